Source: an optimization exercise on an open RTL-to-GDS flow (aim: small area and a short achievable clock period). Production flows keep margins and buffers that such runs may drop.
RTL that was checked went through simulation tests only; none was proved equivalent to the original.
Order is by start time. A run may have started before the one above it ended, and the first run may already hold edits.
Some runs may be left out. An edit can pass the tests and still lose a function that they never use.
No functional check of the RTL was part of runs 3, 10 to 12 and 16 to 18.
Power figures rest on the tool's default switching activity, not on a simulated workload.

<file path="flow/design.v">
module flp32_mac_5stg(
	clk,
	nrst,
	i_a,
	i_b,
	i_c,
	i_valid,
	o_p,
	o_sign,
	o_zero,
	o_nan,
	o_inf,
	o_valid
);
localparam EWIDTH = 8;		 
localparam SWIDTH = 23;		 
localparam RSWIDTH = 23;	 
localparam FWIDTH = 1 + EWIDTH + SWIDTH;
localparam [EWIDTH-1:0] BIAS = (1 << (EWIDTH - 1)) - 1;
localparam L0 = 0;
localparam H0 = 7;
localparam L1 = 8;
localparam H1 = 15;
localparam L2 = 16;
localparam H2 = 23;
input wire			clk;
input wire			nrst;
input wire [FWIDTH-1:0]		i_a;		 
input wire [FWIDTH-1:0]		i_b;
input wire [FWIDTH-1:0]		i_c;
input wire			i_valid;	 
output wire [FWIDTH-1:0]	o_p;		 
output wire			o_sign;		 
output wire			o_zero;		 
output wire			o_nan;		 
output wire			o_inf;		 
output wire			o_valid;	 
reg [FWIDTH-1:0]	a_p0;
reg [FWIDTH-1:0]	b_p0;
reg [FWIDTH-1:0]	c_p0;
reg			valid_p0;
always @(posedge clk or negedge nrst)
begin
	if(!nrst)
	begin
		valid_p0 <= 1'b0;
	end
	else
	begin
		valid_p0 <= i_valid;
		if(i_valid)
		begin
			a_p0 <= i_a;
			b_p0 <= i_b;
			c_p0 <= i_c;
		end
	end
end
wire			u_sna_p0;
wire [EWIDTH-1:0]	u_exa_p0;
wire [SWIDTH:0]		u_sga_p0;
wire			u_zeroa_p0;
wire			u_nana_p0;
wire			u_infa_p0;
wire			u_snb_p0;
wire [EWIDTH-1:0]	u_exb_p0;
wire [SWIDTH:0]		u_sgb_p0;
wire			u_zerob_p0;
wire			u_nanb_p0;
wire			u_infb_p0;
wire			u_snc_p0;
wire [EWIDTH-1:0]	u_exc_p0;
wire [SWIDTH:0]		u_sgc_p0;
wire			u_zeroc_p0;
wire			u_nanc_p0;
wire			u_infc_p0;
flp_unpack #(
	.EWIDTH(EWIDTH),
	.SWIDTH(SWIDTH)
) unpack_a_p0 (
	.i_fpd(a_p0),
	.o_sn(u_sna_p0),
	.o_ex(u_exa_p0),
	.o_sg(u_sga_p0),
	.o_zero(u_zeroa_p0),
	.o_nan(u_nana_p0),
	.o_inf(u_infa_p0)
);
flp_unpack #(
	.EWIDTH(EWIDTH),
	.SWIDTH(SWIDTH)
) unpack_b_p0 (
	.i_fpd(b_p0),
	.o_sn(u_snb_p0),
	.o_ex(u_exb_p0),
	.o_sg(u_sgb_p0),
	.o_zero(u_zerob_p0),
	.o_nan(u_nanb_p0),
	.o_inf(u_infb_p0)
);
flp_unpack #(
	.EWIDTH(EWIDTH),
	.SWIDTH(SWIDTH)
) unpack_c_p0 (
	.i_fpd(c_p0),
	.o_sn(u_snc_p0),
	.o_ex(u_exc_p0),
	.o_sg(u_sgc_p0),
	.o_zero(u_zeroc_p0),
	.o_nan(u_nanc_p0),
	.o_inf(u_infc_p0)
);
wire [2*(SWIDTH+1)-1:0] m_sgp_p0;
flp_imult_stage #(
	.WIDTH(SWIDTH+1),
	.L(L0),
	.H(H0)
) imult_p0 (
	.i_mlpr(u_sgb_p0),
	.i_mlpd(u_sgc_p0),
	.i_prod({2*(SWIDTH+1){1'b0}}),
	.o_prod(m_sgp_p0)
);
reg			valid_p1;
reg			u_sna_p1;
reg [EWIDTH-1:0]	u_exa_p1;
reg [SWIDTH:0]		u_sga_p1;
reg			u_zeroa_p1;
reg			u_nana_p1;
reg			u_infa_p1;
reg			u_snb_p1;
reg [EWIDTH-1:0]	u_exb_p1;
reg [SWIDTH:0]		u_sgb_p1;
reg			u_zerob_p1;
reg			u_nanb_p1;
reg			u_infb_p1;
reg			u_snc_p1;
reg [EWIDTH-1:0]	u_exc_p1;
reg [SWIDTH:0]		u_sgc_p1;
reg			u_zeroc_p1;
reg			u_nanc_p1;
reg			u_infc_p1;
reg [2*(SWIDTH+1)-1:0]	m_psgp_p1;
always @(posedge clk or negedge nrst)
begin
	if(!nrst)
	begin
		valid_p1 <= 1'b0;
	end
	else
	begin
		valid_p1 <= valid_p0;
		if(valid_p0)
		begin
			u_sna_p1 <= u_sna_p0;
			u_exa_p1 <= u_exa_p0;
			u_sga_p1 <= u_sga_p0;
			u_zeroa_p1 <= u_zeroa_p0;
			u_nana_p1 <= u_nana_p0;
			u_infa_p1 <= u_infa_p0;
			u_snb_p1 <= u_snb_p0;
			u_exb_p1 <= u_exb_p0;
			u_sgb_p1 <= u_sgb_p0;
			u_zerob_p1 <= u_zerob_p0;
			u_nanb_p1 <= u_nanb_p0;
			u_infb_p1 <= u_infb_p0;
			u_snc_p1 <= u_snc_p0;
			u_exc_p1 <= u_exc_p0;
			u_sgc_p1 <= u_sgc_p0;
			u_zeroc_p1 <= u_zeroc_p0;
			u_nanc_p1 <= u_nanc_p0;
			u_infc_p1 <= u_infc_p0;
			m_psgp_p1 <= m_sgp_p0;
		end
	end
end
wire [2*(SWIDTH+1)-1:0] m_sgp_p1;
flp_imult_stage #(
	.WIDTH(SWIDTH+1),
	.L(L1),
	.H(H1)
) imult_p1 (
	.i_mlpr(u_sgb_p1),
	.i_mlpd(u_sgc_p1),
	.i_prod(m_psgp_p1),
	.o_prod(m_sgp_p1)
);
wire [EWIDTH+1:0] m_exp_t_p1 = { 2'b00, u_exb_p1 } + { 2'b00, u_exc_p1 }
				- { 2'b00, BIAS };
wire m_sn_p1 = u_snb_p1 ^ u_snc_p1;
wire m_uf_p1 = m_exp_t_p1[EWIDTH+1];
wire m_of_p1 = m_exp_t_p1[EWIDTH] & ~m_uf_p1;
wire m_zero_p1 = u_zerob_p1 | u_zeroc_p1 | m_uf_p1;
wire m_nan_p1 = u_nanb_p1 | u_nanc_p1 | (u_zerob_p1 & u_infc_p1) |
			(u_zeroc_p1 & u_infb_p1);
wire m_inf_p1 = u_infb_p1 | u_infc_p1 | m_of_p1;
wire [EWIDTH-1:0] m_exp_p1 = m_exp_t_p1[EWIDTH-1:0];
reg			valid_p2;
reg			u_sna_p2;
reg [EWIDTH-1:0]	u_exa_p2;
reg [SWIDTH:0]		u_sga_p2;
reg			u_zeroa_p2;
reg			u_nana_p2;
reg			u_infa_p2;
reg [SWIDTH:0]		u_sgb_p2;
reg [SWIDTH:0]		u_sgc_p2;
reg			m_sn_p2;
reg			m_zero_p2;
reg			m_nan_p2;
reg			m_inf_p2;
reg [2*(SWIDTH+1)-1:0]	m_psgp_p2;
reg [EWIDTH-1:0]	m_pexp_p2;
always @(posedge clk or negedge nrst)
begin
	if(!nrst)
	begin
		valid_p2 <= 1'b0;
	end
	else
	begin
		valid_p2 <= valid_p1;
		if(valid_p1)
		begin
			u_sna_p2 <= u_sna_p1;
			u_exa_p2 <= u_exa_p1;
			u_sga_p2 <= u_sga_p1;
			u_zeroa_p2 <= u_zeroa_p1;
			u_nana_p2 <= u_nana_p1;
			u_infa_p2 <= u_infa_p1;
			u_sgb_p2 <= u_sgb_p1;
			u_sgc_p2 <= u_sgc_p1;
			m_sn_p2 <= m_sn_p1;
			m_zero_p2 <= m_zero_p1;
			m_nan_p2 <= m_nan_p1;
			m_inf_p2 <= m_inf_p1;
			m_psgp_p2 <= m_sgp_p1;
			m_pexp_p2 <= m_exp_p1;
		end
	end
end
wire [2*(SWIDTH+1)-1:0] m_sgp_t_p2;
flp_imult_stage #(
	.WIDTH(SWIDTH+1),
	.L(L2),
	.H(H2)
) imult_p2 (
	.i_mlpr(u_sgb_p2),
	.i_mlpd(u_sgc_p2),
	.i_prod(m_psgp_p2),
	.o_prod(m_sgp_t_p2)
);
wire [SWIDTH+RSWIDTH+1:0] m_sgp_p2 = m_zero_p2 ? {SWIDTH+RSWIDTH+2{1'b0}} :
	m_sgp_t_p2;
wire [EWIDTH-1:0] m_exp_p2 = m_zero_p2 ? {EWIDTH{1'b0}} : m_pexp_p2;
reg				valid_p3;
reg				u_sna_p3;
reg [EWIDTH-1:0]		u_exa_p3;
reg [SWIDTH:0]			u_sga_p3;
reg				u_zeroa_p3;
reg				u_nana_p3;
reg				u_infa_p3;
reg				m_sn_p3;
reg				m_zero_p3;
reg				m_nan_p3;
reg				m_inf_p3;
reg [SWIDTH+RSWIDTH+1:0]	m_sgp_p3;
reg [EWIDTH-1:0]		m_exp_p3;
always @(posedge clk or negedge nrst)
begin
	if(!nrst)
	begin
		valid_p3 <= 1'b0;
	end
	else
	begin
		valid_p3 <= valid_p2;
		if(valid_p2)
		begin
			u_sna_p3 <= u_sna_p2;
			u_exa_p3 <= u_exa_p2;
			u_sga_p3 <= u_sga_p2;
			u_zeroa_p3 <= u_zeroa_p2;
			u_nana_p3 <= u_nana_p2;
			u_infa_p3 <= u_infa_p2;
			m_sn_p3 <= m_sn_p2;
			m_zero_p3 <= m_zero_p2;
			m_nan_p3 <= m_nan_p2;
			m_inf_p3 <= m_inf_p2;
			m_sgp_p3 <= m_sgp_p2;
			m_exp_p3 <= m_exp_p2;
		end
	end
end
wire [SWIDTH+RSWIDTH+1:0] ae_sga_p3;
wire [SWIDTH+RSWIDTH+1:0] ae_sgp_p3;
wire [EWIDTH-1:0] ae_exp_p3;
flp_alignr #(
	.EWIDTH(EWIDTH),
	.XWIDTH(SWIDTH+RSWIDTH+2)
) alignr_p3 (
	.i_sg1({ 1'b0, u_sga_p3, {RSWIDTH{1'b0}} }),
	.i_ex1(u_exa_p3),
	.i_sg2(m_sgp_p3),
	.i_ex2(m_exp_p3),
	.o_sg1(ae_sga_p3),
	.o_sg2(ae_sgp_p3),
	.o_ex(ae_exp_p3)
);
wire a_sn_p3;
wire [SWIDTH+RSWIDTH+2:0] a_sg_p3;
wire a_zero_p3;
flp_iadd #(
	.WIDTH(SWIDTH+RSWIDTH+2)
) iadd_p3 (
	.i_sn1(u_sna_p3),
	.i_sg1(ae_sga_p3),
	.i_sn2(m_sn_p3),
	.i_sg2(ae_sgp_p3),
	.o_sn(a_sn_p3),
	.o_sg(a_sg_p3),
	.o_zero(a_zero_p3)
);
reg				valid_p4;
reg				u_sna_p4;
reg				u_zeroa_p4;
reg				u_nana_p4;
reg				u_infa_p4;
reg				m_sn_p4;
reg				m_zero_p4;
reg				m_nan_p4;
reg				m_inf_p4;
reg [EWIDTH-1:0]		ae_exp_p4;
reg				a_sn_p4;
reg [SWIDTH+RSWIDTH+2:0]	a_sg_p4;
reg				a_zero_p4;
always @(posedge clk or negedge nrst)
begin
	if(!nrst)
	begin
		valid_p4 <= 1'b0;
	end
	else
	begin
		valid_p4 <= valid_p3;
		if(valid_p3)
		begin
			u_sna_p4 <= u_sna_p3;
			u_zeroa_p4 <= u_zeroa_p3;
			u_nana_p4 <= u_nana_p3;
			u_infa_p4 <= u_infa_p3;
			m_sn_p4 <= m_sn_p3;
			m_zero_p4 <= m_zero_p3;
			m_nan_p4 <= m_nan_p3;
			m_inf_p4 <= m_inf_p3;
			ae_exp_p4 <= ae_exp_p3;
			a_sn_p4 <= a_sn_p3;
			a_sg_p4 <= a_sg_p3;
			a_zero_p4 <= a_zero_p3;
		end
	end
end
wire [SWIDTH+RSWIDTH:0] n_sg_p4;
wire [EWIDTH+1:0] n_exd_p4;
wire [EWIDTH+1:0] n_exp_p4 = { 2'b0, ae_exp_p4 } + n_exd_p4;
wire n_uf_p4 = n_exp_p4[EWIDTH+1];
wire n_of_p4 = n_exp_p4[EWIDTH] & ~n_uf_p4;
flp_norm #(
	.INWIDTH(SWIDTH+RSWIDTH+3),
	.EWIDTH(EWIDTH),
	.SWIDTH(SWIDTH),
	.RSWIDTH(RSWIDTH)
) norm_p4 (
	.i_sg(a_sg_p4),
	.o_sg(n_sg_p4),
	.o_exd(n_exd_p4)
);
wire [SWIDTH:0] r_sg_p4;
wire [EWIDTH+1:0] r_exd_p4;
wire [EWIDTH+1:0] r_exp_p4 = { 2'b0, ae_exp_p4 } + n_exd_p4 + r_exd_p4;
wire r_uf_p4 = r_exp_p4[EWIDTH+1];
wire r_of_p4 = r_exp_p4[EWIDTH] & ~r_uf_p4;
flp_round #(
	.EWIDTH(EWIDTH),
	.SWIDTH(SWIDTH),
	.RSWIDTH(RSWIDTH)
) round_p4 (
	.i_sg(n_sg_p4),
	.o_sg(r_sg_p4),
	.o_exd(r_exd_p4)
);
wire p_sn_p4 = (u_infa_p4 | m_inf_p4 ? (u_infa_p4 & u_sna_p4) |
			(m_inf_p4 & m_sn_p4) : a_sn_p4);
wire p_zero_p4 = (u_zeroa_p4 & m_zero_p4) | a_zero_p4 | n_uf_p4 | r_uf_p4;
wire p_nan_p4 = u_nana_p4 | m_nan_p4 | (u_infa_p4 & m_inf_p4 &
			(u_sna_p4 ^ m_sn_p4));
wire p_inf_p4 = u_infa_p4 | m_inf_p4 | n_of_p4 | r_of_p4;
wire [EWIDTH-1:0] p_ex_p4 = r_exp_p4[EWIDTH-1:0];
flp_pack #(
	.EWIDTH(EWIDTH),
	.SWIDTH(SWIDTH)
) pack_p4 (
	.i_sn(p_sn_p4),
	.i_ex(p_ex_p4),
	.i_sg(r_sg_p4),
	.i_zero(p_zero_p4),
	.i_nan(p_nan_p4),
	.i_inf(p_inf_p4),
	.o_fpd(o_p)
);
assign o_sign = p_sn_p4;
assign o_zero = p_zero_p4;
assign o_nan = p_nan_p4;
assign o_inf = p_inf_p4;
assign o_valid = valid_p4;
endmodule  
module flp_iadd(
	i_sn1,
	i_sg1,
	i_sn2,
	i_sg2,
	o_sn,
	o_sg,
	o_zero
);
parameter WIDTH = 32;
input wire		i_sn1;
input wire [WIDTH-1:0]	i_sg1;
input wire		i_sn2;
input wire [WIDTH-1:0]	i_sg2;
output wire		o_sn;
output wire [WIDTH:0]	o_sg;
output wire		o_zero;
wire [WIDTH+1:0]	op1 = |i_sg1 ? { {2{i_sn1}}, (i_sn1 ? -i_sg1 : i_sg1) }
				: {WIDTH+2{1'b0}};
wire [WIDTH+1:0]	op2 = |i_sg2 ? { {2{i_sn2}}, (i_sn2 ? -i_sg2 : i_sg2) }
				: {WIDTH+2{1'b0}};
wire [WIDTH+1:0]	sum = op1 + op2;
assign o_sn = sum[WIDTH+1] | (i_sn1 & i_sn2);
assign o_zero = ~|sum;
assign o_sg = o_sn ? -sum[WIDTH:0] : sum[WIDTH:0];
endmodule  
module flp_imult_stage(
	i_mlpr,
	i_mlpd,
	i_prod,
	o_prod
);
parameter WIDTH = 32;	 
parameter L = 0;	 
parameter H = 31;	 
input wire [WIDTH-1:0]		i_mlpr;	 
input wire [WIDTH-1:0]		i_mlpd;	 
input wire [2*WIDTH-1:0]	i_prod;	 
output wire [2*WIDTH-1:0]	o_prod;	 
reg [2*WIDTH-1:0]	prod;		 
wire [2*WIDTH-1:0]	mlpd[L:H];	 
assign o_prod = prod;	 
genvar g;
generate
	for(g = L; g <= H; g = g + 1)
	begin: mlpd_table
		assign mlpd[g] = { {WIDTH-g{1'b0}}, i_mlpd, {g{1'b0}} };
	end
endgenerate
integer i;
always @(*)
begin
	prod = i_prod;
	for(i = L; i <= H; i = i + 1)
	begin
		if(i_mlpr[i] == 1'b1)
			prod = prod + mlpd[i];
	end
end
endmodule  
module flp_pack(
	i_sn,
	i_ex,
	i_sg,
	i_zero,
	i_nan,
	i_inf,
	o_fpd
);
parameter EWIDTH = 8;	 
parameter SWIDTH = 23;	 
input wire			i_sn;	 
input wire [EWIDTH-1:0]		i_ex;	 
input wire [SWIDTH:0]		i_sg;	 
input wire			i_zero;	 
input wire			i_nan;	 
input wire			i_inf;	 
output wire [EWIDTH+SWIDTH:0]	o_fpd;	 
reg [SWIDTH-1:0]	sg;	 
reg [EWIDTH-1:0]	ex;	 
always @(*)
begin
	sg = i_sg[SWIDTH-1:0];
	if(i_nan)
		sg = {SWIDTH{1'b1}};
	else if(i_inf || i_zero)
		sg = {SWIDTH{1'b0}};
end
always @(*)
begin
	ex = i_ex;
	if(i_nan || i_inf)
		ex = {EWIDTH{1'b1}};
	else if(i_zero)
		ex = {EWIDTH{1'b0}};
end
assign o_fpd = { i_sn, ex, sg };
endmodule  
module flp_unpack(
	i_fpd,
	o_sn,
	o_ex,
	o_sg,
	o_zero,
	o_nan,
	o_inf
);
parameter EWIDTH = 8;	 
parameter SWIDTH = 23;	 
input wire [EWIDTH+SWIDTH:0]	i_fpd;	 
output wire			o_sn;	 
output wire [EWIDTH-1:0]	o_ex;	 
output wire [SWIDTH:0]		o_sg;	 
output wire			o_zero;	 
output wire			o_nan;	 
output wire			o_inf;	 
wire			sn = i_fpd[EWIDTH+SWIDTH];
wire [EWIDTH-1:0]	ex = i_fpd[EWIDTH+SWIDTH-1:SWIDTH];
wire [SWIDTH:0]		sg = { 1'b1, i_fpd[SWIDTH-1:0] };
wire zero = ~(|ex);	 
wire aex = &ex;			 
wire osg = |sg[SWIDTH-1:0];	 
wire nan = aex & osg;	 
wire inf = aex & ~osg;	 
assign o_sn = sn;
assign o_ex = ex;
assign o_sg = zero ? {SWIDTH+1{1'b0}} : sg;
assign o_zero = zero;
assign o_nan = nan;
assign o_inf = inf;
endmodule  
module flp_round(
	i_sg,
	o_sg,
	o_exd
);
parameter EWIDTH = 8;	 
parameter SWIDTH = 23;	 
parameter RSWIDTH = 2;	 
localparam INWIDTH = 1 + SWIDTH + RSWIDTH;
input wire [INWIDTH-1:0]	i_sg;	 
output reg [SWIDTH:0]		o_sg;	 
output reg [EWIDTH+1:0]		o_exd;	 
wire s = |i_sg[RSWIDTH-2:0];	 
wire r = i_sg[RSWIDTH-1];	 
wire g = i_sg[RSWIDTH];		 
reg [SWIDTH+1:0]	sg;	 
always @(*)
begin
	sg = { 1'b0, i_sg[INWIDTH-1:RSWIDTH] };
	if((g && r) || (r && s))
		sg = { 1'b0, i_sg[INWIDTH-1:RSWIDTH] } + 1'b1;
end
always @(*)
begin
	o_sg = sg[SWIDTH:0];
	o_exd = {EWIDTH+2{1'b0}};
	if(sg[SWIDTH+1])
	begin
		o_sg = sg[SWIDTH+1:1];
		o_exd = { {EWIDTH+1{1'b0}}, 1'b1 };
	end
end
endmodule  
module flp_norm(
	i_sg,
	o_sg,
	o_exd
);
parameter INWIDTH = 32;		 
parameter EWIDTH = 8;		 
parameter SWIDTH = 23;		 
parameter RSWIDTH = 2;		 
localparam OUTWIDTH = 1 + SWIDTH + RSWIDTH;
input wire [INWIDTH-1:0]	i_sg;	 
output reg [OUTWIDTH-1:0]	o_sg;	 
output reg [EWIDTH+1:0]		o_exd;	 
localparam PW = 64;	 
reg [PW-1:0]	x;
reg [5:0]	lz;
always @(*)
begin
	x = { i_sg, {PW-INWIDTH{1'b0}} };
	lz = 6'd0;
	if(~|x[PW-1:PW-32]) begin x = x << 32; lz[5] = 1'b1; end
	if(~|x[PW-1:PW-16]) begin x = x << 16; lz[4] = 1'b1; end
	if(~|x[PW-1:PW-8]) begin x = x << 8; lz[3] = 1'b1; end
	if(~|x[PW-1:PW-4]) begin x = x << 4; lz[2] = 1'b1; end
	if(~|x[PW-1:PW-2]) begin x = x << 2; lz[1] = 1'b1; end
	if(~x[PW-1]) begin x = x << 1; lz[0] = 1'b1; end
end
always @(*)
begin
	o_sg = { x[PW-1:PW-OUTWIDTH+1], |x[PW-OUTWIDTH:0] };
	o_exd = |i_sg ? (INWIDTH - OUTWIDTH) - { {EWIDTH-4{1'b0}}, lz }
		: {EWIDTH+2{1'b0}};
end
endmodule  
module flp_alignr(
	i_sg1,
	i_ex1,
	i_sg2,
	i_ex2,
	o_sg1,
	o_sg2,
	o_ex
);
parameter EWIDTH = 8;		 
parameter XWIDTH = 24;		 
input wire [XWIDTH-1:0]		i_sg1;	 
input wire [EWIDTH-1:0]		i_ex1;	 
input wire [XWIDTH-1:0]		i_sg2;	 
input wire [EWIDTH-1:0]		i_ex2;	 
output reg [XWIDTH-1:0]		o_sg1;	 
output reg [XWIDTH-1:0]		o_sg2;	 
output wire [EWIDTH-1:0]	o_ex;	 
wire [EWIDTH:0]		exd;	 
wire			exneg;	 
wire [EWIDTH-1:0]	shamt;	 
wire [XWIDTH-1:0]	shsg;	 
wire [XWIDTH-1:0]	shr;	 
wire [XWIDTH-1:0]	mask;	 
wire [XWIDTH-1:0]	sg;	 
assign exd = { 1'b0, i_ex1 } - { 1'b0, i_ex2 };
assign exneg = exd[EWIDTH];
assign shamt = exneg ? -exd[EWIDTH-1:0] : exd[EWIDTH-1:0];
assign shsg = exneg ? i_sg1 : i_sg2;
assign shr = shsg >> shamt;
assign mask = ~({XWIDTH{1'b1}} << shamt);
assign sg = { shr[XWIDTH-1:1], |(shsg & { mask[XWIDTH-2:0], 1'b1 }) };
assign o_ex = exneg ? i_ex2 : i_ex1;
always @(*)
begin
	o_sg1 = exneg ? sg : i_sg1;
	o_sg2 = !exneg ? sg : i_sg2;
end
endmodule  
</file>
<file path="flow/config.mk">
export PLATFORM = sky130hd
export DESIGN_NAME = flp32_mac_5stg
export DESIGN_NICKNAME = flp32_mac_5stg
export VERILOG_FILES = /design/flow/design.v
export SDC_FILE = /design/flow/constraint.sdc
export NUM_CORES = 4
export LEC_CHECK = 0
export CAP_MARGIN = 20
export CORE_MARGIN = 2
export CORE_UTILIZATION = 40
export SLEW_MARGIN = 20
</file>
<file path="flow/constraint.sdc">
create_clock -name core_clock -period 14.0 [get_ports {clk}]
set_input_delay 2.8000 -clock core_clock [delete_from_list [all_inputs] [get_ports {clk}]]
set_output_delay 2.8000 -clock core_clock [all_outputs]
set_load 0.01 [all_outputs]
</file>
<file path="flow/run.sh">
#!/bin/bash
# synth_recipe.tcl (not shown) runs the flow's synth.tcl, then flattens the netlist and writes it again
# the make line also repeats each setting of config.mk as NAME=value (left out here)
make -C /OpenROAD-flow-scripts/flow DESIGN_CONFIG=/design/flow/config.mk WORK_HOME=/design/flow/orfs CLKGATE_MAP_FILE= SYNTH_SCRIPT=/design/flow/synth_recipe.tcl finish
</file>
==> flow_metrics.env, run 1 <==
export IMPL_cts_max_level=2
export IMPL_grt_setup_unrepaired="yes"
export IMPL_gp_congestion=1.04
export IMPL_maxCapViolations=0
export IMPL_hold_slack_ps=365
export IMPL_ys_ff_latch=516
export IMPL_layout_min_cycle_time_ps=13270
export IMPL_clkSinkCount=516
export IMPL_setup_violations=0
export IMPL_grt_max_degree=71
export IMPL_tightest_slew_ps=1180
export IMPL_ff2ff_setup_slack_ps=730
export IMPL_final_max_slew_viol_count=0
export IMPL_portBuffers=135
export IMPL_hold_violations=0
export IMPL_r2r_start="m_psgp_p2[17]"
export IMPL_areaGrowthSynthToFinish_pct=11.0
export IMPL_cts_hold_buffers=0
export IMPL_synthArstFlopShare_pct=0.969
export IMPL_cts_made_buffers=59
export IMPL_die_x_um=412
export IMPL_crit_top_cell="ha_1"
export IMPL_critPathArrivalTime_ps=13710
export IMPL_relSlewSlack_pct=21.3
export IMPL_yosysTopAreaCell="edfxtp_1"
export IMPL_status="complete, no violations"
export IMPL_synth_cells=8054
export IMPL_r2r_cells=61
export IMPL_fin_crit_sh_pct=94.8
export IMPL_fp_dieArea_um2=170000
export IMPL_grt_pass1_vias=60200
export IMPL_synth_area_top_cells="edfxtp_1 (23%), ha_1 (13%), xnor2_1 (5.4%), a21oi_1 (4.4%), o21ai_0 (4.0%)"
export IMPL_crit_type="reg -> reg"
export IMPL_syn_area_um2=66700
export IMPL_fp_dieH_um=412
export IMPL_synth_cell_types=106
export IMPL_seqCellArea_um2=15500
export IMPL_totalWireLength_um=229000
export IMPL_endpoint="m_sgp_p3[46]"
export IMPL_clockRootBuffer="clkbuf_16"
export IMPL_groute_usage_overall_pct=26.0
export IMPL_startpoint_type="flop"
export IMPL_drtAntennaViolNets=0
export IMPL_synth_fp_nets=8858
export IMPL_crit_start="m_psgp_p2[17]"
export IMPL_end_kind="flop"
export IMPL_start_util_pct=40.3
export IMPL_row_count=149
export IMPL_dp_hpwl_um=181000
export IMPL_cts_tree="yes"
export IMPL_nFillCells=16100
export IMPL_overflow=0
export IMPL_ios=136
export IMPL_cts_buffer_depth=3
export IMPL_r2r_end="m_sgp_p3[46]"
export IMPL_drt_iter0_drc=5692
export IMPL_antenna_found_initial=5
export IMPL_cp_buffers_inverters=2
export IMPL_min_path_type="reg -> reg"
export IMPL_cp_required_ps=14450
export IMPL_critPathMaxStageDelay_ps=420
export IMPL_grt_pass1_wl_um=352000
export IMPL_wl_per_cell_um=22.0
export IMPL_crit_cells=61
export IMPL_vias=63800
export IMPL_cp_slowest_cell="edfxtp_1"
export IMPL_crit_family="compound AO/OA/AOI/OAI gates"
export IMPL_drive_gt1_share_pct=10.1
export IMPL_viasPerCell=6.12
export IMPL_drc=0
export IMPL_multi_input_area_um2=49300
export IMPL_yosysTopAreaCellShare_pct=23.0
export IMPL_skew_ps=23.4
export IMPL_synth_edf_count=511
export IMPL_synth_top_flop_cell="edfxtp_1"
export IMPL_core_area_um2=165000
export IMPL_ys_seq_area_share_pct=23.2
export IMPL_ys_warn_count=8
export IMPL_fmax_mhz=75.4
export IMPL_synth_avg_cell_area_um2=8.28
export IMPL_critPathMaxFanout=5
export IMPL_path_clk_slew_ps=60
export IMPL_firstDrtPassIters=6
export IMPL_nets=8983
export IMPL_clk_latency_ps=710
[worst reg2reg max path: cells and delay by family, from the launching register on]
family	cells	cell delay (ps)
buffers and inverters	2	350
and+or+nand+nor	15	2310
DFF	1	420
adders and majority gates	8	2530
AOI/OAI and AO/OA	23	4960
muxes	5	1450
xor gates and xnor gates	8	1000
[synthesized netlist by cell type, types with 31 or more instances]
cell       instances
nor2_1           686
ha_1             678
nand2_1          662
a21oi_1          580
o21ai_0          529
edfxtp_1         511
xnor2_1          412
inv_1            330
nor3_1           277
mux2_2           223
clkbuf_1         216
xor2_1           214
nand3_1          211
mux2i_1          177
a21o_1           172
and2_1           153
nor2b_1          117
a31oi_1          109
or3_1            109
o21a_1           108
o31ai_1          101
a211oi_1          94
nand4_1           82
o211ai_1          82
and3_1            81
nand2b_1          73
o21bai_1          69
or2_2             68
nor4_1            64
buf_1             47
buf_2             41
o22ai_1           41
o41ai_1           39
a31o_2            38
a22oi_1           37
mux4_2            32
o2111ai_1         31
[stage by stage]
step	setup TNS [ps]	area [µm²]	instances	utilization, %	setup slack [ps]
2_1_floorplan	0	66700	8054	-	1010
3_3_place_gp	0	71400	10300	43.2	78.8
3_5_place_dp	-101	71400	10300	43.2	-66.7
4_1_cts	0	73600	10400	44.5	112
5_1_grt	-135	74100	10400	44.8	-38.5
6_report	0	74100	10400	44.8	734
[how the worst min path moves through the flow]
stage                   from       end  slack [ps]  cells after the start
global route        valid_p2  valid_p3         370                      0
finish              valid_p3  valid_p4         360                      0
detailed placement  valid_p3  valid_p4         360                      0
CTS                 valid_p3  valid_p4         370                      0
floorplan           valid_p3  valid_p4         350                      0
global placement    valid_p3  valid_p4         350                      0
[per-layer routing]
| metal | GRT usage, % | vias to the layer above | part of all wire [%] |
|---|---|---|---|
| met3 | 3.41 | 429 | 6.2 |
| met5 | 0 | - | 0.011 |
| li1 | - | 30600 | - |
| met1 | 35.0 | 30700 | 44 |
| met2 | 42.6 | 2021 | 46 |
| met4 | 8.80 | 4 | 3.5 |
[timing repair]
action                                  CTS  global route
resized for setup                         3            92
pin swaps                                 0             5
setup buffers                             0            12
endpoints found under the setup margin    4            26
[layout by cell type, fill, tap and decap left out, types with 97 or more instances in the layout]
cell | netlist | routed
nor2_1 | 686 | 682
ha_1 | 678 | 671
nand2_1 | 662 | 660
a21oi_1 | 580 | 575
o21ai_0 | 529 | 520
edfxtp_1 | 511 | 511
xnor2_1 | 412 | 408
inv_1 | 330 | 328
nor3_1 | 277 | 270
buf_4 | 5 | 238
mux2_2 | 223 | 223
xor2_1 | 214 | 214
nand3_1 | 211 | 211
mux2i_1 | 177 | 177
a21o_1 | 172 | 172
and2_1 | 153 | 146
clkdlybuf4s50_1 | 0 | 135
nor2b_1 | 117 | 116
or3_1 | 109 | 108
o21a_1 | 108 | 108
a31oi_1 | 109 | 105
o31ai_1 | 101 | 97
[registers in the layout, summed over array words and instances, names as in the netlist, 16 cells and up]
name / cells
a_sg_p4: 49
m_psgp_p1: 32
u_sgc_p2: 24
c_p0: 32
u_sgc_p1: 24
u_sgb_p1: 16
a_p0: 32
m_sgp_p3: 48
m_psgp_p2: 40
u_sga_p1: 24
b_p0: 32
u_sga_p3: 24
u_sga_p2: 24
[cell families (layout without fill, tap and decap cells)]
kind of cell             Yosys count  after routing  share of synthesized area, %
AO/OA/AOI/OAI                   2428           2428                          24.1
XOR/XNOR                         627            627                          8.25
adder cells (fa/ha/maj)          705            705                          13.5
buffers and inverters            646            820                          3.75
flip-flops                       516            516                          23.2
multiplexers                     432            432                          7.50
other                              0              4                             0
AND/OR/NAND/NOR                 2700           2700                          19.7
[layout make-up]
class	count	share of cell area (%)
flip-flops and latches	516	20.9
well taps	2189	3.70
multi-input cells	6892	66.5
inverters	335	1.71
clock inverters	45	0.855
diodes	4	0.0135
clock buffers	65	2.02
repair buffers	375	4.27
Power of run 1 is not shown: default switching activity piles up to over one toggle a cycle in this logic, so the estimate is an artifact.
==> inputs of run 2 (changes only) <==
==> flow/design.v (replaced) <==
module flp32_mac_5stg(
	clk,
	nrst,
	i_a,
	i_b,
	i_c,
	i_valid,
	o_p,
	o_sign,
	o_zero,
	o_nan,
	o_inf,
	o_valid
);
parameter CUT_I = 1;	 
parameter CUT_A = 0;	 
parameter CUT_B = 1;	 
parameter CUT_C = 1;	 
parameter CUT_D = 1;	 
parameter CUT_E = 1;	 
parameter CUT_F = 1;	 
input wire		clk;
input wire		nrst;
input wire [31:0]	i_a;
input wire [31:0]	i_b;
input wire [31:0]	i_c;
input wire		i_valid;
output wire [31:0]	o_p;
output wire		o_sign;
output wire		o_zero;
output wire		o_nan;
output wire		o_inf;
output wire		o_valid;
localparam NCUT = CUT_I + CUT_A + CUT_B + CUT_C + CUT_D + CUT_E + CUT_F;
reg [NCUT-1:0] vld;
integer k;
always @(posedge clk or negedge nrst)
begin
	if(!nrst)
		vld <= {NCUT{1'b0}};
	else
	begin
		vld[0] <= i_valid;
		for(k = 1; k < NCUT; k = k + 1)
			vld[k] <= vld[k-1];
	end
end
assign o_valid = vld[NCUT-1];
wire [31:0] a0, b0, c0;
flp_pipe #(.W(96), .EN(CUT_I)) pipe_i (.clk(clk), .d({i_a, i_b, i_c}),
	.q({a0, b0, c0}));
wire [7:0] exb = b0[30:23];
wire [7:0] exc = c0[30:23];
wire zb = ~|exb;
wire zc = ~|exc;
wire infb = (&exb) & ~|b0[22:0];
wire infc = (&exc) & ~|c0[22:0];
wire nanb = (&exb) & |b0[22:0];
wire nanc = (&exc) & |c0[22:0];
wire [23:0] sgb = { ~zb, b0[22:0] & {23{~zb}} };
wire [23:0] sgc = { ~zc, c0[22:0] & {23{~zc}} };
wire [9:0] m_exp_t = { 2'b00, exb } + { 2'b00, exc } - 10'd127;
wire m_uf = m_exp_t[9];
wire m_of = m_exp_t[8] & ~m_uf;
wire m_zero1 = zb | zc | m_uf;
wire m_nan1 = nanb | nanc | (zb & infc) | (zc & infb);
wire m_inf1 = infb | infc | m_of;
wire m_sn1 = b0[31] ^ c0[31];
wire [7:0] m_exp1 = m_zero1 ? 8'd0 : m_exp_t[7:0];
wire [47:0] ms1, mc1;
mul24_csa mul(.x(sgc), .y(sgb), .s(ms1), .c(mc1));
wire [31:0] a2;
wire [47:0] ms2, mc2;
wire m_zero2, m_nan2, m_inf2, m_sn2;
wire [7:0] m_exp2;
flp_pipe #(.W(32+96+12), .EN(CUT_A)) pipe_a (.clk(clk),
	.d({a0, ms1, mc1, m_zero1, m_nan1, m_inf1, m_sn1, m_exp1}),
	.q({a2, ms2, mc2, m_zero2, m_nan2, m_inf2, m_sn2, m_exp2}));
wire [47:0] p2 = ms2 + mc2;
wire [31:0] a3;
wire [47:0] p3;
wire m_zero3, m_nan3, m_inf3, m_sn3;
wire [7:0] m_exp3;
flp_pipe #(.W(32+48+12), .EN(CUT_B)) pipe_b (.clk(clk),
	.d({a2, p2, m_zero2, m_nan2, m_inf2, m_sn2, m_exp2}),
	.q({a3, p3, m_zero3, m_nan3, m_inf3, m_sn3, m_exp3}));
wire [7:0] exa3 = a3[30:23];
wire za3 = ~|exa3;
wire [47:0] sga3 = { 1'b0, ~za3, a3[22:0] & {23{~za3}}, 23'd0 };
wire [8:0] d_ap = { 1'b0, exa3 } - { 1'b0, m_exp3 };
wire [7:0] d_pa = m_exp3 - exa3;
wire exneg = d_ap[8];
wire [7:0] shamt = exneg ? d_pa : d_ap[7:0];
wire [7:0] ae_exp3 = exneg ? m_exp3 : exa3;
wire [47:0] shsg = exneg ? sga3 : (p3 & {48{~m_zero3}});
wire [47:0] shr = shsg >> shamt;
wire [47:0] lmask = ~({48{1'b1}} << shamt);
wire jam = |(shsg & { lmask[46:0], 1'b1 });
wire [47:0] shj = { shr[47:1], jam };
wire [47:0] x3 = exneg ? shj : sga3;
wire [47:0] y3 = exneg ? p3 : shj;
wire infa3 = (&exa3) & ~|a3[22:0];
wire nana3 = (&exa3) & |a3[22:0];
wire sna3 = a3[31];
wire f_inf3 = infa3 | m_inf3;
wire f_sn3 = (infa3 & sna3) | (m_inf3 & m_sn3);
wire f_zz3 = za3 & m_zero3;
wire f_nan3 = nana3 | m_nan3 | (infa3 & m_inf3 & (sna3 ^ m_sn3));
wire [47:0] x4, y4;
wire [7:0] ae_exp4;
wire sna4, m_sn4, f_inf4, f_sn4, f_zz4, f_nan4;
flp_pipe #(.W(96+8+6), .EN(CUT_C)) pipe_c (.clk(clk),
	.d({x3, y3, ae_exp3, sna3, m_sn3, f_inf3, f_sn3, f_zz3, f_nan3}),
	.q({x4, y4, ae_exp4, sna4, m_sn4, f_inf4, f_sn4, f_zz4, f_nan4}));
wire eff = sna4 ^ m_sn4;
wire [49:0] s1 = { 2'b00, x4 } + ({ 2'b00, y4 } ^ {50{eff}}) + { 49'd0, eff };
wire [48:0] s2 = { 1'b0, y4 } - { 1'b0, x4 };
wire s1neg = s1[49];
wire [48:0] a_sg4 = s1neg ? s2 : s1[48:0];
wire a_zero4 = ~|s1;
wire a_sn4 = eff ? (sna4 ? ~s1neg & ~a_zero4 : s1neg) : sna4;
wire [48:0] a_sg5;
wire [7:0] ae_exp5;
wire a_zero5, a_sn5, f_inf5, f_sn5, f_zz5, f_nan5;
flp_pipe #(.W(49+8+6), .EN(CUT_D)) pipe_d (.clk(clk),
	.d({a_sg4, ae_exp4, a_zero4, a_sn4, f_inf4, f_sn4, f_zz4, f_nan4}),
	.q({a_sg5, ae_exp5, a_zero5, a_sn5, f_inf5, f_sn5, f_zz5, f_nan5}));
reg [48:0] nx;
reg [5:0] lz;
always @(*)
begin
	nx = a_sg5;
	lz = 6'd0;
	if(~|nx[48:17]) begin nx = nx << 32; lz[5] = 1'b1; end
	if(~|nx[48:33]) begin nx = nx << 16; lz[4] = 1'b1; end
	if(~|nx[48:41]) begin nx = nx << 8; lz[3] = 1'b1; end
	if(~|nx[48:45]) begin nx = nx << 4; lz[2] = 1'b1; end
	if(~|nx[48:47]) begin nx = nx << 2; lz[1] = 1'b1; end
	if(~nx[48]) begin nx = nx << 1; lz[0] = 1'b1; end
end
wire [23:0] n_sig5 = nx[48:25];
wire n_r5 = nx[24];
wire n_s5 = |nx[23:0];
wire [9:0] n_exp5 = { 2'b00, ae_exp5 } + 10'd2 - { 4'd0, lz };
wire [23:0] n_sig6;
wire [9:0] n_exp6;
wire n_r6, n_s6, a_zero6, a_sn6, f_inf6, f_sn6, f_zz6, f_nan6;
flp_pipe #(.W(24+10+8), .EN(CUT_E)) pipe_e (.clk(clk),
	.d({n_sig5, n_exp5, n_r5, n_s5, a_zero5, a_sn5, f_inf5, f_sn5, f_zz5, f_nan5}),
	.q({n_sig6, n_exp6, n_r6, n_s6, a_zero6, a_sn6, f_inf6, f_sn6, f_zz6, f_nan6}));
wire inc = n_r6 & (n_sig6[0] | n_s6);
wire [24:0] r_sum = { 1'b0, n_sig6 } + { 24'd0, inc };
wire [9:0] r_exp = n_exp6 + { 9'd0, r_sum[24] };
wire n_uf = n_exp6[9];
wire n_of = n_exp6[8] & ~n_exp6[9];
wire r_uf = r_exp[9];
wire r_of = r_exp[8] & ~r_exp[9];
wire p_sn = f_inf6 ? f_sn6 : a_sn6;
wire p_zero = f_zz6 | a_zero6 | n_uf | r_uf;
wire p_nan = f_nan6;
wire p_inf = f_inf6 | n_of | r_of;
wire [7:0] p_ex = (p_nan | p_inf) ? 8'hff : p_zero ? 8'h00 : r_exp[7:0];
wire [22:0] p_fr = p_nan ? {23{1'b1}} : (p_inf | p_zero) ? 23'd0 : r_sum[22:0];
flp_pipe #(.W(36), .EN(CUT_F)) pipe_f (.clk(clk),
	.d({p_sn, p_ex, p_fr, p_sn, p_zero, p_nan, p_inf}),
	.q({o_p, o_sign, o_zero, o_nan, o_inf}));
endmodule  
module mul24_csa(x, y, s, c);
input wire [23:0] x;	 
input wire [23:0] y;	 
output wire [47:0] s;
output wire [47:0] c;
wire b1_1;
wire b2_2;
wire bn_3;
wire pp4;
wire pp5;
wire pp6;
wire pp7;
wire pp8;
wire pp9;
wire pp10;
wire pp11;
wire pp12;
wire pp13;
wire pp14;
wire pp15;
wire pp16;
wire pp17;
wire pp18;
wire pp19;
wire pp20;
wire pp21;
wire pp22;
wire pp23;
wire pp24;
wire pp25;
wire pp26;
wire pp27;
wire pp28;
wire ns29;
wire b1_30;
wire b2_31;
wire bn_32;
wire pp33;
wire pp34;
wire pp35;
wire pp36;
wire pp37;
wire pp38;
wire pp39;
wire pp40;
wire pp41;
wire pp42;
wire pp43;
wire pp44;
wire pp45;
wire pp46;
wire pp47;
wire pp48;
wire pp49;
wire pp50;
wire pp51;
wire pp52;
wire pp53;
wire pp54;
wire pp55;
wire pp56;
wire pp57;
wire ns58;
wire b1_59;
wire b2_60;
wire bn_61;
wire pp62;
wire pp63;
wire pp64;
wire pp65;
wire pp66;
wire pp67;
wire pp68;
wire pp69;
wire pp70;
wire pp71;
wire pp72;
wire pp73;
wire pp74;
wire pp75;
wire pp76;
wire pp77;
wire pp78;
wire pp79;
wire pp80;
wire pp81;
wire pp82;
wire pp83;
wire pp84;
wire pp85;
wire pp86;
wire ns87;
wire b1_88;
wire b2_89;
wire bn_90;
wire pp91;
wire pp92;
wire pp93;
wire pp94;
wire pp95;
wire pp96;
wire pp97;
wire pp98;
wire pp99;
wire pp100;
wire pp101;
wire pp102;
wire pp103;
wire pp104;
wire pp105;
wire pp106;
wire pp107;
wire pp108;
wire pp109;
wire pp110;
wire pp111;
wire pp112;
wire pp113;
wire pp114;
wire pp115;
wire ns116;
wire b1_117;
wire b2_118;
wire bn_119;
wire pp120;
wire pp121;
wire pp122;
wire pp123;
wire pp124;
wire pp125;
wire pp126;
wire pp127;
wire pp128;
wire pp129;
wire pp130;
wire pp131;
wire pp132;
wire pp133;
wire pp134;
wire pp135;
wire pp136;
wire pp137;
wire pp138;
wire pp139;
wire pp140;
wire pp141;
wire pp142;
wire pp143;
wire pp144;
wire ns145;
wire b1_146;
wire b2_147;
wire bn_148;
wire pp149;
wire pp150;
wire pp151;
wire pp152;
wire pp153;
wire pp154;
wire pp155;
wire pp156;
wire pp157;
wire pp158;
wire pp159;
wire pp160;
wire pp161;
wire pp162;
wire pp163;
wire pp164;
wire pp165;
wire pp166;
wire pp167;
wire pp168;
wire pp169;
wire pp170;
wire pp171;
wire pp172;
wire pp173;
wire ns174;
wire b1_175;
wire b2_176;
wire bn_177;
wire pp178;
wire pp179;
wire pp180;
wire pp181;
wire pp182;
wire pp183;
wire pp184;
wire pp185;
wire pp186;
wire pp187;
wire pp188;
wire pp189;
wire pp190;
wire pp191;
wire pp192;
wire pp193;
wire pp194;
wire pp195;
wire pp196;
wire pp197;
wire pp198;
wire pp199;
wire pp200;
wire pp201;
wire pp202;
wire ns203;
wire b1_204;
wire b2_205;
wire bn_206;
wire pp207;
wire pp208;
wire pp209;
wire pp210;
wire pp211;
wire pp212;
wire pp213;
wire pp214;
wire pp215;
wire pp216;
wire pp217;
wire pp218;
wire pp219;
wire pp220;
wire pp221;
wire pp222;
wire pp223;
wire pp224;
wire pp225;
wire pp226;
wire pp227;
wire pp228;
wire pp229;
wire pp230;
wire pp231;
wire ns232;
wire b1_233;
wire b2_234;
wire bn_235;
wire pp236;
wire pp237;
wire pp238;
wire pp239;
wire pp240;
wire pp241;
wire pp242;
wire pp243;
wire pp244;
wire pp245;
wire pp246;
wire pp247;
wire pp248;
wire pp249;
wire pp250;
wire pp251;
wire pp252;
wire pp253;
wire pp254;
wire pp255;
wire pp256;
wire pp257;
wire pp258;
wire pp259;
wire pp260;
wire ns261;
wire b1_262;
wire b2_263;
wire bn_264;
wire pp265;
wire pp266;
wire pp267;
wire pp268;
wire pp269;
wire pp270;
wire pp271;
wire pp272;
wire pp273;
wire pp274;
wire pp275;
wire pp276;
wire pp277;
wire pp278;
wire pp279;
wire pp280;
wire pp281;
wire pp282;
wire pp283;
wire pp284;
wire pp285;
wire pp286;
wire pp287;
wire pp288;
wire pp289;
wire ns290;
wire b1_291;
wire b2_292;
wire bn_293;
wire pp294;
wire pp295;
wire pp296;
wire pp297;
wire pp298;
wire pp299;
wire pp300;
wire pp301;
wire pp302;
wire pp303;
wire pp304;
wire pp305;
wire pp306;
wire pp307;
wire pp308;
wire pp309;
wire pp310;
wire pp311;
wire pp312;
wire pp313;
wire pp314;
wire pp315;
wire pp316;
wire pp317;
wire pp318;
wire ns319;
wire b1_320;
wire b2_321;
wire bn_322;
wire pp323;
wire pp324;
wire pp325;
wire pp326;
wire pp327;
wire pp328;
wire pp329;
wire pp330;
wire pp331;
wire pp332;
wire pp333;
wire pp334;
wire pp335;
wire pp336;
wire pp337;
wire pp338;
wire pp339;
wire pp340;
wire pp341;
wire pp342;
wire pp343;
wire pp344;
wire pp345;
wire pp346;
wire pp347;
wire ns348;
wire pp349;
wire pp350;
wire pp351;
wire pp352;
wire pp353;
wire pp354;
wire pp355;
wire pp356;
wire pp357;
wire pp358;
wire pp359;
wire pp360;
wire pp361;
wire pp362;
wire pp363;
wire pp364;
wire pp365;
wire pp366;
wire pp367;
wire pp368;
wire pp369;
wire pp370;
wire pp371;
wire pp372;
wire hs373;
wire hc374;
wire hs375;
wire hc376;
wire hs377;
wire hc378;
wire hs379;
wire hc380;
wire fs381;
wire fc382;
wire hs383;
wire hc384;
wire fs385;
wire fc386;
wire hs387;
wire hc388;
wire fs389;
wire fc390;
wire fs391;
wire fc392;
wire hs393;
wire hc394;
wire fs395;
wire fc396;
wire fs397;
wire fc398;
wire hs399;
wire hc400;
wire fs401;
wire fc402;
wire fs403;
wire fc404;
wire fs405;
wire fc406;
wire hs407;
wire hc408;
wire fs409;
wire fc410;
wire fs411;
wire fc412;
wire fs413;
wire fc414;
wire hs415;
wire hc416;
wire fs417;
wire fc418;
wire fs419;
wire fc420;
wire fs421;
wire fc422;
wire fs423;
wire fc424;
wire fs425;
wire fc426;
wire fs427;
wire fc428;
wire fs429;
wire fc430;
wire fs431;
wire fc432;
wire fs433;
wire fc434;
wire fs435;
wire fc436;
wire fs437;
wire fc438;
wire fs439;
wire fc440;
wire fs441;
wire fc442;
wire fs443;
wire fc444;
wire fs445;
wire fc446;
wire fs447;
wire fc448;
wire fs449;
wire fc450;
wire fs451;
wire fc452;
wire fs453;
wire fc454;
wire hs455;
wire hc456;
wire fs457;
wire fc458;
wire fs459;
wire fc460;
wire fs461;
wire fc462;
wire fs463;
wire fc464;
wire fs465;
wire fc466;
wire hs467;
wire hc468;
wire fs469;
wire fc470;
wire fs471;
wire fc472;
wire fs473;
wire fc474;
wire hs475;
wire hc476;
wire fs477;
wire fc478;
wire hs479;
wire hc480;
wire hs481;
wire hc482;
wire hs483;
wire hc484;
wire fs485;
wire fc486;
wire hs487;
wire hc488;
wire fs489;
wire fc490;
wire hs491;
wire hc492;
wire fs493;
wire fc494;
wire fs495;
wire fc496;
wire hs497;
wire hc498;
wire fs499;
wire fc500;
wire fs501;
wire fc502;
wire hs503;
wire hc504;
wire fs505;
wire fc506;
wire fs507;
wire fc508;
wire fs509;
wire fc510;
wire fs511;
wire fc512;
wire fs513;
wire fc514;
wire fs515;
wire fc516;
wire fs517;
wire fc518;
wire fs519;
wire fc520;
wire fs521;
wire fc522;
wire fs523;
wire fc524;
wire fs525;
wire fc526;
wire fs527;
wire fc528;
wire fs529;
wire fc530;
wire fs531;
wire fc532;
wire fs533;
wire fc534;
wire fs535;
wire fc536;
wire fs537;
wire fc538;
wire fs539;
wire fc540;
wire fs541;
wire fc542;
wire fs543;
wire fc544;
wire fs545;
wire fc546;
wire fs547;
wire fc548;
wire fs549;
wire fc550;
wire fs551;
wire fc552;
wire fs553;
wire fc554;
wire fs555;
wire fc556;
wire fs557;
wire fc558;
wire fs559;
wire fc560;
wire fs561;
wire fc562;
wire fs563;
wire fc564;
wire fs565;
wire fc566;
wire fs567;
wire fc568;
wire fs569;
wire fc570;
wire fs571;
wire fc572;
wire fs573;
wire fc574;
wire fs575;
wire fc576;
wire fs577;
wire fc578;
wire fs579;
wire fc580;
wire fs581;
wire fc582;
wire fs583;
wire fc584;
wire fs585;
wire fc586;
wire fs587;
wire fc588;
wire fs589;
wire fc590;
wire fs591;
wire fc592;
wire fs593;
wire fc594;
wire fs595;
wire fc596;
wire fs597;
wire fc598;
wire fs599;
wire fc600;
wire fs601;
wire fc602;
wire fs603;
wire fc604;
wire fs605;
wire fc606;
wire fs607;
wire fc608;
wire fs609;
wire fc610;
wire fs611;
wire fc612;
wire fs613;
wire fc614;
wire fs615;
wire fc616;
wire fs617;
wire fc618;
wire fs619;
wire fc620;
wire fs621;
wire fc622;
wire fs623;
wire fc624;
wire fs625;
wire fc626;
wire fs627;
wire fc628;
wire hs629;
wire hc630;
wire fs631;
wire fc632;
wire fs633;
wire fc634;
wire fs635;
wire fc636;
wire hs637;
wire hc638;
wire fs639;
wire fc640;
wire hs641;
wire hc642;
wire hs643;
wire hc644;
wire hs645;
wire hc646;
wire fs647;
wire fc648;
wire hs649;
wire hc650;
wire fs651;
wire fc652;
wire hs653;
wire hc654;
wire fs655;
wire fc656;
wire fs657;
wire fc658;
wire fs659;
wire fc660;
wire fs661;
wire fc662;
wire fs663;
wire fc664;
wire fs665;
wire fc666;
wire fs667;
wire fc668;
wire fs669;
wire fc670;
wire fs671;
wire fc672;
wire fs673;
wire fc674;
wire fs675;
wire fc676;
wire fs677;
wire fc678;
wire fs679;
wire fc680;
wire fs681;
wire fc682;
wire fs683;
wire fc684;
wire fs685;
wire fc686;
wire fs687;
wire fc688;
wire fs689;
wire fc690;
wire fs691;
wire fc692;
wire fs693;
wire fc694;
wire fs695;
wire fc696;
wire fs697;
wire fc698;
wire fs699;
wire fc700;
wire fs701;
wire fc702;
wire fs703;
wire fc704;
wire fs705;
wire fc706;
wire fs707;
wire fc708;
wire fs709;
wire fc710;
wire fs711;
wire fc712;
wire fs713;
wire fc714;
wire fs715;
wire fc716;
wire fs717;
wire fc718;
wire fs719;
wire fc720;
wire fs721;
wire fc722;
wire fs723;
wire fc724;
wire fs725;
wire fc726;
wire fs727;
wire fc728;
wire fs729;
wire fc730;
wire fs731;
wire fc732;
wire fs733;
wire fc734;
wire fs735;
wire fc736;
wire fs737;
wire fc738;
wire fs739;
wire fc740;
wire fs741;
wire fc742;
wire fs743;
wire fc744;
wire fs745;
wire fc746;
wire fs747;
wire fc748;
wire fs749;
wire fc750;
wire fs751;
wire fc752;
wire fs753;
wire fc754;
wire fs755;
wire fc756;
wire fs757;
wire fc758;
wire fs759;
wire fc760;
wire fs761;
wire fc762;
wire fs763;
wire fc764;
wire fs765;
wire fc766;
wire fs767;
wire fc768;
wire fs769;
wire fc770;
wire fs771;
wire fc772;
wire fs773;
wire fc774;
wire fs775;
wire fc776;
wire fs777;
wire fc778;
wire fs779;
wire fc780;
wire fs781;
wire fc782;
wire fs783;
wire fc784;
wire hs785;
wire hc786;
wire fs787;
wire fc788;
wire hs789;
wire hc790;
wire hs791;
wire hc792;
wire hs793;
wire hc794;
wire fs795;
wire fc796;
wire fs797;
wire fc798;
wire fs799;
wire fc800;
wire fs801;
wire fc802;
wire fs803;
wire fc804;
wire fs805;
wire fc806;
wire fs807;
wire fc808;
wire fs809;
wire fc810;
wire fs811;
wire fc812;
wire fs813;
wire fc814;
wire fs815;
wire fc816;
wire fs817;
wire fc818;
wire fs819;
wire fc820;
wire fs821;
wire fc822;
wire fs823;
wire fc824;
wire fs825;
wire fc826;
wire fs827;
wire fc828;
wire fs829;
wire fc830;
wire fs831;
wire fc832;
wire fs833;
wire fc834;
wire fs835;
wire fc836;
wire fs837;
wire fc838;
wire fs839;
wire fc840;
wire fs841;
wire fc842;
wire fs843;
wire fc844;
wire fs845;
wire fc846;
wire fs847;
wire fc848;
wire fs849;
wire fc850;
wire fs851;
wire fc852;
wire fs853;
wire fc854;
wire fs855;
wire fc856;
wire fs857;
wire fc858;
wire fs859;
wire fc860;
wire fs861;
wire fc862;
wire fs863;
wire fc864;
wire fs865;
wire fc866;
wire fs867;
wire fc868;
wire fs869;
wire fc870;
wire fs871;
wire fc872;
wire fs873;
wire fc874;
wire hs875;
wire hc876;
wire hs877;
wire hc878;
wire hs879;
wire hc880;
wire fs881;
wire fc882;
wire fs883;
wire fc884;
wire fs885;
wire fc886;
wire fs887;
wire fc888;
wire fs889;
wire fc890;
wire fs891;
wire fc892;
wire fs893;
wire fc894;
wire fs895;
wire fc896;
wire fs897;
wire fc898;
wire fs899;
wire fc900;
wire fs901;
wire fc902;
wire fs903;
wire fc904;
wire fs905;
wire fc906;
wire fs907;
wire fc908;
wire fs909;
wire fc910;
wire fs911;
wire fc912;
wire fs913;
wire fc914;
wire fs915;
wire fc916;
wire fs917;
wire fc918;
wire fs919;
wire fc920;
wire fs921;
wire fc922;
wire fs923;
wire fc924;
wire fs925;
wire fc926;
wire fs927;
wire fc928;
wire fs929;
wire fc930;
wire fs931;
wire fc932;
wire fs933;
wire fc934;
wire fs935;
wire fc936;
wire fs937;
wire fc938;
wire fs939;
wire fc940;
wire fs941;
wire fc942;
wire fs943;
wire fc944;
wire fs945;
wire fc946;
wire fs947;
wire fc948;
wire fs949;
wire fc950;
wire fs951;
wire fc952;
wire fs953;
wire fc954;
wire fs955;
wire fc956;
wire fs957;
wire fc958;
wire fs959;
wire fc960;
wire fs961;
wire fc962;
wire fs963;
wire fc964;
wire fs965;
wire fc966;
wire fs967;
wire fc968;
assign b1_1 = y[0] ^ 1'b0;
assign b2_2 = (y[1] & ~y[0] & ~1'b0) | (~y[1] & y[0] & 1'b0);
assign bn_3 = y[1];
assign pp4 = ((b1_1 & x[0]) | (b2_2 & 1'b0)) ^ bn_3;
assign pp5 = ((b1_1 & x[1]) | (b2_2 & x[0])) ^ bn_3;
assign pp6 = ((b1_1 & x[2]) | (b2_2 & x[1])) ^ bn_3;
assign pp7 = ((b1_1 & x[3]) | (b2_2 & x[2])) ^ bn_3;
assign pp8 = ((b1_1 & x[4]) | (b2_2 & x[3])) ^ bn_3;
assign pp9 = ((b1_1 & x[5]) | (b2_2 & x[4])) ^ bn_3;
assign pp10 = ((b1_1 & x[6]) | (b2_2 & x[5])) ^ bn_3;
assign pp11 = ((b1_1 & x[7]) | (b2_2 & x[6])) ^ bn_3;
assign pp12 = ((b1_1 & x[8]) | (b2_2 & x[7])) ^ bn_3;
assign pp13 = ((b1_1 & x[9]) | (b2_2 & x[8])) ^ bn_3;
assign pp14 = ((b1_1 & x[10]) | (b2_2 & x[9])) ^ bn_3;
assign pp15 = ((b1_1 & x[11]) | (b2_2 & x[10])) ^ bn_3;
assign pp16 = ((b1_1 & x[12]) | (b2_2 & x[11])) ^ bn_3;
assign pp17 = ((b1_1 & x[13]) | (b2_2 & x[12])) ^ bn_3;
assign pp18 = ((b1_1 & x[14]) | (b2_2 & x[13])) ^ bn_3;
assign pp19 = ((b1_1 & x[15]) | (b2_2 & x[14])) ^ bn_3;
assign pp20 = ((b1_1 & x[16]) | (b2_2 & x[15])) ^ bn_3;
assign pp21 = ((b1_1 & x[17]) | (b2_2 & x[16])) ^ bn_3;
assign pp22 = ((b1_1 & x[18]) | (b2_2 & x[17])) ^ bn_3;
assign pp23 = ((b1_1 & x[19]) | (b2_2 & x[18])) ^ bn_3;
assign pp24 = ((b1_1 & x[20]) | (b2_2 & x[19])) ^ bn_3;
assign pp25 = ((b1_1 & x[21]) | (b2_2 & x[20])) ^ bn_3;
assign pp26 = ((b1_1 & x[22]) | (b2_2 & x[21])) ^ bn_3;
assign pp27 = ((b1_1 & x[23]) | (b2_2 & x[22])) ^ bn_3;
assign pp28 = ((b1_1 & 1'b0) | (b2_2 & x[23])) ^ bn_3;
assign ns29 = ~bn_3;
assign b1_30 = y[2] ^ y[1];
assign b2_31 = (y[3] & ~y[2] & ~y[1]) | (~y[3] & y[2] & y[1]);
assign bn_32 = y[3];
assign pp33 = ((b1_30 & x[0]) | (b2_31 & 1'b0)) ^ bn_32;
assign pp34 = ((b1_30 & x[1]) | (b2_31 & x[0])) ^ bn_32;
assign pp35 = ((b1_30 & x[2]) | (b2_31 & x[1])) ^ bn_32;
assign pp36 = ((b1_30 & x[3]) | (b2_31 & x[2])) ^ bn_32;
assign pp37 = ((b1_30 & x[4]) | (b2_31 & x[3])) ^ bn_32;
assign pp38 = ((b1_30 & x[5]) | (b2_31 & x[4])) ^ bn_32;
assign pp39 = ((b1_30 & x[6]) | (b2_31 & x[5])) ^ bn_32;
assign pp40 = ((b1_30 & x[7]) | (b2_31 & x[6])) ^ bn_32;
assign pp41 = ((b1_30 & x[8]) | (b2_31 & x[7])) ^ bn_32;
assign pp42 = ((b1_30 & x[9]) | (b2_31 & x[8])) ^ bn_32;
assign pp43 = ((b1_30 & x[10]) | (b2_31 & x[9])) ^ bn_32;
assign pp44 = ((b1_30 & x[11]) | (b2_31 & x[10])) ^ bn_32;
assign pp45 = ((b1_30 & x[12]) | (b2_31 & x[11])) ^ bn_32;
assign pp46 = ((b1_30 & x[13]) | (b2_31 & x[12])) ^ bn_32;
assign pp47 = ((b1_30 & x[14]) | (b2_31 & x[13])) ^ bn_32;
assign pp48 = ((b1_30 & x[15]) | (b2_31 & x[14])) ^ bn_32;
assign pp49 = ((b1_30 & x[16]) | (b2_31 & x[15])) ^ bn_32;
assign pp50 = ((b1_30 & x[17]) | (b2_31 & x[16])) ^ bn_32;
assign pp51 = ((b1_30 & x[18]) | (b2_31 & x[17])) ^ bn_32;
assign pp52 = ((b1_30 & x[19]) | (b2_31 & x[18])) ^ bn_32;
assign pp53 = ((b1_30 & x[20]) | (b2_31 & x[19])) ^ bn_32;
assign pp54 = ((b1_30 & x[21]) | (b2_31 & x[20])) ^ bn_32;
assign pp55 = ((b1_30 & x[22]) | (b2_31 & x[21])) ^ bn_32;
assign pp56 = ((b1_30 & x[23]) | (b2_31 & x[22])) ^ bn_32;
assign pp57 = ((b1_30 & 1'b0) | (b2_31 & x[23])) ^ bn_32;
assign ns58 = ~bn_32;
assign b1_59 = y[4] ^ y[3];
assign b2_60 = (y[5] & ~y[4] & ~y[3]) | (~y[5] & y[4] & y[3]);
assign bn_61 = y[5];
assign pp62 = ((b1_59 & x[0]) | (b2_60 & 1'b0)) ^ bn_61;
assign pp63 = ((b1_59 & x[1]) | (b2_60 & x[0])) ^ bn_61;
assign pp64 = ((b1_59 & x[2]) | (b2_60 & x[1])) ^ bn_61;
assign pp65 = ((b1_59 & x[3]) | (b2_60 & x[2])) ^ bn_61;
assign pp66 = ((b1_59 & x[4]) | (b2_60 & x[3])) ^ bn_61;
assign pp67 = ((b1_59 & x[5]) | (b2_60 & x[4])) ^ bn_61;
assign pp68 = ((b1_59 & x[6]) | (b2_60 & x[5])) ^ bn_61;
assign pp69 = ((b1_59 & x[7]) | (b2_60 & x[6])) ^ bn_61;
assign pp70 = ((b1_59 & x[8]) | (b2_60 & x[7])) ^ bn_61;
assign pp71 = ((b1_59 & x[9]) | (b2_60 & x[8])) ^ bn_61;
assign pp72 = ((b1_59 & x[10]) | (b2_60 & x[9])) ^ bn_61;
assign pp73 = ((b1_59 & x[11]) | (b2_60 & x[10])) ^ bn_61;
assign pp74 = ((b1_59 & x[12]) | (b2_60 & x[11])) ^ bn_61;
assign pp75 = ((b1_59 & x[13]) | (b2_60 & x[12])) ^ bn_61;
assign pp76 = ((b1_59 & x[14]) | (b2_60 & x[13])) ^ bn_61;
assign pp77 = ((b1_59 & x[15]) | (b2_60 & x[14])) ^ bn_61;
assign pp78 = ((b1_59 & x[16]) | (b2_60 & x[15])) ^ bn_61;
assign pp79 = ((b1_59 & x[17]) | (b2_60 & x[16])) ^ bn_61;
assign pp80 = ((b1_59 & x[18]) | (b2_60 & x[17])) ^ bn_61;
assign pp81 = ((b1_59 & x[19]) | (b2_60 & x[18])) ^ bn_61;
assign pp82 = ((b1_59 & x[20]) | (b2_60 & x[19])) ^ bn_61;
assign pp83 = ((b1_59 & x[21]) | (b2_60 & x[20])) ^ bn_61;
assign pp84 = ((b1_59 & x[22]) | (b2_60 & x[21])) ^ bn_61;
assign pp85 = ((b1_59 & x[23]) | (b2_60 & x[22])) ^ bn_61;
assign pp86 = ((b1_59 & 1'b0) | (b2_60 & x[23])) ^ bn_61;
assign ns87 = ~bn_61;
assign b1_88 = y[6] ^ y[5];
assign b2_89 = (y[7] & ~y[6] & ~y[5]) | (~y[7] & y[6] & y[5]);
assign bn_90 = y[7];
assign pp91 = ((b1_88 & x[0]) | (b2_89 & 1'b0)) ^ bn_90;
assign pp92 = ((b1_88 & x[1]) | (b2_89 & x[0])) ^ bn_90;
assign pp93 = ((b1_88 & x[2]) | (b2_89 & x[1])) ^ bn_90;
assign pp94 = ((b1_88 & x[3]) | (b2_89 & x[2])) ^ bn_90;
assign pp95 = ((b1_88 & x[4]) | (b2_89 & x[3])) ^ bn_90;
assign pp96 = ((b1_88 & x[5]) | (b2_89 & x[4])) ^ bn_90;
assign pp97 = ((b1_88 & x[6]) | (b2_89 & x[5])) ^ bn_90;
assign pp98 = ((b1_88 & x[7]) | (b2_89 & x[6])) ^ bn_90;
assign pp99 = ((b1_88 & x[8]) | (b2_89 & x[7])) ^ bn_90;
assign pp100 = ((b1_88 & x[9]) | (b2_89 & x[8])) ^ bn_90;
assign pp101 = ((b1_88 & x[10]) | (b2_89 & x[9])) ^ bn_90;
assign pp102 = ((b1_88 & x[11]) | (b2_89 & x[10])) ^ bn_90;
assign pp103 = ((b1_88 & x[12]) | (b2_89 & x[11])) ^ bn_90;
assign pp104 = ((b1_88 & x[13]) | (b2_89 & x[12])) ^ bn_90;
assign pp105 = ((b1_88 & x[14]) | (b2_89 & x[13])) ^ bn_90;
assign pp106 = ((b1_88 & x[15]) | (b2_89 & x[14])) ^ bn_90;
assign pp107 = ((b1_88 & x[16]) | (b2_89 & x[15])) ^ bn_90;
assign pp108 = ((b1_88 & x[17]) | (b2_89 & x[16])) ^ bn_90;
assign pp109 = ((b1_88 & x[18]) | (b2_89 & x[17])) ^ bn_90;
assign pp110 = ((b1_88 & x[19]) | (b2_89 & x[18])) ^ bn_90;
assign pp111 = ((b1_88 & x[20]) | (b2_89 & x[19])) ^ bn_90;
assign pp112 = ((b1_88 & x[21]) | (b2_89 & x[20])) ^ bn_90;
assign pp113 = ((b1_88 & x[22]) | (b2_89 & x[21])) ^ bn_90;
assign pp114 = ((b1_88 & x[23]) | (b2_89 & x[22])) ^ bn_90;
assign pp115 = ((b1_88 & 1'b0) | (b2_89 & x[23])) ^ bn_90;
assign ns116 = ~bn_90;
assign b1_117 = y[8] ^ y[7];
assign b2_118 = (y[9] & ~y[8] & ~y[7]) | (~y[9] & y[8] & y[7]);
assign bn_119 = y[9];
assign pp120 = ((b1_117 & x[0]) | (b2_118 & 1'b0)) ^ bn_119;
assign pp121 = ((b1_117 & x[1]) | (b2_118 & x[0])) ^ bn_119;
assign pp122 = ((b1_117 & x[2]) | (b2_118 & x[1])) ^ bn_119;
assign pp123 = ((b1_117 & x[3]) | (b2_118 & x[2])) ^ bn_119;
assign pp124 = ((b1_117 & x[4]) | (b2_118 & x[3])) ^ bn_119;
assign pp125 = ((b1_117 & x[5]) | (b2_118 & x[4])) ^ bn_119;
assign pp126 = ((b1_117 & x[6]) | (b2_118 & x[5])) ^ bn_119;
assign pp127 = ((b1_117 & x[7]) | (b2_118 & x[6])) ^ bn_119;
assign pp128 = ((b1_117 & x[8]) | (b2_118 & x[7])) ^ bn_119;
assign pp129 = ((b1_117 & x[9]) | (b2_118 & x[8])) ^ bn_119;
assign pp130 = ((b1_117 & x[10]) | (b2_118 & x[9])) ^ bn_119;
assign pp131 = ((b1_117 & x[11]) | (b2_118 & x[10])) ^ bn_119;
assign pp132 = ((b1_117 & x[12]) | (b2_118 & x[11])) ^ bn_119;
assign pp133 = ((b1_117 & x[13]) | (b2_118 & x[12])) ^ bn_119;
assign pp134 = ((b1_117 & x[14]) | (b2_118 & x[13])) ^ bn_119;
assign pp135 = ((b1_117 & x[15]) | (b2_118 & x[14])) ^ bn_119;
assign pp136 = ((b1_117 & x[16]) | (b2_118 & x[15])) ^ bn_119;
assign pp137 = ((b1_117 & x[17]) | (b2_118 & x[16])) ^ bn_119;
assign pp138 = ((b1_117 & x[18]) | (b2_118 & x[17])) ^ bn_119;
assign pp139 = ((b1_117 & x[19]) | (b2_118 & x[18])) ^ bn_119;
assign pp140 = ((b1_117 & x[20]) | (b2_118 & x[19])) ^ bn_119;
assign pp141 = ((b1_117 & x[21]) | (b2_118 & x[20])) ^ bn_119;
assign pp142 = ((b1_117 & x[22]) | (b2_118 & x[21])) ^ bn_119;
assign pp143 = ((b1_117 & x[23]) | (b2_118 & x[22])) ^ bn_119;
assign pp144 = ((b1_117 & 1'b0) | (b2_118 & x[23])) ^ bn_119;
assign ns145 = ~bn_119;
assign b1_146 = y[10] ^ y[9];
assign b2_147 = (y[11] & ~y[10] & ~y[9]) | (~y[11] & y[10] & y[9]);
assign bn_148 = y[11];
assign pp149 = ((b1_146 & x[0]) | (b2_147 & 1'b0)) ^ bn_148;
assign pp150 = ((b1_146 & x[1]) | (b2_147 & x[0])) ^ bn_148;
assign pp151 = ((b1_146 & x[2]) | (b2_147 & x[1])) ^ bn_148;
assign pp152 = ((b1_146 & x[3]) | (b2_147 & x[2])) ^ bn_148;
assign pp153 = ((b1_146 & x[4]) | (b2_147 & x[3])) ^ bn_148;
assign pp154 = ((b1_146 & x[5]) | (b2_147 & x[4])) ^ bn_148;
assign pp155 = ((b1_146 & x[6]) | (b2_147 & x[5])) ^ bn_148;
assign pp156 = ((b1_146 & x[7]) | (b2_147 & x[6])) ^ bn_148;
assign pp157 = ((b1_146 & x[8]) | (b2_147 & x[7])) ^ bn_148;
assign pp158 = ((b1_146 & x[9]) | (b2_147 & x[8])) ^ bn_148;
assign pp159 = ((b1_146 & x[10]) | (b2_147 & x[9])) ^ bn_148;
assign pp160 = ((b1_146 & x[11]) | (b2_147 & x[10])) ^ bn_148;
assign pp161 = ((b1_146 & x[12]) | (b2_147 & x[11])) ^ bn_148;
assign pp162 = ((b1_146 & x[13]) | (b2_147 & x[12])) ^ bn_148;
assign pp163 = ((b1_146 & x[14]) | (b2_147 & x[13])) ^ bn_148;
assign pp164 = ((b1_146 & x[15]) | (b2_147 & x[14])) ^ bn_148;
assign pp165 = ((b1_146 & x[16]) | (b2_147 & x[15])) ^ bn_148;
assign pp166 = ((b1_146 & x[17]) | (b2_147 & x[16])) ^ bn_148;
assign pp167 = ((b1_146 & x[18]) | (b2_147 & x[17])) ^ bn_148;
assign pp168 = ((b1_146 & x[19]) | (b2_147 & x[18])) ^ bn_148;
assign pp169 = ((b1_146 & x[20]) | (b2_147 & x[19])) ^ bn_148;
assign pp170 = ((b1_146 & x[21]) | (b2_147 & x[20])) ^ bn_148;
assign pp171 = ((b1_146 & x[22]) | (b2_147 & x[21])) ^ bn_148;
assign pp172 = ((b1_146 & x[23]) | (b2_147 & x[22])) ^ bn_148;
assign pp173 = ((b1_146 & 1'b0) | (b2_147 & x[23])) ^ bn_148;
assign ns174 = ~bn_148;
assign b1_175 = y[12] ^ y[11];
assign b2_176 = (y[13] & ~y[12] & ~y[11]) | (~y[13] & y[12] & y[11]);
assign bn_177 = y[13];
assign pp178 = ((b1_175 & x[0]) | (b2_176 & 1'b0)) ^ bn_177;
assign pp179 = ((b1_175 & x[1]) | (b2_176 & x[0])) ^ bn_177;
assign pp180 = ((b1_175 & x[2]) | (b2_176 & x[1])) ^ bn_177;
assign pp181 = ((b1_175 & x[3]) | (b2_176 & x[2])) ^ bn_177;
assign pp182 = ((b1_175 & x[4]) | (b2_176 & x[3])) ^ bn_177;
assign pp183 = ((b1_175 & x[5]) | (b2_176 & x[4])) ^ bn_177;
assign pp184 = ((b1_175 & x[6]) | (b2_176 & x[5])) ^ bn_177;
assign pp185 = ((b1_175 & x[7]) | (b2_176 & x[6])) ^ bn_177;
assign pp186 = ((b1_175 & x[8]) | (b2_176 & x[7])) ^ bn_177;
assign pp187 = ((b1_175 & x[9]) | (b2_176 & x[8])) ^ bn_177;
assign pp188 = ((b1_175 & x[10]) | (b2_176 & x[9])) ^ bn_177;
assign pp189 = ((b1_175 & x[11]) | (b2_176 & x[10])) ^ bn_177;
assign pp190 = ((b1_175 & x[12]) | (b2_176 & x[11])) ^ bn_177;
assign pp191 = ((b1_175 & x[13]) | (b2_176 & x[12])) ^ bn_177;
assign pp192 = ((b1_175 & x[14]) | (b2_176 & x[13])) ^ bn_177;
assign pp193 = ((b1_175 & x[15]) | (b2_176 & x[14])) ^ bn_177;
assign pp194 = ((b1_175 & x[16]) | (b2_176 & x[15])) ^ bn_177;
assign pp195 = ((b1_175 & x[17]) | (b2_176 & x[16])) ^ bn_177;
assign pp196 = ((b1_175 & x[18]) | (b2_176 & x[17])) ^ bn_177;
assign pp197 = ((b1_175 & x[19]) | (b2_176 & x[18])) ^ bn_177;
assign pp198 = ((b1_175 & x[20]) | (b2_176 & x[19])) ^ bn_177;
assign pp199 = ((b1_175 & x[21]) | (b2_176 & x[20])) ^ bn_177;
assign pp200 = ((b1_175 & x[22]) | (b2_176 & x[21])) ^ bn_177;
assign pp201 = ((b1_175 & x[23]) | (b2_176 & x[22])) ^ bn_177;
assign pp202 = ((b1_175 & 1'b0) | (b2_176 & x[23])) ^ bn_177;
assign ns203 = ~bn_177;
assign b1_204 = y[14] ^ y[13];
assign b2_205 = (y[15] & ~y[14] & ~y[13]) | (~y[15] & y[14] & y[13]);
assign bn_206 = y[15];
assign pp207 = ((b1_204 & x[0]) | (b2_205 & 1'b0)) ^ bn_206;
assign pp208 = ((b1_204 & x[1]) | (b2_205 & x[0])) ^ bn_206;
assign pp209 = ((b1_204 & x[2]) | (b2_205 & x[1])) ^ bn_206;
assign pp210 = ((b1_204 & x[3]) | (b2_205 & x[2])) ^ bn_206;
assign pp211 = ((b1_204 & x[4]) | (b2_205 & x[3])) ^ bn_206;
assign pp212 = ((b1_204 & x[5]) | (b2_205 & x[4])) ^ bn_206;
assign pp213 = ((b1_204 & x[6]) | (b2_205 & x[5])) ^ bn_206;
assign pp214 = ((b1_204 & x[7]) | (b2_205 & x[6])) ^ bn_206;
assign pp215 = ((b1_204 & x[8]) | (b2_205 & x[7])) ^ bn_206;
assign pp216 = ((b1_204 & x[9]) | (b2_205 & x[8])) ^ bn_206;
assign pp217 = ((b1_204 & x[10]) | (b2_205 & x[9])) ^ bn_206;
assign pp218 = ((b1_204 & x[11]) | (b2_205 & x[10])) ^ bn_206;
assign pp219 = ((b1_204 & x[12]) | (b2_205 & x[11])) ^ bn_206;
assign pp220 = ((b1_204 & x[13]) | (b2_205 & x[12])) ^ bn_206;
assign pp221 = ((b1_204 & x[14]) | (b2_205 & x[13])) ^ bn_206;
assign pp222 = ((b1_204 & x[15]) | (b2_205 & x[14])) ^ bn_206;
assign pp223 = ((b1_204 & x[16]) | (b2_205 & x[15])) ^ bn_206;
assign pp224 = ((b1_204 & x[17]) | (b2_205 & x[16])) ^ bn_206;
assign pp225 = ((b1_204 & x[18]) | (b2_205 & x[17])) ^ bn_206;
assign pp226 = ((b1_204 & x[19]) | (b2_205 & x[18])) ^ bn_206;
assign pp227 = ((b1_204 & x[20]) | (b2_205 & x[19])) ^ bn_206;
assign pp228 = ((b1_204 & x[21]) | (b2_205 & x[20])) ^ bn_206;
assign pp229 = ((b1_204 & x[22]) | (b2_205 & x[21])) ^ bn_206;
assign pp230 = ((b1_204 & x[23]) | (b2_205 & x[22])) ^ bn_206;
assign pp231 = ((b1_204 & 1'b0) | (b2_205 & x[23])) ^ bn_206;
assign ns232 = ~bn_206;
assign b1_233 = y[16] ^ y[15];
assign b2_234 = (y[17] & ~y[16] & ~y[15]) | (~y[17] & y[16] & y[15]);
assign bn_235 = y[17];
assign pp236 = ((b1_233 & x[0]) | (b2_234 & 1'b0)) ^ bn_235;
assign pp237 = ((b1_233 & x[1]) | (b2_234 & x[0])) ^ bn_235;
assign pp238 = ((b1_233 & x[2]) | (b2_234 & x[1])) ^ bn_235;
assign pp239 = ((b1_233 & x[3]) | (b2_234 & x[2])) ^ bn_235;
assign pp240 = ((b1_233 & x[4]) | (b2_234 & x[3])) ^ bn_235;
assign pp241 = ((b1_233 & x[5]) | (b2_234 & x[4])) ^ bn_235;
assign pp242 = ((b1_233 & x[6]) | (b2_234 & x[5])) ^ bn_235;
assign pp243 = ((b1_233 & x[7]) | (b2_234 & x[6])) ^ bn_235;
assign pp244 = ((b1_233 & x[8]) | (b2_234 & x[7])) ^ bn_235;
assign pp245 = ((b1_233 & x[9]) | (b2_234 & x[8])) ^ bn_235;
assign pp246 = ((b1_233 & x[10]) | (b2_234 & x[9])) ^ bn_235;
assign pp247 = ((b1_233 & x[11]) | (b2_234 & x[10])) ^ bn_235;
assign pp248 = ((b1_233 & x[12]) | (b2_234 & x[11])) ^ bn_235;
assign pp249 = ((b1_233 & x[13]) | (b2_234 & x[12])) ^ bn_235;
assign pp250 = ((b1_233 & x[14]) | (b2_234 & x[13])) ^ bn_235;
assign pp251 = ((b1_233 & x[15]) | (b2_234 & x[14])) ^ bn_235;
assign pp252 = ((b1_233 & x[16]) | (b2_234 & x[15])) ^ bn_235;
assign pp253 = ((b1_233 & x[17]) | (b2_234 & x[16])) ^ bn_235;
assign pp254 = ((b1_233 & x[18]) | (b2_234 & x[17])) ^ bn_235;
assign pp255 = ((b1_233 & x[19]) | (b2_234 & x[18])) ^ bn_235;
assign pp256 = ((b1_233 & x[20]) | (b2_234 & x[19])) ^ bn_235;
assign pp257 = ((b1_233 & x[21]) | (b2_234 & x[20])) ^ bn_235;
assign pp258 = ((b1_233 & x[22]) | (b2_234 & x[21])) ^ bn_235;
assign pp259 = ((b1_233 & x[23]) | (b2_234 & x[22])) ^ bn_235;
assign pp260 = ((b1_233 & 1'b0) | (b2_234 & x[23])) ^ bn_235;
assign ns261 = ~bn_235;
assign b1_262 = y[18] ^ y[17];
assign b2_263 = (y[19] & ~y[18] & ~y[17]) | (~y[19] & y[18] & y[17]);
assign bn_264 = y[19];
assign pp265 = ((b1_262 & x[0]) | (b2_263 & 1'b0)) ^ bn_264;
assign pp266 = ((b1_262 & x[1]) | (b2_263 & x[0])) ^ bn_264;
assign pp267 = ((b1_262 & x[2]) | (b2_263 & x[1])) ^ bn_264;
assign pp268 = ((b1_262 & x[3]) | (b2_263 & x[2])) ^ bn_264;
assign pp269 = ((b1_262 & x[4]) | (b2_263 & x[3])) ^ bn_264;
assign pp270 = ((b1_262 & x[5]) | (b2_263 & x[4])) ^ bn_264;
assign pp271 = ((b1_262 & x[6]) | (b2_263 & x[5])) ^ bn_264;
assign pp272 = ((b1_262 & x[7]) | (b2_263 & x[6])) ^ bn_264;
assign pp273 = ((b1_262 & x[8]) | (b2_263 & x[7])) ^ bn_264;
assign pp274 = ((b1_262 & x[9]) | (b2_263 & x[8])) ^ bn_264;
assign pp275 = ((b1_262 & x[10]) | (b2_263 & x[9])) ^ bn_264;
assign pp276 = ((b1_262 & x[11]) | (b2_263 & x[10])) ^ bn_264;
assign pp277 = ((b1_262 & x[12]) | (b2_263 & x[11])) ^ bn_264;
assign pp278 = ((b1_262 & x[13]) | (b2_263 & x[12])) ^ bn_264;
assign pp279 = ((b1_262 & x[14]) | (b2_263 & x[13])) ^ bn_264;
assign pp280 = ((b1_262 & x[15]) | (b2_263 & x[14])) ^ bn_264;
assign pp281 = ((b1_262 & x[16]) | (b2_263 & x[15])) ^ bn_264;
assign pp282 = ((b1_262 & x[17]) | (b2_263 & x[16])) ^ bn_264;
assign pp283 = ((b1_262 & x[18]) | (b2_263 & x[17])) ^ bn_264;
assign pp284 = ((b1_262 & x[19]) | (b2_263 & x[18])) ^ bn_264;
assign pp285 = ((b1_262 & x[20]) | (b2_263 & x[19])) ^ bn_264;
assign pp286 = ((b1_262 & x[21]) | (b2_263 & x[20])) ^ bn_264;
assign pp287 = ((b1_262 & x[22]) | (b2_263 & x[21])) ^ bn_264;
assign pp288 = ((b1_262 & x[23]) | (b2_263 & x[22])) ^ bn_264;
assign pp289 = ((b1_262 & 1'b0) | (b2_263 & x[23])) ^ bn_264;
assign ns290 = ~bn_264;
assign b1_291 = y[20] ^ y[19];
assign b2_292 = (y[21] & ~y[20] & ~y[19]) | (~y[21] & y[20] & y[19]);
assign bn_293 = y[21];
assign pp294 = ((b1_291 & x[0]) | (b2_292 & 1'b0)) ^ bn_293;
assign pp295 = ((b1_291 & x[1]) | (b2_292 & x[0])) ^ bn_293;
assign pp296 = ((b1_291 & x[2]) | (b2_292 & x[1])) ^ bn_293;
assign pp297 = ((b1_291 & x[3]) | (b2_292 & x[2])) ^ bn_293;
assign pp298 = ((b1_291 & x[4]) | (b2_292 & x[3])) ^ bn_293;
assign pp299 = ((b1_291 & x[5]) | (b2_292 & x[4])) ^ bn_293;
assign pp300 = ((b1_291 & x[6]) | (b2_292 & x[5])) ^ bn_293;
assign pp301 = ((b1_291 & x[7]) | (b2_292 & x[6])) ^ bn_293;
assign pp302 = ((b1_291 & x[8]) | (b2_292 & x[7])) ^ bn_293;
assign pp303 = ((b1_291 & x[9]) | (b2_292 & x[8])) ^ bn_293;
assign pp304 = ((b1_291 & x[10]) | (b2_292 & x[9])) ^ bn_293;
assign pp305 = ((b1_291 & x[11]) | (b2_292 & x[10])) ^ bn_293;
assign pp306 = ((b1_291 & x[12]) | (b2_292 & x[11])) ^ bn_293;
assign pp307 = ((b1_291 & x[13]) | (b2_292 & x[12])) ^ bn_293;
assign pp308 = ((b1_291 & x[14]) | (b2_292 & x[13])) ^ bn_293;
assign pp309 = ((b1_291 & x[15]) | (b2_292 & x[14])) ^ bn_293;
assign pp310 = ((b1_291 & x[16]) | (b2_292 & x[15])) ^ bn_293;
assign pp311 = ((b1_291 & x[17]) | (b2_292 & x[16])) ^ bn_293;
assign pp312 = ((b1_291 & x[18]) | (b2_292 & x[17])) ^ bn_293;
assign pp313 = ((b1_291 & x[19]) | (b2_292 & x[18])) ^ bn_293;
assign pp314 = ((b1_291 & x[20]) | (b2_292 & x[19])) ^ bn_293;
assign pp315 = ((b1_291 & x[21]) | (b2_292 & x[20])) ^ bn_293;
assign pp316 = ((b1_291 & x[22]) | (b2_292 & x[21])) ^ bn_293;
assign pp317 = ((b1_291 & x[23]) | (b2_292 & x[22])) ^ bn_293;
assign pp318 = ((b1_291 & 1'b0) | (b2_292 & x[23])) ^ bn_293;
assign ns319 = ~bn_293;
assign b1_320 = y[22] ^ y[21];
assign b2_321 = (y[23] & ~y[22] & ~y[21]) | (~y[23] & y[22] & y[21]);
assign bn_322 = y[23];
assign pp323 = ((b1_320 & x[0]) | (b2_321 & 1'b0)) ^ bn_322;
assign pp324 = ((b1_320 & x[1]) | (b2_321 & x[0])) ^ bn_322;
assign pp325 = ((b1_320 & x[2]) | (b2_321 & x[1])) ^ bn_322;
assign pp326 = ((b1_320 & x[3]) | (b2_321 & x[2])) ^ bn_322;
assign pp327 = ((b1_320 & x[4]) | (b2_321 & x[3])) ^ bn_322;
assign pp328 = ((b1_320 & x[5]) | (b2_321 & x[4])) ^ bn_322;
assign pp329 = ((b1_320 & x[6]) | (b2_321 & x[5])) ^ bn_322;
assign pp330 = ((b1_320 & x[7]) | (b2_321 & x[6])) ^ bn_322;
assign pp331 = ((b1_320 & x[8]) | (b2_321 & x[7])) ^ bn_322;
assign pp332 = ((b1_320 & x[9]) | (b2_321 & x[8])) ^ bn_322;
assign pp333 = ((b1_320 & x[10]) | (b2_321 & x[9])) ^ bn_322;
assign pp334 = ((b1_320 & x[11]) | (b2_321 & x[10])) ^ bn_322;
assign pp335 = ((b1_320 & x[12]) | (b2_321 & x[11])) ^ bn_322;
assign pp336 = ((b1_320 & x[13]) | (b2_321 & x[12])) ^ bn_322;
assign pp337 = ((b1_320 & x[14]) | (b2_321 & x[13])) ^ bn_322;
assign pp338 = ((b1_320 & x[15]) | (b2_321 & x[14])) ^ bn_322;
assign pp339 = ((b1_320 & x[16]) | (b2_321 & x[15])) ^ bn_322;
assign pp340 = ((b1_320 & x[17]) | (b2_321 & x[16])) ^ bn_322;
assign pp341 = ((b1_320 & x[18]) | (b2_321 & x[17])) ^ bn_322;
assign pp342 = ((b1_320 & x[19]) | (b2_321 & x[18])) ^ bn_322;
assign pp343 = ((b1_320 & x[20]) | (b2_321 & x[19])) ^ bn_322;
assign pp344 = ((b1_320 & x[21]) | (b2_321 & x[20])) ^ bn_322;
assign pp345 = ((b1_320 & x[22]) | (b2_321 & x[21])) ^ bn_322;
assign pp346 = ((b1_320 & x[23]) | (b2_321 & x[22])) ^ bn_322;
assign pp347 = ((b1_320 & 1'b0) | (b2_321 & x[23])) ^ bn_322;
assign ns348 = ~bn_322;
assign pp349 = y[23] & x[0];
assign pp350 = y[23] & x[1];
assign pp351 = y[23] & x[2];
assign pp352 = y[23] & x[3];
assign pp353 = y[23] & x[4];
assign pp354 = y[23] & x[5];
assign pp355 = y[23] & x[6];
assign pp356 = y[23] & x[7];
assign pp357 = y[23] & x[8];
assign pp358 = y[23] & x[9];
assign pp359 = y[23] & x[10];
assign pp360 = y[23] & x[11];
assign pp361 = y[23] & x[12];
assign pp362 = y[23] & x[13];
assign pp363 = y[23] & x[14];
assign pp364 = y[23] & x[15];
assign pp365 = y[23] & x[16];
assign pp366 = y[23] & x[17];
assign pp367 = y[23] & x[18];
assign pp368 = y[23] & x[19];
assign pp369 = y[23] & x[20];
assign pp370 = y[23] & x[21];
assign pp371 = y[23] & x[22];
assign pp372 = y[23] & x[23];
assign hs373 = ns29 ^ pp56;
assign hc374 = ns29 & pp56;
assign hs375 = pp57 ^ pp84;
assign hc376 = pp57 & pp84;
assign hs377 = pp20 ^ pp47;
assign hc378 = pp20 & pp47;
assign hs379 = pp21 ^ pp48;
assign hc380 = pp21 & pp48;
assign fs381 = pp22 ^ pp49 ^ pp76;
assign fc382 = (pp22 & pp49) | (pp22 & pp76) | (pp49 & pp76);
assign hs383 = pp103 ^ pp130;
assign hc384 = pp103 & pp130;
assign fs385 = pp23 ^ pp50 ^ pp77;
assign fc386 = (pp23 & pp50) | (pp23 & pp77) | (pp50 & pp77);
assign hs387 = pp104 ^ pp131;
assign hc388 = pp104 & pp131;
assign fs389 = pp24 ^ pp51 ^ pp78;
assign fc390 = (pp24 & pp51) | (pp24 & pp78) | (pp51 & pp78);
assign fs391 = pp105 ^ pp132 ^ pp159;
assign fc392 = (pp105 & pp132) | (pp105 & pp159) | (pp132 & pp159);
assign hs393 = pp186 ^ pp213;
assign hc394 = pp186 & pp213;
assign fs395 = pp25 ^ pp52 ^ pp79;
assign fc396 = (pp25 & pp52) | (pp25 & pp79) | (pp52 & pp79);
assign fs397 = pp106 ^ pp133 ^ pp160;
assign fc398 = (pp106 & pp133) | (pp106 & pp160) | (pp133 & pp160);
assign hs399 = pp187 ^ pp214;
assign hc400 = pp187 & pp214;
assign fs401 = pp26 ^ pp53 ^ pp80;
assign fc402 = (pp26 & pp53) | (pp26 & pp80) | (pp53 & pp80);
assign fs403 = pp107 ^ pp134 ^ pp161;
assign fc404 = (pp107 & pp134) | (pp107 & pp161) | (pp134 & pp161);
assign fs405 = pp188 ^ pp215 ^ pp242;
assign fc406 = (pp188 & pp215) | (pp188 & pp242) | (pp215 & pp242);
assign hs407 = pp269 ^ pp296;
assign hc408 = pp269 & pp296;
assign fs409 = pp27 ^ pp54 ^ pp81;
assign fc410 = (pp27 & pp54) | (pp27 & pp81) | (pp54 & pp81);
assign fs411 = pp108 ^ pp135 ^ pp162;
assign fc412 = (pp108 & pp135) | (pp108 & pp162) | (pp135 & pp162);
assign fs413 = pp189 ^ pp216 ^ pp243;
assign fc414 = (pp189 & pp216) | (pp189 & pp243) | (pp216 & pp243);
assign hs415 = pp270 ^ pp297;
assign hc416 = pp270 & pp297;
assign fs417 = pp28 ^ pp55 ^ pp82;
assign fc418 = (pp28 & pp55) | (pp28 & pp82) | (pp55 & pp82);
assign fs419 = pp109 ^ pp136 ^ pp163;
assign fc420 = (pp109 & pp136) | (pp109 & pp163) | (pp136 & pp163);
assign fs421 = pp190 ^ pp217 ^ pp244;
assign fc422 = (pp190 & pp217) | (pp190 & pp244) | (pp217 & pp244);
assign fs423 = pp271 ^ pp298 ^ pp325;
assign fc424 = (pp271 & pp298) | (pp271 & pp325) | (pp298 & pp325);
assign fs425 = pp83 ^ pp110 ^ pp137;
assign fc426 = (pp83 & pp110) | (pp83 & pp137) | (pp110 & pp137);
assign fs427 = pp164 ^ pp191 ^ pp218;
assign fc428 = (pp164 & pp191) | (pp164 & pp218) | (pp191 & pp218);
assign fs429 = pp245 ^ pp272 ^ pp299;
assign fc430 = (pp245 & pp272) | (pp245 & pp299) | (pp272 & pp299);
assign fs431 = pp326 ^ pp350 ^ 1'b1;
assign fc432 = (pp326 & pp350) | (pp326 & 1'b1) | (pp350 & 1'b1);
assign fs433 = pp111 ^ pp138 ^ pp165;
assign fc434 = (pp111 & pp138) | (pp111 & pp165) | (pp138 & pp165);
assign fs435 = pp192 ^ pp219 ^ pp246;
assign fc436 = (pp192 & pp219) | (pp192 & pp246) | (pp219 & pp246);
assign fs437 = pp273 ^ pp300 ^ pp327;
assign fc438 = (pp273 & pp300) | (pp273 & pp327) | (pp300 & pp327);
assign fs439 = pp351 ^ 1'b1 ^ hs375;
assign fc440 = (pp351 & 1'b1) | (pp351 & hs375) | (1'b1 & hs375);
assign fs441 = ns58 ^ pp85 ^ pp112;
assign fc442 = (ns58 & pp85) | (ns58 & pp112) | (pp85 & pp112);
assign fs443 = pp139 ^ pp166 ^ pp193;
assign fc444 = (pp139 & pp166) | (pp139 & pp193) | (pp166 & pp193);
assign fs445 = pp220 ^ pp247 ^ pp274;
assign fc446 = (pp220 & pp247) | (pp220 & pp274) | (pp247 & pp274);
assign fs447 = pp301 ^ pp328 ^ pp352;
assign fc448 = (pp301 & pp328) | (pp301 & pp352) | (pp328 & pp352);
assign fs449 = pp86 ^ pp113 ^ pp140;
assign fc450 = (pp86 & pp113) | (pp86 & pp140) | (pp113 & pp140);
assign fs451 = pp167 ^ pp194 ^ pp221;
assign fc452 = (pp167 & pp194) | (pp167 & pp221) | (pp194 & pp221);
assign fs453 = pp248 ^ pp275 ^ pp302;
assign fc454 = (pp248 & pp275) | (pp248 & pp302) | (pp275 & pp302);
assign hs455 = pp329 ^ pp353;
assign hc456 = pp329 & pp353;
assign fs457 = ns87 ^ pp114 ^ pp141;
assign fc458 = (ns87 & pp114) | (ns87 & pp141) | (pp114 & pp141);
assign fs459 = pp168 ^ pp195 ^ pp222;
assign fc460 = (pp168 & pp195) | (pp168 & pp222) | (pp195 & pp222);
assign fs461 = pp249 ^ pp276 ^ pp303;
assign fc462 = (pp249 & pp276) | (pp249 & pp303) | (pp276 & pp303);
assign fs463 = pp115 ^ pp142 ^ pp169;
assign fc464 = (pp115 & pp142) | (pp115 & pp169) | (pp142 & pp169);
assign fs465 = pp196 ^ pp223 ^ pp250;
assign fc466 = (pp196 & pp223) | (pp196 & pp250) | (pp223 & pp250);
assign hs467 = pp277 ^ pp304;
assign hc468 = pp277 & pp304;
assign fs469 = ns116 ^ pp143 ^ pp170;
assign fc470 = (ns116 & pp143) | (ns116 & pp170) | (pp143 & pp170);
assign fs471 = pp197 ^ pp224 ^ pp251;
assign fc472 = (pp197 & pp224) | (pp197 & pp251) | (pp224 & pp251);
assign fs473 = pp144 ^ pp171 ^ pp198;
assign fc474 = (pp144 & pp171) | (pp144 & pp198) | (pp171 & pp198);
assign hs475 = pp225 ^ pp252;
assign hc476 = pp225 & pp252;
assign fs477 = ns145 ^ pp172 ^ pp199;
assign fc478 = (ns145 & pp172) | (ns145 & pp199) | (pp172 & pp199);
assign hs479 = pp173 ^ pp200;
assign hc480 = pp173 & pp200;
assign hs481 = pp14 ^ pp41;
assign hc482 = pp14 & pp41;
assign hs483 = pp15 ^ pp42;
assign hc484 = pp15 & pp42;
assign fs485 = pp16 ^ pp43 ^ pp70;
assign fc486 = (pp16 & pp43) | (pp16 & pp70) | (pp43 & pp70);
assign hs487 = pp97 ^ pp124;
assign hc488 = pp97 & pp124;
assign fs489 = pp17 ^ pp44 ^ pp71;
assign fc490 = (pp17 & pp44) | (pp17 & pp71) | (pp44 & pp71);
assign hs491 = pp98 ^ pp125;
assign hc492 = pp98 & pp125;
assign fs493 = pp18 ^ pp45 ^ pp72;
assign fc494 = (pp18 & pp45) | (pp18 & pp72) | (pp45 & pp72);
assign fs495 = pp99 ^ pp126 ^ pp153;
assign fc496 = (pp99 & pp126) | (pp99 & pp153) | (pp126 & pp153);
assign hs497 = pp180 ^ pp207;
assign hc498 = pp180 & pp207;
assign fs499 = pp19 ^ pp46 ^ pp73;
assign fc500 = (pp19 & pp46) | (pp19 & pp73) | (pp46 & pp73);
assign fs501 = pp100 ^ pp127 ^ pp154;
assign fc502 = (pp100 & pp127) | (pp100 & pp154) | (pp127 & pp154);
assign hs503 = pp181 ^ pp208;
assign hc504 = pp181 & pp208;
assign fs505 = pp74 ^ pp101 ^ pp128;
assign fc506 = (pp74 & pp101) | (pp74 & pp128) | (pp101 & pp128);
assign fs507 = pp155 ^ pp182 ^ pp209;
assign fc508 = (pp155 & pp182) | (pp155 & pp209) | (pp182 & pp209);
assign fs509 = pp236 ^ bn_235 ^ hs377;
assign fc510 = (pp236 & bn_235) | (pp236 & hs377) | (bn_235 & hs377);
assign fs511 = pp75 ^ pp102 ^ pp129;
assign fc512 = (pp75 & pp102) | (pp75 & pp129) | (pp102 & pp129);
assign fs513 = pp156 ^ pp183 ^ pp210;
assign fc514 = (pp156 & pp183) | (pp156 & pp210) | (pp183 & pp210);
assign fs515 = pp237 ^ hs379 ^ hc378;
assign fc516 = (pp237 & hs379) | (pp237 & hc378) | (hs379 & hc378);
assign fs517 = pp157 ^ pp184 ^ pp211;
assign fc518 = (pp157 & pp184) | (pp157 & pp211) | (pp184 & pp211);
assign fs519 = pp238 ^ pp265 ^ bn_264;
assign fc520 = (pp238 & pp265) | (pp238 & bn_264) | (pp265 & bn_264);
assign fs521 = fs381 ^ hs383 ^ hc380;
assign fc522 = (fs381 & hs383) | (fs381 & hc380) | (hs383 & hc380);
assign fs523 = pp158 ^ pp185 ^ pp212;
assign fc524 = (pp158 & pp185) | (pp158 & pp212) | (pp185 & pp212);
assign fs525 = pp239 ^ pp266 ^ fs385;
assign fc526 = (pp239 & pp266) | (pp239 & fs385) | (pp266 & fs385);
assign fs527 = hs387 ^ fc382 ^ hc384;
assign fc528 = (hs387 & fc382) | (hs387 & hc384) | (fc382 & hc384);
assign fs529 = pp240 ^ pp267 ^ pp294;
assign fc530 = (pp240 & pp267) | (pp240 & pp294) | (pp267 & pp294);
assign fs531 = bn_293 ^ fs389 ^ fs391;
assign fc532 = (bn_293 & fs389) | (bn_293 & fs391) | (fs389 & fs391);
assign fs533 = hs393 ^ fc386 ^ hc388;
assign fc534 = (hs393 & fc386) | (hs393 & hc388) | (fc386 & hc388);
assign fs535 = pp241 ^ pp268 ^ pp295;
assign fc536 = (pp241 & pp268) | (pp241 & pp295) | (pp268 & pp295);
assign fs537 = fs395 ^ fs397 ^ hs399;
assign fc538 = (fs395 & fs397) | (fs395 & hs399) | (fs397 & hs399);
assign fs539 = fc390 ^ fc392 ^ hc394;
assign fc540 = (fc390 & fc392) | (fc390 & hc394) | (fc392 & hc394);
assign fs541 = pp323 ^ bn_322 ^ fs401;
assign fc542 = (pp323 & bn_322) | (pp323 & fs401) | (bn_322 & fs401);
assign fs543 = fs403 ^ fs405 ^ hs407;
assign fc544 = (fs403 & fs405) | (fs403 & hs407) | (fs405 & hs407);
assign fs545 = fc396 ^ fc398 ^ hc400;
assign fc546 = (fc396 & fc398) | (fc396 & hc400) | (fc398 & hc400);
assign fs547 = pp324 ^ fs409 ^ fs411;
assign fc548 = (pp324 & fs409) | (pp324 & fs411) | (fs409 & fs411);
assign fs549 = fs413 ^ hs415 ^ fc402;
assign fc550 = (fs413 & hs415) | (fs413 & fc402) | (hs415 & fc402);
assign fs551 = fc404 ^ fc406 ^ hc408;
assign fc552 = (fc404 & fc406) | (fc404 & hc408) | (fc406 & hc408);
assign fs553 = pp349 ^ fs417 ^ fs419;
assign fc554 = (pp349 & fs417) | (pp349 & fs419) | (fs417 & fs419);
assign fs555 = fs421 ^ fs423 ^ fc410;
assign fc556 = (fs421 & fs423) | (fs421 & fc410) | (fs423 & fc410);
assign fs557 = fc412 ^ fc414 ^ hc416;
assign fc558 = (fc412 & fc414) | (fc412 & hc416) | (fc414 & hc416);
assign fs559 = hs373 ^ fs425 ^ fs427;
assign fc560 = (hs373 & fs425) | (hs373 & fs427) | (fs425 & fs427);
assign fs561 = fs429 ^ fs431 ^ fc418;
assign fc562 = (fs429 & fs431) | (fs429 & fc418) | (fs431 & fc418);
assign fs563 = fc420 ^ fc422 ^ fc424;
assign fc564 = (fc420 & fc422) | (fc420 & fc424) | (fc422 & fc424);
assign fs565 = hc374 ^ fs433 ^ fs435;
assign fc566 = (hc374 & fs433) | (hc374 & fs435) | (fs433 & fs435);
assign fs567 = fs437 ^ fs439 ^ fc426;
assign fc568 = (fs437 & fs439) | (fs437 & fc426) | (fs439 & fc426);
assign fs569 = fc428 ^ fc430 ^ fc432;
assign fc570 = (fc428 & fc430) | (fc428 & fc432) | (fc430 & fc432);
assign fs571 = hc376 ^ fs441 ^ fs443;
assign fc572 = (hc376 & fs441) | (hc376 & fs443) | (fs441 & fs443);
assign fs573 = fs445 ^ fs447 ^ fc434;
assign fc574 = (fs445 & fs447) | (fs445 & fc434) | (fs447 & fc434);
assign fs575 = fc436 ^ fc438 ^ fc440;
assign fc576 = (fc436 & fc438) | (fc436 & fc440) | (fc438 & fc440);
assign fs577 = 1'b1 ^ fs449 ^ fs451;
assign fc578 = (1'b1 & fs449) | (1'b1 & fs451) | (fs449 & fs451);
assign fs579 = fs453 ^ hs455 ^ fc442;
assign fc580 = (fs453 & hs455) | (fs453 & fc442) | (hs455 & fc442);
assign fs581 = fc444 ^ fc446 ^ fc448;
assign fc582 = (fc444 & fc446) | (fc444 & fc448) | (fc446 & fc448);
assign fs583 = pp330 ^ pp354 ^ fs457;
assign fc584 = (pp330 & pp354) | (pp330 & fs457) | (pp354 & fs457);
assign fs585 = fs459 ^ fs461 ^ fc450;
assign fc586 = (fs459 & fs461) | (fs459 & fc450) | (fs461 & fc450);
assign fs587 = fc452 ^ fc454 ^ hc456;
assign fc588 = (fc452 & fc454) | (fc452 & hc456) | (fc454 & hc456);
assign fs589 = pp331 ^ pp355 ^ 1'b1;
assign fc590 = (pp331 & pp355) | (pp331 & 1'b1) | (pp355 & 1'b1);
assign fs591 = fs463 ^ fs465 ^ hs467;
assign fc592 = (fs463 & fs465) | (fs463 & hs467) | (fs465 & hs467);
assign fs593 = fc458 ^ fc460 ^ fc462;
assign fc594 = (fc458 & fc460) | (fc458 & fc462) | (fc460 & fc462);
assign fs595 = pp278 ^ pp305 ^ pp332;
assign fc596 = (pp278 & pp305) | (pp278 & pp332) | (pp305 & pp332);
assign fs597 = pp356 ^ fs469 ^ fs471;
assign fc598 = (pp356 & fs469) | (pp356 & fs471) | (fs469 & fs471);
assign fs599 = fc464 ^ fc466 ^ hc468;
assign fc600 = (fc464 & fc466) | (fc464 & hc468) | (fc466 & hc468);
assign fs601 = pp279 ^ pp306 ^ pp333;
assign fc602 = (pp279 & pp306) | (pp279 & pp333) | (pp306 & pp333);
assign fs603 = pp357 ^ 1'b1 ^ fs473;
assign fc604 = (pp357 & 1'b1) | (pp357 & fs473) | (1'b1 & fs473);
assign fs605 = hs475 ^ fc470 ^ fc472;
assign fc606 = (hs475 & fc470) | (hs475 & fc472) | (fc470 & fc472);
assign fs607 = pp226 ^ pp253 ^ pp280;
assign fc608 = (pp226 & pp253) | (pp226 & pp280) | (pp253 & pp280);
assign fs609 = pp307 ^ pp334 ^ pp358;
assign fc610 = (pp307 & pp334) | (pp307 & pp358) | (pp334 & pp358);
assign fs611 = fs477 ^ fc474 ^ hc476;
assign fc612 = (fs477 & fc474) | (fs477 & hc476) | (fc474 & hc476);
assign fs613 = pp227 ^ pp254 ^ pp281;
assign fc614 = (pp227 & pp254) | (pp227 & pp281) | (pp254 & pp281);
assign fs615 = pp308 ^ pp335 ^ pp359;
assign fc616 = (pp308 & pp335) | (pp308 & pp359) | (pp335 & pp359);
assign fs617 = 1'b1 ^ hs479 ^ fc478;
assign fc618 = (1'b1 & hs479) | (1'b1 & fc478) | (hs479 & fc478);
assign fs619 = ns174 ^ pp201 ^ pp228;
assign fc620 = (ns174 & pp201) | (ns174 & pp228) | (pp201 & pp228);
assign fs621 = pp255 ^ pp282 ^ pp309;
assign fc622 = (pp255 & pp282) | (pp255 & pp309) | (pp282 & pp309);
assign fs623 = pp336 ^ pp360 ^ hc480;
assign fc624 = (pp336 & pp360) | (pp336 & hc480) | (pp360 & hc480);
assign fs625 = pp202 ^ pp229 ^ pp256;
assign fc626 = (pp202 & pp229) | (pp202 & pp256) | (pp229 & pp256);
assign fs627 = pp283 ^ pp310 ^ pp337;
assign fc628 = (pp283 & pp310) | (pp283 & pp337) | (pp310 & pp337);
assign hs629 = pp361 ^ 1'b1;
assign hc630 = pp361 & 1'b1;
assign fs631 = ns203 ^ pp230 ^ pp257;
assign fc632 = (ns203 & pp230) | (ns203 & pp257) | (pp230 & pp257);
assign fs633 = pp284 ^ pp311 ^ pp338;
assign fc634 = (pp284 & pp311) | (pp284 & pp338) | (pp311 & pp338);
assign fs635 = pp231 ^ pp258 ^ pp285;
assign fc636 = (pp231 & pp258) | (pp231 & pp285) | (pp258 & pp285);
assign hs637 = pp312 ^ pp339;
assign hc638 = pp312 & pp339;
assign fs639 = ns232 ^ pp259 ^ pp286;
assign fc640 = (ns232 & pp259) | (ns232 & pp286) | (pp259 & pp286);
assign hs641 = pp260 ^ pp287;
assign hc642 = pp260 & pp287;
assign hs643 = pp10 ^ pp37;
assign hc644 = pp10 & pp37;
assign hs645 = pp11 ^ pp38;
assign hc646 = pp11 & pp38;
assign fs647 = pp12 ^ pp39 ^ pp66;
assign fc648 = (pp12 & pp39) | (pp12 & pp66) | (pp39 & pp66);
assign hs649 = pp93 ^ pp120;
assign hc650 = pp93 & pp120;
assign fs651 = pp13 ^ pp40 ^ pp67;
assign fc652 = (pp13 & pp40) | (pp13 & pp67) | (pp40 & pp67);
assign hs653 = pp94 ^ pp121;
assign hc654 = pp94 & pp121;
assign fs655 = pp68 ^ pp95 ^ pp122;
assign fc656 = (pp68 & pp95) | (pp68 & pp122) | (pp95 & pp122);
assign fs657 = pp149 ^ bn_148 ^ hs481;
assign fc658 = (pp149 & bn_148) | (pp149 & hs481) | (bn_148 & hs481);
assign fs659 = pp69 ^ pp96 ^ pp123;
assign fc660 = (pp69 & pp96) | (pp69 & pp123) | (pp96 & pp123);
assign fs661 = pp150 ^ hs483 ^ hc482;
assign fc662 = (pp150 & hs483) | (pp150 & hc482) | (hs483 & hc482);
assign fs663 = pp151 ^ pp178 ^ bn_177;
assign fc664 = (pp151 & pp178) | (pp151 & bn_177) | (pp178 & bn_177);
assign fs665 = fs485 ^ hs487 ^ hc484;
assign fc666 = (fs485 & hs487) | (fs485 & hc484) | (hs487 & hc484);
assign fs667 = pp152 ^ pp179 ^ fs489;
assign fc668 = (pp152 & pp179) | (pp152 & fs489) | (pp179 & fs489);
assign fs669 = hs491 ^ fc486 ^ hc488;
assign fc670 = (hs491 & fc486) | (hs491 & hc488) | (fc486 & hc488);
assign fs671 = bn_206 ^ fs493 ^ fs495;
assign fc672 = (bn_206 & fs493) | (bn_206 & fs495) | (fs493 & fs495);
assign fs673 = hs497 ^ fc490 ^ hc492;
assign fc674 = (hs497 & fc490) | (hs497 & hc492) | (fc490 & hc492);
assign fs675 = fs499 ^ fs501 ^ hs503;
assign fc676 = (fs499 & fs501) | (fs499 & hs503) | (fs501 & hs503);
assign fs677 = fc494 ^ fc496 ^ hc498;
assign fc678 = (fc494 & fc496) | (fc494 & hc498) | (fc496 & hc498);
assign fs679 = fs505 ^ fs507 ^ fs509;
assign fc680 = (fs505 & fs507) | (fs505 & fs509) | (fs507 & fs509);
assign fs681 = fc500 ^ fc502 ^ hc504;
assign fc682 = (fc500 & fc502) | (fc500 & hc504) | (fc502 & hc504);
assign fs683 = fs511 ^ fs513 ^ fs515;
assign fc684 = (fs511 & fs513) | (fs511 & fs515) | (fs513 & fs515);
assign fs685 = fc506 ^ fc508 ^ fc510;
assign fc686 = (fc506 & fc508) | (fc506 & fc510) | (fc508 & fc510);
assign fs687 = fs517 ^ fs519 ^ fs521;
assign fc688 = (fs517 & fs519) | (fs517 & fs521) | (fs519 & fs521);
assign fs689 = fc512 ^ fc514 ^ fc516;
assign fc690 = (fc512 & fc514) | (fc512 & fc516) | (fc514 & fc516);
assign fs691 = fs523 ^ fs525 ^ fs527;
assign fc692 = (fs523 & fs525) | (fs523 & fs527) | (fs525 & fs527);
assign fs693 = fc518 ^ fc520 ^ fc522;
assign fc694 = (fc518 & fc520) | (fc518 & fc522) | (fc520 & fc522);
assign fs695 = fs529 ^ fs531 ^ fs533;
assign fc696 = (fs529 & fs531) | (fs529 & fs533) | (fs531 & fs533);
assign fs697 = fc524 ^ fc526 ^ fc528;
assign fc698 = (fc524 & fc526) | (fc524 & fc528) | (fc526 & fc528);
assign fs699 = fs535 ^ fs537 ^ fs539;
assign fc700 = (fs535 & fs537) | (fs535 & fs539) | (fs537 & fs539);
assign fs701 = fc530 ^ fc532 ^ fc534;
assign fc702 = (fc530 & fc532) | (fc530 & fc534) | (fc532 & fc534);
assign fs703 = fs541 ^ fs543 ^ fs545;
assign fc704 = (fs541 & fs543) | (fs541 & fs545) | (fs543 & fs545);
assign fs705 = fc536 ^ fc538 ^ fc540;
assign fc706 = (fc536 & fc538) | (fc536 & fc540) | (fc538 & fc540);
assign fs707 = fs547 ^ fs549 ^ fs551;
assign fc708 = (fs547 & fs549) | (fs547 & fs551) | (fs549 & fs551);
assign fs709 = fc542 ^ fc544 ^ fc546;
assign fc710 = (fc542 & fc544) | (fc542 & fc546) | (fc544 & fc546);
assign fs711 = fs553 ^ fs555 ^ fs557;
assign fc712 = (fs553 & fs555) | (fs553 & fs557) | (fs555 & fs557);
assign fs713 = fc548 ^ fc550 ^ fc552;
assign fc714 = (fc548 & fc550) | (fc548 & fc552) | (fc550 & fc552);
assign fs715 = fs559 ^ fs561 ^ fs563;
assign fc716 = (fs559 & fs561) | (fs559 & fs563) | (fs561 & fs563);
assign fs717 = fc554 ^ fc556 ^ fc558;
assign fc718 = (fc554 & fc556) | (fc554 & fc558) | (fc556 & fc558);
assign fs719 = fs565 ^ fs567 ^ fs569;
assign fc720 = (fs565 & fs567) | (fs565 & fs569) | (fs567 & fs569);
assign fs721 = fc560 ^ fc562 ^ fc564;
assign fc722 = (fc560 & fc562) | (fc560 & fc564) | (fc562 & fc564);
assign fs723 = fs571 ^ fs573 ^ fs575;
assign fc724 = (fs571 & fs573) | (fs571 & fs575) | (fs573 & fs575);
assign fs725 = fc566 ^ fc568 ^ fc570;
assign fc726 = (fc566 & fc568) | (fc566 & fc570) | (fc568 & fc570);
assign fs727 = fs577 ^ fs579 ^ fs581;
assign fc728 = (fs577 & fs579) | (fs577 & fs581) | (fs579 & fs581);
assign fs729 = fc572 ^ fc574 ^ fc576;
assign fc730 = (fc572 & fc574) | (fc572 & fc576) | (fc574 & fc576);
assign fs731 = fs583 ^ fs585 ^ fs587;
assign fc732 = (fs583 & fs585) | (fs583 & fs587) | (fs585 & fs587);
assign fs733 = fc578 ^ fc580 ^ fc582;
assign fc734 = (fc578 & fc580) | (fc578 & fc582) | (fc580 & fc582);
assign fs735 = fs589 ^ fs591 ^ fs593;
assign fc736 = (fs589 & fs591) | (fs589 & fs593) | (fs591 & fs593);
assign fs737 = fc584 ^ fc586 ^ fc588;
assign fc738 = (fc584 & fc586) | (fc584 & fc588) | (fc586 & fc588);
assign fs739 = fs595 ^ fs597 ^ fs599;
assign fc740 = (fs595 & fs597) | (fs595 & fs599) | (fs597 & fs599);
assign fs741 = fc590 ^ fc592 ^ fc594;
assign fc742 = (fc590 & fc592) | (fc590 & fc594) | (fc592 & fc594);
assign fs743 = fs601 ^ fs603 ^ fs605;
assign fc744 = (fs601 & fs603) | (fs601 & fs605) | (fs603 & fs605);
assign fs745 = fc596 ^ fc598 ^ fc600;
assign fc746 = (fc596 & fc598) | (fc596 & fc600) | (fc598 & fc600);
assign fs747 = fs607 ^ fs609 ^ fs611;
assign fc748 = (fs607 & fs609) | (fs607 & fs611) | (fs609 & fs611);
assign fs749 = fc602 ^ fc604 ^ fc606;
assign fc750 = (fc602 & fc604) | (fc602 & fc606) | (fc604 & fc606);
assign fs751 = fs613 ^ fs615 ^ fs617;
assign fc752 = (fs613 & fs615) | (fs613 & fs617) | (fs615 & fs617);
assign fs753 = fc608 ^ fc610 ^ fc612;
assign fc754 = (fc608 & fc610) | (fc608 & fc612) | (fc610 & fc612);
assign fs755 = fs619 ^ fs621 ^ fs623;
assign fc756 = (fs619 & fs621) | (fs619 & fs623) | (fs621 & fs623);
assign fs757 = fc614 ^ fc616 ^ fc618;
assign fc758 = (fc614 & fc616) | (fc614 & fc618) | (fc616 & fc618);
assign fs759 = fs625 ^ fs627 ^ hs629;
assign fc760 = (fs625 & fs627) | (fs625 & hs629) | (fs627 & hs629);
assign fs761 = fc620 ^ fc622 ^ fc624;
assign fc762 = (fc620 & fc622) | (fc620 & fc624) | (fc622 & fc624);
assign fs763 = pp362 ^ fs631 ^ fs633;
assign fc764 = (pp362 & fs631) | (pp362 & fs633) | (fs631 & fs633);
assign fs765 = fc626 ^ fc628 ^ hc630;
assign fc766 = (fc626 & fc628) | (fc626 & hc630) | (fc628 & hc630);
assign fs767 = pp363 ^ 1'b1 ^ fs635;
assign fc768 = (pp363 & 1'b1) | (pp363 & fs635) | (1'b1 & fs635);
assign fs769 = hs637 ^ fc632 ^ fc634;
assign fc770 = (hs637 & fc632) | (hs637 & fc634) | (fc632 & fc634);
assign fs771 = pp313 ^ pp340 ^ pp364;
assign fc772 = (pp313 & pp340) | (pp313 & pp364) | (pp340 & pp364);
assign fs773 = fs639 ^ fc636 ^ hc638;
assign fc774 = (fs639 & fc636) | (fs639 & hc638) | (fc636 & hc638);
assign fs775 = pp314 ^ pp341 ^ pp365;
assign fc776 = (pp314 & pp341) | (pp314 & pp365) | (pp341 & pp365);
assign fs777 = 1'b1 ^ hs641 ^ fc640;
assign fc778 = (1'b1 & hs641) | (1'b1 & fc640) | (hs641 & fc640);
assign fs779 = ns261 ^ pp288 ^ pp315;
assign fc780 = (ns261 & pp288) | (ns261 & pp315) | (pp288 & pp315);
assign fs781 = pp342 ^ pp366 ^ hc642;
assign fc782 = (pp342 & pp366) | (pp342 & hc642) | (pp366 & hc642);
assign fs783 = pp289 ^ pp316 ^ pp343;
assign fc784 = (pp289 & pp316) | (pp289 & pp343) | (pp316 & pp343);
assign hs785 = pp367 ^ 1'b1;
assign hc786 = pp367 & 1'b1;
assign fs787 = ns290 ^ pp317 ^ pp344;
assign fc788 = (ns290 & pp317) | (ns290 & pp344) | (pp317 & pp344);
assign hs789 = pp318 ^ pp345;
assign hc790 = pp318 & pp345;
assign hs791 = pp8 ^ pp35;
assign hc792 = pp8 & pp35;
assign hs793 = pp9 ^ pp36;
assign hc794 = pp9 & pp36;
assign fs795 = pp64 ^ pp91 ^ bn_90;
assign fc796 = (pp64 & pp91) | (pp64 & bn_90) | (pp91 & bn_90);
assign fs797 = pp65 ^ pp92 ^ hs645;
assign fc798 = (pp65 & pp92) | (pp65 & hs645) | (pp92 & hs645);
assign fs799 = bn_119 ^ fs647 ^ hs649;
assign fc800 = (bn_119 & fs647) | (bn_119 & hs649) | (fs647 & hs649);
assign fs801 = fs651 ^ hs653 ^ fc648;
assign fc802 = (fs651 & hs653) | (fs651 & fc648) | (hs653 & fc648);
assign fs803 = fs655 ^ fs657 ^ fc652;
assign fc804 = (fs655 & fs657) | (fs655 & fc652) | (fs657 & fc652);
assign fs805 = fs659 ^ fs661 ^ fc656;
assign fc806 = (fs659 & fs661) | (fs659 & fc656) | (fs661 & fc656);
assign fs807 = fs663 ^ fs665 ^ fc660;
assign fc808 = (fs663 & fs665) | (fs663 & fc660) | (fs665 & fc660);
assign fs809 = fs667 ^ fs669 ^ fc664;
assign fc810 = (fs667 & fs669) | (fs667 & fc664) | (fs669 & fc664);
assign fs811 = fs671 ^ fs673 ^ fc668;
assign fc812 = (fs671 & fs673) | (fs671 & fc668) | (fs673 & fc668);
assign fs813 = fs675 ^ fs677 ^ fc672;
assign fc814 = (fs675 & fs677) | (fs675 & fc672) | (fs677 & fc672);
assign fs815 = fs679 ^ fs681 ^ fc676;
assign fc816 = (fs679 & fs681) | (fs679 & fc676) | (fs681 & fc676);
assign fs817 = fs683 ^ fs685 ^ fc680;
assign fc818 = (fs683 & fs685) | (fs683 & fc680) | (fs685 & fc680);
assign fs819 = fs687 ^ fs689 ^ fc684;
assign fc820 = (fs687 & fs689) | (fs687 & fc684) | (fs689 & fc684);
assign fs821 = fs691 ^ fs693 ^ fc688;
assign fc822 = (fs691 & fs693) | (fs691 & fc688) | (fs693 & fc688);
assign fs823 = fs695 ^ fs697 ^ fc692;
assign fc824 = (fs695 & fs697) | (fs695 & fc692) | (fs697 & fc692);
assign fs825 = fs699 ^ fs701 ^ fc696;
assign fc826 = (fs699 & fs701) | (fs699 & fc696) | (fs701 & fc696);
assign fs827 = fs703 ^ fs705 ^ fc700;
assign fc828 = (fs703 & fs705) | (fs703 & fc700) | (fs705 & fc700);
assign fs829 = fs707 ^ fs709 ^ fc704;
assign fc830 = (fs707 & fs709) | (fs707 & fc704) | (fs709 & fc704);
assign fs831 = fs711 ^ fs713 ^ fc708;
assign fc832 = (fs711 & fs713) | (fs711 & fc708) | (fs713 & fc708);
assign fs833 = fs715 ^ fs717 ^ fc712;
assign fc834 = (fs715 & fs717) | (fs715 & fc712) | (fs717 & fc712);
assign fs835 = fs719 ^ fs721 ^ fc716;
assign fc836 = (fs719 & fs721) | (fs719 & fc716) | (fs721 & fc716);
assign fs837 = fs723 ^ fs725 ^ fc720;
assign fc838 = (fs723 & fs725) | (fs723 & fc720) | (fs725 & fc720);
assign fs839 = fs727 ^ fs729 ^ fc724;
assign fc840 = (fs727 & fs729) | (fs727 & fc724) | (fs729 & fc724);
assign fs841 = fs731 ^ fs733 ^ fc728;
assign fc842 = (fs731 & fs733) | (fs731 & fc728) | (fs733 & fc728);
assign fs843 = fs735 ^ fs737 ^ fc732;
assign fc844 = (fs735 & fs737) | (fs735 & fc732) | (fs737 & fc732);
assign fs845 = fs739 ^ fs741 ^ fc736;
assign fc846 = (fs739 & fs741) | (fs739 & fc736) | (fs741 & fc736);
assign fs847 = fs743 ^ fs745 ^ fc740;
assign fc848 = (fs743 & fs745) | (fs743 & fc740) | (fs745 & fc740);
assign fs849 = fs747 ^ fs749 ^ fc744;
assign fc850 = (fs747 & fs749) | (fs747 & fc744) | (fs749 & fc744);
assign fs851 = fs751 ^ fs753 ^ fc748;
assign fc852 = (fs751 & fs753) | (fs751 & fc748) | (fs753 & fc748);
assign fs853 = fs755 ^ fs757 ^ fc752;
assign fc854 = (fs755 & fs757) | (fs755 & fc752) | (fs757 & fc752);
assign fs855 = fs759 ^ fs761 ^ fc756;
assign fc856 = (fs759 & fs761) | (fs759 & fc756) | (fs761 & fc756);
assign fs857 = fs763 ^ fs765 ^ fc760;
assign fc858 = (fs763 & fs765) | (fs763 & fc760) | (fs765 & fc760);
assign fs859 = fs767 ^ fs769 ^ fc764;
assign fc860 = (fs767 & fs769) | (fs767 & fc764) | (fs769 & fc764);
assign fs861 = fs771 ^ fs773 ^ fc768;
assign fc862 = (fs771 & fs773) | (fs771 & fc768) | (fs773 & fc768);
assign fs863 = fs775 ^ fs777 ^ fc772;
assign fc864 = (fs775 & fs777) | (fs775 & fc772) | (fs777 & fc772);
assign fs865 = fs779 ^ fs781 ^ fc776;
assign fc866 = (fs779 & fs781) | (fs779 & fc776) | (fs781 & fc776);
assign fs867 = fs783 ^ hs785 ^ fc780;
assign fc868 = (fs783 & hs785) | (fs783 & fc780) | (hs785 & fc780);
assign fs869 = pp368 ^ fs787 ^ fc784;
assign fc870 = (pp368 & fs787) | (pp368 & fc784) | (fs787 & fc784);
assign fs871 = pp369 ^ 1'b1 ^ hs789;
assign fc872 = (pp369 & 1'b1) | (pp369 & hs789) | (1'b1 & hs789);
assign fs873 = ns319 ^ pp346 ^ pp370;
assign fc874 = (ns319 & pp346) | (ns319 & pp370) | (pp346 & pp370);
assign hs875 = pp347 ^ pp371;
assign hc876 = pp347 & pp371;
assign hs877 = pp6 ^ pp33;
assign hc878 = pp6 & pp33;
assign hs879 = pp7 ^ pp34;
assign hc880 = pp7 & pp34;
assign fs881 = pp62 ^ bn_61 ^ hs791;
assign fc882 = (pp62 & bn_61) | (pp62 & hs791) | (bn_61 & hs791);
assign fs883 = pp63 ^ hs793 ^ hc792;
assign fc884 = (pp63 & hs793) | (pp63 & hc792) | (hs793 & hc792);
assign fs885 = hs643 ^ fs795 ^ hc794;
assign fc886 = (hs643 & fs795) | (hs643 & hc794) | (fs795 & hc794);
assign fs887 = hc644 ^ fs797 ^ fc796;
assign fc888 = (hc644 & fs797) | (hc644 & fc796) | (fs797 & fc796);
assign fs889 = hc646 ^ fs799 ^ fc798;
assign fc890 = (hc646 & fs799) | (hc646 & fc798) | (fs799 & fc798);
assign fs891 = hc650 ^ fs801 ^ fc800;
assign fc892 = (hc650 & fs801) | (hc650 & fc800) | (fs801 & fc800);
assign fs893 = hc654 ^ fs803 ^ fc802;
assign fc894 = (hc654 & fs803) | (hc654 & fc802) | (fs803 & fc802);
assign fs895 = fc658 ^ fs805 ^ fc804;
assign fc896 = (fc658 & fs805) | (fc658 & fc804) | (fs805 & fc804);
assign fs897 = fc662 ^ fs807 ^ fc806;
assign fc898 = (fc662 & fs807) | (fc662 & fc806) | (fs807 & fc806);
assign fs899 = fc666 ^ fs809 ^ fc808;
assign fc900 = (fc666 & fs809) | (fc666 & fc808) | (fs809 & fc808);
assign fs901 = fc670 ^ fs811 ^ fc810;
assign fc902 = (fc670 & fs811) | (fc670 & fc810) | (fs811 & fc810);
assign fs903 = fc674 ^ fs813 ^ fc812;
assign fc904 = (fc674 & fs813) | (fc674 & fc812) | (fs813 & fc812);
assign fs905 = fc678 ^ fs815 ^ fc814;
assign fc906 = (fc678 & fs815) | (fc678 & fc814) | (fs815 & fc814);
assign fs907 = fc682 ^ fs817 ^ fc816;
assign fc908 = (fc682 & fs817) | (fc682 & fc816) | (fs817 & fc816);
assign fs909 = fc686 ^ fs819 ^ fc818;
assign fc910 = (fc686 & fs819) | (fc686 & fc818) | (fs819 & fc818);
assign fs911 = fc690 ^ fs821 ^ fc820;
assign fc912 = (fc690 & fs821) | (fc690 & fc820) | (fs821 & fc820);
assign fs913 = fc694 ^ fs823 ^ fc822;
assign fc914 = (fc694 & fs823) | (fc694 & fc822) | (fs823 & fc822);
assign fs915 = fc698 ^ fs825 ^ fc824;
assign fc916 = (fc698 & fs825) | (fc698 & fc824) | (fs825 & fc824);
assign fs917 = fc702 ^ fs827 ^ fc826;
assign fc918 = (fc702 & fs827) | (fc702 & fc826) | (fs827 & fc826);
assign fs919 = fc706 ^ fs829 ^ fc828;
assign fc920 = (fc706 & fs829) | (fc706 & fc828) | (fs829 & fc828);
assign fs921 = fc710 ^ fs831 ^ fc830;
assign fc922 = (fc710 & fs831) | (fc710 & fc830) | (fs831 & fc830);
assign fs923 = fc714 ^ fs833 ^ fc832;
assign fc924 = (fc714 & fs833) | (fc714 & fc832) | (fs833 & fc832);
assign fs925 = fc718 ^ fs835 ^ fc834;
assign fc926 = (fc718 & fs835) | (fc718 & fc834) | (fs835 & fc834);
assign fs927 = fc722 ^ fs837 ^ fc836;
assign fc928 = (fc722 & fs837) | (fc722 & fc836) | (fs837 & fc836);
assign fs929 = fc726 ^ fs839 ^ fc838;
assign fc930 = (fc726 & fs839) | (fc726 & fc838) | (fs839 & fc838);
assign fs931 = fc730 ^ fs841 ^ fc840;
assign fc932 = (fc730 & fs841) | (fc730 & fc840) | (fs841 & fc840);
assign fs933 = fc734 ^ fs843 ^ fc842;
assign fc934 = (fc734 & fs843) | (fc734 & fc842) | (fs843 & fc842);
assign fs935 = fc738 ^ fs845 ^ fc844;
assign fc936 = (fc738 & fs845) | (fc738 & fc844) | (fs845 & fc844);
assign fs937 = fc742 ^ fs847 ^ fc846;
assign fc938 = (fc742 & fs847) | (fc742 & fc846) | (fs847 & fc846);
assign fs939 = fc746 ^ fs849 ^ fc848;
assign fc940 = (fc746 & fs849) | (fc746 & fc848) | (fs849 & fc848);
assign fs941 = fc750 ^ fs851 ^ fc850;
assign fc942 = (fc750 & fs851) | (fc750 & fc850) | (fs851 & fc850);
assign fs943 = fc754 ^ fs853 ^ fc852;
assign fc944 = (fc754 & fs853) | (fc754 & fc852) | (fs853 & fc852);
assign fs945 = fc758 ^ fs855 ^ fc854;
assign fc946 = (fc758 & fs855) | (fc758 & fc854) | (fs855 & fc854);
assign fs947 = fc762 ^ fs857 ^ fc856;
assign fc948 = (fc762 & fs857) | (fc762 & fc856) | (fs857 & fc856);
assign fs949 = fc766 ^ fs859 ^ fc858;
assign fc950 = (fc766 & fs859) | (fc766 & fc858) | (fs859 & fc858);
assign fs951 = fc770 ^ fs861 ^ fc860;
assign fc952 = (fc770 & fs861) | (fc770 & fc860) | (fs861 & fc860);
assign fs953 = fc774 ^ fs863 ^ fc862;
assign fc954 = (fc774 & fs863) | (fc774 & fc862) | (fs863 & fc862);
assign fs955 = fc778 ^ fs865 ^ fc864;
assign fc956 = (fc778 & fs865) | (fc778 & fc864) | (fs865 & fc864);
assign fs957 = fc782 ^ fs867 ^ fc866;
assign fc958 = (fc782 & fs867) | (fc782 & fc866) | (fs867 & fc866);
assign fs959 = hc786 ^ fs869 ^ fc868;
assign fc960 = (hc786 & fs869) | (hc786 & fc868) | (fs869 & fc868);
assign fs961 = fc788 ^ fs871 ^ fc870;
assign fc962 = (fc788 & fs871) | (fc788 & fc870) | (fs871 & fc870);
assign fs963 = hc790 ^ fs873 ^ fc872;
assign fc964 = (hc790 & fs873) | (hc790 & fc872) | (fs873 & fc872);
assign fs965 = 1'b1 ^ hs875 ^ fc874;
assign fc966 = (1'b1 & hs875) | (1'b1 & fc874) | (hs875 & fc874);
assign fs967 = ns348 ^ pp372 ^ hc876;
assign fc968 = (ns348 & pp372) | (ns348 & hc876) | (pp372 & hc876);
assign s[0] = pp4;
assign c[0] = bn_3;
assign s[1] = pp5;
assign c[1] = 1'b0;
assign s[2] = bn_32;
assign c[2] = hs877;
assign s[3] = hs879;
assign c[3] = hc878;
assign s[4] = fs881;
assign c[4] = hc880;
assign s[5] = fs883;
assign c[5] = fc882;
assign s[6] = fs885;
assign c[6] = fc884;
assign s[7] = fs887;
assign c[7] = fc886;
assign s[8] = fs889;
assign c[8] = fc888;
assign s[9] = fs891;
assign c[9] = fc890;
assign s[10] = fs893;
assign c[10] = fc892;
assign s[11] = fs895;
assign c[11] = fc894;
assign s[12] = fs897;
assign c[12] = fc896;
assign s[13] = fs899;
assign c[13] = fc898;
assign s[14] = fs901;
assign c[14] = fc900;
assign s[15] = fs903;
assign c[15] = fc902;
assign s[16] = fs905;
assign c[16] = fc904;
assign s[17] = fs907;
assign c[17] = fc906;
assign s[18] = fs909;
assign c[18] = fc908;
assign s[19] = fs911;
assign c[19] = fc910;
assign s[20] = fs913;
assign c[20] = fc912;
assign s[21] = fs915;
assign c[21] = fc914;
assign s[22] = fs917;
assign c[22] = fc916;
assign s[23] = fs919;
assign c[23] = fc918;
assign s[24] = fs921;
assign c[24] = fc920;
assign s[25] = fs923;
assign c[25] = fc922;
assign s[26] = fs925;
assign c[26] = fc924;
assign s[27] = fs927;
assign c[27] = fc926;
assign s[28] = fs929;
assign c[28] = fc928;
assign s[29] = fs931;
assign c[29] = fc930;
assign s[30] = fs933;
assign c[30] = fc932;
assign s[31] = fs935;
assign c[31] = fc934;
assign s[32] = fs937;
assign c[32] = fc936;
assign s[33] = fs939;
assign c[33] = fc938;
assign s[34] = fs941;
assign c[34] = fc940;
assign s[35] = fs943;
assign c[35] = fc942;
assign s[36] = fs945;
assign c[36] = fc944;
assign s[37] = fs947;
assign c[37] = fc946;
assign s[38] = fs949;
assign c[38] = fc948;
assign s[39] = fs951;
assign c[39] = fc950;
assign s[40] = fs953;
assign c[40] = fc952;
assign s[41] = fs955;
assign c[41] = fc954;
assign s[42] = fs957;
assign c[42] = fc956;
assign s[43] = fs959;
assign c[43] = fc958;
assign s[44] = fs961;
assign c[44] = fc960;
assign s[45] = fs963;
assign c[45] = fc962;
assign s[46] = fs965;
assign c[46] = fc964;
assign s[47] = fs967;
assign c[47] = fc966;
endmodule
module flp_pipe(
	clk,
	d,
	q
);
parameter W = 1;	 
parameter EN = 1;	 
input wire		clk;
input wire [W-1:0]	d;
output wire [W-1:0]	q;
generate
	if(EN)
	begin: g_reg
		reg [W-1:0] r;
		always @(posedge clk)
			r <= d;
		assign q = r;
	end
	else
	begin: g_wire
		assign q = d;
	end
endgenerate
endmodule  
==> run 2 against run 1 <==
Still clean. Setup slack improved by 4600 ps. Maximum frequency grew 53%. Die area down 38%.
==> flow_metrics.env, run 2 <==
export IMPL_final_cell_area_um2=44900
export IMPL_final_cell_mix="dfxtp_1 (436), nand2_1 (382), inv_1 (372)"
export IMPL_cts_hold_buffers=0
export IMPL_yosysMostFrequentCell="dfxtp_1"
export IMPL_areaGrowthSynthToFinish_pct=9.86
export IMPL_end_kind="flop"
export IMPL_fmax_mhz=115
export IMPL_ff2ff_setup_slack_ps=5310
export IMPL_reg_top3="pipe_c.g_reg.r: 110 flops, pipe_i.g_reg.r: 96 flops, pipe_b.g_reg.r: 92 flops"
export IMPL_cts_max_level=2
export IMPL_grt_pass1_wl_um=224000
export IMPL_gp_congestion=0.976
export IMPL_die_x_um=324
export IMPL_hold_start="pipe_c.g_reg.r[3]"
export IMPL_yosysTopAreaCellShare_pct=21.5
export IMPL_critPathMaxFanout=67
export IMPL_hold_violations=0
export IMPL_relSlewSlack_pct=28.1
export IMPL_r2r_start="pipe_i.g_reg.r[27]"
export IMPL_antenna_found_initial=1
export IMPL_hold_path_cell_count=0
export IMPL_layout_min_cycle_time_ps=8690
export IMPL_setup_violations=0
export IMPL_mostFrequentLayoutCell="dfxtp_1"
export IMPL_drive_gt1_share_pct=6.22
export IMPL_synth_top_flop_cell="dfxtp_1"
export IMPL_dp_hpwl_um=112000
export IMPL_netlist_top_cells_count="dfxtp_1 (438), nand2_1 (385), inv_1 (372)"
export IMPL_synth_area_top_cells="dfxtp_1 (21%), fa_1 (12%), xnor2_1 (7.6%), ha_1 (7.2%), nand2_1 (3.5%)"
export IMPL_synth_cells=4848
export IMPL_clkSinkCount=444
export IMPL_final_max_slew_viol_count=0
export IMPL_min_to="pipe_d.g_reg.r[3]"
export IMPL_largest_reg_flops=110
export IMPL_drtAntennaViolNets=0
export IMPL_hold_slack_ps=315
export IMPL_clk_latency_ps=640
export IMPL_ys_warn_count=7
export IMPL_crit_type="reg -> reg"
export IMPL_syn_area_um2=40900
export IMPL_cts_setup_buffers=0
export IMPL_core_area_um2=102000
export IMPL_placed_area_um2=43300
export IMPL_viasPerCell=5.95
export IMPL_r2r_end="pipe_b.g_reg.r[58]"
export IMPL_wl_per_cell_um=23.9
export IMPL_firstDrtPassIters=6
export IMPL_fp_dieArea_um2=105000
export IMPL_top_register="pipe_c.g_reg.r"
export IMPL_portBuffers=135
export IMPL_skew_ps=25.8
export IMPL_min_path_type="reg -> reg"
export IMPL_yosysTopAreaCell="dfxtp_1"
export IMPL_drt_iter0_drc=3655
export IMPL_ios=136
export IMPL_synthArstFlopShare_pct=1.35
export IMPL_tns_ps=0
export IMPL_synth_edf_count=0
export IMPL_cts_tree="yes"
export IMPL_fp_dieH_um=324
export IMPL_totalWireLength_um=148000
export IMPL_start_util_pct=40.2
export IMPL_startpoint_type="flop"
export IMPL_row_count=117
export IMPL_grt_setup_unrepaired="no"
export IMPL_ctsResizeCount=0
export IMPL_vias=36800
export IMPL_grt_max_degree=83
export IMPL_cts_made_buffers=48
export IMPL_ys_ff_latch=444
export IMPL_clockRootBuffer="clkbuf_16"
export IMPL_cts_buffer_depth=3
export IMPL_overflow=0
export IMPL_nets=5360
export IMPL_ys_seq_area_share_pct=21.8
export IMPL_tightest_slew_ps=1080
export IMPL_status="complete, no violations"
export IMPL_synth_fp_nets=5420
export IMPL_groute_usage_overall_pct=27.9
export IMPL_cp_required_ps=14550
export IMPL_drc=0
export IMPL_synth_avg_cell_area_um2=8.43
export IMPL_nFillCells=10300
export IMPL_maxCapViolations=0
export IMPL_fin_crit_sh_pct=62.0
export IMPL_path_clk_slew_ps=60
export IMPL_synth_cell_types=116
export IMPL_r2r_cells=24
export IMPL_grt_pass1_vias=36600
export IMPL_critPathArrivalTime_ps=9240
export IMPL_final_util_pct=44.2
-- run 2: final cells by class --
| type | count | area (µm²) | area share [%] |
|---|---|---|---|
| Inverter | 376 | 1410 | 3.14 |
| Timing Repair Buffer | 221 | 2000 | 4.46 |
| Tap cell | 1368 | 1710 | 3.81 |
| Antenna cell | 1 | 2.50 | 0.00557 |
| Sequential cell | 444 | 8920 | 19.9 |
| Clock buffer | 65 | 1330 | 2.95 |
| Multi-Input combinational cell | 3697 | 29300 | 65.2 |
| Clock inverter | 22 | 243 | 0.541 |
-- run 2: worst max path at each step --
stage,start,endpoint,slack [ps],depth (start not counted)
after floorplan,pipe_i.g_reg.r[61],pipe_b.g_reg.r[59],6370,30
after global placement,pipe_i.g_reg.r[25],pipe_b.g_reg.r[58],5590,24
after detailed placement,pipe_i.g_reg.r[29],pipe_b.g_reg.r[58],5410,24
after CTS,pipe_i.g_reg.r[28],pipe_b.g_reg.r[58],5380,24
after global routing,pipe_i.g_reg.r[28],pipe_b.g_reg.r[58],4880,24
final,pipe_i.g_reg.r[27],pipe_b.g_reg.r[58],5310,24
-- run 2: cell families (layout without fill, tap and decap cells) --
kind of cell,Yosys count,in the layout,share of synthesized area (%)
flops,444,444,21.8
simple gates,1128,1128,13.3
xor+xnor,501,501,10.8
compound gates,1394,1394,23.3
other cells,1,2,0.00917
fa+ha+maj,479,479,19.0
buf+inv,707,684,6.74
mux,194,194,5.05
-- run 2: through the flow --
step           setup WS [ps]  cells
2_1_floorplan           6370   4848
4_1_cts                 5380   6192
3_3_place_gp            5590   6105
6_report                5310   6194
5_1_grt                 4880   6193
3_5_place_dp            5410   6105
-- run 2: worst max-delay path, cell delays in order (launching register included) --
cell and delay, ps:
dfxtp_1 440, nor4_4 70, nand2_4 500, buf_4 660, and3_1 970, a22oi_1 240
xnor2_1 180, ha_1 330, fa_1 530, fa_1 520, inv_1 60, fa_1 490
fa_1 520, inv_1 40, ha_1 330, and3_1 240, and3_1 210, nand3_1 80
o21a_1 240, a31oi_1 360, a31oi_1 260, o311ai_1 670, a31oi_1 220, o21ai_0 250
xor2_1 170
-- run 2: per-layer routing --
metal  vias up  share of wire [%]  GRT usage (%)
met2      1801                 46           45.5
met4         0                6.5           16.3
li1      17100                  -              -
met3       472                8.1           4.98
met5         -                  0              0
met1     17500                 40           34.5
Power of run 2 is left out for the same reason.
==> run 3: too many edits to list; what changed since run 2 <==
flow/design.v: 2229 -> 4542 lines; modules unchanged: 0
  flp32_mac_5stg: edited, 167 -> 4536 lines, shown in part
  fa1: new, 6 lines
  removed: mul24_csa, flp_pipe
==> module flp32_mac_5stg, changes in run 3, first 75 of 4637 lines <==
@@ -12,124 +12,4480 @@
 	o_inf,
 	o_valid
 );
-parameter CUT_I = 1;	 
-parameter CUT_A = 0;	 
-parameter CUT_B = 1;	 
-parameter CUT_C = 1;	 
-parameter CUT_D = 1;	 
-parameter CUT_E = 1;	 
-parameter CUT_F = 1;	 
 input wire		clk;
 input wire		nrst;
 input wire [31:0]	i_a;
 input wire [31:0]	i_b;
 input wire [31:0]	i_c;
 input wire		i_valid;
-output wire [31:0]	o_p;
-output wire		o_sign;
-output wire		o_zero;
-output wire		o_nan;
-output wire		o_inf;
+output reg [31:0]	o_p;
+output reg		o_sign;
+output reg		o_zero;
+output reg		o_nan;
+output reg		o_inf;
 output wire		o_valid;
-localparam NCUT = CUT_I + CUT_A + CUT_B + CUT_C + CUT_D + CUT_E + CUT_F;
-reg [NCUT-1:0] vld;
-integer k;
+reg [5:0] vld;
 always @(posedge clk or negedge nrst)
 begin
 	if(!nrst)
-		vld <= {NCUT{1'b0}};
+		vld <= 6'd0;
 	else
-	begin
-		vld[0] <= i_valid;
-		for(k = 1; k < NCUT; k = k + 1)
-			vld[k] <= vld[k-1];
-	end
-end
-assign o_valid = vld[NCUT-1];
-wire [31:0] a0, b0, c0;
-flp_pipe #(.W(96), .EN(CUT_I)) pipe_i (.clk(clk), .d({i_a, i_b, i_c}),
-	.q({a0, b0, c0}));
+		vld <= { vld[4:0], i_valid };
+end
+assign o_valid = vld[5];
+reg [31:0] a0, b0, c0;
+always @(posedge clk)
+begin
+	a0 <= i_a;
+	b0 <= i_b;
+	c0 <= i_c;
+end
+wire [7:0] exa = a0[30:23];
 wire [7:0] exb = b0[30:23];
 wire [7:0] exc = c0[30:23];
+wire za = ~|exa;
 wire zb = ~|exb;
 wire zc = ~|exc;
+wire infa = (&exa) & ~|a0[22:0];
 wire infb = (&exb) & ~|b0[22:0];
 wire infc = (&exc) & ~|c0[22:0];
+wire nana = (&exa) & |a0[22:0];
 wire nanb = (&exb) & |b0[22:0];
 wire nanc = (&exc) & |c0[22:0];
-wire [23:0] sgb = { ~zb, b0[22:0] & {23{~zb}} };
-wire [23:0] sgc = { ~zc, c0[22:0] & {23{~zc}} };
+wire sna = a0[31];
 wire [9:0] m_exp_t = { 2'b00, exb } + { 2'b00, exc } - 10'd127;
 wire m_uf = m_exp_t[9];
==> module fa1 as of run 3 <==
module fa1(a, b, c, s, co);
input wire a, b, c;
output wire s, co;
assign s = a ^ b ^ c;
assign co = (a & b) | (a & c) | (b & c);
endmodule  
--- a/flow/config.mk
+++ b/flow/config.mk
@@ -9,3 +9,5 @@
 export CORE_MARGIN = 2
 export CORE_UTILIZATION = 40
 export SLEW_MARGIN = 20
+export SYNTH_HIERARCHICAL = 1
+export SYNTH_MINIMUM_KEEP_SIZE = 0
==> run 3 against run 2 <==
Setup slack improved by 2000 ps. Sequential cell count rose by 53. Register-to-register slack improved by 2000 ps. Global-route usage fell by 4.3 points. Synthesized area fell by 1.5%. Die area fell by 1.5%. Sequential share of layout area rose by 2.4 points. Hold slack got worse by 2.8 ps. Clock skew rose by 23 ps. Non-clock buffer count fell by 5. Via count fell by 15%.
==> flow_metrics.env, run 3 <==
export IMPL_status="complete, no violations"
export IMPL_startpoint_type="flop"
export IMPL_path_clk_slew_ps=70
export IMPL_die_x_um=321
export IMPL_synth_avg_cell_area_um2=9.65
export IMPL_hold_violations=0
export IMPL_mostFrequentLayoutCell="nand2_1"
export IMPL_crit_top_cell="inv_1"
export IMPL_areaGrowthSynthToFinish_pct=11.4
export IMPL_synth_cell_types=88
export IMPL_critPathMaxFanout=28
export IMPL_fp_dieH_um=321
export IMPL_cts_hold_buffers=0
export IMPL_ios=136
export IMPL_largest_reg_flops=49
export IMPL_cp_buffers_inverters=7
export IMPL_min_path_type="reg -> reg"
export IMPL_reg_top3="a_sg3: 49 flops, oth2: 48 flops, v2r: 48 flops"
export IMPL_final_util_pct=44.9
export IMPL_critPathArrivalTime_ps=7190
export IMPL_layout_min_cycle_time_ps=6660
export IMPL_wl_per_cell_um=22.2
export IMPL_tightest_slew_ps=1080
export IMPL_synth_edf_count=0
export IMPL_crit_cells=23
export IMPL_setup_violations=0
export IMPL_cts_max_level=2
export IMPL_final_cell_mix="nand2_1 (710), fa_1 (534), dfxtp_1 (483)"
export IMPL_synth_top_flop_cell="dfxtp_1"
export IMPL_synthArstFlopShare_pct=1.21
export IMPL_grt_pass1_vias=32200
export IMPL_r2r_cells=23
export IMPL_r2r_end="n_exp4[9]"
export IMPL_diodes=0
export IMPL_grt_max_degree=60
export IMPL_cts_setup_buffers=0
export IMPL_cts_buffer_depth=3
export IMPL_row_count=116
export IMPL_drc=0
export IMPL_grt_setup_unrepaired="no"
export IMPL_cts_tree="yes"
export IMPL_syn_area_um2=40200
export IMPL_ys_ff_latch=497
export IMPL_yosysMostFrequentCell="nand2_1"
export IMPL_synth_area_top_cells="fa_1 (27%), dfxtp_1 (24%), nand2_1 (6.6%), ha_1 (5.1%), mux2i_1 (3.9%)"
export IMPL_drive_gt1_share_pct=8.18
export IMPL_overflow=0
export IMPL_vias=31200
export IMPL_relSlewSlack_pct=28.1
export IMPL_antenna_found_initial=1
export IMPL_fmax_mhz=150
export IMPL_skew_ps=48.9
export IMPL_r2r_start="a_sg3[29]"
export IMPL_cts_made_buffers=57
export IMPL_crit_start="a_sg3[29]"
export IMPL_yosysTopAreaCell="fa_1"
export IMPL_core_area_um2=99900
export IMPL_maxCapViolations=0
export IMPL_viasPerCell=5.65
export IMPL_ff2ff_setup_slack_ps=7340
export IMPL_critPathMaxStageDelay_ps=920
export IMPL_drt_iter0_drc=2548
export IMPL_clockRootBuffer="clkbuf_16"
export IMPL_synth_fp_nets=4967
export IMPL_firstDrtPassIters=6
export IMPL_clkSinkCount=497
export IMPL_top_register="a_sg3"
export IMPL_tns_ps=0
export IMPL_cp_slowest_cell="and4_1"
export IMPL_crit_type="reg -> reg"
export IMPL_drtAntennaViolNets=0
export IMPL_fp_dieArea_um2=103000
export IMPL_synth_cells=4169
export IMPL_cp_required_ps=14530
export IMPL_fin_crit_sh_pct=47.6
export IMPL_ys_seq_area_share_pct=24.8
export IMPL_nets=4968
export IMPL_crit_path_cell_trace="or4_1, nor2_1, a31oi_2, buf_4, clkinv_2, a21oi_1, a2111oi_4, and4_1, inv_4, o21a_1, o21a_1, buf_4, ha_1, inv_1, ha_1, inv_1, fa_1, inv_1, a21oi_1, o21bai_1, a21o_1, a21o_1, a21boi_0"
export IMPL_gp_congestion=0.947
export IMPL_start_util_pct=40.3
export IMPL_portBuffers=135
export IMPL_netlist_top_cells_count="nand2_1 (711), fa_1 (534), dfxtp_1 (491)"
export IMPL_grt_pass1_wl_um=189000
export IMPL_ctsResizeCount=0
export IMPL_final_max_slew_viol_count=0
export IMPL_totalWireLength_um=122000
export IMPL_yosysTopAreaCellShare_pct=26.6
export IMPL_crit_family="simple AND/OR/NAND/NOR gates"
export IMPL_clk_latency_ps=670
export IMPL_dp_hpwl_um=89400
export IMPL_end_kind="flop"
export IMPL_groute_usage_overall_pct=23.6
export IMPL_ys_warn_count=7
export IMPL_endpoint="n_exp4[9]"
-- run 3: cell count changes in the layout (fill, tap and decap cells not counted), sizes merged, moves of 114 or more --
cell,delta
inv,-134
o21ai,-144
xnor2,-243
fa,+296
xor2,-114
nand2,+327
a22oi,-125
a21oi,-136
-- run 3: stage by stage --
stage / hold slack (ps) / cells / setup WS, ps / cell area, µm²
after global placement: 310 / 5409 / 7430 / 42800
final: 312 / 5516 / 7340 / 44800
after global routing: 329 / 5516 / 6780 / 44800
after detailed placement: 312 / 5409 / 7390 / 42800
after floorplan: 310 / 4169 / 8290 / 40200
after CTS: 319 / 5516 / 7450 / 44800
-- run 3: worst reg2reg max path: cells and delay by family, from the launching register on --
kind                       cells  cell delay [ps]
AOI/OAI and AO/OA             10             2100
and+or+nand+nor                3             2090
buffers and inverters          7             1190
adders and majority gates      3              830
DFF                            1              340
-- run 3: kinds of logic after synthesis --
kind of cell / count (synthesis) / synth area share (%)
DFF: 497 / 24.8
adders and majority gates: 699 / 31.7
AOI/OAI and AO/OA: 602 / 10.3
and+or+nand+nor: 1429 / 16.6
muxes: 281 / 8.43
buffers and inverters: 517 / 5.01
xor gates and xnor gates: 144 / 3.13
-- run 3: worst min path at each step --
stage,start,endpoint,slack (ps),depth (start not counted)
2_1_floorplan,a_sn3,a_sn4,310,0
4_1_cts,ae_exp2[4],ae_exp3[4],320,0
5_1_grt,ae_exp2[2],ae_exp3[2],330,0
6_report,ae_exp2[4],ae_exp3[4],310,0
3_5_place_dp,ae_exp2[4],ae_exp3[4],310,0
3_3_place_gp,f_inf3,f_inf4,310,0
-- run 3: cell type report --
| class | count | area, µm² |
|---|---|---|
| clock buffers | 71 | 1520 |
| fillers | 9500 | 55000 |
| inverters | 243 | 916 |
| repair buffers | 216 | 1960 |
| flip-flops and latches | 497 | 9990 |
| clock inverters | 36 | 553 |
| well taps | 1298 | 1620 |
| multi-input cells | 3155 | 28300 |
-- run 3: modules after synthesis (local to each module, per instance) --
| module | area [µm²] | flip-flops and latches | cells inside | copies in the design |
|---|---|---|---|---|
| fa1 | 20.0 | 0 | 1 | 483 |
| flp32_mac_5stg | 30600 | 497 | 3686 | 1 |
-- run 3: metal layers --
layer  GRT usage, %  wire length [µm]
met1           29.1             49800
met2           40.6             59400
met3           3.99              7550
met4           10.5              5760
met5              0                 0
Power of run 3 is not shown: the default activity estimate is doubtful for this run.
--- run 4: outline of the changes from run 3 ---
flow/design.v: 4542 -> 5237 lines; modules unchanged: 1
  flp32_mac_5stg: edited, 4536 -> 5231 lines, shown in part
==> module flp32_mac_5stg, changes in run 4, first 88 of 2230 lines <==
@@ -60,12 +60,12 @@
 wire m_nan = nanb | nanc | (zb & infc) | (zc & infb);
 wire m_inf = infb | infc | m_of;
 wire m_sn = b0[31] ^ c0[31];
-wire [7:0] m_exp = m_zero ? 8'd0 : m_exp_t[7:0];
-wire [8:0] d_ap = { 1'b0, exa } - { 1'b0, m_exp };
-wire [7:0] d_pa = m_exp - exa;
-wire exneg = d_ap[8];
-wire [7:0] shamt = exneg ? d_pa : d_ap[7:0];
-wire [7:0] ae_exp = exneg ? m_exp : exa;
+wire [9:0] dd_t = { 2'b00, exa } - { 2'b00, exb } - { 2'b00, exc } + 10'd127;
+wire [9:0] dn_t = { 2'b00, exb } + { 2'b00, exc } - { 2'b00, exa } - 10'd127;
+wire dneg = dd_t[8] ^ m_of;		 
+wire exneg = ~m_zero & dneg;
+wire [7:0] shamt = m_zero ? exa : dneg ? dn_t[7:0] : dd_t[7:0];
+wire [7:0] ae_exp = exneg ? m_exp_t[7:0] : exa;
 wire f_inf = infa | m_inf;
 wire f_sn = (infa & sna) | (m_inf & m_sn);
 wire f_zz = za & m_zero;
@@ -3156,54 +3156,134 @@
 wire c_p270;
 wire c_g271;
 wire c_p272;
-wire c_s273;
-wire c_s274;
-wire c_s275;
-wire c_s276;
-wire c_s277;
-wire c_s278;
-wire c_s279;
-wire c_s280;
-wire c_s281;
-wire c_s282;
-wire c_s283;
-wire c_s284;
-wire c_s285;
-wire c_s286;
-wire c_s287;
-wire c_s288;
-wire c_s289;
-wire c_s290;
-wire c_s291;
-wire c_s292;
-wire c_s293;
-wire c_s294;
-wire c_s295;
-wire c_s296;
-wire c_s297;
-wire c_s298;
-wire c_s299;
-wire c_s300;
-wire c_s301;
-wire c_s302;
-wire c_s303;
-wire c_s304;
-wire c_s305;
-wire c_s306;
-wire c_s307;
-wire c_s308;
-wire c_s309;
-wire c_s310;
-wire c_s311;
-wire c_s312;
-wire c_s313;
-wire c_s314;
-wire c_s315;
-wire c_s316;
-wire c_s317;
-wire c_s318;
-wire c_s319;
-wire c_s320;
+wire c_g273;
+wire c_p274;
+wire c_g275;
+wire c_p276;
+wire c_g277;
+wire c_p278;
+wire c_g279;
+wire c_p280;
+wire c_g281;
+wire c_p282;
+wire c_g283;
+wire c_p284;
+wire c_g285;
+wire c_p286;
+wire c_g287;
+wire c_p288;
+wire c_g289;
==> run 4 against run 3 <==
Sequential cell count grew 3. Still clean. Cell count grew 4.4%. Count of clock-buffer cells in the layout shrank 1. Utilization is 0.25 points higher. Synthesized cell count grew 5.4%. Largest cell class unchanged. Highest routed layer unchanged.
==> flow_metrics.env, run 4 <==
export IMPL_syn_area_um2=40400
export IMPL_p_per_area_nw_per_um2=248
export IMPL_clkSinkCount=500
export IMPL_final_cell_mix="nand2_1 (788), fa_1 (506), dfxtp_1 (491)"
export IMPL_relSlewSlack_pct=27.5
export IMPL_antenna_found_initial=0
export IMPL_ys_seq_area_share_pct=24.8
export IMPL_reg_top3="a_sg3: 49 flops, oth2: 48 flops"
export IMPL_drtAntennaViolNets=0
export IMPL_grt_max_degree=53
export IMPL_largest_reg_flops=49
export IMPL_ys_warn_count=7
export IMPL_crit_path_cell_trace="buf_4, inv_1, or2_2, o21ai_0, ha_1, nand4_1, nor3_1, nand3_1, a21oi_1, o21bai_1, a311o_1, a21oi_1, or3_1, mux2_2, xor2_1"
export IMPL_path_clk_slew_ps=60
export IMPL_cts_max_level=2
export IMPL_setup_violations=0
export IMPL_crit_top_cell="a21oi_1"
export IMPL_startpoint_type="flop"
export IMPL_nets=5250
export IMPL_final_max_slew_viol_count=0
export IMPL_cp_slowest_cell="inv_1"
export IMPL_drive_gt1_share_pct=6.88
export IMPL_synth_area_top_cells="fa_1 (25%), dfxtp_1 (24%), nand2_1 (7.3%), ha_1 (7.2%), mux2i_1 (3.4%)"
export IMPL_crit_type="reg -> reg"
export IMPL_hold_path_cell_count=0
export IMPL_placed_cells=5648
export IMPL_cts_tree="yes"
export IMPL_critPathMaxStageDelay_ps=740
export IMPL_wl_per_cell_um=21.8
export IMPL_yosysTopAreaCellShare_pct=25.1
export IMPL_cp_required_ps=14570
export IMPL_cts_made_buffers=60
export IMPL_diodes=0
export IMPL_status="complete, no violations"
export IMPL_row_count=116
export IMPL_leakagePower_nw=19.2
export IMPL_irDropWorstVdd_mv=0.127
export IMPL_ys_ff_latch=500
export IMPL_synth_edf_count=0
export IMPL_maxCapViolations=0
export IMPL_synthArstFlopShare_pct=1.20
export IMPL_r2r_cells=15
export IMPL_fmax_mhz=178
export IMPL_cts_buffer_depth=3
export IMPL_gp_congestion=1.01
export IMPL_die_x_um=322
export IMPL_dp_hpwl_um=91100
export IMPL_start_util_pct=40.4
export IMPL_placed_area_um2=43000
export IMPL_synth_fp_nets=5233
export IMPL_top_register="a_sg3"
export IMPL_skew_ps=63.3
export IMPL_synth_top_flop_cell="dfxtp_1"
export IMPL_tns_ps=0
export IMPL_end_kind="flop"
export IMPL_areaGrowthSynthToFinish_pct=11.9
export IMPL_netlist_top_cells_count="nand2_1 (788), fa_1 (506), dfxtp_1 (494)"
export IMPL_core_area_um2=100000
export IMPL_grt_pass1_vias=33300
export IMPL_layout_cells_non_filler=5761
export IMPL_cts_setup_buffers=0
export IMPL_grt_pass1_wl_um=194000
export IMPL_min_path_type="reg -> reg"
export IMPL_drc=0
export IMPL_totalWireLength_um=125000
export IMPL_final_cell_area_um2=45200
export IMPL_drt_iter0_drc=2458
export IMPL_layout_min_cycle_time_ps=5600
export IMPL_mostFrequentLayoutCell="nand2_1"
export IMPL_ctsResizeCount=0
export IMPL_critPathMaxFanout=52
export IMPL_grt_setup_unrepaired="no"
export IMPL_viasPerCell=5.58
export IMPL_vias=32100
export IMPL_power_total_w=0.0112
export IMPL_nFillCells=9772
export IMPL_overflow=0
export IMPL_yosysMostFrequentCell="nand2_1"
export IMPL_clk_latency_ps=700
export IMPL_synth_avg_cell_area_um2=9.20
export IMPL_cts_hold_buffers=0
export IMPL_fp_dieH_um=322
export IMPL_synth_cells=4395
export IMPL_yosysTopAreaCell="fa_1"
export IMPL_ios=136
export IMPL_synth_cell_types=93
export IMPL_hold_violations=0
export IMPL_clockRootBuffer="clkbuf_16"
export IMPL_firstDrtPassIters=8
export IMPL_critPathArrivalTime_ps=6170
export IMPL_tightest_slew_ps=1080
export IMPL_fp_dieArea_um2=104000
export IMPL_groute_usage_overall_pct=24.1
export IMPL_final_util_pct=45.2
export IMPL_fin_crit_sh_pct=40.0
export IMPL_portBuffers=135
## run 4: cell count changes after synthesis, moves of 41 or more
| cell | delta |
|---|---|
| ha_1 | +68 |
| inv_1 | +99 |
| a21oi_1 | +57 |
| nand2_1 | +77 |
| nor3_1 | -41 |
| o21ai_0 | +71 |
## run 4: layout make-up
class | count | area [µm²] | share of cell area, %
clock inverter | 43 | 612 | 1.35
inverter | 342 | 1280 | 2.84
sequential | 500 | 10000 | 22.2
clock buffer | 70 | 1610 | 3.56
multi-input combinational | 3297 | 28100 | 62.2
timing repair buffer | 211 | 1920 | 4.25
tap | 1298 | 1620 | 3.59
## run 4: logic make-up (layout without fill, tap and decap cells)
logic type,after synthesis,count (layout),synth area share (%)
AO/OA/AOI/OAI,786,786,12.8
flip-flops,500,500,24.8
AND/OR/NAND/NOR,1406,1406,15.8
XOR/XNOR,185,185,4.01
buffers and inverters,598,666,5.62
adder cells (fa/ha/maj),740,740,32.3
multiplexers,180,180,4.59
## run 4: worst paths after layout
check | start | end | slack [ps]
max | sh2[1] | a_sg3[25] | 8400
max in group asynchronous | nrst | vld[4] | 11440
min | ae_exp3[0] | ae_exp4[0] | 330
min reg2reg | ae_exp3[0] | ae_exp4[0] | 330
max reg2reg | sh2[1] | a_sg3[25] | 8400
min in group asynchronous | nrst | vld[3] | 2360
## run 4: metal layers
| layer | vias up | part of all wire, % | track usage, % |
|---|---|---|---|
| met5 | - | 0 | 0 |
| met4 | 0 | 5.4 | 12.1 |
| met3 | 398 | 6.0 | 3.31 |
| met2 | 1345 | 49 | 41.9 |
| met1 | 15800 | 40 | 29.2 |
| li1 | 14600 | - | - |
## run 4: report_power, final
group          switching (W)  leakage [nW]  internal [W]
sequential          0.000397          4.21       0.00198
combinational        0.00423          14.0       0.00289
clock               0.000669          1.08       0.00103
total                0.00529          19.2       0.00591
## run 4: worst max-delay path, delay by kind of cell, from the launching register on
kind / cells / cell delay, ps
multiplexers: 1 / 300
buffers and inverters: 2 / 990
AND/OR/NAND/NOR: 5 / 1620
AO/OA/AOI/OAI: 5 / 1500
XOR/XNOR: 1 / 260
adder cells (fa/ha/maj): 1 / 460
flip-flops: 1 / 300
## run 4: per-stage QoR
| step | setup slack, ps | hold WS [ps] |
|---|---|---|
| 2_1_floorplan | 9080 | 310 |
| 4_1_cts | 8440 | 325 |
| 3_5_place_dp | 8460 | 312 |
| 5_1_grt | 7880 | 330 |
| 3_3_place_gp | 8540 | 311 |
| 6_report | 8400 | 325 |
## run 4: modules after synthesis (local to each module, per instance)
module          area, µm²  flops+latches
fa1                  20.0              0
flp32_mac_5stg      30700            500
## Run 5: large edit since run 4, in outline
flow/design.v: 5237 -> 5104 lines; modules unchanged: 1
  flp32_mac_5stg: edited, 5231 -> 5098 lines, shown in part
==> module flp32_mac_5stg as of run 5, first 74 of 5098 lines <==
module flp32_mac_5stg(
	clk,
	nrst,
	i_a,
	i_b,
	i_c,
	i_valid,
	o_p,
	o_sign,
	o_zero,
	o_nan,
	o_inf,
	o_valid
);
input wire		clk;
input wire		nrst;
input wire [31:0]	i_a;
input wire [31:0]	i_b;
input wire [31:0]	i_c;
input wire		i_valid;
output reg [31:0]	o_p;
output reg		o_sign;
output reg		o_zero;
output reg		o_nan;
output reg		o_inf;
output wire		o_valid;
reg [5:0] vld;
always @(posedge clk or negedge nrst)
begin
	if(!nrst)
		vld <= 6'd0;
	else
		vld <= { vld[4:0], i_valid };
end
assign o_valid = vld[5];
reg [31:0] a0, b0, c0;
always @(posedge clk)
begin
	a0 <= i_a;
	b0 <= i_b;
	c0 <= i_c;
end
wire [7:0] exa = a0[30:23];
wire [7:0] exb = b0[30:23];
wire [7:0] exc = c0[30:23];
wire za = ~|exa;
wire zb = ~|exb;
wire zc = ~|exc;
wire infa = (&exa) & ~|a0[22:0];
wire infb = (&exb) & ~|b0[22:0];
wire infc = (&exc) & ~|c0[22:0];
wire nana = (&exa) & |a0[22:0];
wire nanb = (&exb) & |b0[22:0];
wire nanc = (&exc) & |c0[22:0];
wire sna = a0[31];
wire [9:0] m_exp_t = { 2'b00, exb } + { 2'b00, exc } - 10'd127;
wire m_uf = m_exp_t[9];
wire m_of = m_exp_t[8] & ~m_uf;
wire m_zero = zb | zc | m_uf;
wire m_nan = nanb | nanc | (zb & infc) | (zc & infb);
wire m_inf = infb | infc | m_of;
wire m_sn = b0[31] ^ c0[31];
wire [9:0] dd_t = { 2'b00, exa } - { 2'b00, exb } - { 2'b00, exc } + 10'd127;
wire [9:0] dn_t = { 2'b00, exb } + { 2'b00, exc } - { 2'b00, exa } - 10'd127;
wire dneg = dd_t[8] ^ m_of;		 
wire exneg = ~m_zero & dneg;
wire [7:0] shamt = m_zero ? exa : dneg ? dn_t[7:0] : dd_t[7:0];
wire [7:0] ae_exp = exneg ? m_exp_t[7:0] : exa;
wire f_inf = infa | m_inf;
wire f_sn = (infa & sna) | (m_inf & m_sn);
wire f_zz = za & m_zero;
wire f_nan = nana | m_nan | (infa & m_inf & (sna ^ m_sn));
wire [23:0] mx = { 1'b1, c0[22:0] };
wire [23:0] my = { 1'b1, b0[22:0] };
==> run 5 against run 4 <==
Maximum frequency is 17% higher. Register-to-register slack improved by 810 ps. Critical path type unchanged. Cell area increased by 3.3%. Die area up 4.0%. Non-clock buffer count fell by 5. Critical path depth fell by 1. Via count increased by 2.8%. Highest routed layer unchanged. Largest cell class unchanged.
==> flow_metrics.env, run 5 <==
export IMPL_synth_top_flop_cell="dfxtp_1"
export IMPL_fp_dieArea_um2=108000
export IMPL_crit_path_cell_trace="buf_4, mux2_2, o21ai_0, inv_1, ha_1, a21o_1, a21o_1, a221oi_1, o221ai_1, a221o_1, a31oi_2, inv_1, a31o_2, xnor2_1"
export IMPL_wl_per_cell_um=22.3
export IMPL_firstDrtPassIters=6
export IMPL_yosysTopAreaCellShare_pct=23.8
export IMPL_startpoint_type="flop"
export IMPL_path_clk_slew_ps=60
export IMPL_start_util_pct=40.5
export IMPL_vias=33100
export IMPL_cts_hold_buffers=0
export IMPL_cp_required_ps=14580
export IMPL_synth_area_top_cells="fa_1 (24%), dfxtp_1 (24%), ha_1 (9.6%), nand2_1 (7.1%), xnor2_1 (3.9%)"
export IMPL_largest_reg_flops=49
export IMPL_mostFrequentLayoutCell="nand2_1"
export IMPL_groute_usage_overall_pct=24.8
export IMPL_critPathMaxStageDelay_ps=530
export IMPL_r2r_cells=14
export IMPL_grt_pass1_vias=34200
export IMPL_relSlewSlack_pct=27.7
export IMPL_critPathArrivalTime_ps=5380
export IMPL_portBuffers=135
export IMPL_yosysMostFrequentCell="nand2_1"
export IMPL_die_x_um=328
export IMPL_r2r_start="sh2[0]"
export IMPL_ys_ff_latch=504
export IMPL_critPathMaxFanout=34
export IMPL_top_register="a_sg3"
export IMPL_diodes=0
export IMPL_crit_type="reg -> reg"
export IMPL_post_place_ws_ps=9040
export IMPL_row_count=118
export IMPL_drt_iter0_drc=2639
export IMPL_cts_made_buffers=56
export IMPL_hold_violations=0
export IMPL_synth_avg_cell_area_um2=9.22
export IMPL_nFillCells=10200
export IMPL_ctsResizeCount=0
export IMPL_syn_area_um2=42100
export IMPL_skew_ps=45.9
export IMPL_viasPerCell=5.52
export IMPL_ys_seq_area_share_pct=24.1
export IMPL_hold_start="ae_exp1[2]"
export IMPL_final_max_slew_viol_count=0
export IMPL_fp_dieH_um=328
export IMPL_clk_latency_ps=690
export IMPL_fin_crit_sh_pct=34.3
export IMPL_grt_max_degree=53
export IMPL_min_path_type="reg -> reg"
export IMPL_synth_edf_count=0
export IMPL_cts_setup_buffers=0
export IMPL_setup_violations=0
export IMPL_hold_path_cell_count=0
export IMPL_end_kind="flop"
export IMPL_core_area_um2=104000
export IMPL_hold_slack_ps=327
export IMPL_cts_max_level=2
export IMPL_crit_start="sh2[0]"
export IMPL_layout_min_cycle_time_ps=4800
export IMPL_netlist_top_cells_count="nand2_1 (800), fa_1 (500), dfxtp_1 (498)"
export IMPL_synth_cell_types=109
export IMPL_grt_pass1_wl_um=205000
export IMPL_tightest_slew_ps=1080
export IMPL_totalWireLength_um=133000
export IMPL_status="complete, no violations"
export IMPL_fmax_mhz=208
export IMPL_cts_tree="yes"
export IMPL_clkSinkCount=504
export IMPL_drtAntennaViolNets=0
export IMPL_cp_slowest_cell="dfxtp_2"
export IMPL_synth_cells=4561
export IMPL_timing_final_ws_setup_ps=9200
export IMPL_grt_setup_unrepaired="no"
export IMPL_drive_gt1_share_pct=6.48
export IMPL_yosysTopAreaCell="fa_1"
export IMPL_dp_hpwl_um=102000
export IMPL_antenna_found_initial=0
export IMPL_gp_congestion=0.994
export IMPL_overflow=0
export IMPL_synthArstFlopShare_pct=1.19
export IMPL_ios=136
export IMPL_tns_ps=0
export IMPL_cts_buffer_depth=3
export IMPL_final_util_pct=44.9
export IMPL_areaGrowthSynthToFinish_pct=11.0
export IMPL_maxCapViolations=0
export IMPL_synth_fp_nets=5482
export IMPL_ys_warn_count=7
export IMPL_nets=5484
export IMPL_clockRootBuffer="clkbuf_16"
export IMPL_final_cell_mix="nand2_1 (800), fa_1 (500), dfxtp_1 (492)"
export IMPL_drc=0
==> run 5: cell type report <==
class	instances	area, µm²	area share (%)
timing repair buffer	206	1900	4.08
tap	1380	1730	3.70
inverter	412	1550	3.31
multi-input combinational	3383	29400	63.0
sequential	504	10100	21.7
clock buffer	64	1470	3.15
clock inverter	42	528	1.13
==> run 5: path summary, 6_finish.rpt <==
| path | end | slack (ps) |
|---|---|---|
| min in group asynchronous | vld[4] | 2350 |
| setup / recovery | a_sg3[34] | 9200 |
| max in group asynchronous | vld[5] | 11430 |
| setup reg to reg | a_sg3[34] | 9200 |
| hold / removal | ae_exp2[2] | 330 |
| hold reg to reg | ae_exp2[2] | 330 |
==> run 5: worst max-delay path, delay by kind of cell (launching register included) <==
family,cells,cell delay [ps]
xor+xnor,1,120
buf+inv,3,770
compound gates,8,2680
mux,1,400
flops,1,530
fa+ha+maj,1,200
==> run 5: cells by family after synthesis <==
family,after synthesis,share of synthesized area (%)
flip-flops,504,24.1
buffers and inverters,674,6.15
XOR/XNOR,272,5.74
AO/OA/AOI/OAI,785,12.5
adder cells (fa/ha/maj),822,33.4
AND/OR/NAND/NOR,1335,14.1
multiplexers,169,4.15
==> run 5: per-stage QoR <==
stage,instance area [µm²],std cells
finish,46700,5991
global route,46700,5991
CTS,46700,5990
detailed placement,44700,5884
global placement,44700,5884
floorplan,42100,4561
==> run 5: per-module statistics from Yosys, one instance, submodules excluded <==
module	times used	area, µm²	cells inside
fa1	483	20.0	1
flp32_mac_5stg	1	32400	4078
==> run 5: per-layer routing <==
| metal | global-route usage [%] | up-vias | wire, µm |
|---|---|---|---|
| li1 | - | 15100 | - |
| met1 | 31.6 | 16200 | 55300 |
| met2 | 40.4 | 1395 | 61800 |
| met3 | 4.04 | 354 | 9070 |
| met4 | 12.8 | 0 | 7160 |
| met5 | 0 | - | 0 |
Power of run 5 is not shown: the default activity estimate is doubtful for this run.
## Run 6: large edit since run 5, in outline
flow/design.v: 5104 -> 5083 lines; modules unchanged: 1
  flp32_mac_5stg: edited, 5098 -> 5077 lines, shown in part
==> module flp32_mac_5stg, changes in run 6, first 65 of 3322 lines <==
@@ -24,44 +24,52 @@
 output reg		o_nan;
 output reg		o_inf;
 output wire		o_valid;
-reg [5:0] vld;
+reg [6:0] vld;
 always @(posedge clk or negedge nrst)
 begin
 	if(!nrst)
-		vld <= 6'd0;
+		vld <= 7'd0;
 	else
-		vld <= { vld[4:0], i_valid };
+		vld <= { vld[5:0], i_valid };
 end
-assign o_valid = vld[5];
-reg [31:0] a0, b0, c0;
+assign o_valid = vld[6];
+wire [7:0] i_exb = i_b[30:23];
+wire [7:0] i_exc = i_c[30:23];
+wire i_zb = ~|i_exb;
+wire i_zc = ~|i_exc;
+wire i_infb = (&i_exb) & ~|i_b[22:0];
+wire i_infc = (&i_exc) & ~|i_c[22:0];
+wire i_nanb = (&i_exb) & |i_b[22:0];
+wire i_nanc = (&i_exc) & |i_c[22:0];
+reg [31:0] a0;
+reg [22:0] fb0, fc0;
+reg [8:0] sbc0;
+reg snm0, zbc0, mnan0, minf0;
 always @(posedge clk)
 begin
 	a0 <= i_a;
-	b0 <= i_b;
-	c0 <= i_c;
+	fb0 <= i_b[22:0];
+	fc0 <= i_c[22:0];
+	sbc0 <= { 1'b0, i_exb } + { 1'b0, i_exc };
+	snm0 <= i_b[31] ^ i_c[31];
+	zbc0 <= i_zb | i_zc;
+	mnan0 <= i_nanb | i_nanc | (i_zb & i_infc) | (i_zc & i_infb);
+	minf0 <= i_infb | i_infc;
 end
 wire [7:0] exa = a0[30:23];
-wire [7:0] exb = b0[30:23];
-wire [7:0] exc = c0[30:23];
 wire za = ~|exa;
-wire zb = ~|exb;
-wire zc = ~|exc;
 wire infa = (&exa) & ~|a0[22:0];
-wire infb = (&exb) & ~|b0[22:0];
-wire infc = (&exc) & ~|c0[22:0];
 wire nana = (&exa) & |a0[22:0];
-wire nanb = (&exb) & |b0[22:0];
-wire nanc = (&exc) & |c0[22:0];
 wire sna = a0[31];
-wire [9:0] m_exp_t = { 2'b00, exb } + { 2'b00, exc } - 10'd127;
+wire [9:0] m_exp_t = { 1'b0, sbc0 } - 10'd127;
 wire m_uf = m_exp_t[9];
 wire m_of = m_exp_t[8] & ~m_uf;
-wire m_zero = zb | zc | m_uf;
-wire m_nan = nanb | nanc | (zb & infc) | (zc & infb);
-wire m_inf = infb | infc | m_of;
-wire m_sn = b0[31] ^ c0[31];
-wire [9:0] dd_t = { 2'b00, exa } - { 2'b00, exb } - { 2'b00, exc } + 10'd127;
--- a/flow/config.mk
+++ b/flow/config.mk
@@ -8,6 +8,6 @@
 export CAP_MARGIN = 20
 export CORE_MARGIN = 2
 export CORE_UTILIZATION = 40
-export SLEW_MARGIN = 20
+export SLEW_MARGIN = 35
 export SYNTH_HIERARCHICAL = 1
 export SYNTH_MINIMUM_KEEP_SIZE = 0
==> run 6 against run 5 <==
Utilization is 0.37 points higher. Sequential cell count increased by 132. First-iteration DRC count shrank 12%. Synthesized cell count fell by 1.9%. Register-to-register slack gained 470 ps. Cell count grew 0.48%. Global-route usage fell by 3.0 points. Critical endpoint is now o_p[31]. Highest routed layer is now met5.
==> flow_metrics.env, run 6 <==
export IMPL_layout_min_cycle_time_ps=4320
export IMPL_cts_buffer_depth=3
export IMPL_maxCapViolations=0
export IMPL_groute_usage_overall_pct=21.8
export IMPL_clkSinkCount=636
export IMPL_p_per_area_nw_per_um2=247
export IMPL_wl_per_cell_um=20.3
export IMPL_final_util_pct=45.3
export IMPL_gp_congestion=0.954
export IMPL_critPathArrivalTime_ps=1520
export IMPL_hold_slack_ps=325
export IMPL_final_max_slew_viol_count=0
export IMPL_crit_path_cell_trace="clkdlybuf4s50_1"
export IMPL_clockRootBuffer="clkbuf_16"
export IMPL_grt_setup_unrepaired="no"
export IMPL_tightest_slew_ps=917
export IMPL_critPathMaxStageDelay_ps=540
export IMPL_diodes=0
export IMPL_die_x_um=334
export IMPL_crit_family="buffers and inverters"
export IMPL_synth_cell_types=86
export IMPL_synth_edf_count=0
export IMPL_irDropWorstVdd_mv=0.130
export IMPL_yosysTopAreaCellShare_pct=28.9
export IMPL_row_count=121
export IMPL_cp_buffers_inverters=1
export IMPL_crit_type="reg -> out"
export IMPL_viasPerCell=5.27
export IMPL_synth_top_flop_cell="dfxtp_1"
export IMPL_core_area_um2=109000
export IMPL_leakagePower_nw=20.8
export IMPL_cts_hold_buffers=0
export IMPL_critPathMaxFanout=2
export IMPL_ys_seq_area_share_pct=29.3
export IMPL_synth_fp_nets=5382
export IMPL_firstDrtPassIters=7
export IMPL_syn_area_um2=43600
export IMPL_fmax_mhz=231
export IMPL_synth_cells=4476
export IMPL_cts_max_level=3
export IMPL_vias=31700
export IMPL_hold_violations=0
export IMPL_grt_pass1_wl_um=189000
export IMPL_grt_pass1_vias=32700
export IMPL_cts_made_buffers=74
export IMPL_mostFrequentLayoutCell="nand2_1"
export IMPL_drive_gt1_share_pct=6.43
export IMPL_antenna_found_initial=2
export IMPL_startpoint_type="flop"
export IMPL_totalWireLength_um=122000
export IMPL_synthArstFlopShare_pct=1.10
export IMPL_relSlewSlack_pct=38.3
export IMPL_netlist_top_cells_count="nand2_1 (718), dfxtp_1 (629), fa_1 (493)"
export IMPL_largest_reg_flops=49
export IMPL_cts_tree="yes"
export IMPL_ctsResizeCount=0
export IMPL_nets=5452
export IMPL_start_util_pct=40.2
export IMPL_final_cell_mix="nand2_1 (718), dfxtp_1 (623), fa_1 (493)"
export IMPL_portBuffers=135
export IMPL_fin_crit_sh_pct=30.9
export IMPL_grt_max_degree=57
export IMPL_skew_ps=49.8
export IMPL_status="complete, no violations"
export IMPL_top_register="a_sg4"
export IMPL_cp_slowest_cell="clkdlybuf4s50_1"
export IMPL_min_path_type="reg -> reg"
export IMPL_yosysMostFrequentCell="nand2_1"
export IMPL_synth_area_top_cells="dfxtp_1 (29%), fa_1 (23%), ha_1 (9.0%), nand2_1 (6.2%), xnor2_1 (4.1%)"
export IMPL_drc=0
export IMPL_areaGrowthSynthToFinish_pct=12.8
export IMPL_cp_required_ps=11200
export IMPL_ys_ff_latch=636
export IMPL_tns_ps=0
export IMPL_path_clk_slew_ps=60
export IMPL_fp_dieArea_um2=112000
export IMPL_dp_hpwl_um=92000
export IMPL_end_kind="primary output"
export IMPL_overflow=0
export IMPL_yosysTopAreaCell="dfxtp_1"
export IMPL_synth_avg_cell_area_um2=9.74
export IMPL_ios=136
export IMPL_drt_iter0_drc=2330
export IMPL_setup_violations=0
export IMPL_drtAntennaViolNets=0
export IMPL_clk_latency_ps=670
export IMPL_ys_warn_count=7
export IMPL_fp_dieH_um=334
export IMPL_cts_setup_buffers=0
-- run 6: final timing paths --
kind,start,end,slack (ps),cells after the start
min in group asynchronous,nrst,vld[6],2390,1
setup / recovery,o_p[31],o_p[31],9680,1
hold / removal,f_nan4,f_nan5,330,0
max in group asynchronous,nrst,vld[1],11390,1
hold reg to reg,f_nan4,f_nan5,330,0
setup reg to reg,r0_1[3],p2r[47],9680,13
-- run 6: power by group --
part	internal [W]	switching (W)
Sequential	0.00250	0.000623
Clock	0.00126	0.000825
Combinational	0.00298	0.00394
Total	0.00675	0.00539
-- run 6: logic make-up (layout without fill, tap and decap cells) --
| kind of cell | count (synthesis) | count (layout) | synth area share, % |
|---|---|---|---|
| and+or+nand+nor | 1214 | 1214 | 12.3 |
| adders and majority gates | 809 | 809 | 31.7 |
| AOI/OAI and AO/OA | 708 | 708 | 10.6 |
| DFF | 636 | 636 | 29.3 |
| buffers and inverters | 621 | 751 | 5.48 |
| xor gates and xnor gates | 276 | 276 | 5.56 |
| muxes | 212 | 212 | 5.08 |
-- run 6: cell type report --
cell class,instances,area (µm²)
clock buffer,93,2030
clock inverter,43,699
fill,10300,59400
inverter,417,1570
multi-input combinational,3219,28500
sequential,636,12800
tap,1414,1770
timing repair buffer,198,1850
-- run 6: Yosys stat by module (local to each module, per instance) --
module	flops+latches	cells	area, µm²
fa1	0	1	20.0
flp32_mac_5stg	636	3992	33900
-- run 6: layer usage --
metal | GRT usage, % | vias up | part of all wire [%]
met5 | 0 | - | 0.011
met1 | 27.1 | 15300 | 42
li1 | - | 14900 | -
met2 | 37.1 | 1214 | 48
met4 | 9.49 | 2 | 4.3
met3 | 3.80 | 322 | 6.2
-- run 6: metrics by stage --
| step | total power [W] | worst slack, ps | instance area, µm² | instances |
|---|---|---|---|---|
| 2_1_floorplan | 0.00792 | 9850 | 43600 | 4476 |
| 3_3_place_gp | 0.00993 | 9070 | 46400 | 5881 |
| 3_5_place_dp | 0.0100 | 9080 | 46400 | 5884 |
| 4_1_cts | 0.0122 | 9620 | 49200 | 6020 |
| 5_1_grt | 0.0131 | 9480 | 49200 | 6020 |
| 6_report | 0.0121 | 9680 | 49200 | 6020 |
==> inputs of run 7 (changes only) <==
==> flow/flow/run.sh (new file) <==
#!/bin/bash
export BUFFER_PORTS_ARGS="-buffer_cell sky130_fd_sc_hd__buf_2"
bash standard.sh > standard.log 2>&1
==> flow/standard.sh (new file) <==
#!/bin/bash
# synth_recipe.tcl (not shown) runs the flow's synth.tcl, then flattens the netlist and writes it again
# the make line also repeats each setting of config.mk as NAME=value (left out here)
make -C /OpenROAD-flow-scripts/flow DESIGN_CONFIG=/design/flow/config.mk WORK_HOME=/design/flow/orfs CLKGATE_MAP_FILE= SYNTH_SCRIPT=/design/flow/synth_recipe.tcl "${@:-finish}"
removed: flow/run.sh
==> run 7 against run 6 <==
Still clean. Count of clock-buffer cells in the layout increased by 2. First-iteration DRC count increased by 4.6%. Clock skew decreased by 15 ps. Setup slack got worse by 110 ps. Sequential power about the same. Utilization decreased by 0.79 points. Sequential share of layout area increased by 0.46 points. Sequential cell count unchanged. Highest routed layer is now met4.
==> flow_metrics.env, run 7 <==
export IMPL_status="complete, no violations"
export IMPL_synth_avg_cell_area_um2=9.74
export IMPL_critPathMaxFanout=57
export IMPL_groute_usage_overall_pct=21.8
export IMPL_gp_congestion=0.976
export IMPL_critPathMaxStageDelay_ps=630
export IMPL_synth_cell_types=86
export IMPL_mostFrequentLayoutCell="nand2_1"
export IMPL_clkSinkCount=636
export IMPL_vias=32100
export IMPL_synth_area_top_cells="dfxtp_1 (29%), fa_1 (23%), ha_1 (9.0%), nand2_1 (6.2%), xnor2_1 (4.1%)"
export IMPL_p_per_area_nw_per_um2=248
export IMPL_ios=136
export IMPL_clockRootBuffer="clkbuf_16"
export IMPL_fin_crit_sh_pct=31.7
export IMPL_muxShareOfSynthArea_pct=5.08
export IMPL_row_count=121
export IMPL_ff2ff_setup_slack_ps=9570
export IMPL_antenna_found_initial=0
export IMPL_critPathArrivalTime_ps=5040
export IMPL_fmax_mhz=226
export IMPL_grt_max_degree=58
export IMPL_final_max_slew_viol_count=0
export IMPL_setup_violations=0
export IMPL_drive_gt1_share_pct=9.38
export IMPL_synthSimpleGateAreaFrac_pct=12.3
export IMPL_yosysTopAreaCellShare_pct=28.9
export IMPL_overflow=0
export IMPL_diodes=0
export IMPL_cts_buffer_depth=3
export IMPL_crit_family="compound AO/OA/AOI/OAI gates"
export IMPL_relSlewSlack_pct=40.8
export IMPL_cts_setup_buffers=0
export IMPL_yosysMostFrequentCell="nand2_1"
export IMPL_clk_latency_ps=650
export IMPL_cp_slowest_cell="dfxtp_4"
export IMPL_nets=5449
export IMPL_viasPerCell=5.33
export IMPL_leakagePower_nw=20.8
export IMPL_cts_max_level=3
export IMPL_synth_compound_area_share_pct=10.6
export IMPL_synthAdderAreaFrac_pct=31.7
export IMPL_tightest_slew_ps=887
export IMPL_seqCellArea_um2=12800
export IMPL_endpoint="addz3"
export IMPL_cts_hold_buffers=0
export IMPL_irDropWorstVdd_mv=0.125
export IMPL_crit_start="exneg2"
export IMPL_end_kind="flop"
export IMPL_placed_area_um2=45700
export IMPL_start_util_pct=40.2
export IMPL_fp_dieArea_um2=112000
export IMPL_cts_made_buffers=73
export IMPL_nFillCells=10400
export IMPL_r2r_end="addz3"
export IMPL_portBuffers=135
export IMPL_top_register="a_sg4"
export IMPL_synth_fp_nets=5382
export IMPL_final_cell_mix="nand2_1 (718), dfxtp_1 (622), fa_1 (493)"
export IMPL_synth_xor_area_share_pct=5.56
export IMPL_grt_pass1_vias=32900
export IMPL_maxCapViolations=0
export IMPL_firstDrtPassIters=7
export IMPL_cp_buffers_inverters=2
export IMPL_ys_seq_area_share_pct=29.3
export IMPL_drtAntennaViolNets=0
export IMPL_cp_required_ps=14610
export IMPL_grt_pass1_wl_um=189000
export IMPL_tns_ps=0
export IMPL_min_path_type="reg -> reg"
export IMPL_core_area_um2=109000
export IMPL_cts_tree="yes"
export IMPL_path_clk_slew_ps=60
export IMPL_hold_violations=0
export IMPL_skew_ps=34.7
export IMPL_largest_reg_flops=49
export IMPL_r2r_start="exneg2"
export IMPL_crit_cells=15
export IMPL_grt_setup_unrepaired="no"
export IMPL_crit_path_cell_trace="buf_4, nor2_2, buf_4, a22oi_1, nor2_1, a31oi_1, o211ai_1, o21ai_0, mux2i_1, o21ai_0, mux2_2, ha_1, nand4_1, nor4_1, and3_1"
export IMPL_ctsResizeCount=0
export IMPL_netlist_top_cells_count="nand2_1 (718), dfxtp_1 (629), fa_1 (493)"
export IMPL_totalWireLength_um=123000
export IMPL_final_cell_area_um2=48300
export IMPL_synth_cells=4476
export IMPL_crit_type="reg -> reg"
export IMPL_layout_min_cycle_time_ps=4430
export IMPL_areaGrowthSynthToFinish_pct=10.8
export IMPL_drt_iter0_drc=2438
export IMPL_syn_area_um2=43600
export IMPL_synth_top_family_by_area="adder cells"
export IMPL_ys_ff_latch=636
export IMPL_r2r_cells=15
export IMPL_synthArstFlopShare_pct=1.10
export IMPL_multi_input_area_um2=28500
export IMPL_yosysTopAreaCell="dfxtp_1"
export IMPL_fp_dieH_um=334
export IMPL_dp_hpwl_um=91500
export IMPL_ys_warn_count=7
export IMPL_synth_top_flop_cell="dfxtp_1"
export IMPL_startpoint_type="flop"
export IMPL_drc=0
export IMPL_die_x_um=334
export IMPL_wl_per_cell_um=20.4
export IMPL_synth_edf_count=0
run 7: cell counts after synthesis:
Identical to the previous run, type by type.
run 7: how the worst min path moves through the flow:
stage / slack [ps] / start / cells after the start / to
6_report: 320 / a_zero4 / 0 / a_zero5
5_1_grt: 330 / ae_exp2[1] / 0 / ae_exp3[1]
4_1_cts: 330 / ae_exp4[5] / 0 / ae_exp5[5]
3_5_place_dp: 310 / ae_exp1[2] / 0 / ae_exp2[2]
3_3_place_gp: 310 / f_nan4 / 0 / f_nan5
2_1_floorplan: 310 / a_sn4 / 0 / a_sn5
run 7: metal layers:
metal / GRT usage, % / share of wire [%] / wire length, µm
met5: 0 / 0 / 0
met4: 10.0 / 4.8 / 5840
met3: 3.94 / 6.1 / 7540
met2: 36.5 / 47 / 57700
met1: 27.4 / 42 / 51500
run 7: metrics by stage:
stage / utilization (%) / setup slack [ps] / hold slack, ps / instances / power [W]
floorplan: - / 9850 / 310 / 4476 / 0.00792
global placement: 42.1 / 9440 / 310 / 5882 / 0.00989
detailed placement: 42.1 / 9420 / 312 / 5882 / 0.00998
CTS: 44.5 / 9630 / 326 / 6018 / 0.0120
global route: 44.5 / 9260 / 329 / 6018 / 0.0130
finish: 44.5 / 9570 / 324 / 6018 / 0.0120
run 7: cell families after synthesis:
group           Yosys count
flops                   636
xor+xnor                276
buf+inv                 621
compound gates          708
fa+ha+maj               809
simple gates           1214
mux                     212
run 7: cell type report:
| type | instances | share of cell area (%) |
|---|---|---|
| clock inverters | 41 | 1.03 |
| flip-flops and latches | 636 | 26.4 |
| inverters | 417 | 3.24 |
| multi-input cells | 3219 | 59.0 |
| clock buffers | 95 | 4.31 |
| well taps | 1414 | 3.66 |
| repair buffers | 196 | 2.35 |
run 7: where the power goes:
| group | leakage [nW] | switching (W) | internal [W] | total, W |
|---|---|---|---|---|
| sequential | 5.35 | 0.000629 | 0.00250 | 0.00313 |
| combinational | 14.2 | 0.00393 | 0.00293 | 0.00686 |
| clock | 1.25 | 0.000814 | 0.00118 | 0.00200 |
run 7: worst reg2reg max path, delay by kind of cell, from the launching register on:
kind,cells,cell delay (ps)
muxes,2,460
AOI/OAI and AO/OA,5,1480
buffers and inverters,2,890
adders and majority gates,1,140
and+or+nand+nor,5,780
DFF,1,630
run 7: modules after synthesis (local to each module, per instance):
module          cells inside  area [µm²]  flops+latches  times used
flp32_mac_5stg          3992       33900            636           1
fa1                        1        20.0              0         484
==> inputs of run 8 (changes only) <==
--- a/flow/design.v
+++ b/flow/design.v
@@ -3934,18 +3934,14 @@
 wire [25:0] cmp0 = { 1'b0, p2r[47:23] } + { 1'b1, ~sga2 } + { 25'd0, |p2r[22:0] };
 wire [25:0] cmp1 = { 2'b00, p2r[47:24] } + { 1'b1, ~sga2 } + { 25'd0, |p2r[23:0] };
 wire gt = gone2 | (near2 & (sh2[0] ? cmp1[25] : cmp0[25]));
-wire [47:0] ap = shj ^ oth2;
-wire [47:0] ag = shj & oth2;
-wire addz = ~|(shj | oth2);	 
-reg [47:0] ap3, ag3;
+reg [47:0] u3, w3;
 reg [7:0] ae_exp3;
-reg gt3, addz3, exneg3, sna3, eff3, f_inf3, f_sn3, f_zz3, f_nan3;
+reg gt3, exneg3, sna3, eff3, f_inf3, f_sn3, f_zz3, f_nan3;
 always @(posedge clk)
 begin
-	ap3 <= ap;
-	ag3 <= ag;
+	u3 <= shj;
+	w3 <= oth2;
 	gt3 <= gt;
-	addz3 <= addz;
 	ae_exp3 <= ae_exp2;
 	exneg3 <= exneg2;
 	sna3 <= sna2;
@@ -3955,8 +3951,9 @@
 	f_zz3 <= f_zz2;
 	f_nan3 <= f_nan2;
 end
-wire [48:0] bp = { eff3, ap3 };
-wire [48:0] bg = { 1'b0, ag3 };
+wire [48:0] bp = { eff3, u3 ^ w3 };
+wire [48:0] bg = { 1'b0, u3 & w3 };
+wire addz3 = ~|(u3 | w3);	 
 wire acin = eff3 & gt3;
 wire [48:0] as0;
 wire aco, apall;
==> flow/run.sh (new file) <==
#!/bin/bash
# synth_recipe.tcl (not shown) runs the flow's synth.tcl, then flattens the netlist and writes it again
# the make line also repeats each setting of config.mk as NAME=value (left out here)
make -C /OpenROAD-flow-scripts/flow DESIGN_CONFIG=/design/flow/config.mk WORK_HOME=/design/flow/orfs CLKGATE_MAP_FILE= SYNTH_SCRIPT=/design/flow/synth_recipe.tcl finish
--- a/flow/config.mk
+++ b/flow/config.mk
@@ -8,6 +8,6 @@
 export CAP_MARGIN = 20
 export CORE_MARGIN = 2
 export CORE_UTILIZATION = 40
-export SLEW_MARGIN = 35
+export SLEW_MARGIN = 65
 export SYNTH_HIERARCHICAL = 1
 export SYNTH_MINIMUM_KEEP_SIZE = 0
removed: flow/flow/run.sh
removed: flow/standard.sh
==> run 8 against run 7 <==
Still clean. Clock power hardly changed. Power is 1.4% higher. Wire length is 2.5% higher. Non-clock buffer count is 29 higher. Utilization is 1.2 points higher. Maximum frequency is 2.9% higher. Highest routed layer unchanged.
==> flow_metrics.env, run 8 <==
export IMPL_hold_violations=0
export IMPL_tightest_slew_ps=540
export IMPL_cp_required_ps=11200
export IMPL_cts_made_buffers=71
export IMPL_clkSinkCount=635
export IMPL_ys_warn_count=7
export IMPL_synth_fp_nets=5409
export IMPL_synth_area_top_cells="dfxtp_1 (29%), fa_1 (23%), ha_1 (9.0%), nand2_1 (6.2%), xnor2_1 (4.0%)"
export IMPL_synthAdderAreaFrac_pct=31.6
export IMPL_wl_per_cell_um=20.7
export IMPL_yosysTopAreaCell="dfxtp_1"
export IMPL_synth_cells=4503
export IMPL_overflow=0
export IMPL_vias=32200
export IMPL_end_kind="primary output"
export IMPL_fmax_mhz=232
export IMPL_final_cell_area_um2=49600
export IMPL_gp_congestion=0.934
export IMPL_areaGrowthSynthToFinish_pct=13.5
export IMPL_critPathMaxFanout=2
export IMPL_firstDrtPassIters=6
export IMPL_tns_ps=0
export IMPL_synth_compound_area_share_pct=10.8
export IMPL_synth_xor_area_share_pct=5.43
export IMPL_drt_iter0_drc=2159
export IMPL_r2r_cells=11
export IMPL_critPathMaxStageDelay_ps=530
export IMPL_top_register="a_sg4"
export IMPL_yosysMostFrequentCell="nand2_1"
export IMPL_ios=136
export IMPL_status="complete, no violations"
export IMPL_cts_tree="yes"
export IMPL_synthSimpleGateAreaFrac_pct=12.4
export IMPL_crit_family="buffers and inverters"
export IMPL_irDropWorstVdd_mv=0.148
export IMPL_grt_max_degree=73
export IMPL_portBuffers=135
export IMPL_critPathArrivalTime_ps=1510
export IMPL_synth_avg_cell_area_um2=9.70
export IMPL_hold_path_cell_count=0
export IMPL_r2r_start="fb0[15]"
export IMPL_final_max_slew_viol_count=0
export IMPL_setup_violations=0
export IMPL_crit_path_cell_trace="clkdlybuf4s50_1"
export IMPL_relSlewSlack_pct=64.0
export IMPL_ys_ff_latch=635
export IMPL_placed_area_um2=46900
export IMPL_clk_latency_ps=660
export IMPL_crit_start="o_p[31]"
export IMPL_dp_hpwl_um=96100
export IMPL_ys_seq_area_share_pct=29.2
export IMPL_layout_min_cycle_time_ps=4310
export IMPL_muxShareOfSynthArea_pct=4.88
export IMPL_clockRootBuffer="clkbuf_16"
export IMPL_nets=5491
export IMPL_drive_gt1_share_pct=7.22
export IMPL_crit_type="reg -> out"
export IMPL_largest_reg_flops=49
export IMPL_grt_pass1_vias=33400
export IMPL_cts_hold_buffers=0
export IMPL_min_path_type="reg -> reg"
export IMPL_fp_dieH_um=334
export IMPL_fin_crit_sh_pct=30.8
export IMPL_synth_edf_count=0
export IMPL_synth_top_family_by_area="adder cells"
export IMPL_ctsResizeCount=0
export IMPL_ff2ff_setup_slack_ps=9790
export IMPL_skew_ps=21.6
export IMPL_die_x_um=334
export IMPL_antenna_found_initial=1
export IMPL_grt_setup_unrepaired="no"
export IMPL_final_cell_mix="nand2_1 (719), dfxtp_1 (617), fa_1 (494)"
export IMPL_start_util_pct=40.2
export IMPL_cp_slowest_cell="clkdlybuf4s50_1"
export IMPL_maxCapViolations=0
export IMPL_netlist_top_cells_count="nand2_1 (720), dfxtp_1 (628), fa_1 (494)"
export IMPL_path_clk_slew_ps=60
export IMPL_drtAntennaViolNets=0
export IMPL_fp_dieArea_um2=112000
export IMPL_core_area_um2=109000
export IMPL_groute_usage_overall_pct=22.4
export IMPL_viasPerCell=5.31
export IMPL_layout_cells_non_filler=6055
export IMPL_crit_cells=1
export IMPL_cp_buffers_inverters=1
export IMPL_synth_top_flop_cell="dfxtp_1"
export IMPL_p_per_area_nw_per_um2=245
export IMPL_syn_area_um2=43700
export IMPL_cts_buffer_depth=3
export IMPL_drc=0
export IMPL_yosysTopAreaCellShare_pct=28.8
export IMPL_mostFrequentLayoutCell="nand2_1"
export IMPL_synth_cell_types=81
export IMPL_endpoint="o_sign"
export IMPL_synthArstFlopShare_pct=1.10
export IMPL_placed_cells=5923
export IMPL_cts_setup_buffers=0
export IMPL_startpoint_type="flop"
export IMPL_totalWireLength_um=126000
export IMPL_r2r_end="r2_1[24]"
export IMPL_cts_max_level=3
export IMPL_grt_pass1_wl_um=194000
export IMPL_leakagePower_nw=20.5
export IMPL_row_count=121
## run 8: cell count changes after synthesis, moves of 12 or more
| cell | previous run | this run |
|---|---|---|
| nor2_1 | 167 | 139 |
| a221o_1 | 2 | 14 |
| nor3_1 | 43 | 59 |
| o21ai_0 | 125 | 141 |
| a22o_1 | 9 | 25 |
| clkbuf_1 | 161 | 185 |
| inv_1 | 411 | 441 |
| a21o_1 | 96 | 46 |
## run 8: worst min path at each step
stage	from	to	slack, ps
5_1_grt	ae_exp3[3]	ae_exp4[3]	330
3_5_place_dp	ae_exp2[6]	ae_exp3[6]	310
4_1_cts	ae_exp2[6]	ae_exp3[6]	330
2_1_floorplan	a_sn4	a_sn5	310
6_report	a_sn4	a_sn5	320
3_3_place_gp	ae_exp2[0]	ae_exp3[0]	310
## run 8: layout make-up
type	instances	area [µm²]
antenna	2	5.00
clock buffer	94	1990
inverter	448	1690
tap	1414	1770
timing repair buffer	225	2040
fill	10300	59000
sequential	635	12800
clock inverter	33	601
multi-input combinational	3204	28700
## run 8: logic make-up (layout without fill, tap and decap cells)
kind of cell             count (synthesis)  count (layout)
AO/OA/AOI/OAI                          710             710
XOR/XNOR                               271             271
adder cells (fa/ha/maj)                807             807
buffers and inverters                  664             800
flip-flops                             635             635
multiplexers                           207             207
other                                    0               2
AND/OR/NAND/NOR                       1209            1209
## run 8: where the power goes
part           internal, W  switching, W  leakage, nW
Sequential         0.00249      0.000559         5.34
Clock              0.00123      0.000797         1.26
Combinational      0.00298       0.00410         13.9
Total              0.00669       0.00546         20.5
## run 8: stage by stage
stage	worst slack (ps)	total power, W	hold slack, ps	utilization, %
after floorplan	9830	0.00779	310	-
after global placement	9110	0.00990	310	42.9
after detailed placement	9150	0.0101	312	43.2
after CTS	9650	0.0122	326	45.6
after global routing	9580	0.0131	328	45.7
final	9690	0.0121	325	45.7
## run 8: worst register-to-register path, stage by stage (launching register included)
cell	delay, ps
dfxtp_1	660
buf_4	350
nand2_1	130
fa_1	580
fa_1	450
fa_1	410
fa_1	420
fa_1	440
fa_1	380
inv_1	70
ha_1	220
inv_1	50
## run 8: per-layer routing
metal  wire length [µm]  global-route usage [%]
met2              62000                    39.2
met1              51200                    27.2
met3               7030                    3.57
met5                  0                       0
met4               5380                    9.49
## run 8: Yosys stat by module, one instance, submodules excluded
module / flops+latches / times used
fa1: 0 / 484
flp32_mac_5stg: 635 / 1
==> inputs of run 9 (changes only) <==
==> flow/flow/run.sh (new file) <==
#!/bin/bash
export BUFFER_PORTS_ARGS="-buffer_cell sky130_fd_sc_hd__buf_2"
bash standard.sh > standard.log 2>&1
==> flow/standard.sh (new file) <==
#!/bin/bash
# synth_recipe.tcl (not shown) runs the flow's synth.tcl, then flattens the netlist and writes it again
# the make line also repeats each setting of config.mk as NAME=value (left out here)
make -C /OpenROAD-flow-scripts/flow DESIGN_CONFIG=/design/flow/config.mk WORK_HOME=/design/flow/orfs CLKGATE_MAP_FILE= SYNTH_SCRIPT=/design/flow/synth_recipe.tcl "${@:-finish}"
removed: flow/run.sh
==> run 9 against run 8 <==
Wire length fell by 0.28%. Combinational power fell by 0.8%. Critical path depth rose by 10. Largest power group unchanged. Highest routed layer unchanged.
==> flow_metrics.env, run 9 <==
export IMPL_status="complete, no violations"
export IMPL_irDropWorstVdd_mv=0.147
export IMPL_crit_top_cell="fa_1"
export IMPL_end_kind="flop"
export IMPL_tns_ps=0
export IMPL_viasPerCell=5.34
export IMPL_grt_setup_unrepaired="no"
export IMPL_clk_latency_ps=680
export IMPL_layout_cells_non_filler=6058
export IMPL_crit_start="fc0[15]"
export IMPL_synth_fp_nets=5409
export IMPL_top_register="a_sg4"
export IMPL_nFillCells=10200
export IMPL_firstDrtPassIters=6
export IMPL_nets=5492
export IMPL_fmax_mhz=246
export IMPL_fp_dieH_um=334
export IMPL_largest_reg_flops=49
export IMPL_yosysTopAreaCellShare_pct=28.8
export IMPL_critPathArrivalTime_ps=4670
export IMPL_setup_violations=0
export IMPL_grt_max_degree=63
export IMPL_drtAntennaViolNets=0
export IMPL_hold_violations=0
export IMPL_grt_pass1_wl_um=194000
export IMPL_p_per_area_nw_per_um2=247
export IMPL_cp_buffers_inverters=3
export IMPL_cts_setup_buffers=0
export IMPL_skew_ps=63.7
export IMPL_antenna_found_initial=1
export IMPL_cts_max_level=3
export IMPL_leakagePower_nw=20.6
export IMPL_portBuffers=135
export IMPL_fp_dieArea_um2=112000
export IMPL_cts_buffer_depth=3
export IMPL_diodes=0
export IMPL_path_clk_slew_ps=60
export IMPL_placed_area_um2=46300
export IMPL_groute_usage_overall_pct=22.3
export IMPL_clockRootBuffer="clkbuf_16"
export IMPL_row_count=121
export IMPL_start_util_pct=40.2
export IMPL_grt_pass1_vias=33700
export IMPL_fin_crit_sh_pct=29.0
export IMPL_min_path_type="reg -> reg"
export IMPL_power_total_w=0.0121
export IMPL_placed_cells=5922
export IMPL_gp_congestion=0.934
export IMPL_crit_family="adder cells"
export IMPL_maxCapViolations=0
export IMPL_ys_seq_area_share_pct=29.2
export IMPL_final_cell_area_um2=49100
export IMPL_r2r_end="r2_1[24]"
export IMPL_synth_cell_types=81
export IMPL_syn_area_um2=43700
export IMPL_dp_hpwl_um=94800
export IMPL_drive_gt1_share_pct=10.4
export IMPL_startpoint_type="flop"
export IMPL_drt_iter0_drc=2124
export IMPL_netlist_top_cells_count="nand2_1 (720), dfxtp_1 (628), fa_1 (494)"
export IMPL_ff2ff_setup_slack_ps=9930
export IMPL_areaGrowthSynthToFinish_pct=12.3
export IMPL_crit_cells=11
export IMPL_synth_cells=4503
export IMPL_core_area_um2=109000
export IMPL_ctsResizeCount=0
export IMPL_wl_per_cell_um=20.7
export IMPL_crit_path_cell_trace="buf_4, nand2_1, fa_1, fa_1, fa_1, fa_1, fa_1, fa_1, inv_1, ha_1, inv_1"
export IMPL_critPathMaxFanout=18
export IMPL_clkSinkCount=635
export IMPL_synth_edf_count=0
export IMPL_yosysMostFrequentCell="nand2_1"
export IMPL_cts_tree="yes"
export IMPL_totalWireLength_um=125000
export IMPL_crit_type="reg -> reg"
export IMPL_final_cell_mix="nand2_1 (719), dfxtp_1 (620), fa_1 (494)"
export IMPL_cts_made_buffers=73
export IMPL_ios=136
export IMPL_synth_area_top_cells="dfxtp_1 (29%), fa_1 (23%), ha_1 (9.0%), nand2_1 (6.2%), xnor2_1 (4.0%)"
export IMPL_drc=0
export IMPL_vias=32400
export IMPL_ys_warn_count=7
export IMPL_ys_ff_latch=635
export IMPL_mostFrequentLayoutCell="nand2_1"
export IMPL_relSlewSlack_pct=64.4
export IMPL_synth_top_flop_cell="dfxtp_1"
export IMPL_final_max_slew_viol_count=0
export IMPL_cp_required_ps=14610
export IMPL_r2r_start="fc0[15]"
export IMPL_yosysTopAreaCell="dfxtp_1"
export IMPL_layout_min_cycle_time_ps=4070
export IMPL_synth_avg_cell_area_um2=9.70
export IMPL_cp_slowest_cell="fa_1"
export IMPL_r2r_cells=11
export IMPL_synthArstFlopShare_pct=1.10
export IMPL_die_x_um=334
export IMPL_overflow=0
export IMPL_endpoint="r2_1[24]"
export IMPL_cts_hold_buffers=0
export IMPL_tightest_slew_ps=529
export IMPL_critPathMaxStageDelay_ps=550
run 9: worst reg2reg max path, stage by stage, from the launching register on:
cell and delay, ps:
dfxtp_1 510, buf_4 360, nand2_1 120, fa_1 550, fa_1 470, fa_1 430
fa_1 430, fa_1 410, fa_1 380, inv_1 80, ha_1 230, inv_1 50
run 9: worst min path at each step:
stage | slack [ps] | startpoint | endpoint | cells after the start
after floorplan | 310 | a_sn4 | a_sn5 | 0
after global placement | 310 | f_inf4 | f_inf5 | 0
after detailed placement | 310 | ae_exp2[6] | ae_exp3[6] | 0
after CTS | 320 | ae_exp4[1] | ae_exp5[1] | 0
after global routing | 330 | ae_exp1[7] | ae_exp2[7] | 0
final | 320 | f_zz3 | f_zz4 | 0
run 9: kinds of logic after synthesis:
group	after synthesis	synth area share, %
buffers and inverters	664	5.77
muxes	207	4.88
DFF	635	29.2
and+or+nand+nor	1209	12.4
AOI/OAI and AO/OA	710	10.8
adders and majority gates	807	31.6
xor gates and xnor gates	271	5.43
run 9: final cells by class:
type,instances,area [µm²],area share (%)
clock inverter,30,551,1.12
tap,1414,1770,3.61
timing repair buffer,224,1350,2.75
multi-input combinational,3204,28800,58.7
sequential,635,12800,26.0
clock buffer,103,2160,4.40
inverter,448,1690,3.44
run 9: Yosys stat by module, one instance, submodules excluded:
module / cells inside / cell area [µm²] / times used / flip-flops and latches
flp32_mac_5stg: 4019 / 34000 / 1 / 635
fa1: 1 / 20.0 / 484 / 0
run 9: power breakdown:
part | total, W | leakage (nW) | switching (W) | internal (W)
clock network | 0.00207 | 1.31 | 0.000825 | 0.00125
registers | 0.00304 | 5.34 | 0.000557 | 0.00249
logic | 0.00702 | 13.9 | 0.00410 | 0.00292
run 9: layer usage:
layer	GRT usage, %	vias up	share of wire, %
met5	0	-	0
met4	12.1	0	5.5
met3	3.82	365	5.9
met2	37.6	1228	48
met1	27.1	15700	41
li1	-	15100	-
run 9: metrics by stage:
stage                     hold WS (ps)  util, %  worst slack, ps
after floorplan                    310        -             9830
after global placement             310     42.3             9350
after detailed placement           312     42.6             9560
after CTS                          324     45.1             9960
after global routing               327     45.2             9870
final                              324     45.2             9930
==> inputs of run 10 (changes only) <==
--- a/flow/design.v
+++ b/flow/design.v
@@ -43,6 +43,7 @@
 wire i_nanc = (&i_exc) & |i_c[22:0];
 reg [31:0] a0;
 reg [22:0] fb0, fc0;
+reg [22:0] fbn0, fcn0;	 
 reg [8:0] sbc0;
 reg snm0, zbc0, mnan0, minf0;
 always @(posedge clk)
@@ -50,6 +51,8 @@
 	a0 <= i_a;
 	fb0 <= i_b[22:0];
 	fc0 <= i_c[22:0];
+	fbn0 <= ~i_b[22:0];
+	fcn0 <= ~i_c[22:0];
 	sbc0 <= { 1'b0, i_exb } + { 1'b0, i_exc };
 	snm0 <= i_b[31] ^ i_c[31];
 	zbc0 <= i_zb | i_zc;
@@ -80,6 +83,8 @@
 wire f_nan = nana | m_nan | (infa & m_inf & (sna ^ m_sn));
 wire [23:0] mx = { 1'b1, fc0 };
 wire [23:0] my = { 1'b1, fb0 };
+wire [23:0] mxn = { 1'b0, fcn0 };
+wire [23:0] myn = { 1'b0, fbn0 };
 wire [23:0] sga = { ~za, a0[22:0] & {23{~za}} };
 wire [47:0] t_r0, t_r1, t_r2;
 wire t_pp1;
@@ -1582,580 +1587,580 @@
 wire t_fs1498;
 wire t_fc1499;
 assign t_pp1 = ~(mx[0] & my[0]);
-assign t_pp2 = ~(mx[1] & my[0]);
+assign t_pp2 = mxn[1] | myn[0];
 assign t_pp3 = ~(mx[2] & my[0]);
-assign t_pp4 = ~(mx[3] & my[0]);
+assign t_pp4 = mxn[3] | myn[0];
 assign t_pp5 = ~(mx[4] & my[0]);
-assign t_pp6 = ~(mx[5] & my[0]);
+assign t_pp6 = mxn[5] | myn[0];
 assign t_pp7 = ~(mx[6] & my[0]);
-assign t_pp8 = ~(mx[7] & my[0]);
+assign t_pp8 = mxn[7] | myn[0];
 assign t_pp9 = ~(mx[8] & my[0]);
-assign t_pp10 = ~(mx[9] & my[0]);
+assign t_pp10 = mxn[9] | myn[0];
 assign t_pp11 = ~(mx[10] & my[0]);
-assign t_pp12 = ~(mx[11] & my[0]);
+assign t_pp12 = mxn[11] | myn[0];
 assign t_pp13 = ~(mx[12] & my[0]);
-assign t_pp14 = ~(mx[13] & my[0]);
+assign t_pp14 = mxn[13] | myn[0];
 assign t_pp15 = ~(mx[14] & my[0]);
-assign t_pp16 = ~(mx[15] & my[0]);
+assign t_pp16 = mxn[15] | myn[0];
 assign t_pp17 = ~(mx[16] & my[0]);
-assign t_pp18 = ~(mx[17] & my[0]);
+assign t_pp18 = mxn[17] | myn[0];
 assign t_pp19 = ~(mx[18] & my[0]);
-assign t_pp20 = ~(mx[19] & my[0]);
+assign t_pp20 = mxn[19] | myn[0];
 assign t_pp21 = ~(mx[20] & my[0]);
-assign t_pp22 = ~(mx[21] & my[0]);
+assign t_pp22 = mxn[21] | myn[0];
 assign t_pp23 = ~(mx[22] & my[0]);
-assign t_pp24 = ~my[0];
-assign t_pp25 = ~(mx[0] & my[1]);
+assign t_pp24 = myn[0];
+assign t_pp25 = mxn[0] | myn[1];
 assign t_pp26 = ~(mx[1] & my[1]);
-assign t_pp27 = ~(mx[2] & my[1]);
+assign t_pp27 = mxn[2] | myn[1];
 assign t_pp28 = ~(mx[3] & my[1]);
-assign t_pp29 = ~(mx[4] & my[1]);
+assign t_pp29 = mxn[4] | myn[1];
 assign t_pp30 = ~(mx[5] & my[1]);
-assign t_pp31 = ~(mx[6] & my[1]);
+assign t_pp31 = mxn[6] | myn[1];
 assign t_pp32 = ~(mx[7] & my[1]);
-assign t_pp33 = ~(mx[8] & my[1]);
+assign t_pp33 = mxn[8] | myn[1];
 assign t_pp34 = ~(mx[9] & my[1]);
-assign t_pp35 = ~(mx[10] & my[1]);
+assign t_pp35 = mxn[10] | myn[1];
 assign t_pp36 = ~(mx[11] & my[1]);
-assign t_pp37 = ~(mx[12] & my[1]);
+assign t_pp37 = mxn[12] | myn[1];
 assign t_pp38 = ~(mx[13] & my[1]);
-assign t_pp39 = ~(mx[14] & my[1]);
+assign t_pp39 = mxn[14] | myn[1];
 assign t_pp40 = ~(mx[15] & my[1]);
-assign t_pp41 = ~(mx[16] & my[1]);
+assign t_pp41 = mxn[16] | myn[1];
 assign t_pp42 = ~(mx[17] & my[1]);
-assign t_pp43 = ~(mx[18] & my[1]);
+assign t_pp43 = mxn[18] | myn[1];
 assign t_pp44 = ~(mx[19] & my[1]);
-assign t_pp45 = ~(mx[20] & my[1]);
+assign t_pp45 = mxn[20] | myn[1];
 assign t_pp46 = ~(mx[21] & my[1]);
-assign t_pp47 = ~(mx[22] & my[1]);
-assign t_pp48 = ~my[1];
+assign t_pp47 = mxn[22] | myn[1];
+assign t_pp48 = myn[1];
 assign t_pp49 = ~(mx[0] & my[2]);
-assign t_pp50 = ~(mx[1] & my[2]);
+assign t_pp50 = mxn[1] | myn[2];
 assign t_pp51 = ~(mx[2] & my[2]);
-assign t_pp52 = ~(mx[3] & my[2]);
+assign t_pp52 = mxn[3] | myn[2];
 assign t_pp53 = ~(mx[4] & my[2]);
-assign t_pp54 = ~(mx[5] & my[2]);
+assign t_pp54 = mxn[5] | myn[2];
 assign t_pp55 = ~(mx[6] & my[2]);
-assign t_pp56 = ~(mx[7] & my[2]);
+assign t_pp56 = mxn[7] | myn[2];
 assign t_pp57 = ~(mx[8] & my[2]);
-assign t_pp58 = ~(mx[9] & my[2]);
+assign t_pp58 = mxn[9] | myn[2];
 assign t_pp59 = ~(mx[10] & my[2]);
-assign t_pp60 = ~(mx[11] & my[2]);
+assign t_pp60 = mxn[11] | myn[2];
 assign t_pp61 = ~(mx[12] & my[2]);
-assign t_pp62 = ~(mx[13] & my[2]);
+assign t_pp62 = mxn[13] | myn[2];
 assign t_pp63 = ~(mx[14] & my[2]);
-assign t_pp64 = ~(mx[15] & my[2]);
+assign t_pp64 = mxn[15] | myn[2];
 assign t_pp65 = ~(mx[16] & my[2]);
-assign t_pp66 = ~(mx[17] & my[2]);
+assign t_pp66 = mxn[17] | myn[2];
 assign t_pp67 = ~(mx[18] & my[2]);
-assign t_pp68 = ~(mx[19] & my[2]);
+assign t_pp68 = mxn[19] | myn[2];
 assign t_pp69 = ~(mx[20] & my[2]);
-assign t_pp70 = ~(mx[21] & my[2]);
+assign t_pp70 = mxn[21] | myn[2];
 assign t_pp71 = ~(mx[22] & my[2]);
-assign t_pp72 = ~my[2];
-assign t_pp73 = ~(mx[0] & my[3]);
+assign t_pp72 = myn[2];
+assign t_pp73 = mxn[0] | myn[3];
 assign t_pp74 = ~(mx[1] & my[3]);
-assign t_pp75 = ~(mx[2] & my[3]);
+assign t_pp75 = mxn[2] | myn[3];
 assign t_pp76 = ~(mx[3] & my[3]);
-assign t_pp77 = ~(mx[4] & my[3]);
+assign t_pp77 = mxn[4] | myn[3];
 assign t_pp78 = ~(mx[5] & my[3]);
-assign t_pp79 = ~(mx[6] & my[3]);
+assign t_pp79 = mxn[6] | myn[3];
 assign t_pp80 = ~(mx[7] & my[3]);
-assign t_pp81 = ~(mx[8] & my[3]);
+assign t_pp81 = mxn[8] | myn[3];
 assign t_pp82 = ~(mx[9] & my[3]);
-assign t_pp83 = ~(mx[10] & my[3]);
+assign t_pp83 = mxn[10] | myn[3];
 assign t_pp84 = ~(mx[11] & my[3]);
-assign t_pp85 = ~(mx[12] & my[3]);
+assign t_pp85 = mxn[12] | myn[3];
 assign t_pp86 = ~(mx[13] & my[3]);
-assign t_pp87 = ~(mx[14] & my[3]);
+assign t_pp87 = mxn[14] | myn[3];
 assign t_pp88 = ~(mx[15] & my[3]);
-assign t_pp89 = ~(mx[16] & my[3]);
+assign t_pp89 = mxn[16] | myn[3];
 assign t_pp90 = ~(mx[17] & my[3]);
-assign t_pp91 = ~(mx[18] & my[3]);
+assign t_pp91 = mxn[18] | myn[3];
 assign t_pp92 = ~(mx[19] & my[3]);
-assign t_pp93 = ~(mx[20] & my[3]);
+assign t_pp93 = mxn[20] | myn[3];
 assign t_pp94 = ~(mx[21] & my[3]);
-assign t_pp95 = ~(mx[22] & my[3]);
-assign t_pp96 = ~my[3];
+assign t_pp95 = mxn[22] | myn[3];
+assign t_pp96 = myn[3];
 assign t_pp97 = ~(mx[0] & my[4]);
-assign t_pp98 = ~(mx[1] & my[4]);
+assign t_pp98 = mxn[1] | myn[4];
 assign t_pp99 = ~(mx[2] & my[4]);
-assign t_pp100 = ~(mx[3] & my[4]);
+assign t_pp100 = mxn[3] | myn[4];
 assign t_pp101 = ~(mx[4] & my[4]);
-assign t_pp102 = ~(mx[5] & my[4]);
+assign t_pp102 = mxn[5] | myn[4];
 assign t_pp103 = ~(mx[6] & my[4]);
-assign t_pp104 = ~(mx[7] & my[4]);
+assign t_pp104 = mxn[7] | myn[4];
 assign t_pp105 = ~(mx[8] & my[4]);
-assign t_pp106 = ~(mx[9] & my[4]);
+assign t_pp106 = mxn[9] | myn[4];
 assign t_pp107 = ~(mx[10] & my[4]);
-assign t_pp108 = ~(mx[11] & my[4]);
+assign t_pp108 = mxn[11] | myn[4];
 assign t_pp109 = ~(mx[12] & my[4]);
-assign t_pp110 = ~(mx[13] & my[4]);
+assign t_pp110 = mxn[13] | myn[4];
 assign t_pp111 = ~(mx[14] & my[4]);
-assign t_pp112 = ~(mx[15] & my[4]);
+assign t_pp112 = mxn[15] | myn[4];
 assign t_pp113 = ~(mx[16] & my[4]);
-assign t_pp114 = ~(mx[17] & my[4]);
+assign t_pp114 = mxn[17] | myn[4];
 assign t_pp115 = ~(mx[18] & my[4]);
-assign t_pp116 = ~(mx[19] & my[4]);
+assign t_pp116 = mxn[19] | myn[4];
 assign t_pp117 = ~(mx[20] & my[4]);
-assign t_pp118 = ~(mx[21] & my[4]);
+assign t_pp118 = mxn[21] | myn[4];
 assign t_pp119 = ~(mx[22] & my[4]);
-assign t_pp120 = ~my[4];
-assign t_pp121 = ~(mx[0] & my[5]);
+assign t_pp120 = myn[4];
+assign t_pp121 = mxn[0] | myn[5];
 assign t_pp122 = ~(mx[1] & my[5]);
-assign t_pp123 = ~(mx[2] & my[5]);
+assign t_pp123 = mxn[2] | myn[5];
 assign t_pp124 = ~(mx[3] & my[5]);
-assign t_pp125 = ~(mx[4] & my[5]);
+assign t_pp125 = mxn[4] | myn[5];
 assign t_pp126 = ~(mx[5] & my[5]);
-assign t_pp127 = ~(mx[6] & my[5]);
+assign t_pp127 = mxn[6] | myn[5];
 assign t_pp128 = ~(mx[7] & my[5]);
-assign t_pp129 = ~(mx[8] & my[5]);
+assign t_pp129 = mxn[8] | myn[5];
 assign t_pp130 = ~(mx[9] & my[5]);
-assign t_pp131 = ~(mx[10] & my[5]);
+assign t_pp131 = mxn[10] | myn[5];
 assign t_pp132 = ~(mx[11] & my[5]);
-assign t_pp133 = ~(mx[12] & my[5]);
+assign t_pp133 = mxn[12] | myn[5];
 assign t_pp134 = ~(mx[13] & my[5]);
-assign t_pp135 = ~(mx[14] & my[5]);
+assign t_pp135 = mxn[14] | myn[5];
 assign t_pp136 = ~(mx[15] & my[5]);
-assign t_pp137 = ~(mx[16] & my[5]);
+assign t_pp137 = mxn[16] | myn[5];
 assign t_pp138 = ~(mx[17] & my[5]);
-assign t_pp139 = ~(mx[18] & my[5]);
+assign t_pp139 = mxn[18] | myn[5];
 assign t_pp140 = ~(mx[19] & my[5]);
-assign t_pp141 = ~(mx[20] & my[5]);
+assign t_pp141 = mxn[20] | myn[5];
 assign t_pp142 = ~(mx[21] & my[5]);
-assign t_pp143 = ~(mx[22] & my[5]);
-assign t_pp144 = ~my[5];
+assign t_pp143 = mxn[22] | myn[5];
+assign t_pp144 = myn[5];
 assign t_pp145 = ~(mx[0] & my[6]);
-assign t_pp146 = ~(mx[1] & my[6]);
+assign t_pp146 = mxn[1] | myn[6];
 assign t_pp147 = ~(mx[2] & my[6]);
-assign t_pp148 = ~(mx[3] & my[6]);
+assign t_pp148 = mxn[3] | myn[6];
 assign t_pp149 = ~(mx[4] & my[6]);
-assign t_pp150 = ~(mx[5] & my[6]);
+assign t_pp150 = mxn[5] | myn[6];
 assign t_pp151 = ~(mx[6] & my[6]);
-assign t_pp152 = ~(mx[7] & my[6]);
+assign t_pp152 = mxn[7] | myn[6];
 assign t_pp153 = ~(mx[8] & my[6]);
-assign t_pp154 = ~(mx[9] & my[6]);
+assign t_pp154 = mxn[9] | myn[6];
 assign t_pp155 = ~(mx[10] & my[6]);
-assign t_pp156 = ~(mx[11] & my[6]);
+assign t_pp156 = mxn[11] | myn[6];
 assign t_pp157 = ~(mx[12] & my[6]);
-assign t_pp158 = ~(mx[13] & my[6]);
+assign t_pp158 = mxn[13] | myn[6];
 assign t_pp159 = ~(mx[14] & my[6]);
-assign t_pp160 = ~(mx[15] & my[6]);
+assign t_pp160 = mxn[15] | myn[6];
 assign t_pp161 = ~(mx[16] & my[6]);
-assign t_pp162 = ~(mx[17] & my[6]);
+assign t_pp162 = mxn[17] | myn[6];
 assign t_pp163 = ~(mx[18] & my[6]);
-assign t_pp164 = ~(mx[19] & my[6]);
+assign t_pp164 = mxn[19] | myn[6];
 assign t_pp165 = ~(mx[20] & my[6]);
-assign t_pp166 = ~(mx[21] & my[6]);
+assign t_pp166 = mxn[21] | myn[6];
 assign t_pp167 = ~(mx[22] & my[6]);
-assign t_pp168 = ~my[6];
-assign t_pp169 = ~(mx[0] & my[7]);
+assign t_pp168 = myn[6];
+assign t_pp169 = mxn[0] | myn[7];
 assign t_pp170 = ~(mx[1] & my[7]);
-assign t_pp171 = ~(mx[2] & my[7]);
+assign t_pp171 = mxn[2] | myn[7];
 assign t_pp172 = ~(mx[3] & my[7]);
-assign t_pp173 = ~(mx[4] & my[7]);
+assign t_pp173 = mxn[4] | myn[7];
 assign t_pp174 = ~(mx[5] & my[7]);
-assign t_pp175 = ~(mx[6] & my[7]);
+assign t_pp175 = mxn[6] | myn[7];
 assign t_pp176 = ~(mx[7] & my[7]);
-assign t_pp177 = ~(mx[8] & my[7]);
+assign t_pp177 = mxn[8] | myn[7];
 assign t_pp178 = ~(mx[9] & my[7]);
-assign t_pp179 = ~(mx[10] & my[7]);
+assign t_pp179 = mxn[10] | myn[7];
 assign t_pp180 = ~(mx[11] & my[7]);
-assign t_pp181 = ~(mx[12] & my[7]);
+assign t_pp181 = mxn[12] | myn[7];
 assign t_pp182 = ~(mx[13] & my[7]);
-assign t_pp183 = ~(mx[14] & my[7]);
+assign t_pp183 = mxn[14] | myn[7];
 assign t_pp184 = ~(mx[15] & my[7]);
-assign t_pp185 = ~(mx[16] & my[7]);
+assign t_pp185 = mxn[16] | myn[7];
 assign t_pp186 = ~(mx[17] & my[7]);
-assign t_pp187 = ~(mx[18] & my[7]);
+assign t_pp187 = mxn[18] | myn[7];
 assign t_pp188 = ~(mx[19] & my[7]);
-assign t_pp189 = ~(mx[20] & my[7]);
+assign t_pp189 = mxn[20] | myn[7];
 assign t_pp190 = ~(mx[21] & my[7]);
-assign t_pp191 = ~(mx[22] & my[7]);
-assign t_pp192 = ~my[7];
+assign t_pp191 = mxn[22] | myn[7];
+assign t_pp192 = myn[7];
 assign t_pp193 = ~(mx[0] & my[8]);
-assign t_pp194 = ~(mx[1] & my[8]);
+assign t_pp194 = mxn[1] | myn[8];
 assign t_pp195 = ~(mx[2] & my[8]);
-assign t_pp196 = ~(mx[3] & my[8]);
+assign t_pp196 = mxn[3] | myn[8];
 assign t_pp197 = ~(mx[4] & my[8]);
-assign t_pp198 = ~(mx[5] & my[8]);
+assign t_pp198 = mxn[5] | myn[8];
 assign t_pp199 = ~(mx[6] & my[8]);
-assign t_pp200 = ~(mx[7] & my[8]);
+assign t_pp200 = mxn[7] | myn[8];
 assign t_pp201 = ~(mx[8] & my[8]);
-assign t_pp202 = ~(mx[9] & my[8]);
+assign t_pp202 = mxn[9] | myn[8];
 assign t_pp203 = ~(mx[10] & my[8]);
-assign t_pp204 = ~(mx[11] & my[8]);
+assign t_pp204 = mxn[11] | myn[8];
 assign t_pp205 = ~(mx[12] & my[8]);
-assign t_pp206 = ~(mx[13] & my[8]);
+assign t_pp206 = mxn[13] | myn[8];
 assign t_pp207 = ~(mx[14] & my[8]);
-assign t_pp208 = ~(mx[15] & my[8]);
+assign t_pp208 = mxn[15] | myn[8];
 assign t_pp209 = ~(mx[16] & my[8]);
-assign t_pp210 = ~(mx[17] & my[8]);
+assign t_pp210 = mxn[17] | myn[8];
 assign t_pp211 = ~(mx[18] & my[8]);
-assign t_pp212 = ~(mx[19] & my[8]);
+assign t_pp212 = mxn[19] | myn[8];
 assign t_pp213 = ~(mx[20] & my[8]);
-assign t_pp214 = ~(mx[21] & my[8]);
+assign t_pp214 = mxn[21] | myn[8];
 assign t_pp215 = ~(mx[22] & my[8]);
-assign t_pp216 = ~my[8];
-assign t_pp217 = ~(mx[0] & my[9]);
+assign t_pp216 = myn[8];
+assign t_pp217 = mxn[0] | myn[9];
 assign t_pp218 = ~(mx[1] & my[9]);
-assign t_pp219 = ~(mx[2] & my[9]);
+assign t_pp219 = mxn[2] | myn[9];
 assign t_pp220 = ~(mx[3] & my[9]);
-assign t_pp221 = ~(mx[4] & my[9]);
+assign t_pp221 = mxn[4] | myn[9];
 assign t_pp222 = ~(mx[5] & my[9]);
-assign t_pp223 = ~(mx[6] & my[9]);
+assign t_pp223 = mxn[6] | myn[9];
 assign t_pp224 = ~(mx[7] & my[9]);
-assign t_pp225 = ~(mx[8] & my[9]);
+assign t_pp225 = mxn[8] | myn[9];
 assign t_pp226 = ~(mx[9] & my[9]);
-assign t_pp227 = ~(mx[10] & my[9]);
+assign t_pp227 = mxn[10] | myn[9];
 assign t_pp228 = ~(mx[11] & my[9]);
-assign t_pp229 = ~(mx[12] & my[9]);
+assign t_pp229 = mxn[12] | myn[9];
 assign t_pp230 = ~(mx[13] & my[9]);
-assign t_pp231 = ~(mx[14] & my[9]);
+assign t_pp231 = mxn[14] | myn[9];
 assign t_pp232 = ~(mx[15] & my[9]);
-assign t_pp233 = ~(mx[16] & my[9]);
+assign t_pp233 = mxn[16] | myn[9];
 assign t_pp234 = ~(mx[17] & my[9]);
-assign t_pp235 = ~(mx[18] & my[9]);
+assign t_pp235 = mxn[18] | myn[9];
 assign t_pp236 = ~(mx[19] & my[9]);
-assign t_pp237 = ~(mx[20] & my[9]);
+assign t_pp237 = mxn[20] | myn[9];
 assign t_pp238 = ~(mx[21] & my[9]);
-assign t_pp239 = ~(mx[22] & my[9]);
-assign t_pp240 = ~my[9];
+assign t_pp239 = mxn[22] | myn[9];
+assign t_pp240 = myn[9];
 assign t_pp241 = ~(mx[0] & my[10]);
-assign t_pp242 = ~(mx[1] & my[10]);
+assign t_pp242 = mxn[1] | myn[10];
 assign t_pp243 = ~(mx[2] & my[10]);
-assign t_pp244 = ~(mx[3] & my[10]);
+assign t_pp244 = mxn[3] | myn[10];
 assign t_pp245 = ~(mx[4] & my[10]);
-assign t_pp246 = ~(mx[5] & my[10]);
+assign t_pp246 = mxn[5] | myn[10];
 assign t_pp247 = ~(mx[6] & my[10]);
-assign t_pp248 = ~(mx[7] & my[10]);
+assign t_pp248 = mxn[7] | myn[10];
 assign t_pp249 = ~(mx[8] & my[10]);
-assign t_pp250 = ~(mx[9] & my[10]);
+assign t_pp250 = mxn[9] | myn[10];
 assign t_pp251 = ~(mx[10] & my[10]);
-assign t_pp252 = ~(mx[11] & my[10]);
+assign t_pp252 = mxn[11] | myn[10];
 assign t_pp253 = ~(mx[12] & my[10]);
-assign t_pp254 = ~(mx[13] & my[10]);
+assign t_pp254 = mxn[13] | myn[10];
 assign t_pp255 = ~(mx[14] & my[10]);
-assign t_pp256 = ~(mx[15] & my[10]);
+assign t_pp256 = mxn[15] | myn[10];
 assign t_pp257 = ~(mx[16] & my[10]);
-assign t_pp258 = ~(mx[17] & my[10]);
+assign t_pp258 = mxn[17] | myn[10];
 assign t_pp259 = ~(mx[18] & my[10]);
-assign t_pp260 = ~(mx[19] & my[10]);
+assign t_pp260 = mxn[19] | myn[10];
 assign t_pp261 = ~(mx[20] & my[10]);
-assign t_pp262 = ~(mx[21] & my[10]);
+assign t_pp262 = mxn[21] | myn[10];
 assign t_pp263 = ~(mx[22] & my[10]);
-assign t_pp264 = ~my[10];
-assign t_pp265 = ~(mx[0] & my[11]);
+assign t_pp264 = myn[10];
+assign t_pp265 = mxn[0] | myn[11];
 assign t_pp266 = ~(mx[1] & my[11]);
-assign t_pp267 = ~(mx[2] & my[11]);
+assign t_pp267 = mxn[2] | myn[11];
 assign t_pp268 = ~(mx[3] & my[11]);
-assign t_pp269 = ~(mx[4] & my[11]);
+assign t_pp269 = mxn[4] | myn[11];
 assign t_pp270 = ~(mx[5] & my[11]);
-assign t_pp271 = ~(mx[6] & my[11]);
+assign t_pp271 = mxn[6] | myn[11];
 assign t_pp272 = ~(mx[7] & my[11]);
-assign t_pp273 = ~(mx[8] & my[11]);
+assign t_pp273 = mxn[8] | myn[11];
 assign t_pp274 = ~(mx[9] & my[11]);
-assign t_pp275 = ~(mx[10] & my[11]);
+assign t_pp275 = mxn[10] | myn[11];
 assign t_pp276 = ~(mx[11] & my[11]);
-assign t_pp277 = ~(mx[12] & my[11]);
+assign t_pp277 = mxn[12] | myn[11];
 assign t_pp278 = ~(mx[13] & my[11]);
-assign t_pp279 = ~(mx[14] & my[11]);
+assign t_pp279 = mxn[14] | myn[11];
 assign t_pp280 = ~(mx[15] & my[11]);
-assign t_pp281 = ~(mx[16] & my[11]);
+assign t_pp281 = mxn[16] | myn[11];
 assign t_pp282 = ~(mx[17] & my[11]);
-assign t_pp283 = ~(mx[18] & my[11]);
+assign t_pp283 = mxn[18] | myn[11];
 assign t_pp284 = ~(mx[19] & my[11]);
-assign t_pp285 = ~(mx[20] & my[11]);
+assign t_pp285 = mxn[20] | myn[11];
 assign t_pp286 = ~(mx[21] & my[11]);
-assign t_pp287 = ~(mx[22] & my[11]);
-assign t_pp288 = ~my[11];
+assign t_pp287 = mxn[22] | myn[11];
+assign t_pp288 = myn[11];
 assign t_pp289 = ~(mx[0] & my[12]);
-assign t_pp290 = ~(mx[1] & my[12]);
+assign t_pp290 = mxn[1] | myn[12];
 assign t_pp291 = ~(mx[2] & my[12]);
-assign t_pp292 = ~(mx[3] & my[12]);
+assign t_pp292 = mxn[3] | myn[12];
 assign t_pp293 = ~(mx[4] & my[12]);
-assign t_pp294 = ~(mx[5] & my[12]);
+assign t_pp294 = mxn[5] | myn[12];
 assign t_pp295 = ~(mx[6] & my[12]);
-assign t_pp296 = ~(mx[7] & my[12]);
+assign t_pp296 = mxn[7] | myn[12];
 assign t_pp297 = ~(mx[8] & my[12]);
-assign t_pp298 = ~(mx[9] & my[12]);
+assign t_pp298 = mxn[9] | myn[12];
 assign t_pp299 = ~(mx[10] & my[12]);
-assign t_pp300 = ~(mx[11] & my[12]);
+assign t_pp300 = mxn[11] | myn[12];
 assign t_pp301 = ~(mx[12] & my[12]);
-assign t_pp302 = ~(mx[13] & my[12]);
+assign t_pp302 = mxn[13] | myn[12];
 assign t_pp303 = ~(mx[14] & my[12]);
-assign t_pp304 = ~(mx[15] & my[12]);
+assign t_pp304 = mxn[15] | myn[12];
 assign t_pp305 = ~(mx[16] & my[12]);
-assign t_pp306 = ~(mx[17] & my[12]);
+assign t_pp306 = mxn[17] | myn[12];
 assign t_pp307 = ~(mx[18] & my[12]);
-assign t_pp308 = ~(mx[19] & my[12]);
+assign t_pp308 = mxn[19] | myn[12];
 assign t_pp309 = ~(mx[20] & my[12]);
-assign t_pp310 = ~(mx[21] & my[12]);
+assign t_pp310 = mxn[21] | myn[12];
 assign t_pp311 = ~(mx[22] & my[12]);
-assign t_pp312 = ~my[12];
-assign t_pp313 = ~(mx[0] & my[13]);
+assign t_pp312 = myn[12];
+assign t_pp313 = mxn[0] | myn[13];
 assign t_pp314 = ~(mx[1] & my[13]);
-assign t_pp315 = ~(mx[2] & my[13]);
+assign t_pp315 = mxn[2] | myn[13];
 assign t_pp316 = ~(mx[3] & my[13]);
-assign t_pp317 = ~(mx[4] & my[13]);
+assign t_pp317 = mxn[4] | myn[13];
 assign t_pp318 = ~(mx[5] & my[13]);
-assign t_pp319 = ~(mx[6] & my[13]);
+assign t_pp319 = mxn[6] | myn[13];
 assign t_pp320 = ~(mx[7] & my[13]);
-assign t_pp321 = ~(mx[8] & my[13]);
+assign t_pp321 = mxn[8] | myn[13];
 assign t_pp322 = ~(mx[9] & my[13]);
-assign t_pp323 = ~(mx[10] & my[13]);
+assign t_pp323 = mxn[10] | myn[13];
 assign t_pp324 = ~(mx[11] & my[13]);
-assign t_pp325 = ~(mx[12] & my[13]);
+assign t_pp325 = mxn[12] | myn[13];
 assign t_pp326 = ~(mx[13] & my[13]);
-assign t_pp327 = ~(mx[14] & my[13]);
+assign t_pp327 = mxn[14] | myn[13];
 assign t_pp328 = ~(mx[15] & my[13]);
-assign t_pp329 = ~(mx[16] & my[13]);
+assign t_pp329 = mxn[16] | myn[13];
 assign t_pp330 = ~(mx[17] & my[13]);
-assign t_pp331 = ~(mx[18] & my[13]);
+assign t_pp331 = mxn[18] | myn[13];
 assign t_pp332 = ~(mx[19] & my[13]);
-assign t_pp333 = ~(mx[20] & my[13]);
+assign t_pp333 = mxn[20] | myn[13];
 assign t_pp334 = ~(mx[21] & my[13]);
-assign t_pp335 = ~(mx[22] & my[13]);
-assign t_pp336 = ~my[13];
+assign t_pp335 = mxn[22] | myn[13];
+assign t_pp336 = myn[13];
 assign t_pp337 = ~(mx[0] & my[14]);
-assign t_pp338 = ~(mx[1] & my[14]);
+assign t_pp338 = mxn[1] | myn[14];
 assign t_pp339 = ~(mx[2] & my[14]);
-assign t_pp340 = ~(mx[3] & my[14]);
+assign t_pp340 = mxn[3] | myn[14];
 assign t_pp341 = ~(mx[4] & my[14]);
-assign t_pp342 = ~(mx[5] & my[14]);
+assign t_pp342 = mxn[5] | myn[14];
 assign t_pp343 = ~(mx[6] & my[14]);
-assign t_pp344 = ~(mx[7] & my[14]);
+assign t_pp344 = mxn[7] | myn[14];
 assign t_pp345 = ~(mx[8] & my[14]);
-assign t_pp346 = ~(mx[9] & my[14]);
+assign t_pp346 = mxn[9] | myn[14];
 assign t_pp347 = ~(mx[10] & my[14]);
-assign t_pp348 = ~(mx[11] & my[14]);
+assign t_pp348 = mxn[11] | myn[14];
 assign t_pp349 = ~(mx[12] & my[14]);
-assign t_pp350 = ~(mx[13] & my[14]);
+assign t_pp350 = mxn[13] | myn[14];
 assign t_pp351 = ~(mx[14] & my[14]);
-assign t_pp352 = ~(mx[15] & my[14]);
+assign t_pp352 = mxn[15] | myn[14];
 assign t_pp353 = ~(mx[16] & my[14]);
-assign t_pp354 = ~(mx[17] & my[14]);
+assign t_pp354 = mxn[17] | myn[14];
 assign t_pp355 = ~(mx[18] & my[14]);
-assign t_pp356 = ~(mx[19] & my[14]);
+assign t_pp356 = mxn[19] | myn[14];
 assign t_pp357 = ~(mx[20] & my[14]);
-assign t_pp358 = ~(mx[21] & my[14]);
+assign t_pp358 = mxn[21] | myn[14];
 assign t_pp359 = ~(mx[22] & my[14]);
-assign t_pp360 = ~my[14];
-assign t_pp361 = ~(mx[0] & my[15]);
+assign t_pp360 = myn[14];
+assign t_pp361 = mxn[0] | myn[15];
 assign t_pp362 = ~(mx[1] & my[15]);
-assign t_pp363 = ~(mx[2] & my[15]);
+assign t_pp363 = mxn[2] | myn[15];
 assign t_pp364 = ~(mx[3] & my[15]);
-assign t_pp365 = ~(mx[4] & my[15]);
+assign t_pp365 = mxn[4] | myn[15];
 assign t_pp366 = ~(mx[5] & my[15]);
-assign t_pp367 = ~(mx[6] & my[15]);
+assign t_pp367 = mxn[6] | myn[15];
 assign t_pp368 = ~(mx[7] & my[15]);
-assign t_pp369 = ~(mx[8] & my[15]);
+assign t_pp369 = mxn[8] | myn[15];
 assign t_pp370 = ~(mx[9] & my[15]);
-assign t_pp371 = ~(mx[10] & my[15]);
+assign t_pp371 = mxn[10] | myn[15];
 assign t_pp372 = ~(mx[11] & my[15]);
-assign t_pp373 = ~(mx[12] & my[15]);
+assign t_pp373 = mxn[12] | myn[15];
 assign t_pp374 = ~(mx[13] & my[15]);
-assign t_pp375 = ~(mx[14] & my[15]);
+assign t_pp375 = mxn[14] | myn[15];
 assign t_pp376 = ~(mx[15] & my[15]);
-assign t_pp377 = ~(mx[16] & my[15]);
+assign t_pp377 = mxn[16] | myn[15];
 assign t_pp378 = ~(mx[17] & my[15]);
-assign t_pp379 = ~(mx[18] & my[15]);
+assign t_pp379 = mxn[18] | myn[15];
 assign t_pp380 = ~(mx[19] & my[15]);
-assign t_pp381 = ~(mx[20] & my[15]);
+assign t_pp381 = mxn[20] | myn[15];
 assign t_pp382 = ~(mx[21] & my[15]);
-assign t_pp383 = ~(mx[22] & my[15]);
-assign t_pp384 = ~my[15];
+assign t_pp383 = mxn[22] | myn[15];
+assign t_pp384 = myn[15];
 assign t_pp385 = ~(mx[0] & my[16]);
-assign t_pp386 = ~(mx[1] & my[16]);
+assign t_pp386 = mxn[1] | myn[16];
 assign t_pp387 = ~(mx[2] & my[16]);
-assign t_pp388 = ~(mx[3] & my[16]);
+assign t_pp388 = mxn[3] | myn[16];
 assign t_pp389 = ~(mx[4] & my[16]);
-assign t_pp390 = ~(mx[5] & my[16]);
+assign t_pp390 = mxn[5] | myn[16];
 assign t_pp391 = ~(mx[6] & my[16]);
-assign t_pp392 = ~(mx[7] & my[16]);
+assign t_pp392 = mxn[7] | myn[16];
 assign t_pp393 = ~(mx[8] & my[16]);
-assign t_pp394 = ~(mx[9] & my[16]);
+assign t_pp394 = mxn[9] | myn[16];
 assign t_pp395 = ~(mx[10] & my[16]);
-assign t_pp396 = ~(mx[11] & my[16]);
+assign t_pp396 = mxn[11] | myn[16];
 assign t_pp397 = ~(mx[12] & my[16]);
-assign t_pp398 = ~(mx[13] & my[16]);
+assign t_pp398 = mxn[13] | myn[16];
 assign t_pp399 = ~(mx[14] & my[16]);
-assign t_pp400 = ~(mx[15] & my[16]);
+assign t_pp400 = mxn[15] | myn[16];
 assign t_pp401 = ~(mx[16] & my[16]);
-assign t_pp402 = ~(mx[17] & my[16]);
+assign t_pp402 = mxn[17] | myn[16];
 assign t_pp403 = ~(mx[18] & my[16]);
-assign t_pp404 = ~(mx[19] & my[16]);
+assign t_pp404 = mxn[19] | myn[16];
 assign t_pp405 = ~(mx[20] & my[16]);
-assign t_pp406 = ~(mx[21] & my[16]);
+assign t_pp406 = mxn[21] | myn[16];
 assign t_pp407 = ~(mx[22] & my[16]);
-assign t_pp408 = ~my[16];
-assign t_pp409 = ~(mx[0] & my[17]);
+assign t_pp408 = myn[16];
+assign t_pp409 = mxn[0] | myn[17];
 assign t_pp410 = ~(mx[1] & my[17]);
-assign t_pp411 = ~(mx[2] & my[17]);
+assign t_pp411 = mxn[2] | myn[17];
 assign t_pp412 = ~(mx[3] & my[17]);
-assign t_pp413 = ~(mx[4] & my[17]);
+assign t_pp413 = mxn[4] | myn[17];
 assign t_pp414 = ~(mx[5] & my[17]);
-assign t_pp415 = ~(mx[6] & my[17]);
+assign t_pp415 = mxn[6] | myn[17];
 assign t_pp416 = ~(mx[7] & my[17]);
-assign t_pp417 = ~(mx[8] & my[17]);
+assign t_pp417 = mxn[8] | myn[17];
 assign t_pp418 = ~(mx[9] & my[17]);
-assign t_pp419 = ~(mx[10] & my[17]);
+assign t_pp419 = mxn[10] | myn[17];
 assign t_pp420 = ~(mx[11] & my[17]);
-assign t_pp421 = ~(mx[12] & my[17]);
+assign t_pp421 = mxn[12] | myn[17];
 assign t_pp422 = ~(mx[13] & my[17]);
-assign t_pp423 = ~(mx[14] & my[17]);
+assign t_pp423 = mxn[14] | myn[17];
 assign t_pp424 = ~(mx[15] & my[17]);
-assign t_pp425 = ~(mx[16] & my[17]);
+assign t_pp425 = mxn[16] | myn[17];
 assign t_pp426 = ~(mx[17] & my[17]);
-assign t_pp427 = ~(mx[18] & my[17]);
+assign t_pp427 = mxn[18] | myn[17];
 assign t_pp428 = ~(mx[19] & my[17]);
-assign t_pp429 = ~(mx[20] & my[17]);
+assign t_pp429 = mxn[20] | myn[17];
 assign t_pp430 = ~(mx[21] & my[17]);
-assign t_pp431 = ~(mx[22] & my[17]);
-assign t_pp432 = ~my[17];
+assign t_pp431 = mxn[22] | myn[17];
+assign t_pp432 = myn[17];
 assign t_pp433 = ~(mx[0] & my[18]);
-assign t_pp434 = ~(mx[1] & my[18]);
+assign t_pp434 = mxn[1] | myn[18];
 assign t_pp435 = ~(mx[2] & my[18]);
-assign t_pp436 = ~(mx[3] & my[18]);
+assign t_pp436 = mxn[3] | myn[18];
 assign t_pp437 = ~(mx[4] & my[18]);
-assign t_pp438 = ~(mx[5] & my[18]);
+assign t_pp438 = mxn[5] | myn[18];
 assign t_pp439 = ~(mx[6] & my[18]);
-assign t_pp440 = ~(mx[7] & my[18]);
+assign t_pp440 = mxn[7] | myn[18];
 assign t_pp441 = ~(mx[8] & my[18]);
-assign t_pp442 = ~(mx[9] & my[18]);
+assign t_pp442 = mxn[9] | myn[18];
 assign t_pp443 = ~(mx[10] & my[18]);
-assign t_pp444 = ~(mx[11] & my[18]);
+assign t_pp444 = mxn[11] | myn[18];
 assign t_pp445 = ~(mx[12] & my[18]);
-assign t_pp446 = ~(mx[13] & my[18]);
+assign t_pp446 = mxn[13] | myn[18];
 assign t_pp447 = ~(mx[14] & my[18]);
-assign t_pp448 = ~(mx[15] & my[18]);
+assign t_pp448 = mxn[15] | myn[18];
 assign t_pp449 = ~(mx[16] & my[18]);
-assign t_pp450 = ~(mx[17] & my[18]);
+assign t_pp450 = mxn[17] | myn[18];
 assign t_pp451 = ~(mx[18] & my[18]);
-assign t_pp452 = ~(mx[19] & my[18]);
+assign t_pp452 = mxn[19] | myn[18];
 assign t_pp453 = ~(mx[20] & my[18]);
-assign t_pp454 = ~(mx[21] & my[18]);
+assign t_pp454 = mxn[21] | myn[18];
 assign t_pp455 = ~(mx[22] & my[18]);
-assign t_pp456 = ~my[18];
-assign t_pp457 = ~(mx[0] & my[19]);
+assign t_pp456 = myn[18];
+assign t_pp457 = mxn[0] | myn[19];
 assign t_pp458 = ~(mx[1] & my[19]);
-assign t_pp459 = ~(mx[2] & my[19]);
+assign t_pp459 = mxn[2] | myn[19];
 assign t_pp460 = ~(mx[3] & my[19]);
-assign t_pp461 = ~(mx[4] & my[19]);
+assign t_pp461 = mxn[4] | myn[19];
 assign t_pp462 = ~(mx[5] & my[19]);
-assign t_pp463 = ~(mx[6] & my[19]);
+assign t_pp463 = mxn[6] | myn[19];
 assign t_pp464 = ~(mx[7] & my[19]);
-assign t_pp465 = ~(mx[8] & my[19]);
+assign t_pp465 = mxn[8] | myn[19];
 assign t_pp466 = ~(mx[9] & my[19]);
-assign t_pp467 = ~(mx[10] & my[19]);
+assign t_pp467 = mxn[10] | myn[19];
 assign t_pp468 = ~(mx[11] & my[19]);
-assign t_pp469 = ~(mx[12] & my[19]);
+assign t_pp469 = mxn[12] | myn[19];
 assign t_pp470 = ~(mx[13] & my[19]);
-assign t_pp471 = ~(mx[14] & my[19]);
+assign t_pp471 = mxn[14] | myn[19];
 assign t_pp472 = ~(mx[15] & my[19]);
-assign t_pp473 = ~(mx[16] & my[19]);
+assign t_pp473 = mxn[16] | myn[19];
 assign t_pp474 = ~(mx[17] & my[19]);
-assign t_pp475 = ~(mx[18] & my[19]);
+assign t_pp475 = mxn[18] | myn[19];
 assign t_pp476 = ~(mx[19] & my[19]);
-assign t_pp477 = ~(mx[20] & my[19]);
+assign t_pp477 = mxn[20] | myn[19];
 assign t_pp478 = ~(mx[21] & my[19]);
-assign t_pp479 = ~(mx[22] & my[19]);
-assign t_pp480 = ~my[19];
+assign t_pp479 = mxn[22] | myn[19];
+assign t_pp480 = myn[19];
 assign t_pp481 = ~(mx[0] & my[20]);
-assign t_pp482 = ~(mx[1] & my[20]);
+assign t_pp482 = mxn[1] | myn[20];
 assign t_pp483 = ~(mx[2] & my[20]);
-assign t_pp484 = ~(mx[3] & my[20]);
+assign t_pp484 = mxn[3] | myn[20];
 assign t_pp485 = ~(mx[4] & my[20]);
-assign t_pp486 = ~(mx[5] & my[20]);
+assign t_pp486 = mxn[5] | myn[20];
 assign t_pp487 = ~(mx[6] & my[20]);
-assign t_pp488 = ~(mx[7] & my[20]);
+assign t_pp488 = mxn[7] | myn[20];
 assign t_pp489 = ~(mx[8] & my[20]);
-assign t_pp490 = ~(mx[9] & my[20]);
+assign t_pp490 = mxn[9] | myn[20];
 assign t_pp491 = ~(mx[10] & my[20]);
-assign t_pp492 = ~(mx[11] & my[20]);
+assign t_pp492 = mxn[11] | myn[20];
 assign t_pp493 = ~(mx[12] & my[20]);
-assign t_pp494 = ~(mx[13] & my[20]);
+assign t_pp494 = mxn[13] | myn[20];
 assign t_pp495 = ~(mx[14] & my[20]);
-assign t_pp496 = ~(mx[15] & my[20]);
+assign t_pp496 = mxn[15] | myn[20];
 assign t_pp497 = ~(mx[16] & my[20]);
-assign t_pp498 = ~(mx[17] & my[20]);
+assign t_pp498 = mxn[17] | myn[20];
 assign t_pp499 = ~(mx[18] & my[20]);
-assign t_pp500 = ~(mx[19] & my[20]);
+assign t_pp500 = mxn[19] | myn[20];
 assign t_pp501 = ~(mx[20] & my[20]);
-assign t_pp502 = ~(mx[21] & my[20]);
+assign t_pp502 = mxn[21] | myn[20];
 assign t_pp503 = ~(mx[22] & my[20]);
-assign t_pp504 = ~my[20];
-assign t_pp505 = ~(mx[0] & my[21]);
+assign t_pp504 = myn[20];
+assign t_pp505 = mxn[0] | myn[21];
 assign t_pp506 = ~(mx[1] & my[21]);
-assign t_pp507 = ~(mx[2] & my[21]);
+assign t_pp507 = mxn[2] | myn[21];
 assign t_pp508 = ~(mx[3] & my[21]);
-assign t_pp509 = ~(mx[4] & my[21]);
+assign t_pp509 = mxn[4] | myn[21];
 assign t_pp510 = ~(mx[5] & my[21]);
-assign t_pp511 = ~(mx[6] & my[21]);
+assign t_pp511 = mxn[6] | myn[21];
 assign t_pp512 = ~(mx[7] & my[21]);
-assign t_pp513 = ~(mx[8] & my[21]);
+assign t_pp513 = mxn[8] | myn[21];
 assign t_pp514 = ~(mx[9] & my[21]);
-assign t_pp515 = ~(mx[10] & my[21]);
+assign t_pp515 = mxn[10] | myn[21];
 assign t_pp516 = ~(mx[11] & my[21]);
-assign t_pp517 = ~(mx[12] & my[21]);
+assign t_pp517 = mxn[12] | myn[21];
 assign t_pp518 = ~(mx[13] & my[21]);
-assign t_pp519 = ~(mx[14] & my[21]);
+assign t_pp519 = mxn[14] | myn[21];
 assign t_pp520 = ~(mx[15] & my[21]);
-assign t_pp521 = ~(mx[16] & my[21]);
+assign t_pp521 = mxn[16] | myn[21];
 assign t_pp522 = ~(mx[17] & my[21]);
-assign t_pp523 = ~(mx[18] & my[21]);
+assign t_pp523 = mxn[18] | myn[21];
 assign t_pp524 = ~(mx[19] & my[21]);
-assign t_pp525 = ~(mx[20] & my[21]);
+assign t_pp525 = mxn[20] | myn[21];
 assign t_pp526 = ~(mx[21] & my[21]);
-assign t_pp527 = ~(mx[22] & my[21]);
-assign t_pp528 = ~my[21];
+assign t_pp527 = mxn[22] | myn[21];
+assign t_pp528 = myn[21];
 assign t_pp529 = ~(mx[0] & my[22]);
-assign t_pp530 = ~(mx[1] & my[22]);
+assign t_pp530 = mxn[1] | myn[22];
 assign t_pp531 = ~(mx[2] & my[22]);
-assign t_pp532 = ~(mx[3] & my[22]);
+assign t_pp532 = mxn[3] | myn[22];
 assign t_pp533 = ~(mx[4] & my[22]);
-assign t_pp534 = ~(mx[5] & my[22]);
+assign t_pp534 = mxn[5] | myn[22];
 assign t_pp535 = ~(mx[6] & my[22]);
-assign t_pp536 = ~(mx[7] & my[22]);
+assign t_pp536 = mxn[7] | myn[22];
 assign t_pp537 = ~(mx[8] & my[22]);
-assign t_pp538 = ~(mx[9] & my[22]);
+assign t_pp538 = mxn[9] | myn[22];
 assign t_pp539 = ~(mx[10] & my[22]);
-assign t_pp540 = ~(mx[11] & my[22]);
+assign t_pp540 = mxn[11] | myn[22];
 assign t_pp541 = ~(mx[12] & my[22]);
-assign t_pp542 = ~(mx[13] & my[22]);
+assign t_pp542 = mxn[13] | myn[22];
 assign t_pp543 = ~(mx[14] & my[22]);
-assign t_pp544 = ~(mx[15] & my[22]);
+assign t_pp544 = mxn[15] | myn[22];
 assign t_pp545 = ~(mx[16] & my[22]);
-assign t_pp546 = ~(mx[17] & my[22]);
+assign t_pp546 = mxn[17] | myn[22];
 assign t_pp547 = ~(mx[18] & my[22]);
-assign t_pp548 = ~(mx[19] & my[22]);
+assign t_pp548 = mxn[19] | myn[22];
 assign t_pp549 = ~(mx[20] & my[22]);
-assign t_pp550 = ~(mx[21] & my[22]);
+assign t_pp550 = mxn[21] | myn[22];
 assign t_pp551 = ~(mx[22] & my[22]);
-assign t_pp552 = ~my[22];
-assign t_pp553 = ~mx[0];
-assign t_pp554 = ~mx[1];
-assign t_pp555 = ~mx[2];
-assign t_pp556 = ~mx[3];
-assign t_pp557 = ~mx[4];
-assign t_pp558 = ~mx[5];
-assign t_pp559 = ~mx[6];
-assign t_pp560 = ~mx[7];
-assign t_pp561 = ~mx[8];
-assign t_pp562 = ~mx[9];
-assign t_pp563 = ~mx[10];
-assign t_pp564 = ~mx[11];
-assign t_pp565 = ~mx[12];
-assign t_pp566 = ~mx[13];
-assign t_pp567 = ~mx[14];
-assign t_pp568 = ~mx[15];
-assign t_pp569 = ~mx[16];
-assign t_pp570 = ~mx[17];
-assign t_pp571 = ~mx[18];
-assign t_pp572 = ~mx[19];
-assign t_pp573 = ~mx[20];
-assign t_pp574 = ~mx[21];
-assign t_pp575 = ~mx[22];
+assign t_pp552 = myn[22];
+assign t_pp553 = mxn[0];
+assign t_pp554 = mxn[1];
+assign t_pp555 = mxn[2];
+assign t_pp556 = mxn[3];
+assign t_pp557 = mxn[4];
+assign t_pp558 = mxn[5];
+assign t_pp559 = mxn[6];
+assign t_pp560 = mxn[7];
+assign t_pp561 = mxn[8];
+assign t_pp562 = mxn[9];
+assign t_pp563 = mxn[10];
+assign t_pp564 = mxn[11];
+assign t_pp565 = mxn[12];
+assign t_pp566 = mxn[13];
+assign t_pp567 = mxn[14];
+assign t_pp568 = mxn[15];
+assign t_pp569 = mxn[16];
+assign t_pp570 = mxn[17];
+assign t_pp571 = mxn[18];
+assign t_pp572 = mxn[19];
+assign t_pp573 = mxn[20];
+assign t_pp574 = mxn[21];
+assign t_pp575 = mxn[22];
 assign t_hs576 = ~(t_pp4 ^ t_pp27);
 assign t_hc577 = t_pp4 | t_pp27;
 fa1 u_t_fs578(.a(t_pp5), .b(t_pp28), .c(t_pp51), .s(t_fs578), .co(t_fc579));
==> run 10 against run 9 <==
Hold slack got worse by 5.1 ps. Global-route usage up 1.0 points. Cell area grew 3.4%. Still clean. Sequential share of layout area increased by 1.2 points. Clock skew shrank 38 ps. Non-clock buffer count shrank 42. Via count is 2.5% higher. Synthesized area up 4.2%. Count of clock-buffer cells in the layout fell by 1. Utilization fell by 0.15 points. Highest routed layer is now met5.
==> flow_metrics.env, run 10 <==
export IMPL_relSlewSlack_pct=60.1
export IMPL_drc=0
export IMPL_fp_dieArea_um2=117000
export IMPL_start_util_pct=40.4
export IMPL_crit_type="reg -> reg"
export IMPL_totalWireLength_um=137000
export IMPL_ys_ff_latch=681
export IMPL_ctsResizeCount=0
export IMPL_status="complete, no violations"
export IMPL_leakagePower_nw=20.8
export IMPL_grt_max_degree=64
export IMPL_antenna_found_initial=3
export IMPL_cts_buffer_depth=3
export IMPL_tns_ps=0
export IMPL_hold_slack_ps=319
export IMPL_groute_usage_overall_pct=23.3
export IMPL_startpoint_type="flop"
export IMPL_synth_top_flop_cell="dfxtp_1"
export IMPL_fin_crit_sh_pct=29.3
export IMPL_skew_ps=25.7
export IMPL_cts_max_level=3
export IMPL_row_count=123
export IMPL_min_path_type="reg -> reg"
export IMPL_yosysMostFrequentCell="dfxtp_1"
export IMPL_synth_cells=4566
export IMPL_setup_violations=0
export IMPL_placed_area_um2=48000
export IMPL_timing_final_ws_setup_ps=9890
export IMPL_cts_tree="yes"
export IMPL_netlist_top_cells_count="dfxtp_1 (674), fa_1 (494), inv_1 (443)"
export IMPL_critPathMaxFanout=7
export IMPL_dp_hpwl_um=106000
export IMPL_met1_usage_pct=28.9
export IMPL_hold_violations=0
export IMPL_top_register="a_sg4"
export IMPL_nets=5520
export IMPL_post_place_ws_ps=9620
export IMPL_fmax_mhz=243
export IMPL_mostFrequentLayoutCell="dfxtp_1"
export IMPL_largest_reg_flops=49
export IMPL_path_clk_slew_ps=60
export IMPL_cts_made_buffers=74
export IMPL_final_cell_mix="dfxtp_1 (579), fa_1 (494), inv_1 (441)"
export IMPL_yosysTopAreaCellShare_pct=29.6
export IMPL_end_kind="flop"
export IMPL_fp_dieH_um=341
export IMPL_clockRootBuffer="clkbuf_16"
export IMPL_synthArstFlopShare_pct=1.03
export IMPL_met3_usage_pct=4.48
export IMPL_drive_gt1_share_pct=17.0
export IMPL_wl_per_cell_um=22.1
export IMPL_irDropWorstVdd_mv=0.130
export IMPL_synth_avg_cell_area_um2=9.97
export IMPL_synth_area_top_cells="dfxtp_1 (30%), fa_1 (22%), ha_1 (8.6%), xnor2_1 (3.8%), or2_2 (3.7%)"
export IMPL_drtAntennaViolNets=0
export IMPL_cp_required_ps=14590
export IMPL_grt_setup_unrepaired="no"
export IMPL_cts_setup_buffers=0
export IMPL_gp_congestion=0.949
export IMPL_cts_hold_buffers=0
export IMPL_top_usage_layer="met2"
export IMPL_final_max_slew_viol_count=0
export IMPL_clk_latency_ps=660
export IMPL_portBuffers=135
export IMPL_viasPerCell=5.38
export IMPL_critPathArrivalTime_ps=4690
export IMPL_synth_cell_types=87
export IMPL_overflow=0
export IMPL_yosysTopAreaCell="dfxtp_1"
export IMPL_clkSinkCount=681
export IMPL_grt_pass1_vias=34100
export IMPL_ys_warn_count=7
export IMPL_ys_seq_area_share_pct=30.0
export IMPL_maxCapViolations=0
export IMPL_syn_area_um2=45500
export IMPL_layout_min_cycle_time_ps=4110
export IMPL_grt_pass1_wl_um=207000
export IMPL_die_x_um=341
export IMPL_ios=136
export IMPL_tightest_slew_ps=597
export IMPL_p_per_area_nw_per_um2=246
export IMPL_final_cell_area_um2=50700
export IMPL_globalRouteMet2Util_pct=38.1
export IMPL_firstDrtPassIters=6
export IMPL_core_area_um2=113000
export IMPL_synth_fp_nets=5472
export IMPL_synth_edf_count=0
export IMPL_vias=33200
export IMPL_drt_iter0_drc=2843
export IMPL_areaGrowthSynthToFinish_pct=11.5
run 10: Yosys stat by module (local to each module, per instance):
module | cells inside | cell area, µm²
flp32_mac_5stg | 4082 | 35800
fa1 | 1 | 20.0
run 10: metrics by stage:
| stage | util [%] | cells | total power [W] |
|---|---|---|---|
| final | 45.0 | 6176 | 0.0125 |
| after global routing | 45.0 | 6174 | 0.0135 |
| after CTS | 45.0 | 6173 | 0.0125 |
| after detailed placement | 42.6 | 6037 | 0.0104 |
| after global placement | 42.2 | 6024 | 0.0102 |
| after floorplan | - | 4566 | 0.00803 |
run 10: cell families (layout without fill, tap and decap cells):
logic type,after synthesis,after routing,synth area share (%)
and+or+nand+nor,1216,1216,13.6
adders and majority gates,808,808,30.3
AOI/OAI and AO/OA,720,720,10.5
DFF,681,681,30.0
buffers and inverters,659,767,5.54
xor gates and xnor gates,272,272,5.23
muxes,210,210,4.77
other,0,2,0
run 10: power by group:
group / leakage (nW) / internal, W / switching (W) / total (W)
Sequential: 5.73 / 0.00263 / 0.000654 / 0.00329
Clock: 1.29 / 0.00124 / 0.000824 / 0.00206
Combinational: 13.8 / 0.00299 / 0.00415 / 0.00714
run 10: critical path, cell delays in order (launching register included):
cell     delay (ps)
dfxtp_1         460
buf_4           270
or2_2           320
fa_1            490
fa_1            460
fa_1            440
fa_1            490
fa_1            420
fa_1            360
inv_1            70
ha_1            220
inv_1            50
run 10: layout make-up:
class / instances / area [µm²]
fillers: 10700 / 61900
clock buffers: 102 / 2150
inverters: 449 / 1690
repair buffers: 182 / 1060
clock inverters: 34 / 494
well taps: 1500 / 1880
multi-input cells: 3226 / 29700
diodes: 2 / 5.00
flip-flops and latches: 681 / 13800
run 10: final timing paths:
path / end / start / slack (ps) / cells past startpoint
max: r2_1[24] / fcn0[15] / 9890 / 11
min: f_zz2 / f_zz1 / 320 / 0
max reg2reg: r2_1[24] / fcn0[15] / 9890 / 11
min reg2reg: f_zz2 / f_zz1 / 320 / 0
max in group asynchronous: vld[6] / nrst / 11880 / 1
min in group asynchronous: vld[5] / nrst / 1970 / 1
run 10: per-layer routing:
metal	share of wire [%]	routed length (µm)
met1	41	55400
met2	46	63000
met3	6.9	9430
met4	6.4	8720
met5	0.015	21
==> inputs of run 11 (changes only) <==
--- a/flow/design.v
+++ b/flow/design.v
@@ -43,7 +43,6 @@
 wire i_nanc = (&i_exc) & |i_c[22:0];
 reg [31:0] a0;
 reg [22:0] fb0, fc0;
-reg [22:0] fbn0, fcn0;	 
 reg [8:0] sbc0;
 reg snm0, zbc0, mnan0, minf0;
 always @(posedge clk)
@@ -51,8 +50,6 @@
 	a0 <= i_a;
 	fb0 <= i_b[22:0];
 	fc0 <= i_c[22:0];
-	fbn0 <= ~i_b[22:0];
-	fcn0 <= ~i_c[22:0];
 	sbc0 <= { 1'b0, i_exb } + { 1'b0, i_exc };
 	snm0 <= i_b[31] ^ i_c[31];
 	zbc0 <= i_zb | i_zc;
@@ -83,8 +80,6 @@
 wire f_nan = nana | m_nan | (infa & m_inf & (sna ^ m_sn));
 wire [23:0] mx = { 1'b1, fc0 };
 wire [23:0] my = { 1'b1, fb0 };
-wire [23:0] mxn = { 1'b0, fcn0 };
-wire [23:0] myn = { 1'b0, fbn0 };
 wire [23:0] sga = { ~za, a0[22:0] & {23{~za}} };
 wire [47:0] t_r0, t_r1, t_r2;
 wire t_pp1;
@@ -1587,580 +1582,580 @@
 wire t_fs1498;
 wire t_fc1499;
 assign t_pp1 = ~(mx[0] & my[0]);
-assign t_pp2 = mxn[1] | myn[0];
+assign t_pp2 = ~(mx[1] & my[0]);
 assign t_pp3 = ~(mx[2] & my[0]);
-assign t_pp4 = mxn[3] | myn[0];
+assign t_pp4 = ~(mx[3] & my[0]);
 assign t_pp5 = ~(mx[4] & my[0]);
-assign t_pp6 = mxn[5] | myn[0];
+assign t_pp6 = ~(mx[5] & my[0]);
 assign t_pp7 = ~(mx[6] & my[0]);
-assign t_pp8 = mxn[7] | myn[0];
+assign t_pp8 = ~(mx[7] & my[0]);
 assign t_pp9 = ~(mx[8] & my[0]);
-assign t_pp10 = mxn[9] | myn[0];
+assign t_pp10 = ~(mx[9] & my[0]);
 assign t_pp11 = ~(mx[10] & my[0]);
-assign t_pp12 = mxn[11] | myn[0];
+assign t_pp12 = ~(mx[11] & my[0]);
 assign t_pp13 = ~(mx[12] & my[0]);
-assign t_pp14 = mxn[13] | myn[0];
+assign t_pp14 = ~(mx[13] & my[0]);
 assign t_pp15 = ~(mx[14] & my[0]);
-assign t_pp16 = mxn[15] | myn[0];
+assign t_pp16 = ~(mx[15] & my[0]);
 assign t_pp17 = ~(mx[16] & my[0]);
-assign t_pp18 = mxn[17] | myn[0];
+assign t_pp18 = ~(mx[17] & my[0]);
 assign t_pp19 = ~(mx[18] & my[0]);
-assign t_pp20 = mxn[19] | myn[0];
+assign t_pp20 = ~(mx[19] & my[0]);
 assign t_pp21 = ~(mx[20] & my[0]);
-assign t_pp22 = mxn[21] | myn[0];
+assign t_pp22 = ~(mx[21] & my[0]);
 assign t_pp23 = ~(mx[22] & my[0]);
-assign t_pp24 = myn[0];
-assign t_pp25 = mxn[0] | myn[1];
+assign t_pp24 = ~my[0];
+assign t_pp25 = ~(mx[0] & my[1]);
 assign t_pp26 = ~(mx[1] & my[1]);
-assign t_pp27 = mxn[2] | myn[1];
+assign t_pp27 = ~(mx[2] & my[1]);
 assign t_pp28 = ~(mx[3] & my[1]);
-assign t_pp29 = mxn[4] | myn[1];
+assign t_pp29 = ~(mx[4] & my[1]);
 assign t_pp30 = ~(mx[5] & my[1]);
-assign t_pp31 = mxn[6] | myn[1];
+assign t_pp31 = ~(mx[6] & my[1]);
 assign t_pp32 = ~(mx[7] & my[1]);
-assign t_pp33 = mxn[8] | myn[1];
+assign t_pp33 = ~(mx[8] & my[1]);
 assign t_pp34 = ~(mx[9] & my[1]);
-assign t_pp35 = mxn[10] | myn[1];
+assign t_pp35 = ~(mx[10] & my[1]);
 assign t_pp36 = ~(mx[11] & my[1]);
-assign t_pp37 = mxn[12] | myn[1];
+assign t_pp37 = ~(mx[12] & my[1]);
 assign t_pp38 = ~(mx[13] & my[1]);
-assign t_pp39 = mxn[14] | myn[1];
+assign t_pp39 = ~(mx[14] & my[1]);
 assign t_pp40 = ~(mx[15] & my[1]);
-assign t_pp41 = mxn[16] | myn[1];
+assign t_pp41 = ~(mx[16] & my[1]);
 assign t_pp42 = ~(mx[17] & my[1]);
-assign t_pp43 = mxn[18] | myn[1];
+assign t_pp43 = ~(mx[18] & my[1]);
 assign t_pp44 = ~(mx[19] & my[1]);
-assign t_pp45 = mxn[20] | myn[1];
+assign t_pp45 = ~(mx[20] & my[1]);
 assign t_pp46 = ~(mx[21] & my[1]);
-assign t_pp47 = mxn[22] | myn[1];
-assign t_pp48 = myn[1];
+assign t_pp47 = ~(mx[22] & my[1]);
+assign t_pp48 = ~my[1];
 assign t_pp49 = ~(mx[0] & my[2]);
-assign t_pp50 = mxn[1] | myn[2];
+assign t_pp50 = ~(mx[1] & my[2]);
 assign t_pp51 = ~(mx[2] & my[2]);
-assign t_pp52 = mxn[3] | myn[2];
+assign t_pp52 = ~(mx[3] & my[2]);
 assign t_pp53 = ~(mx[4] & my[2]);
-assign t_pp54 = mxn[5] | myn[2];
+assign t_pp54 = ~(mx[5] & my[2]);
 assign t_pp55 = ~(mx[6] & my[2]);
-assign t_pp56 = mxn[7] | myn[2];
+assign t_pp56 = ~(mx[7] & my[2]);
 assign t_pp57 = ~(mx[8] & my[2]);
-assign t_pp58 = mxn[9] | myn[2];
+assign t_pp58 = ~(mx[9] & my[2]);
 assign t_pp59 = ~(mx[10] & my[2]);
-assign t_pp60 = mxn[11] | myn[2];
+assign t_pp60 = ~(mx[11] & my[2]);
 assign t_pp61 = ~(mx[12] & my[2]);
-assign t_pp62 = mxn[13] | myn[2];
+assign t_pp62 = ~(mx[13] & my[2]);
 assign t_pp63 = ~(mx[14] & my[2]);
-assign t_pp64 = mxn[15] | myn[2];
+assign t_pp64 = ~(mx[15] & my[2]);
 assign t_pp65 = ~(mx[16] & my[2]);
-assign t_pp66 = mxn[17] | myn[2];
+assign t_pp66 = ~(mx[17] & my[2]);
 assign t_pp67 = ~(mx[18] & my[2]);
-assign t_pp68 = mxn[19] | myn[2];
+assign t_pp68 = ~(mx[19] & my[2]);
 assign t_pp69 = ~(mx[20] & my[2]);
-assign t_pp70 = mxn[21] | myn[2];
+assign t_pp70 = ~(mx[21] & my[2]);
 assign t_pp71 = ~(mx[22] & my[2]);
-assign t_pp72 = myn[2];
-assign t_pp73 = mxn[0] | myn[3];
+assign t_pp72 = ~my[2];
+assign t_pp73 = ~(mx[0] & my[3]);
 assign t_pp74 = ~(mx[1] & my[3]);
-assign t_pp75 = mxn[2] | myn[3];
+assign t_pp75 = ~(mx[2] & my[3]);
 assign t_pp76 = ~(mx[3] & my[3]);
-assign t_pp77 = mxn[4] | myn[3];
+assign t_pp77 = ~(mx[4] & my[3]);
 assign t_pp78 = ~(mx[5] & my[3]);
-assign t_pp79 = mxn[6] | myn[3];
+assign t_pp79 = ~(mx[6] & my[3]);
 assign t_pp80 = ~(mx[7] & my[3]);
-assign t_pp81 = mxn[8] | myn[3];
+assign t_pp81 = ~(mx[8] & my[3]);
 assign t_pp82 = ~(mx[9] & my[3]);
-assign t_pp83 = mxn[10] | myn[3];
+assign t_pp83 = ~(mx[10] & my[3]);
 assign t_pp84 = ~(mx[11] & my[3]);
-assign t_pp85 = mxn[12] | myn[3];
+assign t_pp85 = ~(mx[12] & my[3]);
 assign t_pp86 = ~(mx[13] & my[3]);
-assign t_pp87 = mxn[14] | myn[3];
+assign t_pp87 = ~(mx[14] & my[3]);
 assign t_pp88 = ~(mx[15] & my[3]);
-assign t_pp89 = mxn[16] | myn[3];
+assign t_pp89 = ~(mx[16] & my[3]);
 assign t_pp90 = ~(mx[17] & my[3]);
-assign t_pp91 = mxn[18] | myn[3];
+assign t_pp91 = ~(mx[18] & my[3]);
 assign t_pp92 = ~(mx[19] & my[3]);
-assign t_pp93 = mxn[20] | myn[3];
+assign t_pp93 = ~(mx[20] & my[3]);
 assign t_pp94 = ~(mx[21] & my[3]);
-assign t_pp95 = mxn[22] | myn[3];
-assign t_pp96 = myn[3];
+assign t_pp95 = ~(mx[22] & my[3]);
+assign t_pp96 = ~my[3];
 assign t_pp97 = ~(mx[0] & my[4]);
-assign t_pp98 = mxn[1] | myn[4];
+assign t_pp98 = ~(mx[1] & my[4]);
 assign t_pp99 = ~(mx[2] & my[4]);
-assign t_pp100 = mxn[3] | myn[4];
+assign t_pp100 = ~(mx[3] & my[4]);
 assign t_pp101 = ~(mx[4] & my[4]);
-assign t_pp102 = mxn[5] | myn[4];
+assign t_pp102 = ~(mx[5] & my[4]);
 assign t_pp103 = ~(mx[6] & my[4]);
-assign t_pp104 = mxn[7] | myn[4];
+assign t_pp104 = ~(mx[7] & my[4]);
 assign t_pp105 = ~(mx[8] & my[4]);
-assign t_pp106 = mxn[9] | myn[4];
+assign t_pp106 = ~(mx[9] & my[4]);
 assign t_pp107 = ~(mx[10] & my[4]);
-assign t_pp108 = mxn[11] | myn[4];
+assign t_pp108 = ~(mx[11] & my[4]);
 assign t_pp109 = ~(mx[12] & my[4]);
-assign t_pp110 = mxn[13] | myn[4];
+assign t_pp110 = ~(mx[13] & my[4]);
 assign t_pp111 = ~(mx[14] & my[4]);
-assign t_pp112 = mxn[15] | myn[4];
+assign t_pp112 = ~(mx[15] & my[4]);
 assign t_pp113 = ~(mx[16] & my[4]);
-assign t_pp114 = mxn[17] | myn[4];
+assign t_pp114 = ~(mx[17] & my[4]);
 assign t_pp115 = ~(mx[18] & my[4]);
-assign t_pp116 = mxn[19] | myn[4];
+assign t_pp116 = ~(mx[19] & my[4]);
 assign t_pp117 = ~(mx[20] & my[4]);
-assign t_pp118 = mxn[21] | myn[4];
+assign t_pp118 = ~(mx[21] & my[4]);
 assign t_pp119 = ~(mx[22] & my[4]);
-assign t_pp120 = myn[4];
-assign t_pp121 = mxn[0] | myn[5];
+assign t_pp120 = ~my[4];
+assign t_pp121 = ~(mx[0] & my[5]);
 assign t_pp122 = ~(mx[1] & my[5]);
-assign t_pp123 = mxn[2] | myn[5];
+assign t_pp123 = ~(mx[2] & my[5]);
 assign t_pp124 = ~(mx[3] & my[5]);
-assign t_pp125 = mxn[4] | myn[5];
+assign t_pp125 = ~(mx[4] & my[5]);
 assign t_pp126 = ~(mx[5] & my[5]);
-assign t_pp127 = mxn[6] | myn[5];
+assign t_pp127 = ~(mx[6] & my[5]);
 assign t_pp128 = ~(mx[7] & my[5]);
-assign t_pp129 = mxn[8] | myn[5];
+assign t_pp129 = ~(mx[8] & my[5]);
 assign t_pp130 = ~(mx[9] & my[5]);
-assign t_pp131 = mxn[10] | myn[5];
+assign t_pp131 = ~(mx[10] & my[5]);
 assign t_pp132 = ~(mx[11] & my[5]);
-assign t_pp133 = mxn[12] | myn[5];
+assign t_pp133 = ~(mx[12] & my[5]);
 assign t_pp134 = ~(mx[13] & my[5]);
-assign t_pp135 = mxn[14] | myn[5];
+assign t_pp135 = ~(mx[14] & my[5]);
 assign t_pp136 = ~(mx[15] & my[5]);
-assign t_pp137 = mxn[16] | myn[5];
+assign t_pp137 = ~(mx[16] & my[5]);
 assign t_pp138 = ~(mx[17] & my[5]);
-assign t_pp139 = mxn[18] | myn[5];
+assign t_pp139 = ~(mx[18] & my[5]);
 assign t_pp140 = ~(mx[19] & my[5]);
-assign t_pp141 = mxn[20] | myn[5];
+assign t_pp141 = ~(mx[20] & my[5]);
 assign t_pp142 = ~(mx[21] & my[5]);
-assign t_pp143 = mxn[22] | myn[5];
-assign t_pp144 = myn[5];
+assign t_pp143 = ~(mx[22] & my[5]);
+assign t_pp144 = ~my[5];
 assign t_pp145 = ~(mx[0] & my[6]);
-assign t_pp146 = mxn[1] | myn[6];
+assign t_pp146 = ~(mx[1] & my[6]);
 assign t_pp147 = ~(mx[2] & my[6]);
-assign t_pp148 = mxn[3] | myn[6];
+assign t_pp148 = ~(mx[3] & my[6]);
 assign t_pp149 = ~(mx[4] & my[6]);
-assign t_pp150 = mxn[5] | myn[6];
+assign t_pp150 = ~(mx[5] & my[6]);
 assign t_pp151 = ~(mx[6] & my[6]);
-assign t_pp152 = mxn[7] | myn[6];
+assign t_pp152 = ~(mx[7] & my[6]);
 assign t_pp153 = ~(mx[8] & my[6]);
-assign t_pp154 = mxn[9] | myn[6];
+assign t_pp154 = ~(mx[9] & my[6]);
 assign t_pp155 = ~(mx[10] & my[6]);
-assign t_pp156 = mxn[11] | myn[6];
+assign t_pp156 = ~(mx[11] & my[6]);
 assign t_pp157 = ~(mx[12] & my[6]);
-assign t_pp158 = mxn[13] | myn[6];
+assign t_pp158 = ~(mx[13] & my[6]);
 assign t_pp159 = ~(mx[14] & my[6]);
-assign t_pp160 = mxn[15] | myn[6];
+assign t_pp160 = ~(mx[15] & my[6]);
 assign t_pp161 = ~(mx[16] & my[6]);
-assign t_pp162 = mxn[17] | myn[6];
+assign t_pp162 = ~(mx[17] & my[6]);
 assign t_pp163 = ~(mx[18] & my[6]);
-assign t_pp164 = mxn[19] | myn[6];
+assign t_pp164 = ~(mx[19] & my[6]);
 assign t_pp165 = ~(mx[20] & my[6]);
-assign t_pp166 = mxn[21] | myn[6];
+assign t_pp166 = ~(mx[21] & my[6]);
 assign t_pp167 = ~(mx[22] & my[6]);
-assign t_pp168 = myn[6];
-assign t_pp169 = mxn[0] | myn[7];
+assign t_pp168 = ~my[6];
+assign t_pp169 = ~(mx[0] & my[7]);
 assign t_pp170 = ~(mx[1] & my[7]);
-assign t_pp171 = mxn[2] | myn[7];
+assign t_pp171 = ~(mx[2] & my[7]);
 assign t_pp172 = ~(mx[3] & my[7]);
-assign t_pp173 = mxn[4] | myn[7];
+assign t_pp173 = ~(mx[4] & my[7]);
 assign t_pp174 = ~(mx[5] & my[7]);
-assign t_pp175 = mxn[6] | myn[7];
+assign t_pp175 = ~(mx[6] & my[7]);
 assign t_pp176 = ~(mx[7] & my[7]);
-assign t_pp177 = mxn[8] | myn[7];
+assign t_pp177 = ~(mx[8] & my[7]);
 assign t_pp178 = ~(mx[9] & my[7]);
-assign t_pp179 = mxn[10] | myn[7];
+assign t_pp179 = ~(mx[10] & my[7]);
 assign t_pp180 = ~(mx[11] & my[7]);
-assign t_pp181 = mxn[12] | myn[7];
+assign t_pp181 = ~(mx[12] & my[7]);
 assign t_pp182 = ~(mx[13] & my[7]);
-assign t_pp183 = mxn[14] | myn[7];
+assign t_pp183 = ~(mx[14] & my[7]);
 assign t_pp184 = ~(mx[15] & my[7]);
-assign t_pp185 = mxn[16] | myn[7];
+assign t_pp185 = ~(mx[16] & my[7]);
 assign t_pp186 = ~(mx[17] & my[7]);
-assign t_pp187 = mxn[18] | myn[7];
+assign t_pp187 = ~(mx[18] & my[7]);
 assign t_pp188 = ~(mx[19] & my[7]);
-assign t_pp189 = mxn[20] | myn[7];
+assign t_pp189 = ~(mx[20] & my[7]);
 assign t_pp190 = ~(mx[21] & my[7]);
-assign t_pp191 = mxn[22] | myn[7];
-assign t_pp192 = myn[7];
+assign t_pp191 = ~(mx[22] & my[7]);
+assign t_pp192 = ~my[7];
 assign t_pp193 = ~(mx[0] & my[8]);
-assign t_pp194 = mxn[1] | myn[8];
+assign t_pp194 = ~(mx[1] & my[8]);
 assign t_pp195 = ~(mx[2] & my[8]);
-assign t_pp196 = mxn[3] | myn[8];
+assign t_pp196 = ~(mx[3] & my[8]);
 assign t_pp197 = ~(mx[4] & my[8]);
-assign t_pp198 = mxn[5] | myn[8];
+assign t_pp198 = ~(mx[5] & my[8]);
 assign t_pp199 = ~(mx[6] & my[8]);
-assign t_pp200 = mxn[7] | myn[8];
+assign t_pp200 = ~(mx[7] & my[8]);
 assign t_pp201 = ~(mx[8] & my[8]);
-assign t_pp202 = mxn[9] | myn[8];
+assign t_pp202 = ~(mx[9] & my[8]);
 assign t_pp203 = ~(mx[10] & my[8]);
-assign t_pp204 = mxn[11] | myn[8];
+assign t_pp204 = ~(mx[11] & my[8]);
 assign t_pp205 = ~(mx[12] & my[8]);
-assign t_pp206 = mxn[13] | myn[8];
+assign t_pp206 = ~(mx[13] & my[8]);
 assign t_pp207 = ~(mx[14] & my[8]);
-assign t_pp208 = mxn[15] | myn[8];
+assign t_pp208 = ~(mx[15] & my[8]);
 assign t_pp209 = ~(mx[16] & my[8]);
-assign t_pp210 = mxn[17] | myn[8];
+assign t_pp210 = ~(mx[17] & my[8]);
 assign t_pp211 = ~(mx[18] & my[8]);
-assign t_pp212 = mxn[19] | myn[8];
+assign t_pp212 = ~(mx[19] & my[8]);
 assign t_pp213 = ~(mx[20] & my[8]);
-assign t_pp214 = mxn[21] | myn[8];
+assign t_pp214 = ~(mx[21] & my[8]);
 assign t_pp215 = ~(mx[22] & my[8]);
-assign t_pp216 = myn[8];
-assign t_pp217 = mxn[0] | myn[9];
+assign t_pp216 = ~my[8];
+assign t_pp217 = ~(mx[0] & my[9]);
 assign t_pp218 = ~(mx[1] & my[9]);
-assign t_pp219 = mxn[2] | myn[9];
+assign t_pp219 = ~(mx[2] & my[9]);
 assign t_pp220 = ~(mx[3] & my[9]);
-assign t_pp221 = mxn[4] | myn[9];
+assign t_pp221 = ~(mx[4] & my[9]);
 assign t_pp222 = ~(mx[5] & my[9]);
-assign t_pp223 = mxn[6] | myn[9];
+assign t_pp223 = ~(mx[6] & my[9]);
 assign t_pp224 = ~(mx[7] & my[9]);
-assign t_pp225 = mxn[8] | myn[9];
+assign t_pp225 = ~(mx[8] & my[9]);
 assign t_pp226 = ~(mx[9] & my[9]);
-assign t_pp227 = mxn[10] | myn[9];
+assign t_pp227 = ~(mx[10] & my[9]);
 assign t_pp228 = ~(mx[11] & my[9]);
-assign t_pp229 = mxn[12] | myn[9];
+assign t_pp229 = ~(mx[12] & my[9]);
 assign t_pp230 = ~(mx[13] & my[9]);
-assign t_pp231 = mxn[14] | myn[9];
+assign t_pp231 = ~(mx[14] & my[9]);
 assign t_pp232 = ~(mx[15] & my[9]);
-assign t_pp233 = mxn[16] | myn[9];
+assign t_pp233 = ~(mx[16] & my[9]);
 assign t_pp234 = ~(mx[17] & my[9]);
-assign t_pp235 = mxn[18] | myn[9];
+assign t_pp235 = ~(mx[18] & my[9]);
 assign t_pp236 = ~(mx[19] & my[9]);
-assign t_pp237 = mxn[20] | myn[9];
+assign t_pp237 = ~(mx[20] & my[9]);
 assign t_pp238 = ~(mx[21] & my[9]);
-assign t_pp239 = mxn[22] | myn[9];
-assign t_pp240 = myn[9];
+assign t_pp239 = ~(mx[22] & my[9]);
+assign t_pp240 = ~my[9];
 assign t_pp241 = ~(mx[0] & my[10]);
-assign t_pp242 = mxn[1] | myn[10];
+assign t_pp242 = ~(mx[1] & my[10]);
 assign t_pp243 = ~(mx[2] & my[10]);
-assign t_pp244 = mxn[3] | myn[10];
+assign t_pp244 = ~(mx[3] & my[10]);
 assign t_pp245 = ~(mx[4] & my[10]);
-assign t_pp246 = mxn[5] | myn[10];
+assign t_pp246 = ~(mx[5] & my[10]);
 assign t_pp247 = ~(mx[6] & my[10]);
-assign t_pp248 = mxn[7] | myn[10];
+assign t_pp248 = ~(mx[7] & my[10]);
 assign t_pp249 = ~(mx[8] & my[10]);
-assign t_pp250 = mxn[9] | myn[10];
+assign t_pp250 = ~(mx[9] & my[10]);
 assign t_pp251 = ~(mx[10] & my[10]);
-assign t_pp252 = mxn[11] | myn[10];
+assign t_pp252 = ~(mx[11] & my[10]);
 assign t_pp253 = ~(mx[12] & my[10]);
-assign t_pp254 = mxn[13] | myn[10];
+assign t_pp254 = ~(mx[13] & my[10]);
 assign t_pp255 = ~(mx[14] & my[10]);
-assign t_pp256 = mxn[15] | myn[10];
+assign t_pp256 = ~(mx[15] & my[10]);
 assign t_pp257 = ~(mx[16] & my[10]);
-assign t_pp258 = mxn[17] | myn[10];
+assign t_pp258 = ~(mx[17] & my[10]);
 assign t_pp259 = ~(mx[18] & my[10]);
-assign t_pp260 = mxn[19] | myn[10];
+assign t_pp260 = ~(mx[19] & my[10]);
 assign t_pp261 = ~(mx[20] & my[10]);
-assign t_pp262 = mxn[21] | myn[10];
+assign t_pp262 = ~(mx[21] & my[10]);
 assign t_pp263 = ~(mx[22] & my[10]);
-assign t_pp264 = myn[10];
-assign t_pp265 = mxn[0] | myn[11];
+assign t_pp264 = ~my[10];
+assign t_pp265 = ~(mx[0] & my[11]);
 assign t_pp266 = ~(mx[1] & my[11]);
-assign t_pp267 = mxn[2] | myn[11];
+assign t_pp267 = ~(mx[2] & my[11]);
 assign t_pp268 = ~(mx[3] & my[11]);
-assign t_pp269 = mxn[4] | myn[11];
+assign t_pp269 = ~(mx[4] & my[11]);
 assign t_pp270 = ~(mx[5] & my[11]);
-assign t_pp271 = mxn[6] | myn[11];
+assign t_pp271 = ~(mx[6] & my[11]);
 assign t_pp272 = ~(mx[7] & my[11]);
-assign t_pp273 = mxn[8] | myn[11];
+assign t_pp273 = ~(mx[8] & my[11]);
 assign t_pp274 = ~(mx[9] & my[11]);
-assign t_pp275 = mxn[10] | myn[11];
+assign t_pp275 = ~(mx[10] & my[11]);
 assign t_pp276 = ~(mx[11] & my[11]);
-assign t_pp277 = mxn[12] | myn[11];
+assign t_pp277 = ~(mx[12] & my[11]);
 assign t_pp278 = ~(mx[13] & my[11]);
-assign t_pp279 = mxn[14] | myn[11];
+assign t_pp279 = ~(mx[14] & my[11]);
 assign t_pp280 = ~(mx[15] & my[11]);
-assign t_pp281 = mxn[16] | myn[11];
+assign t_pp281 = ~(mx[16] & my[11]);
 assign t_pp282 = ~(mx[17] & my[11]);
-assign t_pp283 = mxn[18] | myn[11];
+assign t_pp283 = ~(mx[18] & my[11]);
 assign t_pp284 = ~(mx[19] & my[11]);
-assign t_pp285 = mxn[20] | myn[11];
+assign t_pp285 = ~(mx[20] & my[11]);
 assign t_pp286 = ~(mx[21] & my[11]);
-assign t_pp287 = mxn[22] | myn[11];
-assign t_pp288 = myn[11];
+assign t_pp287 = ~(mx[22] & my[11]);
+assign t_pp288 = ~my[11];
 assign t_pp289 = ~(mx[0] & my[12]);
-assign t_pp290 = mxn[1] | myn[12];
+assign t_pp290 = ~(mx[1] & my[12]);
 assign t_pp291 = ~(mx[2] & my[12]);
-assign t_pp292 = mxn[3] | myn[12];
+assign t_pp292 = ~(mx[3] & my[12]);
 assign t_pp293 = ~(mx[4] & my[12]);
-assign t_pp294 = mxn[5] | myn[12];
+assign t_pp294 = ~(mx[5] & my[12]);
 assign t_pp295 = ~(mx[6] & my[12]);
-assign t_pp296 = mxn[7] | myn[12];
+assign t_pp296 = ~(mx[7] & my[12]);
 assign t_pp297 = ~(mx[8] & my[12]);
-assign t_pp298 = mxn[9] | myn[12];
+assign t_pp298 = ~(mx[9] & my[12]);
 assign t_pp299 = ~(mx[10] & my[12]);
-assign t_pp300 = mxn[11] | myn[12];
+assign t_pp300 = ~(mx[11] & my[12]);
 assign t_pp301 = ~(mx[12] & my[12]);
-assign t_pp302 = mxn[13] | myn[12];
+assign t_pp302 = ~(mx[13] & my[12]);
 assign t_pp303 = ~(mx[14] & my[12]);
-assign t_pp304 = mxn[15] | myn[12];
+assign t_pp304 = ~(mx[15] & my[12]);
 assign t_pp305 = ~(mx[16] & my[12]);
-assign t_pp306 = mxn[17] | myn[12];
+assign t_pp306 = ~(mx[17] & my[12]);
 assign t_pp307 = ~(mx[18] & my[12]);
-assign t_pp308 = mxn[19] | myn[12];
+assign t_pp308 = ~(mx[19] & my[12]);
 assign t_pp309 = ~(mx[20] & my[12]);
-assign t_pp310 = mxn[21] | myn[12];
+assign t_pp310 = ~(mx[21] & my[12]);
 assign t_pp311 = ~(mx[22] & my[12]);
-assign t_pp312 = myn[12];
-assign t_pp313 = mxn[0] | myn[13];
+assign t_pp312 = ~my[12];
+assign t_pp313 = ~(mx[0] & my[13]);
 assign t_pp314 = ~(mx[1] & my[13]);
-assign t_pp315 = mxn[2] | myn[13];
+assign t_pp315 = ~(mx[2] & my[13]);
 assign t_pp316 = ~(mx[3] & my[13]);
-assign t_pp317 = mxn[4] | myn[13];
+assign t_pp317 = ~(mx[4] & my[13]);
 assign t_pp318 = ~(mx[5] & my[13]);
-assign t_pp319 = mxn[6] | myn[13];
+assign t_pp319 = ~(mx[6] & my[13]);
 assign t_pp320 = ~(mx[7] & my[13]);
-assign t_pp321 = mxn[8] | myn[13];
+assign t_pp321 = ~(mx[8] & my[13]);
 assign t_pp322 = ~(mx[9] & my[13]);
-assign t_pp323 = mxn[10] | myn[13];
+assign t_pp323 = ~(mx[10] & my[13]);
 assign t_pp324 = ~(mx[11] & my[13]);
-assign t_pp325 = mxn[12] | myn[13];
+assign t_pp325 = ~(mx[12] & my[13]);
 assign t_pp326 = ~(mx[13] & my[13]);
-assign t_pp327 = mxn[14] | myn[13];
+assign t_pp327 = ~(mx[14] & my[13]);
 assign t_pp328 = ~(mx[15] & my[13]);
-assign t_pp329 = mxn[16] | myn[13];
+assign t_pp329 = ~(mx[16] & my[13]);
 assign t_pp330 = ~(mx[17] & my[13]);
-assign t_pp331 = mxn[18] | myn[13];
+assign t_pp331 = ~(mx[18] & my[13]);
 assign t_pp332 = ~(mx[19] & my[13]);
-assign t_pp333 = mxn[20] | myn[13];
+assign t_pp333 = ~(mx[20] & my[13]);
 assign t_pp334 = ~(mx[21] & my[13]);
-assign t_pp335 = mxn[22] | myn[13];
-assign t_pp336 = myn[13];
+assign t_pp335 = ~(mx[22] & my[13]);
+assign t_pp336 = ~my[13];
 assign t_pp337 = ~(mx[0] & my[14]);
-assign t_pp338 = mxn[1] | myn[14];
+assign t_pp338 = ~(mx[1] & my[14]);
 assign t_pp339 = ~(mx[2] & my[14]);
-assign t_pp340 = mxn[3] | myn[14];
+assign t_pp340 = ~(mx[3] & my[14]);
 assign t_pp341 = ~(mx[4] & my[14]);
-assign t_pp342 = mxn[5] | myn[14];
+assign t_pp342 = ~(mx[5] & my[14]);
 assign t_pp343 = ~(mx[6] & my[14]);
-assign t_pp344 = mxn[7] | myn[14];
+assign t_pp344 = ~(mx[7] & my[14]);
 assign t_pp345 = ~(mx[8] & my[14]);
-assign t_pp346 = mxn[9] | myn[14];
+assign t_pp346 = ~(mx[9] & my[14]);
 assign t_pp347 = ~(mx[10] & my[14]);
-assign t_pp348 = mxn[11] | myn[14];
+assign t_pp348 = ~(mx[11] & my[14]);
 assign t_pp349 = ~(mx[12] & my[14]);
-assign t_pp350 = mxn[13] | myn[14];
+assign t_pp350 = ~(mx[13] & my[14]);
 assign t_pp351 = ~(mx[14] & my[14]);
-assign t_pp352 = mxn[15] | myn[14];
+assign t_pp352 = ~(mx[15] & my[14]);
 assign t_pp353 = ~(mx[16] & my[14]);
-assign t_pp354 = mxn[17] | myn[14];
+assign t_pp354 = ~(mx[17] & my[14]);
 assign t_pp355 = ~(mx[18] & my[14]);
-assign t_pp356 = mxn[19] | myn[14];
+assign t_pp356 = ~(mx[19] & my[14]);
 assign t_pp357 = ~(mx[20] & my[14]);
-assign t_pp358 = mxn[21] | myn[14];
+assign t_pp358 = ~(mx[21] & my[14]);
 assign t_pp359 = ~(mx[22] & my[14]);
-assign t_pp360 = myn[14];
-assign t_pp361 = mxn[0] | myn[15];
+assign t_pp360 = ~my[14];
+assign t_pp361 = ~(mx[0] & my[15]);
 assign t_pp362 = ~(mx[1] & my[15]);
-assign t_pp363 = mxn[2] | myn[15];
+assign t_pp363 = ~(mx[2] & my[15]);
 assign t_pp364 = ~(mx[3] & my[15]);
-assign t_pp365 = mxn[4] | myn[15];
+assign t_pp365 = ~(mx[4] & my[15]);
 assign t_pp366 = ~(mx[5] & my[15]);
-assign t_pp367 = mxn[6] | myn[15];
+assign t_pp367 = ~(mx[6] & my[15]);
 assign t_pp368 = ~(mx[7] & my[15]);
-assign t_pp369 = mxn[8] | myn[15];
+assign t_pp369 = ~(mx[8] & my[15]);
 assign t_pp370 = ~(mx[9] & my[15]);
-assign t_pp371 = mxn[10] | myn[15];
+assign t_pp371 = ~(mx[10] & my[15]);
 assign t_pp372 = ~(mx[11] & my[15]);
-assign t_pp373 = mxn[12] | myn[15];
+assign t_pp373 = ~(mx[12] & my[15]);
 assign t_pp374 = ~(mx[13] & my[15]);
-assign t_pp375 = mxn[14] | myn[15];
+assign t_pp375 = ~(mx[14] & my[15]);
 assign t_pp376 = ~(mx[15] & my[15]);
-assign t_pp377 = mxn[16] | myn[15];
+assign t_pp377 = ~(mx[16] & my[15]);
 assign t_pp378 = ~(mx[17] & my[15]);
-assign t_pp379 = mxn[18] | myn[15];
+assign t_pp379 = ~(mx[18] & my[15]);
 assign t_pp380 = ~(mx[19] & my[15]);
-assign t_pp381 = mxn[20] | myn[15];
+assign t_pp381 = ~(mx[20] & my[15]);
 assign t_pp382 = ~(mx[21] & my[15]);
-assign t_pp383 = mxn[22] | myn[15];
-assign t_pp384 = myn[15];
+assign t_pp383 = ~(mx[22] & my[15]);
+assign t_pp384 = ~my[15];
 assign t_pp385 = ~(mx[0] & my[16]);
-assign t_pp386 = mxn[1] | myn[16];
+assign t_pp386 = ~(mx[1] & my[16]);
 assign t_pp387 = ~(mx[2] & my[16]);
-assign t_pp388 = mxn[3] | myn[16];
+assign t_pp388 = ~(mx[3] & my[16]);
 assign t_pp389 = ~(mx[4] & my[16]);
-assign t_pp390 = mxn[5] | myn[16];
+assign t_pp390 = ~(mx[5] & my[16]);
 assign t_pp391 = ~(mx[6] & my[16]);
-assign t_pp392 = mxn[7] | myn[16];
+assign t_pp392 = ~(mx[7] & my[16]);
 assign t_pp393 = ~(mx[8] & my[16]);
-assign t_pp394 = mxn[9] | myn[16];
+assign t_pp394 = ~(mx[9] & my[16]);
 assign t_pp395 = ~(mx[10] & my[16]);
-assign t_pp396 = mxn[11] | myn[16];
+assign t_pp396 = ~(mx[11] & my[16]);
 assign t_pp397 = ~(mx[12] & my[16]);
-assign t_pp398 = mxn[13] | myn[16];
+assign t_pp398 = ~(mx[13] & my[16]);
 assign t_pp399 = ~(mx[14] & my[16]);
-assign t_pp400 = mxn[15] | myn[16];
+assign t_pp400 = ~(mx[15] & my[16]);
 assign t_pp401 = ~(mx[16] & my[16]);
-assign t_pp402 = mxn[17] | myn[16];
+assign t_pp402 = ~(mx[17] & my[16]);
 assign t_pp403 = ~(mx[18] & my[16]);
-assign t_pp404 = mxn[19] | myn[16];
+assign t_pp404 = ~(mx[19] & my[16]);
 assign t_pp405 = ~(mx[20] & my[16]);
-assign t_pp406 = mxn[21] | myn[16];
+assign t_pp406 = ~(mx[21] & my[16]);
 assign t_pp407 = ~(mx[22] & my[16]);
-assign t_pp408 = myn[16];
-assign t_pp409 = mxn[0] | myn[17];
+assign t_pp408 = ~my[16];
+assign t_pp409 = ~(mx[0] & my[17]);
 assign t_pp410 = ~(mx[1] & my[17]);
-assign t_pp411 = mxn[2] | myn[17];
+assign t_pp411 = ~(mx[2] & my[17]);
 assign t_pp412 = ~(mx[3] & my[17]);
-assign t_pp413 = mxn[4] | myn[17];
+assign t_pp413 = ~(mx[4] & my[17]);
 assign t_pp414 = ~(mx[5] & my[17]);
-assign t_pp415 = mxn[6] | myn[17];
+assign t_pp415 = ~(mx[6] & my[17]);
 assign t_pp416 = ~(mx[7] & my[17]);
-assign t_pp417 = mxn[8] | myn[17];
+assign t_pp417 = ~(mx[8] & my[17]);
 assign t_pp418 = ~(mx[9] & my[17]);
-assign t_pp419 = mxn[10] | myn[17];
+assign t_pp419 = ~(mx[10] & my[17]);
 assign t_pp420 = ~(mx[11] & my[17]);
-assign t_pp421 = mxn[12] | myn[17];
+assign t_pp421 = ~(mx[12] & my[17]);
 assign t_pp422 = ~(mx[13] & my[17]);
-assign t_pp423 = mxn[14] | myn[17];
+assign t_pp423 = ~(mx[14] & my[17]);
 assign t_pp424 = ~(mx[15] & my[17]);
-assign t_pp425 = mxn[16] | myn[17];
+assign t_pp425 = ~(mx[16] & my[17]);
 assign t_pp426 = ~(mx[17] & my[17]);
-assign t_pp427 = mxn[18] | myn[17];
+assign t_pp427 = ~(mx[18] & my[17]);
 assign t_pp428 = ~(mx[19] & my[17]);
-assign t_pp429 = mxn[20] | myn[17];
+assign t_pp429 = ~(mx[20] & my[17]);
 assign t_pp430 = ~(mx[21] & my[17]);
-assign t_pp431 = mxn[22] | myn[17];
-assign t_pp432 = myn[17];
+assign t_pp431 = ~(mx[22] & my[17]);
+assign t_pp432 = ~my[17];
 assign t_pp433 = ~(mx[0] & my[18]);
-assign t_pp434 = mxn[1] | myn[18];
+assign t_pp434 = ~(mx[1] & my[18]);
 assign t_pp435 = ~(mx[2] & my[18]);
-assign t_pp436 = mxn[3] | myn[18];
+assign t_pp436 = ~(mx[3] & my[18]);
 assign t_pp437 = ~(mx[4] & my[18]);
-assign t_pp438 = mxn[5] | myn[18];
+assign t_pp438 = ~(mx[5] & my[18]);
 assign t_pp439 = ~(mx[6] & my[18]);
-assign t_pp440 = mxn[7] | myn[18];
+assign t_pp440 = ~(mx[7] & my[18]);
 assign t_pp441 = ~(mx[8] & my[18]);
-assign t_pp442 = mxn[9] | myn[18];
+assign t_pp442 = ~(mx[9] & my[18]);
 assign t_pp443 = ~(mx[10] & my[18]);
-assign t_pp444 = mxn[11] | myn[18];
+assign t_pp444 = ~(mx[11] & my[18]);
 assign t_pp445 = ~(mx[12] & my[18]);
-assign t_pp446 = mxn[13] | myn[18];
+assign t_pp446 = ~(mx[13] & my[18]);
 assign t_pp447 = ~(mx[14] & my[18]);
-assign t_pp448 = mxn[15] | myn[18];
+assign t_pp448 = ~(mx[15] & my[18]);
 assign t_pp449 = ~(mx[16] & my[18]);
-assign t_pp450 = mxn[17] | myn[18];
+assign t_pp450 = ~(mx[17] & my[18]);
 assign t_pp451 = ~(mx[18] & my[18]);
-assign t_pp452 = mxn[19] | myn[18];
+assign t_pp452 = ~(mx[19] & my[18]);
 assign t_pp453 = ~(mx[20] & my[18]);
-assign t_pp454 = mxn[21] | myn[18];
+assign t_pp454 = ~(mx[21] & my[18]);
 assign t_pp455 = ~(mx[22] & my[18]);
-assign t_pp456 = myn[18];
-assign t_pp457 = mxn[0] | myn[19];
+assign t_pp456 = ~my[18];
+assign t_pp457 = ~(mx[0] & my[19]);
 assign t_pp458 = ~(mx[1] & my[19]);
-assign t_pp459 = mxn[2] | myn[19];
+assign t_pp459 = ~(mx[2] & my[19]);
 assign t_pp460 = ~(mx[3] & my[19]);
-assign t_pp461 = mxn[4] | myn[19];
+assign t_pp461 = ~(mx[4] & my[19]);
 assign t_pp462 = ~(mx[5] & my[19]);
-assign t_pp463 = mxn[6] | myn[19];
+assign t_pp463 = ~(mx[6] & my[19]);
 assign t_pp464 = ~(mx[7] & my[19]);
-assign t_pp465 = mxn[8] | myn[19];
+assign t_pp465 = ~(mx[8] & my[19]);
 assign t_pp466 = ~(mx[9] & my[19]);
-assign t_pp467 = mxn[10] | myn[19];
+assign t_pp467 = ~(mx[10] & my[19]);
 assign t_pp468 = ~(mx[11] & my[19]);
-assign t_pp469 = mxn[12] | myn[19];
+assign t_pp469 = ~(mx[12] & my[19]);
 assign t_pp470 = ~(mx[13] & my[19]);
-assign t_pp471 = mxn[14] | myn[19];
+assign t_pp471 = ~(mx[14] & my[19]);
 assign t_pp472 = ~(mx[15] & my[19]);
-assign t_pp473 = mxn[16] | myn[19];
+assign t_pp473 = ~(mx[16] & my[19]);
 assign t_pp474 = ~(mx[17] & my[19]);
-assign t_pp475 = mxn[18] | myn[19];
+assign t_pp475 = ~(mx[18] & my[19]);
 assign t_pp476 = ~(mx[19] & my[19]);
-assign t_pp477 = mxn[20] | myn[19];
+assign t_pp477 = ~(mx[20] & my[19]);
 assign t_pp478 = ~(mx[21] & my[19]);
-assign t_pp479 = mxn[22] | myn[19];
-assign t_pp480 = myn[19];
+assign t_pp479 = ~(mx[22] & my[19]);
+assign t_pp480 = ~my[19];
 assign t_pp481 = ~(mx[0] & my[20]);
-assign t_pp482 = mxn[1] | myn[20];
+assign t_pp482 = ~(mx[1] & my[20]);
 assign t_pp483 = ~(mx[2] & my[20]);
-assign t_pp484 = mxn[3] | myn[20];
+assign t_pp484 = ~(mx[3] & my[20]);
 assign t_pp485 = ~(mx[4] & my[20]);
-assign t_pp486 = mxn[5] | myn[20];
+assign t_pp486 = ~(mx[5] & my[20]);
 assign t_pp487 = ~(mx[6] & my[20]);
-assign t_pp488 = mxn[7] | myn[20];
+assign t_pp488 = ~(mx[7] & my[20]);
 assign t_pp489 = ~(mx[8] & my[20]);
-assign t_pp490 = mxn[9] | myn[20];
+assign t_pp490 = ~(mx[9] & my[20]);
 assign t_pp491 = ~(mx[10] & my[20]);
-assign t_pp492 = mxn[11] | myn[20];
+assign t_pp492 = ~(mx[11] & my[20]);
 assign t_pp493 = ~(mx[12] & my[20]);
-assign t_pp494 = mxn[13] | myn[20];
+assign t_pp494 = ~(mx[13] & my[20]);
 assign t_pp495 = ~(mx[14] & my[20]);
-assign t_pp496 = mxn[15] | myn[20];
+assign t_pp496 = ~(mx[15] & my[20]);
 assign t_pp497 = ~(mx[16] & my[20]);
-assign t_pp498 = mxn[17] | myn[20];
+assign t_pp498 = ~(mx[17] & my[20]);
 assign t_pp499 = ~(mx[18] & my[20]);
-assign t_pp500 = mxn[19] | myn[20];
+assign t_pp500 = ~(mx[19] & my[20]);
 assign t_pp501 = ~(mx[20] & my[20]);
-assign t_pp502 = mxn[21] | myn[20];
+assign t_pp502 = ~(mx[21] & my[20]);
 assign t_pp503 = ~(mx[22] & my[20]);
-assign t_pp504 = myn[20];
-assign t_pp505 = mxn[0] | myn[21];
+assign t_pp504 = ~my[20];
+assign t_pp505 = ~(mx[0] & my[21]);
 assign t_pp506 = ~(mx[1] & my[21]);
-assign t_pp507 = mxn[2] | myn[21];
+assign t_pp507 = ~(mx[2] & my[21]);
 assign t_pp508 = ~(mx[3] & my[21]);
-assign t_pp509 = mxn[4] | myn[21];
+assign t_pp509 = ~(mx[4] & my[21]);
 assign t_pp510 = ~(mx[5] & my[21]);
-assign t_pp511 = mxn[6] | myn[21];
+assign t_pp511 = ~(mx[6] & my[21]);
 assign t_pp512 = ~(mx[7] & my[21]);
-assign t_pp513 = mxn[8] | myn[21];
+assign t_pp513 = ~(mx[8] & my[21]);
 assign t_pp514 = ~(mx[9] & my[21]);
-assign t_pp515 = mxn[10] | myn[21];
+assign t_pp515 = ~(mx[10] & my[21]);
 assign t_pp516 = ~(mx[11] & my[21]);
-assign t_pp517 = mxn[12] | myn[21];
+assign t_pp517 = ~(mx[12] & my[21]);
 assign t_pp518 = ~(mx[13] & my[21]);
-assign t_pp519 = mxn[14] | myn[21];
+assign t_pp519 = ~(mx[14] & my[21]);
 assign t_pp520 = ~(mx[15] & my[21]);
-assign t_pp521 = mxn[16] | myn[21];
+assign t_pp521 = ~(mx[16] & my[21]);
 assign t_pp522 = ~(mx[17] & my[21]);
-assign t_pp523 = mxn[18] | myn[21];
+assign t_pp523 = ~(mx[18] & my[21]);
 assign t_pp524 = ~(mx[19] & my[21]);
-assign t_pp525 = mxn[20] | myn[21];
+assign t_pp525 = ~(mx[20] & my[21]);
 assign t_pp526 = ~(mx[21] & my[21]);
-assign t_pp527 = mxn[22] | myn[21];
-assign t_pp528 = myn[21];
+assign t_pp527 = ~(mx[22] & my[21]);
+assign t_pp528 = ~my[21];
 assign t_pp529 = ~(mx[0] & my[22]);
-assign t_pp530 = mxn[1] | myn[22];
+assign t_pp530 = ~(mx[1] & my[22]);
 assign t_pp531 = ~(mx[2] & my[22]);
-assign t_pp532 = mxn[3] | myn[22];
+assign t_pp532 = ~(mx[3] & my[22]);
 assign t_pp533 = ~(mx[4] & my[22]);
-assign t_pp534 = mxn[5] | myn[22];
+assign t_pp534 = ~(mx[5] & my[22]);
 assign t_pp535 = ~(mx[6] & my[22]);
-assign t_pp536 = mxn[7] | myn[22];
+assign t_pp536 = ~(mx[7] & my[22]);
 assign t_pp537 = ~(mx[8] & my[22]);
-assign t_pp538 = mxn[9] | myn[22];
+assign t_pp538 = ~(mx[9] & my[22]);
 assign t_pp539 = ~(mx[10] & my[22]);
-assign t_pp540 = mxn[11] | myn[22];
+assign t_pp540 = ~(mx[11] & my[22]);
 assign t_pp541 = ~(mx[12] & my[22]);
-assign t_pp542 = mxn[13] | myn[22];
+assign t_pp542 = ~(mx[13] & my[22]);
 assign t_pp543 = ~(mx[14] & my[22]);
-assign t_pp544 = mxn[15] | myn[22];
+assign t_pp544 = ~(mx[15] & my[22]);
 assign t_pp545 = ~(mx[16] & my[22]);
-assign t_pp546 = mxn[17] | myn[22];
+assign t_pp546 = ~(mx[17] & my[22]);
 assign t_pp547 = ~(mx[18] & my[22]);
-assign t_pp548 = mxn[19] | myn[22];
+assign t_pp548 = ~(mx[19] & my[22]);
 assign t_pp549 = ~(mx[20] & my[22]);
-assign t_pp550 = mxn[21] | myn[22];
+assign t_pp550 = ~(mx[21] & my[22]);
 assign t_pp551 = ~(mx[22] & my[22]);
-assign t_pp552 = myn[22];
-assign t_pp553 = mxn[0];
-assign t_pp554 = mxn[1];
-assign t_pp555 = mxn[2];
-assign t_pp556 = mxn[3];
-assign t_pp557 = mxn[4];
-assign t_pp558 = mxn[5];
-assign t_pp559 = mxn[6];
-assign t_pp560 = mxn[7];
-assign t_pp561 = mxn[8];
-assign t_pp562 = mxn[9];
-assign t_pp563 = mxn[10];
-assign t_pp564 = mxn[11];
-assign t_pp565 = mxn[12];
-assign t_pp566 = mxn[13];
-assign t_pp567 = mxn[14];
-assign t_pp568 = mxn[15];
-assign t_pp569 = mxn[16];
-assign t_pp570 = mxn[17];
-assign t_pp571 = mxn[18];
-assign t_pp572 = mxn[19];
-assign t_pp573 = mxn[20];
-assign t_pp574 = mxn[21];
-assign t_pp575 = mxn[22];
+assign t_pp552 = ~my[22];
+assign t_pp553 = ~mx[0];
+assign t_pp554 = ~mx[1];
+assign t_pp555 = ~mx[2];
+assign t_pp556 = ~mx[3];
+assign t_pp557 = ~mx[4];
+assign t_pp558 = ~mx[5];
+assign t_pp559 = ~mx[6];
+assign t_pp560 = ~mx[7];
+assign t_pp561 = ~mx[8];
+assign t_pp562 = ~mx[9];
+assign t_pp563 = ~mx[10];
+assign t_pp564 = ~mx[11];
+assign t_pp565 = ~mx[12];
+assign t_pp566 = ~mx[13];
+assign t_pp567 = ~mx[14];
+assign t_pp568 = ~mx[15];
+assign t_pp569 = ~mx[16];
+assign t_pp570 = ~mx[17];
+assign t_pp571 = ~mx[18];
+assign t_pp572 = ~mx[19];
+assign t_pp573 = ~mx[20];
+assign t_pp574 = ~mx[21];
+assign t_pp575 = ~mx[22];
 assign t_hs576 = ~(t_pp4 ^ t_pp27);
 assign t_hc577 = t_pp4 | t_pp27;
 fa1 u_t_fs578(.a(t_pp5), .b(t_pp28), .c(t_pp51), .s(t_fs578), .co(t_fc579));
@@ -3441,102 +3436,102 @@
 wire c_s398;
 wire c_s399;
 wire c_s400;
-assign c_g1 = ~ns[0] & ~nc[0];
-assign c_p2 = ~ns[0] ^ ~nc[0];
-assign c_g3 = ~ns[1] & ~nc[1];
-assign c_p4 = ~ns[1] ^ ~nc[1];
-assign c_g5 = ~ns[2] & ~nc[2];
-assign c_p6 = ~ns[2] ^ ~nc[2];
-assign c_g7 = ~ns[3] & ~nc[3];
-assign c_p8 = ~ns[3] ^ ~nc[3];
-assign c_g9 = ~ns[4] & ~nc[4];
-assign c_p10 = ~ns[4] ^ ~nc[4];
-assign c_g11 = ~ns[5] & ~nc[5];
-assign c_p12 = ~ns[5] ^ ~nc[5];
-assign c_g13 = ~ns[6] & ~nc[6];
-assign c_p14 = ~ns[6] ^ ~nc[6];
-assign c_g15 = ~ns[7] & ~nc[7];
-assign c_p16 = ~ns[7] ^ ~nc[7];
-assign c_g17 = ~ns[8] & ~nc[8];
-assign c_p18 = ~ns[8] ^ ~nc[8];
-assign c_g19 = ~ns[9] & ~nc[9];
-assign c_p20 = ~ns[9] ^ ~nc[9];
-assign c_g21 = ~ns[10] & ~nc[10];
-assign c_p22 = ~ns[10] ^ ~nc[10];
-assign c_g23 = ~ns[11] & ~nc[11];
-assign c_p24 = ~ns[11] ^ ~nc[11];
-assign c_g25 = ~ns[12] & ~nc[12];
-assign c_p26 = ~ns[12] ^ ~nc[12];
-assign c_g27 = ~ns[13] & ~nc[13];
-assign c_p28 = ~ns[13] ^ ~nc[13];
-assign c_g29 = ~ns[14] & ~nc[14];
-assign c_p30 = ~ns[14] ^ ~nc[14];
-assign c_g31 = ~ns[15] & ~nc[15];
-assign c_p32 = ~ns[15] ^ ~nc[15];
-assign c_g33 = ~ns[16] & ~nc[16];
-assign c_p34 = ~ns[16] ^ ~nc[16];
-assign c_g35 = ~ns[17] & ~nc[17];
-assign c_p36 = ~ns[17] ^ ~nc[17];
-assign c_g37 = ~ns[18] & ~nc[18];
-assign c_p38 = ~ns[18] ^ ~nc[18];
-assign c_g39 = ~ns[19] & ~nc[19];
-assign c_p40 = ~ns[19] ^ ~nc[19];
-assign c_g41 = ~ns[20] & ~nc[20];
-assign c_p42 = ~ns[20] ^ ~nc[20];
-assign c_g43 = ~ns[21] & ~nc[21];
-assign c_p44 = ~ns[21] ^ ~nc[21];
-assign c_g45 = ~ns[22] & ~nc[22];
-assign c_p46 = ~ns[22] ^ ~nc[22];
-assign c_g47 = ~ns[23] & ~nc[23];
-assign c_p48 = ~ns[23] ^ ~nc[23];
-assign c_g49 = ~ns[24] & ~nc[24];
-assign c_p50 = ~ns[24] ^ ~nc[24];
-assign c_g51 = ~ns[25] & ~nc[25];
-assign c_p52 = ~ns[25] ^ ~nc[25];
-assign c_g53 = ~ns[26] & ~nc[26];
-assign c_p54 = ~ns[26] ^ ~nc[26];
-assign c_g55 = ~ns[27] & ~nc[27];
-assign c_p56 = ~ns[27] ^ ~nc[27];
-assign c_g57 = ~ns[28] & ~nc[28];
-assign c_p58 = ~ns[28] ^ ~nc[28];
-assign c_g59 = ~ns[29] & ~nc[29];
-assign c_p60 = ~ns[29] ^ ~nc[29];
-assign c_g61 = ~ns[30] & ~nc[30];
-assign c_p62 = ~ns[30] ^ ~nc[30];
-assign c_g63 = ~ns[31] & ~nc[31];
-assign c_p64 = ~ns[31] ^ ~nc[31];
-assign c_g65 = ~ns[32] & ~nc[32];
-assign c_p66 = ~ns[32] ^ ~nc[32];
-assign c_g67 = ~ns[33] & ~nc[33];
-assign c_p68 = ~ns[33] ^ ~nc[33];
-assign c_g69 = ~ns[34] & ~nc[34];
-assign c_p70 = ~ns[34] ^ ~nc[34];
-assign c_g71 = ~ns[35] & ~nc[35];
-assign c_p72 = ~ns[35] ^ ~nc[35];
-assign c_g73 = ~ns[36] & ~nc[36];
-assign c_p74 = ~ns[36] ^ ~nc[36];
-assign c_g75 = ~ns[37] & ~nc[37];
-assign c_p76 = ~ns[37] ^ ~nc[37];
-assign c_g77 = ~ns[38] & ~nc[38];
-assign c_p78 = ~ns[38] ^ ~nc[38];
-assign c_g79 = ~ns[39] & ~nc[39];
-assign c_p80 = ~ns[39] ^ ~nc[39];
-assign c_g81 = ~ns[40] & ~nc[40];
-assign c_p82 = ~ns[40] ^ ~nc[40];
-assign c_g83 = ~ns[41] & ~nc[41];
-assign c_p84 = ~ns[41] ^ ~nc[41];
-assign c_g85 = ~ns[42] & ~nc[42];
-assign c_p86 = ~ns[42] ^ ~nc[42];
-assign c_g87 = ~ns[43] & ~nc[43];
-assign c_p88 = ~ns[43] ^ ~nc[43];
-assign c_g89 = ~ns[44] & ~nc[44];
-assign c_p90 = ~ns[44] ^ ~nc[44];
-assign c_g91 = ~ns[45] & ~nc[45];
-assign c_p92 = ~ns[45] ^ ~nc[45];
-assign c_g93 = ~ns[46] & ~nc[46];
-assign c_p94 = ~ns[46] ^ ~nc[46];
-assign c_g95 = ~ns[47] & ~nc[47];
-assign c_p96 = ~ns[47] ^ ~nc[47];
+assign c_g1 = ns[0] & nc[0];
+assign c_p2 = ns[0] ^ nc[0];
+assign c_g3 = ns[1] & nc[1];
+assign c_p4 = ns[1] ^ nc[1];
+assign c_g5 = ns[2] & nc[2];
+assign c_p6 = ns[2] ^ nc[2];
+assign c_g7 = ns[3] & nc[3];
+assign c_p8 = ns[3] ^ nc[3];
+assign c_g9 = ns[4] & nc[4];
+assign c_p10 = ns[4] ^ nc[4];
+assign c_g11 = ns[5] & nc[5];
+assign c_p12 = ns[5] ^ nc[5];
+assign c_g13 = ns[6] & nc[6];
+assign c_p14 = ns[6] ^ nc[6];
+assign c_g15 = ns[7] & nc[7];
+assign c_p16 = ns[7] ^ nc[7];
+assign c_g17 = ns[8] & nc[8];
+assign c_p18 = ns[8] ^ nc[8];
+assign c_g19 = ns[9] & nc[9];
+assign c_p20 = ns[9] ^ nc[9];
+assign c_g21 = ns[10] & nc[10];
+assign c_p22 = ns[10] ^ nc[10];
+assign c_g23 = ns[11] & nc[11];
+assign c_p24 = ns[11] ^ nc[11];
+assign c_g25 = ns[12] & nc[12];
+assign c_p26 = ns[12] ^ nc[12];
+assign c_g27 = ns[13] & nc[13];
+assign c_p28 = ns[13] ^ nc[13];
+assign c_g29 = ns[14] & nc[14];
+assign c_p30 = ns[14] ^ nc[14];
+assign c_g31 = ns[15] & nc[15];
+assign c_p32 = ns[15] ^ nc[15];
+assign c_g33 = ns[16] & nc[16];
+assign c_p34 = ns[16] ^ nc[16];
+assign c_g35 = ns[17] & nc[17];
+assign c_p36 = ns[17] ^ nc[17];
+assign c_g37 = ns[18] & nc[18];
+assign c_p38 = ns[18] ^ nc[18];
+assign c_g39 = ns[19] & nc[19];
+assign c_p40 = ns[19] ^ nc[19];
+assign c_g41 = ns[20] & nc[20];
+assign c_p42 = ns[20] ^ nc[20];
+assign c_g43 = ns[21] & nc[21];
+assign c_p44 = ns[21] ^ nc[21];
+assign c_g45 = ns[22] & nc[22];
+assign c_p46 = ns[22] ^ nc[22];
+assign c_g47 = ns[23] & nc[23];
+assign c_p48 = ns[23] ^ nc[23];
+assign c_g49 = ns[24] & nc[24];
+assign c_p50 = ns[24] ^ nc[24];
+assign c_g51 = ns[25] & nc[25];
+assign c_p52 = ns[25] ^ nc[25];
+assign c_g53 = ns[26] & nc[26];
+assign c_p54 = ns[26] ^ nc[26];
+assign c_g55 = ns[27] & nc[27];
+assign c_p56 = ns[27] ^ nc[27];
+assign c_g57 = ns[28] & nc[28];
+assign c_p58 = ns[28] ^ nc[28];
+assign c_g59 = ns[29] & nc[29];
+assign c_p60 = ns[29] ^ nc[29];
+assign c_g61 = ns[30] & nc[30];
+assign c_p62 = ns[30] ^ nc[30];
+assign c_g63 = ns[31] & nc[31];
+assign c_p64 = ns[31] ^ nc[31];
+assign c_g65 = ns[32] & nc[32];
+assign c_p66 = ns[32] ^ nc[32];
+assign c_g67 = ns[33] & nc[33];
+assign c_p68 = ns[33] ^ nc[33];
+assign c_g69 = ns[34] & nc[34];
+assign c_p70 = ns[34] ^ nc[34];
+assign c_g71 = ns[35] & nc[35];
+assign c_p72 = ns[35] ^ nc[35];
+assign c_g73 = ns[36] & nc[36];
+assign c_p74 = ns[36] ^ nc[36];
+assign c_g75 = ns[37] & nc[37];
+assign c_p76 = ns[37] ^ nc[37];
+assign c_g77 = ns[38] & nc[38];
+assign c_p78 = ns[38] ^ nc[38];
+assign c_g79 = ns[39] & nc[39];
+assign c_p80 = ns[39] ^ nc[39];
+assign c_g81 = ns[40] & nc[40];
+assign c_p82 = ns[40] ^ nc[40];
+assign c_g83 = ns[41] & nc[41];
+assign c_p84 = ns[41] ^ nc[41];
+assign c_g85 = ns[42] & nc[42];
+assign c_p86 = ns[42] ^ nc[42];
+assign c_g87 = ns[43] & nc[43];
+assign c_p88 = ns[43] ^ nc[43];
+assign c_g89 = ns[44] & nc[44];
+assign c_p90 = ns[44] ^ nc[44];
+assign c_g91 = ns[45] & nc[45];
+assign c_p92 = ns[45] ^ nc[45];
+assign c_g93 = ns[46] & nc[46];
+assign c_p94 = ns[46] ^ nc[46];
+assign c_g95 = ns[47] & nc[47];
+assign c_p96 = ns[47] ^ nc[47];
 assign c_g97 = c_g3 | (c_p4 & c_g1);
 assign c_p98 = c_p4 & c_p2;
 assign c_g99 = c_g7 | (c_p8 & c_g5);
@@ -3793,102 +3788,102 @@
 assign c_p350 = c_p286 & c_p320;
 assign c_g351 = c_g287 | (c_p288 & c_g319);
 assign c_p352 = c_p288 & c_p320;
-assign c_s353 = c_p2;
-assign c_s354 = c_p4 ^ c_g1;
-assign c_s355 = c_p6 ^ c_g97;
-assign c_s356 = c_p8 ^ c_g145;
-assign c_s357 = c_p10 ^ c_g147;
-assign c_s358 = c_p12 ^ c_g193;
-assign c_s359 = c_p14 ^ c_g195;
-assign c_s360 = c_p16 ^ c_g197;
-assign c_s361 = c_p18 ^ c_g199;
-assign c_s362 = c_p20 ^ c_g241;
-assign c_s363 = c_p22 ^ c_g243;
-assign c_s364 = c_p24 ^ c_g245;
-assign c_s365 = c_p26 ^ c_g247;
-assign c_s366 = c_p28 ^ c_g249;
-assign c_s367 = c_p30 ^ c_g251;
-assign c_s368 = c_p32 ^ c_g253;
-assign c_s369 = c_p34 ^ c_g255;
-assign c_s370 = c_p36 ^ c_g289;
-assign c_s371 = c_p38 ^ c_g291;
-assign c_s372 = c_p40 ^ c_g293;
-assign c_s373 = c_p42 ^ c_g295;
-assign c_s374 = c_p44 ^ c_g297;
-assign c_s375 = c_p46 ^ c_g299;
-assign c_s376 = c_p48 ^ c_g301;
-assign c_s377 = c_p50 ^ c_g303;
-assign c_s378 = c_p52 ^ c_g305;
-assign c_s379 = c_p54 ^ c_g307;
-assign c_s380 = c_p56 ^ c_g309;
-assign c_s381 = c_p58 ^ c_g311;
-assign c_s382 = c_p60 ^ c_g313;
-assign c_s383 = c_p62 ^ c_g315;
-assign c_s384 = c_p64 ^ c_g317;
-assign c_s385 = c_p66 ^ c_g319;
-assign c_s386 = c_p68 ^ c_g321;
-assign c_s387 = c_p70 ^ c_g323;
-assign c_s388 = c_p72 ^ c_g325;
-assign c_s389 = c_p74 ^ c_g327;
-assign c_s390 = c_p76 ^ c_g329;
-assign c_s391 = c_p78 ^ c_g331;
-assign c_s392 = c_p80 ^ c_g333;
-assign c_s393 = c_p82 ^ c_g335;
-assign c_s394 = c_p84 ^ c_g337;
-assign c_s395 = c_p86 ^ c_g339;
-assign c_s396 = c_p88 ^ c_g341;
-assign c_s397 = c_p90 ^ c_g343;
-assign c_s398 = c_p92 ^ c_g345;
-assign c_s399 = c_p94 ^ c_g347;
-assign c_s400 = c_p96 ^ c_g349;
-assign p2[0] = c_s353;
-assign p2[1] = c_s354;
-assign p2[2] = c_s355;
-assign p2[3] = c_s356;
-assign p2[4] = c_s357;
-assign p2[5] = c_s358;
-assign p2[6] = c_s359;
-assign p2[7] = c_s360;
-assign p2[8] = c_s361;
-assign p2[9] = c_s362;
-assign p2[10] = c_s363;
-assign p2[11] = c_s364;
-assign p2[12] = c_s365;
-assign p2[13] = c_s366;
-assign p2[14] = c_s367;
-assign p2[15] = c_s368;
-assign p2[16] = c_s369;
-assign p2[17] = c_s370;
-assign p2[18] = c_s371;
-assign p2[19] = c_s372;
-assign p2[20] = c_s373;
-assign p2[21] = c_s374;
-assign p2[22] = c_s375;
-assign p2[23] = c_s376;
-assign p2[24] = c_s377;
-assign p2[25] = c_s378;
-assign p2[26] = c_s379;
-assign p2[27] = c_s380;
-assign p2[28] = c_s381;
-assign p2[29] = c_s382;
-assign p2[30] = c_s383;
-assign p2[31] = c_s384;
-assign p2[32] = c_s385;
-assign p2[33] = c_s386;
-assign p2[34] = c_s387;
-assign p2[35] = c_s388;
-assign p2[36] = c_s389;
-assign p2[37] = c_s390;
-assign p2[38] = c_s391;
-assign p2[39] = c_s392;
-assign p2[40] = c_s393;
-assign p2[41] = c_s394;
-assign p2[42] = c_s395;
-assign p2[43] = c_s396;
-assign p2[44] = c_s397;
-assign p2[45] = c_s398;
-assign p2[46] = c_s399;
-assign p2[47] = c_s400;
+assign c_s353 = c_p2 ^ 1'b1;
+assign c_s354 = c_p4 ^ (c_g1 | (c_p2 & 1'b1));
+assign c_s355 = c_p6 ^ (c_g97 | (c_p98 & 1'b1));
+assign c_s356 = c_p8 ^ (c_g145 | (c_p146 & 1'b1));
+assign c_s357 = c_p10 ^ (c_g147 | (c_p148 & 1'b1));
+assign c_s358 = c_p12 ^ (c_g193 | (c_p194 & 1'b1));
+assign c_s359 = c_p14 ^ (c_g195 | (c_p196 & 1'b1));
+assign c_s360 = c_p16 ^ (c_g197 | (c_p198 & 1'b1));
+assign c_s361 = c_p18 ^ (c_g199 | (c_p200 & 1'b1));
+assign c_s362 = c_p20 ^ (c_g241 | (c_p242 & 1'b1));
+assign c_s363 = c_p22 ^ (c_g243 | (c_p244 & 1'b1));
+assign c_s364 = c_p24 ^ (c_g245 | (c_p246 & 1'b1));
+assign c_s365 = c_p26 ^ (c_g247 | (c_p248 & 1'b1));
+assign c_s366 = c_p28 ^ (c_g249 | (c_p250 & 1'b1));
+assign c_s367 = c_p30 ^ (c_g251 | (c_p252 & 1'b1));
+assign c_s368 = c_p32 ^ (c_g253 | (c_p254 & 1'b1));
+assign c_s369 = c_p34 ^ (c_g255 | (c_p256 & 1'b1));
+assign c_s370 = c_p36 ^ (c_g289 | (c_p290 & 1'b1));
+assign c_s371 = c_p38 ^ (c_g291 | (c_p292 & 1'b1));
+assign c_s372 = c_p40 ^ (c_g293 | (c_p294 & 1'b1));
+assign c_s373 = c_p42 ^ (c_g295 | (c_p296 & 1'b1));
+assign c_s374 = c_p44 ^ (c_g297 | (c_p298 & 1'b1));
+assign c_s375 = c_p46 ^ (c_g299 | (c_p300 & 1'b1));
+assign c_s376 = c_p48 ^ (c_g301 | (c_p302 & 1'b1));
+assign c_s377 = c_p50 ^ (c_g303 | (c_p304 & 1'b1));
+assign c_s378 = c_p52 ^ (c_g305 | (c_p306 & 1'b1));
+assign c_s379 = c_p54 ^ (c_g307 | (c_p308 & 1'b1));
+assign c_s380 = c_p56 ^ (c_g309 | (c_p310 & 1'b1));
+assign c_s381 = c_p58 ^ (c_g311 | (c_p312 & 1'b1));
+assign c_s382 = c_p60 ^ (c_g313 | (c_p314 & 1'b1));
+assign c_s383 = c_p62 ^ (c_g315 | (c_p316 & 1'b1));
+assign c_s384 = c_p64 ^ (c_g317 | (c_p318 & 1'b1));
+assign c_s385 = c_p66 ^ (c_g319 | (c_p320 & 1'b1));
+assign c_s386 = c_p68 ^ (c_g321 | (c_p322 & 1'b1));
+assign c_s387 = c_p70 ^ (c_g323 | (c_p324 & 1'b1));
+assign c_s388 = c_p72 ^ (c_g325 | (c_p326 & 1'b1));
+assign c_s389 = c_p74 ^ (c_g327 | (c_p328 & 1'b1));
+assign c_s390 = c_p76 ^ (c_g329 | (c_p330 & 1'b1));
+assign c_s391 = c_p78 ^ (c_g331 | (c_p332 & 1'b1));
+assign c_s392 = c_p80 ^ (c_g333 | (c_p334 & 1'b1));
+assign c_s393 = c_p82 ^ (c_g335 | (c_p336 & 1'b1));
+assign c_s394 = c_p84 ^ (c_g337 | (c_p338 & 1'b1));
+assign c_s395 = c_p86 ^ (c_g339 | (c_p340 & 1'b1));
+assign c_s396 = c_p88 ^ (c_g341 | (c_p342 & 1'b1));
+assign c_s397 = c_p90 ^ (c_g343 | (c_p344 & 1'b1));
+assign c_s398 = c_p92 ^ (c_g345 | (c_p346 & 1'b1));
+assign c_s399 = c_p94 ^ (c_g347 | (c_p348 & 1'b1));
+assign c_s400 = c_p96 ^ (c_g349 | (c_p350 & 1'b1));
+assign p2[0] = ~c_s353;
+assign p2[1] = ~c_s354;
+assign p2[2] = ~c_s355;
+assign p2[3] = ~c_s356;
+assign p2[4] = ~c_s357;
+assign p2[5] = ~c_s358;
+assign p2[6] = ~c_s359;
+assign p2[7] = ~c_s360;
+assign p2[8] = ~c_s361;
+assign p2[9] = ~c_s362;
+assign p2[10] = ~c_s363;
+assign p2[11] = ~c_s364;
+assign p2[12] = ~c_s365;
+assign p2[13] = ~c_s366;
+assign p2[14] = ~c_s367;
+assign p2[15] = ~c_s368;
+assign p2[16] = ~c_s369;
+assign p2[17] = ~c_s370;
+assign p2[18] = ~c_s371;
+assign p2[19] = ~c_s372;
+assign p2[20] = ~c_s373;
+assign p2[21] = ~c_s374;
+assign p2[22] = ~c_s375;
+assign p2[23] = ~c_s376;
+assign p2[24] = ~c_s377;
+assign p2[25] = ~c_s378;
+assign p2[26] = ~c_s379;
+assign p2[27] = ~c_s380;
+assign p2[28] = ~c_s381;
+assign p2[29] = ~c_s382;
+assign p2[30] = ~c_s383;
+assign p2[31] = ~c_s384;
+assign p2[32] = ~c_s385;
+assign p2[33] = ~c_s386;
+assign p2[34] = ~c_s387;
+assign p2[35] = ~c_s388;
+assign p2[36] = ~c_s389;
+assign p2[37] = ~c_s390;
+assign p2[38] = ~c_s391;
+assign p2[39] = ~c_s392;
+assign p2[40] = ~c_s393;
+assign p2[41] = ~c_s394;
+assign p2[42] = ~c_s395;
+assign p2[43] = ~c_s396;
+assign p2[44] = ~c_s397;
+assign p2[45] = ~c_s398;
+assign p2[46] = ~c_s399;
+assign p2[47] = ~c_s400;
 wire [47:0] sga48 = { 1'b0, sga1, 23'd0 };
 wire big = |shamt1[7:6];
 wire [5:0] sh = shamt1[5:0] | {6{big}};
==> run 11 against run 10 <==
Register-to-register slack about the same. Cell area is 5.1% lower. Critical path depth unchanged. Hold slack gained 6.3 ps. Clock power shrank 2%. Highest routed layer is now met4.
==> flow_metrics.env, run 11 <==
export IMPL_synthArstFlopShare_pct=1.10
export IMPL_synth_avg_cell_area_um2=9.96
export IMPL_status="complete, no violations"
export IMPL_cp_required_ps=14610
export IMPL_row_count=120
export IMPL_ys_ff_latch=635
export IMPL_grt_max_degree=77
export IMPL_synth_area_top_cells="dfxtp_1 (29%), fa_1 (24%), ha_1 (7.8%), nand2_1 (5.9%), mux2i_1 (4.7%)"
export IMPL_mostFrequentLayoutCell="nand2_1"
export IMPL_grt_setup_unrepaired="no"
export IMPL_layout_min_cycle_time_ps=4100
export IMPL_cts_made_buffers=72
export IMPL_groute_usage_overall_pct=22.0
export IMPL_gp_congestion=0.944
export IMPL_wl_per_cell_um=21.0
export IMPL_final_cell_mix="nand2_1 (676), dfxtp_1 (612), fa_1 (513)"
export IMPL_drt_iter0_drc=2423
export IMPL_fp_dieH_um=332
export IMPL_cts_tree="yes"
export IMPL_end_kind="flop"
export IMPL_viasPerCell=5.35
export IMPL_fin_crit_sh_pct=29.3
export IMPL_crit_type="reg -> reg"
export IMPL_antenna_found_initial=1
export IMPL_setup_violations=0
export IMPL_synth_cells=4318
export IMPL_totalWireLength_um=123000
export IMPL_die_x_um=332
export IMPL_clockRootBuffer="clkbuf_16"
export IMPL_maxCapViolations=0
export IMPL_dp_hpwl_um=92300
export IMPL_layout_cells_non_filler=5860
export IMPL_final_max_slew_viol_count=0
export IMPL_tns_ps=0
export IMPL_start_util_pct=40.2
export IMPL_synth_top_flop_cell="dfxtp_1"
export IMPL_cts_setup_buffers=0
export IMPL_met1_length_um=51400
export IMPL_highest_layer="met4"
export IMPL_clk_latency_ps=670
export IMPL_hold_violations=0
export IMPL_yosysMostFrequentCell="nand2_1"
export IMPL_drtAntennaViolNets=0
export IMPL_min_path_type="reg -> reg"
export IMPL_cts_hold_buffers=0
export IMPL_ios=136
export IMPL_critPathMaxFanout=13
export IMPL_yosysTopAreaCellShare_pct=29.2
export IMPL_critPathArrivalTime_ps=4710
export IMPL_placed_cells=5729
export IMPL_vias=31400
export IMPL_core_area_um2=107000
export IMPL_timing_final_ws_setup_ps=9900
export IMPL_cts_buffer_depth=3
export IMPL_netlist_top_cells_count="nand2_1 (678), dfxtp_1 (628), fa_1 (513)"
export IMPL_ctsResizeCount=0
export IMPL_largest_reg_flops=49
export IMPL_fmax_mhz=244
export IMPL_path_clk_slew_ps=60
export IMPL_cts_max_level=3
export IMPL_wl_met2_um=58300
export IMPL_diodes=0
export IMPL_areaGrowthSynthToFinish_pct=12.0
export IMPL_synth_cell_types=82
export IMPL_ys_seq_area_share_pct=29.6
export IMPL_overflow=0
export IMPL_post_place_ws_ps=9480
export IMPL_top_register="a_sg4"
export IMPL_grt_pass1_wl_um=189000
export IMPL_final_util_pct=45.1
export IMPL_grt_pass1_vias=32400
export IMPL_portBuffers=135
export IMPL_drc=0
export IMPL_skew_ps=43.6
export IMPL_nFillCells=10200
export IMPL_nets=5284
export IMPL_yosysTopAreaCell="dfxtp_1"
export IMPL_startpoint_type="flop"
export IMPL_hold_slack_ps=326
export IMPL_drive_gt1_share_pct=10.4
export IMPL_synth_fp_nets=5199
export IMPL_irDropWorstVdd_mv=0.201
export IMPL_firstDrtPassIters=6
export IMPL_relSlewSlack_pct=66.7
export IMPL_p_per_area_nw_per_um2=245
export IMPL_synth_edf_count=0
export IMPL_clkSinkCount=635
export IMPL_fp_dieArea_um2=110000
export IMPL_ys_warn_count=7
export IMPL_syn_area_um2=43000
export IMPL_met3RoutedLength_um=7860
export IMPL_tightest_slew_ps=495
export IMPL_leakagePower_nw=20.0
==> run 11: cell families (layout without fill, tap and decap cells) <==
kind of cell,Yosys count,count (layout),share of synthesized area [%]
AOI/OAI and AO/OA,667,667,10.3
adders and majority gates,782,782,31.7
and+or+nand+nor,1171,1171,12.1
muxes,255,255,6.22
DFF,635,635,29.6
xor gates and xnor gates,243,243,4.95
buffers and inverters,565,704,5.05
==> run 11: report_power, final <==
part           internal (W)  total [W]  switching (W)
registers           0.00248    0.00306       0.000587
logic               0.00286    0.00670        0.00384
clock network       0.00118    0.00201       0.000827
==> run 11: area by class of cell <==
class	instances	area, µm²	area share (%)
well taps	1403	1760	3.64
inverters	360	1360	2.83
repair buffers	216	1320	2.73
multi-input cells	3118	28400	58.9
clock buffers	89	1960	4.06
clock inverters	39	616	1.28
flip-flops and latches	635	12800	26.5
==> run 11: per-stage QoR <==
stage	total power (W)	cell area (µm²)
2_1_floorplan	0.00755	43000
3_3_place_gp	0.00958	45200
3_5_place_dp	0.00975	45500
4_1_cts	0.0118	48100
5_1_grt	0.0127	48200
6_report	0.0118	48200
==> run 11: final timing paths <==
kind	startpoint	end	slack [ps]	depth (start not counted)
setup / recovery	fb0[6]	r2_1[24]	9900	11
hold / removal	ae_exp3[1]	ae_exp4[1]	330	0
setup reg to reg	fb0[6]	r2_1[24]	9900	11
hold reg to reg	ae_exp3[1]	ae_exp4[1]	330	0
max in group asynchronous	nrst	vld[4]	11880	1
min in group asynchronous	nrst	vld[2]	1940	1
==> run 11: layer usage <==
metal	track usage, %	vias up
met5	0	-
met4	9.75	0
met3	4.22	326
met2	37.1	1196
met1	27.4	15300
li1	-	14600
==> run 11: worst max-delay path, cell delays in order, from the launching register on <==
cell	delay, ps
dfxtp_2	540
buf_4	350
nand2_1	120
fa_1	570
fa_1	450
fa_1	430
fa_1	410
fa_1	440
fa_1	380
inv_1	70
ha_1	230
inv_1	50
==> run 11: Yosys stat by module (local to each module, per instance) <==
| module | cell area, µm² | flops+latches |
|---|---|---|
| fa1 | 20.0 | 0 |
| flp32_mac_5stg | 33300 | 635 |
==> inputs of run 12 (changes only) <==
--- a/flow/config.mk
+++ b/flow/config.mk
@@ -8,6 +8,7 @@
 export CAP_MARGIN = 20
 export CORE_MARGIN = 2
 export CORE_UTILIZATION = 40
+export CTS_BUF_LIST = sky130_fd_sc_hd__clkbuf_8
 export SLEW_MARGIN = 65
 export SYNTH_HIERARCHICAL = 1
 export SYNTH_MINIMUM_KEEP_SIZE = 0
==> run 12 against run 11 <==
Cell area down 0.29%. Highest routed layer unchanged. Maximum frequency fell by 0.20%. Clock power shrank 8%. Critical path depth unchanged. Wire length about the same.
==> flow_metrics.env, run 12 <==
export IMPL_core_area_um2=107000
export IMPL_dp_hpwl_um=92300
export IMPL_leakagePower_nw=20.0
export IMPL_p_per_area_nw_per_um2=242
export IMPL_cts_buffer_depth=3
export IMPL_startpoint_type="flop"
export IMPL_placed_area_um2=45500
export IMPL_p_clk_share_pct=15.8
export IMPL_top_register="a_sg4"
export IMPL_drtAntennaViolNets=0
export IMPL_areaGrowthSynthToFinish_pct=11.7
export IMPL_synth_compound_area_share_pct=10.3
export IMPL_fmax_mhz=243
export IMPL_drive_gt1_share_pct=11.5
export IMPL_tightest_slew_ps=495
export IMPL_final_cell_mix="nand2_1 (676), dfxtp_1 (612), fa_1 (513)"
export IMPL_fp_dieArea_um2=110000
export IMPL_mostFrequentLayoutCell="nand2_1"
export IMPL_cp_required_ps=14730
export IMPL_gp_congestion=0.944
export IMPL_final_max_slew_viol_count=0
export IMPL_synthArstFlopShare_pct=1.10
export IMPL_setup_violations=0
export IMPL_firstDrtPassIters=6
export IMPL_nets=5318
export IMPL_vias=31600
export IMPL_die_x_um=332
export IMPL_end_kind="flop"
export IMPL_cp_buffers_inverters=3
export IMPL_clk_latency_ps=790
export IMPL_start_util_pct=40.2
export IMPL_cts_max_level=3
export IMPL_grt_setup_unrepaired="no"
export IMPL_crit_top_cell="fa_1"
export IMPL_synthAdderAreaFrac_pct=31.7
export IMPL_drt_iter0_drc=2355
export IMPL_crit_type="reg -> reg"
export IMPL_synth_xor_area_share_pct=4.95
export IMPL_grt_max_degree=77
export IMPL_crit_family="adder cells"
export IMPL_yosysMostFrequentCell="nand2_1"
export IMPL_maxCapViolations=0
export IMPL_drc=0
export IMPL_fin_crit_sh_pct=29.3
export IMPL_netlist_top_cells_count="nand2_1 (678), dfxtp_1 (628), fa_1 (513)"
export IMPL_hold_violations=0
export IMPL_p_seq_share_pct=26.3
export IMPL_clockRootBuffer="clkbuf_8"
export IMPL_synth_cells=4318
export IMPL_pwr_share_comb_pct=57.9
export IMPL_viasPerCell=5.33
export IMPL_antenna_found_initial=1
export IMPL_ff2ff_setup_slack_ps=9890
export IMPL_ys_ff_latch=635
export IMPL_post_place_ws_ps=9480
export IMPL_clkSinkCount=635
export IMPL_synth_area_top_cells="dfxtp_1 (29%), fa_1 (24%), ha_1 (7.8%), nand2_1 (5.9%), mux2i_1 (4.7%)"
export IMPL_critPathMaxFanout=13
export IMPL_wl_per_cell_um=20.8
export IMPL_switchingPower_w=0.00525
export IMPL_path_clk_slew_ps=60
export IMPL_ctsResizeCount=0
export IMPL_critPathArrivalTime_ps=4840
export IMPL_largest_reg_flops=49
export IMPL_yosysTopAreaCellShare_pct=29.2
export IMPL_layout_min_cycle_time_ps=4110
export IMPL_muxShareOfSynthArea_pct=6.22
export IMPL_syn_area_um2=43000
export IMPL_synth_avg_cell_area_um2=9.96
export IMPL_irDropWorstVdd_mv=0.143
export IMPL_synth_top_flop_cell="dfxtp_1"
export IMPL_skew_ps=58.9
export IMPL_critPathMaxStageDelay_ps=570
export IMPL_crit_path_cell_trace="buf_4, nand2_1, fa_1, fa_1, fa_1, fa_1, fa_1, fa_1, inv_1, ha_1, inv_1"
export IMPL_min_path_type="reg -> reg"
export IMPL_totalWireLength_um=123000
export IMPL_grt_pass1_vias=32800
export IMPL_cts_setup_buffers=0
export IMPL_grt_pass1_wl_um=189000
export IMPL_synthSimpleGateAreaFrac_pct=12.1
export IMPL_synth_edf_count=0
export IMPL_yosysTopAreaCell="dfxtp_1"
export IMPL_synth_fp_nets=5199
export IMPL_overflow=0
export IMPL_cts_hold_buffers=0
export IMPL_p_int_w=0.00637
export IMPL_row_count=120
export IMPL_synth_top_family_by_area="adder cells"
export IMPL_ios=136
export IMPL_timing_final_ws_setup_ps=9890
export IMPL_cts_made_buffers=106
export IMPL_groute_usage_overall_pct=22.0
export IMPL_synth_cell_types=82
export IMPL_cp_slowest_cell="fa_1"
export IMPL_ys_warn_count=7
export IMPL_p_sw_share_pct=45.2
export IMPL_cts_tree="yes"
export IMPL_final_cell_area_um2=48000
export IMPL_status="complete, no violations"
export IMPL_fp_dieH_um=332
export IMPL_relSlewSlack_pct=66.8
export IMPL_portBuffers=135
export IMPL_ys_seq_area_share_pct=29.6
export IMPL_tns_ps=0
[run 12: worst paths after layout]
kind,from,endpoint,cells past startpoint
max,fb0[6],r2_1[24],11
min in group asynchronous,nrst,vld[6],1
min,ae_exp3[7],ae_exp4[7],0
max in group asynchronous,nrst,vld[2],1
min reg2reg,ae_exp3[7],ae_exp4[7],0
max reg2reg,fb0[6],r2_1[24],11
[run 12: metrics by stage]
stage | std cells | util, % | hold slack (ps) | power, W
floorplan | 4318 | - | 310 | 0.00755
global placement | 5717 | 42.2 | 311 | 0.00958
detailed placement | 5729 | 42.6 | 312 | 0.00975
CTS | 5922 | 44.8 | 324 | 0.0116
global route | 5926 | 44.9 | 322 | 0.0125
finish | 5926 | 44.9 | 319 | 0.0116
[run 12: final cells by class]
class,count,area (µm²)
clock inverters,66,679
inverters,360,1360
multi-input cells,3118,28400
well taps,1403,1760
fillers,10300,58900
clock buffers,127,1750
repair buffers,216,1320
diodes,1,2.50
flip-flops and latches,635,12800
[run 12: cell families (layout without fill, tap and decap cells)]
kind of cell | after synthesis | count (layout)
and+or+nand+nor | 1171 | 1171
adders and majority gates | 782 | 782
AOI/OAI and AO/OA | 667 | 667
DFF | 635 | 635
buffers and inverters | 565 | 769
muxes | 255 | 255
xor gates and xnor gates | 243 | 243
other | 0 | 1
[run 12: modules after synthesis, one instance, submodules excluded]
module          flops+latches  cells inside
flp32_mac_5stg            635          3834
fa1                         0             1
[run 12: power groups by stage]
stage	Clock [W]	Sequential (W)	Combinational [W]
detailed placement	0	0.00309	0.00666
global placement	0	0.00307	0.00651
CTS	0.00189	0.00305	0.00670
global route	0.00196	0.00312	0.00744
finish	0.00184	0.00306	0.00672
floorplan	0	0.00282	0.00473
[run 12: metal layers]
metal  up-vias  global-route usage, %  wire length (µm)
met5         -                      0                 0
met4         0                   9.46              4950
met3       310                   4.27              7600
met2      1261                   37.4             59100
met1     15400                   27.2             51600
li1      14700                      -                 -
==> inputs of run 13 (changes only) <==
--- a/flow/design.v
+++ b/flow/design.v
@@ -657,26 +657,26 @@
 wire t_pp573;
 wire t_pp574;
 wire t_pp575;
-wire t_hs576;
-wire t_hc577;
+wire t_fs576;
+wire t_fc577;
 wire t_fs578;
 wire t_fc579;
-wire t_hs580;
-wire t_hc581;
+wire t_fs580;
+wire t_fc581;
 wire t_fs582;
 wire t_fc583;
 wire t_fs584;
 wire t_fc585;
-wire t_hs586;
-wire t_hc587;
+wire t_fs586;
+wire t_fc587;
 wire t_fs588;
 wire t_fc589;
 wire t_fs590;
 wire t_fc591;
 wire t_fs592;
 wire t_fc593;
-wire t_hs594;
-wire t_hc595;
+wire t_fs594;
+wire t_fc595;
 wire t_fs596;
 wire t_fc597;
 wire t_fs598;
@@ -685,8 +685,8 @@
 wire t_fc601;
 wire t_fs602;
 wire t_fc603;
-wire t_hs604;
-wire t_hc605;
+wire t_fs604;
+wire t_fc605;
 wire t_fs606;
 wire t_fc607;
 wire t_fs608;
@@ -697,8 +697,8 @@
 wire t_fc613;
 wire t_fs614;
 wire t_fc615;
-wire t_hs616;
-wire t_hc617;
+wire t_fs616;
+wire t_fc617;
 wire t_fs618;
 wire t_fc619;
 wire t_fs620;
@@ -711,8 +711,8 @@
 wire t_fc627;
 wire t_fs628;
 wire t_fc629;
-wire t_hs630;
-wire t_hc631;
+wire t_fs630;
+wire t_fc631;
 wire t_fs632;
 wire t_fc633;
 wire t_fs634;
@@ -727,8 +727,8 @@
 wire t_fc643;
 wire t_fs644;
 wire t_fc645;
-wire t_hs646;
-wire t_hc647;
+wire t_fs646;
+wire t_fc647;
 wire t_fs648;
 wire t_fc649;
 wire t_fs650;
@@ -745,8 +745,8 @@
 wire t_fc661;
 wire t_fs662;
 wire t_fc663;
-wire t_hs664;
-wire t_hc665;
+wire t_fs664;
+wire t_fc665;
 wire t_fs666;
 wire t_fc667;
 wire t_fs668;
@@ -765,8 +765,8 @@
 wire t_fc681;
 wire t_fs682;
 wire t_fc683;
-wire t_hs684;
-wire t_hc685;
+wire t_fs684;
+wire t_fc685;
 wire t_fs686;
 wire t_fc687;
 wire t_fs688;
@@ -787,8 +787,8 @@
 wire t_fc703;
 wire t_fs704;
 wire t_fc705;
-wire t_hs706;
-wire t_hc707;
+wire t_fs706;
+wire t_fc707;
 wire t_fs708;
 wire t_fc709;
 wire t_fs710;
@@ -811,8 +811,8 @@
 wire t_fc727;
 wire t_fs728;
 wire t_fc729;
-wire t_hs730;
-wire t_hc731;
+wire t_fs730;
+wire t_fc731;
 wire t_fs732;
 wire t_fc733;
 wire t_fs734;
@@ -837,8 +837,8 @@
 wire t_fc753;
 wire t_fs754;
 wire t_fc755;
-wire t_hs756;
-wire t_hc757;
+wire t_fs756;
+wire t_fc757;
 wire t_fs758;
 wire t_fc759;
 wire t_fs760;
@@ -865,8 +865,8 @@
 wire t_fc781;
 wire t_fs782;
 wire t_fc783;
-wire t_hs784;
-wire t_hc785;
+wire t_fs784;
+wire t_fc785;
 wire t_fs786;
 wire t_fc787;
 wire t_fs788;
@@ -895,8 +895,8 @@
 wire t_fc811;
 wire t_fs812;
 wire t_fc813;
-wire t_hs814;
-wire t_hc815;
+wire t_fs814;
+wire t_fc815;
 wire t_fs816;
 wire t_fc817;
 wire t_fs818;
@@ -927,8 +927,8 @@
 wire t_fc843;
 wire t_fs844;
 wire t_fc845;
-wire t_hs846;
-wire t_hc847;
+wire t_fs846;
+wire t_fc847;
 wire t_fs848;
 wire t_fc849;
 wire t_fs850;
@@ -961,8 +961,8 @@
 wire t_fc877;
 wire t_fs878;
 wire t_fc879;
-wire t_hs880;
-wire t_hc881;
+wire t_fs880;
+wire t_fc881;
 wire t_fs882;
 wire t_fc883;
 wire t_fs884;
@@ -997,8 +997,8 @@
 wire t_fc913;
 wire t_fs914;
 wire t_fc915;
-wire t_hs916;
-wire t_hc917;
+wire t_fs916;
+wire t_fc917;
 wire t_fs918;
 wire t_fc919;
 wire t_fs920;
@@ -1035,8 +1035,8 @@
 wire t_fc951;
 wire t_fs952;
 wire t_fc953;
-wire t_hs954;
-wire t_hc955;
+wire t_fs954;
+wire t_fc955;
 wire t_fs956;
 wire t_fc957;
 wire t_fs958;
@@ -1075,8 +1075,8 @@
 wire t_fc991;
 wire t_fs992;
 wire t_fc993;
-wire t_hs994;
-wire t_hc995;
+wire t_fs994;
+wire t_fc995;
 wire t_fs996;
 wire t_fc997;
 wire t_fs998;
@@ -2156,41 +2156,34 @@
 assign t_pp573 = ~mx[20];
 assign t_pp574 = ~mx[21];
 assign t_pp575 = ~mx[22];
-assign t_hs576 = ~(t_pp4 ^ t_pp27);
-assign t_hc577 = t_pp4 | t_pp27;
+fa1 u_t_fs576(.a(t_pp4), .b(t_pp27), .c(t_pp50), .s(t_fs576), .co(t_fc577));
 fa1 u_t_fs578(.a(t_pp5), .b(t_pp28), .c(t_pp51), .s(t_fs578), .co(t_fc579));
-assign t_hs580 = ~(t_pp74 ^ t_pp97);
-assign t_hc581 = t_pp74 | t_pp97;
+fa1 u_t_fs580(.a(t_pp74), .b(t_pp97), .c(t_fc577), .s(t_fs580), .co(t_fc581));
 fa1 u_t_fs582(.a(t_pp6), .b(t_pp29), .c(t_pp52), .s(t_fs582), .co(t_fc583));
 fa1 u_t_fs584(.a(t_pp75), .b(t_pp98), .c(t_pp121), .s(t_fs584), .co(t_fc585));
-assign t_hs586 = ~(t_hc581 ^ t_fc579);
-assign t_hc587 = t_hc581 | t_fc579;
+fa1 u_t_fs586(.a(t_fc579), .b(t_fs582), .c(t_fs584), .s(t_fs586), .co(t_fc587));
 fa1 u_t_fs588(.a(t_pp7), .b(t_pp30), .c(t_pp53), .s(t_fs588), .co(t_fc589));
 fa1 u_t_fs590(.a(t_pp76), .b(t_pp99), .c(t_pp122), .s(t_fs590), .co(t_fc591));
 fa1 u_t_fs592(.a(t_pp145), .b(t_fc583), .c(t_fc585), .s(t_fs592), .co(t_fc593));
-assign t_hs594 = ~(t_fs588 ^ t_fs590);
-assign t_hc595 = t_fs588 | t_fs590;
+fa1 u_t_fs594(.a(t_fs588), .b(t_fs590), .c(t_fc587), .s(t_fs594), .co(t_fc595));
 fa1 u_t_fs596(.a(t_pp8), .b(t_pp31), .c(t_pp54), .s(t_fs596), .co(t_fc597));
 fa1 u_t_fs598(.a(t_pp77), .b(t_pp100), .c(t_pp123), .s(t_fs598), .co(t_fc599));
 fa1 u_t_fs600(.a(t_pp146), .b(t_pp169), .c(t_fc589), .s(t_fs600), .co(t_fc601));
 fa1 u_t_fs602(.a(t_fc591), .b(t_fs596), .c(t_fs598), .s(t_fs602), .co(t_fc603));
-assign t_hs604 = ~(t_fc593 ^ t_hc595);
-assign t_hc605 = t_fc593 | t_hc595;
+fa1 u_t_fs604(.a(t_fc593), .b(t_fs600), .c(t_fs602), .s(t_fs604), .co(t_fc605));
 fa1 u_t_fs606(.a(t_pp9), .b(t_pp32), .c(t_pp55), .s(t_fs606), .co(t_fc607));
 fa1 u_t_fs608(.a(t_pp78), .b(t_pp101), .c(t_pp124), .s(t_fs608), .co(t_fc609));
 fa1 u_t_fs610(.a(t_pp147), .b(t_pp170), .c(t_pp193), .s(t_fs610), .co(t_fc611));
 fa1 u_t_fs612(.a(t_fc597), .b(t_fc599), .c(t_fs606), .s(t_fs612), .co(t_fc613));
 fa1 u_t_fs614(.a(t_fs608), .b(t_fs610), .c(t_fc601), .s(t_fs614), .co(t_fc615));
-assign t_hs616 = ~(t_fc603 ^ t_fs612);
-assign t_hc617 = t_fc603 | t_fs612;
+fa1 u_t_fs616(.a(t_fc603), .b(t_fs612), .c(t_fs614), .s(t_fs616), .co(t_fc617));
 fa1 u_t_fs618(.a(t_pp10), .b(t_pp33), .c(t_pp56), .s(t_fs618), .co(t_fc619));
 fa1 u_t_fs620(.a(t_pp79), .b(t_pp102), .c(t_pp125), .s(t_fs620), .co(t_fc621));
 fa1 u_t_fs622(.a(t_pp148), .b(t_pp171), .c(t_pp194), .s(t_fs622), .co(t_fc623));
 fa1 u_t_fs624(.a(t_pp217), .b(t_fc607), .c(t_fc609), .s(t_fs624), .co(t_fc625));
 fa1 u_t_fs626(.a(t_fc611), .b(t_fs618), .c(t_fs620), .s(t_fs626), .co(t_fc627));
 fa1 u_t_fs628(.a(t_fs622), .b(t_fc613), .c(t_fs624), .s(t_fs628), .co(t_fc629));
-assign t_hs630 = ~(t_fs626 ^ t_fc615);
-assign t_hc631 = t_fs626 | t_fc615;
+fa1 u_t_fs630(.a(t_fs626), .b(t_fc615), .c(t_fs628), .s(t_fs630), .co(t_fc631));
 fa1 u_t_fs632(.a(t_pp11), .b(t_pp34), .c(t_pp57), .s(t_fs632), .co(t_fc633));
 fa1 u_t_fs634(.a(t_pp80), .b(t_pp103), .c(t_pp126), .s(t_fs634), .co(t_fc635));
 fa1 u_t_fs636(.a(t_pp149), .b(t_pp172), .c(t_pp195), .s(t_fs636), .co(t_fc637));
@@ -2198,8 +2191,7 @@
 fa1 u_t_fs640(.a(t_fc621), .b(t_fc623), .c(t_fs632), .s(t_fs640), .co(t_fc641));
 fa1 u_t_fs642(.a(t_fs634), .b(t_fs636), .c(t_fc625), .s(t_fs642), .co(t_fc643));
 fa1 u_t_fs644(.a(t_fc627), .b(t_fs638), .c(t_fs640), .s(t_fs644), .co(t_fc645));
-assign t_hs646 = ~(t_fc629 ^ t_fs642);
-assign t_hc647 = t_fc629 | t_fs642;
+fa1 u_t_fs646(.a(t_fc629), .b(t_fs642), .c(t_fs644), .s(t_fs646), .co(t_fc647));
 fa1 u_t_fs648(.a(t_pp12), .b(t_pp35), .c(t_pp58), .s(t_fs648), .co(t_fc649));
 fa1 u_t_fs650(.a(t_pp81), .b(t_pp104), .c(t_pp127), .s(t_fs650), .co(t_fc651));
 fa1 u_t_fs652(.a(t_pp150), .b(t_pp173), .c(t_pp196), .s(t_fs652), .co(t_fc653));
@@ -2208,8 +2200,7 @@
 fa1 u_t_fs658(.a(t_fs648), .b(t_fs650), .c(t_fs652), .s(t_fs658), .co(t_fc659));
 fa1 u_t_fs660(.a(t_fs654), .b(t_fc639), .c(t_fc641), .s(t_fs660), .co(t_fc661));
 fa1 u_t_fs662(.a(t_fs656), .b(t_fs658), .c(t_fc643), .s(t_fs662), .co(t_fc663));
-assign t_hs664 = ~(t_fc645 ^ t_fs660);
-assign t_hc665 = t_fc645 | t_fs660;
+fa1 u_t_fs664(.a(t_fc645), .b(t_fs660), .c(t_fs662), .s(t_fs664), .co(t_fc665));
 fa1 u_t_fs666(.a(t_pp13), .b(t_pp36), .c(t_pp59), .s(t_fs666), .co(t_fc667));
 fa1 u_t_fs668(.a(t_pp82), .b(t_pp105), .c(t_pp128), .s(t_fs668), .co(t_fc669));
 fa1 u_t_fs670(.a(t_pp151), .b(t_pp174), .c(t_pp197), .s(t_fs670), .co(t_fc671));
@@ -2219,8 +2210,7 @@
 fa1 u_t_fs678(.a(t_fs668), .b(t_fs670), .c(t_fs672), .s(t_fs678), .co(t_fc679));
 fa1 u_t_fs680(.a(t_fc657), .b(t_fc659), .c(t_fs674), .s(t_fs680), .co(t_fc681));
 fa1 u_t_fs682(.a(t_fs676), .b(t_fs678), .c(t_fc661), .s(t_fs682), .co(t_fc683));
-assign t_hs684 = ~(t_fs680 ^ t_fc663);
-assign t_hc685 = t_fs680 | t_fc663;
+fa1 u_t_fs684(.a(t_fs680), .b(t_fc663), .c(t_fs682), .s(t_fs684), .co(t_fc685));
 fa1 u_t_fs686(.a(t_pp14), .b(t_pp37), .c(t_pp60), .s(t_fs686), .co(t_fc687));
 fa1 u_t_fs688(.a(t_pp83), .b(t_pp106), .c(t_pp129), .s(t_fs688), .co(t_fc689));
 fa1 u_t_fs690(.a(t_pp152), .b(t_pp175), .c(t_pp198), .s(t_fs690), .co(t_fc691));
@@ -2231,8 +2221,7 @@
 fa1 u_t_fs700(.a(t_fs692), .b(t_fc675), .c(t_fc677), .s(t_fs700), .co(t_fc701));
 fa1 u_t_fs702(.a(t_fc679), .b(t_fs694), .c(t_fs696), .s(t_fs702), .co(t_fc703));
 fa1 u_t_fs704(.a(t_fs698), .b(t_fc681), .c(t_fs700), .s(t_fs704), .co(t_fc705));
-assign t_hs706 = ~(t_fs702 ^ t_fc683);
-assign t_hc707 = t_fs702 | t_fc683;
+fa1 u_t_fs706(.a(t_fs702), .b(t_fc683), .c(t_fs704), .s(t_fs706), .co(t_fc707));
 fa1 u_t_fs708(.a(t_pp15), .b(t_pp38), .c(t_pp61), .s(t_fs708), .co(t_fc709));
 fa1 u_t_fs710(.a(t_pp84), .b(t_pp107), .c(t_pp130), .s(t_fs710), .co(t_fc711));
 fa1 u_t_fs712(.a(t_pp153), .b(t_pp176), .c(t_pp199), .s(t_fs712), .co(t_fc713));
@@ -2244,8 +2233,7 @@
 fa1 u_t_fs724(.a(t_fc695), .b(t_fc697), .c(t_fc699), .s(t_fs724), .co(t_fc725));
 fa1 u_t_fs726(.a(t_fs718), .b(t_fs720), .c(t_fs722), .s(t_fs726), .co(t_fc727));
 fa1 u_t_fs728(.a(t_fc701), .b(t_fc703), .c(t_fs724), .s(t_fs728), .co(t_fc729));
-assign t_hs730 = ~(t_fs726 ^ t_fc705);
-assign t_hc731 = t_fs726 | t_fc705;
+fa1 u_t_fs730(.a(t_fs726), .b(t_fc705), .c(t_fs728), .s(t_fs730), .co(t_fc731));
 fa1 u_t_fs732(.a(t_pp16), .b(t_pp39), .c(t_pp62), .s(t_fs732), .co(t_fc733));
 fa1 u_t_fs734(.a(t_pp85), .b(t_pp108), .c(t_pp131), .s(t_fs734), .co(t_fc735));
 fa1 u_t_fs736(.a(t_pp154), .b(t_pp177), .c(t_pp200), .s(t_fs736), .co(t_fc737));
@@ -2258,8 +2246,7 @@
 fa1 u_t_fs750(.a(t_fc721), .b(t_fc723), .c(t_fs742), .s(t_fs750), .co(t_fc751));
 fa1 u_t_fs752(.a(t_fs744), .b(t_fs746), .c(t_fc725), .s(t_fs752), .co(t_fc753));
 fa1 u_t_fs754(.a(t_fs748), .b(t_fc727), .c(t_fs750), .s(t_fs754), .co(t_fc755));
-assign t_hs756 = ~(t_fc729 ^ t_fs752);
-assign t_hc757 = t_fc729 | t_fs752;
+fa1 u_t_fs756(.a(t_fc729), .b(t_fs752), .c(t_fs754), .s(t_fs756), .co(t_fc757));
 fa1 u_t_fs758(.a(t_pp17), .b(t_pp40), .c(t_pp63), .s(t_fs758), .co(t_fc759));
 fa1 u_t_fs760(.a(t_pp86), .b(t_pp109), .c(t_pp132), .s(t_fs760), .co(t_fc761));
 fa1 u_t_fs762(.a(t_pp155), .b(t_pp178), .c(t_pp201), .s(t_fs762), .co(t_fc763));
@@ -2273,8 +2260,7 @@
 fa1 u_t_fs778(.a(t_fs768), .b(t_fs770), .c(t_fs772), .s(t_fs778), .co(t_fc779));
 fa1 u_t_fs780(.a(t_fs774), .b(t_fc749), .c(t_fc751), .s(t_fs780), .co(t_fc781));
 fa1 u_t_fs782(.a(t_fs776), .b(t_fs778), .c(t_fc753), .s(t_fs782), .co(t_fc783));
-assign t_hs784 = ~(t_fc755 ^ t_fs780);
-assign t_hc785 = t_fc755 | t_fs780;
+fa1 u_t_fs784(.a(t_fc755), .b(t_fs780), .c(t_fs782), .s(t_fs784), .co(t_fc785));
 fa1 u_t_fs786(.a(t_pp18), .b(t_pp41), .c(t_pp64), .s(t_fs786), .co(t_fc787));
 fa1 u_t_fs788(.a(t_pp87), .b(t_pp110), .c(t_pp133), .s(t_fs788), .co(t_fc789));
 fa1 u_t_fs790(.a(t_pp156), .b(t_pp179), .c(t_pp202), .s(t_fs790), .co(t_fc791));
@@ -2289,8 +2275,7 @@
 fa1 u_t_fs808(.a(t_fs798), .b(t_fs800), .c(t_fs802), .s(t_fs808), .co(t_fc809));
 fa1 u_t_fs810(.a(t_fc777), .b(t_fs804), .c(t_fc779), .s(t_fs810), .co(t_fc811));
 fa1 u_t_fs812(.a(t_fs806), .b(t_fs808), .c(t_fc781), .s(t_fs812), .co(t_fc813));
-assign t_hs814 = ~(t_fs810 ^ t_fc783);
-assign t_hc815 = t_fs810 | t_fc783;
+fa1 u_t_fs814(.a(t_fs810), .b(t_fc783), .c(t_fs812), .s(t_fs814), .co(t_fc815));
 fa1 u_t_fs816(.a(t_pp19), .b(t_pp42), .c(t_pp65), .s(t_fs816), .co(t_fc817));
 fa1 u_t_fs818(.a(t_pp88), .b(t_pp111), .c(t_pp134), .s(t_fs818), .co(t_fc819));
 fa1 u_t_fs820(.a(t_pp157), .b(t_pp180), .c(t_pp203), .s(t_fs820), .co(t_fc821));
@@ -2306,8 +2291,7 @@
 fa1 u_t_fs840(.a(t_fs832), .b(t_fs834), .c(t_fc805), .s(t_fs840), .co(t_fc841));
 fa1 u_t_fs842(.a(t_fc807), .b(t_fc809), .c(t_fs836), .s(t_fs842), .co(t_fc843));
 fa1 u_t_fs844(.a(t_fs838), .b(t_fs840), .c(t_fc811), .s(t_fs844), .co(t_fc845));
-assign t_hs846 = ~(t_fs842 ^ t_fc813);
-assign t_hc847 = t_fs842 | t_fc813;
+fa1 u_t_fs846(.a(t_fs842), .b(t_fc813), .c(t_fs844), .s(t_fs846), .co(t_fc847));
 fa1 u_t_fs848(.a(t_pp20), .b(t_pp43), .c(t_pp66), .s(t_fs848), .co(t_fc849));
 fa1 u_t_fs850(.a(t_pp89), .b(t_pp112), .c(t_pp135), .s(t_fs850), .co(t_fc851));
 fa1 u_t_fs852(.a(t_pp158), .b(t_pp181), .c(t_pp204), .s(t_fs852), .co(t_fc853));
@@ -2324,8 +2308,7 @@
 fa1 u_t_fs874(.a(t_fs866), .b(t_fc837), .c(t_fc839), .s(t_fs874), .co(t_fc875));
 fa1 u_t_fs876(.a(t_fs868), .b(t_fs870), .c(t_fs872), .s(t_fs876), .co(t_fc877));
 fa1 u_t_fs878(.a(t_fc841), .b(t_fc843), .c(t_fs874), .s(t_fs878), .co(t_fc879));
-assign t_hs880 = ~(t_fs876 ^ t_fc845);
-assign t_hc881 = t_fs876 | t_fc845;
+fa1 u_t_fs880(.a(t_fs876), .b(t_fc845), .c(t_fs878), .s(t_fs880), .co(t_fc881));
 fa1 u_t_fs882(.a(t_pp21), .b(t_pp44), .c(t_pp67), .s(t_fs882), .co(t_fc883));
 fa1 u_t_fs884(.a(t_pp90), .b(t_pp113), .c(t_pp136), .s(t_fs884), .co(t_fc885));
 fa1 u_t_fs886(.a(t_pp159), .b(t_pp182), .c(t_pp205), .s(t_fs886), .co(t_fc887));
@@ -2343,8 +2326,7 @@
 fa1 u_t_fs910(.a(t_fc869), .b(t_fc871), .c(t_fs904), .s(t_fs910), .co(t_fc911));
 fa1 u_t_fs912(.a(t_fc873), .b(t_fs906), .c(t_fs908), .s(t_fs912), .co(t_fc913));
 fa1 u_t_fs914(.a(t_fc875), .b(t_fs910), .c(t_fc877), .s(t_fs914), .co(t_fc915));
-assign t_hs916 = ~(t_fs912 ^ t_fc879);
-assign t_hc917 = t_fs912 | t_fc879;
+fa1 u_t_fs916(.a(t_fs912), .b(t_fc879), .c(t_fs914), .s(t_fs916), .co(t_fc917));
 fa1 u_t_fs918(.a(t_pp22), .b(t_pp45), .c(t_pp68), .s(t_fs918), .co(t_fc919));
 fa1 u_t_fs920(.a(t_pp91), .b(t_pp114), .c(t_pp137), .s(t_fs920), .co(t_fc921));
 fa1 u_t_fs922(.a(t_pp160), .b(t_pp183), .c(t_pp206), .s(t_fs922), .co(t_fc923));
@@ -2363,8 +2345,7 @@
 fa1 u_t_fs948(.a(t_fc905), .b(t_fc907), .c(t_fc909), .s(t_fs948), .co(t_fc949));
 fa1 u_t_fs950(.a(t_fs942), .b(t_fs944), .c(t_fs946), .s(t_fs950), .co(t_fc951));
 fa1 u_t_fs952(.a(t_fc911), .b(t_fc913), .c(t_fs948), .s(t_fs952), .co(t_fc953));
-assign t_hs954 = ~(t_fs950 ^ t_fc915);
-assign t_hc955 = t_fs950 | t_fc915;
+fa1 u_t_fs954(.a(t_fs950), .b(t_fc915), .c(t_fs952), .s(t_fs954), .co(t_fc955));
 fa1 u_t_fs956(.a(t_pp23), .b(t_pp46), .c(t_pp69), .s(t_fs956), .co(t_fc957));
 fa1 u_t_fs958(.a(t_pp92), .b(t_pp115), .c(t_pp138), .s(t_fs958), .co(t_fc959));
 fa1 u_t_fs960(.a(t_pp161), .b(t_pp184), .c(t_pp207), .s(t_fs960), .co(t_fc961));
@@ -2384,8 +2365,7 @@
 fa1 u_t_fs988(.a(t_fc945), .b(t_fs980), .c(t_fc947), .s(t_fs988), .co(t_fc989));
 fa1 u_t_fs990(.a(t_fs982), .b(t_fs984), .c(t_fc949), .s(t_fs990), .co(t_fc991));
 fa1 u_t_fs992(.a(t_fs986), .b(t_fc951), .c(t_fs988), .s(t_fs992), .co(t_fc993));
-assign t_hs994 = ~(t_fc953 ^ t_fs990);
-assign t_hc995 = t_fc953 | t_fs990;
+fa1 u_t_fs994(.a(t_fc953), .b(t_fs990), .c(t_fs992), .s(t_fs994), .co(t_fc995));
 fa1 u_t_fs996(.a(t_pp24), .b(t_pp47), .c(t_pp70), .s(t_fs996), .co(t_fc997));
 fa1 u_t_fs998(.a(t_pp93), .b(t_pp116), .c(t_pp139), .s(t_fs998), .co(t_fc999));
 fa1 u_t_fs1000(.a(t_pp162), .b(t_pp185), .c(t_pp208), .s(t_fs1000), .co(t_fc1001));
@@ -2649,69 +2629,69 @@
 assign t_r0[2] = t_pp3;
 assign t_r1[2] = t_pp26;
 assign t_r2[2] = t_pp49;
-assign t_r0[3] = t_pp50;
-assign t_r1[3] = t_pp73;
-assign t_r2[3] = t_hs576;
-assign t_r0[4] = t_hc577;
-assign t_r1[4] = t_hs580;
-assign t_r2[4] = t_fs578;
-assign t_r0[5] = t_fs582;
-assign t_r1[5] = t_fs584;
-assign t_r2[5] = t_hs586;
-assign t_r0[6] = t_hc587;
-assign t_r1[6] = t_hs594;
-assign t_r2[6] = t_fs592;
-assign t_r0[7] = t_fs600;
-assign t_r1[7] = t_fs602;
-assign t_r2[7] = t_hs604;
-assign t_r0[8] = t_hc605;
-assign t_r1[8] = t_fs614;
-assign t_r2[8] = t_hs616;
-assign t_r0[9] = t_hc617;
-assign t_r1[9] = t_fs628;
-assign t_r2[9] = t_hs630;
-assign t_r0[10] = t_hc631;
-assign t_r1[10] = t_fs644;
-assign t_r2[10] = t_hs646;
-assign t_r0[11] = t_hc647;
-assign t_r1[11] = t_fs662;
-assign t_r2[11] = t_hs664;
-assign t_r0[12] = t_hc665;
-assign t_r1[12] = t_fs682;
-assign t_r2[12] = t_hs684;
-assign t_r0[13] = t_hc685;
-assign t_r1[13] = t_fs704;
-assign t_r2[13] = t_hs706;
-assign t_r0[14] = t_fs728;
-assign t_r1[14] = t_hc707;
-assign t_r2[14] = t_hs730;
-assign t_r0[15] = t_fs754;
-assign t_r1[15] = t_hc731;
-assign t_r2[15] = t_hs756;
-assign t_r0[16] = t_hc757;
-assign t_r1[16] = t_hs784;
-assign t_r2[16] = t_fs782;
-assign t_r0[17] = t_hc785;
-assign t_r1[17] = t_fs812;
-assign t_r2[17] = t_hs814;
-assign t_r0[18] = t_fs844;
-assign t_r1[18] = t_hc815;
-assign t_r2[18] = t_hs846;
-assign t_r0[19] = t_fs878;
-assign t_r1[19] = t_hc847;
-assign t_r2[19] = t_hs880;
-assign t_r0[20] = t_fs914;
-assign t_r1[20] = t_hc881;
-assign t_r2[20] = t_hs916;
-assign t_r0[21] = t_fs952;
-assign t_r1[21] = t_hc917;
-assign t_r2[21] = t_hs954;
-assign t_r0[22] = t_fs992;
-assign t_r1[22] = t_hc955;
-assign t_r2[22] = t_hs994;
-assign t_r0[23] = t_hc995;
-assign t_r1[23] = t_hs1036;
-assign t_r2[23] = t_fs1034;
+assign t_r0[3] = t_pp73;
+assign t_r1[3] = t_fs576;
+assign t_r2[3] = 1'b1;
+assign t_r0[4] = t_fs578;
+assign t_r1[4] = t_fs580;
+assign t_r2[4] = 1'b1;
+assign t_r0[5] = t_fc581;
+assign t_r1[5] = t_fs586;
+assign t_r2[5] = 1'b1;
+assign t_r0[6] = t_fs592;
+assign t_r1[6] = t_fs594;
+assign t_r2[6] = 1'b1;
+assign t_r0[7] = t_fc595;
+assign t_r1[7] = t_fs604;
+assign t_r2[7] = 1'b1;
+assign t_r0[8] = t_fc605;
+assign t_r1[8] = t_fs616;
+assign t_r2[8] = 1'b1;
+assign t_r0[9] = t_fc617;
+assign t_r1[9] = t_fs630;
+assign t_r2[9] = 1'b1;
+assign t_r0[10] = t_fc631;
+assign t_r1[10] = t_fs646;
+assign t_r2[10] = 1'b1;
+assign t_r0[11] = t_fc647;
+assign t_r1[11] = t_fs664;
+assign t_r2[11] = 1'b1;
+assign t_r0[12] = t_fc665;
+assign t_r1[12] = t_fs684;
+assign t_r2[12] = 1'b1;
+assign t_r0[13] = t_fc685;
+assign t_r1[13] = t_fs706;
+assign t_r2[13] = 1'b1;
+assign t_r0[14] = t_fc707;
+assign t_r1[14] = t_fs730;
+assign t_r2[14] = 1'b1;
+assign t_r0[15] = t_fc731;
+assign t_r1[15] = t_fs756;
+assign t_r2[15] = 1'b1;
+assign t_r0[16] = t_fc757;
+assign t_r1[16] = t_fs784;
+assign t_r2[16] = 1'b1;
+assign t_r0[17] = t_fc785;
+assign t_r1[17] = t_fs814;
+assign t_r2[17] = 1'b1;
+assign t_r0[18] = t_fc815;
+assign t_r1[18] = t_fs846;
+assign t_r2[18] = 1'b1;
+assign t_r0[19] = t_fc847;
+assign t_r1[19] = t_fs880;
+assign t_r2[19] = 1'b1;
+assign t_r0[20] = t_fc881;
+assign t_r1[20] = t_fs916;
+assign t_r2[20] = 1'b1;
+assign t_r0[21] = t_fc917;
+assign t_r1[21] = t_fs954;
+assign t_r2[21] = 1'b1;
+assign t_r0[22] = t_fc955;
+assign t_r1[22] = t_fs994;
+assign t_r2[22] = 1'b1;
+assign t_r0[23] = t_hs1036;
+assign t_r1[23] = t_fs1034;
+assign t_r2[23] = t_fc995;
 assign t_r0[24] = t_hc1037;
 assign t_r1[24] = t_fs1076;
 assign t_r2[24] = t_hs1078;
@@ -2809,46 +2789,46 @@
 wire [47:0] ns, nc;
 wire u_fs1;
 wire u_fc2;
-wire u_fs3;
-wire u_fc4;
-wire u_fs5;
-wire u_fc6;
-wire u_fs7;
-wire u_fc8;
-wire u_fs9;
-wire u_fc10;
-wire u_fs11;
-wire u_fc12;
-wire u_fs13;
-wire u_fc14;
-wire u_fs15;
-wire u_fc16;
-wire u_fs17;
-wire u_fc18;
-wire u_fs19;
-wire u_fc20;
-wire u_fs21;
-wire u_fc22;
-wire u_fs23;
-wire u_fc24;
-wire u_fs25;
-wire u_fc26;
-wire u_fs27;
-wire u_fc28;
-wire u_fs29;
-wire u_fc30;
-wire u_fs31;
-wire u_fc32;
-wire u_fs33;
-wire u_fc34;
-wire u_fs35;
-wire u_fc36;
-wire u_fs37;
-wire u_fc38;
-wire u_fs39;
-wire u_fc40;
-wire u_fs41;
-wire u_fc42;
+wire u_hs3;
+wire u_hc4;
+wire u_hs5;
+wire u_hc6;
+wire u_hs7;
+wire u_hc8;
+wire u_hs9;
+wire u_hc10;
+wire u_hs11;
+wire u_hc12;
+wire u_hs13;
+wire u_hc14;
+wire u_hs15;
+wire u_hc16;
+wire u_hs17;
+wire u_hc18;
+wire u_hs19;
+wire u_hc20;
+wire u_hs21;
+wire u_hc22;
+wire u_hs23;
+wire u_hc24;
+wire u_hs25;
+wire u_hc26;
+wire u_hs27;
+wire u_hc28;
+wire u_hs29;
+wire u_hc30;
+wire u_hs31;
+wire u_hc32;
+wire u_hs33;
+wire u_hc34;
+wire u_hs35;
+wire u_hc36;
+wire u_hs37;
+wire u_hc38;
+wire u_hs39;
+wire u_hc40;
+wire u_hs41;
+wire u_hc42;
 wire u_fs43;
 wire u_fc44;
 wire u_fs45;
@@ -2896,26 +2876,46 @@
 wire u_fs87;
 wire u_fc88;
 fa1 u_u_fs1(.a(r0_1[2]), .b(r1_1[2]), .c(r2_1[2]), .s(u_fs1), .co(u_fc2));
-fa1 u_u_fs3(.a(r0_1[3]), .b(r1_1[3]), .c(r2_1[3]), .s(u_fs3), .co(u_fc4));
-fa1 u_u_fs5(.a(r0_1[4]), .b(r1_1[4]), .c(r2_1[4]), .s(u_fs5), .co(u_fc6));
-fa1 u_u_fs7(.a(r0_1[5]), .b(r1_1[5]), .c(r2_1[5]), .s(u_fs7), .co(u_fc8));
-fa1 u_u_fs9(.a(r0_1[6]), .b(r1_1[6]), .c(r2_1[6]), .s(u_fs9), .co(u_fc10));
-fa1 u_u_fs11(.a(r0_1[7]), .b(r1_1[7]), .c(r2_1[7]), .s(u_fs11), .co(u_fc12));
-fa1 u_u_fs13(.a(r0_1[8]), .b(r1_1[8]), .c(r2_1[8]), .s(u_fs13), .co(u_fc14));
-fa1 u_u_fs15(.a(r0_1[9]), .b(r1_1[9]), .c(r2_1[9]), .s(u_fs15), .co(u_fc16));
-fa1 u_u_fs17(.a(r0_1[10]), .b(r1_1[10]), .c(r2_1[10]), .s(u_fs17), .co(u_fc18));
-fa1 u_u_fs19(.a(r0_1[11]), .b(r1_1[11]), .c(r2_1[11]), .s(u_fs19), .co(u_fc20));
-fa1 u_u_fs21(.a(r0_1[12]), .b(r1_1[12]), .c(r2_1[12]), .s(u_fs21), .co(u_fc22));
-fa1 u_u_fs23(.a(r0_1[13]), .b(r1_1[13]), .c(r2_1[13]), .s(u_fs23), .co(u_fc24));
-fa1 u_u_fs25(.a(r0_1[14]), .b(r1_1[14]), .c(r2_1[14]), .s(u_fs25), .co(u_fc26));
-fa1 u_u_fs27(.a(r0_1[15]), .b(r1_1[15]), .c(r2_1[15]), .s(u_fs27), .co(u_fc28));
-fa1 u_u_fs29(.a(r0_1[16]), .b(r1_1[16]), .c(r2_1[16]), .s(u_fs29), .co(u_fc30));
-fa1 u_u_fs31(.a(r0_1[17]), .b(r1_1[17]), .c(r2_1[17]), .s(u_fs31), .co(u_fc32));
-fa1 u_u_fs33(.a(r0_1[18]), .b(r1_1[18]), .c(r2_1[18]), .s(u_fs33), .co(u_fc34));
-fa1 u_u_fs35(.a(r0_1[19]), .b(r1_1[19]), .c(r2_1[19]), .s(u_fs35), .co(u_fc36));
-fa1 u_u_fs37(.a(r0_1[20]), .b(r1_1[20]), .c(r2_1[20]), .s(u_fs37), .co(u_fc38));
-fa1 u_u_fs39(.a(r0_1[21]), .b(r1_1[21]), .c(r2_1[21]), .s(u_fs39), .co(u_fc40));
-fa1 u_u_fs41(.a(r0_1[22]), .b(r1_1[22]), .c(r2_1[22]), .s(u_fs41), .co(u_fc42));
+assign u_hs3 = ~(r0_1[3] ^ r1_1[3]);
+assign u_hc4 = r0_1[3] | r1_1[3];
+assign u_hs5 = ~(r0_1[4] ^ r1_1[4]);
+assign u_hc6 = r0_1[4] | r1_1[4];
+assign u_hs7 = ~(r0_1[5] ^ r1_1[5]);
+assign u_hc8 = r0_1[5] | r1_1[5];
+assign u_hs9 = ~(r0_1[6] ^ r1_1[6]);
+assign u_hc10 = r0_1[6] | r1_1[6];
+assign u_hs11 = ~(r0_1[7] ^ r1_1[7]);
+assign u_hc12 = r0_1[7] | r1_1[7];
+assign u_hs13 = ~(r0_1[8] ^ r1_1[8]);
+assign u_hc14 = r0_1[8] | r1_1[8];
+assign u_hs15 = ~(r0_1[9] ^ r1_1[9]);
+assign u_hc16 = r0_1[9] | r1_1[9];
+assign u_hs17 = ~(r0_1[10] ^ r1_1[10]);
+assign u_hc18 = r0_1[10] | r1_1[10];
+assign u_hs19 = ~(r0_1[11] ^ r1_1[11]);
+assign u_hc20 = r0_1[11] | r1_1[11];
+assign u_hs21 = ~(r0_1[12] ^ r1_1[12]);
+assign u_hc22 = r0_1[12] | r1_1[12];
+assign u_hs23 = ~(r0_1[13] ^ r1_1[13]);
+assign u_hc24 = r0_1[13] | r1_1[13];
+assign u_hs25 = ~(r0_1[14] ^ r1_1[14]);
+assign u_hc26 = r0_1[14] | r1_1[14];
+assign u_hs27 = ~(r0_1[15] ^ r1_1[15]);
+assign u_hc28 = r0_1[15] | r1_1[15];
+assign u_hs29 = ~(r0_1[16] ^ r1_1[16]);
+assign u_hc30 = r0_1[16] | r1_1[16];
+assign u_hs31 = ~(r0_1[17] ^ r1_1[17]);
+assign u_hc32 = r0_1[17] | r1_1[17];
+assign u_hs33 = ~(r0_1[18] ^ r1_1[18]);
+assign u_hc34 = r0_1[18] | r1_1[18];
+assign u_hs35 = ~(r0_1[19] ^ r1_1[19]);
+assign u_hc36 = r0_1[19] | r1_1[19];
+assign u_hs37 = ~(r0_1[20] ^ r1_1[20]);
+assign u_hc38 = r0_1[20] | r1_1[20];
+assign u_hs39 = ~(r0_1[21] ^ r1_1[21]);
+assign u_hc40 = r0_1[21] | r1_1[21];
+assign u_hs41 = ~(r0_1[22] ^ r1_1[22]);
+assign u_hc42 = r0_1[22] | r1_1[22];
 fa1 u_u_fs43(.a(r0_1[23]), .b(r1_1[23]), .c(r2_1[23]), .s(u_fs43), .co(u_fc44));
 fa1 u_u_fs45(.a(r0_1[24]), .b(r1_1[24]), .c(r2_1[24]), .s(u_fs45), .co(u_fc46));
 fa1 u_u_fs47(.a(r0_1[25]), .b(r1_1[25]), .c(r2_1[25]), .s(u_fs47), .co(u_fc48));
@@ -2945,48 +2945,48 @@
 assign nc[1] = r1_1[1];
 assign ns[2] = u_fs1;
 assign nc[2] = 1'b1;
-assign ns[3] = u_fs3;
+assign ns[3] = u_hs3;
 assign nc[3] = u_fc2;
-assign ns[4] = u_fs5;
-assign nc[4] = u_fc4;
-assign ns[5] = u_fs7;
-assign nc[5] = u_fc6;
-assign ns[6] = u_fs9;
-assign nc[6] = u_fc8;
-assign ns[7] = u_fs11;
-assign nc[7] = u_fc10;
-assign ns[8] = u_fs13;
-assign nc[8] = u_fc12;
-assign ns[9] = u_fs15;
-assign nc[9] = u_fc14;
-assign ns[10] = u_fs17;
-assign nc[10] = u_fc16;
-assign ns[11] = u_fs19;
-assign nc[11] = u_fc18;
-assign ns[12] = u_fs21;
-assign nc[12] = u_fc20;
-assign ns[13] = u_fs23;
-assign nc[13] = u_fc22;
-assign ns[14] = u_fs25;
-assign nc[14] = u_fc24;
-assign ns[15] = u_fs27;
-assign nc[15] = u_fc26;
-assign ns[16] = u_fs29;
-assign nc[16] = u_fc28;
-assign ns[17] = u_fs31;
-assign nc[17] = u_fc30;
-assign ns[18] = u_fs33;
-assign nc[18] = u_fc32;
-assign ns[19] = u_fs35;
-assign nc[19] = u_fc34;
-assign ns[20] = u_fs37;
-assign nc[20] = u_fc36;
-assign ns[21] = u_fs39;
-assign nc[21] = u_fc38;
-assign ns[22] = u_fs41;
-assign nc[22] = u_fc40;
+assign ns[4] = u_hs5;
+assign nc[4] = u_hc4;
+assign ns[5] = u_hs7;
+assign nc[5] = u_hc6;
+assign ns[6] = u_hs9;
+assign nc[6] = u_hc8;
+assign ns[7] = u_hs11;
+assign nc[7] = u_hc10;
+assign ns[8] = u_hs13;
+assign nc[8] = u_hc12;
+assign ns[9] = u_hs15;
+assign nc[9] = u_hc14;
+assign ns[10] = u_hs17;
+assign nc[10] = u_hc16;
+assign ns[11] = u_hs19;
+assign nc[11] = u_hc18;
+assign ns[12] = u_hs21;
+assign nc[12] = u_hc20;
+assign ns[13] = u_hs23;
+assign nc[13] = u_hc22;
+assign ns[14] = u_hs25;
+assign nc[14] = u_hc24;
+assign ns[15] = u_hs27;
+assign nc[15] = u_hc26;
+assign ns[16] = u_hs29;
+assign nc[16] = u_hc28;
+assign ns[17] = u_hs31;
+assign nc[17] = u_hc30;
+assign ns[18] = u_hs33;
+assign nc[18] = u_hc32;
+assign ns[19] = u_hs35;
+assign nc[19] = u_hc34;
+assign ns[20] = u_hs37;
+assign nc[20] = u_hc36;
+assign ns[21] = u_hs39;
+assign nc[21] = u_hc38;
+assign ns[22] = u_hs41;
+assign nc[22] = u_hc40;
 assign ns[23] = u_fs43;
-assign nc[23] = u_fc42;
+assign nc[23] = u_hc42;
 assign ns[24] = u_fs45;
 assign nc[24] = u_fc44;
 assign ns[25] = u_fs47;
--- a/flow/config.mk
+++ b/flow/config.mk
@@ -9,6 +9,7 @@
 export CORE_MARGIN = 2
 export CORE_UTILIZATION = 40
 export CTS_BUF_LIST = sky130_fd_sc_hd__clkbuf_8
+export CTS_CLUSTER_SIZE = 20
 export SLEW_MARGIN = 65
 export SYNTH_HIERARCHICAL = 1
 export SYNTH_MINIMUM_KEEP_SIZE = 0
==> run 13 against run 12 <==
Synthesized cell count about the same. Maximum frequency is 1.5% higher. Non-clock buffer count increased by 1. Critical path type is now reg -> out. Setup slack gained 62 ps. Sequential share of layout area fell by 0.66 points.
==> flow_metrics.env, run 13 <==
export IMPL_fp_dieH_um=331
export IMPL_r2r_cells=11
export IMPL_fin_crit_sh_pct=28.9
export IMPL_netlist_top_cells_count="nand2_1 (718), dfxtp_1 (608), fa_1 (513)"
export IMPL_cts_max_level=3
export IMPL_crit_start="o_p[23]"
export IMPL_crit_family="flip-flops"
export IMPL_viasPerCell=5.33
export IMPL_clkSinkCount=615
export IMPL_timing_final_ws_setup_ps=9950
export IMPL_min_path_type="reg -> reg"
export IMPL_synth_compound_area_share_pct=10.5
export IMPL_synth_fp_nets=5197
export IMPL_row_count=119
export IMPL_mostFrequentLayoutCell="nand2_1"
export IMPL_switchingPower_w=0.00519
export IMPL_areaGrowthSynthToFinish_pct=11.7
export IMPL_firstDrtPassIters=6
export IMPL_cts_tree="yes"
export IMPL_ys_seq_area_share_pct=28.9
export IMPL_grt_max_degree=71
export IMPL_start_util_pct=40.5
export IMPL_fp_dieArea_um2=109000
export IMPL_ys_warn_count=7
export IMPL_p_sw_share_pct=45.1
export IMPL_largest_reg_flops=49
export IMPL_drt_iter0_drc=2258
export IMPL_post_place_ws_ps=9420
export IMPL_p_seq_share_pct=26.2
export IMPL_antenna_found_initial=3
export IMPL_irDropWorstVdd_mv=0.134
export IMPL_drtAntennaViolNets=0
export IMPL_p_per_area_nw_per_um2=242
export IMPL_status="complete, no violations"
export IMPL_groute_usage_overall_pct=22.1
export IMPL_tightest_slew_ps=568
export IMPL_synth_top_flop_cell="dfxtp_1"
export IMPL_path_clk_slew_ps=60
export IMPL_layout_min_cycle_time_ps=4050
export IMPL_ff2ff_setup_slack_ps=10030
export IMPL_cp_buffers_inverters=1
export IMPL_ys_ff_latch=615
export IMPL_ios=136
export IMPL_vias=31400
export IMPL_synth_xor_area_share_pct=5.29
export IMPL_yosysMostFrequentCell="nand2_1"
export IMPL_synthAdderAreaFrac_pct=32.0
export IMPL_nets=5307
export IMPL_hold_start="a_sn4"
export IMPL_drc=0
export IMPL_grt_setup_unrepaired="no"
export IMPL_synthSimpleGateAreaFrac_pct=12.3
export IMPL_p_int_w=0.00633
export IMPL_r2r_start="fb0[14]"
export IMPL_yosysTopAreaCellShare_pct=28.5
export IMPL_maxCapViolations=0
export IMPL_crit_cells=1
export IMPL_synthArstFlopShare_pct=1.14
export IMPL_clk_latency_ps=800
export IMPL_critPathArrivalTime_ps=1250
export IMPL_grt_pass1_wl_um=187000
export IMPL_leakagePower_nw=19.9
export IMPL_hold_violations=0
export IMPL_cp_slowest_cell="dfxtp_1"
export IMPL_muxShareOfSynthArea_pct=5.61
export IMPL_cts_setup_buffers=0
export IMPL_critPathMaxStageDelay_ps=320
export IMPL_final_cell_mix="nand2_1 (716), dfxtp_1 (592), fa_1 (513)"
export IMPL_overflow=0
export IMPL_setup_violations=0
export IMPL_clockRootBuffer="clkbuf_8"
export IMPL_critPathMaxFanout=1
export IMPL_synth_avg_cell_area_um2=9.89
export IMPL_placed_area_um2=45100
export IMPL_gp_congestion=0.935
export IMPL_portBuffers=135
export IMPL_cts_buffer_depth=3
export IMPL_startpoint_type="flop"
export IMPL_relSlewSlack_pct=62.0
export IMPL_endpoint="o_p[23]"
export IMPL_final_cell_area_um2=47700
export IMPL_totalWireLength_um=120000
export IMPL_p_clk_share_pct=15.9
export IMPL_wl_per_cell_um=20.4
export IMPL_ctsResizeCount=0
export IMPL_top_register="a_sg4"
export IMPL_syn_area_um2=42700
export IMPL_fmax_mhz=247
export IMPL_cts_hold_buffers=0
export IMPL_yosysTopAreaCell="dfxtp_1"
export IMPL_cp_required_ps=11200
export IMPL_cts_made_buffers=104
export IMPL_drive_gt1_share_pct=11.2
export IMPL_core_area_um2=106000
export IMPL_grt_pass1_vias=32900
export IMPL_die_x_um=331
export IMPL_crit_type="reg -> out"
export IMPL_crit_path_cell_trace="buf_2"
export IMPL_r2r_end="r2_1[24]"
export IMPL_pwr_share_comb_pct=57.9
export IMPL_synth_cell_types=84
export IMPL_synth_edf_count=0
export IMPL_skew_ps=40.9
export IMPL_dp_hpwl_um=90300
export IMPL_tns_ps=0
export IMPL_synth_top_family_by_area="adder cells"
export IMPL_synth_area_top_cells="dfxtp_1 (29%), fa_1 (24%), ha_1 (7.9%), nand2_1 (6.3%), mux2i_1 (4.5%)"
export IMPL_end_kind="primary output"
export IMPL_final_max_slew_viol_count=0
export IMPL_synth_cells=4316
run 13: cells by family (layout without fill, tap and decap cells):
family                     Yosys count  in the layout
AOI/OAI and AO/OA                  672            672
xor gates and xnor gates           257            257
adders and majority gates          784            784
buffers and inverters              592            788
DFF                                615            615
muxes                              229            229
other                                0              2
and+or+nand+nor                   1167           1167
run 13: through the flow:
| stage | std cells | total power, W | hold WS (ps) | util (%) |
|---|---|---|---|---|
| final | 5905 | 0.0115 | 325 | 45.2 |
| after global routing | 5904 | 0.0125 | 327 | 45.2 |
| after CTS | 5898 | 0.0116 | 315 | 45.1 |
| after detailed placement | 5706 | 0.00969 | 312 | 42.7 |
| after global placement | 5698 | 0.00951 | 310 | 42.5 |
| after floorplan | 4316 | 0.00759 | 310 | - |
run 13: worst min path at each step:
stage,end,cells past startpoint
floorplan,a_sn5,0
global placement,f_sn3,0
detailed placement,f_nan5,0
CTS,f_sn4,0
global route,sna3,0
finish,a_sn5,0
run 13: layout make-up:
cell class,count,area [µm²]
multi-input combinational,3109,28300
antenna,2,5.00
inverter,379,1430
fill,10000,57900
timing repair buffer,217,1350
clock inverter,65,701
clock buffer,127,1750
tap,1391,1740
sequential,615,12400
run 13: per-module statistics from Yosys (local to each module, per instance):
| module | flops+latches | cell area [µm²] | copies in the design | cells inside |
|---|---|---|---|---|
| fa1 | 0 | 20.0 | 484 | 1 |
| flp32_mac_5stg | 615 | 33000 | 1 | 3832 |
run 13: per-layer routing:
layer	GRT usage [%]	vias to the layer above	part of all wire, %
met4	10.6	2	5.1
met5	0	-	0.0075
li1	-	14600	-
met3	3.79	382	5.9
met2	37.2	1162	48
met1	27.4	15300	41
run 13: power groups by stage:
stage | Sequential (W) | Combinational (W) | Clock, W
6_report | 0.00302 | 0.00667 | 0.00183
5_1_grt | 0.00308 | 0.00745 | 0.00196
4_1_cts | 0.00302 | 0.00666 | 0.00188
3_5_place_dp | 0.00306 | 0.00663 | 0
3_3_place_gp | 0.00305 | 0.00647 | 0
2_1_floorplan | 0.00277 | 0.00483 | 0
==> inputs of run 14 (changes only) <==
--- a/flow/config.mk
+++ b/flow/config.mk
@@ -9,7 +9,6 @@
 export CORE_MARGIN = 2
 export CORE_UTILIZATION = 40
 export CTS_BUF_LIST = sky130_fd_sc_hd__clkbuf_8
-export CTS_CLUSTER_SIZE = 20
 export SLEW_MARGIN = 65
 export SYNTH_HIERARCHICAL = 1
 export SYNTH_MINIMUM_KEEP_SIZE = 0
==> run 14 against run 13 <==
Combinational power is essentially flat. Critical path depth is the same. Utilization stayed put. Via count did not move. Sequential share of layout area stayed put. Synthesized cell count did not move. Maximum frequency unchanged. Sequential cell count did not move. Register-to-register slack hardly changed. Cell area stayed put. Hold slack is the same. Critical path type unchanged. Critical endpoint unchanged. Largest power group unchanged. Highest routed layer unchanged.
==> flow_metrics.env, run 14 <==
export IMPL_status="complete, no violations"
export IMPL_synthAdderAreaFrac_pct=32.0
export IMPL_synth_cells=4316
export IMPL_synth_edf_count=0
export IMPL_clk_latency_ps=800
export IMPL_highest_layer="met5"
export IMPL_wl_per_cell_um=20.4
export IMPL_synth_compound_area_share_pct=10.5
export IMPL_layout_min_cycle_time_ps=4050
export IMPL_maxCapViolations=0
export IMPL_cp_buffers_inverters=1
export IMPL_grt_pass1_wl_um=187000
export IMPL_areaGrowthSynthToFinish_pct=11.7
export IMPL_pwr_share_comb_pct=57.9
export IMPL_dp_hpwl_um=90300
export IMPL_grt_pass1_vias=32900
export IMPL_overflow=0
export IMPL_setup_violations=0
export IMPL_min_path_type="reg -> reg"
export IMPL_hold_violations=0
export IMPL_critPathMaxFanout=1
export IMPL_synth_area_top_cells="dfxtp_1 (29%), fa_1 (24%), ha_1 (7.9%), nand2_1 (6.3%), mux2i_1 (4.5%)"
export IMPL_p_clk_share_pct=15.9
export IMPL_fin_crit_sh_pct=28.9
export IMPL_switchingPower_w=0.00519
export IMPL_p_per_area_nw_per_um2=242
export IMPL_leakagePower_nw=19.9
export IMPL_irDropWorstVdd_mv=0.134
export IMPL_p_seq_share_pct=26.2
export IMPL_row_count=119
export IMPL_tightest_slew_ps=568
export IMPL_tns_ps=0
export IMPL_final_cell_mix="nand2_1 (716), dfxtp_1 (592), fa_1 (513)"
export IMPL_cts_made_buffers=104
export IMPL_ys_ff_latch=615
export IMPL_ios=136
export IMPL_vias=31400
export IMPL_grt_max_degree=71
export IMPL_portBuffers=135
export IMPL_totalWireLength_um=120000
export IMPL_nets=5307
export IMPL_crit_family="flip-flops"
export IMPL_cts_max_level=3
export IMPL_synth_xor_area_share_pct=5.29
export IMPL_post_place_ws_ps=9420
export IMPL_largest_reg_flops=49
export IMPL_gp_congestion=0.935
export IMPL_mostFrequentLayoutCell="nand2_1"
export IMPL_groute_usage_overall_pct=22.1
export IMPL_synth_cell_types=84
export IMPL_ys_seq_area_share_pct=28.9
export IMPL_synth_top_family_by_area="adder cells"
export IMPL_crit_type="reg -> out"
export IMPL_clockRootBuffer="clkbuf_8"
export IMPL_top_register="a_sg4"
export IMPL_synth_top_flop_cell="dfxtp_1"
export IMPL_ff2ff_setup_slack_ps=10030
export IMPL_clkSinkCount=615
export IMPL_wl_met2_um=57400
export IMPL_yosysTopAreaCellShare_pct=28.5
export IMPL_drive_gt1_share_pct=11.2
export IMPL_netlist_top_cells_count="nand2_1 (718), dfxtp_1 (608), fa_1 (513)"
export IMPL_critPathArrivalTime_ps=1250
export IMPL_grt_setup_unrepaired="no"
export IMPL_final_cell_area_um2=47700
export IMPL_ctsResizeCount=0
export IMPL_p_sw_share_pct=45.1
export IMPL_crit_cells=1
export IMPL_ys_warn_count=7
export IMPL_p_int_w=0.00633
export IMPL_viasPerCell=5.33
export IMPL_antenna_found_initial=3
export IMPL_fp_dieArea_um2=109000
export IMPL_fp_dieH_um=331
export IMPL_met3RoutedLength_um=7070
export IMPL_cts_hold_buffers=0
export IMPL_fmax_mhz=247
export IMPL_start_util_pct=40.5
export IMPL_cts_setup_buffers=0
export IMPL_crit_path_cell_trace="buf_2"
export IMPL_skew_ps=40.9
export IMPL_r2r_end="r2_1[24]"
export IMPL_critPathMaxStageDelay_ps=320
export IMPL_synth_avg_cell_area_um2=9.89
export IMPL_r2r_start="fb0[14]"
export IMPL_endpoint="o_p[23]"
export IMPL_die_x_um=331
export IMPL_muxShareOfSynthArea_pct=5.61
export IMPL_hold_slack_ps=325
export IMPL_r2r_cells=11
export IMPL_placed_area_um2=45100
export IMPL_path_clk_slew_ps=60
export IMPL_drt_iter0_drc=2258
export IMPL_met1_length_um=49800
export IMPL_cp_slowest_cell="dfxtp_1"
export IMPL_drc=0
export IMPL_end_kind="primary output"
export IMPL_synthArstFlopShare_pct=1.14
export IMPL_synthSimpleGateAreaFrac_pct=12.3
export IMPL_timing_final_ws_setup_ps=9950
export IMPL_relSlewSlack_pct=62.0
export IMPL_final_max_slew_viol_count=0
export IMPL_crit_start="o_p[23]"
export IMPL_cts_tree="yes"
export IMPL_startpoint_type="flop"
export IMPL_syn_area_um2=42700
export IMPL_synth_fp_nets=5197
export IMPL_cts_buffer_depth=3
export IMPL_core_area_um2=106000
export IMPL_firstDrtPassIters=6
export IMPL_drtAntennaViolNets=0
export IMPL_yosysMostFrequentCell="nand2_1"
export IMPL_yosysTopAreaCell="dfxtp_1"
export IMPL_cp_required_ps=11200
==> run 14: power groups by stage <==
stage | combinational (W) | sequential, W | clock [W]
global route | 0.00745 | 0.00308 | 0.00196
global placement | 0.00647 | 0.00305 | 0
detailed placement | 0.00663 | 0.00306 | 0
floorplan | 0.00483 | 0.00277 | 0
CTS | 0.00666 | 0.00302 | 0.00188
finish | 0.00667 | 0.00302 | 0.00183
==> run 14: final cells by class <==
class,count,area [µm²]
fillers,10000,57900
multi-input cells,3109,28300
flip-flops and latches,615,12400
clock buffers,127,1750
well taps,1391,1740
inverters,379,1430
repair buffers,217,1350
clock inverters,65,701
diodes,2,5.00
==> run 14: metrics by stage <==
step / util (%) / std cells / power (W)
floorplan: - / 4316 / 0.00759
global placement: 42.5 / 5698 / 0.00951
detailed placement: 42.7 / 5706 / 0.00969
CTS: 45.1 / 5898 / 0.0116
global route: 45.2 / 5904 / 0.0125
finish: 45.2 / 5905 / 0.0115
==> run 14: cell families (layout without fill, tap and decap cells) <==
| group | after synthesis | count (layout) |
|---|---|---|
| flops | 615 | 615 |
| simple gates | 1167 | 1167 |
| fa+ha+maj | 784 | 784 |
| mux | 229 | 229 |
| other cells | 0 | 2 |
| xor+xnor | 257 | 257 |
| compound gates | 672 | 672 |
| buf+inv | 592 | 788 |
==> run 14: worst min path at each step <==
stage               slack [ps]  cells past startpoint      to   start
detailed placement         310                      0  f_nan5  f_nan4
global route               330                      0    sna3    sna2
CTS                        310                      0   f_sn4   f_sn3
global placement           310                      0   f_sn3   f_sn2
finish                     320                      0   a_sn5   a_sn4
floorplan                  310                      0   a_sn5   a_sn4
==> run 14: per-module statistics from Yosys (local to each module, per instance) <==
| module | flops+latches | cells inside | copies in the design | area, µm² |
|---|---|---|---|---|
| fa1 | 0 | 1 | 484 | 20.0 |
| flp32_mac_5stg | 615 | 3832 | 1 | 33000 |
==> run 14: routing by layer <==
metal  track usage, %  vias up
li1                 -    14600
met1             27.4    15300
met3             3.79      382
met4             10.6        2
met5                0        -
met2             37.2     1162
==> inputs of run 15 (changes only) <==
--- a/flow/config.mk
+++ b/flow/config.mk
@@ -9,6 +9,6 @@
 export CORE_MARGIN = 2
 export CORE_UTILIZATION = 40
 export CTS_BUF_LIST = sky130_fd_sc_hd__clkbuf_8
-export SLEW_MARGIN = 65
+export SLEW_MARGIN = 50
 export SYNTH_HIERARCHICAL = 1
 export SYNTH_MINIMUM_KEEP_SIZE = 0
==> run 15 against run 14 <==
Still clean. Cell area shrank 0.78%. Hold slack lost 15 ps. Cell count shrank 0.25%. Die area is the same. Non-clock buffer count shrank 8. Utilization shrank 0.35 points. Power shrank 1.1%. Maximum frequency shrank 2.7%. Global-route usage is essentially flat. Via count is essentially flat. First-iteration DRC count shrank 3.5%. Count of clock-buffer cells in the layout is the same. Largest power group unchanged. Highest routed layer unchanged.
==> flow_metrics.env, run 15 <==
export IMPL_ys_warn_count=7
export IMPL_cts_hold_buffers=0
export IMPL_drc=0
export IMPL_largest_reg_flops=49
export IMPL_synth_area_top_cells="dfxtp_1 (29%), fa_1 (24%), ha_1 (7.9%), nand2_1 (6.3%), mux2i_1 (4.5%)"
export IMPL_layout_min_cycle_time_ps=4160
export IMPL_yosysMostFrequentCell="nand2_1"
export IMPL_nets=5298
export IMPL_tightest_slew_ps=701
export IMPL_netlist_top_cells_count="nand2_1 (718), dfxtp_1 (608), fa_1 (513)"
export IMPL_crit_top_cell="fa_1"
export IMPL_maxCapViolations=0
export IMPL_cp_buffers_inverters=3
export IMPL_hold_violations=0
export IMPL_final_cell_mix="nand2_1 (718), dfxtp_1 (598), fa_1 (513)"
export IMPL_areaGrowthSynthToFinish_pct=10.8
export IMPL_grt_pass1_wl_um=187000
export IMPL_final_max_slew_viol_count=0
export IMPL_crit_start="fb0[14]"
export IMPL_viasPerCell=5.33
export IMPL_yosysTopAreaCell="dfxtp_1"
export IMPL_die_x_um=331
export IMPL_top_register="a_sg4"
export IMPL_irDropWorstVdd_mv=0.157
export IMPL_synth_compound_area_share_pct=10.5
export IMPL_drt_iter0_drc=2178
export IMPL_portBuffers=135
export IMPL_wl_per_cell_um=20.4
export IMPL_skew_ps=45.4
export IMPL_path_clk_slew_ps=70
export IMPL_cts_max_level=3
export IMPL_synthArstFlopShare_pct=1.14
export IMPL_row_count=119
export IMPL_synth_cells=4316
export IMPL_synth_cell_types=84
export IMPL_synth_edf_count=0
export IMPL_cp_slowest_cell="dfxtp_1"
export IMPL_end_kind="flop"
export IMPL_post_place_ws_ps=9370
export IMPL_groute_usage_overall_pct=22.0
export IMPL_ys_seq_area_share_pct=28.9
export IMPL_cts_made_buffers=103
export IMPL_critPathMaxStageDelay_ps=710
export IMPL_synth_top_family_by_area="adder cells"
export IMPL_final_cell_area_um2=47300
export IMPL_critPathMaxFanout=13
export IMPL_placed_area_um2=44900
export IMPL_firstDrtPassIters=5
export IMPL_totalWireLength_um=120000
export IMPL_core_area_um2=106000
export IMPL_tns_ps=0
export IMPL_synthAdderAreaFrac_pct=32.0
export IMPL_min_path_type="reg -> reg"
export IMPL_fp_dieH_um=331
export IMPL_clockRootBuffer="clkbuf_8"
export IMPL_r2r_start="fb0[14]"
export IMPL_timing_final_ws_setup_ps=9840
export IMPL_ctsResizeCount=0
export IMPL_leakagePower_nw=19.8
export IMPL_dp_hpwl_um=90200
export IMPL_start_util_pct=40.5
export IMPL_gp_congestion=0.935
export IMPL_ios=136
export IMPL_crit_family="adder cells"
export IMPL_fin_crit_sh_pct=29.7
export IMPL_relSlewSlack_pct=52.8
export IMPL_synth_xor_area_share_pct=5.29
export IMPL_cts_setup_buffers=0
export IMPL_synth_fp_nets=5197
export IMPL_fmax_mhz=241
export IMPL_cts_tree="yes"
export IMPL_grt_setup_unrepaired="no"
export IMPL_p_per_area_nw_per_um2=241
export IMPL_drive_gt1_share_pct=10.2
export IMPL_critPathArrivalTime_ps=4880
export IMPL_fp_dieArea_um2=109000
export IMPL_crit_type="reg -> reg"
export IMPL_final_util_pct=44.8
export IMPL_grt_max_degree=71
export IMPL_synth_avg_cell_area_um2=9.89
export IMPL_setup_violations=0
export IMPL_antenna_found_initial=2
export IMPL_synth_top_flop_cell="dfxtp_1"
export IMPL_syn_area_um2=42700
export IMPL_yosysTopAreaCellShare_pct=28.5
export IMPL_crit_path_cell_trace="buf_4, nand2_1, fa_1, fa_1, fa_1, fa_1, fa_1, fa_1, inv_1, ha_1, inv_1"
export IMPL_vias=31400
export IMPL_ys_ff_latch=615
export IMPL_status="complete, no violations"
export IMPL_drtAntennaViolNets=0
export IMPL_startpoint_type="flop"
export IMPL_cts_buffer_depth=3
export IMPL_clkSinkCount=615
export IMPL_cp_required_ps=14730
export IMPL_grt_pass1_vias=32700
export IMPL_overflow=0
export IMPL_clk_latency_ps=790
export IMPL_hold_start="sna2"
export IMPL_mostFrequentLayoutCell="nand2_1"
export IMPL_muxShareOfSynthArea_pct=5.61
export IMPL_synthSimpleGateAreaFrac_pct=12.3
==> run 15: cell counts after synthesis <==
No cell type changed its count.
==> run 15: cell type report <==
cell class	instances	area (µm²)
antenna	1	2.50
clock buffer	127	1750
clock inverter	59	618
fill	10100	58200
inverter	379	1420
multi-input combinational	3109	28200
sequential	615	12400
tap	1391	1740
timing repair buffer	209	1260
==> run 15: per-module statistics from Yosys (local to each module, per instance) <==
module | cell area (µm²) | cells
flp32_mac_5stg | 33000 | 3832
fa1 | 20.0 | 1
==> run 15: layer usage <==
layer	part of all wire [%]	routed length, µm	global-route usage, %
met3	6.3	7540	3.93
met5	0.0075	9	0
met4	4.8	5770	10.2
met1	41	49300	27.3
met2	48	57700	37.3
==> run 15: logic make-up after synthesis <==
logic type / count (synthesis)
and+or+nand+nor: 1167
AOI/OAI and AO/OA: 672
xor gates and xnor gates: 257
buffers and inverters: 592
adders and majority gates: 784
DFF: 615
muxes: 229
==> run 15: where the power goes <==
part | internal [W] | switching (W)
registers | 0.00243 | 0.000605
logic | 0.00284 | 0.00375
clock network | 0.00100 | 0.000773
==> run 15: path summary, 6_finish.rpt <==
| kind | end | slack [ps] | cells past startpoint |
|---|---|---|---|
| min | sna3 | 310 | 0 |
| max reg2reg | r2_1[24] | 9840 | 11 |
| min in group asynchronous | vld[4] | 1870 | 1 |
| max in group asynchronous | vld[6] | 11970 | 1 |
| min reg2reg | sna3 | 310 | 0 |
| max | r2_1[24] | 9840 | 11 |
==> run 15: stage by stage <==
stage	std cells	total power [W]	hold slack, ps
after floorplan	4316	0.00759	310
after global placement	5698	0.00951	310
final	5890	0.0114	310
after CTS	5889	0.0115	317
after global routing	5890	0.0124	328
after detailed placement	5703	0.00963	312
==> inputs of run 16 (changes only) <==
--- a/flow/design.v
+++ b/flow/design.v
@@ -3953,10 +3953,8 @@
 end
 wire [48:0] bp = { eff3, u3 ^ w3 };
 wire [48:0] bg = { 1'b0, u3 & w3 };
-wire addz3 = ~|(u3 | w3);	 
 wire acin = eff3 & gt3;
 wire [48:0] as0;
-wire aco, apall;
 wire d_g1;
 wire d_p2;
 wire d_g3;
@@ -4624,12 +4622,10 @@
 assign as0[46] = d_s307;
 assign as0[47] = d_s308;
 assign as0[48] = d_s309;
-assign aco = d_g259;
-assign apall = d_p260;
 wire [48:0] a_sg = as0 ^ {49{eff3 & ~gt3}};
-wire a_zero = eff3 ? apall : addz3;
+wire a_zero = ~|a_sg;
 wire u_gt = gt3;
-wire w_gt = ~gt3 & ~apall;
+wire w_gt = ~gt3 & ~a_zero;
 wire x_gt = exneg3 ? u_gt : w_gt;
 wire x_lt = exneg3 ? w_gt : u_gt;
 wire a_sn = eff3 ? (sna3 ? x_gt : x_lt) : sna3;
--- a/flow/config.mk
+++ b/flow/config.mk
@@ -9,6 +9,6 @@
 export CORE_MARGIN = 2
 export CORE_UTILIZATION = 40
 export CTS_BUF_LIST = sky130_fd_sc_hd__clkbuf_8
-export SLEW_MARGIN = 50
+export SLEW_MARGIN = 65
 export SYNTH_HIERARCHICAL = 1
 export SYNTH_MINIMUM_KEEP_SIZE = 0
==> run 16 against run 15 <==
Wire length down 0.59%. Non-clock buffer count rose by 5. Critical path depth up 7. Combinational power down 0.6%. Global-route usage up 0.14 points. Cell area decreased by 1.6%. Sequential share of layout area up 0.45 points. Count of clock-buffer cells in the layout grew 4. Critical endpoint is now p2r[46]. Largest power group unchanged.
==> flow_metrics.env, run 16 <==
export IMPL_status="complete, no violations"
export IMPL_netlist_top_cells_count="nand2_1 (724), dfxtp_1 (608), fa_1 (513)"
export IMPL_ys_seq_area_share_pct=29.6
export IMPL_critPathArrivalTime_ps=4780
export IMPL_hold_violations=0
export IMPL_cp_slowest_cell="a211oi_1"
export IMPL_ys_ff_latch=615
export IMPL_grt_max_degree=78
export IMPL_crit_type="reg -> reg"
export IMPL_top_register="a_sg4"
export IMPL_end_kind="flop"
export IMPL_pwr_share_comb_pct=58.2
export IMPL_tightest_slew_ps=513
export IMPL_fp_dieH_um=327
export IMPL_dp_hpwl_um=89600
export IMPL_totalWireLength_um=120000
export IMPL_min_path_type="reg -> reg"
export IMPL_fmax_mhz=241
export IMPL_cts_buffer_depth=3
export IMPL_final_max_slew_viol_count=0
export IMPL_groute_usage_overall_pct=22.2
export IMPL_synth_cell_types=88
export IMPL_relSlewSlack_pct=65.6
export IMPL_antenna_found_initial=1
export IMPL_tns_ps=0
export IMPL_row_count=118
export IMPL_portBuffers=135
export IMPL_grt_setup_unrepaired="no"
export IMPL_synth_avg_cell_area_um2=9.72
export IMPL_wl_per_cell_um=20.4
export IMPL_setup_violations=0
export IMPL_cts_setup_buffers=0
export IMPL_p_per_area_nw_per_um2=241
export IMPL_drt_iter0_drc=2260
export IMPL_overflow=0
export IMPL_final_cell_mix="nand2_1 (720), dfxtp_1 (596), fa_1 (513)"
export IMPL_ctsResizeCount=0
export IMPL_switchingPower_w=0.00510
export IMPL_vias=31200
export IMPL_cts_max_level=3
export IMPL_p_sw_share_pct=45.3
export IMPL_syn_area_um2=41800
export IMPL_synth_area_top_cells="dfxtp_1 (29%), fa_1 (25%), ha_1 (6.6%), nand2_1 (6.5%), xnor2_1 (4.2%)"
export IMPL_cts_tree="yes"
export IMPL_firstDrtPassIters=6
export IMPL_skew_ps=50.0
export IMPL_gp_congestion=0.928
export IMPL_ys_warn_count=7
export IMPL_synth_top_flop_cell="dfxtp_1"
export IMPL_critPathMaxStageDelay_ps=520
export IMPL_mostFrequentLayoutCell="nand2_1"
export IMPL_clk_latency_ps=780
export IMPL_crit_top_cell="inv_1"
export IMPL_leakagePower_nw=19.1
export IMPL_drive_gt1_share_pct=11.2
export IMPL_viasPerCell=5.32
export IMPL_critPathMaxFanout=3
export IMPL_cts_made_buffers=104
export IMPL_drtAntennaViolNets=0
export IMPL_yosysTopAreaCellShare_pct=29.2
export IMPL_irDropWorstVdd_mv=0.137
export IMPL_p_int_w=0.00614
export IMPL_grt_pass1_vias=32500
export IMPL_synthArstFlopShare_pct=1.14
export IMPL_hold_slack_ps=324
export IMPL_cp_required_ps=14620
export IMPL_crit_path_cell_trace="inv_1, ha_1, inv_1, ha_1, inv_1, fa_1, inv_1, o21ai_1, a21oi_1, o2111ai_1, a2111oi_1, buf_4, o2111ai_1, a211oi_1, a21o_1, a21o_1, a31oi_1, xor2_1"
export IMPL_core_area_um2=103000
export IMPL_p_seq_share_pct=26.4
export IMPL_ios=136
export IMPL_grt_pass1_wl_um=185000
export IMPL_startpoint_type="flop"
export IMPL_nets=5235
export IMPL_fp_dieArea_um2=107000
export IMPL_p_clk_share_pct=15.4
export IMPL_cts_hold_buffers=0
export IMPL_synth_fp_nets=5128
export IMPL_start_util_pct=40.3
export IMPL_path_clk_slew_ps=60
export IMPL_drc=0
export IMPL_clkSinkCount=615
export IMPL_maxCapViolations=0
export IMPL_areaGrowthSynthToFinish_pct=11.5
export IMPL_fin_crit_sh_pct=29.7
export IMPL_crit_family="compound AO/OA/AOI/OAI gates"
export IMPL_clockRootBuffer="clkbuf_8"
export IMPL_cp_buffers_inverters=5
export IMPL_synth_cells=4295
export IMPL_yosysMostFrequentCell="nand2_1"
export IMPL_synth_edf_count=0
export IMPL_largest_reg_flops=49
export IMPL_yosysTopAreaCell="dfxtp_1"
export IMPL_layout_min_cycle_time_ps=4160
export IMPL_die_x_um=327
[run 16: cell count changes after synthesis, moves of 13 or more]
cell,delta
xor2_1,-16
a21oi_1,+40
inv_1,-96
o21ai_0,+13
nand2b_1,+23
a21o_1,-13
nand4_1,-18
nor2_1,+117
mux2i_1,-39
nor3_1,+21
ha_1,-48
xnor2_1,+22
[run 16: logic make-up after synthesis]
family	count (synthesis)	synth area share [%]
AND/OR/NAND/NOR	1331	14.2
adder cells (fa/ha/maj)	734	31.2
AO/OA/AOI/OAI	679	10.6
flip-flops	615	29.6
buffers and inverters	496	4.51
XOR/XNOR	262	5.50
multiplexers	178	4.42
[run 16: per-layer routing]
layer  global-route usage (%)  vias up  share of wire (%)  wire length (µm)
li1                         -    14500                  -                 -
met1                     27.2    15100                 41             49200
met2                     38.2     1198                 48             58000
met3                     3.49      348                5.7              6820
met4                     10.4        0                4.6              5540
met5                        0        -                  0                 0
[run 16: final cells by class]
type | instances | area, µm²
clock buffer | 131 | 1800
tap | 1380 | 1730
multi-input combinational | 3184 | 27800
timing repair buffer | 214 | 1320
inverter | 283 | 1070
sequential | 615 | 12400
antenna | 1 | 2.50
clock inverter | 57 | 514
fill | 9830 | 56900
[run 16: worst paths after layout]
check,startpoint,to,slack (ps),depth (start not counted)
max in group asynchronous,nrst,vld[0],12000,1
setup reg to reg,r0_1[4],p2r[46],9840,18
setup / recovery,r0_1[4],p2r[46],9840,18
hold / removal,f_zz2,f_zz3,320,0
min in group asynchronous,nrst,vld[6],1840,1
hold reg to reg,f_zz2,f_zz3,320,0
[run 16: per-stage QoR]
stage	cell area, µm²	cells	worst slack [ps]	utilization (%)	total power [W]
global placement	43900	5667	9430	42.4	0.00938
detailed placement	44200	5675	9450	42.7	0.00952
floorplan	41800	4295	9730	-	0.00749
finish	46600	5865	9840	45.0	0.0112
CTS	46500	5863	9780	44.9	0.0113
global route	46600	5865	9550	45.0	0.0122
[run 16: modules after synthesis (local to each module, per instance)]
module | flops+latches | cells inside | times used | area [µm²]
fa1 | 0 | 1 | 484 | 20.0
flp32_mac_5stg | 615 | 3811 | 1 | 32100
[run 16: power by group through the flow]
stage	Combinational [W]	Clock, W	Sequential [W]
after global placement	0.00640	0	0.00298
after global routing	0.00729	0.00185	0.00302
final	0.00655	0.00173	0.00296
after detailed placement	0.00652	0	0.00300
after floorplan	0.00475	0	0.00274
after CTS	0.00655	0.00178	0.00296
==> inputs of run 17 (changes only) <==
--- a/flow/design.v
+++ b/flow/design.v
@@ -3936,12 +3936,13 @@
 wire gt = gone2 | (near2 & (sh2[0] ? cmp1[25] : cmp0[25]));
 reg [47:0] u3, w3;
 reg [7:0] ae_exp3;
-reg gt3, exneg3, sna3, eff3, f_inf3, f_sn3, f_zz3, f_nan3;
+reg gt3, addz3, exneg3, sna3, eff3, f_inf3, f_sn3, f_zz3, f_nan3;
 always @(posedge clk)
 begin
 	u3 <= shj;
 	w3 <= oth2;
 	gt3 <= gt;
+	addz3 <= ~|(shj | oth2);	 
 	ae_exp3 <= ae_exp2;
 	exneg3 <= exneg2;
 	sna3 <= sna2;
@@ -3955,6 +3956,7 @@
 wire [48:0] bg = { 1'b0, u3 & w3 };
 wire acin = eff3 & gt3;
 wire [48:0] as0;
+wire aco, apall;
 wire d_g1;
 wire d_p2;
 wire d_g3;
@@ -4622,10 +4624,12 @@
 assign as0[46] = d_s307;
 assign as0[47] = d_s308;
 assign as0[48] = d_s309;
+assign aco = d_g259;
+assign apall = d_p260;
 wire [48:0] a_sg = as0 ^ {49{eff3 & ~gt3}};
-wire a_zero = ~|a_sg;
+wire a_zero = eff3 ? apall : addz3;
 wire u_gt = gt3;
-wire w_gt = ~gt3 & ~a_zero;
+wire w_gt = ~gt3 & ~apall;
 wire x_gt = exneg3 ? u_gt : w_gt;
 wire x_lt = exneg3 ? w_gt : u_gt;
 wire a_sn = eff3 ? (sna3 ? x_gt : x_lt) : sna3;
==> run 17 against run 16 <==
Die area up 2.8%. Power rose by 3.9%. Non-clock buffer count increased by 19. Count of clock-buffer cells in the layout did not move. First-iteration DRC count increased by 44%. Largest power group unchanged. Highest routed layer is now met5.
==> flow_metrics.env, run 17 <==
export IMPL_ys_warn_count=7
export IMPL_yosysMostFrequentCell="nand2_1"
export IMPL_synth_cells=4413
export IMPL_portBuffers=135
export IMPL_yosysTopAreaCellShare_pct=28.4
export IMPL_top_usage_layer="met2"
export IMPL_status="complete, no violations"
export IMPL_path_clk_slew_ps=70
export IMPL_globalRouteMet2Util_pct=41.3
export IMPL_synth_area_top_cells="dfxtp_1 (28%), fa_1 (24%), nand2_1 (6.6%), ha_1 (6.4%), xnor2_1 (3.7%)"
export IMPL_fin_crit_sh_pct=28.9
export IMPL_largest_reg_flops=49
export IMPL_final_max_slew_viol_count=0
export IMPL_netlist_top_cells_count="nand2_1 (751), dfxtp_1 (609), fa_1 (513)"
export IMPL_cts_tree="yes"
export IMPL_totalWireLength_um=138000
export IMPL_row_count=120
export IMPL_setup_violations=0
export IMPL_final_cell_mix="nand2_1 (750), dfxtp_1 (585), fa_1 (513)"
export IMPL_fmax_mhz=247
export IMPL_drt_iter0_drc=3260
export IMPL_met3_usage_pct=4.78
export IMPL_irDropWorstVdd_mv=0.145
export IMPL_min_path_type="reg -> reg"
export IMPL_hold_violations=0
export IMPL_areaGrowthSynthToFinish_pct=11.9
export IMPL_nets=5351
export IMPL_cts_hold_buffers=0
export IMPL_wl_per_cell_um=23.0
export IMPL_relSlewSlack_pct=60.3
export IMPL_crit_path_cell_trace="buf_2"
export IMPL_fp_dieH_um=332
export IMPL_grt_max_degree=81
export IMPL_cts_max_level=3
export IMPL_dp_hpwl_um=102000
export IMPL_antenna_found_initial=4
export IMPL_cts_setup_buffers=0
export IMPL_viasPerCell=5.64
export IMPL_tightest_slew_ps=579
export IMPL_vias=33900
export IMPL_clk_latency_ps=800
export IMPL_synth_top_flop_cell="dfxtp_1"
export IMPL_skew_ps=79.4
export IMPL_critPathMaxFanout=2
export IMPL_critPathMaxStageDelay_ps=320
export IMPL_synth_fp_nets=5246
export IMPL_cts_made_buffers=103
export IMPL_ys_seq_area_share_pct=28.8
export IMPL_nFillCells=10100
export IMPL_synth_cell_types=86
export IMPL_clkSinkCount=616
export IMPL_crit_type="reg -> out"
export IMPL_grt_pass1_wl_um=209000
export IMPL_start_util_pct=40.2
export IMPL_ios=136
export IMPL_r2r_start="exneg2"
export IMPL_r2r_cells=13
export IMPL_ff2ff_setup_slack_ps=10060
export IMPL_tns_ps=0
export IMPL_crit_family="flip-flops"
export IMPL_crit_start="o_p[31]"
export IMPL_cts_buffer_depth=3
export IMPL_r2r_end="addz3"
export IMPL_synth_edf_count=0
export IMPL_maxCapViolations=0
export IMPL_firstDrtPassIters=8
export IMPL_power_total_w=0.0117
export IMPL_fp_dieArea_um2=110000
export IMPL_yosysTopAreaCell="dfxtp_1"
export IMPL_synthArstFlopShare_pct=1.14
export IMPL_crit_cells=1
export IMPL_p_per_area_nw_per_um2=243
export IMPL_gp_congestion=1.00
export IMPL_ctsResizeCount=0
export IMPL_ys_ff_latch=616
export IMPL_overflow=0
export IMPL_syn_area_um2=43000
export IMPL_die_x_um=332
export IMPL_leakagePower_nw=19.8
export IMPL_mostFrequentLayoutCell="nand2_1"
export IMPL_cp_required_ps=11200
export IMPL_cp_buffers_inverters=1
export IMPL_top_register="a_sg4"
export IMPL_layout_min_cycle_time_ps=4040
export IMPL_grt_pass1_vias=34900
export IMPL_drc=0
export IMPL_cp_slowest_cell="dfxtp_1"
export IMPL_end_kind="primary output"
export IMPL_drtAntennaViolNets=0
export IMPL_endpoint="o_sign"
export IMPL_met1_usage_pct=30.1
export IMPL_core_area_um2=107000
export IMPL_startpoint_type="flop"
export IMPL_synth_avg_cell_area_um2=9.73
export IMPL_critPathArrivalTime_ps=1240
export IMPL_drive_gt1_share_pct=12.2
export IMPL_grt_setup_unrepaired="no"
export IMPL_clockRootBuffer="clkbuf_8"
export IMPL_groute_usage_overall_pct=24.6
[run 17: cell type report]
cell class / instances / area (µm²) / share of cell area [%]
multi-input combinational: 3284 / 28900 / 60.0
sequential: 616 / 12400 / 25.8
clock buffer: 131 / 1800 / 3.75
tap: 1403 / 1760 / 3.65
timing repair buffer: 233 / 1460 / 3.03
inverter: 280 / 1060 / 2.20
clock inverter: 64 / 717 / 1.49
antenna: 3 / 7.51 / 0.0156
[run 17: how the worst min path moves through the flow]
stage / cells after the start / endpoint / startpoint / slack, ps
4_1_cts: 0 / a_zero5 / a_zero4 / 310
2_1_floorplan: 0 / a_sn5 / a_sn4 / 310
5_1_grt: 0 / f_zz3 / f_zz2 / 300
3_3_place_gp: 0 / f_inf3 / f_inf2 / 310
6_report: 0 / a_zero5 / a_zero4 / 310
3_5_place_dp: 0 / eff2 / eff1 / 310
[run 17: metrics by stage]
step / std cells / instance area [µm²] / hold slack (ps) / utilization, % / worst slack [ps]
CTS: 6006 / 47900 / 305 / 44.9 / 9870
global placement: 5791 / 45000 / 310 / 42.1 / 9460
global route: 6013 / 48100 / 303 / 45.0 / 9850
floorplan: 4413 / 43000 / 310 / - / 9730
finish: 6014 / 48100 / 314 / 45.0 / 9960
detailed placement: 5811 / 45400 / 312 / 42.6 / 9490
[run 17: report_power, final]
group / internal (W) / switching, W
clock: 0.00107 / 0.000814
combinational: 0.00285 / 0.00386
sequential: 0.00244 / 0.000643
[run 17: per-layer routing]
layer | share of wire (%) | wire length, µm
met1 | 40 | 54800
met5 | 0.0080 | 11
met4 | 5.6 | 7770
met3 | 7.4 | 10300
met2 | 47 | 65400
[run 17: cells by family after synthesis]
kind of cell | count (synthesis) | share of synthesized area [%]
compound gates | 777 | 12.1
buf+inv | 513 | 4.71
simple gates | 1333 | 14.1
flops | 616 | 28.8
xor+xnor | 260 | 5.30
mux | 180 | 4.60
fa+ha+maj | 734 | 30.3
[run 17: per-module statistics from Yosys, one instance, submodules excluded]
module	copies in the design	cell area [µm²]	cells inside	flip-flops and latches
flp32_mac_5stg	1	33300	3929	616
fa1	484	20.0	1	0
==> inputs of run 18 (changes only) <==
--- a/flow/config.mk
+++ b/flow/config.mk
@@ -9,6 +9,6 @@
 export CORE_MARGIN = 2
 export CORE_UTILIZATION = 40
 export CTS_BUF_LIST = sky130_fd_sc_hd__clkbuf_8
-export SLEW_MARGIN = 65
+export SLEW_MARGIN = 80
 export SYNTH_HIERARCHICAL = 1
 export SYNTH_MINIMUM_KEEP_SIZE = 0
==> run 18 against run 17 <==
Synthesized cell count unchanged. Hold slack better by 7.5 ps. Critical path depth up 18. Critical path type is now reg -> reg. Global-route usage increased by 0.35 points. Clock skew shrank 35 ps. Still clean on timing, DRC and antenna. Cell area rose by 7.6%.
==> flow_metrics.env, run 18 <==
export IMPL_tns_ps=0
export IMPL_fmax_mhz=184
export IMPL_portBuffers=135
export IMPL_fin_crit_sh_pct=38.8
export IMPL_wl_per_cell_um=22.8
export IMPL_cts_buffer_depth=3
export IMPL_firstDrtPassIters=7
export IMPL_grt_pass1_wl_um=212000
export IMPL_netlist_top_cells_count="nand2_1 (751), dfxtp_1 (609), fa_1 (513)"
export IMPL_crit_path_cell_trace="buf_8, buf_8, buf_16, nor2_1, buf_4, a22o_1, a222oi_1, clkdlybuf4s50_1, buf_1, clkdlybuf4s50_1, clkdlybuf4s50_1, nand2_1, nand2_1, a222oi_1, clkdlybuf4s50_1, nor4b_2, clkdlybuf4s25_1, and3_1, and3_1"
export IMPL_synth_fp_nets=5246
export IMPL_drt_iter0_drc=3343
export IMPL_synth_cells=4413
export IMPL_gp_congestion=1.00
export IMPL_start_util_pct=40.2
export IMPL_synth_edf_count=0
export IMPL_final_cell_mix="nand2_1 (739), dfxtp_1 (515), fa_1 (513)"
export IMPL_ys_warn_count=7
export IMPL_synthAdderAreaFrac_pct=30.3
export IMPL_clockRootBuffer="clkbuf_8"
export IMPL_ctsResizeCount=0
export IMPL_cp_required_ps=14730
export IMPL_ys_ff_latch=616
export IMPL_crit_top_cell="clkdlybuf4s50_1"
export IMPL_nFillCells=9801
export IMPL_hold_violations=0
export IMPL_areaGrowthSynthToFinish_pct=20.4
export IMPL_critPathMaxStageDelay_ps=560
export IMPL_path_clk_slew_ps=70
export IMPL_final_max_slew_viol_count=0
export IMPL_clkSinkCount=616
export IMPL_crit_type="reg -> reg"
export IMPL_irDropWorstVdd_mv=0.137
export IMPL_largest_reg_flops=49
export IMPL_groute_usage_overall_pct=25.0
export IMPL_skew_ps=44.1
export IMPL_ios=136
export IMPL_startpoint_type="flop"
export IMPL_synth_avg_cell_area_um2=9.73
export IMPL_drtAntennaViolNets=0
export IMPL_p_per_area_nw_per_um2=240
export IMPL_end_kind="flop"
export IMPL_clk_latency_ps=820
export IMPL_yosysTopAreaCell="dfxtp_1"
export IMPL_yosysTopAreaCellShare_pct=28.4
export IMPL_multi_input_area_um2=30900
export IMPL_antenna_found_initial=7
export IMPL_cts_setup_buffers=0
export IMPL_cts_made_buffers=102
export IMPL_critPathMaxFanout=31
export IMPL_synth_top_family_by_area="adder cells"
export IMPL_grt_setup_unrepaired="no"
export IMPL_dp_hpwl_um=105000
export IMPL_cp_slowest_cell="clkdlybuf4s50_1"
export IMPL_synth_top_flop_cell="dfxtp_1"
export IMPL_fp_dieArea_um2=110000
export IMPL_layout_min_cycle_time_ps=5440
export IMPL_synthArstFlopShare_pct=1.14
export IMPL_vias=34500
export IMPL_ys_seq_area_share_pct=28.8
export IMPL_yosysMostFrequentCell="nand2_1"
export IMPL_synth_cell_types=86
export IMPL_grt_pass1_vias=35600
export IMPL_die_x_um=332
export IMPL_nets=5482
export IMPL_drc=0
export IMPL_status="complete, no violations"
export IMPL_totalWireLength_um=140000
export IMPL_leakagePower_nw=20.9
export IMPL_top_register="a_sg4"
export IMPL_muxShareOfSynthArea_pct=4.60
export IMPL_cts_hold_buffers=0
export IMPL_critPathArrivalTime_ps=6170
export IMPL_setup_violations=0
export IMPL_synthSimpleGateAreaFrac_pct=14.1
export IMPL_core_area_um2=107000
export IMPL_synth_area_top_cells="dfxtp_1 (28%), fa_1 (24%), nand2_1 (6.6%), ha_1 (6.4%), xnor2_1 (3.7%)"
export IMPL_syn_area_um2=43000
export IMPL_cts_tree="yes"
export IMPL_overflow=0
export IMPL_synth_compound_area_share_pct=12.1
export IMPL_row_count=120
export IMPL_cts_max_level=3
export IMPL_min_path_type="reg -> reg"
export IMPL_fp_dieH_um=332
export IMPL_power_total_w=0.0124
export IMPL_synth_xor_area_share_pct=5.30
export IMPL_seqCellArea_um2=12600
export IMPL_drive_gt1_share_pct=19.6
export IMPL_tightest_slew_ps=384
export IMPL_maxCapViolations=0
export IMPL_mostFrequentLayoutCell="nand2_1"
export IMPL_viasPerCell=5.63
export IMPL_relSlewSlack_pct=74.4
export IMPL_grt_max_degree=44
==> run 18: stage by stage <==
step	hold slack (ps)	worst slack (ps)	utilization, %	cells	instance area, µm²
detailed placement	312	9260	45.3	5927	48400
finish	321	8560	48.4	6137	51700
floorplan	310	9730	-	4413	43000
global placement	310	9460	42.1	5791	45000
global route	324	8420	48.4	6137	51700
CTS	319	9180	47.5	6113	50700
==> run 18: cell families after synthesis <==
family,Yosys count
AOI/OAI and AO/OA,777
adders and majority gates,734
and+or+nand+nor,1333
DFF,616
buffers and inverters,513
xor gates and xnor gates,260
muxes,180
==> run 18: worst paths after layout <==
kind,start,endpoint,slack [ps],cells past startpoint
setup / recovery,exneg2,addz3,8560,19
hold / removal,eff1,eff2,320,0
setup reg to reg,exneg2,addz3,8560,19
min in group asynchronous,nrst,vld[3],1800,1
hold reg to reg,eff1,eff2,320,0
max in group asynchronous,nrst,vld[5],12050,1
==> run 18: worst max-delay path, delay by kind of cell, from the launching register on <==
kind,cells,cell delay [ps]
buffers and inverters,10,3480
AO/OA/AOI/OAI,3,660
AND/OR/NAND/NOR,6,730
flip-flops,1,480
==> run 18: routing by layer <==
metal  global-route usage [%]  up-vias  share of wire [%]  routed length, µm
met2                     41.7     1689                 47              66300
met3                     4.39      479                7.4              10400
li1                         -    15500                  -                  -
met4                     14.4        2                6.2               8730
met1                     30.4    16900                 39              54600
met5                        0        -             0.0064                  9
==> run 18: cell type report <==
cell class,instances,share of cell area (%)
Multi-Input combinational cell,3284,59.8
Inverter,280,2.07
Antenna cell,3,0.0145
Clock inverter,59,1.15
Sequential cell,616,24.3
Clock buffer,127,3.38
Tap cell,1403,3.40
Timing Repair Buffer,365,5.91
==> run 18: Yosys stat by module (local to each module, per instance) <==
module	cells	flip-flops and latches	times used
flp32_mac_5stg	3929	616	1
fa1	1	0	484
==> run 18: power by group <==
group / internal [W] / switching (W)
clock network: 0.000969 / 0.000785
registers: 0.00248 / 0.000696
logic: 0.00327 / 0.00419
==> inputs of run 19 (changes only) <==
--- a/flow/design.v
+++ b/flow/design.v
@@ -3936,13 +3936,12 @@
 wire gt = gone2 | (near2 & (sh2[0] ? cmp1[25] : cmp0[25]));
 reg [47:0] u3, w3;
 reg [7:0] ae_exp3;
-reg gt3, addz3, exneg3, sna3, eff3, f_inf3, f_sn3, f_zz3, f_nan3;
+reg gt3, exneg3, sna3, eff3, f_inf3, f_sn3, f_zz3, f_nan3;
 always @(posedge clk)
 begin
 	u3 <= shj;
 	w3 <= oth2;
 	gt3 <= gt;
-	addz3 <= ~|(shj | oth2);	 
 	ae_exp3 <= ae_exp2;
 	exneg3 <= exneg2;
 	sna3 <= sna2;
@@ -3954,6 +3953,7 @@
 end
 wire [48:0] bp = { eff3, u3 ^ w3 };
 wire [48:0] bg = { 1'b0, u3 & w3 };
+wire addz3 = ~|(u3 | w3);	 
 wire acin = eff3 & gt3;
 wire [48:0] as0;
 wire aco, apall;
--- a/flow/config.mk
+++ b/flow/config.mk
@@ -9,6 +9,8 @@
 export CORE_MARGIN = 2
 export CORE_UTILIZATION = 40
 export CTS_BUF_LIST = sky130_fd_sc_hd__clkbuf_8
-export SLEW_MARGIN = 80
+export CTS_CLUSTER_DIAMETER = 50
+export CTS_CLUSTER_SIZE = 25
+export SLEW_MARGIN = 65
 export SYNTH_HIERARCHICAL = 1
 export SYNTH_MINIMUM_KEEP_SIZE = 0
==> run 19 against run 18 <==
Critical endpoint is now r2_1[24]. Via count is 9.5% lower. Critical path type unchanged. Utilization is 3.9 points lower. Sequential cell count is 1 lower. Maximum frequency is 35% higher. Cell count is 4.7% lower. Clock power is 18% lower. Sequential power is 5% lower. Synthesized cell count is 2.2% lower.
==> flow_metrics.env, run 19 <==
export IMPL_min_to="a_sn5"
export IMPL_grt_pass1_vias=32400
export IMPL_synth_cell_types=84
export IMPL_fmax_mhz=248
export IMPL_firstDrtPassIters=6
export IMPL_hold_violations=0
export IMPL_synth_avg_cell_area_um2=9.89
export IMPL_final_cell_area_um2=47000
export IMPL_p_per_area_nw_per_um2=237
export IMPL_clkSinkCount=615
export IMPL_crit_type="reg -> reg"
export IMPL_core_area_um2=106000
export IMPL_cts_hold_buffers=0
export IMPL_ys_warn_count=7
export IMPL_areaGrowthSynthToFinish_pct=9.98
export IMPL_ios=136
export IMPL_synth_cells=4316
export IMPL_wl_per_cell_um=20.4
export IMPL_hold_path_cell_count=0
export IMPL_synth_top_flop_cell="dfxtp_1"
export IMPL_r2r_cells=11
export IMPL_grt_max_degree=71
export IMPL_critPathMaxFanout=21
export IMPL_viasPerCell=5.34
export IMPL_ys_ff_latch=615
export IMPL_switchingPower_w=0.00519
export IMPL_top_register="a_sg4"
export IMPL_cts_tree="yes"
export IMPL_synthSimpleGateAreaFrac_pct=12.3
export IMPL_r2r_start="fb0[6]"
export IMPL_syn_area_um2=42700
export IMPL_start_util_pct=40.5
export IMPL_final_cell_mix="nand2_1 (716), dfxtp_1 (592), fa_1 (513)"
export IMPL_cts_buffer_depth=3
export IMPL_power_total_w=0.0111
export IMPL_fp_dieH_um=331
export IMPL_synth_top_family_by_area="adder cells"
export IMPL_muxShareOfSynthArea_pct=5.61
export IMPL_fp_dieArea_um2=109000
export IMPL_mostFrequentLayoutCell="nand2_1"
export IMPL_netlist_top_cells_count="nand2_1 (718), dfxtp_1 (608), fa_1 (513)"
export IMPL_cp_required_ps=14680
export IMPL_end_kind="flop"
export IMPL_tns_ps=0
export IMPL_yosysMostFrequentCell="nand2_1"
export IMPL_drive_gt1_share_pct=10.5
export IMPL_leakagePower_nw=19.4
export IMPL_min_path_type="reg -> reg"
export IMPL_final_max_slew_viol_count=0
export IMPL_antenna_found_initial=2
export IMPL_overflow=0
export IMPL_drc=0
export IMPL_p_clk_share_pct=12.9
export IMPL_cts_max_level=3
export IMPL_p_seq_share_pct=27.1
export IMPL_synth_xor_area_share_pct=5.29
export IMPL_synthAdderAreaFrac_pct=32.0
export IMPL_startpoint_type="flop"
export IMPL_grt_setup_unrepaired="no"
export IMPL_cts_setup_buffers=0
export IMPL_synth_edf_count=0
export IMPL_synth_area_top_cells="dfxtp_1 (29%), fa_1 (24%), ha_1 (7.9%), nand2_1 (6.3%), mux2i_1 (4.5%)"
export IMPL_hold_start="a_sn4"
export IMPL_drtAntennaViolNets=0
export IMPL_dp_hpwl_um=90300
export IMPL_largest_reg_flops=49
export IMPL_timing_final_ws_setup_ps=9960
export IMPL_gp_congestion=0.935
export IMPL_synthArstFlopShare_pct=1.14
export IMPL_fin_crit_sh_pct=28.8
export IMPL_relSlewSlack_pct=62.1
export IMPL_drt_iter0_drc=2236
export IMPL_groute_usage_overall_pct=21.9
export IMPL_critPathArrivalTime_ps=4710
export IMPL_placed_area_um2=45100
export IMPL_grt_pass1_wl_um=185000
export IMPL_synth_fp_nets=5197
export IMPL_synth_compound_area_share_pct=10.5
export IMPL_path_clk_slew_ps=100
export IMPL_cts_made_buffers=74
export IMPL_totalWireLength_um=119000
export IMPL_p_sw_share_pct=46.7
export IMPL_skew_ps=61.8
export IMPL_post_place_ws_ps=9420
export IMPL_r2r_end="r2_1[24]"
export IMPL_die_x_um=331
export IMPL_setup_violations=0
export IMPL_irDropWorstVdd_mv=0.145
export IMPL_seqCellArea_um2=12400
export IMPL_maxCapViolations=0
export IMPL_yosysTopAreaCellShare_pct=28.5
export IMPL_yosysTopAreaCell="dfxtp_1"
export IMPL_layout_min_cycle_time_ps=4040
export IMPL_status="complete, no violations"
export IMPL_multi_input_area_um2=28300
export IMPL_tightest_slew_ps=567
export IMPL_clockRootBuffer="clkbuf_8"
export IMPL_clk_latency_ps=770
export IMPL_pwr_share_comb_pct=60.0
export IMPL_ys_seq_area_share_pct=28.9
export IMPL_p_int_w=0.00593
export IMPL_vias=31300
export IMPL_ff2ff_setup_slack_ps=9960
export IMPL_portBuffers=135
export IMPL_ctsResizeCount=0
export IMPL_nets=5277
export IMPL_row_count=119
export IMPL_nFillCells=10100
==> run 19: metal layers <==
layer / vias up / GRT usage [%] / wire length (µm)
li1: 14500 / - / -
met1: 15300 / 27.3 / 49700
met2: 1127 / 37.0 / 57400
met3: 341 / 3.63 / 6630
met4: 0 / 9.95 / 5740
met5: - / 0 / 0
==> run 19: worst max path at each step <==
stage,endpoint,cells past startpoint,start
5_1_grt,r2_1[24],11,fb0[6]
4_1_cts,o_p[23],1,o_p[23]
3_5_place_dp,sbc0[8],11,i_b[23]
6_report,r2_1[24],11,fb0[6]
2_1_floorplan,sbc0[8],10,i_b[23]
3_3_place_gp,sbc0[8],11,i_b[23]
==> run 19: cells by family (layout without fill, tap and decap cells) <==
group                      count (synthesis)  after routing
other                                      0              2
AOI/OAI and AO/OA                        672            672
xor gates and xnor gates                 257            257
DFF                                      615            615
buffers and inverters                    592            730
and+or+nand+nor                         1167           1167
muxes                                    229            229
adders and majority gates                784            784
==> run 19: layout make-up <==
cell class | count | area share, %
inverters | 379 | 3.03
clock buffers | 75 | 2.20
diodes | 2 | 0.0107
clock inverters | 59 | 1.48
repair buffers | 217 | 2.88
flip-flops and latches | 615 | 26.4
multi-input cells | 3109 | 60.3
well taps | 1391 | 3.71
==> run 19: stage by stage <==
step / hold WS, ps / cells / utilization, %
2_1_floorplan: 310 / 4316 / -
3_3_place_gp: 310 / 5698 / 42.5
3_5_place_dp: 312 / 5706 / 42.7
4_1_cts: 321 / 5840 / 44.4
5_1_grt: 319 / 5846 / 44.5
6_report: 332 / 5847 / 44.5
==> run 19: modules after synthesis, one instance, submodules excluded <==
module | area, µm² | cells
fa1 | 20.0 | 1
flp32_mac_5stg | 33000 | 3832
==> run 19: power groups by stage <==
stage          logic, W  clock network (W)  registers (W)
6_report        0.00667            0.00143        0.00302
3_5_place_dp    0.00663                  0        0.00306
5_1_grt         0.00745            0.00155        0.00308
3_3_place_gp    0.00647                  0        0.00305
2_1_floorplan   0.00483                  0        0.00277
4_1_cts         0.00666            0.00148        0.00302
==> run 19: worst max-delay path, cell delays in order (launching register included) <==
cell     delay, ps
dfxtp_1        390
buf_4          390
nand2_1        160
fa_1           580
fa_1           440
fa_1           430
fa_1           410
fa_1           410
fa_1           370
inv_1           70
ha_1           220
inv_1           50

==> separate check: timing with driven ports <==
Ports are ideal in the flow. The routed layouts listed here were re-timed in OpenROAD.
Step 1 assumes that a clkbuf_16 drives the clock port and a buf_2 every other input.
Step 2 times the ports against the registers' clock, not the clock port: input delays grow and output delays shrink by t, the midpoint of the rising clock arrivals with the driver on.
a / b / c = ideal ports / drivers / drivers and shift; a / b = the first two.
| run | t (ns) | setup WS [ns] | worst setup path after step 2 | slew at the worst register clock pin (ns) |
|---|---|---|---|---|
| run 1 | 0.786 | 0.734 / 0.734 / 0.734 | register to register | 0.07 / 0.07 |
| run 2 | 0.690 | 5.313 / 5.313 / 5.313 | register to register | 0.07 / 0.07 |
| run 3 | 0.712 | 7.341 / 7.341 / 7.341 | register to register | 0.07 / 0.07 |
| run 4 | 0.736 | 8.398 / 8.398 / 8.398 | register to register | 0.06 / 0.06 |
| run 5 | 0.743 | 9.203 / 9.203 / 9.203 | register to register | 0.07 / 0.07 |
| run 6 | 0.713 | 9.676 / 9.608 / 9.135 | input to register | 0.07 / 0.07 |
| run 7 | 0.712 | 9.567 / 9.567 / 9.490 | input to register | 0.07 / 0.07 |
| run 8 | 0.723 | 9.692 / 9.620 / 9.100 | input to register | 0.07 / 0.07 |
| run 9 | 0.716 | 9.934 / 9.934 / 9.543 | input to register | 0.07 / 0.07 |
| run 10 | 0.716 | 9.892 / 9.892 / 9.589 | input to register | 0.07 / 0.07 |
| run 11 | 0.719 | 9.901 / 9.901 / 9.455 | input to register | 0.07 / 0.07 |
| run 12 | 0.832 | 9.892 / 9.862 / 9.464 | input to register | 0.07 / 0.07 |
| run 13 | 0.847 | 9.954 / 9.887 / 9.377 | input to register | 0.07 / 0.07 |
| run 14 | 0.847 | 9.954 / 9.887 / 9.377 | input to register | 0.07 / 0.07 |
| run 15 | 0.837 | 9.843 / 9.843 / 9.325 | input to register | 0.07 / 0.07 |
| run 16 | 0.822 | 9.844 / 9.844 / 9.417 | input to register | 0.07 / 0.07 |
| run 17 | 0.822 | 9.957 / 9.889 / 9.497 | input to register | 0.08 / 0.08 |
| run 18 | 0.858 | 8.563 / 8.563 / 8.563 | register to register | 0.07 / 0.07 |
| run 19 | 0.809 | 9.964 / 9.934 / 9.369 | input to register | 0.12 / 0.12 |
After both steps every run listed still meets setup and hold. For run 19, which loses most, drivers alone change the setup slack by -0.030 ns; drivers and shift together by -0.595 ns.
